Context: an optimization exercise on an open-source flow, tuned for small area, a short achievable clock period and few clock cycles. The choices shown serve that exercise and are no tape-out recipe.
At most, simulation tests tie the RTL to the original design; equivalence was not proved.
Order is by start time. A run may have started before the one above it ended, and the first run may already hold edits.
Some runs may be left out. An edit can pass the tests and still lose a function that they never use.
Only the layout flow was run in runs 7 to 10, 12 and 14; the RTL was not checked for function there.
Power figures rest on the tool's default switching activity, not on a simulated workload.

**design/flow/design.v**
```verilog
module fetch(f_PC,imem_data,imem_error,f_icode,f_ifun,instr_valid,need_regids,need_valC,f_rA,f_rB,f_valC,f_valP,predPC,f_stat);
input [63:0]f_PC;
input [79:0]imem_data;
output reg imem_error;
output reg[3:0]f_icode,f_ifun;
output reg  instr_valid,need_regids,need_valC;
output reg [3:0]f_rA,f_rB;
output reg[63:0]f_valC;
output reg [63:0] f_valP;
reg halt;
output reg [63:0]predPC;
output reg [2:0] f_stat;
always@(*)begin
halt = 0;
imem_error = (f_PC > 64'd1023);
if(imem_error)begin
    f_icode = 4'h1;
    f_ifun = 4'h0;
end
else begin
    f_icode = imem_data[7:4];
    f_ifun = imem_data[3:0];
end
if(f_icode==4'h0 && !imem_error)
    halt = 1;
if((f_icode)==4'h3 || (f_icode)==4'h4 || (f_icode)==4'h5 || (f_icode)==4'h7 || (f_icode)==4'h8 )
     need_valC=1'b1;
else
     need_valC=1'b0;
if((f_icode==4'h2) || (f_icode==4'h3) || (f_icode==4'h4) || (f_icode==4'h5) || (f_icode==4'h6) || (f_icode==4'hA) || (f_icode==4'hB) )
     need_regids=1'b1;
else
     need_regids=1'b0;
if(f_icode <= 4'hB)
     instr_valid = 1'b1;
else
     instr_valid = 1'b0;
if(need_regids)begin
    f_rA = imem_data[15:12];
    f_rB = imem_data[11:8];
    f_valC = imem_data[79:16];
end
else begin
    f_rA = 4'hF;
    f_rB = 4'hF;
    f_valC = imem_data[71:8];
end
f_valP = f_PC + 64'd1 + {63'd0,need_regids} + {60'd0,need_valC,3'd0};
end
always@(*)begin
if(f_icode==4'h7 || f_icode==4'h8)
    predPC=f_valC;
else
    predPC=f_valP;
end
always@(*)begin
    if(imem_error==1)
        f_stat=3'h2;
    else if(instr_valid==0)
        f_stat=3'h3;
    else if(halt==1)
        f_stat=3'h4;
    else
        f_stat=3'h1;
end
endmodule
module selectPC(F_predPC,W_valM,M_valA,M_Cnd,M_icode,W_icode,updatedPC);
input [63:0]F_predPC,W_valM,M_valA;
input M_Cnd;
input [3:0]M_icode,W_icode;
output reg[63:0]updatedPC;
always@(*)begin
    if(W_icode==4'h9)
        updatedPC=W_valM; 
    else if(M_icode==4'h7 && M_Cnd==0)
        updatedPC=M_valA;
    else
        updatedPC=F_predPC;
end
endmodule
module f_reg(clk,rst,F_stall,f_PC,predPC,F_predPC);
input clk,rst;
input F_stall;
input[63:0]predPC,f_PC;
output reg [63:0]F_predPC;
always@(posedge clk)begin
  if(rst)
    F_predPC <= 64'd0;
  else if(F_stall==1)
    F_predPC <= f_PC;
  else
    F_predPC <= predPC;
end
endmodule
module D_register(clk, rst, f_stat, f_icode, f_ifun, f_rA, f_rB, f_valC, f_valP, D_stat, D_stall, D_bubble, D_icode, D_ifun,D_rA,D_rB,D_valC,D_valP);
input clk,rst, D_bubble, D_stall;
input [3:0] f_rA, f_rB, f_icode,f_ifun;
input [63:0] f_valC, f_valP;
input [2:0] f_stat;
output reg [3:0] D_rA, D_rB, D_icode, D_ifun;
output reg [63:0] D_valC, D_valP;
output reg [2:0] D_stat;
always @(posedge(clk)) begin
    if (rst || (D_stall == 1'b0 && D_bubble == 1'b1)) begin  
        D_icode <= 4'h1;
        D_ifun <= 4'h0;
        D_rA <= 4'hF;
        D_rB <= 4'hF;
        D_stat <= 3'd1;
    end
    else if (D_stall == 1'b0) begin  
        D_icode <= f_icode;
        D_ifun <= f_ifun;
        D_rA <= f_rA;
        D_rB <= f_rB;
        D_valC <= f_valC;
        D_valP <= f_valP;
        D_stat <= f_stat;
    end
end
endmodule
module decode(D_icode,D_rA,D_rB,D_valP,
e_dstE,e_valE,M_dstE,M_valE,M_dstM,m_valM,W_dstM, W_valM,W_dstE,W_valE,
d_valA,d_valB, d_dstE,d_dstM, d_srcA,d_srcB,
rax, rcx, rdx, rbx, rsp, rbp, rsi, rdi, r8, r9, r10, r11, r12, r13, r14);
input [3:0] D_icode;
input [3:0] D_rA,D_rB;
input [63:0] e_valE, M_valE, m_valM,W_valM,W_valE, D_valP;
input [3:0] e_dstE, M_dstE, M_dstM, W_dstM, W_dstE;
input [63:0] rax;
input [63:0] rcx;
input [63:0] rdx;
input [63:0] rbx;
input [63:0] rsp;
input [63:0] rbp;
input [63:0] rsi;
input [63:0] rdi;
input [63:0] r8;
input [63:0] r9;
input [63:0] r10;
input [63:0] r11;
input [63:0] r12;
input [63:0] r13;
input [63:0] r14;
output reg [63:0] d_valA,d_valB;
output reg [3:0] d_dstE, d_dstM, d_srcA, d_srcB;
reg [63:0] rfA, rfB;
wire [63:0] rf [0:15];
assign rf[0] = rax;
assign rf[1] = rcx;
assign rf[2] = rdx;
assign rf[3] = rbx;
assign rf[4] = rsp;
assign rf[5] = rbp;
assign rf[6] = rsi;
assign rf[7] = rdi;
assign rf[8] = r8;
assign rf[9] = r9;
assign rf[10] = r10;
assign rf[11] = r11;
assign rf[12] = r12;
assign rf[13] = r13;
assign rf[14] = r14;
assign rf[15] = 64'd0;
always@(*) begin
case(D_icode)
    4'h2,4'h4,4'h6,4'hA : d_srcA = D_rA;
    4'h9,4'hB : d_srcA = 4'h4;
    default : d_srcA = 4'hF;
endcase
case(D_icode)
    4'h4,4'h6,4'h5 : d_srcB = D_rB;
    4'hA,4'hB,4'h8, 4'h9 : d_srcB = 4'h4;
    default : d_srcB = 4'hF;
endcase
case(D_icode)
    4'h2,4'h3, 4'h6 : d_dstE = D_rB;
    4'hA,4'hB,4'h8,4'h9 : d_dstE = 4'h4;
    default : d_dstE = 4'hF;
endcase
case(D_icode)
    4'h5,4'hB: d_dstM = D_rA;
    default : d_dstM = 4'hF;
endcase
end
always@(*) begin
    rfA = rf[d_srcA];
    if (D_icode == 4'h8 ||D_icode == 4'h7)
    d_valA = D_valP;  
    else if (d_srcA == 4'hF)
    d_valA = 64'd0;
    else if (d_srcA == e_dstE)
    d_valA = e_valE;  
    else if(d_srcA == M_dstM)
    d_valA = m_valM;  
    else if(d_srcA == M_dstE)
    d_valA = M_valE;  
    else if(d_srcA == W_dstM)
    d_valA = W_valM;  
    else if(d_srcA == W_dstE)
    d_valA = W_valE;  
    else
    d_valA = rfA; 
end
always @(*) begin
    rfB = rf[d_srcB];
    if (d_srcB == 4'hF)
    d_valB = 64'd0;
    else if(d_srcB == e_dstE)
    d_valB = e_valE;  
    else if(d_srcB == M_dstM)
    d_valB = m_valM;  
    else if(d_srcB == M_dstE)
    d_valB = M_valE;  
    else if(d_srcB == W_dstM)
    d_valB = W_valM;  
    else if(d_srcB == W_dstE)
    d_valB = W_valE;  
    else
    d_valB = rfB;
end
endmodule
module e_reg(clk,rst,E_bubble,D_icode,D_ifun,D_valC,d_valA,d_valB,d_dstE,d_dstM,D_stat,E_stat,E_icode,E_ifun,E_valC,E_valA,E_valB,E_dstE,E_dstM);
input clk,rst,E_bubble;
input [2:0] D_stat;
input [3:0] D_icode,D_ifun,d_dstE,d_dstM;
input [63:0] D_valC,d_valA,d_valB;
output reg [2:0]E_stat;
output reg [3:0]E_icode,E_ifun;
output reg [63:0]E_valC,E_valB,E_valA;
output reg[3:0]  E_dstE ,E_dstM;
always@(posedge(clk))begin
    if(rst || E_bubble == 1)begin  
        E_icode<=4'h1;
        E_ifun<=4'h0;
        E_dstE<=4'hF;
        E_dstM<=4'hF;
        E_stat<=3'd1;
    end
    else begin  
        E_stat <= D_stat ;
        E_icode<=D_icode;
        E_ifun<=D_ifun;
        E_dstE<=d_dstE;
        E_dstM<=d_dstM;
        E_valA <= d_valA ;
        E_valB <=d_valB ;
        E_valC <= D_valC ;
    end
end
endmodule
module full_adder_1bit(A,B,Cin,Sum,Carry);
input A,B,Cin;
output Sum,Carry;
wire temp1,temp2,temp3,temp4;
xor(temp1,A,B);
xor(Sum,temp1,Cin);
and(temp2,temp1,Cin);
and(temp3,A,B);
or(Carry,temp2,temp3);
endmodule
module adder_64bit(A,B,Sum,carry_overflow);
input [63:0]A;
input [63:0]B;
output [63:0] Sum;
output carry_overflow;
wire [64:0] Cin;
assign Cin[0]=1'b0;
genvar iterator_add;
generate
    for(iterator_add=0;iterator_add<64;iterator_add=iterator_add+1)begin
      full_adder_1bit inst3(A[iterator_add],B[iterator_add],Cin[iterator_add],Sum[iterator_add],Cin[iterator_add+1]);
    end
endgenerate
assign carry_overflow=Cin[64];
endmodule
module and_1bit(A,B,Y);
input A,B;
output Y;
wire temp;
and(temp,A,B);
assign Y=temp;
endmodule
module and_64bit(A,B,Y);
input [63:0] A;
input [63:0] B;
output[63:0] Y;
genvar iterator_and;
generate
    for(iterator_and=0;iterator_and<64;iterator_and=iterator_and+1)begin
      and_1bit inst1(A[iterator_and],B[iterator_and],Y[iterator_and]);
    end
endgenerate
endmodule
module full_subtractor_1bit(A,B,Cin,M,Sum,Carry);
input A,B,Cin,M;
output Sum,Carry;
wire temp1,temp2,temp3,temp4;
wire bxorM;
xor(bxorM,B,M);
xor(temp1,A,bxorM);
xor(Sum,temp1,Cin);
and(temp2,temp1,Cin);
and(temp3,A,bxorM);
or(Carry,temp2,temp3);
endmodule
module subtractor_64bit(A,B,Sum,carry_overflow);
input [63:0]A;
input [63:0]B;
output [63:0] Sum;
output carry_overflow;
wire M;
assign M=1'b1;
wire [64:0] Cin;
assign Cin[0]=1'b1;
genvar iterator_sub;
generate
    for(iterator_sub=0;iterator_sub<64;iterator_sub=iterator_sub+1)begin
      full_subtractor_1bit inst3(A[iterator_sub],B[iterator_sub],Cin[iterator_sub],M,Sum[iterator_sub],Cin[iterator_sub+1]);
    end
endgenerate
assign carry_overflow=Cin[64];
endmodule
module xor_1bit(A,B,Y);
input A,B;
output Y;
wire temp;
xor(temp,A,B);
assign Y=temp;
endmodule
module xor_64bit(A,B,Y);
input [63:0] A;
input [63:0] B;
output[63:0] Y;
genvar iterator_xor;
generate
    for(iterator_xor=0;iterator_xor<64;iterator_xor=iterator_xor+1)begin
      xor_1bit inst2(A[iterator_xor],B[iterator_xor],Y[iterator_xor]);
    end
endgenerate
endmodule
module alu_64bit(Control,X,Y,Result,carry,Zero_flag,Sign_flag,Overflow_flag);
input [63:0]X;
input [63:0]Y;
input [1:0] Control;
output reg [63:0] Result;
output reg carry;
output reg Zero_flag,Sign_flag,Overflow_flag;
wire[63:0]adder_out;
wire adder_overflow;
wire[63:0]subtractor_out;
wire subtractor_overflow;
wire[63:0]and_out;
wire[63:0]xor_out;
adder_64bit inst10(X,Y,adder_out,adder_overflow);
subtractor_64bit inst1(X,Y,subtractor_out,subtractor_overflow);
and_64bit inst2(X,Y,and_out);
xor_64bit inst3(X,Y,xor_out);
always@(*)
begin
    case(Control)
    2'b00:begin  
        Result=adder_out;
        carry=adder_overflow;
        Overflow_flag=(X[63]==Y[63]) && (Result[63]!=X[63]);
    end
    2'b01:begin  
        Result=subtractor_out;
        carry=subtractor_overflow;
        Overflow_flag=(X[63]!=Y[63]) && (Result[63]!=X[63]);
    end
    2'b10:begin
        Result=and_out;
        carry=1'b0;
        Overflow_flag=1'b0;
    end
    default:begin
        Result=xor_out;
        carry=1'b0;
        Overflow_flag=1'b0;
    end
    endcase
    Zero_flag=(Result==64'd0);
    Sign_flag=Result[63];
end
endmodule
module ALU_A(E_icode,E_valA,E_valC,alu_A);
input [3:0]E_icode;
input [63:0]E_valA,E_valC;
output reg [63:0] alu_A;
always @(*)begin
if(E_icode==4'h2 || E_icode==4'h6)
     alu_A=E_valA;
else if(E_icode==4'h3|| E_icode==4'h4||E_icode==4'h5)
     alu_A=E_valC;
else if(E_icode==4'h8||E_icode==4'hA)
     alu_A=-64'd8;
else if(E_icode==4'h9||E_icode==4'hB)
     alu_A=64'd8;
else
     alu_A=64'd0;
end
endmodule
module ALU_B(E_icode,E_valB,alu_B);
input [3:0]E_icode;
input [63:0]E_valB;
output reg[63:0]alu_B;
always @(*)begin
if(E_icode==4'h4||E_icode==4'h5|| E_icode==4'h6|| E_icode==4'h8||E_icode==4'h9|| E_icode==4'hA||E_icode==4'hB)
     alu_B=E_valB;
else
     alu_B=64'b0;
end
endmodule
module alu_exe(clk,rst,set_cc,E_icode,E_ifun,alu_A,alu_B,e_valE,e_Cnd);
input clk,rst;
input [3:0]E_icode,E_ifun;
input[63:0]alu_A,alu_B;
output [63:0]e_valE;
output reg e_Cnd;
input set_cc;
reg ZF,SF,OF;
wire tempzf,tempsf,tempof;
reg [1:0]alu_fn;
wire carrytemp;
always @(*)begin
if(E_icode==4'h6)
     alu_fn=E_ifun[1:0];
else
     alu_fn=2'b0;
end
alu_64bit inst(alu_fn,alu_B,alu_A,e_valE,carrytemp,tempzf,tempsf,tempof);
always @(posedge clk)begin
if(rst)begin
    ZF<=1'b1;
    SF<=1'b0;
    OF<=1'b0;
end
else if(set_cc==1)begin
    ZF<=tempzf;
    SF<=tempsf;
    OF<=tempof;
end
end
always @(*)begin
if(E_icode==4'h7||E_icode==4'h2)begin
    case(E_ifun)
    4'h0: e_Cnd=1'b1;             
    4'h1: e_Cnd=(SF^OF)|ZF;       
    4'h2: e_Cnd=SF^OF;            
    4'h3: e_Cnd=ZF;               
    4'h4: e_Cnd=~ZF;              
    4'h5: e_Cnd=~(SF^OF);         
    4'h6: e_Cnd=~(SF^OF) & ~ZF;   
    default: e_Cnd=1'b0;
    endcase
end
else
    e_Cnd=1'b0;
end
endmodule
module execute(clk,rst,set_cc,E_icode,E_ifun,E_valC,E_valA,E_valB,E_dstE,e_Cnd,e_valE,e_dstE);
input clk,rst;
input [3:0]E_icode,E_ifun;
input set_cc;
input [63:0]E_valA,E_valC,E_valB;
input [3:0] E_dstE;
wire [63:0] alu_A;
wire [63:0] alu_B;
output wire[63:0] e_valE;
output reg [3:0] e_dstE;
output wire e_Cnd;
ALU_A inst1(E_icode,E_valA,E_valC,alu_A);
ALU_B inst2(E_icode,E_valB,alu_B);
alu_exe inst3(clk,rst,set_cc,E_icode,E_ifun,alu_A,alu_B,e_valE,e_Cnd);
always @(*) begin
    if(E_icode == 4'h2 && e_Cnd == 1'b0)
        e_dstE = 4'hF;
    else
        e_dstE = E_dstE;
end
endmodule
module M_register(clk, rst, E_stat, E_icode, e_dstE, E_dstM, E_valA, e_valE, e_Cnd, M_bubble, M_stat, M_icode, M_Cnd, M_valE, M_valA, M_dstE, M_dstM);
input clk, rst;
input [2:0] E_stat;
input [3:0] E_icode;
input [3:0] e_dstE, E_dstM;
input [63:0] E_valA, e_valE;
input e_Cnd, M_bubble;
output reg [2:0] M_stat;
output reg [3:0] M_icode;
output reg [3:0] M_dstE, M_dstM;
output reg [63:0] M_valA, M_valE;
output reg M_Cnd;
always@(posedge clk)
    begin
        if(rst || M_bubble == 1'b1) 
        begin
            M_icode <= 4'h1;
            M_dstE <= 4'hF;
            M_dstM <= 4'hF;
            M_stat <= 3'd1;
        end
        else begin
            M_icode <= E_icode;
            M_dstE <= e_dstE;
            M_dstM <= E_dstM;
            M_valA <= E_valA;
            M_valE <= e_valE;
            M_Cnd <= e_Cnd;
            M_stat <= E_stat;
        end
    end
endmodule
module memory(M_icode, M_stat, M_valE, M_valA, m_stat, m_valM, dmem_addr, dmem_wdata, dmem_we, dmem_rdata);
input [3:0] M_icode;
input [2:0] M_stat;
input [63:0] M_valE, M_valA;
input [63:0] dmem_rdata;
output reg[2:0] m_stat;
output reg [63:0] m_valM;
output reg [10:0] dmem_addr;
output reg [63:0] dmem_wdata;
output reg dmem_we;
reg dmem_error;
reg mem_read,mem_write;
reg [63:0] mem_addr;
always@(*) begin
    mem_read = (M_icode == 4'h5 || M_icode == 4'hB || M_icode == 4'h9);
    mem_write = (M_icode == 4'h4|| M_icode == 4'hA || M_icode == 4'h8);
    if (M_icode == 4'hB || M_icode == 4'h9)
        mem_addr = M_valA;
    else
        mem_addr = M_valE;
    dmem_error = (mem_read || mem_write) && (mem_addr > 64'd2000);
    dmem_addr = mem_addr[10:0];
    dmem_wdata = M_valA;
    dmem_we = mem_write && !dmem_error;
    m_valM = dmem_rdata;
    if(dmem_error == 1'b1)
        m_stat = 3'd2;  
    else
        m_stat = M_stat;
end
endmodule
module W_register(clk,rst,m_stat,M_icode,M_valE,m_valM, M_dstE, M_dstM,W_stall, W_stat,W_icode, W_valE, W_valM,W_dstE,W_dstM);
input clk,rst;
input [2:0] m_stat;
input [3:0] M_icode;
input [63:0] M_valE, m_valM;
input [3:0] M_dstE, M_dstM;
input W_stall;
output reg [2:0] W_stat;
output reg [3:0] W_icode;
output reg [63:0] W_valE, W_valM;
output reg [3:0] W_dstE, W_dstM;
always @(posedge clk)begin
    if(rst)begin
        W_stat <= 3'd1;
        W_icode <= 4'h1;
        W_dstE <= 4'hF;
        W_dstM <= 4'hF;
    end
    else if(W_stall == 1'b0)begin
        W_stat <= m_stat;
        W_icode <= M_icode;
        W_valE <= M_valE;
        W_valM <= m_valM;
        W_dstE <= M_dstE;
        W_dstM <= M_dstM;
    end
end
endmodule
module writeBack(clk,rst,W_stat,W_valE, W_valM, W_dstE, W_dstM, rax, rcx, rdx, rbx, rsp, rbp, rsi, rdi, r8, r9, r10, r11, r12, r13, r14);
input clk,rst;
input [2:0] W_stat;
input [63:0] W_valE,W_valM;
input [3:0] W_dstE, W_dstM;
output [63:0] rax;
output [63:0] rcx;
output [63:0] rdx;
output [63:0] rbx;
output [63:0] rsp;
output [63:0] rbp;
output [63:0] rsi;
output [63:0] rdi;
output [63:0] r8;
output [63:0] r9;
output [63:0] r10;
output [63:0] r11;
output [63:0] r12;
output [63:0] r13;
output [63:0] r14;
reg [63:0] register_file[0:14];
wire [63:0] init_val [0:14];
assign init_val[0] = 64'h1;
assign init_val[1] = 64'h8;
assign init_val[2] = 64'h6;
assign init_val[3] = 64'h5;
assign init_val[4] = 64'h100;
assign init_val[5] = 64'h6;
assign init_val[6] = 64'h7;
assign init_val[7] = 64'h5;
assign init_val[8] = 64'h9;
assign init_val[9] = 64'ha;
assign init_val[10] = 64'hb;
assign init_val[11] = 64'h1;
assign init_val[12] = 64'h2;
assign init_val[13] = 64'h3;
assign init_val[14] = 64'h4;
genvar g;
generate
for (g = 0; g < 15; g = g + 1) begin : rf
always@(posedge clk)begin
    if(rst)
        register_file[g] <= init_val[g];
    else if(W_stat == 3'd1 && W_dstM == g)
        register_file[g] <= W_valM;
    else if(W_stat == 3'd1 && W_dstE == g)
        register_file[g] <= W_valE;
end
end
endgenerate
assign rax = register_file[0];
assign rcx = register_file[1];
assign rdx = register_file[2];
assign rbx = register_file[3];
assign rsp = register_file[4];
assign rbp = register_file[5];
assign rsi = register_file[6];
assign rdi = register_file[7];
assign r8 = register_file[8];
assign r9 = register_file[9];
assign r10 = register_file[10];
assign r11 = register_file[11];
assign r12 = register_file[12];
assign r13 = register_file[13];
assign r14 = register_file[14];
endmodule
module control(W_stat,m_stat,M_icode,e_Cnd,E_dstM,E_icode,d_srcA,d_srcB,D_icode,W_stall,M_bubble,set_cc,E_bubble,D_bubble,D_stall,F_stall);
input [2:0] W_stat,m_stat;
input [3:0] M_icode,E_icode,D_icode;
input e_Cnd;
input [3:0] E_dstM,d_srcA,d_srcB;
output reg W_stall, M_bubble, set_cc, E_bubble, D_bubble, D_stall, F_stall;
always @(*)begin
    if((E_icode == 4'h5 || E_icode == 4'hB) &&(E_dstM == d_srcA || E_dstM == d_srcB) || (D_icode == 4'h9 || E_icode == 4'h9 ||M_icode == 4'h9))
    F_stall = 1'b1;
    else
    F_stall = 1'b0;
    if((E_icode == 4'h5 || E_icode == 4'hB) &&(E_dstM == d_srcA || E_dstM == d_srcB))
    D_stall= 1'b1;
    else
    D_stall = 1'b0;
    if (((E_icode == 4'h7) && !e_Cnd) || (!((E_icode == 4'h5 || E_icode == 4'hb) && (E_dstM == d_srcA || E_dstM == d_srcB)) && (D_icode == 4'h9 || E_icode == 4'h9 || M_icode == 4'h9)))
    D_bubble =1'b1;
    else
    D_bubble = 1'b0;
    if (((E_icode == 4'h7) && !e_Cnd) || ((E_icode == 4'h5 || E_icode == 4'hb) && (E_dstM == d_srcA || E_dstM == d_srcB)))
    E_bubble =1'b1;
    else
    E_bubble = 1'b0;
    if(E_icode == 4'h6 && !(m_stat==3'd2 || m_stat == 3'd3 || m_stat==3'd4) && !(W_stat==3'd2 || W_stat == 3'd3 || W_stat==3'd4))
    set_cc = 1'b1;
    else
    set_cc=1'b0;
    if(m_stat != 3'd1 || W_stat != 3'd1 )
    M_bubble = 1'b1;
    else
    M_bubble=1'b0;
    if(W_stat != 3'd1)
    W_stall = 1'b1;
    else
    W_stall=1'b0;
end
endmodule
module y86_pipe(clk, rst, imem_addr, imem_data, dmem_addr, dmem_wdata, dmem_we, dmem_rdata, stat);
input clk;
input rst;
output [9:0] imem_addr;
input [79:0] imem_data;
output [10:0] dmem_addr;
output [63:0] dmem_wdata;
output dmem_we;
input [63:0] dmem_rdata;
output [2:0] stat;
wire [63:0] f_PC;
wire imem_error;
wire[3:0]f_icode,f_ifun;
wire  instr_valid,need_regids,need_valC;
wire [3:0]f_rA,f_rB;
wire[63:0]f_valC;
wire [63:0] f_valP;
wire [63:0]predPC;
wire [2:0] f_stat;
wire F_stall;
wire [63:0]F_predPC;
wire D_bubble, D_stall;
wire [3:0] D_rA, D_rB, D_icode, D_ifun;
wire [63:0] D_valC, D_valP;
wire [2:0] D_stat;
wire [63:0] rax, rcx, rdx, rbx, rsp, rbp, rsi, rdi;
wire [63:0] r8, r9, r10, r11, r12, r13, r14;
wire [63:0] d_valA,d_valB;
wire [3:0] d_dstE, d_dstM, d_srcA, d_srcB;
wire E_bubble;
wire [2:0]E_stat;
wire [3:0]E_icode,E_ifun;
wire [63:0]E_valC,E_valB,E_valA;
wire[3:0]  E_dstE ,E_dstM;
wire set_cc;
wire[63:0] e_valE;
wire [3:0] e_dstE;
wire e_Cnd;
wire M_bubble;
wire [2:0] M_stat;
wire [3:0] M_icode;
wire [3:0] M_dstE, M_dstM;
wire [63:0] M_valA, M_valE;
wire M_Cnd;
wire[2:0] m_stat;
wire [63:0] m_valM;
wire W_stall;
wire [2:0] W_stat;
wire [3:0] W_icode;
wire [63:0] W_valE, W_valM;
wire [3:0] W_dstE, W_dstM;
selectPC inst0(F_predPC,W_valM,M_valA,M_Cnd,M_icode,W_icode,f_PC);
f_reg inst1(clk,rst,F_stall,f_PC,predPC,F_predPC);
fetch inst2(f_PC,imem_data,imem_error,f_icode,f_ifun,instr_valid,need_regids,need_valC,f_rA,f_rB,f_valC,f_valP,predPC,f_stat);
D_register inst3(clk,rst, f_stat, f_icode, f_ifun, f_rA, f_rB, f_valC, f_valP, D_stat, D_stall, D_bubble, D_icode, D_ifun,D_rA,D_rB,D_valC,D_valP);
decode inst4(D_icode,D_rA,D_rB,D_valP,
e_dstE,e_valE,M_dstE,M_valE,M_dstM,m_valM,W_dstM, W_valM,W_dstE,W_valE,
d_valA, d_valB, d_dstE,d_dstM, d_srcA,d_srcB,
rax, rcx, rdx, rbx, rsp, rbp, rsi, rdi, r8, r9, r10, r11, r12, r13, r14);
e_reg inst5(clk,rst,E_bubble,D_icode,D_ifun,D_valC,d_valA,d_valB,d_dstE,d_dstM,D_stat,E_stat,E_icode,E_ifun,E_valC,E_valA,E_valB,E_dstE,E_dstM);
execute inst6(clk,rst,set_cc,E_icode,E_ifun,E_valC,E_valA,E_valB,E_dstE,e_Cnd,e_valE,e_dstE);
M_register inst7(clk,rst, E_stat, E_icode, e_dstE, E_dstM, E_valA, e_valE, e_Cnd, M_bubble, M_stat, M_icode, M_Cnd, M_valE, M_valA, M_dstE, M_dstM);
memory inst8(M_icode, M_stat, M_valE, M_valA, m_stat, m_valM, dmem_addr, dmem_wdata, dmem_we, dmem_rdata);
W_register inst9(clk,rst,m_stat,M_icode,M_valE,m_valM, M_dstE, M_dstM,W_stall, W_stat,W_icode, W_valE, W_valM,W_dstE,W_dstM);
writeBack inst10(clk,rst,W_stat,W_valE, W_valM, W_dstE, W_dstM, rax, rcx, rdx, rbx, rsp, rbp, rsi, rdi, r8, r9, r10, r11, r12, r13, r14);
control inst11(W_stat,m_stat,M_icode,e_Cnd,E_dstM,E_icode,d_srcA,d_srcB,D_icode,W_stall,M_bubble,set_cc,E_bubble,D_bubble,D_stall,F_stall);
assign imem_addr = f_PC[9:0];
assign stat = W_stat;
endmodule
```
**design/flow/run.sh**
```bash
#!/bin/bash
# synth_recipe.tcl (not shown) runs the flow's synth.tcl, then flattens the netlist and writes it again
# the make line also repeats each setting of config.mk as NAME=value (left out here)
make -C /OpenROAD-flow-scripts/flow DESIGN_CONFIG=/design/flow/config.mk WORK_HOME=/design/flow/orfs CLKGATE_MAP_FILE= SYNTH_SCRIPT=/design/flow/synth_recipe.tcl finish
```
**design/flow/config.mk**
```make
export PLATFORM = sky130hd
export DESIGN_NAME = y86_pipe
export DESIGN_NICKNAME = y86_pipe
export VERILOG_FILES = /design/flow/design.v
export SDC_FILE = /design/flow/constraint.sdc
export NUM_CORES = 8
export LEC_CHECK = 0
export CAP_MARGIN = 20
export CORE_MARGIN = 2
export CORE_UTILIZATION = 25
export SLEW_MARGIN = 20
```
**design/flow/constraint.sdc**
```tcl
create_clock -name core_clock -period 28.0 [get_ports {clk}]
set_input_delay 5.6000 -clock core_clock [delete_from_list [all_inputs] [get_ports {clk}]]
set_output_delay 5.6000 -clock core_clock [all_outputs]
set_load 0.01 [all_outputs]
```
==> summary.md, run 1 <==
| Metric | Value |
|---|---|
| Hold Startpoint | inst3.D_valC[19]$_DFFE_PP_ |
| CTS H-Tree Depth | 4 |
| CTS Buf Count | 187 |
| Core box area | 389,000 sq um |
| Most frequent cells in the layout | nor2_1, mux2i_1, dfxtp_1 |
| Slew of the pin with the lowest slew margin | 1330 ps |
| Reg2reg start | inst5.E_icode[1]$_SDFF_PP0_ |
| Congestion Overflow GR | 0 |
| Fin crit period | 27,340 ps |
| Die height | 630 um |
| Worst R2R Setup Slack | 660 ps |
| Synth Flop Type | dfxtp_1 |
| GRT Overall Usage | 0.266 |
| Synthesized cell area | 97,900 sq um |
| Final cycle utilization of the critical path | 0.976 |
| Fraction of registers with async set or reset after synthesis | 0 |
| DIE AREA | 396,000 sq um |
| Worst reg2reg path depth | 77 |
| FILL cells | 40,700 |
| Finished Core Util | 0.289 |
| R2R Path End | inst6.inst3.ZF$_SDFFE_PP1P_ |
| Final WL | 555,000 um |
| Leak pwr | 39.8 nW |
| Proportion of layout cells with a drive suffix above 1 | 0.113 |
| Critical Path Source Type | flip-flop |
| Hold Buf Count CTS | 0 |
| Postcts setup bufs | 0 |
| Total power | 10.1 mW |
| Vias in the first global route | 91,300 |
| Port bufs | 234 |
| Critical Path Fanout Max | 5 |
| Initial antenna violation count | 80 |
| Final setup viols | 0 |
| Vias per cell | 6.43 |
| Synth warn | 17 |
| Drt drc | 0 |
| Pwr Density | 90.0 nW/um^2 |
| Max Slew Vio Count | 0 |
| IO Count | 235 |
| Worst skew pair latency | 920 ps |
| Detail Placement HPWL | 358,000 um |
| First-pass GRT wire length | 754,000 um |
| Wire per inst | 35.4 um |
| Die width | 630 um |
| Final Skew | 56.7 ps |
| CP Class | flip-flop to flip-flop |
| Yosys reg bits | 1,672 |
| Most frequent CP cell | fa_2 |
| Multi-input logic area | 54,400 sq um |
| Most common cell after layout, fill and taps aside | nor2_1 |
| Hold Crit Depth | 0 |
| Final hold vios | 0 |
| Max stage delay on crit path | 550 ps |
| Post-Syn Area per Cell | 9.15 sq um |
| Sequential cell area | 39,300 sq um |
| Clock root buffer master | clkbuf_16 |
| Largest net degree at the start of global routing | 198 |
| DR vias | 101,000 |
| Min-delay worst type | flip-flop to flip-flop |
| WP data arrival | 28,180 ps |
| Post-synth EDFFs | 577 |
| Area growth, synth to finish | 15.0% |
| Pre-antenna DRT Iters | 14 |
| # clock sinks | 1,672 |
| Nets | 10,600 |
| Fmax | 0.0366 GHz |
| Initial core utilization | 0.251 |
| Outcome | timing/DRC/antenna clean |
| Clock Path Buffers | 3 |
| Count of unique library cells instantiated by Yosys | 106 |
| Peak supply drop | 0.127 mV |
| Slew HR | 0.114 |
| Sequential area share after synthesis | 0.401 |
| CP required | 28,840 ps |
| GPL Wtd Cong | 1.01 |
| Max-cap violation count | 0 |
| CTS tree | yes |
| Reg clk slew, reported paths | 70 ps |
| Slowest CP cell | or4_4 |
| Site Rows | 229 |
| Hold WS | 406 ps |
| Crit end category | flip-flop |
| Iter 0 DRT Violations | 18,700 |
| Syn Inst Count | 10,700 |
| WHS Endpoint | inst5.E_valC[19]$_DFFE_PN_ |
| Post-route ant nets | 0 |
==> layer usage <==
layer | share of wire | wire length, um | up-vias | track usage
met1 | 0.35 | 194000 | 48700 | 0.318
met4 | 0.11 | 60000 | 48 | 0.232
met5 | 0.0011 | 615 | - | 0.00580
met3 | 0.15 | 85900 | 2878 | 0.118
met2 | 0.39 | 214000 | 9506 | 0.358
li1 | - | - | 39700 | -
==> what timing repair did <==
item                                    4_1_cts  5_1_grt
pin swaps                                    15       40
resized for setup                            26       10
hold endpoints to repair                      0        0
endpoints found under the setup margin       10        4
==> per-stage QoR <==
step	TNS (ps)	cells	cell area, sq um	setup WS, ps
floorplan	0	10700	98100	27.7
global placement	-1990	15200	106000	-938
detailed placement	-2940	15200	106000	-1020
CTS	0	15600	112000	25.4
global route	-12.1	15600	112000	-12.1
finish	0	15700	113000	658
==> critical path: cells and delay by family (launching register included) <==
kind	cells	cell delay, ps
adders and majority gates	62	24120
and+or+nand+nor	5	1460
AOI/OAI and AO/OA	4	600
buffers and inverters	5	550
DFF	1	360
xor gates and xnor gates	1	160
==> area by class of cell <==
cell class                 count  share of cell area
antenna                       73             0.00162
multi-input combinational   7611               0.483
clock inverter                78             0.00683
inverter                     145             0.00486
clock buffer                 268              0.0480
tap                         5197              0.0578
sequential                  1672               0.349
timing repair buffer         624              0.0486
==> registers in the layout, summed over array words and instances, names as in the netlist, 64 cells and up <==
signal                cells
inst9.W_valE             64
inst5.E_valC             64
inst3.D_valP             64
inst5.E_valA             64
inst9.W_valM             64
inst5.E_valB             64
inst7.M_valA             64
inst10.register_file    960
inst1.F_predPC           64
inst7.M_valE             64
inst3.D_valC             64
==> logic make-up after synthesis <==
group,count (synthesis),share of synthesized area
AO/OA/AOI/OAI,3153,0.237
XOR/XNOR,120,0.0107
adder cells (fa/ha/maj),192,0.0341
buffers and inverters,1410,0.0556
flip-flops,1672,0.401
multiplexers,1232,0.129
AND/OR/NAND/NOR,2914,0.133
==> worst max-delay path by stage <==
stage | cells past startpoint | endpoint | from | slack, ps
2_1_floorplan | 79 | inst6.inst3.ZF$_SDFFE_PP1P_ | inst5.E_icode[1]$_SDFF_PP0_ | 30
3_3_place_gp | 78 | inst6.inst3.ZF$_SDFFE_PP1P_ | inst5.E_icode[1]$_SDFF_PP0_ | -940
3_5_place_dp | 78 | inst6.inst3.ZF$_SDFFE_PP1P_ | inst5.E_icode[1]$_SDFF_PP0_ | -1020
4_1_cts | 78 | inst6.inst3.ZF$_SDFFE_PP1P_ | inst5.E_icode[1]$_SDFF_PP0_ | 30
5_1_grt | 77 | inst6.inst3.ZF$_SDFFE_PP1P_ | inst5.E_icode[1]$_SDFF_PP0_ | -10
6_report | 77 | inst6.inst3.ZF$_SDFFE_PP1P_ | inst5.E_icode[1]$_SDFF_PP0_ | 660
==> Yosys cell counts, types with 123 or more instances <==
library cell / count / share of area
fa_1: 124 / 0.025
a22oi_1: 425 / 0.033
nor3_1: 152 / 0.0078
a21oi_1: 389 / 0.020
mux2i_1: 1091 / 0.11
edfxtp_1: 577 / 0.18
buf_1: 219 / 0.0084
nor2_1: 1325 / 0.051
nand3_1: 236 / 0.012
mux2_2: 123 / 0.014
nand4_1: 157 / 0.010
nand2_1: 687 / 0.026
inv_1: 142 / 0.0054
clkbuf_1: 961 / 0.037
o21ai_0: 328 / 0.017
a211oi_1: 1020 / 0.078
dfxtp_1: 1095 / 0.22
==> report_power, final <==
group          total (mW)  switching (mW)  internal (mW)
sequential           3.70           0.658           3.04
combinational        3.84            2.66           1.18
clock                2.59            1.14           1.45
Testbench counts, summed over its fixed seeds: cycles 17,438.
==> run 2, diff against run 1 <==
==> design/flow/design.v (replaced) <==
module y86_pipe(clk, rst, imem_addr, imem_data, dmem_addr, dmem_wdata, dmem_we, dmem_rdata, stat);
input clk;
input rst;
output [9:0] imem_addr;
input [79:0] imem_data;
output [10:0] dmem_addr;
output [63:0] dmem_wdata;
output dmem_we;
input [63:0] dmem_rdata;
output [2:0] stat;
localparam [2:0] S_AOK = 3'd1, S_ADR = 3'd2, S_INS = 3'd3, S_HLT = 3'd4;
localparam [3:0] RNONE = 4'hF, RSP = 4'h4;
reg [9:0]  pc;           
reg        pc_bad;       
reg        fetch_on;     
reg        x_v;          
reg        x_ok;         
reg [2:0]  x_stat;
reg [3:0]  x_icode, x_ifun, x_rA, x_rB;
reg [63:0] x_valC;
reg [10:0] x_valP;
reg        m_we;         
reg        m_load;       
reg        m_ret;        
reg [10:0] m_addr;
reg [63:0] m_wdata;
reg [63:0] m_valE;
reg [3:0]  m_dstE, m_dstM;
reg [63:0] rf [0:14];
reg [14:0] rv;           
reg        zf, sf, of;
reg [2:0]  stat_r;
wire live = (stat_r == S_AOK);
function [63:0] init_val(input [3:0] r);
    case (r)
        4'd0: init_val = 64'h1;
        4'd1: init_val = 64'h8;
        4'd2: init_val = 64'h6;
        4'd3: init_val = 64'h5;
        4'd4: init_val = 64'h100;
        4'd5: init_val = 64'h6;
        4'd6: init_val = 64'h7;
        4'd7: init_val = 64'h5;
        4'd8: init_val = 64'h9;
        4'd9: init_val = 64'ha;
        4'd10: init_val = 64'hb;
        4'd11: init_val = 64'h1;
        4'd12: init_val = 64'h2;
        4'd13: init_val = 64'h3;
        4'd14: init_val = 64'h4;
        default: init_val = 64'h0;
    endcase
endfunction
wire [63:0] rf_rd [0:15];
genvar gi;
generate
for (gi = 0; gi < 15; gi = gi + 1) begin : rdv
    assign rf_rd[gi] = rv[gi] ? rf[gi] : init_val(gi);
end
endgenerate
assign rf_rd[15] = 64'd0;
wire xi_rr   = (x_icode == 4'h2);
wire xi_ir   = (x_icode == 4'h3);
wire xi_rm   = (x_icode == 4'h4);
wire xi_mr   = (x_icode == 4'h5);
wire xi_op   = (x_icode == 4'h6);
wire xi_call = (x_icode == 4'h8);
wire xi_ret  = (x_icode == 4'h9);
wire xi_push = (x_icode == 4'hA);
wire xi_pop  = (x_icode == 4'hB);
wire x_useA = x_ok & (xi_rr | xi_rm | xi_op | xi_push);
wire x_useB = x_ok & (xi_rm | xi_mr | xi_op);
wire x_useS = x_ok & (xi_call | xi_ret | xi_push | xi_pop);
wire [3:0] srcA = x_rA;
wire [3:0] srcB = x_useS ? RSP : x_rB;
wire ldstall = x_v & (m_dstM != RNONE) &
               ((x_useA & (srcA == m_dstM)) | ((x_useB | x_useS) & (srcB == m_dstM)));
wire x_act = x_v & live & ~ldstall;
wire [63:0] valA = (srcA != RNONE && srcA == m_dstE) ? m_valE : rf_rd[srcA];
wire [63:0] valB = (srcB != RNONE && srcB == m_dstE) ? m_valE : rf_rd[srcB];
function cond(input [3:0] fn, input z, input s, input o);
    case (fn)
        4'h0: cond = 1'b1;
        4'h1: cond = (s ^ o) | z;
        4'h2: cond = s ^ o;
        4'h3: cond = z;
        4'h4: cond = ~z;
        4'h5: cond = ~(s ^ o);
        4'h6: cond = ~(s ^ o) & ~z;
        default: cond = 1'b0;
    endcase
endfunction
reg [63:0] aluA, aluB;
always @(*) begin
    case (x_icode)
        4'h2, 4'h6:        aluA = valA;
        4'h3, 4'h4, 4'h5:  aluA = x_valC;
        4'h8, 4'hA:        aluA = -64'd8;
        4'h9, 4'hB:        aluA = 64'd8;
        default:           aluA = 64'd0;
    endcase
    case (x_icode)
        4'h4, 4'h5, 4'h6, 4'h8, 4'h9, 4'hA, 4'hB: aluB = valB;
        default:                                  aluB = 64'd0;
    endcase
end
wire [1:0] alu_fn = xi_op ? x_ifun[1:0] : 2'b00;
wire       alu_sub = (alu_fn == 2'b01);
wire [63:0] alu_sum = aluB + (alu_sub ? ~aluA : aluA) + {63'd0, alu_sub};
reg  [63:0] valE;
always @(*) begin
    case (alu_fn)
        2'b00, 2'b01: valE = alu_sum;
        2'b10:        valE = aluB & aluA;
        default:      valE = aluB ^ aluA;
    endcase
end
wire n_zf = (valE == 64'd0);
wire n_sf = valE[63];
wire n_of = (alu_fn == 2'b00) ? ((aluA[63] == aluB[63]) & (valE[63] != aluB[63])) :
            (alu_fn == 2'b01) ? ((aluA[63] != aluB[63]) & (valE[63] != aluB[63])) : 1'b0;
wire x_setcc = x_act & xi_op;
wire c_zf = x_setcc ? n_zf : zf;
wire c_sf = x_setcc ? n_sf : sf;
wire c_of = x_setcc ? n_of : of;
wire x_cnd = cond(x_ifun, zf, sf, of);
wire x_memrd = xi_mr | xi_pop | xi_ret;
wire x_memwr = xi_rm | xi_push | xi_call;
wire x_mem   = x_ok & (x_memrd | x_memwr);
wire [63:0] x_addr = (xi_pop | xi_ret) ? valB : valE;
wire x_addr_bad = (x_addr > 64'd2000);
wire x_fault = x_act & x_mem & x_addr_bad;
wire x_go = x_act & x_ok & ~x_fault;       
wire [3:0] x_dstE = (xi_op | xi_ir | (xi_rr & x_cnd)) ? x_rB :
                    (xi_call | xi_ret | xi_push | xi_pop) ? RSP : RNONE;
wire [3:0] x_dstM = (xi_mr | xi_pop) ? x_rA : RNONE;
wire [3:0] f_icode = imem_data[7:4];
wire [3:0] f_ifun  = imem_data[3:0];
wire f_regids = (f_icode == 4'h2) | (f_icode == 4'h3) | (f_icode == 4'h4) | (f_icode == 4'h5) |
                (f_icode == 4'h6) | (f_icode == 4'hA) | (f_icode == 4'hB);
wire f_hasC   = (f_icode == 4'h3) | (f_icode == 4'h4) | (f_icode == 4'h5) |
                (f_icode == 4'h7) | (f_icode == 4'h8);
wire [63:0] f_valC = f_regids ? imem_data[79:16] : imem_data[71:8];
wire [10:0] pc1  = {1'b0, pc} + 11'd1;
wire [10:0] pc2  = {1'b0, pc} + 11'd2;
wire [10:0] pc9  = {1'b0, pc} + 11'd9;
wire [10:0] pc10 = {1'b0, pc} + 11'd10;
wire [10:0] f_valP = f_hasC ? (f_regids ? pc10 : pc9) : (f_regids ? pc2 : pc1);
wire [2:0] f_stat = pc_bad ? S_ADR :
                    (f_icode > 4'hB) ? S_INS :
                    (f_icode == 4'h0) ? S_HLT : S_AOK;
wire f_ok = (f_stat == S_AOK);
wire f_jmp  = (f_icode == 4'h7);
wire f_call = (f_icode == 4'h8);
wire f_ret  = (f_icode == 4'h9);
wire f_taken = cond(f_ifun, c_zf, c_sf, c_of);
wire f_go = fetch_on & live & ~ldstall;
wire f_to_C = f_call | (f_jmp & f_taken);
wire [9:0] f_npc = f_to_C ? f_valC[9:0] : f_valP[9:0];
wire f_nbad = f_to_C ? (|f_valC[63:10]) : f_valP[10];
wire f_early = f_go & ~f_ok & ~(x_act & x_mem);
assign dmem_addr  = m_addr;
assign dmem_wdata = m_wdata;
assign dmem_we    = m_we;
assign imem_addr  = pc;
assign stat       = stat_r;
wire m_ret_go = m_ret;
wire [63:0] wbus = m_load ? dmem_rdata : m_valE;
wire [63:0] wsp  = (m_dstM == RSP) ? dmem_rdata : m_valE;
always @(posedge clk) begin
    if (rst) begin
        pc <= 10'd0;
        pc_bad <= 1'b0;
        fetch_on <= 1'b1;
    end else if (m_ret_go) begin
        pc <= dmem_rdata[9:0];
        pc_bad <= |dmem_rdata[63:10];
        fetch_on <= 1'b1;
    end else if (f_go) begin
        pc <= f_npc;
        pc_bad <= f_nbad;
        if (f_ret | ~f_ok) fetch_on <= 1'b0;
    end
end
always @(posedge clk) begin
    if (rst) x_v <= 1'b0;
    else if (~ldstall) x_v <= f_go;
    if (~ldstall) begin
        x_ok <= f_ok;
        x_stat <= f_stat;
        x_icode <= f_icode;
        x_ifun <= f_ifun;
        x_rA <= f_regids ? imem_data[15:12] : RNONE;
        x_rB <= f_regids ? imem_data[11:8] : RNONE;
        x_valC <= f_valC;
        x_valP <= f_valP;
    end
end
always @(posedge clk) begin
    if (rst) begin
        m_we <= 1'b0;
        m_load <= 1'b0;
        m_ret <= 1'b0;
        m_dstE <= RNONE;
        m_dstM <= RNONE;
    end else begin
        m_we <= x_go & x_memwr;
        m_load <= x_go & (xi_mr | xi_pop);
        m_ret <= x_go & xi_ret;
        m_dstE <= x_go ? x_dstE : RNONE;
        m_dstM <= x_go ? x_dstM : RNONE;
    end
    m_addr <= x_addr[10:0];
    m_wdata <= xi_call ? {53'd0, x_valP} : valA;
    m_valE <= valE;
end
always @(posedge clk) begin
    if (rst) begin
        zf <= 1'b1; sf <= 1'b0; of <= 1'b0;
    end else if (x_setcc) begin
        zf <= n_zf; sf <= n_sf; of <= n_of;
    end
end
always @(posedge clk) begin
    if (rst) stat_r <= S_AOK;
    else if (live) begin
        if (x_act & ~x_ok) stat_r <= x_stat;
        else if (x_fault) stat_r <= S_ADR;
        else if (f_early) stat_r <= f_stat;
    end
end
genvar gr;
generate
for (gr = 0; gr < 15; gr = gr + 1) begin : rfw
    wire wen = (m_dstE == gr) | (m_dstM == gr);
    always @(posedge clk) begin
        if (rst) rv[gr] <= 1'b0;
        else if (wen) rv[gr] <= 1'b1;
        if (wen) rf[gr] <= (gr == 4) ? wsp : wbus;
    end
end
endgenerate
endmodule
==> summary.md, run 2 <==
| Metric | Value |
|---|---|
| Critical Path Source Type | flip-flop |
| Largest reg by FF count | rf |
| WHS Endpoint | stat_r[0]$_SDFFE_PP1P_ |
| Final Skew | 66.6 ps (+9.93 ps) |
| DR vias | 68,700 (-32%) |
| Final cycle utilization of the critical path | 0.414 (-0.562) |
| Clock root buffer master | clkbuf_16 |
| CTS-repair resized insts | 0 (-100%) |
| FILL cells | 27,800 (-32%) |
| Largest net degree at the start of global routing | 95 (-52%) |
| Pwr Density | 58.6 nW/um^2 (-35%) |
| CP required | 28,690 ps (-150 ps) |
| Synth Area in Simple Gates | 0.229 (+0.0959) |
| Pre-antenna DRT Iters | 12 (-2) |
| Iter 0 DRT Violations | 15,500 (-17%) |
| Count of unique library cells instantiated by Yosys | 102 (-3.8%) |
| Top post-synthesis cells by area | edfxtp_1, nand3_1, dfxtp_1 |
| Final setup viols | 0 (unchanged) |
| Nets | 7,219 (-32%) |
| Vias in the first global route | 63,000 (-31%) |
| Reg clk slew, reported paths | 60 ps (about the same) |
| Congestion Overflow GR | 0 (unchanged) |
| Max stage delay on crit path | 700 ps (+150 ps) |
| # clock sinks | 1,239 (-26%) |
| Port bufs | 234 (unchanged) |
| Initial antenna violation count | 31 (-61%) |
| CTS tree | yes |
| Initial core utilization | 0.252 (+0.000450) |
| Int Pwr | 3.33 mW (-41%) |
| Hold WS | 470 ps (+64.0 ps) |
| Final hold vios | 0 (unchanged) |
| DIE AREA | 277,000 sq um (-30%) |
| GPL Wtd Cong | 1.02 (+0.70%) |
| GRT Overall Usage | 0.255 (-0.0115) |
| Worst skew pair latency | 860 ps (-60 ps) |
| Setup_tns | 0 ps (unchanged) |
| Synth warn | 2 (-15) |
| Adder-cell share of the synthesized area | 0.0236 (-0.0104) |
| Outcome | timing/DRC/antenna clean |
| Fin crit period | 11,600 ps (-15,740 ps) |
| Worst reg2reg path depth | 33 (-57%) |
| XOR/XNOR share of the synthesized area | 0.0154 (+0.00465) |
| Detail Placement HPWL | 240,000 um (-33%) |
| Cell taking the most area after synthesis | edfxtp_1 |
| First-pass GRT wire length | 502,000 um (-33%) |
| Net Sw Frac | 0.287 (-0.153) |
| Die width | 527 um (-16%) |
| Slew of the pin with the lowest slew margin | 1270 ps (-54.9 ps) |
| Total power | 4.67 mW (-54%) |
| Yosys reg bits | 1,239 (-26%) |
| Finished Core Util | 0.294 (+0.00468) |
| CTS Buf Count | 138 (-26%) |
| Crit end category | flip-flop |
| Clock Power Share | 0.402 (+0.146) |
| Most common cell after layout, fill and taps aside | nand3_1 |
| Core box area | 271,000 sq um (-30%) |
| Synthesized cell area | 68,300 sq um (-30%) |
| Site Rows | 191 (-17%) |
| Drt drc | 0 (unchanged) |
| CP Class | flip-flop to flip-flop |
| Peak supply drop | 0.0488 mV (-62%) |
| Largest family of logic cells by synthesized area | simple AND/OR/NAND/NOR gates |
| Final WL | 372,000 um (-33%) |
| Share of power burned in registers | 0.463 (+0.098) |
| Multiplexer share of the synthesized area | 0.0303 (-0.0983) |
| RSZ-0062 raised after global routing | no |
| Wire per inst | 34.9 um (-1.5%) |
| CTS H-Tree Depth | 4 (unchanged) |
| Vias per cell | 6.45 (+0.18%) |
| Postcts setup bufs | 0 (unchanged) |
| Yosys top cell area share | 0.464 (+0.240) |
| WP data arrival | 12,300 ps (-15,880 ps) |
| Hold Buf Count CTS | 0 (unchanged) |
| Clock Path Buffers | 3 (unchanged) |
| Worst R2R Setup Slack | 16,400 ps (+15,740 ps) |
| Post-synth EDFFs | 1,055 (+83%) |
| Hold Startpoint | x_stat[0]$_DFFE_PN_ |
| Synth Area in Compound Gates | 0.145 (-0.0920) |
| R2R Path End | pc_bad$_SDFFE_PP0P_ |
| Logic pwr share | 0.135 (-0.244) |
| Post-Syn Area per Cell | 9.77 sq um (+6.8%) |
| Syn Inst Count | 6,987 (-35%) |
| Critical Path Fanout Max | 38 (+33) |
| Fmax | 0.0862 GHz (+140%) |
| Hold Crit Depth | 2 (+2) |
| Max-cap violation count | 0 (unchanged) |
| Leak pwr | 26.9 nW (-32%) |
| Most frequent CP cell | buf_4 |
| Sequential area share after synthesis | 0.518 (+0.117) |
| Most frequent cells in the layout | nand3_1, edfxtp_1, nand2_1 |
| Synth Flop Type | edfxtp_1 |
| Cell area after layout | 79,700 sq um (-29%) |
| Die height | 527 um (-16%) |
| Most common cell in the netlist | nand3_1 |
| Slowest CP cell | a211oi_1 |
| Post-route ant nets | 0 (unchanged) |
| Area growth, synth to finish | 16.7% |
| Post-synth top cells | nand3_1, edfxtp_1, nand2_1 |
| Min-delay worst type | flip-flop to flip-flop |
| Slew HR | 0.151 (+0.0366) |
| Max FFs per register | 960 (unchanged) |
| Proportion of layout cells with a drive suffix above 1 | 0.0979 (-0.0147) |
| IO Count | 235 (unchanged) |
| Max Slew Vio Count | 0 (unchanged) |
| Sw Pwr | 1.34 mW (-70%) |
| Reg2reg start | x_rA[0]$_SDFFCE_PP1N_ |
| Fraction of registers with async set or reset after synthesis | 0 (unchanged) |
| Placed inst area | 75,000 sq um (-29%) |
run 2: changes by cell type in the layout (fill, tap and decap cells not counted), moves of 176 or more:
cell | previous run | this run
nor2_1 | 1303 | 332
a211oi_1 | 1018 | 87
edfxtp_1 | 577 | 1055
mux2i_1 | 1089 | 47
nand3_1 | 232 | 1177
a22oi_1 | 423 | 7
a31oi_1 | 38 | 214
dfxtp_1 | 1088 | 168
run 2: cell type report:
type                       instances  area [sq um]  share of cell area
timing repair buffer             443          4100              0.0514
multi-input combinational       5072         30900               0.387
clock buffer                     188          3820              0.0479
clock inverter                    63           713             0.00895
antenna                           32          80.1             0.00101
sequential                      1239         35400               0.445
tap                             3570          4470              0.0561
inverter                          53           199             0.00250
run 2: worst max path at each step:
stage	slack, ps	startpoint	endpoint
floorplan	18630	m_dstM[1]$_SDFF_PP1_	pc_bad$_SDFFE_PP0P_
global placement	17270	x_rA[0]$_SDFFCE_PP1N_	pc_bad$_SDFFE_PP0P_
detailed placement	17210	x_rA[0]$_SDFFCE_PP1N_	pc_bad$_SDFFE_PP0P_
CTS	17130	x_rA[0]$_SDFFCE_PP1N_	pc_bad$_SDFFE_PP0P_
global route	16220	x_rA[0]$_SDFFCE_PP1N_	pc_bad$_SDFFE_PP0P_
finish	16400	x_rA[0]$_SDFFCE_PP1N_	pc_bad$_SDFFE_PP0P_
run 2: per-stage QoR:
stage          cells  worst slack, ps
2_1_floorplan   6987            18630
3_3_place_gp   10400            17270
3_5_place_dp   10400            17210
4_1_cts        10600            17130
5_1_grt        10600            16220
6_report       10700            16400
run 2: metal layers:
metal / up-vias / track usage / part of all wire
met5: - / 0 / 0.00019
met4: 10 / 0.196 / 0.098
met3: 1920 / 0.101 / 0.16
met2: 7159 / 0.350 / 0.39
met1: 32800 / 0.315 / 0.35
li1: 26800 / - / -
run 2: critical path, delay by kind of cell, from the launching register on:
family	cells	cell delay, ps
AO/OA/AOI/OAI	16	4550
AND/OR/NAND/NOR	11	3910
buffers and inverters	4	1960
adder cells (fa/ha/maj)	1	450
flip-flops	1	320
XOR/XNOR	1	120
run 2: cells by family (layout without fill, tap and decap cells):
group                      Yosys count  in the layout
and+or+nand+nor                   3090           3090
AOI/OAI and AO/OA                 1547           1547
DFF                               1239           1239
buffers and inverters              676            747
muxes                              189            189
adders and majority gates          129            129
xor gates and xnor gates           117            117
other                                0             32
run 2: power groups by stage:
stage	Combinational, mW	Sequential, mW	Clock, mW
final	0.629	2.16	1.88
after global routing	0.637	2.16	1.94
after CTS	0.593	2.16	1.87
after detailed placement	0.591	2.20	0
after global placement	0.588	2.20	0
after floorplan	0.295	2.17	0
Testbench counts for the RTL of run 2, summed over its fixed seeds: cycles 15,233.
==> run 3, diff against run 2 <==
==> design/flow/design.v (replaced) <==
module y86_pipe(clk, rst, imem_addr, imem_data, dmem_addr, dmem_wdata, dmem_we, dmem_rdata, stat);
input clk;
input rst;
output [9:0] imem_addr;
input [79:0] imem_data;
output [10:0] dmem_addr;
output [63:0] dmem_wdata;
output dmem_we;
input [63:0] dmem_rdata;
output [2:0] stat;
localparam [2:0] S_AOK = 3'd1, S_ADR = 3'd2, S_INS = 3'd3, S_HLT = 3'd4;
localparam [3:0] RNONE = 4'hF, RSP = 4'h4;
reg [9:0]  pc;           
reg        pc_bad;       
reg        fetch_on;     
reg        x_v;          
reg        x_ok;         
reg [2:0]  x_stat;
reg [3:0]  x_icode, x_ifun, x_rA, x_rB;
reg [63:0] x_valC;
reg [10:0] x_valP;
reg [14:0] x_selA, x_selB;   
reg        x_fwdA, x_fwdB;   
reg        x_ldst;           
reg        m_we;         
reg        m_load;       
reg        m_ret;        
reg [10:0] m_addr;
reg [63:0] m_wdata;
reg [63:0] m_valE;
reg [3:0]  m_dstE, m_dstM;
reg [63:0] rf [0:14];
reg [14:0] rv;           
reg        zf, sf, of;
reg [2:0]  stat_r;
wire live = (stat_r == S_AOK);
function cond(input [3:0] fn, input z, input s, input o);
    case (fn)
        4'h0: cond = 1'b1;
        4'h1: cond = (s ^ o) | z;
        4'h2: cond = s ^ o;
        4'h3: cond = z;
        4'h4: cond = ~z;
        4'h5: cond = ~(s ^ o);
        4'h6: cond = ~(s ^ o) & ~z;
        default: cond = 1'b0;
    endcase
endfunction
function [14:0] onehot(input [3:0] r);
    onehot = (r == RNONE) ? 15'd0 : (15'd1 << r);
endfunction
wire xi_rr   = (x_icode == 4'h2);
wire xi_ir   = (x_icode == 4'h3);
wire xi_rm   = (x_icode == 4'h4);
wire xi_mr   = (x_icode == 4'h5);
wire xi_op   = (x_icode == 4'h6);
wire xi_call = (x_icode == 4'h8);
wire xi_ret  = (x_icode == 4'h9);
wire xi_push = (x_icode == 4'hA);
wire xi_pop  = (x_icode == 4'hB);
wire x_act = x_v & live & ~x_ldst;
wire [64*15-1:0] rf_flat;
genvar gi;
generate
for (gi = 0; gi < 15; gi = gi + 1) begin : rff
    assign rf_flat[64*gi +: 64] = rf[gi];
end
endgenerate
wire [63:0] valA, valB;
y86_rdport rpa(.sel(x_selA), .rv(rv), .rf(rf_flat), .fwd(x_fwdA), .fval(m_valE), .val(valA));
y86_rdport rpb(.sel(x_selB), .rv(rv), .rf(rf_flat), .fwd(x_fwdB), .fval(m_valE), .val(valB));
reg [63:0] aluA, aluB;
always @(*) begin
    case (x_icode)
        4'h2, 4'h6:        aluA = valA;
        4'h3, 4'h4, 4'h5:  aluA = x_valC;
        4'h8, 4'hA:        aluA = -64'd8;
        4'h9, 4'hB:        aluA = 64'd8;
        default:           aluA = 64'd0;
    endcase
    case (x_icode)
        4'h4, 4'h5, 4'h6, 4'h8, 4'h9, 4'hA, 4'hB: aluB = valB;
        default:                                  aluB = 64'd0;
    endcase
end
wire [1:0] alu_fn = xi_op ? x_ifun[1:0] : 2'b00;
wire [63:0] valE;
wire n_zf, n_sf, n_of;
y86_alu alu(.fn(alu_fn), .a(aluA), .b(aluB), .e(valE), .zf(n_zf), .sf(n_sf), .of(n_of));
wire x_setcc = x_act & xi_op;
wire x_cnd = cond(x_ifun, zf, sf, of);
wire x_memrd = xi_mr | xi_pop | xi_ret;
wire x_memwr = xi_rm | xi_push | xi_call;
wire x_mem   = x_ok & (x_memrd | x_memwr);
wire x_spaddr = xi_pop | xi_ret;
wire x_addr_bad = x_spaddr ? (valB > 64'd2000) : (valE > 64'd2000);
wire x_fault = x_act & x_mem & x_addr_bad;
wire x_go = x_act & x_ok & ~x_fault;       
wire [3:0] x_dstE = (xi_op | xi_ir | (xi_rr & x_cnd)) ? x_rB :
                    (xi_call | xi_ret | xi_push | xi_pop) ? RSP : RNONE;
wire [3:0] x_dstM = (xi_mr | xi_pop) ? x_rA : RNONE;
wire [3:0] x_fdstE = x_act ? x_dstE : RNONE;
wire [3:0] x_fdstM = x_act ? x_dstM : RNONE;
wire [3:0] f_icode = imem_data[7:4];
wire [3:0] f_ifun  = imem_data[3:0];
wire [3:0] f_rA    = imem_data[15:12];
wire [3:0] f_rB    = imem_data[11:8];
wire f_regids = (f_icode == 4'h2) | (f_icode == 4'h3) | (f_icode == 4'h4) | (f_icode == 4'h5) |
                (f_icode == 4'h6) | (f_icode == 4'hA) | (f_icode == 4'hB);
wire f_hasC   = (f_icode == 4'h3) | (f_icode == 4'h4) | (f_icode == 4'h5) |
                (f_icode == 4'h7) | (f_icode == 4'h8);
wire [10:0] pc1  = {1'b0, pc} + 11'd1;
wire [10:0] pc2  = {1'b0, pc} + 11'd2;
wire [10:0] pc9  = {1'b0, pc} + 11'd9;
wire [10:0] pc10 = {1'b0, pc} + 11'd10;
wire [10:0] f_valP = f_hasC ? (f_regids ? pc10 : pc9) : (f_regids ? pc2 : pc1);
wire [2:0] f_stat = pc_bad ? S_ADR :
                    (f_icode > 4'hB) ? S_INS :
                    (f_icode == 4'h0) ? S_HLT : S_AOK;
wire f_ok = (f_stat == S_AOK);
wire f_jmp  = (f_icode == 4'h7);
wire f_call = (f_icode == 4'h8);
wire f_ret  = (f_icode == 4'h9);
wire f_go = fetch_on & live & ~x_ldst;
wire f_useA = f_ok & ((f_icode == 4'h2) | (f_icode == 4'h4) | (f_icode == 4'h6) | (f_icode == 4'hA));
wire f_useB = f_ok & ((f_icode == 4'h4) | (f_icode == 4'h5) | (f_icode == 4'h6));
wire f_useS = f_ok & ((f_icode == 4'h8) | (f_icode == 4'h9) | (f_icode == 4'hA) | (f_icode == 4'hB));
wire [3:0] f_srcA = f_useA ? f_rA : RNONE;
wire [3:0] f_srcB = f_useS ? RSP : f_useB ? f_rB : RNONE;
wire f_fwdA = (f_srcA != RNONE) & (f_srcA == x_fdstE);
wire f_fwdB = (f_srcB != RNONE) & (f_srcB == x_fdstE);
wire f_ldst = (x_fdstM != RNONE) & ((f_srcA == x_fdstM) | (f_srcB == x_fdstM));
wire c_zf = x_setcc ? n_zf : zf;
wire c_sf = x_setcc ? n_sf : sf;
wire c_of = x_setcc ? n_of : of;
wire f_taken = cond(f_ifun, c_zf, c_sf, c_of);
wire f_toC_now = f_call | (f_jmp & (f_ifun == 4'h0));
wire f_cjmp = f_jmp & (f_ifun != 4'h0);
wire [9:0] npc_nt  = f_toC_now ? imem_data[17:8] : f_valP[9:0];
wire       nbad_nt = f_toC_now ? (|imem_data[71:18]) : f_valP[10];
wire [9:0] f_npc   = (f_cjmp & f_taken) ? imem_data[17:8] : npc_nt;
wire       f_nbad  = (f_cjmp & f_taken) ? (|imem_data[71:18]) : nbad_nt;
wire f_early = f_go & ~f_ok & ~(x_act & x_mem);
assign dmem_addr  = m_addr;
assign dmem_wdata = m_wdata;
assign dmem_we    = m_we;
assign imem_addr  = pc;
assign stat       = stat_r;
wire [63:0] wbus = m_load ? dmem_rdata : m_valE;
wire [63:0] wsp  = (m_dstM == RSP) ? dmem_rdata : m_valE;
always @(posedge clk) begin
    if (rst) begin
        pc <= 10'd0;
        pc_bad <= 1'b0;
        fetch_on <= 1'b1;
    end else if (m_ret) begin
        pc <= dmem_rdata[9:0];
        pc_bad <= |dmem_rdata[63:10];
        fetch_on <= 1'b1;
    end else if (f_go) begin
        pc <= f_npc;
        pc_bad <= f_nbad;
        if (f_ret | ~f_ok) fetch_on <= 1'b0;
    end
end
always @(posedge clk) begin
    if (rst) begin
        x_v <= 1'b0;
        x_ldst <= 1'b0;
        x_fwdA <= 1'b0;
        x_fwdB <= 1'b0;
    end else if (x_ldst) begin
        x_ldst <= 1'b0;
        x_fwdA <= 1'b0;
        x_fwdB <= 1'b0;
    end else begin
        x_v <= f_go;
        x_ldst <= f_go & f_ldst;
        x_fwdA <= f_fwdA;
        x_fwdB <= f_fwdB;
    end
    if (~x_ldst) begin
        x_ok <= f_ok;
        x_stat <= f_stat;
        x_icode <= f_icode;
        x_ifun <= f_ifun;
        x_rA <= f_regids ? f_rA : RNONE;
        x_rB <= f_regids ? f_rB : RNONE;
        x_valC <= imem_data[79:16];
        x_valP <= f_valP;
        x_selA <= onehot(f_srcA);
        x_selB <= onehot(f_srcB);
    end
end
always @(posedge clk) begin
    if (rst) begin
        m_we <= 1'b0;
        m_load <= 1'b0;
        m_ret <= 1'b0;
        m_dstE <= RNONE;
        m_dstM <= RNONE;
    end else begin
        m_we <= x_go & x_memwr;
        m_load <= x_go & (xi_mr | xi_pop);
        m_ret <= x_go & xi_ret;
        m_dstE <= x_go ? x_dstE : RNONE;
        m_dstM <= x_go ? x_dstM : RNONE;
    end
    m_addr <= x_spaddr ? valB[10:0] : valE[10:0];
    m_wdata <= xi_call ? {53'd0, x_valP} : valA;
    m_valE <= valE;
end
always @(posedge clk) begin
    if (rst) begin
        zf <= 1'b1; sf <= 1'b0; of <= 1'b0;
    end else if (x_setcc) begin
        zf <= n_zf; sf <= n_sf; of <= n_of;
    end
end
always @(posedge clk) begin
    if (rst) stat_r <= S_AOK;
    else if (live) begin
        if (x_act & ~x_ok) stat_r <= x_stat;
        else if (x_fault) stat_r <= S_ADR;
        else if (f_early) stat_r <= f_stat;
    end
end
genvar gr;
generate
for (gr = 0; gr < 15; gr = gr + 1) begin : rfw
    wire wen = (m_dstE == gr) | (m_dstM == gr);
    always @(posedge clk) begin
        if (rst) rv[gr] <= 1'b0;
        else if (wen) rv[gr] <= 1'b1;
        if (wen) rf[gr] <= (gr == 4) ? wsp : wbus;
    end
end
endgenerate
endmodule
module y86_rdport(sel, rv, rf, fwd, fval, val);
input [14:0] sel;
input [14:0] rv;
input [64*15-1:0] rf;
input fwd;
input [63:0] fval;
output reg [63:0] val;
function [8:0] init_val(input [3:0] r);
    case (r)
        4'd0: init_val = 9'h1;
        4'd1: init_val = 9'h8;
        4'd2: init_val = 9'h6;
        4'd3: init_val = 9'h5;
        4'd4: init_val = 9'h100;
        4'd5: init_val = 9'h6;
        4'd6: init_val = 9'h7;
        4'd7: init_val = 9'h5;
        4'd8: init_val = 9'h9;
        4'd9: init_val = 9'ha;
        4'd10: init_val = 9'hb;
        4'd11: init_val = 9'h1;
        4'd12: init_val = 9'h2;
        4'd13: init_val = 9'h3;
        4'd14: init_val = 9'h4;
        default: init_val = 9'h0;
    endcase
endfunction
wire [14:0] s = sel & rv & {15{~fwd}};
wire [14:0] si = sel & ~rv & {15{~fwd}};
reg [8:0] ini;
integer i;
always @(*) begin
    ini = 9'd0;
    for (i = 0; i < 15; i = i + 1)
        ini = ini | ({9{si[i]}} & init_val(i));
    val = ({64{fwd}} & fval) | {55'd0, ini};
    for (i = 0; i < 15; i = i + 1)
        val = val | ({64{s[i]}} & rf[64*i +: 64]);
end
endmodule
module y86_alu(fn, a, b, e, zf, sf, of);
input [1:0] fn;
input [63:0] a, b;
output [63:0] e;
output zf, sf, of;
wire sub = (fn == 2'b01);
wire [63:0] a2 = sub ? ~a : a;
wire [63:0] p = b ^ a2;
wire [63:0] g = b & a2;
wire [63:0] G [0:6];
wire [63:0] P [0:6];
assign G[0] = {g[63:1], g[0] | (p[0] & sub)};
assign P[0] = p;
genvar k, i;
generate
for (k = 0; k < 6; k = k + 1) begin : lvl
    for (i = 0; i < 64; i = i + 1) begin : bt
        if (i >= (1 << k)) begin : comb
            assign G[k+1][i] = G[k][i] | (P[k][i] & G[k][i - (1 << k)]);
            assign P[k+1][i] = P[k][i] & P[k][i - (1 << k)];
        end else begin : pass
            assign G[k+1][i] = G[k][i];
            assign P[k+1][i] = P[k][i];
        end
    end
end
endgenerate
wire [64:0] c = {G[6], sub};      
wire [63:0] sum = p ^ c[63:0];
assign e = (fn == 2'b10) ? g : (fn == 2'b11) ? p : sum;
assign zf = (e == 64'd0);
assign sf = e[63];
assign of = ~fn[1] & (c[64] ^ c[63]);
endmodule
==> design/flow/flow/run.sh (new file) <==
#!/bin/bash
# The standard ORFS layout (standard.sh, unchanged synthesis), with
# repair_timing asked to leave extra setup slack, so that the design is sized
# for a clock well below the design's period. The log of the ORFS run is
# kept in standard.log; ORFS's own per-step logs are under orfs/logs.
set -e
bash standard.sh SETUP_SLACK_MARGIN=20 finish > standard.log 2>&1
==> design/flow/standard.sh (new file) <==
#!/bin/bash
# synth_recipe.tcl (not shown) runs the flow's synth.tcl, then flattens the netlist and writes it again
# the make line also repeats each setting of config.mk as NAME=value (left out here)
make -C /OpenROAD-flow-scripts/flow DESIGN_CONFIG=/design/flow/config.mk WORK_HOME=/design/flow/orfs CLKGATE_MAP_FILE= SYNTH_SCRIPT=/design/flow/synth_recipe.tcl "${@:-finish}"
--- a/design/flow/config.mk
+++ b/design/flow/config.mk
@@ -7,5 +7,5 @@
 export LEC_CHECK = 0
 export CAP_MARGIN = 20
 export CORE_MARGIN = 2
-export CORE_UTILIZATION = 25
+export CORE_UTILIZATION = 40
 export SLEW_MARGIN = 20
removed: design/flow/run.sh
==> summary.md, run 3 <==
| Metric | Value |
|---|---|
| Outcome | failed layout checks |
| SO Viols | capacitance limit, slew limit |
| Wire per inst | 40.0 um (+15%) |
| Largest reg by FF count | rf |
| Largest family of logic cells by synthesized area | compound AO/OA/AOI/OAI gates |
| Yosys top cell area share | 0.532 (+0.0685) |
| Critical Path Source Type | flip-flop |
| Critical Path Fanout Max | 33 (-13%) |
| Max FFs per register | 960 (unchanged) |
| Most common cell after layout, fill and taps aside | edfxtp_1 |
| Final Skew | 42.0 ps (-24.6 ps) |
| Die height | 395 um (-25%) |
| CP Class | flip-flop to flip-flop |
| Slew of the pin with the lowest slew margin | 1730 ps (+452 ps) |
| Final hold vios | 0 (unchanged) |
| Synthesized cell area | 61,200 sq um (-10%) |
| Yosys reg bits | 1,272 (+2.7%) |
| Max-cap violation count | 1 (+1) |
| RSZ-0062 raised after global routing | no |
| Core box area | 152,000 sq um (-44%) |
| Drt drc | 0 (unchanged) |
| Max Slew Vio Count | 16 (+16) |
| Die width | 395 um (-25%) |
| Final WL | 299,000 um (-19%) |
| First-pass GRT wire length | 401,000 um (-20%) |
| Area growth, synth to finish | 16.6% (about the same) |
| Reg clk slew, reported paths | 60 ps (about the same) |
| Total power | 4.38 mW (-6.2%) |
| Fmax | 0.124 GHz (+44%) |
| Iter 0 DRT Violations | 10,700 (-31%) |
| Hold Crit Depth | 2 (unchanged) |
| Pre-antenna DRT Iters | 8 (-4) |
| Slew HR | -0.151 (-0.301) |
| Synth Area in Compound Gates | 0.211 (+0.0663) |
| Synth Flop Type | edfxtp_1 |
| GRT Overall Usage | 0.364 (+0.109) |
| Initial antenna violation count | 28 (-9.7%) |
| Post-synth top cells | edfxtp_1, a22oi_1, nor2_1 |
| Adder-cell share of the synthesized area | 0.0140 (-0.00965) |
| XOR/XNOR share of the synthesized area | 0.0152 (-0.000219) |
| FILL cells | 13,500 (-52%) |
| Pwr Density | 61.4 nW/um^2 (+4.8%) |
| Hold Buf Count CTS | 0 (unchanged) |
| Sequential area share after synthesis | 0.594 (+0.0757) |
| Vias per cell | 7.25 (+12%) |
| Post-route ant nets | 0 (unchanged) |
| Syn Inst Count | 5,186 (-26%) |
| Post-Syn Area per Cell | 11.8 sq um (+21%) |
| Max stage delay on crit path | 630 ps (-70 ps) |
| GPL Wtd Cong | 1.01 (-1.2%) |
| Count of unique library cells instantiated by Yosys | 96 (-5.9%) |
| Multiplexer share of the synthesized area | 0.0268 (-0.00352) |
| Largest net degree at the start of global routing | 77 (-19%) |
| # clock sinks | 1,272 (+2.7%) |
| Top post-synthesis cells by area | edfxtp_1, a22oi_1, dfxtp_1 |
| CTS Buf Count | 138 (unchanged) |
| Congestion Overflow GR | 0 (unchanged) |
| Vias in the first global route | 50,800 (-19%) |
| Peak supply drop | 0.0554 mV (+14%) |
| Fin crit period | 8030 ps (-3570 ps) |
| Post-synth EDFFs | 1,085 (+2.8%) |
| R2R Path End | pc_bad$_SDFFE_PP0P_ |
| Hold Startpoint | x_rB[2]$_SDFFCE_PP1N_ |
| Synth Area in Simple Gates | 0.112 (-0.117) |
| Worst skew pair latency | 820 ps (-40 ps) |
| Most frequent cells in the layout | edfxtp_1, a22oi_1, nor2_1 |
| Detail Placement HPWL | 182,000 um (-24%) |
| CTS H-Tree Depth | 4 (unchanged) |
| Final cycle utilization of the critical path | 0.287 (-0.128) |
| DR vias | 54,200 (-21%) |
| Final setup viols | 0 (unchanged) |
| Slowest CP cell | or4_1 |
| Worst R2R Setup Slack | 19,970 ps (+3570 ps) |
| Reg2reg start | x_fwdA$_SDFF_PP0_ |
| WHS Endpoint | m_dstE[2]$_SDFF_PP1_ |
| CP required | 28,730 ps (+40 ps) |
| Min-delay worst type | flip-flop to flip-flop |
| DIE AREA | 156,000 sq um (-44%) |
| Site Rows | 143 (-25%) |
| Synth warn | 4 (+2) |
| Nets | 5,540 (-23%) |
| Worst reg2reg path depth | 26 (-21%) |
| Most common cell in the netlist | edfxtp_1 |
| Fraction of registers with async set or reset after synthesis | 0 (unchanged) |
| Setup_tns | 0 ps (unchanged) |
| IO Count | 235 (unchanged) |
| Crit end category | flip-flop |
| Proportion of layout cells with a drive suffix above 1 | 0.124 (+0.0259) |
| Clock root buffer master | clkbuf_16 |
| Cell taking the most area after synthesis | edfxtp_1 |
| Initial core utilization | 0.403 (+0.151) |
| Leak pwr | 23.6 nW (-13%) |
| Clock Path Buffers | 3 (unchanged) |
| CTS tree | yes |
| Port bufs | 234 (unchanged) |
| WP data arrival | 8760 ps (-3540 ps) |
-- run 3: area by class of cell --
type,instances,area (sq um),area share
Tap cell,2030,2540,0.0356
Clock inverter,74,712,0.00998
Clock buffer,175,3710,0.0521
Timing Repair Buffer,376,3660,0.0513
Sequential cell,1272,36300,0.509
Antenna cell,18,45.0,0.000631
Multi-Input combinational cell,3486,24100,0.338
Inverter,53,204,0.00286
-- run 3: through the flow --
step,setup slack [ps],instances,hold WS [ps],util,instance area [sq um]
final,19970,7484,463,0.470,71300
after global routing,19960,7471,501,0.469,71300
after CTS,20000,7437,463,0.465,70600
after detailed placement,18460,7178,453,0.434,65900
after global placement,18410,7177,451,0.434,65900
after floorplan,20680,5186,432,-,61200
-- run 3: worst max-delay path by stage --
stage	start	to	slack, ps	cells past startpoint
final	x_fwdA$_SDFF_PP0_	pc_bad$_SDFFE_PP0P_	19970	26
after global routing	x_fwdA$_SDFF_PP0_	pc_bad$_SDFFE_PP0P_	19960	27
after CTS	x_fwdA$_SDFF_PP0_	m_dstM[0]$_SDFF_PP1_	20000	26
after detailed placement	x_fwdA$_SDFF_PP0_	pc[3]$_SDFFE_PP0P_	18460	25
after global placement	x_fwdA$_SDFF_PP0_	pc_bad$_SDFFE_PP0P_	18410	25
after floorplan	imem_data[6]	pc[8]$_SDFFE_PP0P_	20680	10
-- run 3: per-layer routing --
metal  vias to the layer above  GRT usage  part of all wire  wire length, um
met5                         -          0           0.00049              147
met4                        22      0.216             0.073            21900
met3                      1258      0.155              0.16            49100
met2                      5357      0.532              0.42           125000
met1                     26500      0.446              0.34           103000
li1                      21100          -                 -                -
-- run 3: cell families after synthesis --
family / Yosys count
simple gates: 1391
fa+ha+maj: 68
mux: 147
flops: 1272
buf+inv: 438
xor+xnor: 106
compound gates: 1764
-- run 3: report_power, final --
part | switching (mW) | internal, mW | leakage, nW
clock network | 0.810 | 1.02 | 2.15
registers | 0.0547 | 2.13 | 11.7
logic | 0.253 | 0.114 | 9.73
total | 1.12 | 3.27 | 23.6
-- run 3: repair_timing --
action | in CTS | in global routing
resized for setup | 47 | 100
pin swaps | 3 | 11
cloned | 4 | 7
setup endpoints to repair | 25 | 24
buffers inserted | 6 | 21
-- run 3: critical path: cells and delay by family (launching register included) --
kind	cells	cell delay, ps
xor gates and xnor gates	2	290
AOI/OAI and AO/OA	10	2750
adders and majority gates	1	400
buffers and inverters	3	980
and+or+nand+nor	10	2910
DFF	1	500
Testbench counts for the RTL of run 3, summed over its fixed seeds: cycles 15,233.
==> run 4, diff against run 3 <==
==> design/flow/design.v (replaced) <==
module y86_pipe(clk, rst, imem_addr, imem_data, dmem_addr, dmem_wdata, dmem_we, dmem_rdata, stat);
input clk;
input rst;
output [9:0] imem_addr;
input [79:0] imem_data;
output [10:0] dmem_addr;
output [63:0] dmem_wdata;
output dmem_we;
input [63:0] dmem_rdata;
output [2:0] stat;
localparam [2:0] S_AOK = 3'd1, S_ADR = 3'd2;
localparam [3:0] RNONE = 4'hF, RSP = 4'h4;
reg [9:0]  pc;           
reg        pc_bad;       
reg        fetch_on;     
reg        x_v;          
reg        x_ok;         
reg [2:0]  x_stat;
reg [3:0]  x_icode, x_ifun, x_rA, x_rB;
reg [63:0] x_valC;
reg [10:0] x_valP;
reg [14:0] x_selA, x_selB;   
reg        x_fwdA, x_fwdB;   
reg        x_ldst;           
reg        x_retE;           
reg        m_we;         
reg        m_load;       
reg        m_ret;        
reg [10:0] m_addr;
reg [63:0] m_wdata;
reg [63:0] m_valE;
reg [3:0]  m_dstE, m_dstM;
reg [63:0] rf [0:14];
reg [14:0] rv;           
reg        zf, lt;       
reg [2:0]  stat_r;
wire live = (stat_r == S_AOK);
wire [64*15-1:0] rf_flat;
genvar gi;
generate
for (gi = 0; gi < 15; gi = gi + 1) begin : rff
    assign rf_flat[64*gi +: 64] = rf[gi];
end
endgenerate
wire x_act = x_v & live & ~x_ldst;
wire [63:0] valA, valE;
wire [10:0] x_addr;
wire        x_addr_bad, n_zf, n_lt, x_cnd, x_setcc, x_mem, x_memwr, x_load, x_isret, x_call;
wire [3:0]  x_dstE, x_dstM;
y86_exec ex(
    .icode(x_icode), .ifun(x_ifun), .rA(x_rA), .rB(x_rB), .valC(x_valC),
    .selA(x_selA), .selB(x_selB), .fwdA(x_fwdA), .fwdB(x_fwdB),
    .rv(rv), .rf(rf_flat), .m_valE(m_valE), .zf(zf), .lt(lt), .ok(x_ok),
    .valA(valA), .valE(valE), .addr(x_addr), .addr_bad(x_addr_bad),
    .n_zf(n_zf), .n_lt(n_lt), .cnd(x_cnd), .isop(x_setcc), .mem(x_mem), .memwr(x_memwr),
    .load(x_load), .isret(x_isret), .call(x_call), .dstE(x_dstE), .dstM(x_dstM));
wire x_fault = x_act & x_mem & x_addr_bad;
wire x_go = x_act & x_ok & ~x_fault;       
wire x_cc = x_act & x_setcc;               
wire [10:0] rsp_reg = rv[4] ? rf[4][10:0] : 11'h100;
wire [10:0] rsp_m   = (m_dstM == RSP) ? dmem_rdata[10:0] : m_valE[10:0];
wire        m_wsp   = (m_dstE == RSP) | (m_dstM == RSP);
wire [10:0] rsp_now = (x_act & (x_dstE == RSP)) ? valE[10:0] : m_wsp ? rsp_m : rsp_reg;
wire        f_go, f_ok, f_early, f_stop, f_retE, f_ldst, f_fwdA, f_fwdB;
wire [2:0]  f_stat;
wire [9:0]  f_npc;
wire        f_nbad;
wire [10:0] f_valP;
wire [3:0]  f_rA, f_rB;
wire [14:0] f_selA, f_selB;
y86_fetch fe(
    .imem_data(imem_data), .pc(pc), .pc_bad(pc_bad), .fetch_on(fetch_on), .live(live),
    .x_ldst(x_ldst), .x_act(x_act), .x_mem(x_mem),
    .x_dstE(x_dstE), .x_dstM(x_dstM),
    .x_cc(x_cc), .n_zf(n_zf), .n_lt(n_lt), .zf(zf), .lt(lt),
    .go(f_go), .ok(f_ok), .stat(f_stat), .early(f_early), .stop(f_stop), .retE(f_retE),
    .npc(f_npc), .nbad(f_nbad), .valP(f_valP), .rA(f_rA), .rB(f_rB),
    .selA(f_selA), .selB(f_selB), .fwdA(f_fwdA), .fwdB(f_fwdB), .ldst(f_ldst));
assign dmem_addr  = m_addr;
assign dmem_wdata = m_wdata;
assign dmem_we    = m_we;
assign imem_addr  = pc;
assign stat       = stat_r;
wire [63:0] wbus = m_load ? dmem_rdata : m_valE;
wire [63:0] wsp  = (m_dstM == RSP) ? dmem_rdata : m_valE;
wire ret_now = m_ret | (x_v & x_retE & live);
always @(posedge clk) begin
    if (rst) begin
        pc <= 10'd0;
        pc_bad <= 1'b0;
        fetch_on <= 1'b1;
    end else if (ret_now) begin
        pc <= dmem_rdata[9:0];
        pc_bad <= |dmem_rdata[63:10];
        fetch_on <= 1'b1;
    end else if (f_go) begin
        pc <= f_npc;
        pc_bad <= f_nbad;
        if (f_stop) fetch_on <= 1'b0;
    end
end
always @(posedge clk) begin
    if (rst) begin
        x_v <= 1'b0;
        x_ldst <= 1'b0;
        x_fwdA <= 1'b0;
        x_fwdB <= 1'b0;
        x_retE <= 1'b0;
    end else if (x_ldst) begin
        x_ldst <= 1'b0;
        x_fwdA <= 1'b0;
        x_fwdB <= 1'b0;
    end else begin
        x_v <= f_go;
        x_ldst <= f_go & f_ldst;
        x_fwdA <= f_fwdA;
        x_fwdB <= f_fwdB;
        x_retE <= f_retE;
    end
    if (~x_ldst) begin
        x_ok <= f_ok;
        x_stat <= f_stat;
        x_icode <= imem_data[7:4];
        x_ifun <= imem_data[3:0];
        x_rA <= f_rA;
        x_rB <= f_rB;
        x_valC <= imem_data[79:16];
        x_valP <= f_valP;
        x_selA <= f_selA;
        x_selB <= f_selB;
    end
end
always @(posedge clk) begin
    if (rst) begin
        m_we <= 1'b0;
        m_load <= 1'b0;
        m_ret <= 1'b0;
        m_dstE <= RNONE;
        m_dstM <= RNONE;
    end else begin
        m_we <= x_go & x_memwr;
        m_load <= x_go & x_load;
        m_ret <= x_go & x_isret & ~x_retE;
        m_dstE <= x_go ? x_dstE : RNONE;
        m_dstM <= x_go ? x_dstM : RNONE;
    end
    m_addr <= f_retE ? rsp_now : x_addr;
    m_wdata <= x_call ? {53'd0, x_valP} : valA;
    m_valE <= valE;
end
always @(posedge clk) begin
    if (rst) begin
        zf <= 1'b1; lt <= 1'b0;
    end else if (x_cc) begin
        zf <= n_zf; lt <= n_lt;
    end
end
always @(posedge clk) begin
    if (rst) stat_r <= S_AOK;
    else if (live) begin
        if (x_act & ~x_ok) stat_r <= x_stat;
        else if (x_fault) stat_r <= S_ADR;
        else if (f_early) stat_r <= f_stat;
    end
end
genvar gr;
generate
for (gr = 0; gr < 15; gr = gr + 1) begin : rfw
    wire wen = (m_dstE == gr) | (m_dstM == gr);
    always @(posedge clk) begin
        if (rst) rv[gr] <= 1'b0;
        else if (wen) rv[gr] <= 1'b1;
        if (wen) rf[gr] <= (gr == 4) ? wsp : wbus;
    end
end
endgenerate
endmodule
module y86_fetch(imem_data, pc, pc_bad, fetch_on, live, x_ldst, x_act, x_mem, x_dstE, x_dstM,
                 x_cc, n_zf, n_lt, zf, lt,
                 go, ok, stat, early, stop, retE, npc, nbad, valP, rA, rB,
                 selA, selB, fwdA, fwdB, ldst);
input [79:0] imem_data;
input [9:0]  pc;
input        pc_bad, fetch_on, live, x_ldst, x_act, x_mem;
input [3:0]  x_dstE, x_dstM;
input        x_cc, n_zf, n_lt, zf, lt;
output       go, ok, early, stop, retE;
output [2:0] stat;
output [9:0] npc;
output       nbad;
output [10:0] valP;
output [3:0] rA, rB;
output [14:0] selA, selB;
output       fwdA, fwdB, ldst;
localparam [2:0] S_AOK = 3'd1, S_ADR = 3'd2, S_INS = 3'd3, S_HLT = 3'd4;
localparam [3:0] RNONE = 4'hF, RSP = 4'h4;
wire [3:0] icode = imem_data[7:4];
wire [3:0] ifun  = imem_data[3:0];
wire regids = (icode == 4'h2) | (icode == 4'h3) | (icode == 4'h4) | (icode == 4'h5) |
              (icode == 4'h6) | (icode == 4'hA) | (icode == 4'hB);
wire hasC   = (icode == 4'h3) | (icode == 4'h4) | (icode == 4'h5) |
              (icode == 4'h7) | (icode == 4'h8);
wire [10:0] pc1  = {1'b0, pc} + 11'd1;
wire [10:0] pc2  = {1'b0, pc} + 11'd2;
wire [10:0] pc9  = {1'b0, pc} + 11'd9;
wire [10:0] pc10 = {1'b0, pc} + 11'd10;
assign valP = hasC ? (regids ? pc10 : pc9) : (regids ? pc2 : pc1);
assign stat = pc_bad ? S_ADR :
              (icode > 4'hB) ? S_INS :
              (icode == 4'h0) ? S_HLT : S_AOK;
assign ok = (stat == S_AOK);
wire jmp  = (icode == 4'h7);
wire call = (icode == 4'h8);
wire ret  = (icode == 4'h9);
assign go = fetch_on & live & ~x_ldst;
assign stop = ret | ~ok;
assign retE = go & ok & ret & ~(x_act & x_mem);
assign early = go & ~ok & ~(x_act & x_mem);
assign rA = regids ? imem_data[15:12] : RNONE;
assign rB = regids ? imem_data[11:8] : RNONE;
wire useA = ok & ((icode == 4'h2) | (icode == 4'h4) | (icode == 4'h6) | (icode == 4'hA));
wire useB = ok & ((icode == 4'h4) | (icode == 4'h5) | (icode == 4'h6));
wire useS = ok & ((icode == 4'h8) | (icode == 4'h9) | (icode == 4'hA) | (icode == 4'hB));
wire [3:0] srcA = useA ? imem_data[15:12] : RNONE;
wire [3:0] srcB = useS ? RSP : useB ? imem_data[11:8] : RNONE;
assign selA = (srcA == RNONE) ? 15'd0 : (15'd1 << srcA);
assign selB = (srcB == RNONE) ? 15'd0 : (15'd1 << srcB);
wire [3:0] pdE = x_act ? x_dstE : RNONE;
wire [3:0] pdM = x_act ? x_dstM : RNONE;
assign fwdA = (srcA != RNONE) & (srcA == pdE);
assign fwdB = (srcB != RNONE) & (srcB == pdE);
assign ldst = (pdM != RNONE) & ((srcA == pdM) | (srcB == pdM));
wire c_zf = x_cc ? n_zf : zf;
wire c_lt = x_cc ? n_lt : lt;
reg taken;
always @(*) begin
    case (ifun)
        4'h0: taken = 1'b1;
        4'h1: taken = c_lt | c_zf;
        4'h2: taken = c_lt;
        4'h3: taken = c_zf;
        4'h4: taken = ~c_zf;
        4'h5: taken = ~c_lt;
        4'h6: taken = ~c_lt & ~c_zf;
        default: taken = 1'b0;
    endcase
end
wire toC = call | (jmp & taken);
assign npc  = toC ? imem_data[17:8] : valP[9:0];
assign nbad = toC ? (|imem_data[71:18]) : valP[10];
endmodule
module y86_exec(icode, ifun, rA, rB, valC, selA, selB, fwdA, fwdB, rv, rf, m_valE, zf, lt, ok,
                valA, valE, addr, addr_bad, n_zf, n_lt, cnd, isop, mem, memwr, load, isret, call,
                dstE, dstM);
input [3:0]  icode, ifun, rA, rB;
input [63:0] valC;
input [14:0] selA, selB;
input        fwdA, fwdB;
input [14:0] rv;
input [64*15-1:0] rf;
input [63:0] m_valE;
input        zf, lt, ok;
output [63:0] valA, valE;
output [10:0] addr;
output       addr_bad, n_zf, n_lt, cnd, isop, mem, memwr, load, isret, call;
output [3:0] dstE, dstM;
localparam [3:0] RNONE = 4'hF, RSP = 4'h4;
wire i_rr   = (icode == 4'h2);
wire i_ir   = (icode == 4'h3);
wire i_rm   = (icode == 4'h4);
wire i_mr   = (icode == 4'h5);
wire i_op   = (icode == 4'h6);
wire i_call = (icode == 4'h8);
wire i_ret  = (icode == 4'h9);
wire i_push = (icode == 4'hA);
wire i_pop  = (icode == 4'hB);
wire [63:0] valB;
y86_rdport rpa(.sel(selA), .rv(rv), .rf(rf), .fwd(fwdA), .fval(m_valE), .val(valA));
y86_rdport rpb(.sel(selB), .rv(rv), .rf(rf), .fwd(fwdB), .fval(m_valE), .val(valB));
reg [63:0] aluA, aluB;
always @(*) begin
    case (icode)
        4'h2, 4'h6:        aluA = valA;
        4'h3, 4'h4, 4'h5:  aluA = valC;
        4'h8, 4'hA:        aluA = -64'd8;
        4'h9, 4'hB:        aluA = 64'd8;
        default:           aluA = 64'd0;
    endcase
    case (icode)
        4'h4, 4'h5, 4'h6, 4'h8, 4'h9, 4'hA, 4'hB: aluB = valB;
        default:                                  aluB = 64'd0;
    endcase
end
wire [1:0] fn = i_op ? ifun[1:0] : 2'b00;
y86_alu alu(.fn(fn), .a(aluA), .b(aluB), .e(valE), .zf(n_zf), .lt(n_lt));
assign isop = i_op;
reg c;
always @(*) begin
    case (ifun)
        4'h0: c = 1'b1;
        4'h1: c = lt | zf;
        4'h2: c = lt;
        4'h3: c = zf;
        4'h4: c = ~zf;
        4'h5: c = ~lt;
        4'h6: c = ~lt & ~zf;
        default: c = 1'b0;
    endcase
end
assign cnd = c;
assign memwr = i_rm | i_push | i_call;
assign mem   = ok & (i_mr | i_pop | i_ret | memwr);
assign load  = i_mr | i_pop;
assign isret = i_ret;
assign call  = i_call;
wire spaddr = i_pop | i_ret;
assign addr = spaddr ? valB[10:0] : valE[10:0];
assign addr_bad = spaddr ? (valB > 64'd2000) : (valE > 64'd2000);
assign dstE = (i_op | i_ir | (i_rr & c)) ? rB :
              (i_call | i_ret | i_push | i_pop) ? RSP : RNONE;
assign dstM = (i_mr | i_pop) ? rA : RNONE;
endmodule
module y86_rdport(sel, rv, rf, fwd, fval, val);
input [14:0] sel;
input [14:0] rv;
input [64*15-1:0] rf;
input fwd;
input [63:0] fval;
output reg [63:0] val;
function [8:0] init_val(input [3:0] r);
    case (r)
        4'd0: init_val = 9'h1;
        4'd1: init_val = 9'h8;
        4'd2: init_val = 9'h6;
        4'd3: init_val = 9'h5;
        4'd4: init_val = 9'h100;
        4'd5: init_val = 9'h6;
        4'd6: init_val = 9'h7;
        4'd7: init_val = 9'h5;
        4'd8: init_val = 9'h9;
        4'd9: init_val = 9'ha;
        4'd10: init_val = 9'hb;
        4'd11: init_val = 9'h1;
        4'd12: init_val = 9'h2;
        4'd13: init_val = 9'h3;
        4'd14: init_val = 9'h4;
        default: init_val = 9'h0;
    endcase
endfunction
wire [14:0] s = sel & rv & {15{~fwd}};
wire [14:0] si = sel & ~rv & {15{~fwd}};
reg [8:0] ini;
integer i;
always @(*) begin
    ini = 9'd0;
    for (i = 0; i < 15; i = i + 1)
        ini = ini | ({9{si[i]}} & init_val(i));
    val = ({64{fwd}} & fval) | {55'd0, ini};
    for (i = 0; i < 15; i = i + 1)
        val = val | ({64{s[i]}} & rf[64*i +: 64]);
end
endmodule
module y86_alu(fn, a, b, e, zf, lt);
input [1:0] fn;
input [63:0] a, b;
output [63:0] e;
output zf, lt;
wire sub = (fn == 2'b01);
wire [63:0] a2 = sub ? ~a : a;
wire [63:0] p = b ^ a2;
wire [63:0] g = b & a2;
wire [63:0] G [0:6];
wire [63:0] P [0:6];
assign G[0] = {g[63:1], g[0] | (p[0] & sub)};
assign P[0] = p;
genvar k, i;
generate
for (k = 0; k < 6; k = k + 1) begin : lvl
    for (i = 0; i < 64; i = i + 1) begin : bt
        if (i >= (1 << k)) begin : comb
            assign G[k+1][i] = G[k][i] | (P[k][i] & G[k][i - (1 << k)]);
            assign P[k+1][i] = P[k][i] & P[k][i - (1 << k)];
        end else begin : pass
            assign G[k+1][i] = G[k][i];
            assign P[k+1][i] = P[k][i];
        end
    end
end
endgenerate
wire [64:0] c = {G[6], sub};      
wire [63:0] sum = p ^ c[63:0];
assign e = (fn == 2'b10) ? g : (fn == 2'b11) ? p : sum;
wire [63:0] zneed = {a2[62:0] | b[62:0], sub};
wire z_sum = &(p ~^ zneed);
wire z_and = ~|g;
wire z_xor = ~|p;
assign zf = (fn == 2'b10) ? z_and : (fn == 2'b11) ? z_xor : z_sum;
assign lt = (fn == 2'b10) ? g[63] : (fn == 2'b11) ? p[63] : (p[63] ^ c[64]);
endmodule
--- a/design/flow/flow/run.sh
+++ b/design/flow/flow/run.sh
@@ -4,4 +4,4 @@
 # for a clock well below the design's period. The log of the ORFS run is
 # kept in standard.log; ORFS's own per-step logs are under orfs/logs.
 set -e
-bash standard.sh SETUP_SLACK_MARGIN=20 finish > standard.log 2>&1
+bash standard.sh SETUP_SLACK_MARGIN=20.5 finish > standard.log 2>&1
--- a/design/flow/config.mk
+++ b/design/flow/config.mk
@@ -9,3 +9,4 @@
 export CORE_MARGIN = 2
 export CORE_UTILIZATION = 40
 export SLEW_MARGIN = 20
+export SYNTH_HIERARCHICAL = 1
==> summary.md, run 4 <==
| Metric | Value |
|---|---|
| Outcome | timing/DRC/antenna clean |
| FILL cells | 13,700 (+1.7%) |
| Area growth, synth to finish | 21.7% |
| Fmax | 0.130 GHz (+4.3%) |
| Post-place setup slack | 17,090 ps (-1370 ps) |
| Hold Startpoint | x_valP[1]$_DFFE_PN_ |
| Nets | 5,794 (+4.6%) |
| GRT Overall Usage | 0.372 (+0.00800) |
| CTS Buf Count | 139 (+0.72%) |
| Syn Inst Count | 5,145 (-0.79%) |
| Final cycle utilization of the critical path | 0.275 (-0.0118) |
| Fin crit period | 7700 ps (-330 ps) |
| Final setup viols | 0 (unchanged) |
| CP startpoint | x_fwdB$_SDFF_PP0_ |
| Final hold vios | 0 (unchanged) |
| Slew HR | 0.0601 (+0.211) |
| Worst skew pair latency | 840 ps (+20 ps) |
| Net Sw Frac | 0.275 (+0.0199) |
| Critical Path Fanout Max | 46 (+39%) |
| Worst reg2reg path depth | 29 (+12%) |
| Die height | 403 um (+2.0%) |
| Largest net degree at the start of global routing | 77 (unchanged) |
| Setup WS post-layout | 20,300 ps (+330 ps) |
| Reg2reg start | x_fwdB$_SDFF_PP0_ |
| Most frequent CP cell | a21oi_4 |
| GPL Wtd Cong | 1.05 (+4.1%) |
| Hold WS | 477 ps (+14.0 ps) |
| Max stage delay on crit path | 550 ps (-80 ps) |
| Min-delay worst type | flip-flop to flip-flop |
| Max FFs per register | 960 (unchanged) |
| Detail Placement HPWL | 189,000 um (+3.8%) |
| Largest reg by FF count | rf |
| Initial antenna violation count | 44 (+57%) |
| Drt drc | 0 (unchanged) |
| Final WL | 316,000 um (+5.6%) |
| CTS tree | yes |
| Most frequent cells in the layout | edfxtp_1, a22o_1, a221oi_1 |
| Slowest CP cell | dfxtp_4 |
| Site Rows | 146 (+2.1%) |
| R2R Path End | stat_r[2]$_SDFFE_PP0P_ |
| Max Slew Vio Count | 0 (-16) |
| Iter 0 DRT Violations | 10,200 (-4.5%) |
| Post-route ant nets | 0 (unchanged) |
| Slew of the pin with the lowest slew margin | 1410 ps (-316 ps) |
| Vias in the first global route | 50,000 (-1.7%) |
| Synth warn | 12 (+8) |
| IO Count | 235 (unchanged) |
| Final Skew | 57.1 ps (+15.1 ps) |
| Reg clk slew, reported paths | 60 ps (about the same) |
| Port bufs | 234 (unchanged) |
| Synthesized cell area | 63,700 sq um (+4.1%) |
| WP data arrival | 8410 ps (-350 ps) |
| CTS H-Tree Depth | 4 (unchanged) |
| Peak supply drop | 0.0540 mV (-2.5%) |
| Clock Path Buffers | 3 (unchanged) |
| Worst R2R Setup Slack | 20,300 ps (+330 ps) |
| Fin cells | 7,732 (+3.3%) |
| Leak pwr | 26.6 nW (+13%) |
| Wire per inst | 40.9 um (+2.2%) |
| Dpl cells | 7,150 (-0.39%) |
| Int Pwr | 3.43 mW (+5.0%) |
| Sw Pwr | 1.30 mW (+16%) |
| Finished Core Util | 0.490 (+0.0202) |
| Most common cell after layout, fill and taps aside | edfxtp_1 |
| RSZ-0062 raised after global routing | yes |
| Clock Power Share | 0.401 (-0.017) |
| First-pass GRT wire length | 418,000 um (+4.4%) |
| Max-cap violation count | 0 (-1) |
| Setup_tns | 0 ps (unchanged) |
| DIE AREA | 163,000 sq um (+4.1%) |
| Core box area | 158,000 sq um (+4.3%) |
| DR vias | 55,000 (+1.5%) |
| Share of power burned in registers | 0.469 (-0.029) |
| Proportion of layout cells with a drive suffix above 1 | 0.193 (+0.0689) |
| Hold Buf Count CTS | 0 (unchanged) |
| Congestion Overflow GR | 0 (unchanged) |
| Initial core utilization | 0.402 (-0.000495) |
| Pwr Density | 61.0 nW/um^2 (-0.75%) |
| Logic pwr share | 0.131 (+0.047) |
| Hold Crit Depth | 1 (-1) |
| # clock sinks | 1,272 (unchanged) |
| WHS Endpoint | m_wdata[1]$_DFF_P_ |
| Clock root buffer master | clkbuf_16 |
| Pre-antenna DRT Iters | 7 (-1) |
| Die width | 403 um (+2.0%) |
| Crit end category | flip-flop |
| CP Class | flip-flop to flip-flop |
| Vias per cell | 7.12 (-1.8%) |
| Critical Path Source Type | flip-flop |
| Post-Syn Area per Cell | 12.4 sq um (+5.0%) |
| CP required | 28,700 ps (-30 ps) |
-- run 4: cell type report --
| type | count | area [sq um] | share of cell area |
|---|---|---|---|
| antenna | 24 | 60.1 | 0.000774 |
| clock inverter | 72 | 860 | 0.0111 |
| tap | 2072 | 2590 | 0.0334 |
| inverter | 166 | 628 | 0.00810 |
| clock buffer | 187 | 3770 | 0.0486 |
| sequential | 1272 | 36400 | 0.469 |
| multi-input combinational | 3319 | 26800 | 0.345 |
| timing repair buffer | 620 | 6520 | 0.0840 |
-- run 4: worst max-delay path, delay by kind of cell, from the launching register on --
kind / cells / cell delay [ps]
adders and majority gates: 1 / 280
AOI/OAI and AO/OA: 14 / 2660
DFF: 1 / 550
and+or+nand+nor: 8 / 2920
buffers and inverters: 5 / 860
xor gates and xnor gates: 1 / 190
-- run 4: metrics by stage --
stage,power [mW],cell area [sq um]
2_1_floorplan,2.50,63700
3_3_place_gp,2.76,67600
3_5_place_dp,2.76,67600
4_1_cts,4.66,75600
5_1_grt,4.81,77500
6_report,4.73,77600
-- run 4: power by group through the flow --
stage                     logic, mW  registers (mW)  clock network (mW)
after global placement        0.514            2.25                   0
after detailed placement      0.515            2.25                   0
after global routing          0.632            2.22                1.96
after floorplan               0.281            2.22                   0
final                         0.619            2.22                1.90
after CTS                     0.558            2.21                1.89
-- run 4: worst max-delay path by stage --
stage,end
3_3_place_gp,m_dstE[1]$_SDFF_PP1_
3_5_place_dp,m_dstE[0]$_SDFF_PP1_
4_1_cts,m_dstE[0]$_SDFF_PP1_
6_report,stat_r[2]$_SDFFE_PP0P_
2_1_floorplan,pc[6]$_SDFFE_PP0P_
5_1_grt,stat_r[2]$_SDFFE_PP0P_
-- run 4: timing repair --
action / CTS / global route
resized for setup: 318 / 188
pin swaps: 105 / 109
setup buffers: 164 / 97
gates cloned: 32 / 6
setup endpoints to repair: 50 / 28
-- run 4: layer usage --
metal	global-route usage	vias up	part of all wire
li1	-	21500	-
met1	0.463	27200	0.35
met2	0.532	5014	0.41
met3	0.134	1310	0.15
met4	0.270	24	0.092
met5	0	-	0.00058
Testbench counts for the RTL of run 4, summed over its fixed seeds: cycles 14,942.
==> run 5, diff against run 4 <==
--- a/design/flow/design.v
+++ b/design/flow/design.v
@@ -18,7 +18,6 @@
 reg [2:0]  x_stat;
 reg [3:0]  x_icode, x_ifun, x_rA, x_rB;
 reg [63:0] x_valC;
-reg [10:0] x_valP;
 reg [14:0] x_selA, x_selB;   
 reg        x_fwdA, x_fwdB;   
 reg        x_ldst;           
@@ -26,6 +25,7 @@
 reg        m_we;         
 reg        m_load;       
 reg        m_ret;        
+reg        m_bad;        
 reg [10:0] m_addr;
 reg [63:0] m_wdata;
 reg [63:0] m_valE;
@@ -34,7 +34,7 @@
 reg [14:0] rv;           
 reg        zf, lt;       
 reg [2:0]  stat_r;
-wire live = (stat_r == S_AOK);
+wire live = (stat_r == S_AOK) & ~m_bad;
 wire [64*15-1:0] rf_flat;
 genvar gi;
 generate
@@ -54,14 +54,13 @@
     .valA(valA), .valE(valE), .addr(x_addr), .addr_bad(x_addr_bad),
     .n_zf(n_zf), .n_lt(n_lt), .cnd(x_cnd), .isop(x_setcc), .mem(x_mem), .memwr(x_memwr),
     .load(x_load), .isret(x_isret), .call(x_call), .dstE(x_dstE), .dstM(x_dstM));
-wire x_fault = x_act & x_mem & x_addr_bad;
-wire x_go = x_act & x_ok & ~x_fault;       
+wire x_go = x_act & x_ok;                  
 wire x_cc = x_act & x_setcc;               
 wire [10:0] rsp_reg = rv[4] ? rf[4][10:0] : 11'h100;
 wire [10:0] rsp_m   = (m_dstM == RSP) ? dmem_rdata[10:0] : m_valE[10:0];
 wire        m_wsp   = (m_dstE == RSP) | (m_dstM == RSP);
 wire [10:0] rsp_now = (x_act & (x_dstE == RSP)) ? valE[10:0] : m_wsp ? rsp_m : rsp_reg;
-wire        f_go, f_ok, f_early, f_stop, f_retE, f_ldst, f_fwdA, f_fwdB;
+wire        f_go, f_ok, f_early, f_stop, f_retE, f_ldst, f_fwdA, f_fwdB, f_call;
 wire [2:0]  f_stat;
 wire [9:0]  f_npc;
 wire        f_nbad;
@@ -73,12 +72,12 @@
     .x_ldst(x_ldst), .x_act(x_act), .x_mem(x_mem),
     .x_dstE(x_dstE), .x_dstM(x_dstM),
     .x_cc(x_cc), .n_zf(n_zf), .n_lt(n_lt), .zf(zf), .lt(lt),
-    .go(f_go), .ok(f_ok), .stat(f_stat), .early(f_early), .stop(f_stop), .retE(f_retE),
+    .go(f_go), .ok(f_ok), .call(f_call), .stat(f_stat), .early(f_early), .stop(f_stop), .retE(f_retE),
     .npc(f_npc), .nbad(f_nbad), .valP(f_valP), .rA(f_rA), .rB(f_rB),
     .selA(f_selA), .selB(f_selB), .fwdA(f_fwdA), .fwdB(f_fwdB), .ldst(f_ldst));
 assign dmem_addr  = m_addr;
 assign dmem_wdata = m_wdata;
-assign dmem_we    = m_we;
+assign dmem_we    = m_we & ~m_bad;
 assign imem_addr  = pc;
 assign stat       = stat_r;
 wire [63:0] wbus = m_load ? dmem_rdata : m_valE;
@@ -124,8 +123,7 @@
         x_ifun <= imem_data[3:0];
         x_rA <= f_rA;
         x_rB <= f_rB;
-        x_valC <= imem_data[79:16];
-        x_valP <= f_valP;
+        x_valC <= f_call ? {53'd0, f_valP} : imem_data[79:16];
         x_selA <= f_selA;
         x_selB <= f_selB;
     end
@@ -135,17 +133,19 @@
         m_we <= 1'b0;
         m_load <= 1'b0;
         m_ret <= 1'b0;
+        m_bad <= 1'b0;
         m_dstE <= RNONE;
         m_dstM <= RNONE;
     end else begin
         m_we <= x_go & x_memwr;
         m_load <= x_go & x_load;
         m_ret <= x_go & x_isret & ~x_retE;
+        m_bad <= x_go & x_mem & x_addr_bad;
         m_dstE <= x_go ? x_dstE : RNONE;
         m_dstM <= x_go ? x_dstM : RNONE;
     end
     m_addr <= f_retE ? rsp_now : x_addr;
-    m_wdata <= x_call ? {53'd0, x_valP} : valA;
+    m_wdata <= x_call ? x_valC : valA;
     m_valE <= valE;
 end
 always @(posedge clk) begin
@@ -157,16 +157,16 @@
 end
 always @(posedge clk) begin
     if (rst) stat_r <= S_AOK;
-    else if (live) begin
-        if (x_act & ~x_ok) stat_r <= x_stat;
-        else if (x_fault) stat_r <= S_ADR;
+    else if (stat_r == S_AOK) begin
+        if (m_bad) stat_r <= S_ADR;
+        else if (x_act & ~x_ok) stat_r <= x_stat;
         else if (f_early) stat_r <= f_stat;
     end
 end
 genvar gr;
 generate
 for (gr = 0; gr < 15; gr = gr + 1) begin : rfw
-    wire wen = (m_dstE == gr) | (m_dstM == gr);
+    wire wen = ((m_dstE == gr) | (m_dstM == gr)) & ~m_bad;
     always @(posedge clk) begin
         if (rst) rv[gr] <= 1'b0;
         else if (wen) rv[gr] <= 1'b1;
@@ -177,14 +177,14 @@
 endmodule
 module y86_fetch(imem_data, pc, pc_bad, fetch_on, live, x_ldst, x_act, x_mem, x_dstE, x_dstM,
                  x_cc, n_zf, n_lt, zf, lt,
-                 go, ok, stat, early, stop, retE, npc, nbad, valP, rA, rB,
+                 go, ok, call, stat, early, stop, retE, npc, nbad, valP, rA, rB,
                  selA, selB, fwdA, fwdB, ldst);
 input [79:0] imem_data;
 input [9:0]  pc;
 input        pc_bad, fetch_on, live, x_ldst, x_act, x_mem;
 input [3:0]  x_dstE, x_dstM;
 input        x_cc, n_zf, n_lt, zf, lt;
-output       go, ok, early, stop, retE;
+output       go, ok, call, early, stop, retE;
 output [2:0] stat;
 output [9:0] npc;
 output       nbad;
@@ -210,7 +210,7 @@
               (icode == 4'h0) ? S_HLT : S_AOK;
 assign ok = (stat == S_AOK);
 wire jmp  = (icode == 4'h7);
-wire call = (icode == 4'h8);
+assign call = (icode == 4'h8);
 wire ret  = (icode == 4'h9);
 assign go = fetch_on & live & ~x_ldst;
 assign stop = ret | ~ok;
==> design/flow/flow/run.sh (replaced) <==
#!/bin/bash
# The standard ORFS layout (standard.sh, unchanged synthesis) with:
#  - repair_timing asked to leave extra setup slack (sized for a faster clock),
#    without gate cloning;
#  - ports buffered with buf_2 cells;
#  - clock tree: larger sink clusters and no dummy balancing loads.
# The log of the ORFS run is kept in standard.log; ORFS's per-step logs are
# under orfs/logs.
set -e
bash standard.sh SETUP_SLACK_MARGIN=20.5 SKIP_GATE_CLONING=1 \
  "BUFFER_PORTS_ARGS=-buffer_cell sky130_fd_sc_hd__buf_2" \
  "CTS_ARGS=-sink_clustering_enable -repair_clock_nets -dont_use_dummy_load -sink_clustering_size 22 -sink_clustering_max_diameter 80" \
  finish > standard.log 2>&1
==> summary.md, run 5 <==
| Metric | Value |
|---|---|
| Synthesized cell area | 64,400 sq um (+1.0%) |
| CTS tree | yes |
| Hold Startpoint | fetch_on$_SDFFE_PP1P_ |
| Critical Path Source Type | primary input |
| CTS Buf Count | 78 (-44%) |
| Largest reg by FF count | rf |
| Crit end category | flip-flop |
| DR vias | 53,500 (-2.8%) |
| Max FFs per register | 960 (unchanged) |
| CP Class | primary input to flip-flop |
| Final cycle utilization of the critical path | 0.271 (-0.00405) |
| Clock Path Buffers | 3 (unchanged) |
| Nets | 5,620 (-3.0%) |
| Pwr Density | 55.3 nW/um^2 (-9.4%) |
| CTS H-Tree Depth | 3 (-1) |
| Slew HR | 0.113 (+0.0525) |
| Peak supply drop | 0.0542 mV (+0.40%) |
| Largest net degree at the start of global routing | 70 (-9.1%) |
| Vias per cell | 7.10 (-0.19%) |
| Setup_tns | 0 ps (unchanged) |
| Reg2reg start | x_fwdB$_SDFF_PP0_ |
| Sequential cell area | 36,000 sq um (-0.91%) |
| Hold Crit Depth | 2 (+1) |
| Congestion Overflow GR | 0 (unchanged) |
| Reg clk slew, reported paths | 80 ps (+20 ps) |
| First-pass GRT wire length | 399,000 um (-4.6%) |
| Initial antenna violation count | 39 (-11%) |
| Min-delay worst type | flip-flop to flip-flop |
| Critical Path Fanout Max | 2 (-96%) |
| Final setup viols | 0 (unchanged) |
| Fin crit period | 7590 ps (-113 ps) |
| Drt drc | 0 (unchanged) |
| DIE AREA | 164,000 sq um (+1.0%) |
| Hold WS | 490 ps (+13.2 ps) |
| Initial core utilization | 0.402 (-0.000526) |
| R2R Path End | m_bad$_SDFF_PP0_ |
| Vias in the first global route | 49,300 (-1.3%) |
| FILL cells | 14,600 (+6.5%) |
| Final Skew | 113 ps (+55.6 ps) |
| Core box area | 160,000 sq um (+1.1%) |
| Proportion of layout cells with a drive suffix above 1 | 0.169 (-0.0240) |
| WP data arrival | 8110 ps (-300 ps) |
| Syn Inst Count | 5,231 (+1.7%) |
| Worst skew pair latency | 760 ps (-80 ps) |
| Site Rows | 147 (+0.68%) |
| Final WL | 298,000 um (-5.7%) |
| Max Slew Vio Count | 0 (unchanged) |
| Fmax | 0.132 GHz (+1.5%) |
| Post-Syn Area per Cell | 12.3 sq um (-0.64%) |
| WHS Endpoint | fetch_on$_SDFFE_PP1P_ |
| Pre-antenna DRT Iters | 10 (+3) |
| Port bufs | 234 (unchanged) |
| Slew of the pin with the lowest slew margin | 1320 ps (-86.8 ps) |
| Area growth, synth to finish | 9.96% |
| Total power | 3.91 mW (-17%) |
| Leak pwr | 24.2 nW (-9.1%) |
| Post-route ant nets | 0 (unchanged) |
| Wire per inst | 39.6 um (-3.1%) |
| Die width | 405 um (+0.50%) |
| # clock sinks | 1,262 (-0.79%) |
| Worst R2R Setup Slack | 20,460 ps (+160 ps) |
| GRT Overall Usage | 0.348 (-0.0240) |
| CP required | 28,520 ps (-180 ps) |
| Outcome | timing/DRC/antenna clean |
| RSZ-0062 raised after global routing | no |
| Worst reg2reg path depth | 24 (-17%) |
| IO Count | 235 (unchanged) |
| Final hold vios | 0 (unchanged) |
| Die height | 405 um (+0.50%) |
| Max-cap violation count | 0 (unchanged) |
| GPL Wtd Cong | 1.04 (-1.2%) |
| Clock root buffer master | clkbuf_16 |
| Most common cell after layout, fill and taps aside | edfxtp_1 |
| Most frequent cells in the layout | edfxtp_1, a22o_1, a221oi_1 |
| Multi-input logic area | 26,100 sq um (-2.7%) |
| Detail Placement HPWL | 190,000 um (+0.61%) |
| Synth warn | 12 (unchanged) |
| Iter 0 DRT Violations | 10,300 (+0.89%) |
run 5: final cells by class:
| class | instances | share of cell area |
|---|---|---|
| diodes | 25 | 0.000884 |
| clock buffers | 78 | 0.0276 |
| inverters | 180 | 0.00960 |
| multi-input cells | 3365 | 0.368 |
| flip-flops and latches | 1262 | 0.509 |
| well taps | 2160 | 0.0382 |
| repair buffers | 457 | 0.0466 |
run 5: worst max-delay path, stage by stage:
cell and delay, ps:
buf_2 120, nor4_4 850, nand4_1 230, or4_4 660, mux2_2 310, mux2i_1 130, a21o_1 140, a31oi_1 50
run 5: layer usage:
layer,global-route usage,wire length [um]
met2,0.507,125000
met5,0,477
met1,0.434,106000
met3,0.135,45500
met4,0.211,21500
run 5: worst max path at each step:
stage                           start  slack, ps  cells past startpoint                   to
finish                  imem_data[24]      20410                      8  pc_bad$_SDFFE_PP0P_
floorplan                imem_data[5]      20530                      5  x_valC[3]$_DFFE_PN_
global placement    x_fwdA$_SDFF_PP0_      18910                     28  pc_bad$_SDFFE_PP0P_
global route        x_fwdB$_SDFF_PP0_      20470                     26   pc[5]$_SDFFE_PP0P_
CTS                     imem_data[21]      20390                      8  pc_bad$_SDFFE_PP0P_
detailed placement  x_fwdA$_SDFF_PP0_      18890                     28  pc_bad$_SDFFE_PP0P_
run 5: power breakdown:
part / internal (mW) / switching [mW]
clock network: 0.495 / 0.634
logic: 0.173 / 0.408
registers: 2.14 / 0.0656
run 5: repair_timing:
action | 4_1_cts | 5_1_grt
cloned | 0 | 0
pin swaps | 18 | 24
buffers inserted | 54 | 55
resized for setup | 82 | 48
endpoints found under the setup margin | 27 | 22
hold endpoints to repair | 0 | 0
hold buffers | 0 | 0
run 5: stage by stage:
stage	std cells	worst slack [ps]	instance area [sq um]	utilization
after detailed placement	7315	18890	67200	0.419
after global placement	7315	18910	67200	0.419
after global routing	7505	20470	70700	0.441
after floorplan	5231	20530	64400	-
after CTS	7447	20390	70000	0.437
final	7527	20410	70800	0.442
Testbench counts for the RTL of run 5, summed over its fixed seeds: cycles 14,942.
==> run 6, diff against run 5 <==
--- a/design/flow/design.v
+++ b/design/flow/design.v
@@ -11,8 +11,9 @@
 localparam [2:0] S_AOK = 3'd1, S_ADR = 3'd2;
 localparam [3:0] RNONE = 4'hF, RSP = 4'h4;
 reg [9:0]  pc;           
-reg        pc_bad;       
+reg [3:0]  pcb;          
 reg        fetch_on;     
+reg [10:0] ra;           
 reg        x_v;          
 reg        x_ok;         
 reg [2:0]  x_stat;
@@ -54,79 +55,68 @@
     .valA(valA), .valE(valE), .addr(x_addr), .addr_bad(x_addr_bad),
     .n_zf(n_zf), .n_lt(n_lt), .cnd(x_cnd), .isop(x_setcc), .mem(x_mem), .memwr(x_memwr),
     .load(x_load), .isret(x_isret), .call(x_call), .dstE(x_dstE), .dstM(x_dstM));
-wire x_go = x_act & x_ok;                  
-wire x_cc = x_act & x_setcc;               
+wire x_go = x_act & x_ok & ~x_kill;        
+wire x_cc = x_act & x_setcc & ~x_kill;     
 wire [10:0] rsp_reg = rv[4] ? rf[4][10:0] : 11'h100;
 wire [10:0] rsp_m   = (m_dstM == RSP) ? dmem_rdata[10:0] : m_valE[10:0];
 wire        m_wsp   = (m_dstE == RSP) | (m_dstM == RSP);
 wire [10:0] rsp_now = (x_act & (x_dstE == RSP)) ? valE[10:0] : m_wsp ? rsp_m : rsp_reg;
-wire        f_go, f_ok, f_early, f_stop, f_retE, f_ldst, f_fwdA, f_fwdB, f_call;
+wire x_retX = x_v & x_retE & live;
+wire [10:0] pred = x_retX ? x_valC[10:0] : m_wdata[10:0];
+wire mis;
+wire x_kill = m_ret & mis;
+wire        f_go, f_ok, f_early, f_retE, f_ldst, f_fwdA, f_fwdB;
 wire [2:0]  f_stat;
-wire [9:0]  f_npc;
-wire        f_nbad;
-wire [10:0] f_valP;
 wire [3:0]  f_rA, f_rB;
 wire [14:0] f_selA, f_selB;
+wire [63:0] f_valC;
+wire [9:0]  pc_d;
+wire [3:0]  pcb_d;
+wire        fetch_on_d;
+wire [10:0] ra_d;
 y86_fetch fe(
-    .imem_data(imem_data), .pc(pc), .pc_bad(pc_bad), .fetch_on(fetch_on), .live(live),
-    .x_ldst(x_ldst), .x_act(x_act), .x_mem(x_mem),
-    .x_dstE(x_dstE), .x_dstM(x_dstM),
+    .rst(rst), .imem_data(imem_data), .pc(pc), .pcb(pcb), .fetch_on(fetch_on), .ra(ra), .live(live),
+    .x_act(x_act), .x_mem(x_mem), .x_dstE(x_dstE), .x_dstM(x_dstM),
     .x_cc(x_cc), .n_zf(n_zf), .n_lt(n_lt), .zf(zf), .lt(lt),
-    .go(f_go), .ok(f_ok), .call(f_call), .stat(f_stat), .early(f_early), .stop(f_stop), .retE(f_retE),
-    .npc(f_npc), .nbad(f_nbad), .valP(f_valP), .rA(f_rA), .rB(f_rB),
+    .rdata(dmem_rdata), .rchk(x_retX | m_ret), .pred(pred), .mis(mis),
+    .pc_d(pc_d), .pcb_d(pcb_d), .fetch_on_d(fetch_on_d), .ra_d(ra_d),
+    .go(f_go), .ok(f_ok), .stat(f_stat), .early(f_early), .retE(f_retE),
+    .valC(f_valC), .rA(f_rA), .rB(f_rB),
     .selA(f_selA), .selB(f_selB), .fwdA(f_fwdA), .fwdB(f_fwdB), .ldst(f_ldst));
 assign dmem_addr  = m_addr;
 assign dmem_wdata = m_wdata;
-assign dmem_we    = m_we & ~m_bad;
+assign dmem_we    = m_we;
 assign imem_addr  = pc;
 assign stat       = stat_r;
 wire [63:0] wbus = m_load ? dmem_rdata : m_valE;
 wire [63:0] wsp  = (m_dstM == RSP) ? dmem_rdata : m_valE;
-wire ret_now = m_ret | (x_v & x_retE & live);
 always @(posedge clk) begin
-    if (rst) begin
-        pc <= 10'd0;
-        pc_bad <= 1'b0;
-        fetch_on <= 1'b1;
-    end else if (ret_now) begin
-        pc <= dmem_rdata[9:0];
-        pc_bad <= |dmem_rdata[63:10];
-        fetch_on <= 1'b1;
-    end else if (f_go) begin
-        pc <= f_npc;
-        pc_bad <= f_nbad;
-        if (f_stop) fetch_on <= 1'b0;
-    end
+    pc <= pc_d;
+    pcb <= pcb_d;
+    fetch_on <= fetch_on_d;
+    ra <= ra_d;
 end
 always @(posedge clk) begin
     if (rst) begin
         x_v <= 1'b0;
         x_ldst <= 1'b0;
-        x_fwdA <= 1'b0;
-        x_fwdB <= 1'b0;
         x_retE <= 1'b0;
-    end else if (x_ldst) begin
-        x_ldst <= 1'b0;
-        x_fwdA <= 1'b0;
-        x_fwdB <= 1'b0;
     end else begin
-        x_v <= f_go;
-        x_ldst <= f_go & f_ldst;
-        x_fwdA <= f_fwdA;
-        x_fwdB <= f_fwdB;
-        x_retE <= f_retE;
-    end
-    if (~x_ldst) begin
-        x_ok <= f_ok;
-        x_stat <= f_stat;
-        x_icode <= imem_data[7:4];
-        x_ifun <= imem_data[3:0];
-        x_rA <= f_rA;
-        x_rB <= f_rB;
-        x_valC <= f_call ? {53'd0, f_valP} : imem_data[79:16];
-        x_selA <= f_selA;
-        x_selB <= f_selB;
-    end
+        x_v <= f_go & ~mis;
+        x_ldst <= f_go & f_ldst & ~mis;
+        x_retE <= f_retE & ~mis;
+    end
+    x_fwdA <= f_fwdA;
+    x_fwdB <= f_fwdB;
+    x_ok <= f_ok;
+    x_stat <= f_stat;
+    x_icode <= imem_data[7:4];
+    x_ifun <= imem_data[3:0];
+    x_rA <= f_rA;
+    x_rB <= f_rB;
+    x_valC <= f_valC;
+    x_selA <= f_selA;
+    x_selB <= f_selB;
 end
 always @(posedge clk) begin
     if (rst) begin
@@ -137,7 +127,7 @@
         m_dstE <= RNONE;
         m_dstM <= RNONE;
     end else begin
-        m_we <= x_go & x_memwr;
+        m_we <= x_go & x_memwr & ~x_addr_bad;
         m_load <= x_go & x_load;
         m_ret <= x_go & x_isret & ~x_retE;
         m_bad <= x_go & x_mem & x_addr_bad;
@@ -145,7 +135,7 @@
         m_dstM <= x_go ? x_dstM : RNONE;
     end
     m_addr <= f_retE ? rsp_now : x_addr;
-    m_wdata <= x_call ? x_valC : valA;
+    m_wdata <= (x_call | x_isret) ? x_valC : valA;
     m_valE <= valE;
 end
 always @(posedge clk) begin
@@ -159,8 +149,8 @@
     if (rst) stat_r <= S_AOK;
     else if (stat_r == S_AOK) begin
         if (m_bad) stat_r <= S_ADR;
-        else if (x_act & ~x_ok) stat_r <= x_stat;
-        else if (f_early) stat_r <= f_stat;
+        else if (x_act & ~x_ok & ~x_kill) stat_r <= x_stat;
+        else if (f_early & ~mis) stat_r <= f_stat;
     end
 end
 genvar gr;
@@ -175,20 +165,31 @@
 end
 endgenerate
 endmodule
-module y86_fetch(imem_data, pc, pc_bad, fetch_on, live, x_ldst, x_act, x_mem, x_dstE, x_dstM,
-                 x_cc, n_zf, n_lt, zf, lt,
-                 go, ok, call, stat, early, stop, retE, npc, nbad, valP, rA, rB,
+module y86_fetch(rst, imem_data, pc, pcb, fetch_on, ra, live, x_act, x_mem, x_dstE, x_dstM,
+                 x_cc, n_zf, n_lt, zf, lt, rdata, rchk, pred, mis,
+                 pc_d, pcb_d, fetch_on_d, ra_d,
+                 go, ok, stat, early, retE, valC, rA, rB,
                  selA, selB, fwdA, fwdB, ldst);
+input        rst;
 input [79:0] imem_data;
 input [9:0]  pc;
-input        pc_bad, fetch_on, live, x_ldst, x_act, x_mem;
+input [3:0]  pcb;
+input        fetch_on;
+input [10:0] ra;
+input        live, x_act, x_mem;
 input [3:0]  x_dstE, x_dstM;
 input        x_cc, n_zf, n_lt, zf, lt;
-output       go, ok, call, early, stop, retE;
+input [63:0] rdata;
+input        rchk;
+input [10:0] pred;
+output       mis;
+output [9:0] pc_d;
+output [3:0] pcb_d;
+output       fetch_on_d;
+output [10:0] ra_d;
+output       go, ok, early, retE;
 output [2:0] stat;
-output [9:0] npc;
-output       nbad;
-output [10:0] valP;
+output [63:0] valC;
 output [3:0] rA, rB;
 output [14:0] selA, selB;
 output       fwdA, fwdB, ldst;
@@ -204,20 +205,20 @@
 wire [10:0] pc2  = {1'b0, pc} + 11'd2;
 wire [10:0] pc9  = {1'b0, pc} + 11'd9;
 wire [10:0] pc10 = {1'b0, pc} + 11'd10;
-assign valP = hasC ? (regids ? pc10 : pc9) : (regids ? pc2 : pc1);
-assign stat = pc_bad ? S_ADR :
+wire [10:0] valP = hasC ? (regids ? pc10 : pc9) : (regids ? pc2 : pc1);
+assign stat = (|pcb) ? S_ADR :
               (icode > 4'hB) ? S_INS :
               (icode == 4'h0) ? S_HLT : S_AOK;
 assign ok = (stat == S_AOK);
 wire jmp  = (icode == 4'h7);
-assign call = (icode == 4'h8);
+wire call = (icode == 4'h8);
 wire ret  = (icode == 4'h9);
-assign go = fetch_on & live & ~x_ldst;
-assign stop = ret | ~ok;
+assign go = fetch_on & live;
 assign retE = go & ok & ret & ~(x_act & x_mem);
 assign early = go & ~ok & ~(x_act & x_mem);
 assign rA = regids ? imem_data[15:12] : RNONE;
 assign rB = regids ? imem_data[11:8] : RNONE;
+assign valC = call ? {53'd0, valP} : ret ? {53'd0, ra} : imem_data[79:16];
 wire useA = ok & ((icode == 4'h2) | (icode == 4'h4) | (icode == 4'h6) | (icode == 4'hA));
 wire useB = ok & ((icode == 4'h4) | (icode == 4'h5) | (icode == 4'h6));
 wire useS = ok & ((icode == 4'h8) | (icode == 4'h9) | (icode == 4'hA) | (icode == 4'hB));
@@ -246,8 +247,17 @@
     endcase
 end
 wire toC = call | (jmp & taken);
-assign npc  = toC ? imem_data[17:8] : valP[9:0];
-assign nbad = toC ? (|imem_data[71:18]) : valP[10];
+function [3:0] hi4(input [63:0] v);
+    hi4 = {|v[63:50], |v[49:36], |v[35:22], |v[21:10]};
+endfunction
+wire [9:0] npc  = ret ? ra[9:0] : toC ? imem_data[17:8] : valP[9:0];
+wire [3:0] npcb = ret ? {3'd0, ra[10]} : toC ? hi4(imem_data[71:8]) : {3'd0, valP[10]};
+assign mis = rchk & (rdata != {53'd0, pred});
+wire adv = go & ~ldst;             
+assign pc_d       = rst ? 10'd0 : mis ? rdata[9:0] : adv ? npc : pc;
+assign pcb_d      = rst ? 4'd0 : mis ? hi4(rdata) : adv ? npcb : pcb;
+assign fetch_on_d = rst | mis | (fetch_on & ~(adv & ~ok));
+assign ra_d       = rst ? 11'd0 : (go & call & ~mis) ? valP : ra;
 endmodule
 module y86_exec(icode, ifun, rA, rB, valC, selA, selB, fwdA, fwdB, rv, rf, m_valE, zf, lt, ok,
                 valA, valE, addr, addr_bad, n_zf, n_lt, cnd, isop, mem, memwr, load, isret, call,
==> summary.md, run 6 <==
| Metric | Value |
|---|---|
| Outcome | timing/DRC/antenna clean |
| DIE AREA | 164,000 sq um (-0.13%) |
| Die width | 405 um (about the same) |
| Largest reg by FF count | rf |
| CP required | 28,550 ps (+30 ps) |
| Most frequent cells in the layout | edfxtp_1, a22o_1, a221oi_1 |
| Final WL | 300,000 um (+0.55%) |
| Fin crit period | 8560 ps (+975 ps) |
| Slowest CP cell | nor3_4 |
| GRT Overall Usage | 0.353 (+0.00480) |
| Nets | 5,770 (+2.7%) |
| Vias in the first global route | 49,200 (-0.24%) |
| Pre-antenna DRT Iters | 7 (-3) |
| Peak supply drop | 0.0442 mV (-19%) |
| Finished Core Util | 0.440 (-0.00210) |
| CTS H-Tree Depth | 3 (unchanged) |
| Setup_tns | 0 ps (unchanged) |
| Worst R2R Setup Slack | 19,590 ps (-870 ps) |
| Setup WS post-layout | 19,440 ps (-975 ps) |
| DR vias | 53,600 (+0.26%) |
| Final setup viols | 0 (unchanged) |
| Die height | 405 um (about the same) |
| Hold Crit Depth | 1 (-1) |
| Post-Syn Area per Cell | 11.9 sq um (-3.3%) |
| Max Slew Vio Count | 0 (unchanged) |
| Final hold vios | 0 (unchanged) |
| Iter 0 DRT Violations | 9,936 (-3.7%) |
| Largest net degree at the start of global routing | 54 (-23%) |
| Proportion of layout cells with a drive suffix above 1 | 0.161 (-0.00807) |
| Max FFs per register | 960 (unchanged) |
| Most common cell after layout, fill and taps aside | edfxtp_1 |
| Leak pwr | 24.1 nW (-0.53%) |
| Hold Startpoint | x_retE$_SDFF_PP0_ |
| Final Skew | 97.1 ps (-15.5 ps) |
| Reg2reg start | x_fwdA$_DFF_P_ |
| Slew of the pin with the lowest slew margin | 1300 ps (-20.8 ps) |
| Most frequent CP cell | buf_4 |
| First-pass GRT wire length | 403,000 um (+1.0%) |
| Hold Buf Count CTS | 0 (unchanged) |
| Synthesized cell area | 64,300 sq um (-0.14%) |
| WHS Endpoint | m_ret$_SDFF_PP0_ |
| Worst skew pair latency | 730 ps (-30 ps) |
| Min-delay worst type | flip-flop to flip-flop |
| Wire per inst | 39.5 um (-0.33%) |
| GPL Wtd Cong | 1.09 (+5.3%) |
| Synth warn | 12 (unchanged) |
| Reg clk slew, reported paths | 80 ps (about the same) |
| RSZ-0062 raised after global routing | yes |
| Max stage delay on crit path | 530 ps (-320 ps) |
| Drt drc | 0 (unchanged) |
| CTS Buf Count | 78 (unchanged) |
| Syn Inst Count | 5,404 (+3.3%) |
| IO Count | 235 (unchanged) |
| Slew HR | 0.124 (+0.0112) |
| Detail Placement HPWL | 200,000 um (+5.3%) |
| Pwr Density | 58.9 nW/um^2 (+6.6%) |
| Clock root buffer master | clkbuf_16 |
| Congestion Overflow GR | 0 (unchanged) |
| Final cycle utilization of the critical path | 0.306 (+0.0348) |
| Critical Path, Cell by Cell | buf_8 -> nor4_4 -> buf_4 -> nand3_4 -> nor3_4 -> a21boi_4 -> buf_12 -> nand2_4 -> nand4_1 -> inv_2 -> mux2i_2 -> a211oi_2 -> o221ai_4 -> buf_6 -> nand2_8 -> buf_4 -> a22o_1 -> o211ai_1 -> a31oi_1 |
| Post-route ant nets | 0 (unchanged) |
| Clock Path Buffers | 3 (unchanged) |
| Total power | 4.15 mW (+6.0%) |
| CP Class | primary input to flip-flop |
| Initial core utilization | 0.402 (about the same) |
| Core box area | 160,000 sq um (-0.11%) |
| Crit end category | flip-flop |
| # clock sinks | 1,276 (+1.1%) |
| WP data arrival | 9110 ps (+1000 ps) |
| Critical Path Source Type | primary input |
| Post-place setup slack | 18,080 ps (-805 ps) |
| Area growth, synth to finish | 9.46% |
| Critical Path Fanout Max | 6 (+4) |
| R2R Path End | pc[6]$_DFF_P_ |
| Max-cap violation count | 0 (unchanged) |
| Worst reg2reg path depth | 27 (+13%) |
| Initial antenna violation count | 23 (-41%) |
| Vias per cell | 7.06 (-0.61%) |
| Port bufs | 234 (unchanged) |
| Fmax | 0.117 GHz (-11%) |
| CTS tree | yes |
| Site Rows | 147 (unchanged) |
==> run 6: cell count changes in the layout (fill, tap and decap cells not counted), sizes merged, moves of 14 or more <==
cell / change
nor3: +18
and2: +17
o21ai: +56
inv: +26
edfxtp: -114
xor2: +14
buf: -15
dfxtp: +128
==> run 6: worst max-delay path by stage <==
stage	from	endpoint	cells after the start
after floorplan	dmem_rdata[44]	pc[1]$_DFF_P_	15
after global placement	dmem_rdata[13]	pc[1]$_DFF_P_	17
after detailed placement	dmem_rdata[13]	pc[5]$_DFF_P_	17
after CTS	dmem_rdata[14]	pc[1]$_DFF_P_	17
after global routing	dmem_rdata[14]	pc[1]$_DFF_P_	17
final	dmem_rdata[14]	pc[7]$_DFF_P_	19
==> run 6: where the power goes <==
part / leakage, nW / internal [mW] / switching [mW]
logic: 11.7 / 0.219 / 0.533
registers: 11.4 / 2.16 / 0.109
clock network: 0.961 / 0.495 / 0.632
==> run 6: critical path, delay by kind of cell <==
| family | cells | cell delay (ps) |
|---|---|---|
| AND/OR/NAND/NOR | 6 | 1230 |
| multiplexers | 1 | 260 |
| buffers and inverters | 6 | 980 |
| AO/OA/AOI/OAI | 6 | 1030 |
==> run 6: per-stage QoR <==
step / std cells / hold slack [ps] / instance area [sq um]
global route: 7579 / 452 / 70300
finish: 7593 / 446 / 70400
global placement: 7419 / 414 / 67100
detailed placement: 7420 / 419 / 67200
CTS: 7555 / 444 / 70000
floorplan: 5404 / 399 / 64400
==> run 6: repair_timing <==
action,CTS,global route
resized for setup,93,38
buffers inserted,57,23
pin swaps,38,32
endpoints found under the setup margin,59,56
==> run 6: layout make-up <==
class / count / area (sq um)
Fill cell: 14700 / 89700
Sequential cell: 1276 / 35200
Multi-Input combinational cell: 3493 / 26900
Timing Repair Buffer: 440 / 2930
Tap cell: 2086 / 2610
Clock buffer: 78 / 1950
Inverter: 205 / 769
Antenna cell: 15 / 37.5
==> run 6: layer usage <==
metal	global-route usage	vias to the layer above	wire length, um
met5	0	-	71
met4	0.213	10	21600
met3	0.125	907	43800
met2	0.519	4393	127000
met1	0.443	26700	107000
li1	-	21600	-
Testbench counts for the RTL of run 6, summed over its fixed seeds: cycles 14,529.
==> run 7, diff against run 6 <==
--- a/design/flow/design.v
+++ b/design/flow/design.v
@@ -226,14 +226,38 @@
 wire [3:0] srcB = useS ? RSP : useB ? imem_data[11:8] : RNONE;
 assign selA = (srcA == RNONE) ? 15'd0 : (15'd1 << srcA);
 assign selB = (srcB == RNONE) ? 15'd0 : (15'd1 << srcB);
-wire [3:0] pdE = x_act ? x_dstE : RNONE;
-wire [3:0] pdM = x_act ? x_dstM : RNONE;
-assign fwdA = (srcA != RNONE) & (srcA == pdE);
-assign fwdB = (srcB != RNONE) & (srcB == pdE);
-assign ldst = (pdM != RNONE) & ((srcA == pdM) | (srcB == pdM));
+y86_hazard hz(.srcA(srcA), .srcB(srcB), .pdE(x_act ? x_dstE : RNONE), .pdM(x_act ? x_dstM : RNONE),
+              .fwdA(fwdA), .fwdB(fwdB), .ldst(ldst));
+wire taken;
+y86_taken tk(.ifun(ifun), .x_cc(x_cc), .n_zf(n_zf), .n_lt(n_lt), .zf(zf), .lt(lt), .taken(taken));
+wire [3:0] rhi, chi;
+y86_retchk rc(.rdata(rdata), .rchk(rchk), .pred(pred), .mis(mis), .hi(rhi));
+y86_hi4 ch(.v(imem_data[71:8]), .hi(chi));
+wire adv = go & ~ldst;             
+wire uj  = call | (jmp & (ifun == 4'h0));
+wire [9:0] npc  = ret ? ra[9:0] : uj ? imem_data[17:8] : valP[9:0];
+wire [3:0] npcb = ret ? {3'd0, ra[10]} : uj ? chi : {3'd0, valP[10]};
+y86_pcnext pn(.rst(rst), .mis(mis), .rpc(rdata[9:0]), .rpcb(rhi),
+              .cj(adv & jmp & (ifun != 4'h0)), .taken(taken), .cpc(imem_data[17:8]), .cpcb(chi),
+              .adv(adv), .npc(npc), .npcb(npcb), .pc(pc), .pcb(pcb), .pc_d(pc_d), .pcb_d(pcb_d));
+assign fetch_on_d = rst | mis | (fetch_on & ~(adv & ~ok));
+assign ra_d       = rst ? 11'd0 : (go & call & ~mis) ? valP : ra;
+endmodule
+module y86_pcnext(rst, mis, rpc, rpcb, cj, taken, cpc, cpcb, adv, npc, npcb, pc, pcb, pc_d, pcb_d);
+input        rst, mis, cj, taken, adv;
+input [9:0]  rpc, cpc, npc, pc;
+input [3:0]  rpcb, cpcb, npcb, pcb;
+output [9:0] pc_d;
+output [3:0] pcb_d;
+assign pc_d  = rst ? 10'd0 : mis ? rpc : (cj & taken) ? cpc : adv ? npc : pc;
+assign pcb_d = rst ? 4'd0 : mis ? rpcb : (cj & taken) ? cpcb : adv ? npcb : pcb;
+endmodule
+module y86_taken(ifun, x_cc, n_zf, n_lt, zf, lt, taken);
+input [3:0] ifun;
+input       x_cc, n_zf, n_lt, zf, lt;
+output reg  taken;
 wire c_zf = x_cc ? n_zf : zf;
 wire c_lt = x_cc ? n_lt : lt;
-reg taken;
 always @(*) begin
     case (ifun)
         4'h0: taken = 1'b1;
@@ -246,18 +270,28 @@
         default: taken = 1'b0;
     endcase
 end
-wire toC = call | (jmp & taken);
-function [3:0] hi4(input [63:0] v);
-    hi4 = {|v[63:50], |v[49:36], |v[35:22], |v[21:10]};
-endfunction
-wire [9:0] npc  = ret ? ra[9:0] : toC ? imem_data[17:8] : valP[9:0];
-wire [3:0] npcb = ret ? {3'd0, ra[10]} : toC ? hi4(imem_data[71:8]) : {3'd0, valP[10]};
-assign mis = rchk & (rdata != {53'd0, pred});
-wire adv = go & ~ldst;             
-assign pc_d       = rst ? 10'd0 : mis ? rdata[9:0] : adv ? npc : pc;
-assign pcb_d      = rst ? 4'd0 : mis ? hi4(rdata) : adv ? npcb : pcb;
-assign fetch_on_d = rst | mis | (fetch_on & ~(adv & ~ok));
-assign ra_d       = rst ? 11'd0 : (go & call & ~mis) ? valP : ra;
+endmodule
+module y86_hi4(v, hi);
+input [63:0] v;
+output [3:0] hi;
+assign hi = {|v[63:50], |v[49:36], |v[35:22], |v[21:10]};
+endmodule
+module y86_retchk(rdata, rchk, pred, mis, hi);
+input [63:0] rdata;
+input        rchk;
+input [10:0] pred;
+output       mis;
+output [3:0] hi;
+assign hi = {|rdata[63:50], |rdata[49:36], |rdata[35:22], |rdata[21:10]};
+assign mis = rchk & ((rdata[10:0] != pred) | (|rdata[63:11]));
+endmodule
+module y86_hazard(srcA, srcB, pdE, pdM, fwdA, fwdB, ldst);
+input [3:0] srcA, srcB, pdE, pdM;
+output fwdA, fwdB, ldst;
+localparam [3:0] RNONE = 4'hF;
+assign fwdA = (srcA != RNONE) & (srcA == pdE);
+assign fwdB = (srcB != RNONE) & (srcB == pdE);
+assign ldst = (pdM != RNONE) & ((srcA == pdM) | (srcB == pdM));
 endmodule
 module y86_exec(icode, ifun, rA, rB, valC, selA, selB, fwdA, fwdB, rv, rf, m_valE, zf, lt, ok,
                 valA, valE, addr, addr_bad, n_zf, n_lt, cnd, isop, mem, memwr, load, isret, call,
==> summary.md, run 7 <==
| Metric | Value |
|---|---|
| Nets | 5,854 (+1.5%) |
| Placed inst area | 67,500 sq um (+0.43%) |
| Min-delay worst type | flip-flop to flip-flop |
| Setup WS post-layout | 19,720 ps (+286 ps) |
| Fmax | 0.121 GHz (+3.5%) |
| Cell area after layout | 71,400 sq um (+1.5%) |
| # clock sinks | 1,276 (unchanged) |
| Port bufs | 234 (unchanged) |
| Vias in the first global route | 49,900 (+1.6%) |
| Synth warn | 12 (unchanged) |
| Hold Buf Count CTS | 0 (unchanged) |
| Proportion of layout cells with a drive suffix above 1 | 0.167 (+0.00673) |
| Iter 0 DRT Violations | 9,466 (-4.7%) |
| Setup_tns | 0 ps (unchanged) |
| CP Class | primary input to flip-flop |
| Slew HR | 0.0860 (-0.0378) |
| Site Rows | 147 (unchanged) |
| Most common cell after layout, fill and taps aside | edfxtp_1 |
| Detail Placement HPWL | 193,000 um (-3.5%) |
| Max-cap violation count | 0 (unchanged) |
| Worst reg2reg path depth | 22 (-19%) |
| Clock Path Buffers | 3 (unchanged) |
| R2R Path End | m_we$_SDFF_PP0_ |
| Hold Crit Depth | 1 (unchanged) |
| Final WL | 302,000 um (+0.59%) |
| Final Skew | 91.3 ps (-5.81 ps) |
| Final setup viols | 0 (unchanged) |
| Post-route ant nets | 0 (unchanged) |
| Core box area | 161,000 sq um (+0.34%) |
| Clock root buffer master | clkbuf_16 |
| CTS tree | yes |
| First-pass GRT wire length | 405,000 um (+0.44%) |
| Pwr Density | 58.6 nW/um^2 (-0.59%) |
| Crit end category | flip-flop |
| Peak supply drop | 0.0463 mV (+4.9%) |
| Fin cells | 7,754 (+2.1%) |
| WHS Endpoint | m_ret$_SDFF_PP0_ |
| Most frequent cells in the layout | edfxtp_1, a22o_1, a221oi_1 |
| Largest reg by FF count | rf |
| Reg2reg start | x_fwdB$_DFF_P_ |
| Max stage delay on crit path | 560 ps (+30 ps) |
| GPL Wtd Cong | 1.04 (-4.3%) |
| Max FFs per register | 960 (unchanged) |
| Wire per inst | 38.9 um (-1.5%) |
| FILL cells | 14,800 (+0.33%) |
| Initial core utilization | 0.403 (+0.00135) |
| Area growth, synth to finish | 10.3% |
| Synthesized cell area | 64,700 sq um (+0.68%) |
| Post-Syn Area per Cell | 11.8 sq um (-0.50%) |
| Post-place setup slack | 17,680 ps (-405 ps) |
| Reg clk slew, reported paths | 90 ps (about the same) |
| Max Slew Vio Count | 0 (unchanged) |
| Dpl cells | 7,539 (+1.6%) |
| Most frequent CP cell | nand4_1 |
| CTS H-Tree Depth | 3 (unchanged) |
| Total power | 4.18 mW (+0.88%) |
| DIE AREA | 165,000 sq um (+0.67%) |
| Die height | 406 um (+0.34%) |
| Vias per cell | 6.98 (-1.1%) |
| Syn Inst Count | 5,468 (+1.2%) |
| WP data arrival | 8860 ps (-250 ps) |
| Slowest CP cell | nor4_4 |
| Largest net degree at the start of global routing | 69 (+28%) |
| GRT Overall Usage | 0.351 (-0.00164) |
| Critical Path Fanout Max | 7 (+1) |
| Congestion Overflow GR | 0 (unchanged) |
| Sequential cell area | 35,200 sq um (about the same) |
| Hold Startpoint | x_retE$_SDFF_PP0_ |
| IO Count | 235 (unchanged) |
| Outcome | timing/DRC/antenna clean |
| Initial antenna violation count | 40 (+74%) |
| Die width | 406 um (+0.34%) |
| Leak pwr | 24.5 nW (+1.7%) |
| DR vias | 54,200 (+1.0%) |
| CP required | 28,580 ps (+30 ps) |
| Fin crit period | 8280 ps (-286 ps) |
| Critical Path, Cell by Cell | buf_8 -> nor4_4 -> nand4_1 -> buf_4 -> nor2_4 -> a31oi_4 -> buf_12 -> nand2_4 -> nand4_1 -> inv_2 -> mux2i_4 -> mux2i_1 -> nand4_1 -> buf_4 -> nand2_4 -> buf_12 -> nor3_1 -> a2111oi_1 |
| RSZ-0062 raised after global routing | yes |
| Drt drc | 0 (unchanged) |
| Worst R2R Setup Slack | 20,380 ps (+790 ps) |
| Pre-antenna DRT Iters | 7 (unchanged) |
| CTS Buf Count | 81 (+3.8%) |
| Final hold vios | 0 (unchanged) |
| Worst skew pair latency | 730 ps (about the same) |
| Critical Path Source Type | primary input |
| CP startpoint | dmem_rdata[61] |
| Multi-input logic area | 27,300 sq um (+1.5%) |
| Final cycle utilization of the critical path | 0.296 (-0.0102) |
| Slew of the pin with the lowest slew margin | 1360 ps (+54.3 ps) |
==> run 7: per-stage QoR <==
step / utilization / hold WS, ps
after CTS: 0.440 / 423
after global routing: 0.444 / 458
after detailed placement: 0.420 / 418
after global placement: 0.420 / 415
after floorplan: - / 399
final: 0.445 / 430
==> run 7: how the worst max path moves through the flow <==
stage,end,slack [ps],depth (start not counted)
2_1_floorplan,pc[2]$_DFF_P_,19790,13
3_5_place_dp,pc[9]$_DFF_P_,17680,15
4_1_cts,pcb[2]$_DFF_P_,19930,17
5_1_grt,pc[1]$_DFF_P_,19650,17
3_3_place_gp,pc[0]$_DFF_P_,17690,15
6_report,pcb[3]$_DFF_P_,19720,18
==> run 7: final cells by class <==
cell class	instances	area share
clock buffer	81	0.0284
multi-input combinational	3551	0.382
antenna	18	0.000631
sequential	1276	0.493
timing repair buffer	461	0.0475
inverter	207	0.0109
tap	2160	0.0378
==> run 7: timing repair <==
item	in CTS	in global routing
gates resized for setup	112	69
hold endpoints to repair	0	0
buffers inserted	76	40
setup endpoints to repair	58	30
pin swaps	45	33
==> run 7: critical path, delay by kind of cell <==
family                 cells  cell delay (ps)
multiplexers               2              510
AO/OA/AOI/OAI              2              490
AND/OR/NAND/NOR            8             1360
buffers and inverters      6              890
==> run 7: power by group <==
part / internal (mW) / switching [mW] / total, mW
Clock: 0.513 / 0.638 / 1.15
Sequential: 2.15 / 0.0925 / 2.24
Combinational: 0.244 / 0.547 / 0.791
Total: 2.91 / 1.28 / 4.18
==> run 7: layer usage <==
layer | global-route usage | share of wire | vias to the layer above
met5 | 0 | 0.00082 | -
met4 | 0.189 | 0.064 | 28
met3 | 0.117 | 0.14 | 941
met2 | 0.517 | 0.43 | 4343
met1 | 0.454 | 0.37 | 27000
li1 | - | - | 21900
==> run 8, diff against run 7 <==
--- a/design/flow/design.v
+++ b/design/flow/design.v
@@ -13,7 +13,6 @@
 reg [9:0]  pc;           
 reg [3:0]  pcb;          
 reg        fetch_on;     
-reg [10:0] ra;           
 reg        x_v;          
 reg        x_ok;         
 reg [2:0]  x_stat;
@@ -55,16 +54,13 @@
     .valA(valA), .valE(valE), .addr(x_addr), .addr_bad(x_addr_bad),
     .n_zf(n_zf), .n_lt(n_lt), .cnd(x_cnd), .isop(x_setcc), .mem(x_mem), .memwr(x_memwr),
     .load(x_load), .isret(x_isret), .call(x_call), .dstE(x_dstE), .dstM(x_dstM));
-wire x_go = x_act & x_ok & ~x_kill;        
-wire x_cc = x_act & x_setcc & ~x_kill;     
+wire x_go = x_act & x_ok;                  
+wire x_cc = x_act & x_setcc;               
 wire [10:0] rsp_reg = rv[4] ? rf[4][10:0] : 11'h100;
 wire [10:0] rsp_m   = (m_dstM == RSP) ? dmem_rdata[10:0] : m_valE[10:0];
 wire        m_wsp   = (m_dstE == RSP) | (m_dstM == RSP);
 wire [10:0] rsp_now = (x_act & (x_dstE == RSP)) ? valE[10:0] : m_wsp ? rsp_m : rsp_reg;
-wire x_retX = x_v & x_retE & live;
-wire [10:0] pred = x_retX ? x_valC[10:0] : m_wdata[10:0];
-wire mis;
-wire x_kill = m_ret & mis;
+wire ret_now = m_ret | (x_v & x_retE & live);
 wire        f_go, f_ok, f_early, f_retE, f_ldst, f_fwdA, f_fwdB;
 wire [2:0]  f_stat;
 wire [3:0]  f_rA, f_rB;
@@ -73,13 +69,12 @@
 wire [9:0]  pc_d;
 wire [3:0]  pcb_d;
 wire        fetch_on_d;
-wire [10:0] ra_d;
 y86_fetch fe(
-    .rst(rst), .imem_data(imem_data), .pc(pc), .pcb(pcb), .fetch_on(fetch_on), .ra(ra), .live(live),
+    .rst(rst), .imem_data(imem_data), .pc(pc), .pcb(pcb), .fetch_on(fetch_on), .live(live),
     .x_act(x_act), .x_mem(x_mem), .x_dstE(x_dstE), .x_dstM(x_dstM),
     .x_cc(x_cc), .n_zf(n_zf), .n_lt(n_lt), .zf(zf), .lt(lt),
-    .rdata(dmem_rdata), .rchk(x_retX | m_ret), .pred(pred), .mis(mis),
-    .pc_d(pc_d), .pcb_d(pcb_d), .fetch_on_d(fetch_on_d), .ra_d(ra_d),
+    .rdata(dmem_rdata), .ret_now(ret_now),
+    .pc_d(pc_d), .pcb_d(pcb_d), .fetch_on_d(fetch_on_d),
     .go(f_go), .ok(f_ok), .stat(f_stat), .early(f_early), .retE(f_retE),
     .valC(f_valC), .rA(f_rA), .rB(f_rB),
     .selA(f_selA), .selB(f_selB), .fwdA(f_fwdA), .fwdB(f_fwdB), .ldst(f_ldst));
@@ -94,7 +89,6 @@
     pc <= pc_d;
     pcb <= pcb_d;
     fetch_on <= fetch_on_d;
-    ra <= ra_d;
 end
 always @(posedge clk) begin
     if (rst) begin
@@ -102,9 +96,9 @@
         x_ldst <= 1'b0;
         x_retE <= 1'b0;
     end else begin
-        x_v <= f_go & ~mis;
-        x_ldst <= f_go & f_ldst & ~mis;
-        x_retE <= f_retE & ~mis;
+        x_v <= f_go;
+        x_ldst <= f_go & f_ldst;
+        x_retE <= f_retE;
     end
     x_fwdA <= f_fwdA;
     x_fwdB <= f_fwdB;
@@ -135,7 +129,7 @@
         m_dstM <= x_go ? x_dstM : RNONE;
     end
     m_addr <= f_retE ? rsp_now : x_addr;
-    m_wdata <= (x_call | x_isret) ? x_valC : valA;
+    m_wdata <= x_call ? x_valC : valA;
     m_valE <= valE;
 end
 always @(posedge clk) begin
@@ -149,8 +143,8 @@
     if (rst) stat_r <= S_AOK;
     else if (stat_r == S_AOK) begin
         if (m_bad) stat_r <= S_ADR;
-        else if (x_act & ~x_ok & ~x_kill) stat_r <= x_stat;
-        else if (f_early & ~mis) stat_r <= f_stat;
+        else if (x_act & ~x_ok) stat_r <= x_stat;
+        else if (f_early) stat_r <= f_stat;
     end
 end
 genvar gr;
@@ -165,9 +159,9 @@
 end
 endgenerate
 endmodule
-module y86_fetch(rst, imem_data, pc, pcb, fetch_on, ra, live, x_act, x_mem, x_dstE, x_dstM,
-                 x_cc, n_zf, n_lt, zf, lt, rdata, rchk, pred, mis,
-                 pc_d, pcb_d, fetch_on_d, ra_d,
+module y86_fetch(rst, imem_data, pc, pcb, fetch_on, live, x_act, x_mem, x_dstE, x_dstM,
+                 x_cc, n_zf, n_lt, zf, lt, rdata, ret_now,
+                 pc_d, pcb_d, fetch_on_d,
                  go, ok, stat, early, retE, valC, rA, rB,
                  selA, selB, fwdA, fwdB, ldst);
 input        rst;
@@ -175,18 +169,14 @@
 input [9:0]  pc;
 input [3:0]  pcb;
 input        fetch_on;
-input [10:0] ra;
 input        live, x_act, x_mem;
 input [3:0]  x_dstE, x_dstM;
 input        x_cc, n_zf, n_lt, zf, lt;
 input [63:0] rdata;
-input        rchk;
-input [10:0] pred;
-output       mis;
+input        ret_now;
 output [9:0] pc_d;
 output [3:0] pcb_d;
 output       fetch_on_d;
-output [10:0] ra_d;
 output       go, ok, early, retE;
 output [2:0] stat;
 output [63:0] valC;
@@ -218,7 +208,7 @@
 assign early = go & ~ok & ~(x_act & x_mem);
 assign rA = regids ? imem_data[15:12] : RNONE;
 assign rB = regids ? imem_data[11:8] : RNONE;
-assign valC = call ? {53'd0, valP} : ret ? {53'd0, ra} : imem_data[79:16];
+assign valC = call ? {53'd0, valP} : imem_data[79:16];
 wire useA = ok & ((icode == 4'h2) | (icode == 4'h4) | (icode == 4'h6) | (icode == 4'hA));
 wire useB = ok & ((icode == 4'h4) | (icode == 4'h5) | (icode == 4'h6));
 wire useS = ok & ((icode == 4'h8) | (icode == 4'h9) | (icode == 4'hA) | (icode == 4'hB));
@@ -231,26 +221,25 @@
 wire taken;
 y86_taken tk(.ifun(ifun), .x_cc(x_cc), .n_zf(n_zf), .n_lt(n_lt), .zf(zf), .lt(lt), .taken(taken));
 wire [3:0] rhi, chi;
-y86_retchk rc(.rdata(rdata), .rchk(rchk), .pred(pred), .mis(mis), .hi(rhi));
+y86_hi4 rh(.v(rdata), .hi(rhi));
 y86_hi4 ch(.v(imem_data[71:8]), .hi(chi));
 wire adv = go & ~ldst;             
 wire uj  = call | (jmp & (ifun == 4'h0));
-wire [9:0] npc  = ret ? ra[9:0] : uj ? imem_data[17:8] : valP[9:0];
-wire [3:0] npcb = ret ? {3'd0, ra[10]} : uj ? chi : {3'd0, valP[10]};
-y86_pcnext pn(.rst(rst), .mis(mis), .rpc(rdata[9:0]), .rpcb(rhi),
+wire [9:0] npc  = uj ? imem_data[17:8] : valP[9:0];
+wire [3:0] npcb = uj ? chi : {3'd0, valP[10]};
+y86_pcnext pn(.rst(rst), .redir(ret_now), .rpc(rdata[9:0]), .rpcb(rhi),
               .cj(adv & jmp & (ifun != 4'h0)), .taken(taken), .cpc(imem_data[17:8]), .cpcb(chi),
               .adv(adv), .npc(npc), .npcb(npcb), .pc(pc), .pcb(pcb), .pc_d(pc_d), .pcb_d(pcb_d));
-assign fetch_on_d = rst | mis | (fetch_on & ~(adv & ~ok));
-assign ra_d       = rst ? 11'd0 : (go & call & ~mis) ? valP : ra;
+assign fetch_on_d = rst | ret_now | (fetch_on & ~(adv & (ret | ~ok)));
 endmodule
-module y86_pcnext(rst, mis, rpc, rpcb, cj, taken, cpc, cpcb, adv, npc, npcb, pc, pcb, pc_d, pcb_d);
-input        rst, mis, cj, taken, adv;
+module y86_pcnext(rst, redir, rpc, rpcb, cj, taken, cpc, cpcb, adv, npc, npcb, pc, pcb, pc_d, pcb_d);
+input        rst, redir, cj, taken, adv;
 input [9:0]  rpc, cpc, npc, pc;
 input [3:0]  rpcb, cpcb, npcb, pcb;
 output [9:0] pc_d;
 output [3:0] pcb_d;
-assign pc_d  = rst ? 10'd0 : mis ? rpc : (cj & taken) ? cpc : adv ? npc : pc;
-assign pcb_d = rst ? 4'd0 : mis ? rpcb : (cj & taken) ? cpcb : adv ? npcb : pcb;
+assign pc_d  = rst ? 10'd0 : redir ? rpc : (cj & taken) ? cpc : adv ? npc : pc;
+assign pcb_d = rst ? 4'd0 : redir ? rpcb : (cj & taken) ? cpcb : adv ? npcb : pcb;
 endmodule
 module y86_taken(ifun, x_cc, n_zf, n_lt, zf, lt, taken);
 input [3:0] ifun;
@@ -276,15 +265,6 @@
 output [3:0] hi;
 assign hi = {|v[63:50], |v[49:36], |v[35:22], |v[21:10]};
 endmodule
-module y86_retchk(rdata, rchk, pred, mis, hi);
-input [63:0] rdata;
-input        rchk;
-input [10:0] pred;
-output       mis;
-output [3:0] hi;
-assign hi = {|rdata[63:50], |rdata[49:36], |rdata[35:22], |rdata[21:10]};
-assign mis = rchk & ((rdata[10:0] != pred) | (|rdata[63:11]));
-endmodule
 module y86_hazard(srcA, srcB, pdE, pdM, fwdA, fwdB, ldst);
 input [3:0] srcA, srcB, pdE, pdM;
 output fwdA, fwdB, ldst;
==> summary.md, run 8 <==
| Metric | Value |
|---|---|
| Drt drc | 0 (unchanged) |
| CP startpoint | x_fwdA$_DFF_P_ |
| Congestion Overflow GR | 0 (unchanged) |
| CP Buf/Inv Count | 4 (-2) |
| Setup_tns | 0 ps (unchanged) |
| Die height | 403 um (-0.74%) |
| Largest reg by FF count | rf |
| Worst R2R Setup Slack | 20,450 ps (+70 ps) |
| Proportion of layout cells with a drive suffix above 1 | 0.161 (-0.00599) |
| Initial core utilization | 0.403 (-0.000537) |
| Worst skew pair latency | 740 ps (about the same) |
| Max stage delay on crit path | 570 ps (about the same) |
| Clock Path Buffers | 3 (unchanged) |
| Worst reg2reg path depth | 24 (+9.1%) |
| Wire per inst | 39.2 um (+0.83%) |
| Synthesized cell area | 63,800 sq um (-1.5%) |
| Max FFs per register | 960 (unchanged) |
| Vias in the first global route | 48,600 (-2.8%) |
| CP required | 28,580 ps (about the same) |
| Crit end category | flip-flop |
| R2R Path End | m_we$_SDFF_PP0_ |
| DR vias | 52,800 (-2.4%) |
| Max-cap violation count | 0 (unchanged) |
| Final WL | 293,000 um (-2.9%) |
| Min-delay worst type | flip-flop to flip-flop |
| Final hold vios | 0 (unchanged) |
| Final setup viols | 0 (unchanged) |
| Hold Buf Count CTS | 0 (unchanged) |
| Pwr Density | 59.4 nW/um^2 (+1.4%) |
| Port bufs | 234 (unchanged) |
| CP Class | flip-flop to flip-flop |
| Fmax | 0.132 GHz (+9.6%) |
| Reg clk slew, reported paths | 90 ps (about the same) |
| Post-route ant nets | 0 (unchanged) |
| Family with the most delay on the worst path | simple AND/OR/NAND/NOR gates |
| Detail Placement HPWL | 188,000 um (-2.8%) |
| Slowest CP cell | buf_4 |
| Leak pwr | 23.8 nW (-2.9%) |
| Critical Path, Cell by Cell | and3b_4 -> buf_4 -> buf_6 -> a221oi_1 -> nand4_1 -> buf_4 -> a22o_1 -> xnor2_1 -> inv_1 -> ha_1 -> a31oi_1 -> o221ai_4 -> a31oi_4 -> o21ai_1 -> or3_1 -> a31o_2 -> xor2_1 -> nor2_1 -> a21oi_1 -> nor3_1 -> nand3_1 -> nor4_4 -> a21oi_1 -> nor3b_2 |
| Max Slew Vio Count | 0 (unchanged) |
| Hold Startpoint | x_retE$_SDFF_PP0_ |
| Critical Path Source Type | flip-flop |
| Final Skew | 104 ps (+13.1 ps) |
| Final cycle utilization of the critical path | 0.270 (-0.0259) |
| Die width | 403 um (-0.74%) |
| GRT Overall Usage | 0.343 (-0.00782) |
| Synth warn | 12 (unchanged) |
| Slew of the pin with the lowest slew margin | 1220 ps (-134 ps) |
| Most common cell after layout, fill and taps aside | edfxtp_1 |
| Most frequent cells in the layout | edfxtp_1, a22o_1, a221oi_1 |
| Pre-antenna DRT Iters | 8 (+1) |
| WP data arrival | 8130 ps (-730 ps) |
| Fin crit period | 7550 ps (-726 ps) |
| Outcome | timing/DRC/antenna clean |
| Post-Syn Area per Cell | 12.0 sq um (+1.8%) |
| # clock sinks | 1,265 (-0.86%) |
| GPL Wtd Cong | 1.03 (-1.1%) |
| Site Rows | 146 (-0.68%) |
| Nets | 5,658 (-3.3%) |
| RSZ-0062 raised after global routing | yes |
| CTS H-Tree Depth | 3 (unchanged) |
| CTS Buf Count | 81 (unchanged) |
| Initial antenna violation count | 42 (+5.0%) |
| Critical Path Fanout Max | 27 (+20) |
| IO Count | 235 (unchanged) |
| Slew HR | 0.177 (+0.0913) |
| Reg2reg start | x_fwdA$_DFF_P_ |
| Core box area | 158,000 sq um (-1.4%) |
| Syn Inst Count | 5,293 (-3.2%) |
| CTS tree | yes |
| Clock root buffer master | clkbuf_16 |
| Hold Crit Depth | 1 (unchanged) |
| Peak supply drop | 0.0506 mV (+9.1%) |
| Area growth, synth to finish | 9.29% |
| Largest net degree at the start of global routing | 65 (-5.8%) |
| DIE AREA | 163,000 sq um (-1.5%) |
| WHS Endpoint | m_ret$_SDFF_PP0_ |
| Vias per cell | 7.08 (+1.3%) |
| First-pass GRT wire length | 392,000 um (-3.1%) |
| Total power | 4.14 mW (-1.0%) |
| Iter 0 DRT Violations | 9,457 (-0.095%) |
run 8: changes by cell type in the layout (fill, tap and decap cells not counted), moves of 12 or more:
cell	change
inv_1	-13
o22ai_1	-20
mux2_2	-12
nand4_1	-19
a211oi_1	+13
nor3_1	-17
o31ai_1	+13
nor2_1	-20
buf_4	-22
or3_1	-12
a21o_1	-23
run 8: timing repair:
item	in CTS	in global routing
pin swaps	26	46
setup endpoints to repair	27	19
resized for setup	66	60
setup buffers	31	52
run 8: layout make-up:
type	instances	area (sq um)
diodes	14	35.0
clock buffers	81	2030
fillers	14500	88700
well taps	2072	2590
flip-flops and latches	1265	34900
repair buffers	430	3100
inverters	193	724
multi-input cells	3411	26200
run 8: metal layers:
| metal | routed length, um | GRT usage |
|---|---|---|
| met5 | 163 | 0 |
| met2 | 127000 | 0.516 |
| met1 | 106000 | 0.437 |
| met3 | 42300 | 0.116 |
| met4 | 17600 | 0.180 |
run 8: through the flow:
step	cells	instance area (sq um)	hold slack, ps	utilization	setup WS (ps)
finish	7466	69700	436	0.440	20450
global route	7453	69600	457	0.440	20440
CTS	7400	68900	435	0.435	20490
detailed placement	7288	66300	435	0.418	19240
global placement	7285	66200	425	0.418	19290
floorplan	5293	63800	411	-	20260
run 8: worst reg2reg max path, stage by stage, from the launching register on:
cell,delay (ps)
dfxtp_4,430
and3b_4,540
buf_4,580
buf_6,450
a221oi_1,230
nand4_1,120
buf_4,170
a22o_1,150
xnor2_1,200
inv_1,80
ha_1,400
a31oi_1,330
o221ai_4,180
a31oi_4,360
o21ai_1,270
or3_1,460
a31o_2,290
xor2_1,160
nor2_1,110
a21oi_1,210
nor3_1,520
nand3_1,300
nor4_4,510
a21oi_1,180
nor3b_2,190
run 8: worst max path at each step:
stage	end	slack (ps)	cells after the start
2_1_floorplan	pc[2]$_DFF_P_	20260	13
3_3_place_gp	pc[0]$_DFF_P_	19290	13
5_1_grt	pc[4]$_DFF_P_	20440	14
3_5_place_dp	m_we$_SDFF_PP0_	19240	24
6_report	m_we$_SDFF_PP0_	20450	24
4_1_cts	m_we$_SDFF_PP0_	20490	25
run 8: where the power goes:
part	leakage [nW]	total, mW	switching, mW	internal [mW]
registers	11.3	2.21	0.0769	2.13
logic	11.5	0.780	0.542	0.237
clock network	0.998	1.15	0.635	0.513
total	23.8	4.14	1.25	2.88
==> run 9, diff against run 8 <==
--- a/design/flow/design.v
+++ b/design/flow/design.v
@@ -19,6 +19,7 @@
 reg [3:0]  x_icode, x_ifun, x_rA, x_rB;
 reg [63:0] x_valC;
 reg [14:0] x_selA, x_selB;   
+reg [8:0]  x_iniA, x_iniB;   
 reg        x_fwdA, x_fwdB;   
 reg        x_ldst;           
 reg        x_retE;           
@@ -46,11 +47,15 @@
 wire [63:0] valA, valE;
 wire [10:0] x_addr;
 wire        x_addr_bad, n_zf, n_lt, x_cnd, x_setcc, x_mem, x_memwr, x_load, x_isret, x_call;
+wire [3:0]  f_t;             
+wire        f_told;          
+wire        taken;           
 wire [3:0]  x_dstE, x_dstM;
 y86_exec ex(
     .icode(x_icode), .ifun(x_ifun), .rA(x_rA), .rB(x_rB), .valC(x_valC),
-    .selA(x_selA), .selB(x_selB), .fwdA(x_fwdA), .fwdB(x_fwdB),
-    .rv(rv), .rf(rf_flat), .m_valE(m_valE), .zf(zf), .lt(lt), .ok(x_ok),
+    .selA(x_selA), .selB(x_selB), .iniA(x_iniA), .iniB(x_iniB), .fwdA(x_fwdA), .fwdB(x_fwdB),
+    .rf(rf_flat), .m_valE(m_valE), .zf(zf), .lt(lt), .ok(x_ok),
+    .act(x_act), .ft(f_t), .ftold(f_told), .taken(taken),
     .valA(valA), .valE(valE), .addr(x_addr), .addr_bad(x_addr_bad),
     .n_zf(n_zf), .n_lt(n_lt), .cnd(x_cnd), .isop(x_setcc), .mem(x_mem), .memwr(x_memwr),
     .load(x_load), .isret(x_isret), .call(x_call), .dstE(x_dstE), .dstM(x_dstM));
@@ -65,6 +70,8 @@
 wire [2:0]  f_stat;
 wire [3:0]  f_rA, f_rB;
 wire [14:0] f_selA, f_selB;
+wire [8:0]  f_iniA, f_iniB;
+wire [14:0] rwen;            
 wire [63:0] f_valC;
 wire [9:0]  pc_d;
 wire [3:0]  pcb_d;
@@ -72,12 +79,13 @@
 y86_fetch fe(
     .rst(rst), .imem_data(imem_data), .pc(pc), .pcb(pcb), .fetch_on(fetch_on), .live(live),
     .x_act(x_act), .x_mem(x_mem), .x_dstE(x_dstE), .x_dstM(x_dstM),
-    .x_cc(x_cc), .n_zf(n_zf), .n_lt(n_lt), .zf(zf), .lt(lt),
+    .zf(zf), .lt(lt), .t(f_t), .told(f_told), .taken(taken),
+    .rv_n(rv | rwen),
     .rdata(dmem_rdata), .ret_now(ret_now),
     .pc_d(pc_d), .pcb_d(pcb_d), .fetch_on_d(fetch_on_d),
     .go(f_go), .ok(f_ok), .stat(f_stat), .early(f_early), .retE(f_retE),
     .valC(f_valC), .rA(f_rA), .rB(f_rB),
-    .selA(f_selA), .selB(f_selB), .fwdA(f_fwdA), .fwdB(f_fwdB), .ldst(f_ldst));
+    .selA(f_selA), .selB(f_selB), .iniA(f_iniA), .iniB(f_iniB), .fwdA(f_fwdA), .fwdB(f_fwdB), .ldst(f_ldst));
 assign dmem_addr  = m_addr;
 assign dmem_wdata = m_wdata;
 assign dmem_we    = m_we;
@@ -111,6 +119,8 @@
     x_valC <= f_valC;
     x_selA <= f_selA;
     x_selB <= f_selB;
+    x_iniA <= f_iniA;
+    x_iniB <= f_iniB;
 end
 always @(posedge clk) begin
     if (rst) begin
@@ -151,6 +161,7 @@
 generate
 for (gr = 0; gr < 15; gr = gr + 1) begin : rfw
     wire wen = ((m_dstE == gr) | (m_dstM == gr)) & ~m_bad;
+    assign rwen[gr] = wen;
     always @(posedge clk) begin
         if (rst) rv[gr] <= 1'b0;
         else if (wen) rv[gr] <= 1'b1;
@@ -160,10 +171,10 @@
 endgenerate
 endmodule
 module y86_fetch(rst, imem_data, pc, pcb, fetch_on, live, x_act, x_mem, x_dstE, x_dstM,
-                 x_cc, n_zf, n_lt, zf, lt, rdata, ret_now,
+                 zf, lt, t, told, taken, rv_n, rdata, ret_now,
                  pc_d, pcb_d, fetch_on_d,
                  go, ok, stat, early, retE, valC, rA, rB,
-                 selA, selB, fwdA, fwdB, ldst);
+                 selA, selB, iniA, iniB, fwdA, fwdB, ldst);
 input        rst;
 input [79:0] imem_data;
 input [9:0]  pc;
@@ -171,7 +182,11 @@
 input        fetch_on;
 input        live, x_act, x_mem;
 input [3:0]  x_dstE, x_dstM;
-input        x_cc, n_zf, n_lt, zf, lt;
+input        zf, lt;
+output [3:0] t;
+output       told;
+input        taken;
+input [14:0] rv_n;
 input [63:0] rdata;
 input        ret_now;
 output [9:0] pc_d;
@@ -182,9 +197,29 @@
 output [63:0] valC;
 output [3:0] rA, rB;
 output [14:0] selA, selB;
+output [8:0] iniA, iniB;
 output       fwdA, fwdB, ldst;
 localparam [2:0] S_AOK = 3'd1, S_ADR = 3'd2, S_INS = 3'd3, S_HLT = 3'd4;
 localparam [3:0] RNONE = 4'hF, RSP = 4'h4;
+function [8:0] init9(input [14:0] oh);
+    init9 = ({9{oh[0]}} & 9'h1) | ({9{oh[1]}} & 9'h8) | ({9{oh[2]}} & 9'h6) |
+            ({9{oh[3]}} & 9'h5) | ({9{oh[4]}} & 9'h100) | ({9{oh[5]}} & 9'h6) |
+            ({9{oh[6]}} & 9'h7) | ({9{oh[7]}} & 9'h5) | ({9{oh[8]}} & 9'h9) |
+            ({9{oh[9]}} & 9'ha) | ({9{oh[10]}} & 9'hb) | ({9{oh[11]}} & 9'h1) |
+            ({9{oh[12]}} & 9'h2) | ({9{oh[13]}} & 9'h3) | ({9{oh[14]}} & 9'h4);
+endfunction
+function cond(input [3:0] fn, input z, input l);
+    case (fn)
+        4'h0: cond = 1'b1;
+        4'h1: cond = l | z;
+        4'h2: cond = l;
+        4'h3: cond = z;
+        4'h4: cond = ~z;
+        4'h5: cond = ~l;
+        4'h6: cond = ~l & ~z;
+        default: cond = 1'b0;
+    endcase
+endfunction
 wire [3:0] icode = imem_data[7:4];
 wire [3:0] ifun  = imem_data[3:0];
 wire regids = (icode == 4'h2) | (icode == 4'h3) | (icode == 4'h4) | (icode == 4'h5) |
@@ -214,12 +249,16 @@
 wire useS = ok & ((icode == 4'h8) | (icode == 4'h9) | (icode == 4'hA) | (icode == 4'hB));
 wire [3:0] srcA = useA ? imem_data[15:12] : RNONE;
 wire [3:0] srcB = useS ? RSP : useB ? imem_data[11:8] : RNONE;
-assign selA = (srcA == RNONE) ? 15'd0 : (15'd1 << srcA);
-assign selB = (srcB == RNONE) ? 15'd0 : (15'd1 << srcB);
 y86_hazard hz(.srcA(srcA), .srcB(srcB), .pdE(x_act ? x_dstE : RNONE), .pdM(x_act ? x_dstM : RNONE),
               .fwdA(fwdA), .fwdB(fwdB), .ldst(ldst));
-wire taken;
-y86_taken tk(.ifun(ifun), .x_cc(x_cc), .n_zf(n_zf), .n_lt(n_lt), .zf(zf), .lt(lt), .taken(taken));
+wire [14:0] ohA = (srcA == RNONE) ? 15'd0 : (15'd1 << srcA);
+wire [14:0] ohB = (srcB == RNONE) ? 15'd0 : (15'd1 << srcB);
+assign selA = ohA & rv_n & {15{~fwdA}};
+assign selB = ohB & rv_n & {15{~fwdB}};
+assign iniA = fwdA ? 9'd0 : init9(ohA & ~rv_n);
+assign iniB = fwdB ? 9'd0 : init9(ohB & ~rv_n);
+assign t = {cond(ifun, 1'b1, 1'b1), cond(ifun, 1'b1, 1'b0), cond(ifun, 1'b0, 1'b1), cond(ifun, 1'b0, 1'b0)};
+assign told = cond(ifun, zf, lt);
 wire [3:0] rhi, chi;
 y86_hi4 rh(.v(rdata), .hi(rhi));
 y86_hi4 ch(.v(imem_data[71:8]), .hi(chi));
@@ -238,27 +277,11 @@
 input [3:0]  rpcb, cpcb, npcb, pcb;
 output [9:0] pc_d;
 output [3:0] pcb_d;
-assign pc_d  = rst ? 10'd0 : redir ? rpc : (cj & taken) ? cpc : adv ? npc : pc;
-assign pcb_d = rst ? 4'd0 : redir ? rpcb : (cj & taken) ? cpcb : adv ? npcb : pcb;
-endmodule
-module y86_taken(ifun, x_cc, n_zf, n_lt, zf, lt, taken);
-input [3:0] ifun;
-input       x_cc, n_zf, n_lt, zf, lt;
-output reg  taken;
-wire c_zf = x_cc ? n_zf : zf;
-wire c_lt = x_cc ? n_lt : lt;
-always @(*) begin
-    case (ifun)
-        4'h0: taken = 1'b1;
-        4'h1: taken = c_lt | c_zf;
-        4'h2: taken = c_lt;
-        4'h3: taken = c_zf;
-        4'h4: taken = ~c_zf;
-        4'h5: taken = ~c_lt;
-        4'h6: taken = ~c_lt & ~c_zf;
-        default: taken = 1'b0;
-    endcase
-end
+wire tk = cj & ~rst & ~redir;
+wire [9:0] opc  = rst ? 10'd0 : redir ? rpc : adv ? npc : pc;
+wire [3:0] opcb = rst ? 4'd0 : redir ? rpcb : adv ? npcb : pcb;
+assign pc_d  = (tk & taken) ? cpc : opc;
+assign pcb_d = (tk & taken) ? cpcb : opcb;
 endmodule
 module y86_hi4(v, hi);
 input [63:0] v;
@@ -273,17 +296,22 @@
 assign fwdB = (srcB != RNONE) & (srcB == pdE);
 assign ldst = (pdM != RNONE) & ((srcA == pdM) | (srcB == pdM));
 endmodule
-module y86_exec(icode, ifun, rA, rB, valC, selA, selB, fwdA, fwdB, rv, rf, m_valE, zf, lt, ok,
+module y86_exec(icode, ifun, rA, rB, valC, selA, selB, iniA, iniB, fwdA, fwdB, rf, m_valE, zf, lt, ok,
+                act, ft, ftold, taken,
                 valA, valE, addr, addr_bad, n_zf, n_lt, cnd, isop, mem, memwr, load, isret, call,
                 dstE, dstM);
 input [3:0]  icode, ifun, rA, rB;
 input [63:0] valC;
 input [14:0] selA, selB;
+input [8:0]  iniA, iniB;
 input        fwdA, fwdB;
-input [14:0] rv;
 input [64*15-1:0] rf;
 input [63:0] m_valE;
 input        zf, lt, ok;
+input        act;
+input [3:0]  ft;
+input        ftold;
+output       taken;
 output [63:0] valA, valE;
 output [10:0] addr;
 output       addr_bad, n_zf, n_lt, cnd, isop, mem, memwr, load, isret, call;
@@ -299,8 +327,8 @@
 wire i_push = (icode == 4'hA);
 wire i_pop  = (icode == 4'hB);
 wire [63:0] valB;
-y86_rdport rpa(.sel(selA), .rv(rv), .rf(rf), .fwd(fwdA), .fval(m_valE), .val(valA));
-y86_rdport rpb(.sel(selB), .rv(rv), .rf(rf), .fwd(fwdB), .fval(m_valE), .val(valB));
+y86_rdport rpa(.sel(selA), .ini(iniA), .rf(rf), .fwd(fwdA), .fval(m_valE), .val(valA));
+y86_rdport rpb(.sel(selB), .ini(iniB), .rf(rf), .fwd(fwdB), .fval(m_valE), .val(valB));
 reg [63:0] aluA, aluB;
 always @(*) begin
     case (icode)
@@ -318,6 +346,8 @@
 wire [1:0] fn = i_op ? ifun[1:0] : 2'b00;
 y86_alu alu(.fn(fn), .a(aluA), .b(aluB), .e(valE), .zf(n_zf), .lt(n_lt));
 assign isop = i_op;
+wire [1:0] fl = {n_zf, n_lt};
+assign taken = (act & i_op) ? ft[fl] : ftold;
 reg c;
 always @(*) begin
     case (ifun)
@@ -344,44 +374,18 @@
               (i_call | i_ret | i_push | i_pop) ? RSP : RNONE;
 assign dstM = (i_mr | i_pop) ? rA : RNONE;
 endmodule
-module y86_rdport(sel, rv, rf, fwd, fval, val);
+module y86_rdport(sel, ini, rf, fwd, fval, val);
 input [14:0] sel;
-input [14:0] rv;
+input [8:0] ini;
 input [64*15-1:0] rf;
 input fwd;
 input [63:0] fval;
 output reg [63:0] val;
-function [8:0] init_val(input [3:0] r);
-    case (r)
-        4'd0: init_val = 9'h1;
-        4'd1: init_val = 9'h8;
-        4'd2: init_val = 9'h6;
-        4'd3: init_val = 9'h5;
-        4'd4: init_val = 9'h100;
-        4'd5: init_val = 9'h6;
-        4'd6: init_val = 9'h7;
-        4'd7: init_val = 9'h5;
-        4'd8: init_val = 9'h9;
-        4'd9: init_val = 9'ha;
-        4'd10: init_val = 9'hb;
-        4'd11: init_val = 9'h1;
-        4'd12: init_val = 9'h2;
-        4'd13: init_val = 9'h3;
-        4'd14: init_val = 9'h4;
-        default: init_val = 9'h0;
-    endcase
-endfunction
-wire [14:0] s = sel & rv & {15{~fwd}};
-wire [14:0] si = sel & ~rv & {15{~fwd}};
-reg [8:0] ini;
 integer i;
 always @(*) begin
-    ini = 9'd0;
-    for (i = 0; i < 15; i = i + 1)
-        ini = ini | ({9{si[i]}} & init_val(i));
     val = ({64{fwd}} & fval) | {55'd0, ini};
     for (i = 0; i < 15; i = i + 1)
-        val = val | ({64{s[i]}} & rf[64*i +: 64]);
+        val = val | ({64{sel[i]}} & rf[64*i +: 64]);
 end
 endmodule
 module y86_alu(fn, a, b, e, zf, lt);
--- a/design/flow/flow/run.sh
+++ b/design/flow/flow/run.sh
@@ -7,7 +7,7 @@
 # The log of the ORFS run is kept in standard.log; ORFS's per-step logs are
 # under orfs/logs.
 set -e
-bash standard.sh SETUP_SLACK_MARGIN=20.5 SKIP_GATE_CLONING=1 \
+bash standard.sh SETUP_SLACK_MARGIN=21.0 SKIP_GATE_CLONING=1 \
   "BUFFER_PORTS_ARGS=-buffer_cell sky130_fd_sc_hd__buf_2" \
   "CTS_ARGS=-sink_clustering_enable -repair_clock_nets -dont_use_dummy_load -sink_clustering_size 22 -sink_clustering_max_diameter 80" \
   finish > standard.log 2>&1
==> summary.md, run 9 <==
| Metric | Value |
|---|---|
| Port bufs | 234 (unchanged) |
| # clock sinks | 1,283 (+1.4%) |
| Max-cap violation count | 0 (unchanged) |
| CP required | 28,590 ps (about the same) |
| Multi-input logic area | 26,600 sq um (+1.2%) |
| Most frequent cells in the layout | edfxtp_1, a22o_1, a221oi_1 |
| Slew HR | 0.157 (-0.0206) |
| Final Skew | 116 ps (+11.1 ps) |
| Setup_tns | 0 ps (unchanged) |
| IO Count | 235 (unchanged) |
| CP Class | primary input to flip-flop |
| Congestion Overflow GR | 0 (unchanged) |
| First-pass GRT wire length | 397,000 um (+1.2%) |
| Fmax | 0.134 GHz (+1.3%) |
| Max stage delay on crit path | 320 ps (-250 ps) |
| CTS H-Tree Depth | 3 (unchanged) |
| Post-route ant nets | 0 (unchanged) |
| Final cycle utilization of the critical path | 0.266 (-0.00344) |
| Largest reg by FF count | rf |
| DR vias | 52,800 (+0.017%) |
| Dpl cells | 7,387 (+1.4%) |
| Wire per inst | 39.1 um (-0.29%) |
| Die height | 405 um (+0.48%) |
| Area growth, synth to finish | 10.3% |
| Synthesized cell area | 64,400 sq um (+0.97%) |
| Clock Path Buffers | 3 (unchanged) |
| Site Rows | 147 (+0.68%) |
| Die width | 405 um (+0.48%) |
| Detail Placement HPWL | 188,000 um (+0.43%) |
| Max FFs per register | 960 (unchanged) |
| Crit end category | flip-flop |
| Outcome | timing/DRC/antenna clean |
| Post-Syn Area per Cell | 12.1 sq um (+0.69%) |
| Hold Buf Count CTS | 0 (unchanged) |
| Critical Path Source Type | primary input |
| WP data arrival | 8040 ps (-90 ps) |
| RSZ-0062 raised after global routing | yes |
| Leak pwr | 24.5 nW (+2.9%) |
| Proportion of layout cells with a drive suffix above 1 | 0.181 (+0.0193) |
| Vias in the first global route | 49,400 (+1.7%) |
| Final setup viols | 0 (unchanged) |
| Post-place setup slack | 19,120 ps (-126 ps) |
| Reg clk slew, reported paths | 90 ps (about the same) |
| Final WL | 298,000 um (+1.6%) |
| DIE AREA | 164,000 sq um (+0.96%) |
| GPL Wtd Cong | 1.06 (+2.1%) |
| Setup WS post-layout | 20,540 ps (+96.4 ps) |
| Vias per cell | 6.94 (-1.9%) |
| Sequential cell area | 35,400 sq um (+1.4%) |
| Largest net degree at the start of global routing | 60 (-7.7%) |
| Pre-antenna DRT Iters | 19 (+11) |
| Peak supply drop | 0.0417 mV (-17%) |
| Max Slew Vio Count | 0 (unchanged) |
| Synth warn | 12 (unchanged) |
| Min-delay worst type | flip-flop to flip-flop |
| Drt drc | 0 (unchanged) |
| Critical Path Fanout Max | 8 (-70%) |
| Finished Core Util | 0.443 (+0.00308) |
| CP Buf/Inv Count | 3 (-1) |
| Fin crit period | 7460 ps (-96.4 ps) |
| Final hold vios | 0 (unchanged) |
| Initial core utilization | 0.402 (-0.000708) |
| Core box area | 160,000 sq um (+1.1%) |
| Syn Inst Count | 5,308 (+0.28%) |
| Pwr Density | 59.2 nW/um^2 (-0.32%) |
| Family with the most delay on the worst path | simple AND/OR/NAND/NOR gates |
| Fin cells | 7,611 (+1.9%) |
| Critical Path, Cell by Cell | buf_12 -> nand2_4 -> nand2_4 -> nor3_4 -> or2b_1 -> xnor2_1 -> nand4_1 -> a21oi_2 -> nor2_4 -> buf_8 -> and3b_2 -> and4bb_4 -> buf_12 -> a32o_1 |
| CTS Buf Count | 76 (-6.2%) |
| Nets | 5,709 (+0.90%) |
| Slowest CP cell | nor3_4 |
| Slew of the pin with the lowest slew margin | 1250 ps (+28.9 ps) |
| Clock root buffer master | clkbuf_16 |
| GRT Overall Usage | 0.346 (+0.00275) |
| Initial antenna violation count | 30 (-29%) |
| Most common cell after layout, fill and taps aside | edfxtp_1 |
| Worst skew pair latency | 750 ps (about the same) |
| Iter 0 DRT Violations | 8,414 (-11%) |
| FILL cells | 14,700 (+1.9%) |
| CTS tree | yes |
[run 9: repair_timing]
| item | 4_1_cts | 5_1_grt |
|---|---|---|
| pin swaps | 50 | 37 |
| resized for setup | 131 | 107 |
| setup endpoints to repair | 83 | 63 |
| endpoints found under the hold margin | 0 | 0 |
| buffers inserted | 73 | 55 |
[run 9: final timing paths]
check,from,to,slack (ps),depth (start not counted)
worst max-delay path,imem_data[6],pc[0]$_DFF_P_,20540,14
worst min register to register,x_retE$_SDFF_PP0_,m_ret$_SDFF_PP0_,440,1
worst max register to register,x_selA[10]$_DFF_P_,pc[0]$_DFF_P_,20880,20
worst min-delay path,x_retE$_SDFF_PP0_,m_ret$_SDFF_PP0_,440,1
[run 9: per-layer routing]
metal,part of all wire,track usage
met5,0.00051,0.000595
met4,0.061,0.184
met3,0.13,0.0886
met2,0.44,0.523
met1,0.38,0.455
[run 9: cell type report]
type,instances,area share
Clock buffer,76,0.0268
Antenna cell,20,0.000705
Sequential cell,1283,0.499
Timing Repair Buffer,473,0.0516
Tap cell,2160,0.0381
Multi-Input combinational cell,3424,0.374
Inverter,175,0.00926
[run 9: power breakdown]
part / switching, mW / leakage, nW / internal (mW) / total, mW
Combinational: 0.562 / 12.1 / 0.283 / 0.844
Sequential: 0.0836 / 11.5 / 2.17 / 2.25
Clock: 0.624 / 0.937 / 0.483 / 1.11
Total: 1.27 / 24.5 / 2.93 / 4.20
[run 9: metrics by stage]
| step | power, mW | area, sq um | hold slack, ps |
|---|---|---|---|
| floorplan | 2.71 | 64500 | 411 |
| global placement | 3.03 | 66700 | 428 |
| detailed placement | 3.03 | 66700 | 428 |
| CTS | 4.14 | 69900 | 440 |
| global route | 4.30 | 70900 | 465 |
| finish | 4.20 | 71000 | 439 |
==> run 10, diff against run 9 <==
--- a/design/flow/flow/run.sh
+++ b/design/flow/flow/run.sh
@@ -7,7 +7,7 @@
 # The log of the ORFS run is kept in standard.log; ORFS's per-step logs are
 # under orfs/logs.
 set -e
-bash standard.sh SETUP_SLACK_MARGIN=21.0 SKIP_GATE_CLONING=1 \
+bash standard.sh SETUP_SLACK_MARGIN=20.5 SKIP_GATE_CLONING=1 \
   "BUFFER_PORTS_ARGS=-buffer_cell sky130_fd_sc_hd__buf_2" \
   "CTS_ARGS=-sink_clustering_enable -repair_clock_nets -dont_use_dummy_load -sink_clustering_size 22 -sink_clustering_max_diameter 80" \
   finish > standard.log 2>&1
--- a/design/flow/config.mk
+++ b/design/flow/config.mk
@@ -7,6 +7,6 @@
 export LEC_CHECK = 0
 export CAP_MARGIN = 20
 export CORE_MARGIN = 2
-export CORE_UTILIZATION = 40
+export CORE_UTILIZATION = 55
 export SLEW_MARGIN = 20
 export SYNTH_HIERARCHICAL = 1
==> summary.md, run 10 <==
| Metric | Value |
|---|---|
| Fmax | 0.132 GHz (-1.2%) |
| Slowest CP cell | nand4_1 |
| Proportion of layout cells with a drive suffix above 1 | 0.151 (-0.0292) |
| CTS H-Tree Depth | 3 (unchanged) |
| Max stage delay on crit path | 1000 ps (+680 ps) |
| Vias in the first global route | 49,800 (+0.93%) |
| Iter 0 DRT Violations | 9,499 (+13%) |
| Wire per inst | 42.3 um (+8.2%) |
| RSZ-0062 raised after global routing | no |
| CTS Buf Count | 73 (-3.9%) |
| DR vias | 53,400 (+1.0%) |
| Die width | 346 um (-15%) |
| Critical Path, Cell by Cell | buf_2 -> nor4_1 -> nand4_1 -> nand2b_1 -> a32o_1 |
| Peak supply drop | 0.0620 mV (+49%) |
| Drt drc | 0 (unchanged) |
| Worst reg2reg path depth | 26 (+30%) |
| Post-route ant nets | 0 (unchanged) |
| GPL Wtd Cong | 1.09 (+3.0%) |
| WP data arrival | 8130 ps (+90 ps) |
| Worst R2R Setup Slack | 20,590 ps (-290 ps) |
| Final cycle utilization of the critical path | 0.270 (+0.00336) |
| GRT Overall Usage | 0.471 (+0.125) |
| Critical Path Fanout Max | 3 (-5) |
| Post-Syn Area per Cell | 12.1 sq um (unchanged) |
| Detail Placement HPWL | 186,000 um (-1.1%) |
| WHS Endpoint | m_ret$_SDFF_PP0_ |
| Congestion Overflow GR | 0 (unchanged) |
| Worst skew pair latency | 720 ps (-30 ps) |
| Hold Startpoint | x_retE$_SDFF_PP0_ |
| Fin crit period | 7550 ps (+94.0 ps) |
| # clock sinks | 1,283 (unchanged) |
| Outcome | timing/DRC/antenna clean |
| Min-delay worst type | flip-flop to flip-flop |
| Hold Buf Count CTS | 0 (unchanged) |
| Synth warn | 12 (unchanged) |
| Core box area | 116,000 sq um (-27%) |
| Global Route met3 Usage | 0.131 (+0.0421) |
| Critical Path Source Type | primary input |
| Syn Inst Count | 5,308 (unchanged) |
| Clock Path Buffers | 3 (unchanged) |
| CP required | 28,580 ps (about the same) |
| GRT busiest layer | met2 |
| Pre-antenna DRT Iters | 21 (+2) |
| Hold Crit Depth | 1 (unchanged) |
| Port bufs | 234 (unchanged) |
| Pwr Density | 60.3 nW/um^2 (+1.9%) |
| Vias per cell | 7.75 (+12%) |
| Synthesized cell area | 64,400 sq um (unchanged) |
| Final Skew | 95.0 ps (-20.5 ps) |
| Final hold vios | 0 (unchanged) |
| Most frequent cells in the layout | edfxtp_1, a22o_1, a221oi_1 |
| Final WL | 291,000 um (-2.1%) |
| CTS tree | yes |
| M2 GR Usage | 0.696 (+0.173) |
| Placed inst area | 65,800 sq um (-1.3%) |
| Leak pwr | 23.8 nW (-2.6%) |
| IO Count | 235 (unchanged) |
| Crit end category | flip-flop |
| Slew of the pin with the lowest slew margin | 1430 ps (+180 ps) |
| Largest reg by FF count | rf |
| Reg clk slew, reported paths | 90 ps (about the same) |
| Largest net degree at the start of global routing | 65 (+8.3%) |
| Site Rows | 125 (-15%) |
| Slew HR | 0.0365 (-0.120) |
| Final setup viols | 0 (unchanged) |
| M1 GR Usage | 0.596 (+0.141) |
| Cell area after layout | 68,600 sq um (-3.4%) |
| Initial core utilization | 0.554 (+0.152) |
| Nets | 5,626 (-1.5%) |
| Most common cell after layout, fill and taps aside | edfxtp_1 |
| Initial antenna violation count | 26 (-13%) |
| DIE AREA | 120,000 sq um (-27%) |
| CP Class | primary input to flip-flop |
| Family with the most delay on the worst path | simple AND/OR/NAND/NOR gates |
| CP startpoint | dmem_rdata[42] |
| R2R Path End | m_we$_SDFF_PP0_ |
| Area growth, synth to finish | 6.56% |
| First-pass GRT wire length | 396,000 um (-0.24%) |
| Clock root buffer master | clkbuf_16 |
| Max FFs per register | 960 (unchanged) |
| Reg2reg start | x_selA[12]$_DFF_P_ |
| Die height | 346 um (-15%) |
| CP Buf/Inv Count | 1 (-2) |
| Max-cap violation count | 0 (unchanged) |
| Max Slew Vio Count | 0 (unchanged) |
| Setup_tns | 0 ps (unchanged) |
## run 10: cell type report
cell class	instances	area (sq um)
Sequential cell	1283	35400
Multi-Input combinational cell	3424	26100
Antenna cell	16	40.0
Timing Repair Buffer	393	2630
Inverter	175	657
Fill cell	9511	47600
Clock buffer	73	1830
Tap cell	1524	1910
## run 10: metal layers
metal / share of wire / routed length [um]
met2: 0.42 / 123000
met1: 0.35 / 101000
met3: 0.14 / 39900
met5: 0.00054 / 157
met4: 0.093 / 27100
## run 10: how the worst max path moves through the flow
stage	end	slack, ps	depth (start not counted)
after floorplan	pcb[0]$_DFF_P_	20350	13
after global placement	pcb[2]$_DFF_P_	19060	11
after detailed placement	m_we$_SDFF_PP0_	19020	22
after CTS	pc[6]$_DFF_P_	20530	10
after global routing	pcb[0]$_DFF_P_	20480	13
final	pcb[2]$_DFF_P_	20450	5
## run 10: repair_timing
item,in CTS,in global routing
gates resized for setup,20,55
setup endpoints to repair,68,29
buffers inserted,31,21
cloned,0,0
pin swaps,19,12
## run 10: worst reg2reg max path, cell delays in order, from the launching register on
cell	delay, ps
dfxtp_4	470
buf_6	340
buf_6	310
a22o_1	240
a221oi_1	220
nand4_1	120
buf_4	210
a221o_1	400
xnor2_1	510
inv_1	110
ha_2	390
inv_1	80
o21bai_1	70
a21oi_1	240
o21ai_0	240
a221oi_1	330
a21bo_2	290
a221oi_1	330
buf_4	220
o21ai_1	150
xnor2_1	240
a21oi_1	170
nor4_1	330
nand4_1	310
nor4_4	550
a21oi_1	230
nor3b_2	200
## run 10: where the power goes
group | switching, mW | internal [mW]
clock network | 0.611 | 0.465
logic | 0.561 | 0.251
registers | 0.0820 | 2.17
total | 1.25 | 2.88
## run 10: metrics by stage
stage	total power [mW]	worst slack, ps	cells	util	hold WS, ps
finish	4.14	20450	6888	0.590	444
global route	4.22	20480	6882	0.590	460
CTS	4.08	20530	6851	0.586	443
detailed placement	3.03	19020	6747	0.567	429
global placement	3.03	19060	6747	0.566	426
floorplan	2.71	20350	5315	-	411
==> run 11, diff against run 10 <==
--- a/design/flow/design.v
+++ b/design/flow/design.v
@@ -405,9 +405,9 @@
 generate
 for (k = 0; k < 6; k = k + 1) begin : lvl
     for (i = 0; i < 64; i = i + 1) begin : bt
-        if (i >= (1 << k)) begin : comb
-            assign G[k+1][i] = G[k][i] | (P[k][i] & G[k][i - (1 << k)]);
-            assign P[k+1][i] = P[k][i] & P[k][i - (1 << k)];
+        if (((i >> k) & 1) == 1) begin : comb
+            assign G[k+1][i] = G[k][i] | (P[k][i] & G[k][((i >> k) << k) - 1]);
+            assign P[k+1][i] = P[k][i] & P[k][((i >> k) << k) - 1];
         end else begin : pass
             assign G[k+1][i] = G[k][i];
             assign P[k+1][i] = P[k][i];
==> summary.md, run 11 <==
| Metric | Value |
|---|---|
| Outcome | timing/DRC/antenna clean |
| Max FFs per register | 960 (unchanged) |
| CP required | 28,610 ps (+30 ps) |
| Die height | 343 um (-0.87%) |
| Final setup viols | 0 (unchanged) |
| Syn Inst Count | 5,051 (-4.8%) |
| Clock root buffer master | clkbuf_16 |
| Share of power burned in registers | 0.554 (+0.010) |
| Pre-antenna DRT Iters | 10 (-52%) |
| Net Sw Frac | 0.295 (-0.00800) |
| Core box area | 114,000 sq um (-1.7%) |
| DR vias | 50,100 (-6.1%) |
| RSZ-0062 raised after global routing | yes |
| Synthesized cell area | 63,200 sq um (-1.8%) |
| Critical Path Fanout Max | 32 (+29) |
| Peak supply drop | 0.0778 mV (+25%) |
| Max-cap violation count | 0 (unchanged) |
| Post-route ant nets | 0 (unchanged) |
| Vias in the first global route | 46,600 (-6.6%) |
| Max stage delay on crit path | 530 ps (-470 ps) |
| CP Buf/Inv Count | 3 (+2) |
| Hold WS | 442 ps (-1.52 ps) |
| Leak pwr | 23.3 nW (-2.3%) |
| Fin crit period | 7430 ps (-121 ps) |
| Most frequent CP cell | nand4_1 |
| Port bufs | 234 (unchanged) |
| Most common cell after layout, fill and taps aside | edfxtp_1 |
| DIE AREA | 118,000 sq um (-1.7%) |
| Reg clk slew, reported paths | 90 ps (about the same) |
| Site Rows | 124 (-0.80%) |
| Sw Pwr | 1.20 mW (-4.3%) |
| Setup_tns | 0 ps (unchanged) |
| # clock sinks | 1,283 (unchanged) |
| Slew of the pin with the lowest slew margin | 1300 ps (-136 ps) |
| WP data arrival | 8040 ps (-90 ps) |
| Max Slew Vio Count | 0 (unchanged) |
| Most frequent cells in the layout | edfxtp_1, a22o_1, a221oi_1 |
| Congestion Overflow GR | 0 (unchanged) |
| Wire per inst | 40.8 um (-3.6%) |
| Drt drc | 0 (unchanged) |
| GRT Overall Usage | 0.446 (-0.0251) |
| Final WL | 270,000 um (-7.3%) |
| Iter 0 DRT Violations | 8,055 (-15%) |
| CTS tree | yes |
| Cell area after layout | 67,100 sq um (-2.1%) |
| Worst skew pair latency | 720 ps (about the same) |
| Clock Power Share | 0.261 (about the same) |
| Fmax | 0.135 GHz (+1.6%) |
| Initial antenna violation count | 16 (-38%) |
| Synth warn | 12 (unchanged) |
| CP Class | flip-flop to flip-flop |
| IO Count | 235 (unchanged) |
| Proportion of layout cells with a drive suffix above 1 | 0.157 (+0.00507) |
| Clock Path Buffers | 3 (unchanged) |
| Die width | 343 um (-0.87%) |
| Pwr Density | 60.6 nW/um^2 (+0.39%) |
| Slew HR | 0.129 (+0.0921) |
| CTS Buf Count | 71 (-2.7%) |
| Post-Syn Area per Cell | 12.5 sq um (+3.2%) |
| Area growth, synth to finish | 6.17% |
| Min-delay worst type | flip-flop to flip-flop |
| First-pass GRT wire length | 365,000 um (-7.7%) |
| Final hold vios | 0 (unchanged) |
| Vias per cell | 7.57 (-2.3%) |
| Final Skew | 102 ps (+7.18 ps) |
| Critical Path, Cell by Cell | buf_6 -> buf_6 -> a22o_1 -> a221oi_1 -> nand4_1 -> a221o_1 -> xnor2_1 -> inv_1 -> ha_1 -> nand4_1 -> or4_1 -> nor3_1 -> o21ai_2 -> a21oi_2 -> o31a_1 -> o21a_1 -> o31ai_1 -> nor4_1 -> nand4_1 -> nor4_4 -> a21oi_1 -> nor3b_2 |
| Nets | 5,381 (-4.4%) |
| Hold Buf Count CTS | 0 (unchanged) |
| Total power | 4.07 mW (-1.7%) |
| Initial core utilization | 0.554 (about the same) |
| GPL Wtd Cong | 1.08 (-1.1%) |
| Logic pwr share | 0.186 (-0.010) |
| CTS H-Tree Depth | 3 (unchanged) |
| Int Pwr | 2.87 mW (-0.60%) |
| Largest net degree at the start of global routing | 57 (-12%) |
| Crit end category | flip-flop |
| Final cycle utilization of the critical path | 0.265 (-0.00431) |
| Detail Placement HPWL | 173,000 um (-7.2%) |
| Placed inst area | 64,700 sq um (-1.7%) |
| Largest reg by FF count | rf |
| Critical Path Source Type | flip-flop |
| Slowest CP cell | ha_1 |
| Family with the most delay on the worst path | simple AND/OR/NAND/NOR gates |
-- run 11: path summary, 6_finish.rpt --
path | startpoint | end | slack (ps) | cells after the start
worst max-delay path | x_selA[13]$_DFF_P_ | m_we$_SDFF_PP0_ | 20570 | 22
worst max register to register | x_selA[13]$_DFF_P_ | m_we$_SDFF_PP0_ | 20570 | 22
worst min-delay path | x_retE$_SDFF_PP0_ | m_ret$_SDFF_PP0_ | 440 | 1
worst min register to register | x_retE$_SDFF_PP0_ | m_ret$_SDFF_PP0_ | 440 | 1
-- run 11: through the flow --
step | setup WS, ps | util | std cells
final | 20570 | 0.588 | 6621
after global routing | 20460 | 0.588 | 6615
after CTS | 20480 | 0.585 | 6586
after floorplan | 20350 | - | 5058
after global placement | 19440 | 0.567 | 6497
after detailed placement | 19440 | 0.567 | 6497
-- run 11: final cells by class --
class | instances | area [sq um]
repair buffers | 380 | 2450
diodes | 11 | 27.5
flip-flops and latches | 1283 | 35400
fillers | 9351 | 47000
inverters | 163 | 612
multi-input cells | 3201 | 25000
clock buffers | 71 | 1780
well taps | 1512 | 1890
-- run 11: timing repair --
action | CTS | global route
pin swaps | 11 | 21
endpoints found under the setup margin | 65 | 29
endpoints found under the hold margin | 0 | 0
cloned | 0 | 0
gates resized for setup | 17 | 29
buffers inserted | 18 | 24
-- run 11: power groups by stage --
stage                     sequential [mW]  clock (mW)  combinational, mW
after detailed placement             2.29           0              0.707
after CTS                            2.25        1.06              0.722
after global routing                 2.25        1.12              0.784
after global placement               2.29           0              0.704
final                                2.25        1.06              0.755
after floorplan                      2.26           0              0.440
-- run 11: per-layer routing --
layer | GRT usage | routed length (um)
met5 | 0 | 88
met1 | 0.572 | 95500
met3 | 0.119 | 35600
met2 | 0.658 | 115000
met4 | 0.313 | 23600
Testbench counts for the RTL of run 11, summed over its fixed seeds: cycles 14,933.
==> run 12, diff against run 11 <==
--- a/design/flow/design.v
+++ b/design/flow/design.v
@@ -405,9 +405,9 @@
 generate
 for (k = 0; k < 6; k = k + 1) begin : lvl
     for (i = 0; i < 64; i = i + 1) begin : bt
-        if (((i >> k) & 1) == 1) begin : comb
-            assign G[k+1][i] = G[k][i] | (P[k][i] & G[k][((i >> k) << k) - 1]);
-            assign P[k+1][i] = P[k][i] & P[k][((i >> k) << k) - 1];
+        if (i >= (1 << k)) begin : comb
+            assign G[k+1][i] = G[k][i] | (P[k][i] & G[k][i - (1 << k)]);
+            assign P[k+1][i] = P[k][i] & P[k][i - (1 << k)];
         end else begin : pass
             assign G[k+1][i] = G[k][i];
             assign P[k+1][i] = P[k][i];
--- a/design/flow/flow/run.sh
+++ b/design/flow/flow/run.sh
@@ -7,7 +7,7 @@
 # The log of the ORFS run is kept in standard.log; ORFS's per-step logs are
 # under orfs/logs.
 set -e
-bash standard.sh SETUP_SLACK_MARGIN=20.5 SKIP_GATE_CLONING=1 \
+bash standard.sh SETUP_SLACK_MARGIN=21.0 SKIP_GATE_CLONING=1 \
   "BUFFER_PORTS_ARGS=-buffer_cell sky130_fd_sc_hd__buf_2" \
   "CTS_ARGS=-sink_clustering_enable -repair_clock_nets -dont_use_dummy_load -sink_clustering_size 22 -sink_clustering_max_diameter 80" \
   finish > standard.log 2>&1
==> summary.md, run 12 <==
| Metric | Value |
|---|---|
| Outcome | timing/DRC/antenna clean |
| Nets | 5,689 (+5.7%) |
| Largest net degree at the start of global routing | 65 (+14%) |
| CP Class | primary input to flip-flop |
| Post-Syn Area per Cell | 12.1 sq um (-3.1%) |
| Net Sw Frac | 0.305 (+0.00954) |
| Critical Path Fanout Max | 6 (-81%) |
| Final hold vios | 0 (unchanged) |
| Core box area | 116,000 sq um (+1.8%) |
| Synthesized cell area | 64,400 sq um (+1.8%) |
| CTS tree | yes |
| Detail Placement HPWL | 186,000 um (+7.3%) |
| Site Rows | 125 (+0.81%) |
| CTS Buf Count | 73 (+2.8%) |
| Slowest CP cell | nand4_1 |
| FILL cells | 9,438 (+0.93%) |
| Syn Inst Count | 5,308 (+5.1%) |
| Vias in the first global route | 50,000 (+7.4%) |
| First-pass GRT wire length | 398,000 um (+8.8%) |
| Critical Path Source Type | primary input |
| CP Buf/Inv Count | 1 (-2) |
| Initial antenna violation count | 25 (+9) |
| Final WL | 294,000 um (+8.7%) |
| Hold Startpoint | x_retE$_SDFF_PP0_ |
| Max stage delay on crit path | 950 ps (+420 ps) |
| Final Skew | 90.9 ps (-11.3 ps) |
| DR vias | 54,100 (+8.0%) |
| Worst R2R Setup Slack | 20,900 ps (+330 ps) |
| Area growth, synth to finish | 8.51% |
| Logic pwr share | 0.202 (+0.016) |
| Vias per cell | 7.78 (+2.8%) |
| R2R Path End | m_bad$_SDFF_PP0_ |
| Peak supply drop | 0.0690 mV (-11%) |
| Most frequent cells in the layout | edfxtp_1, a22o_1, a221oi_1 |
| Worst skew pair latency | 710 ps (about the same) |
| GPL Wtd Cong | 1.09 (+1.4%) |
| Max Slew Vio Count | 0 (unchanged) |
| RSZ-0062 raised after global routing | yes |
| WHS Endpoint | m_ret$_SDFF_PP0_ |
| Setup_tns | 0 ps (unchanged) |
| Critical Path, Cell by Cell | buf_2 -> nor4_1 -> nand4_1 -> nand2b_1 -> a32o_1 |
| Reg clk slew, reported paths | 80 ps (about the same) |
| Proportion of layout cells with a drive suffix above 1 | 0.177 (+0.0209) |
| Synth warn | 12 (unchanged) |
| Post-route ant nets | 0 (unchanged) |
| Max FFs per register | 960 (unchanged) |
| Reg2reg start | x_selA[14]$_DFF_P_ |
| Clock root buffer master | clkbuf_16 |
| WP data arrival | 7920 ps (-120 ps) |
| Clock Power Share | 0.260 (about the same) |
| Slew HR | 0.144 (+0.0159) |
| Pwr Density | 59.8 nW/um^2 (-1.3%) |
| DIE AREA | 120,000 sq um (+1.8%) |
| Pre-antenna DRT Iters | 7 (-3) |
| CP required | 28,570 ps (-40 ps) |
| Largest reg by FF count | rf |
| Hold Crit Depth | 1 (unchanged) |
| Crit end category | flip-flop |
| Congestion Overflow GR | 0 (unchanged) |
| Leak pwr | 24.3 nW (+4.5%) |
| Iter 0 DRT Violations | 9,800 (+22%) |
| # clock sinks | 1,283 (unchanged) |
| Die height | 346 um (+0.88%) |
| Final setup viols | 0 (unchanged) |
| Fin crit period | 7350 ps (-82.4 ps) |
| Min-delay worst type | flip-flop to flip-flop |
| Hold WS | 440 ps (-2.31 ps) |
| Port bufs | 234 (unchanged) |
| IO Count | 235 (unchanged) |
| Die width | 346 um (+0.88%) |
| CTS H-Tree Depth | 3 (unchanged) |
| Initial core utilization | 0.554 (about the same) |
| Share of power burned in registers | 0.538 (-0.016) |
| Worst reg2reg path depth | 24 (+9.1%) |
| Wire per inst | 42.2 um (+3.4%) |
| Max-cap violation count | 0 (unchanged) |
| Clock Path Buffers | 3 (unchanged) |
| Most common cell after layout, fill and taps aside | edfxtp_1 |
| Final cycle utilization of the critical path | 0.262 (-0.00294) |
| Int Pwr | 2.90 mW (+1.3%) |
| Family with the most delay on the worst path | simple AND/OR/NAND/NOR gates |
| GRT Overall Usage | 0.473 (+0.0273) |
| Drt drc | 0 (unchanged) |
| Slew of the pin with the lowest slew margin | 1280 ps (-12.8 ps) |
| Sw Pwr | 1.27 mW (+6.0%) |
| Fmax | 0.136 GHz (+1.1%) |
==> run 12: cell type report <==
type / count / area, sq um / area share
diodes: 22 / 55.1 / 0.000788
clock buffers: 73 / 1830 / 0.0262
inverters: 175 / 657 / 0.00940
multi-input cells: 3424 / 26700 / 0.382
flip-flops and latches: 1283 / 35400 / 0.507
well taps: 1524 / 1910 / 0.0273
repair buffers: 456 / 3320 / 0.0475
==> run 12: timing repair <==
action	4_1_cts	5_1_grt
buffers inserted	78	30
hold buffers	0	0
resized for setup	129	110
setup endpoints to repair	81	69
pin swaps	64	32
==> run 12: power by group through the flow <==
stage | clock, mW | combinational, mW | sequential, mW
2_1_floorplan | 0 | 0.455 | 2.26
3_3_place_gp | 0 | 0.740 | 2.28
3_5_place_dp | 0 | 0.745 | 2.28
4_1_cts | 1.08 | 0.777 | 2.24
5_1_grt | 1.14 | 0.864 | 2.25
6_report | 1.08 | 0.843 | 2.25
==> run 12: stage by stage <==
stage	utilization	power (mW)	setup slack, ps	instances	cell area, sq um
after floorplan	-	2.71	20360	5315	64500
after global placement	0.567	3.02	18910	6754	65900
after detailed placement	0.568	3.03	18970	6754	65900
after CTS	0.594	4.09	20850	6905	69000
after global routing	0.601	4.26	20700	6947	69800
final	0.601	4.17	20650	6957	69900
==> run 12: worst max-delay path by stage <==
stage,start,to,slack (ps),depth (start not counted)
2_1_floorplan,imem_data[7],pcb[0]$_DFF_P_,20360,13
5_1_grt,imem_data[7],pc[2]$_DFF_P_,20700,13
3_3_place_gp,imem_data[6],x_selA[9]$_DFF_P_,18910,9
6_report,dmem_rdata[30],pcb[1]$_DFF_P_,20650,5
3_5_place_dp,imem_data[7],pcb[2]$_DFF_P_,18970,12
4_1_cts,imem_data[6],pc[2]$_DFF_P_,20850,13
==> run 12: per-layer routing <==
metal / vias up / wire [um] / GRT usage
li1: 21200 / - / -
met1: 26600 / 102000 / 0.603
met2: 5041 / 120000 / 0.669
met3: 1222 / 42200 / 0.145
met4: 20 / 29500 / 0.375
met5: - / 299 / 0.0112
==> run 13, diff against run 12 <==
--- a/design/flow/design.v
+++ b/design/flow/design.v
@@ -405,9 +405,9 @@
 generate
 for (k = 0; k < 6; k = k + 1) begin : lvl
     for (i = 0; i < 64; i = i + 1) begin : bt
-        if (i >= (1 << k)) begin : comb
-            assign G[k+1][i] = G[k][i] | (P[k][i] & G[k][i - (1 << k)]);
-            assign P[k+1][i] = P[k][i] & P[k][i - (1 << k)];
+        if (((i >> k) & 1) == 1) begin : comb
+            assign G[k+1][i] = G[k][i] | (P[k][i] & G[k][((i >> k) << k) - 1]);
+            assign P[k+1][i] = P[k][i] & P[k][((i >> k) << k) - 1];
         end else begin : pass
             assign G[k+1][i] = G[k][i];
             assign P[k+1][i] = P[k][i];
--- a/design/flow/flow/run.sh
+++ b/design/flow/flow/run.sh
@@ -7,7 +7,7 @@
 # The log of the ORFS run is kept in standard.log; ORFS's per-step logs are
 # under orfs/logs.
 set -e
-bash standard.sh SETUP_SLACK_MARGIN=21.0 SKIP_GATE_CLONING=1 \
+bash standard.sh SETUP_SLACK_MARGIN=20.5 SKIP_GATE_CLONING=1 \
   "BUFFER_PORTS_ARGS=-buffer_cell sky130_fd_sc_hd__buf_2" \
   "CTS_ARGS=-sink_clustering_enable -repair_clock_nets -dont_use_dummy_load -sink_clustering_size 22 -sink_clustering_max_diameter 80" \
   finish > standard.log 2>&1
--- a/design/flow/config.mk
+++ b/design/flow/config.mk
@@ -7,6 +7,6 @@
 export LEC_CHECK = 0
 export CAP_MARGIN = 20
 export CORE_MARGIN = 2
-export CORE_UTILIZATION = 55
+export CORE_UTILIZATION = 65
 export SLEW_MARGIN = 20
 export SYNTH_HIERARCHICAL = 1
==> summary.md, run 13 <==
| Metric | Value |
|---|---|
| Congestion Overflow GR | 0 (unchanged) |
| Final hold vios | 0 (unchanged) |
| Synth warn | 12 (unchanged) |
| Reg clk slew, reported paths | 90 ps (about the same) |
| CTS H-Tree Depth | 3 (unchanged) |
| FILL cells | 6,983 (-26%) |
| Critical Path Source Type | flip-flop |
| Max FFs per register | 960 (unchanged) |
| Final Skew | 65.0 ps (-25.9 ps) |
| Most common cell after layout, fill and taps aside | edfxtp_1 |
| DR vias | 51,500 (-4.9%) |
| Critical Path Fanout Max | 42 (+36) |
| Int Pwr | 2.86 mW (-1.5%) |
| RSZ-0062 raised after global routing | yes |
| Pre-antenna DRT Iters | 10 (+3) |
| Vias in the first global route | 48,200 (-3.7%) |
| Dpl cells | 6,248 (-7.5%) |
| CP Depth | 19 (+14) |
| Final setup viols | 0 (unchanged) |
| Fin cells | 6,375 (-8.4%) |
| Post-route ant nets | 0 (unchanged) |
| Die width | 316 um (-8.7%) |
| Port bufs | 234 (unchanged) |
| Pwr Density | 60.6 nW/um^2 (+1.4%) |
| Min-delay worst type | flip-flop to flip-flop |
| Syn Inst Count | 5,051 (-4.8%) |
| Clock Path Buffers | 3 (unchanged) |
| Share of power burned in registers | 0.558 (+0.020) |
| CP Class | flip-flop to flip-flop |
| Largest net degree at the start of global routing | 84 (+29%) |
| Sequential cell area | 35,400 sq um (about the same) |
| Initial antenna violation count | 14 (-44%) |
| Hold Startpoint | x_retE$_SDFF_PP0_ |
| Post-place setup slack | 19,090 ps (+119 ps) |
| Core box area | 96,600 sq um (-17%) |
| Iter 0 DRT Violations | 10,200 (+4.1%) |
| Vias per cell | 8.08 (+3.8%) |
| Setup_tns | 0 ps (unchanged) |
| Leak pwr | 23.2 nW (-4.7%) |
| Clock root buffer master | clkbuf_16 |
| Total power | 4.04 mW (-3.2%) |
| Slew HR | 0.213 (+0.0684) |
| CTS Buf Count | 70 (-4.1%) |
| Family with the most delay on the worst path | compound AO/OA/AOI/OAI gates |
| Placed inst area | 64,300 sq um (-2.5%) |
| Synthesized cell area | 63,200 sq um (-1.8%) |
| Setup WS post-layout | 20,380 ps (-270 ps) |
| Site Rows | 114 (-8.8%) |
| CP Buf/Inv Count | 3 (+2) |
| DIE AREA | 99,800 sq um (-17%) |
| WP data arrival | 8220 ps (+300 ps) |
| Max-cap violation count | 0 (unchanged) |
| Post-Syn Area per Cell | 12.5 sq um (+3.2%) |
| Clock Power Share | 0.259 (about the same) |
| Final cycle utilization of the critical path | 0.272 (+0.00964) |
| # clock sinks | 1,283 (unchanged) |
| Nets | 5,367 (-5.7%) |
| Fin crit period | 7620 ps (+270 ps) |
| Area growth, synth to finish | 5.36% |
| Final WL | 257,000 um (-13%) |
| CP required | 28,600 ps (+30 ps) |
| First-pass GRT wire length | 353,000 um (-11%) |
| Multi-input logic area | 24,900 sq um (-6.5%) |
| Proportion of layout cells with a drive suffix above 1 | 0.152 (-0.0252) |
| GRT Overall Usage | 0.504 (+0.0305) |
| IO Count | 235 (unchanged) |
| Critical Path, Cell by Cell | buf_4 -> a22o_1 -> a221oi_1 -> nand4_1 -> a221o_1 -> xnor2_1 -> inv_1 -> ha_1 -> xnor2_1 -> nor4_1 -> nand4_1 -> nor4_1 -> a41oi_1 -> o21ai_0 -> mux4_2 -> mux2_2 -> a31oi_4 -> buf_4 -> a32o_1 |
| Peak supply drop | 0.0833 mV (+21%) |
| Sw Pwr | 1.18 mW (-7.3%) |
| Die height | 316 um (-8.7%) |
| Drt drc | 0 (unchanged) |
| Initial core utilization | 0.655 (+0.101) |
| Reg2reg start | x_selA[6]$_DFF_P_ |
| Max stage delay on crit path | 910 ps (-40 ps) |
| Net Sw Frac | 0.292 (-0.0129) |
| Cell area after layout | 66,600 sq um (-4.6%) |
| Crit end category | flip-flop |
| Detail Placement HPWL | 159,000 um (-14%) |
| Hold Crit Depth | 1 (unchanged) |
| Largest reg by FF count | rf |
| Max Slew Vio Count | 0 (unchanged) |
| Slew of the pin with the lowest slew margin | 1180 ps (-103 ps) |
| Most frequent cells in the layout | edfxtp_1, a22o_1, a221oi_1 |
| CP startpoint | x_selA[6]$_DFF_P_ |
| Worst reg2reg path depth | 19 (-21%) |
| Worst skew pair latency | 710 ps (about the same) |
| Fmax | 0.131 GHz (-3.5%) |
| Logic pwr share | 0.183 (-0.019) |
| Wire per inst | 40.3 um (-4.5%) |
| CTS tree | yes |
| Worst R2R Setup Slack | 20,380 ps (-520 ps) |
| Slowest CP cell | o21ai_0 |
| Outcome | timing/DRC/antenna clean |
| GPL Wtd Cong | 1.09 (about the same) |
[run 13: layout make-up]
cell class              instances  area share
flip-flops and latches       1283       0.532
multi-input cells            3201       0.374
clock buffers                  70      0.0263
inverters                     163     0.00918
repair buffers                367      0.0344
diodes                         15    0.000563
well taps                    1276      0.0240
[run 13: final timing paths]
path                                         end
worst min-delay path            m_ret$_SDFF_PP0_
worst max register to register    pcb[3]$_DFF_P_
worst max-delay path              pcb[3]$_DFF_P_
worst min register to register  m_ret$_SDFF_PP0_
[run 13: power groups by stage]
stage	clock [mW]	combinational (mW)	sequential (mW)
after detailed placement	0	0.680	2.29
after global placement	0	0.673	2.29
after CTS	1.03	0.694	2.25
final	1.05	0.738	2.25
after floorplan	0	0.440	2.26
after global routing	1.09	0.763	2.26
[run 13: worst reg2reg max path: cells and delay by family (launching register included)]
kind / cells / cell delay, ps
flip-flops: 1 / 530
XOR/XNOR: 2 / 600
AND/OR/NAND/NOR: 4 / 1570
AO/OA/AOI/OAI: 7 / 2670
adder cells (fa/ha/maj): 1 / 620
multiplexers: 2 / 770
buffers and inverters: 3 / 790
[run 13: layer usage]
metal,wire (um),GRT usage,part of all wire
met3,40600,0.173,0.16
met1,85000,0.633,0.33
met2,106000,0.718,0.41
met4,24800,0.387,0.096
met5,107,0,0.00042
[run 13: repair_timing]
action                     4_1_cts  5_1_grt
buffers inserted                11       31
resized for setup                7       24
hold endpoints to repair         0        0
pin swaps                        7       25
setup endpoints to repair       43       48
hold buffers                     0        0
[run 13: per-stage QoR]
| step | hold WS, ps | utilization |
|---|---|---|
| floorplan | 411 | - |
| global placement | 436 | 0.666 |
| detailed placement | 423 | 0.666 |
| CTS | 421 | 0.686 |
| global route | 451 | 0.690 |
| finish | 422 | 0.690 |
Testbench counts for the RTL of run 13, summed over its fixed seeds: cycles 14,933.
==> run 14, diff against run 13 <==
--- a/design/flow/design.v
+++ b/design/flow/design.v
@@ -344,7 +344,8 @@
     endcase
 end
 wire [1:0] fn = i_op ? ifun[1:0] : 2'b00;
-y86_alu alu(.fn(fn), .a(aluA), .b(aluB), .e(valE), .zf(n_zf), .lt(n_lt));
+wire big;
+y86_alu alu(.fn(fn), .a(aluA), .b(aluB), .e(valE), .zf(n_zf), .lt(n_lt), .big(big));
 assign isop = i_op;
 wire [1:0] fl = {n_zf, n_lt};
 assign taken = (act & i_op) ? ft[fl] : ftold;
@@ -369,7 +370,7 @@
 assign call  = i_call;
 wire spaddr = i_pop | i_ret;
 assign addr = spaddr ? valB[10:0] : valE[10:0];
-assign addr_bad = spaddr ? (valB > 64'd2000) : (valE > 64'd2000);
+assign addr_bad = spaddr ? (valB > 64'd2000) : big;
 assign dstE = (i_op | i_ir | (i_rr & c)) ? rB :
               (i_call | i_ret | i_push | i_pop) ? RSP : RNONE;
 assign dstM = (i_mr | i_pop) ? rA : RNONE;
@@ -388,11 +389,12 @@
         val = val | ({64{sel[i]}} & rf[64*i +: 64]);
 end
 endmodule
-module y86_alu(fn, a, b, e, zf, lt);
+module y86_alu(fn, a, b, e, zf, lt, big);
 input [1:0] fn;
 input [63:0] a, b;
 output [63:0] e;
 output zf, lt;
+output big;      
 wire sub = (fn == 2'b01);
 wire [63:0] a2 = sub ? ~a : a;
 wire [63:0] p = b ^ a2;
@@ -419,7 +421,11 @@
 wire [63:0] sum = p ^ c[63:0];
 assign e = (fn == 2'b10) ? g : (fn == 2'b11) ? p : sum;
 wire [63:0] zneed = {a2[62:0] | b[62:0], sub};
-wire z_sum = &(p ~^ zneed);
+wire zhi = &(p[63:12] ~^ zneed[63:12]);
+wire z_sum = zhi & (&(p[11:0] ~^ zneed[11:0]));
+wire [10:0] sl = sum[10:0];
+assign big = ~(zhi & (p[11] ~^ c[11])) |
+             (&sl[10:6] & (sl[5] | (sl[4] & (|sl[3:0]))));
 wire z_and = ~|g;
 wire z_xor = ~|p;
 assign zf = (fn == 2'b10) ? z_and : (fn == 2'b11) ? z_xor : z_sum;
--- a/design/flow/flow/run.sh
+++ b/design/flow/flow/run.sh
@@ -7,7 +7,7 @@
 # The log of the ORFS run is kept in standard.log; ORFS's per-step logs are
 # under orfs/logs.
 set -e
-bash standard.sh SETUP_SLACK_MARGIN=20.5 SKIP_GATE_CLONING=1 \
+bash standard.sh SETUP_SLACK_MARGIN=21.0 SKIP_GATE_CLONING=1 \
   "BUFFER_PORTS_ARGS=-buffer_cell sky130_fd_sc_hd__buf_2" \
   "CTS_ARGS=-sink_clustering_enable -repair_clock_nets -dont_use_dummy_load -sink_clustering_size 22 -sink_clustering_max_diameter 80" \
   finish > standard.log 2>&1
--- a/design/flow/config.mk
+++ b/design/flow/config.mk
@@ -7,6 +7,6 @@
 export LEC_CHECK = 0
 export CAP_MARGIN = 20
 export CORE_MARGIN = 2
-export CORE_UTILIZATION = 65
+export CORE_UTILIZATION = 55
 export SLEW_MARGIN = 20
 export SYNTH_HIERARCHICAL = 1
==> summary.md, run 14 <==
| Metric | Value |
|---|---|
| Outcome | timing/DRC/antenna clean |
| FILL cells | 9,324 (+34%) |
| Worst skew pair latency | 690 ps (-20 ps) |
| Largest reg by FF count | rf |
| WL met3 | 37,600 um (-7.2%) |
| DR vias | 50,800 (-1.3%) |
| Most common cell in the netlist | edfxtp_1 |
| Vias per cell | 7.64 (-5.4%) |
| Final WL | 274,000 um (+6.9%) |
| Max layer used | met5 |
| Top post-synthesis cells by area | edfxtp_1, dfxtp_1, a22o_1 |
| # clock sinks | 1,283 (unchanged) |
| Final Skew | 70.8 ps (+5.79 ps) |
| Most common cell after layout, fill and taps aside | edfxtp_1 |
| Hold Buf Count CTS | 0 (unchanged) |
| Worst R2R Setup Slack | 20,450 ps (+60 ps) |
| Area growth, synth to finish | 6.44% |
| Most frequent CP cell | nand4_1 |
| R2R Path End | pc[5]$_DFF_P_ |
| CTS Buf Count | 71 (+1.4%) |
| WL met2 | 117,000 um (+9.9%) |
| Worst reg2reg path depth | 20 (+1) |
| Leak pwr | 23.7 nW (+2.4%) |
| Count of unique library cells instantiated by Yosys | 120 |
| Slew of the pin with the lowest slew margin | 1180 ps (-1.36 ps) |
| Post-place setup slack | 19,300 ps (+210 ps) |
| Synthesized cell area | 63,500 sq um (+0.34%) |
| Min-delay worst type | flip-flop to flip-flop |
| Drt drc | 0 (unchanged) |
| Congestion Overflow GR | 0 (unchanged) |
| Final setup viols | 0 (unchanged) |
| Max Slew Vio Count | 0 (unchanged) |
| RSZ-0062 raised after global routing | yes |
| DIE AREA | 118,000 sq um (+18%) |
| Setup WS post-layout | 20,450 ps (+64.3 ps) |
| Setup_tns | 0 ps (unchanged) |
| Core box area | 114,000 sq um (+18%) |
| Clock Path Buffers | 3 (unchanged) |
| CP Class | flip-flop to flip-flop |
| Critical Path Source Type | flip-flop |
| Wire per inst | 41.3 um (+2.5%) |
| Most frequent cells in the layout | edfxtp_1, a22o_1, a221oi_1 |
| Pwr Density | 60.7 nW/um^2 (+0.20%) |
| Proportion of layout cells with a drive suffix above 1 | 0.165 (+0.0125) |
| First-pass GRT wire length | 373,000 um (+5.8%) |
| Port bufs | 234 (unchanged) |
| Yosys top cell area share | 0.454 |
| CP required | 28,540 ps (-60 ps) |
| Die width | 344 um (+8.8%) |
| Family with the most delay on the worst path | simple AND/OR/NAND/NOR gates |
| Max-cap violation count | 0 (unchanged) |
| Fmax | 0.132 GHz (+0.85%) |
| Met1 Wirelength | 98,100 um (+15%) |
| Slew HR | 0.214 (+0.000904) |
| WP data arrival | 8100 ps (-120 ps) |
| Sequential area share after synthesis | 0.556 |
| CTS H-Tree Depth | 3 (unchanged) |
| Nets | 5,406 (+0.73%) |
| Critical Path Fanout Max | 29 (-31%) |
| Yosys reg bits | 1,283 |
| Crit end category | flip-flop |
| Max stage delay on crit path | 600 ps (-310 ps) |
| Synth warn | 12 (unchanged) |
| Post-synth EDFFs | 960 |
| Hold Startpoint | x_retE$_SDFF_PP0_ |
| GRT Overall Usage | 0.453 (-0.0507) |
| IO Count | 235 (unchanged) |
| Detail Placement HPWL | 171,000 um (+7.1%) |
| Pre-antenna DRT Iters | 8 (-2) |
| Final hold vios | 0 (unchanged) |
| Post-Syn Area per Cell | 12.5 sq um (about the same) |
| CTS tree | yes |
| Site Rows | 124 (+8.8%) |
| Total power | 4.10 mW (+1.6%) |
| Cell area after layout | 67,500 sq um (+1.4%) |
| Reg clk slew, reported paths | 90 ps (about the same) |
| CP Buf/Inv Count | 3 (unchanged) |
| Peak supply drop | 0.0677 mV (-19%) |
| Largest net degree at the start of global routing | 78 (-7.1%) |
| Hold Crit Depth | 1 (unchanged) |
| Synth Flop Type | edfxtp_1 |
| Fraction of registers with async set or reset after synthesis | 0 |
| Post-synth top cells | edfxtp_1, a22o_1, a221oi_1 |
| Post-route ant nets | 0 (unchanged) |
| Initial core utilization | 0.555 (-0.100) |
| Slowest CP cell | a221o_1 |
| GPL Wtd Cong | 1.04 (-4.1%) |
| Cell taking the most area after synthesis | edfxtp_1 |
| Final cycle utilization of the critical path | 0.270 (-0.00230) |
| Clock root buffer master | clkbuf_16 |
| Placed inst area | 65,000 sq um (+0.99%) |
| Fin crit period | 7550 ps (-64.3 ps) |
| Iter 0 DRT Violations | 8,357 (-18%) |
| Reg2reg start | x_selA[9]$_DFF_P_ |
| Syn Inst Count | 5,068 (+0.34%) |
| Die height | 344 um (+8.8%) |
| Vias in the first global route | 47,600 (-1.2%) |
| WHS Endpoint | m_ret$_SDFF_PP0_ |
| Critical Path, Cell by Cell | buf_4 -> a22o_1 -> a221oi_1 -> nand4_1 -> a221o_1 -> xnor2_1 -> inv_1 -> ha_1 -> xor2_1 -> nand4_1 -> nor4_1 -> nand4_1 -> nor4_1 -> a41oi_1 -> o21ai_2 -> mux4_2 -> mux2_2 -> and4bb_4 -> buf_12 -> a32o_1 |
| Max FFs per register | 960 (unchanged) |
| Initial antenna violation count | 20 (+6) |
run 14: changes by cell type in the layout (fill, tap and decap cells not counted), sizes merged, moves of 5 or more:
cell,previous run,this run
buf,365,395
and2b,3,23
a21o,10,26
nor2,129,113
nor2b,105,90
xnor2,111,123
nor4,95,84
a31oi,8,15
a211oi,19,25
a21oi,140,134
a22oi,80,75
nand2b,37,32
run 14: worst register-to-register path, cell delays in order, from the launching register on:
cell      delay (ps)
dfxtp_4          550
buf_4            470
a22o_1           340
a221oi_1         290
nand4_1          590
a221o_1          600
xnor2_1          540
inv_1            100
ha_1             450
xor2_1           170
nand4_1          110
nor4_1           500
nand4_1          320
nor4_1           580
a41oi_1          110
o21ai_2          390
mux4_2           380
mux2_2           330
and4bb_4         250
buf_12           140
a32o_1           210
run 14: cells by family (layout without fill, tap and decap cells):
kind of cell,count (synthesis),after routing,synth area share
fa+ha+maj,136,136,0.0275
flops,1283,1283,0.556
xor+xnor,183,183,0.0253
other cells,1,23,0.0000591
compound gates,1493,1493,0.195
mux,219,219,0.0382
simple gates,1169,1169,0.104
buf+inv,584,632,0.0544
run 14: worst max path at each step:
stage / to / cells past startpoint / slack (ps) / from
detailed placement: m_addr[8]$_DFF_P_ / 8 / 19300 / imem_data[7]
CTS: pc[5]$_DFF_P_ / 14 / 20750 / imem_data[6]
global placement: m_addr[8]$_DFF_P_ / 8 / 19360 / imem_data[7]
global route: pc[7]$_DFF_P_ / 16 / 20580 / imem_data[6]
finish: pc[5]$_DFF_P_ / 20 / 20450 / x_selA[9]$_DFF_P_
floorplan: pcb[0]$_DFF_P_ / 13 / 20360 / imem_data[7]
run 14: power breakdown:
group | switching (mW) | internal (mW)
clock | 0.609 | 0.453
sequential | 0.0881 | 2.17
combinational | 0.520 | 0.258
total | 1.22 | 2.88
run 14: final cells by class:
| type | instances | area [sq um] | area share |
|---|---|---|---|
| antenna | 15 | 37.5 | 0.000556 |
| clock buffer | 71 | 1780 | 0.0263 |
| inverter | 165 | 619 | 0.00917 |
| multi-input combinational | 3208 | 25200 | 0.373 |
| sequential | 1283 | 35400 | 0.525 |
| tap | 1512 | 1890 | 0.0280 |
| timing repair buffer | 396 | 2590 | 0.0383 |
run 14: layer usage:
metal,up-vias,global-route usage
li1,20200,-
met2,4302,0.665
met4,14,0.292
met1,25300,0.590
met3,970,0.128
met5,-,0
run 14: repair_timing:
item,CTS,global route
setup buffers,40,16
setup endpoints to repair,77,56
gates resized for setup,41,23
pin swaps,27,15
run 14: modules after synthesis, one instance, submodules excluded:
module / flops+latches / cell area (sq um)
y86_alu: 0 / 7320
y86_exec: 0 / 2010
y86_fetch: 0 / 2440
y86_hazard: 0 / 211
y86_hi4: 0 / 110
y86_pcnext: 0 / 534
y86_pipe: 1283 / 39100
y86_rdport: 0 / 5830
run 14: stage by stage:
step	std cells	hold WS, ps	util
after floorplan	5075	411	-
after global routing	6637	496	0.590
after CTS	6619	469	0.588
final	6650	482	0.591
after global placement	6508	450	0.568
after detailed placement	6508	446	0.568
==> run 15, diff against run 14 <==
--- a/design/flow/design.v
+++ b/design/flow/design.v
@@ -344,8 +344,7 @@
     endcase
 end
 wire [1:0] fn = i_op ? ifun[1:0] : 2'b00;
-wire big;
-y86_alu alu(.fn(fn), .a(aluA), .b(aluB), .e(valE), .zf(n_zf), .lt(n_lt), .big(big));
+y86_alu alu(.fn(fn), .a(aluA), .b(aluB), .e(valE), .zf(n_zf), .lt(n_lt));
 assign isop = i_op;
 wire [1:0] fl = {n_zf, n_lt};
 assign taken = (act & i_op) ? ft[fl] : ftold;
@@ -370,7 +369,7 @@
 assign call  = i_call;
 wire spaddr = i_pop | i_ret;
 assign addr = spaddr ? valB[10:0] : valE[10:0];
-assign addr_bad = spaddr ? (valB > 64'd2000) : big;
+assign addr_bad = spaddr ? (valB > 64'd2000) : (valE > 64'd2000);
 assign dstE = (i_op | i_ir | (i_rr & c)) ? rB :
               (i_call | i_ret | i_push | i_pop) ? RSP : RNONE;
 assign dstM = (i_mr | i_pop) ? rA : RNONE;
@@ -389,12 +388,11 @@
         val = val | ({64{sel[i]}} & rf[64*i +: 64]);
 end
 endmodule
-module y86_alu(fn, a, b, e, zf, lt, big);
+module y86_alu(fn, a, b, e, zf, lt);
 input [1:0] fn;
 input [63:0] a, b;
 output [63:0] e;
 output zf, lt;
-output big;      
 wire sub = (fn == 2'b01);
 wire [63:0] a2 = sub ? ~a : a;
 wire [63:0] p = b ^ a2;
@@ -421,11 +419,7 @@
 wire [63:0] sum = p ^ c[63:0];
 assign e = (fn == 2'b10) ? g : (fn == 2'b11) ? p : sum;
 wire [63:0] zneed = {a2[62:0] | b[62:0], sub};
-wire zhi = &(p[63:12] ~^ zneed[63:12]);
-wire z_sum = zhi & (&(p[11:0] ~^ zneed[11:0]));
-wire [10:0] sl = sum[10:0];
-assign big = ~(zhi & (p[11] ~^ c[11])) |
-             (&sl[10:6] & (sl[5] | (sl[4] & (|sl[3:0]))));
+wire z_sum = &(p ~^ zneed);
 wire z_and = ~|g;
 wire z_xor = ~|p;
 assign zf = (fn == 2'b10) ? z_and : (fn == 2'b11) ? z_xor : z_sum;
==> summary.md, run 15 <==
| Metric | Value |
|---|---|
| Outcome | timing/DRC/antenna clean |
| Max Slew Vio Count | 0 (unchanged) |
| Most frequent CP cell | nand2_4 |
| Largest net degree at the start of global routing | 75 (-3.8%) |
| Slew HR | 0.140 (-0.0739) |
| Slew of the pin with the lowest slew margin | 1280 ps (+97.3 ps) |
| First-pass GRT wire length | 368,000 um (-1.3%) |
| Finished Core Util | 0.594 (+0.00285) |
| Pwr Density | 60.3 nW/um^2 (-0.69%) |
| Die width | 343 um (-0.17%) |
| Critical Path Fanout Max | 8 (-72%) |
| Final hold vios | 0 (unchanged) |
| CP required | 28,550 ps (about the same) |
| Clock root buffer master | clkbuf_16 |
| Core box area | 114,000 sq um (-0.14%) |
| Fmax | 0.136 GHz (+2.9%) |
| Slowest CP cell | or2b_1 |
| Iter 0 DRT Violations | 8,363 (+0.072%) |
| Port bufs | 234 (unchanged) |
| Congestion Overflow GR | 0 (unchanged) |
| Peak supply drop | 0.0474 mV (-30%) |
| GRT Overall Usage | 0.447 (-0.00600) |
| Critical Path Source Type | primary input |
| Vias per cell | 7.59 (-0.64%) |
| # clock sinks | 1,283 (unchanged) |
| Min-delay worst type | flip-flop to flip-flop |
| Worst skew pair latency | 710 ps (+20 ps) |
| Initial antenna violation count | 12 (-40%) |
| Final cycle utilization of the critical path | 0.262 (-0.00770) |
| FILL cells | 9,396 (+0.77%) |
| Most common cell after layout, fill and taps aside | edfxtp_1 |
| Post-Syn Area per Cell | 12.5 sq um (about the same) |
| Total power | 4.09 mW (-0.34%) |
| GPL Wtd Cong | 1.08 (+3.3%) |
| Synthesized cell area | 63,200 sq um (-0.34%) |
| Max stage delay on crit path | 310 ps (-290 ps) |
| Site Rows | 124 (unchanged) |
| Critical Path, Cell by Cell | buf_12 -> nand2_4 -> nand2_4 -> nor3_4 -> or2b_1 -> xnor2_1 -> nand4_1 -> a21oi_2 -> nor2_4 -> and3b_2 -> and4bb_4 -> buf_6 -> a32o_1 |
| Crit end category | flip-flop |
| Max-cap violation count | 0 (unchanged) |
| WP data arrival | 7890 ps (-210 ps) |
| CP Class | primary input to flip-flop |
| Nets | 5,418 (+0.22%) |
| Largest reg by FF count | rf |
| Clock Path Buffers | 3 (unchanged) |
| Detail Placement HPWL | 169,000 um (-0.89%) |
| CTS tree | yes |
| Post-route ant nets | 0 (unchanged) |
| CTS Buf Count | 71 (unchanged) |
| Die height | 343 um (-0.17%) |
| Fin crit period | 7340 ps (-215 ps) |
| Final setup viols | 0 (unchanged) |
| Synth warn | 12 (unchanged) |
| Proportion of layout cells with a drive suffix above 1 | 0.170 (+0.00526) |
| Most frequent cells in the layout | edfxtp_1, a22o_1, a221oi_1 |
| Final WL | 270,000 um (-1.5%) |
| Syn Inst Count | 5,051 (-0.34%) |
| Leak pwr | 23.5 nW (-0.79%) |
| Post-place setup slack | 19,110 ps (-193 ps) |
| DR vias | 50,500 (-0.53%) |
| RSZ-0062 raised after global routing | yes |
| Max FFs per register | 960 (unchanged) |
| Wire per inst | 40.6 um (-1.6%) |
| Vias in the first global route | 47,600 (-0.090%) |
| Area growth, synth to finish | 7.16% |
| Pre-antenna DRT Iters | 7 (-1) |
| IO Count | 235 (unchanged) |
| Reg clk slew, reported paths | 90 ps (about the same) |
| Drt drc | 0 (unchanged) |
| Setup_tns | 0 ps (unchanged) |
| Setup WS post-layout | 20,660 ps (+215 ps) |
| Initial core utilization | 0.554 (-0.00111) |
| DIE AREA | 118,000 sq um (-0.33%) |
| Final Skew | 79.3 ps (+8.59 ps) |
| CTS H-Tree Depth | 3 (unchanged) |
[run 15: changes by cell type in the layout (fill, tap and decap cells not counted), sizes merged, moves of 6 or more]
cell,change
a21o,-16
and2b,-20
buf,+21
nor4,+11
nor2b,+15
a211oi,-6
xnor2,-12
a31oi,-7
a21oi,+6
nor2,+16
[run 15: power breakdown]
group	switching [mW]	internal (mW)	leakage, nW
clock	0.612	0.453	0.875
combinational	0.508	0.258	11.2
sequential	0.0874	2.17	11.5
total	1.21	2.88	23.5
[run 15: layout make-up]
| type | instances | area [sq um] | share of cell area |
|---|---|---|---|
| multi-input combinational | 3201 | 25200 | 0.371 |
| clock buffer | 71 | 1780 | 0.0262 |
| tap | 1512 | 1890 | 0.0279 |
| timing repair buffer | 417 | 2870 | 0.0424 |
| antenna | 10 | 25.0 | 0.000369 |
| sequential | 1283 | 35400 | 0.523 |
| inverter | 163 | 612 | 0.00903 |
[run 15: what timing repair did]
item | in CTS | in global routing
setup buffers | 55 | 28
hold buffers | 0 | 0
resized for setup | 52 | 64
endpoints found under the setup margin | 73 | 66
pin swaps | 38 | 46
[run 15: path summary, 6_finish.rpt]
kind	from	end	slack (ps)	cells after the start
setup / recovery	imem_data[7]	pc[5]$_DFF_P_	20660	13
setup reg to reg	x_selA[13]$_DFF_P_	pc[5]$_DFF_P_	20800	19
hold reg to reg	x_retE$_SDFF_PP0_	m_ret$_SDFF_PP0_	460	1
hold / removal	x_retE$_SDFF_PP0_	m_ret$_SDFF_PP0_	460	1
[run 15: worst max-delay path, delay by kind of cell]
family | cells | cell delay [ps]
simple gates | 8 | 1390
compound gates | 2 | 470
buf+inv | 2 | 250
xor+xnor | 1 | 170
[run 15: routing by layer]
layer / wire length [um] / GRT usage
met2: 116000 / 0.667
met5: 35 / 0
met4: 23500 / 0.309
met3: 35400 / 0.113
met1: 95500 / 0.574
[run 15: metrics by stage]
stage,hold WS (ps),instance area (sq um),cells
floorplan,411,63400,5058
global placement,432,64700,6493
detailed placement,440,64700,6493
CTS,452,67200,6619
global route,474,67800,6649
finish,456,67800,6657
Testbench counts for the RTL of run 15, summed over its fixed seeds: cycles 14,933.
==> run 16, diff against run 15 <==
--- a/design/flow/design.v
+++ b/design/flow/design.v
@@ -47,15 +47,11 @@
 wire [63:0] valA, valE;
 wire [10:0] x_addr;
 wire        x_addr_bad, n_zf, n_lt, x_cnd, x_setcc, x_mem, x_memwr, x_load, x_isret, x_call;
-wire [3:0]  f_t;             
-wire        f_told;          
-wire        taken;           
 wire [3:0]  x_dstE, x_dstM;
 y86_exec ex(
     .icode(x_icode), .ifun(x_ifun), .rA(x_rA), .rB(x_rB), .valC(x_valC),
     .selA(x_selA), .selB(x_selB), .iniA(x_iniA), .iniB(x_iniB), .fwdA(x_fwdA), .fwdB(x_fwdB),
     .rf(rf_flat), .m_valE(m_valE), .zf(zf), .lt(lt), .ok(x_ok),
-    .act(x_act), .ft(f_t), .ftold(f_told), .taken(taken),
     .valA(valA), .valE(valE), .addr(x_addr), .addr_bad(x_addr_bad),
     .n_zf(n_zf), .n_lt(n_lt), .cnd(x_cnd), .isop(x_setcc), .mem(x_mem), .memwr(x_memwr),
     .load(x_load), .isret(x_isret), .call(x_call), .dstE(x_dstE), .dstM(x_dstM));
@@ -79,7 +75,7 @@
 y86_fetch fe(
     .rst(rst), .imem_data(imem_data), .pc(pc), .pcb(pcb), .fetch_on(fetch_on), .live(live),
     .x_act(x_act), .x_mem(x_mem), .x_dstE(x_dstE), .x_dstM(x_dstM),
-    .zf(zf), .lt(lt), .t(f_t), .told(f_told), .taken(taken),
+    .zf(zf), .lt(lt), .x_cc(x_cc), .n_zf(n_zf), .n_lt(n_lt),
     .rv_n(rv | rwen),
     .rdata(dmem_rdata), .ret_now(ret_now),
     .pc_d(pc_d), .pcb_d(pcb_d), .fetch_on_d(fetch_on_d),
@@ -171,7 +167,7 @@
 endgenerate
 endmodule
 module y86_fetch(rst, imem_data, pc, pcb, fetch_on, live, x_act, x_mem, x_dstE, x_dstM,
-                 zf, lt, t, told, taken, rv_n, rdata, ret_now,
+                 zf, lt, x_cc, n_zf, n_lt, rv_n, rdata, ret_now,
                  pc_d, pcb_d, fetch_on_d,
                  go, ok, stat, early, retE, valC, rA, rB,
                  selA, selB, iniA, iniB, fwdA, fwdB, ldst);
@@ -183,9 +179,7 @@
 input        live, x_act, x_mem;
 input [3:0]  x_dstE, x_dstM;
 input        zf, lt;
-output [3:0] t;
-output       told;
-input        taken;
+input        x_cc, n_zf, n_lt;
 input [14:0] rv_n;
 input [63:0] rdata;
 input        ret_now;
@@ -249,7 +243,8 @@
 wire useS = ok & ((icode == 4'h8) | (icode == 4'h9) | (icode == 4'hA) | (icode == 4'hB));
 wire [3:0] srcA = useA ? imem_data[15:12] : RNONE;
 wire [3:0] srcB = useS ? RSP : useB ? imem_data[11:8] : RNONE;
-y86_hazard hz(.srcA(srcA), .srcB(srcB), .pdE(x_act ? x_dstE : RNONE), .pdM(x_act ? x_dstM : RNONE),
+y86_hazard hz(.rA(imem_data[15:12]), .rB(imem_data[11:8]), .useA(useA), .useB(useB), .useS(useS),
+              .pdE(x_act ? x_dstE : RNONE), .pdM(x_act ? x_dstM : RNONE),
               .fwdA(fwdA), .fwdB(fwdB), .ldst(ldst));
 wire [14:0] ohA = (srcA == RNONE) ? 15'd0 : (15'd1 << srcA);
 wire [14:0] ohB = (srcB == RNONE) ? 15'd0 : (15'd1 << srcB);
@@ -257,8 +252,9 @@
 assign selB = ohB & rv_n & {15{~fwdB}};
 assign iniA = fwdA ? 9'd0 : init9(ohA & ~rv_n);
 assign iniB = fwdB ? 9'd0 : init9(ohB & ~rv_n);
-assign t = {cond(ifun, 1'b1, 1'b1), cond(ifun, 1'b1, 1'b0), cond(ifun, 1'b0, 1'b1), cond(ifun, 1'b0, 1'b0)};
-assign told = cond(ifun, zf, lt);
+wire told = cond(ifun, zf, lt);
+wire tl1 = x_cc ? cond(ifun, n_zf, 1'b1) : told;     
+wire tl0 = x_cc ? cond(ifun, n_zf, 1'b0) : told;     
 wire [3:0] rhi, chi;
 y86_hi4 rh(.v(rdata), .hi(rhi));
 y86_hi4 ch(.v(imem_data[71:8]), .hi(chi));
@@ -266,38 +262,53 @@
 wire uj  = call | (jmp & (ifun == 4'h0));
 wire [9:0] npc  = uj ? imem_data[17:8] : valP[9:0];
 wire [3:0] npcb = uj ? chi : {3'd0, valP[10]};
+wire [13:0] pn1, pn0;
 y86_pcnext pn(.rst(rst), .redir(ret_now), .rpc(rdata[9:0]), .rpcb(rhi),
-              .cj(adv & jmp & (ifun != 4'h0)), .taken(taken), .cpc(imem_data[17:8]), .cpcb(chi),
-              .adv(adv), .npc(npc), .npcb(npcb), .pc(pc), .pcb(pcb), .pc_d(pc_d), .pcb_d(pcb_d));
+              .cj(adv & jmp & (ifun != 4'h0)), .tl1(tl1), .tl0(tl0), .cpc(imem_data[17:8]), .cpcb(chi),
+              .adv(adv), .npc(npc), .npcb(npcb), .pc(pc), .pcb(pcb), .pn1(pn1), .pn0(pn0));
+wire [13:0] pnx;
+y86_lsel ls(.lt(n_lt), .a(pn1), .b(pn0), .y(pnx));
+assign pc_d  = pnx[9:0];
+assign pcb_d = pnx[13:10];
 assign fetch_on_d = rst | ret_now | (fetch_on & ~(adv & (ret | ~ok)));
 endmodule
-module y86_pcnext(rst, redir, rpc, rpcb, cj, taken, cpc, cpcb, adv, npc, npcb, pc, pcb, pc_d, pcb_d);
-input        rst, redir, cj, taken, adv;
+module y86_pcnext(rst, redir, rpc, rpcb, cj, tl1, tl0, cpc, cpcb, adv, npc, npcb, pc, pcb, pn1, pn0);
+input        rst, redir, cj, tl1, tl0, adv;
 input [9:0]  rpc, cpc, npc, pc;
 input [3:0]  rpcb, cpcb, npcb, pcb;
-output [9:0] pc_d;
-output [3:0] pcb_d;
+output [13:0] pn1, pn0;
 wire tk = cj & ~rst & ~redir;
-wire [9:0] opc  = rst ? 10'd0 : redir ? rpc : adv ? npc : pc;
-wire [3:0] opcb = rst ? 4'd0 : redir ? rpcb : adv ? npcb : pcb;
-assign pc_d  = (tk & taken) ? cpc : opc;
-assign pcb_d = (tk & taken) ? cpcb : opcb;
+wire [13:0] o = rst ? 14'd0 : redir ? {rpcb, rpc} : adv ? {npcb, npc} : {pcb, pc};
+assign pn1 = (tk & tl1) ? {cpcb, cpc} : o;
+assign pn0 = (tk & tl0) ? {cpcb, cpc} : o;
+endmodule
+module y86_lsel(lt, a, b, y);
+input lt;
+input [13:0] a, b;
+output [13:0] y;
+assign y = lt ? a : b;
 endmodule
 module y86_hi4(v, hi);
 input [63:0] v;
 output [3:0] hi;
 assign hi = {|v[63:50], |v[49:36], |v[35:22], |v[21:10]};
 endmodule
-module y86_hazard(srcA, srcB, pdE, pdM, fwdA, fwdB, ldst);
-input [3:0] srcA, srcB, pdE, pdM;
+module y86_hazard(rA, rB, useA, useB, useS, pdE, pdM, fwdA, fwdB, ldst);
+input [3:0] rA, rB, pdE, pdM;
+input useA, useB, useS;
 output fwdA, fwdB, ldst;
-localparam [3:0] RNONE = 4'hF;
-assign fwdA = (srcA != RNONE) & (srcA == pdE);
-assign fwdB = (srcB != RNONE) & (srcB == pdE);
-assign ldst = (pdM != RNONE) & ((srcA == pdM) | (srcB == pdM));
+localparam [3:0] RNONE = 4'hF, RSP = 4'h4;
+wire aE = (rA == pdE) & (rA != RNONE);
+wire bE = (rB == pdE) & (rB != RNONE);
+wire sE = (pdE == RSP);
+wire aM = (rA == pdM) & (rA != RNONE);
+wire bM = (rB == pdM) & (rB != RNONE);
+wire sM = (pdM == RSP);
+assign fwdA = useA & aE;
+assign fwdB = (useS & sE) | (useB & bE);
+assign ldst = (useA & aM) | (useS & sM) | (useB & bM);
 endmodule
 module y86_exec(icode, ifun, rA, rB, valC, selA, selB, iniA, iniB, fwdA, fwdB, rf, m_valE, zf, lt, ok,
-                act, ft, ftold, taken,
                 valA, valE, addr, addr_bad, n_zf, n_lt, cnd, isop, mem, memwr, load, isret, call,
                 dstE, dstM);
 input [3:0]  icode, ifun, rA, rB;
@@ -308,10 +319,6 @@
 input [64*15-1:0] rf;
 input [63:0] m_valE;
 input        zf, lt, ok;
-input        act;
-input [3:0]  ft;
-input        ftold;
-output       taken;
 output [63:0] valA, valE;
 output [10:0] addr;
 output       addr_bad, n_zf, n_lt, cnd, isop, mem, memwr, load, isret, call;
@@ -344,10 +351,9 @@
     endcase
 end
 wire [1:0] fn = i_op ? ifun[1:0] : 2'b00;
-y86_alu alu(.fn(fn), .a(aluA), .b(aluB), .e(valE), .zf(n_zf), .lt(n_lt));
+wire big;
+y86_alu alu(.fn(fn), .a(aluA), .b(aluB), .e(valE), .zf(n_zf), .lt(n_lt), .big(big));
 assign isop = i_op;
-wire [1:0] fl = {n_zf, n_lt};
-assign taken = (act & i_op) ? ft[fl] : ftold;
 reg c;
 always @(*) begin
     case (ifun)
@@ -369,7 +375,7 @@
 assign call  = i_call;
 wire spaddr = i_pop | i_ret;
 assign addr = spaddr ? valB[10:0] : valE[10:0];
-assign addr_bad = spaddr ? (valB > 64'd2000) : (valE > 64'd2000);
+assign addr_bad = spaddr ? (valB > 64'd2000) : big;
 assign dstE = (i_op | i_ir | (i_rr & c)) ? rB :
               (i_call | i_ret | i_push | i_pop) ? RSP : RNONE;
 assign dstM = (i_mr | i_pop) ? rA : RNONE;
@@ -388,11 +394,12 @@
         val = val | ({64{sel[i]}} & rf[64*i +: 64]);
 end
 endmodule
-module y86_alu(fn, a, b, e, zf, lt);
+module y86_alu(fn, a, b, e, zf, lt, big);
 input [1:0] fn;
 input [63:0] a, b;
 output [63:0] e;
 output zf, lt;
+output big;      
 wire sub = (fn == 2'b01);
 wire [63:0] a2 = sub ? ~a : a;
 wire [63:0] p = b ^ a2;
@@ -419,7 +426,11 @@
 wire [63:0] sum = p ^ c[63:0];
 assign e = (fn == 2'b10) ? g : (fn == 2'b11) ? p : sum;
 wire [63:0] zneed = {a2[62:0] | b[62:0], sub};
-wire z_sum = &(p ~^ zneed);
+wire zhi = &(p[63:12] ~^ zneed[63:12]);
+wire z_sum = zhi & (&(p[11:0] ~^ zneed[11:0]));
+wire [10:0] sl = sum[10:0];
+assign big = ~(zhi & (p[11] ~^ c[11])) |
+             (&sl[10:6] & (sl[5] | (sl[4] & (|sl[3:0]))));
 wire z_and = ~|g;
 wire z_xor = ~|p;
 assign zf = (fn == 2'b10) ? z_and : (fn == 2'b11) ? z_xor : z_sum;
==> summary.md, run 16 <==
| Metric | Value |
|---|---|
| Clock root buffer master | clkbuf_16 |
| Fmax | 0.136 GHz (-0.13%) |
| Slew of the pin with the lowest slew margin | 1210 ps (-64.1 ps) |
| Top post-synthesis cells by area | edfxtp_1, dfxtp_1, a22o_1 |
| Largest reg by FF count | rf |
| Yosys top cell area share | 0.452 |
| Slew HR | 0.185 (+0.0448) |
| Final Skew | 76.0 ps (-3.39 ps) |
| Setup_tns | 0 ps (unchanged) |
| WP data arrival | 7900 ps (about the same) |
| Largest family of logic cells by synthesized area | compound AO/OA/AOI/OAI gates |
| Most common cell after layout, fill and taps aside | edfxtp_1 |
| CP Class | primary input to flip-flop |
| Site Rows | 124 (unchanged) |
| Count of unique library cells instantiated by Yosys | 109 |
| Sequential area share after synthesis | 0.553 |
| Synthesized cell area | 63,800 sq um (+0.95%) |
| First-pass GRT wire length | 371,000 um (+0.71%) |
| Post-synth top cells | edfxtp_1, a22o_1, a221oi_1 |
| Die width | 345 um (+0.47%) |
| GRT Overall Usage | 0.445 (-0.00169) |
| Wire per inst | 40.6 um (-0.13%) |
| Crit end category | flip-flop |
| Post-synth EDFFs | 960 |
| Logic pwr share | 0.145 (-0.042) |
| Worst skew pair latency | 710 ps (about the same) |
| CP startpoint | dmem_rdata[50] |
| Family with the most delay on the worst path | simple AND/OR/NAND/NOR gates |
| Reg clk slew, reported paths | 70 ps (-20 ps) |
| CP Depth | 6 (-7) |
| DR vias | 50,500 (+0.018%) |
| Nets | 5,462 (+0.81%) |
| # clock sinks | 1,283 (unchanged) |
| CP required | 28,560 ps (about the same) |
| Max-cap violation count | 0 (unchanged) |
| Net Sw Frac | 0.271 (-0.0243) |
| Finished Core Util | 0.597 (+0.00381) |
| Vias per cell | 7.55 (-0.55%) |
| Worst R2R Setup Slack | 20,920 ps (+120 ps) |
| Clock Power Share | 0.281 (+0.020) |
| Detail Placement HPWL | 167,000 um (-1.1%) |
| M1 GR Usage | 0.563 (-0.0109) |
| CP endpoint | pcb[3]$_DFF_P_ |
| Clock Path Buffers | 3 (unchanged) |
| Max Slew Vio Count | 0 (unchanged) |
| RSZ-0062 raised after global routing | yes |
| Iter 0 DRT Violations | 8,238 (-1.5%) |
| Most frequent cells in the layout | edfxtp_1, a22o_1, a221oi_1 |
| Synth warn | 12 (unchanged) |
| Outcome | timing/DRC/antenna clean |
| Final setup viols | 0 (unchanged) |
| Peak supply drop | 0.0493 mV (+4.1%) |
| XOR/XNOR share of the synthesized area | 0.0255 |
| Reg2reg start | x_selA[0]$_DFF_P_ |
| IO Count | 235 (unchanged) |
| Initial antenna violation count | 7 (-5) |
| Fin crit period | 7350 ps (+9.50 ps) |
| Int Pwr | 2.77 mW (-3.8%) |
| Final hold vios | 0 (unchanged) |
| Fin cells | 6,695 (+0.57%) |
| Area growth, synth to finish | 7.42% |
| CTS H-Tree Depth | 3 (unchanged) |
| GRT busiest layer | met2 |
| Synth Area in Compound Gates | 0.198 |
| Congestion Overflow GR | 0 (unchanged) |
| Min-delay worst type | flip-flop to flip-flop |
| Initial core utilization | 0.556 (+0.00224) |
| Share of power burned in registers | 0.575 (+0.023) |
| Worst reg2reg path depth | 25 (+6) |
| Synth Flop Type | edfxtp_1 |
| DIE AREA | 119,000 sq um (+0.94%) |
| Critical Path Fanout Max | 3 (-5) |
| Max FFs per register | 960 (unchanged) |
| R2R Path End | pc[4]$_DFF_P_ |
| Final WL | 272,000 um (+0.44%) |
| Most common cell in the netlist | edfxtp_1 |
| Final cycle utilization of the critical path | 0.262 (+0.000339) |
| Post-route ant nets | 0 (unchanged) |
| Hold WS | 482 ps (+25.9 ps) |
| Syn Inst Count | 5,120 (+1.4%) |
| Hold Buf Count CTS | 0 (unchanged) |
| Drt drc | 0 (unchanged) |
| Die height | 345 um (+0.47%) |
| Leak pwr | 24.0 nW (+2.1%) |
| Pre-antenna DRT Iters | 6 (-1) |
| Multiplexer share of the synthesized area | 0.0377 |
| Synth Area in Simple Gates | 0.104 |
| Critical Path Source Type | primary input |
| Critical Path, Cell by Cell | buf_2 -> nor4_1 -> nand4_1 -> nor2b_1 -> o41ai_1 -> mux2_4 |
| CTS tree | yes |
| Dpl cells | 6,542 (+0.75%) |
| M2 GR Usage | 0.663 (-0.00384) |
| Max stage delay on crit path | 780 ps (+470 ps) |
| Pwr Density | 55.4 nW/um^2 (-8.1%) |
| Largest net degree at the start of global routing | 72 (-4.0%) |
| Sw Pwr | 1.03 mW (-15%) |
| Fraction of registers with async set or reset after synthesis | 0 |
| Total power | 3.80 mW (-7.0%) |
| Cell taking the most area after synthesis | edfxtp_1 |
| Global Route met3 Usage | 0.110 (-0.00332) |
| Port bufs | 234 (unchanged) |
| Core box area | 115,000 sq um (+0.54%) |
| Slowest CP cell | nand4_1 |
| Vias in the first global route | 48,400 (+1.9%) |
| GPL Wtd Cong | 0.991 (-8.1%) |
| Proportion of layout cells with a drive suffix above 1 | 0.178 (+0.00840) |
| Post-Syn Area per Cell | 12.5 sq um (-0.41%) |
| CTS Buf Count | 71 (unchanged) |
| Adder-cell share of the synthesized area | 0.0272 |
| FILL cells | 9,412 (+0.17%) |
| Yosys reg bits | 1,283 |
| CP Buf/Inv Count | 1 (-1) |
run 16: worst min path at each step:
stage                     slack [ps]              start  depth (start not counted)               end
after floorplan                  410  x_retE$_SDFF_PP0_                          1  m_ret$_SDFF_PP0_
final                            480   fetch_on$_DFF_P_                          1  fetch_on$_DFF_P_
after CTS                        490   fetch_on$_DFF_P_                          1  fetch_on$_DFF_P_
after global placement           460   fetch_on$_DFF_P_                          1  fetch_on$_DFF_P_
after global routing             510   fetch_on$_DFF_P_                          1  fetch_on$_DFF_P_
after detailed placement         470   fetch_on$_DFF_P_                          1  fetch_on$_DFF_P_
run 16: modules after synthesis, one instance, submodules excluded:
module | cells inside | cell area, sq um | flip-flops and latches
y86_rdport | 697 | 5830 | 0
y86_exec | 250 | 1870 | 0
y86_pcnext | 115 | 1010 | 0
y86_alu | 1036 | 7320 | 0
y86_fetch | 391 | 2290 | 0
y86_hi4 | 19 | 110 | 0
y86_pipe | 1849 | 39100 | 1283
y86_hazard | 32 | 238 | 0
y86_lsel | 15 | 169 | 0
run 16: timing repair:
| item | CTS | global route |
|---|---|---|
| endpoints found under the setup margin | 39 | 43 |
| gates resized for setup | 98 | 46 |
| pin swaps | 44 | 15 |
| setup buffers | 66 | 11 |
run 16: per-stage QoR:
stage	setup slack, ps	cell area [sq um]
final	20650	68600
after global routing	20760	68600
after CTS	20910	68200
after detailed placement	19120	65400
after global placement	19200	65400
after floorplan	20430	64100
run 16: area by class of cell:
cell class,instances,area [sq um],area share
sequential,1283,35400,0.517
tap,1512,1890,0.0276
antenna,4,10.0,0.000146
timing repair buffer,409,2890,0.0421
multi-input combinational,3253,26000,0.379
inverter,163,617,0.00899
clock buffer,71,1780,0.0259
run 16: logic make-up (layout without fill, tap and decap cells):
| logic type | count (synthesis) | in the layout |
|---|---|---|
| mux | 217 | 217 |
| xor+xnor | 186 | 186 |
| buf+inv | 591 | 643 |
| simple gates | 1188 | 1188 |
| flops | 1283 | 1283 |
| fa+ha+maj | 135 | 135 |
| compound gates | 1519 | 1519 |
| other cells | 1 | 12 |
run 16: power groups by stage:
stage,Clock (mW),Combinational (mW),Sequential (mW)
after detailed placement,0,0.488,2.22
final,1.07,0.551,2.18
after CTS,1.06,0.527,2.18
after floorplan,0,0.330,2.21
after global placement,0,0.485,2.22
after global routing,1.12,0.576,2.19
run 16: worst reg2reg max path, delay by kind of cell (launching register included):
family	cells	cell delay (ps)
flops	1	570
fa+ha+maj	1	390
buf+inv	5	1050
simple gates	8	2270
mux	1	300
compound gates	8	1810
xor+xnor	2	560
run 16: layer usage:
| layer | wire length (um) | part of all wire |
|---|---|---|
| met3 | 34000 | 0.13 |
| met5 | 39 | 0.00014 |
| met4 | 25000 | 0.092 |
| met1 | 96000 | 0.35 |
| met2 | 117000 | 0.43 |
Testbench counts for the RTL of run 16, summed over its fixed seeds: cycles 14,933.
==> run 17, diff against run 16 <==
--- a/design/flow/flow/run.sh
+++ b/design/flow/flow/run.sh
@@ -7,7 +7,7 @@
 # The log of the ORFS run is kept in standard.log; ORFS's per-step logs are
 # under orfs/logs.
 set -e
-bash standard.sh SETUP_SLACK_MARGIN=21.0 SKIP_GATE_CLONING=1 \
+bash standard.sh SETUP_SLACK_MARGIN=21.5 SKIP_GATE_CLONING=1 \
   "BUFFER_PORTS_ARGS=-buffer_cell sky130_fd_sc_hd__buf_2" \
   "CTS_ARGS=-sink_clustering_enable -repair_clock_nets -dont_use_dummy_load -sink_clustering_size 22 -sink_clustering_max_diameter 80" \
   finish > standard.log 2>&1
==> summary.md, run 17 <==
| Metric | Value |
|---|---|
| Min-delay worst type | flip-flop to flip-flop |
| CTS tree | yes |
| Initial antenna violation count | 11 (+4) |
| Most common cell in the netlist | edfxtp_1 |
| Sequential cell area | 35,500 sq um (+0.33%) |
| Critical Path Fanout Max | 4 (+1) |
| Vias in the first global route | 48,100 (-0.66%) |
| Final WL | 273,000 um (+0.35%) |
| Largest reg by FF count | rf |
| Multi-input logic area | 26,300 sq um (+1.4%) |
| Slew of the pin with the lowest slew margin | 1160 ps (-54.3 ps) |
| RSZ-0062 raised after global routing | yes |
| Reg clk slew, reported paths | 90 ps (+20 ps) |
| Sequential area share after synthesis | 0.553 (unchanged) |
| Post-synth EDFFs | 960 (unchanged) |
| Peak supply drop | 0.0665 mV (+35%) |
| R2R Path End | pc[3]$_DFF_P_ |
| Max Slew Vio Count | 0 (unchanged) |
| Die width | 345 um (unchanged) |
| Post-route ant nets | 0 (unchanged) |
| Core box area | 115,000 sq um (unchanged) |
| WHS Endpoint | m_ret$_SDFF_PP0_ |
| Worst skew pair latency | 710 ps (about the same) |
| Cell area after layout | 69,900 sq um (+1.9%) |
| Largest net degree at the start of global routing | 88 (+22%) |
| Proportion of layout cells with a drive suffix above 1 | 0.206 (+0.0281) |
| Nets | 5,504 (+0.77%) |
| Yosys reg bits | 1,283 (unchanged) |
| Worst reg2reg path depth | 24 (-4.0%) |
| Final cycle utilization of the critical path | 0.258 (-0.00446) |
| Vias per cell | 7.57 (+0.33%) |
| Setup_tns | 0 ps (unchanged) |
| Worst R2R Setup Slack | 20,800 ps (-120 ps) |
| Final hold vios | 0 (unchanged) |
| Slowest CP cell | o41ai_1 |
| CP required | 28,610 ps (+50 ps) |
| Slew HR | 0.221 (+0.0367) |
| Crit end category | flip-flop |
| Max FFs per register | 960 (unchanged) |
| Pwr Density | 55.4 nW/um^2 (about the same) |
| Placed inst area | 65,400 sq um (about the same) |
| Drt drc | 0 (unchanged) |
| Synth warn | 12 (unchanged) |
| CP Class | primary input to flip-flop |
| First-pass GRT wire length | 370,000 um (-0.26%) |
| Setup WS post-layout | 20,780 ps (+125 ps) |
| Site Rows | 124 (unchanged) |
| Finished Core Util | 0.609 (+0.0116) |
| Top post-synthesis cells by area | edfxtp_1, dfxtp_1, a22o_1 |
| Critical Path Source Type | primary input |
| Wire per inst | 40.4 um (-0.34%) |
| GPL Wtd Cong | 1.03 (+3.9%) |
| Final Skew | 80.6 ps (+4.64 ps) |
| DIE AREA | 119,000 sq um (unchanged) |
| WP data arrival | 7830 ps (-70 ps) |
| Hold Buf Count CTS | 0 (unchanged) |
| Post-Syn Area per Cell | 12.5 sq um (unchanged) |
| Post-place setup slack | 19,090 ps (-34.9 ps) |
| Max-cap violation count | 0 (unchanged) |
| Max stage delay on crit path | 420 ps (-360 ps) |
| Outcome | timing/DRC/antenna clean |
| Fin crit period | 7220 ps (-125 ps) |
| DR vias | 51,100 (+1.0%) |
| Iter 0 DRT Violations | 8,159 (-0.96%) |
| Post-synth top cells | edfxtp_1, a22o_1, a221oi_1 |
| Most frequent cells in the layout | edfxtp_1, a22o_1, a221oi_1 |
| Fraction of registers with async set or reset after synthesis | 0 (unchanged) |
| GRT Overall Usage | 0.444 (-0.00123) |
| Most common cell after layout, fill and taps aside | edfxtp_1 |
| Syn Inst Count | 5,120 (unchanged) |
| Detail Placement HPWL | 165,000 um (-1.1%) |
| Pre-antenna DRT Iters | 10 (+4) |
| Initial core utilization | 0.556 (unchanged) |
| FILL cells | 9,162 (-2.7%) |
| Total power | 3.87 mW (+1.8%) |
| Final setup viols | 0 (unchanged) |
| Count of unique library cells instantiated by Yosys | 109 (unchanged) |
| CTS H-Tree Depth | 3 (unchanged) |
| Fmax | 0.138 GHz (+1.7%) |
| Congestion Overflow GR | 0 (unchanged) |
| Reg2reg start | x_selB[9]$_DFF_P_ |
| Critical Path, Cell by Cell | buf_12 -> buf_4 -> nor3b_4 -> or3_4 -> xor2_1 -> xnor2_1 -> o21ai_0 -> a211oi_4 -> o41ai_1 -> mux2_2 |
| Hold Crit Depth | 1 (unchanged) |
| Port bufs | 234 (unchanged) |
| Clock root buffer master | clkbuf_16 |
| Synthesized cell area | 63,800 sq um (unchanged) |
| Yosys top cell area share | 0.452 (unchanged) |
| # clock sinks | 1,283 (unchanged) |
| CTS Buf Count | 73 (+2.8%) |
| IO Count | 235 (unchanged) |
| Die height | 345 um (unchanged) |
| Clock Path Buffers | 3 (unchanged) |
| Synth Flop Type | edfxtp_1 |
| Leak pwr | 24.5 nW (+1.7%) |
| Area growth, synth to finish | 9.50% |
| Cell taking the most area after synthesis | edfxtp_1 |
| Hold Startpoint | x_retE$_SDFF_PP0_ |
-- run 17: cell counts after synthesis --
No cell type changed its count.
-- run 17: layer usage --
metal | global-route usage | vias to the layer above | part of all wire
li1 | - | 20500 | -
met1 | 0.567 | 25700 | 0.35
met2 | 0.665 | 3854 | 0.43
met3 | 0.102 | 945 | 0.12
met4 | 0.323 | 8 | 0.092
met5 | 0 | - | 0.00024
-- run 17: worst max path at each step --
stage                       startpoint             end  slack, ps  cells after the start
after floorplan           imem_data[6]   pc[8]$_DFF_P_      20430                     14
after global placement    imem_data[5]  pcb[3]$_DFF_P_      19190                     13
after detailed placement  imem_data[5]  pcb[3]$_DFF_P_      19090                     13
after CTS                 imem_data[5]   pc[6]$_DFF_P_      20840                     10
after global routing      imem_data[5]   pc[3]$_DFF_P_      20690                     10
final                     imem_data[5]   pc[3]$_DFF_P_      20780                     10
-- run 17: kinds of logic (layout without fill, tap and decap cells) --
family / after synthesis / count (layout) / share of synthesized area
buf+inv: 591 / 685 / 0.0537
other cells: 1 / 16 / 0.0000587
flops: 1283 / 1283 / 0.553
simple gates: 1188 / 1188 / 0.104
compound gates: 1519 / 1519 / 0.198
xor+xnor: 186 / 186 / 0.0255
fa+ha+maj: 135 / 135 / 0.0272
mux: 217 / 217 / 0.0377
-- run 17: Yosys stat by module (local to each module, per instance), a selection --
module / area (sq um) / flip-flops and latches / cells inside / times used
y86_hazard: 238 / 0 / 32 / 1
y86_lsel: 169 / 0 / 15 / 1
y86_pipe: 39100 / 1283 / 1849 / 1
y86_rdport: 5830 / 0 / 697 / 2
y86_fetch: 2290 / 0 / 391 / 1
y86_alu: 7320 / 0 / 1036 / 1
y86_exec: 1870 / 0 / 250 / 1
y86_pcnext: 1010 / 0 / 115 / 1
-- run 17: area by class of cell --
type                            instances  area share
Sequential cell                      1283       0.508
Tap cell                             1512      0.0271
Antenna cell                            8    0.000286
Multi-Input combinational cell       3253       0.377
Inverter                              163     0.00882
Timing Repair Buffer                  449      0.0526
Clock buffer                           73      0.0261
-- run 17: worst max-delay path, delay by kind of cell --
kind | cells | cell delay [ps]
AOI/OAI and AO/OA | 3 | 830
and+or+nand+nor | 2 | 530
xor gates and xnor gates | 2 | 360
buffers and inverters | 2 | 260
muxes | 1 | 240
-- run 17: report_power, final --
part	internal (mW)	switching [mW]
combinational	0.221	0.375
sequential	2.13	0.0573
clock	0.465	0.621
-- run 17: repair_timing --
action	in CTS	in global routing
setup endpoints to repair	178	178
pin swaps	60	39
setup buffers	91	37
resized for setup	209	157
gates cloned	0	0
-- run 17: per-stage QoR --
stage	std cells	hold WS, ps
after floorplan	5127	411
after global placement	6532	452
after detailed placement	6532	439
after CTS	6696	462
after global routing	6735	497
final	6741	488
==> run 18, diff against run 17 <==
--- a/design/flow/flow/run.sh
+++ b/design/flow/flow/run.sh
@@ -7,7 +7,7 @@
 # The log of the ORFS run is kept in standard.log; ORFS's per-step logs are
 # under orfs/logs.
 set -e
-bash standard.sh SETUP_SLACK_MARGIN=21.5 SKIP_GATE_CLONING=1 \
+bash standard.sh SETUP_SLACK_MARGIN=21.0 SKIP_GATE_CLONING=1 \
   "BUFFER_PORTS_ARGS=-buffer_cell sky130_fd_sc_hd__buf_2" \
   "CTS_ARGS=-sink_clustering_enable -repair_clock_nets -dont_use_dummy_load -sink_clustering_size 22 -sink_clustering_max_diameter 80" \
   finish > standard.log 2>&1
--- a/design/flow/config.mk
+++ b/design/flow/config.mk
@@ -7,6 +7,6 @@
 export LEC_CHECK = 0
 export CAP_MARGIN = 20
 export CORE_MARGIN = 2
-export CORE_UTILIZATION = 55
+export CORE_UTILIZATION = 48
 export SLEW_MARGIN = 20
 export SYNTH_HIERARCHICAL = 1
==> summary.md, run 18 <==
| Metric | Value |
|---|---|
| Synthesized cell area | 63,800 sq um (unchanged) |
| Final setup viols | 0 (unchanged) |
| Nets | 5,480 (-0.44%) |
| Die width | 369 um (+7.0%) |
| Synth warn | 12 (unchanged) |
| Leak pwr | 24.2 nW (-1.1%) |
| First-pass GRT wire length | 373,000 um (+0.87%) |
| Max Slew Vio Count | 0 (unchanged) |
| Logic pwr share | 0.144 (-0.010) |
| CTS H-Tree Depth | 3 (unchanged) |
| Most frequent cells in the layout | edfxtp_1, a22o_1, a221oi_1 |
| Top post-synthesis cells by area | edfxtp_1, dfxtp_1, a22o_1 |
| IO Count | 235 (unchanged) |
| Critical Path Source Type | primary input |
| Cell taking the most area after synthesis | edfxtp_1 |
| Finished Core Util | 0.524 (-0.0846) |
| Int Pwr | 2.81 mW (-0.19%) |
| Multi-input logic area | 26,000 sq um (-1.4%) |
| Hold Buf Count CTS | 0 (unchanged) |
| Max-cap violation count | 0 (unchanged) |
| Final Skew | 77.6 ps (-3.01 ps) |
| Clock root buffer master | clkbuf_16 |
| Count of unique library cells instantiated by Yosys | 109 (unchanged) |
| Sw Pwr | 1.04 mW (-1.7%) |
| Congestion Overflow GR | 0 (unchanged) |
| CTS tree | yes |
| FILL cells | 11,400 (+24%) |
| Iter 0 DRT Violations | 7,954 (-2.5%) |
| Post-route ant nets | 0 (unchanged) |
| CTS Buf Count | 77 (+5.5%) |
| RSZ-0062 raised after global routing | yes |
| Setup WS post-layout | 20,810 ps (+34.2 ps) |
| Crit end category | flip-flop |
| Worst skew pair latency | 740 ps (+30 ps) |
| Pre-antenna DRT Iters | 8 (-2) |
| Clock Path Buffers | 3 (unchanged) |
| Core box area | 132,000 sq um (+15%) |
| Vias in the first global route | 48,100 (+0.033%) |
| Largest reg by FF count | rf |
| Clock Power Share | 0.289 (+0.008) |
| Pwr Density | 55.7 nW/um^2 (+0.56%) |
| Most common cell in the netlist | edfxtp_1 |
| Syn Inst Count | 5,120 (unchanged) |
| Post-synth top cells | edfxtp_1, a22o_1, a221oi_1 |
| DR vias | 50,700 (-0.70%) |
| Net Sw Frac | 0.269 (-0.00297) |
| Slew HR | 0.218 (-0.00325) |
| Fmax | 0.139 GHz (+0.48%) |
| Max stage delay on crit path | 330 ps (-90 ps) |
| Slowest CP cell | nor4b_4 |
| Critical Path Fanout Max | 14 (+10) |
| Setup_tns | 0 ps (unchanged) |
| # clock sinks | 1,283 (unchanged) |
| Vias per cell | 7.29 (-3.8%) |
| Sequential cell area | 35,400 sq um (-0.33%) |
| CP Class | primary input to flip-flop |
| Initial core utilization | 0.484 (-0.0717) |
| Slew of the pin with the lowest slew margin | 1170 ps (+14.5 ps) |
| Fraction of registers with async set or reset after synthesis | 0 (unchanged) |
| Post-synth EDFFs | 960 (unchanged) |
| GRT Overall Usage | 0.389 (-0.0547) |
| Final hold vios | 0 (unchanged) |
| Sequential area share after synthesis | 0.553 (unchanged) |
| Post-place setup slack | 19,150 ps (+64.0 ps) |
| Max FFs per register | 960 (unchanged) |
| Fin crit period | 7190 ps (-34.2 ps) |
| Most frequent CP cell | buf_12 |
| CP required | 28,580 ps (-30 ps) |
| Yosys reg bits | 1,283 (unchanged) |
| Initial antenna violation count | 5 (-6) |
| GPL Wtd Cong | 1.01 (-1.6%) |
| Final WL | 273,000 um (+0.16%) |
| WP data arrival | 7770 ps (-60 ps) |
| Wire per inst | 39.2 um (-2.9%) |
| Yosys top cell area share | 0.452 (unchanged) |
| Synth Flop Type | edfxtp_1 |
| Site Rows | 133 (+7.3%) |
| Die height | 369 um (+7.0%) |
| Critical Path, Cell by Cell | buf_12 -> buf_12 -> nor4b_4 -> nand2_1 -> o21bai_2 -> nor2_4 -> and3b_2 -> nor4bb_4 -> buf_12 -> buf_12 -> nand2_2 -> o41ai_4 -> mux2_4 |
| Most common cell after layout, fill and taps aside | edfxtp_1 |
| Final cycle utilization of the critical path | 0.257 (-0.00122) |
| Largest net degree at the start of global routing | 66 (-25%) |
| Min-delay worst type | flip-flop to flip-flop |
| Area growth, synth to finish | 8.25% |
| Reg clk slew, reported paths | 90 ps (about the same) |
| Drt drc | 0 (unchanged) |
| DIE AREA | 136,000 sq um (+14%) |
| Share of power burned in registers | 0.567 (+0.002) |
| Port bufs | 234 (unchanged) |
| Detail Placement HPWL | 168,000 um (+1.6%) |
| Post-Syn Area per Cell | 12.5 sq um (unchanged) |
| Hold WS | 475 ps (-12.7 ps) |
| Proportion of layout cells with a drive suffix above 1 | 0.182 (-0.0244) |
| Outcome | timing/DRC/antenna clean |
| Peak supply drop | 0.0548 mV (-18%) |
-- run 18: cell counts after synthesis --
No cell type changed its count.
-- run 18: stage by stage --
step | instances | power [mW] | instance area (sq um)
global placement | 6795 | 2.71 | 65800
global route | 6952 | 3.94 | 69100
finish | 6955 | 3.85 | 69100
floorplan | 5127 | 2.54 | 64100
detailed placement | 6795 | 2.71 | 65800
CTS | 6933 | 3.82 | 68700
-- run 18: layer usage --
metal	GRT usage	routed length, um	vias to the layer above
met5	0.00178	0	-
met4	0.255	21600	0
met3	0.0813	30900	828
met2	0.599	121000	3747
met1	0.498	99700	25600
li1	-	-	20500
-- run 18: critical path, delay by kind of cell --
family	cells	cell delay, ps
buffers and inverters	4	570
AND/OR/NAND/NOR	6	1010
multiplexers	1	290
AO/OA/AOI/OAI	2	280
-- run 18: what timing repair did --
action                                  4_1_cts  5_1_grt
setup buffers                                61       19
cloned                                        0        0
pin swaps                                    42       20
endpoints found under the setup margin       50       20
gates resized for setup                      76       60
-- run 18: layout make-up --
type | count | share of cell area
clock buffer | 77 | 0.0279
multi-input combinational | 3253 | 0.376
antenna | 3 | 0.000109
sequential | 1283 | 0.513
inverter | 163 | 0.00896
tap | 1755 | 0.0318
timing repair buffer | 421 | 0.0430
-- run 18: final timing paths --
path              slack, ps  cells after the start               from          endpoint
setup / recovery      20810                     13       imem_data[4]     pc[2]$_DFF_P_
hold / removal          480                      1  x_retE$_SDFF_PP0_  m_ret$_SDFF_PP0_
setup reg to reg      20940                     20  x_selA[7]$_DFF_P_     pc[3]$_DFF_P_
hold reg to reg         480                      1  x_retE$_SDFF_PP0_  m_ret$_SDFF_PP0_
-- run 18: per-module statistics from Yosys, one instance, submodules excluded --
module / flops+latches / cell area, sq um / cells / times used
y86_rdport: 0 / 5830 / 697 / 2
y86_alu: 0 / 7320 / 1036 / 1
y86_pcnext: 0 / 1010 / 115 / 1
y86_fetch: 0 / 2290 / 391 / 1
y86_pipe: 1283 / 39100 / 1849 / 1
y86_hi4: 0 / 110 / 19 / 2
y86_lsel: 0 / 169 / 15 / 1
y86_hazard: 0 / 238 / 32 / 1
y86_exec: 0 / 1870 / 250 / 1
-- run 18: kinds of logic after synthesis --
family,count (synthesis),synth area share
xor+xnor,186,0.0255
flops,1283,0.553
compound gates,1519,0.198
fa+ha+maj,135,0.0272
mux,217,0.0377
other cells,1,0.0000587
simple gates,1188,0.104
buf+inv,591,0.0537
-- run 18: power groups by stage --
stage | registers, mW | logic [mW] | clock network [mW]
3_5_place_dp | 2.22 | 0.488 | 0
3_3_place_gp | 2.22 | 0.485 | 0
2_1_floorplan | 2.21 | 0.330 | 0
5_1_grt | 2.19 | 0.578 | 1.17
6_report | 2.18 | 0.554 | 1.11
4_1_cts | 2.18 | 0.528 | 1.11
==> run 19, diff against run 18 <==
--- a/design/flow/config.mk
+++ b/design/flow/config.mk
@@ -8,5 +8,6 @@
 export CAP_MARGIN = 20
 export CORE_MARGIN = 2
 export CORE_UTILIZATION = 48
+export PLACE_DENSITY = 0.75
 export SLEW_MARGIN = 20
 export SYNTH_HIERARCHICAL = 1
==> summary.md, run 19 <==
| Metric | Value |
|---|---|
| Outcome | timing/DRC/antenna clean |
| Fin crit period | 7170 ps (-21.2 ps) |
| Post-Syn Area per Cell | 12.5 sq um (unchanged) |
| Cell taking the most area after synthesis | edfxtp_1 |
| Min-delay worst type | flip-flop to flip-flop |
| DR vias | 51,800 (+2.1%) |
| Finished Core Util | 0.525 (+0.000788) |
| Slew of the pin with the lowest slew margin | 1190 ps (+20.1 ps) |
| Final setup viols | 0 (unchanged) |
| Hold Buf Count CTS | 0 (unchanged) |
| Clock root buffer master | clkbuf_16 |
| Total power | 3.85 mW (+0.12%) |
| Final Skew | 78.3 ps (+0.736 ps) |
| Pwr Density | 55.7 nW/um^2 (about the same) |
| Peak supply drop | 0.0565 mV (+3.0%) |
| Initial core utilization | 0.484 (unchanged) |
| Final hold vios | 0 (unchanged) |
| Critical Path Fanout Max | 9 (-5) |
| Setup WS post-layout | 20,830 ps (+21.2 ps) |
| Hold Crit Depth | 1 (unchanged) |
| Top post-synthesis cells by area | edfxtp_1, dfxtp_1, a22o_1 |
| Slew HR | 0.205 (-0.0134) |
| CP required | 28,610 ps (+30 ps) |
| CTS Buf Count | 73 (-5.2%) |
| Die width | 369 um (unchanged) |
| Nets | 5,482 (+0.036%) |
| Sequential area share after synthesis | 0.553 (unchanged) |
| CTS tree | yes |
| Setup_tns | 0 ps (unchanged) |
| Synth Flop Type | edfxtp_1 |
| Vias in the first global route | 49,700 (+3.2%) |
| # clock sinks | 1,283 (unchanged) |
| Yosys top cell area share | 0.452 (unchanged) |
| Worst skew pair latency | 740 ps (about the same) |
| Congestion Overflow GR | 0 (unchanged) |
| GRT Overall Usage | 0.371 (-0.0185) |
| Post-route ant nets | 0 (unchanged) |
| Site Rows | 133 (unchanged) |
| Reg clk slew, reported paths | 90 ps (about the same) |
| Post-place setup slack | 19,160 ps (+9.80 ps) |
| Iter 0 DRT Violations | 9,368 (+18%) |
| Wire per inst | 37.7 um (-4.0%) |
| Max Slew Vio Count | 0 (unchanged) |
| Pre-antenna DRT Iters | 9 (+1) |
| Sequential cell area | 35,400 sq um (about the same) |
| Port bufs | 234 (unchanged) |
| Multi-input logic area | 26,100 sq um (+0.46%) |
| WP data arrival | 7770 ps (about the same) |
| Detail Placement HPWL | 161,000 um (-4.3%) |
| Largest net degree at the start of global routing | 66 (unchanged) |
| Synth warn | 12 (unchanged) |
| Count of unique library cells instantiated by Yosys | 109 (unchanged) |
| IO Count | 235 (unchanged) |
| Die height | 369 um (unchanged) |
| Fraction of registers with async set or reset after synthesis | 0 (unchanged) |
| Proportion of layout cells with a drive suffix above 1 | 0.184 (+0.00243) |
| Largest reg by FF count | rf |
| Syn Inst Count | 5,120 (unchanged) |
| Core box area | 132,000 sq um (unchanged) |
| RSZ-0062 raised after global routing | yes |
| Clock Path Buffers | 3 (unchanged) |
| Max-cap violation count | 0 (unchanged) |
| Post-synth top cells | edfxtp_1, a22o_1, a221oi_1 |
| Worst reg2reg path depth | 24 (+20%) |
| Area growth, synth to finish | 8.41% |
| CP Class | primary input to flip-flop |
| Crit end category | flip-flop |
| DIE AREA | 136,000 sq um (unchanged) |
| Leak pwr | 24.2 nW (about the same) |
| Hold WS | 465 ps (-9.59 ps) |
| Drt drc | 0 (unchanged) |
| Max FFs per register | 960 (unchanged) |
| Post-synth EDFFs | 960 (unchanged) |
| Fmax | 0.140 GHz (+0.30%) |
| Synthesized cell area | 63,800 sq um (unchanged) |
| FILL cells | 11,100 (-2.5%) |
| Most frequent cells in the layout | edfxtp_1, a22o_1, a221oi_1 |
| Most common cell in the netlist | edfxtp_1 |
| GPL Wtd Cong | 1.03 (+1.6%) |
| Yosys reg bits | 1,283 (unchanged) |
| Vias per cell | 7.44 (+2.0%) |
| Most common cell after layout, fill and taps aside | edfxtp_1 |
| Final cycle utilization of the critical path | 0.256 (-0.000757) |
| CTS H-Tree Depth | 3 (unchanged) |
| Critical Path Source Type | primary input |
| First-pass GRT wire length | 362,000 um (-3.1%) |
| Final WL | 262,000 um (-4.0%) |
| Initial antenna violation count | 7 (+2) |
==> run 19: cell counts after synthesis <==
Identical to the previous run, type by type.
==> run 19: kinds of logic (layout without fill, tap and decap cells) <==
family / count (synthesis) / after routing / share of synthesized area
DFF: 1283 / 1283 / 0.553
and+or+nand+nor: 1188 / 1188 / 0.104
buffers and inverters: 591 / 663 / 0.0537
other: 1 / 15 / 0.0000587
adders and majority gates: 135 / 135 / 0.0272
AOI/OAI and AO/OA: 1519 / 1519 / 0.198
xor gates and xnor gates: 186 / 186 / 0.0255
muxes: 217 / 217 / 0.0377
==> run 19: layer usage <==
layer | vias up | global-route usage | share of wire
met2 | 4874 | 0.534 | 0.41
met5 | - | 0.00249 | 0.00027
met4 | 8 | 0.275 | 0.099
met3 | 1297 | 0.115 | 0.16
li1 | 20500 | - | -
met1 | 25100 | 0.469 | 0.34
==> run 19: final timing paths <==
path,endpoint,startpoint,slack [ps]
setup / recovery,pc[6]$_DFF_P_,imem_data[5],20830
hold / removal,m_ret$_SDFF_PP0_,x_retE$_SDFF_PP0_,470
setup reg to reg,pcb[0]$_DFF_P_,x_selA[1]$_DFF_P_,20950
hold reg to reg,m_ret$_SDFF_PP0_,x_retE$_SDFF_PP0_,470
==> run 19: modules after synthesis, one instance, submodules excluded, excerpt <==
module | times used | cells | area [sq um]
y86_hi4 | 2 | 19 | 110
y86_hazard | 1 | 32 | 238
y86_rdport | 2 | 697 | 5830
y86_fetch | 1 | 391 | 2290
y86_pipe | 1 | 1849 | 39100
y86_exec | 1 | 250 | 1870
y86_pcnext | 1 | 115 | 1010
==> run 19: cell type report <==
cell class                 count  area share
antenna                        7    0.000253
clock buffer                  73      0.0264
inverter                     163     0.00895
sequential                  1283       0.512
tap                         1755      0.0317
multi-input combinational   3253       0.377
timing repair buffer         427      0.0441
==> run 19: through the flow <==
step,instance area [sq um],std cells
finish,69200,6961
global route,69200,6954
CTS,68500,6919
detailed placement,65800,6786
global placement,65800,6786
floorplan,64100,5127
==> run 19: repair_timing <==
item / in CTS / in global routing
endpoints found under the setup margin: 54 / 37
pin swaps: 40 / 39
setup buffers: 60 / 35
gates resized for setup: 87 / 82
==> run 19: report_power, final <==
| part | internal [mW] | total (mW) | switching (mW) | leakage, nW |
|---|---|---|---|---|
| logic | 0.220 | 0.596 | 0.376 | 11.8 |
| clock network | 0.465 | 1.07 | 0.610 | 0.900 |
| registers | 2.13 | 2.18 | 0.0551 | 11.5 |
| total | 2.81 | 3.85 | 1.04 | 24.2 |
==> run 19: critical path, cell delays in order <==
cell	delay [ps]
buf_12	110
buf_6	120
a21oi_2	70
or3_4	430
a41oi_4	330
nor3_2	100
xnor2_1	260
o21ai_2	120
a211oi_4	260
o41ai_2	100
mux2_4	290
==> run 20, diff against run 19 <==
--- a/design/flow/flow/run.sh
+++ b/design/flow/flow/run.sh
@@ -8,6 +8,6 @@
 # under orfs/logs.
 set -e
 bash standard.sh SETUP_SLACK_MARGIN=21.0 SKIP_GATE_CLONING=1 \
-  "BUFFER_PORTS_ARGS=-buffer_cell sky130_fd_sc_hd__buf_2" \
+  "BUFFER_PORTS_ARGS=-buffer_cell sky130_fd_sc_hd__buf_1" \
   "CTS_ARGS=-sink_clustering_enable -repair_clock_nets -dont_use_dummy_load -sink_clustering_size 22 -sink_clustering_max_diameter 80" \
   finish > standard.log 2>&1
--- a/design/flow/config.mk
+++ b/design/flow/config.mk
@@ -8,6 +8,5 @@
 export CAP_MARGIN = 20
 export CORE_MARGIN = 2
 export CORE_UTILIZATION = 48
-export PLACE_DENSITY = 0.75
 export SLEW_MARGIN = 20
 export SYNTH_HIERARCHICAL = 1
==> summary.md, run 20 <==
| Metric | Value |
|---|---|
| Largest family of logic cells by synthesized area | compound AO/OA/AOI/OAI gates |
| Initial core utilization | 0.484 (unchanged) |
| Largest reg by FF count | rf |
| Port bufs | 234 (unchanged) |
| Most common cell in the netlist | edfxtp_1 |
| Synth Area in Compound Gates | 0.198 (unchanged) |
| Synthesized cell area | 63,800 sq um (unchanged) |
| Worst skew pair latency | 760 ps (+20 ps) |
| Yosys reg bits | 1,283 (unchanged) |
| CTS H-Tree Depth | 3 (unchanged) |
| Final setup viols | 0 (unchanged) |
| Synth Area in Simple Gates | 0.104 (unchanged) |
| Detail Placement HPWL | 169,000 um (+4.7%) |
| Met1 Wirelength | 98,800 um (+12%) |
| First-pass GRT wire length | 371,000 um (+2.5%) |
| Final WL | 271,000 um (+3.4%) |
| Setup WS post-layout | 20,820 ps (-9.80 ps) |
| Dpl cells | 6,802 (+0.24%) |
| Max layer used | met5 |
| Vias in the first global route | 48,200 (-3.0%) |
| Net Sw Frac | 0.271 (+0.000931) |
| GPL Wtd Cong | 1.02 (-0.68%) |
| Slew of the pin with the lowest slew margin | 1200 ps (+5.26 ps) |
| WL met3 | 31,100 um (-24%) |
| Wire per inst | 38.9 um (+3.3%) |
| Hold WS | 463 ps (-2.95 ps) |
| Sequential area share after synthesis | 0.553 (unchanged) |
| Iter 0 DRT Violations | 7,239 (-23%) |
| Clock root buffer master | clkbuf_16 |
| Post-Syn Area per Cell | 12.5 sq um (unchanged) |
| Fmax | 0.139 GHz (-0.14%) |
| Reg clk slew, reported paths | 90 ps (about the same) |
| Pwr Density | 56.1 nW/um^2 (+0.71%) |
| Core box area | 132,000 sq um (unchanged) |
| Congestion Overflow GR | 0 (unchanged) |
| CTS tree | yes |
| Final Skew | 99.8 ps (+21.5 ps) |
| Fraction of registers with async set or reset after synthesis | 0 (unchanged) |
| Cell taking the most area after synthesis | edfxtp_1 |
| Multiplexer share of the synthesized area | 0.0377 (unchanged) |
| Synth Flop Type | edfxtp_1 |
| Adder-cell share of the synthesized area | 0.0272 (unchanged) |
| WL met2 | 118,000 um (+9.9%) |
| Setup_tns | 0 ps (unchanged) |
| Share of power burned in registers | 0.565 (-0.002) |
| Pre-antenna DRT Iters | 8 (-1) |
| Proportion of layout cells with a drive suffix above 1 | 0.142 (-0.0425) |
| Sw Pwr | 1.05 mW (+0.63%) |
| Post-synth EDFFs | 960 (unchanged) |
| Max Slew Vio Count | 0 (unchanged) |
| WHS Endpoint | m_ret$_SDFF_PP0_ |
| Hold Crit Depth | 1 (unchanged) |
| Vias per cell | 7.26 (-2.4%) |
| FILL cells | 11,500 (+3.4%) |
| Initial antenna violation count | 6 (-1) |
| Slowest CP cell | nand4_1 |
| Clock Path Buffers | 3 (unchanged) |
| WP data arrival | 7780 ps (about the same) |
| Logic pwr share | 0.141 (-0.014) |
| Post-route ant nets | 0 (unchanged) |
| Leak pwr | 23.5 nW (-3.0%) |
| Finished Core Util | 0.523 (-0.00224) |
| Crit end category | flip-flop |
| Drt drc | 0 (unchanged) |
| Critical Path Fanout Max | 3 (-6) |
| RSZ-0062 raised after global routing | yes |
| DIE AREA | 136,000 sq um (unchanged) |
| Die height | 369 um (unchanged) |
| Total power | 3.86 mW (+0.28%) |
| IO Count | 235 (unchanged) |
| Critical Path Source Type | primary input |
| Top post-synthesis cells by area | edfxtp_1, dfxtp_1, a22o_1 |
| Largest net degree at the start of global routing | 68 (+3.0%) |
| Final hold vios | 0 (unchanged) |
| Final cycle utilization of the critical path | 0.256 (+0.000350) |
| Int Pwr | 2.82 mW (+0.15%) |
| Fin cells | 6,964 (+0.043%) |
| Count of unique library cells instantiated by Yosys | 109 (unchanged) |
| Cell area after layout | 68,900 sq um (-0.43%) |
| Post-place setup slack | 18,840 ps (-323 ps) |
| Hold Startpoint | x_retE$_SDFF_PP0_ |
| R2R Path End | pc[7]$_DFF_P_ |
| Syn Inst Count | 5,120 (unchanged) |
| CP required | 28,610 ps (about the same) |
| Yosys top cell area share | 0.452 (unchanged) |
| Max FFs per register | 960 (unchanged) |
| Most frequent cells in the layout | edfxtp_1, a22o_1, a221oi_1 |
| Post-synth top cells | edfxtp_1, a22o_1, a221oi_1 |
| Family with the most delay on the worst path | simple AND/OR/NAND/NOR gates |
| Worst R2R Setup Slack | 20,880 ps (-70 ps) |
| Min-delay worst type | flip-flop to flip-flop |
| Die width | 369 um (unchanged) |
| Peak supply drop | 0.0546 mV (-3.4%) |
| Area growth, synth to finish | 7.95% |
| DR vias | 50,500 (-2.4%) |
| CP Buf/Inv Count | 1 (-1) |
| Nets | 5,487 (+0.091%) |
| # clock sinks | 1,283 (unchanged) |
| Placed inst area | 65,600 sq um (-0.29%) |
| CP Class | primary input to flip-flop |
| GRT Overall Usage | 0.386 (+0.0152) |
| Synth warn | 12 (unchanged) |
| XOR/XNOR share of the synthesized area | 0.0255 (unchanged) |
| Site Rows | 133 (unchanged) |
| Most common cell after layout, fill and taps aside | edfxtp_1 |
| Worst reg2reg path depth | 26 (+8.3%) |
| Slew HR | 0.201 (-0.00351) |
| Fin crit period | 7180 ps (+9.80 ps) |
| CTS Buf Count | 79 (+8.2%) |
| Clock Power Share | 0.294 (+0.015) |
| Max-cap violation count | 0 (unchanged) |
| Critical Path, Cell by Cell | buf_1 -> nor4_4 -> nand4_1 -> nor2b_2 -> o41ai_2 -> mux2_4 |
| Reg2reg start | x_selA[4]$_DFF_P_ |
| Max stage delay on crit path | 850 ps (+420 ps) |
| Outcome | timing/DRC/antenna clean |
run 20: cell counts after synthesis:
Identical to the previous run, type by type.
run 20: kinds of logic (layout without fill, tap and decap cells):
logic type / Yosys count / count (layout)
other cells: 1 / 13
xor+xnor: 186 / 186
buf+inv: 591 / 668
flops: 1283 / 1283
simple gates: 1188 / 1188
mux: 217 / 217
compound gates: 1519 / 1519
fa+ha+maj: 135 / 135
run 20: metal layers:
metal	up-vias	global-route usage
li1	20500	-
met1	25500	0.492
met2	3697	0.586
met3	873	0.0857
met4	10	0.269
met5	-	0
run 20: what timing repair did:
action	CTS	global route
resized for setup	105	44
pin swaps	39	31
hold buffers	0	0
buffers inserted	60	18
setup endpoints to repair	69	26
run 20: final cells by class:
type                            instances  area [sq um]  area share
Inverter                              163           619     0.00899
Clock buffer                           79          1980      0.0287
Tap cell                             1755          2200      0.0319
Sequential cell                      1283         35400       0.514
Multi-Input combinational cell       3253         26000       0.378
Timing Repair Buffer                  426          2650      0.0385
Antenna cell                            5          12.5    0.000182
run 20: worst max path at each step:
| stage | to | from | cells after the start | slack, ps |
|---|---|---|---|---|
| global placement | pcb[3]$_DFF_P_ | imem_data[5] | 13 | 18920 |
| finish | pcb[2]$_DFF_P_ | dmem_rdata[37] | 6 | 20820 |
| CTS | pc[6]$_DFF_P_ | imem_data[4] | 10 | 20860 |
| floorplan | pc[9]$_DFF_P_ | imem_data[6] | 11 | 20430 |
| detailed placement | pcb[3]$_DFF_P_ | imem_data[5] | 13 | 18840 |
| global route | pc[5]$_DFF_P_ | imem_data[7] | 12 | 20800 |
run 20: power by group through the flow:
stage | Sequential [mW] | Clock [mW] | Combinational [mW]
2_1_floorplan | 2.21 | 0 | 0.330
3_3_place_gp | 2.22 | 0 | 0.479
3_5_place_dp | 2.22 | 0 | 0.481
4_1_cts | 2.18 | 1.14 | 0.522
5_1_grt | 2.19 | 1.20 | 0.573
6_report | 2.18 | 1.13 | 0.545
run 20: Yosys stat by module (local to each module, per instance):
module	times used	area (sq um)
y86_hi4	2	110
y86_hazard	1	238
y86_exec	1	1870
y86_lsel	1	169
y86_pipe	1	39100
y86_rdport	2	5830
y86_alu	1	7320
y86_pcnext	1	1010
y86_fetch	1	2290
==> run 21, diff against run 20 <==
--- a/design/flow/flow/run.sh
+++ b/design/flow/flow/run.sh
@@ -9,5 +9,5 @@
 set -e
 bash standard.sh SETUP_SLACK_MARGIN=21.0 SKIP_GATE_CLONING=1 \
   "BUFFER_PORTS_ARGS=-buffer_cell sky130_fd_sc_hd__buf_1" \
-  "CTS_ARGS=-sink_clustering_enable -repair_clock_nets -dont_use_dummy_load -sink_clustering_size 22 -sink_clustering_max_diameter 80" \
+  "CTS_ARGS=-sink_clustering_enable -repair_clock_nets -dont_use_dummy_load -sink_clustering_size 12 -sink_clustering_max_diameter 50 -buf_list sky130_fd_sc_hd__clkbuf_8" \
   finish > standard.log 2>&1
==> summary.md, run 21 <==
| Metric | Value |
|---|---|
| Outcome | timing/DRC/antenna clean |
| Top post-synthesis cells by area | edfxtp_1, dfxtp_1, a22o_1 |
| Detail Placement HPWL | 169,000 um (unchanged) |
| Core box area | 132,000 sq um (unchanged) |
| Setup_tns | 0 ps (unchanged) |
| First-pass GRT wire length | 372,000 um (+0.41%) |
| Most frequent cells in the layout | edfxtp_1, a22o_1, a221oi_1 |
| Critical Path Fanout Max | 28 (+25) |
| R2R Path End | m_valE[58]$_DFF_P_ |
| Setup WS post-layout | 20,890 ps (+66.4 ps) |
| FILL cells | 11,500 (+0.17%) |
| Worst reg2reg path depth | 17 (-35%) |
| CTS Buf Count | 150 (+90%) |
| GPL Wtd Cong | 1.02 (unchanged) |
| Most common cell after layout, fill and taps aside | edfxtp_1 |
| Final cycle utilization of the critical path | 0.254 (-0.00237) |
| Sequential area share after synthesis | 0.553 (unchanged) |
| Worst skew pair latency | 950 ps (+190 ps) |
| Synth Flop Type | edfxtp_1 |
| Total power | 3.87 mW (+0.21%) |
| Slew of the pin with the lowest slew margin | 1200 ps (+4.31 ps) |
| Post-synth EDFFs | 960 (unchanged) |
| Sw Pwr | 1.07 mW (+2.0%) |
| Nets | 5,564 (+1.4%) |
| Peak supply drop | 0.0557 mV (+2.1%) |
| CTS tree | yes |
| Final setup viols | 0 (unchanged) |
| Synth warn | 12 (unchanged) |
| Max Slew Vio Count | 0 (unchanged) |
| Fmax | 0.141 GHz (+0.93%) |
| Pre-antenna DRT Iters | 8 (unchanged) |
| Slew HR | 0.198 (-0.00287) |
| GRT Overall Usage | 0.388 (+0.00234) |
| Vias in the first global route | 48,600 (+0.90%) |
| Die height | 369 um (unchanged) |
| Leak pwr | 23.9 nW (+2.0%) |
| Reg clk slew, reported paths | 80 ps (about the same) |
| Reg2reg start | x_selA[11]$_DFF_P_ |
| Pwr Density | 55.9 nW/um^2 (-0.30%) |
| Fin cells | 7,043 (+1.1%) |
| Post-route ant nets | 0 (unchanged) |
| Int Pwr | 2.80 mW (-0.47%) |
| Fin crit period | 7110 ps (-66.4 ps) |
| Net Sw Frac | 0.276 (+0.00490) |
| Dpl cells | 6,802 (unchanged) |
| Final Skew | 113 ps (+12.8 ps) |
| Wire per inst | 38.7 um (-0.56%) |
| Logic pwr share | 0.144 (+0.003) |
| Initial antenna violation count | 9 (+3) |
| Fraction of registers with async set or reset after synthesis | 0 (unchanged) |
| WP data arrival | 7860 ps (+80 ps) |
| Clock Path Buffers | 3 (unchanged) |
| Max FFs per register | 960 (unchanged) |
| Drt drc | 0 (unchanged) |
| Clock Power Share | 0.292 (-0.002) |
| Yosys reg bits | 1,283 (unchanged) |
| DR vias | 50,900 (+0.79%) |
| WHS Endpoint | m_ret$_SDFF_PP0_ |
| Synthesized cell area | 63,800 sq um (unchanged) |
| Most common cell in the netlist | edfxtp_1 |
| CP Class | flip-flop to flip-flop |
| Cell taking the most area after synthesis | edfxtp_1 |
| Largest net degree at the start of global routing | 68 (unchanged) |
| Worst R2R Setup Slack | 20,890 ps (about the same) |
| Post-synth top cells | edfxtp_1, a22o_1, a221oi_1 |
| CTS H-Tree Depth | 4 (+1) |
| # clock sinks | 1,283 (unchanged) |
| Vias per cell | 7.23 (-0.34%) |
| Die width | 369 um (unchanged) |
| Critical Path Source Type | flip-flop |
| Count of unique library cells instantiated by Yosys | 109 (unchanged) |
| Area growth, synth to finish | 8.50% |
| Site Rows | 133 (unchanged) |
| Post-place setup slack | 18,840 ps (unchanged) |
| Congestion Overflow GR | 0 (unchanged) |
| Post-Syn Area per Cell | 12.5 sq um (unchanged) |
| Proportion of layout cells with a drive suffix above 1 | 0.174 (+0.0316) |
| Clock root buffer master | clkbuf_8 |
| Hold Crit Depth | 1 (unchanged) |
| Port bufs | 234 (unchanged) |
| Final WL | 272,000 um (+0.57%) |
| Crit end category | flip-flop |
| DIE AREA | 136,000 sq um (unchanged) |
| IO Count | 235 (unchanged) |
| RSZ-0062 raised after global routing | yes |
| Hold Startpoint | x_retE$_SDFF_PP0_ |
| CP required | 28,750 ps (+140 ps) |
| Share of power burned in registers | 0.564 (about the same) |
| Max-cap violation count | 0 (unchanged) |
| Initial core utilization | 0.484 (unchanged) |
| Largest reg by FF count | rf |
| Final hold vios | 0 (unchanged) |
| Min-delay worst type | flip-flop to flip-flop |
| Syn Inst Count | 5,120 (unchanged) |
| Iter 0 DRT Violations | 7,923 (+9.4%) |
| Yosys top cell area share | 0.452 (unchanged) |
| Hold Buf Count CTS | 0 (unchanged) |
-- run 21: cell types whose count changed in the layout (fill, tap and decap cells not counted), sizes merged --
cell	previous run	this run
diode	5	7
clkbuf	81	156
clkinv	2	1
inv	161	162
buf	424	426
-- run 21: area by class of cell --
| cell class | instances | area, sq um | share of cell area |
|---|---|---|---|
| antenna | 7 | 17.5 | 0.000253 |
| tap | 1755 | 2200 | 0.0317 |
| clock buffer | 150 | 2060 | 0.0298 |
| multi-input combinational | 3253 | 25800 | 0.373 |
| inverter | 163 | 617 | 0.00891 |
| timing repair buffer | 432 | 3030 | 0.0438 |
| sequential | 1283 | 35500 | 0.513 |
-- run 21: timing repair --
action,in CTS,in global routing
buffers inserted,41,43
pin swaps,16,39
hold endpoints to repair,0,0
endpoints found under the setup margin,127,70
resized for setup,214,83
-- run 21: critical path, cell delays in order, from the launching register on --
cell and delay (ps):
dfxtp_4 530, buf_4 420, a22oi_1 250, and4_1 230, nand4_1 540, a221o_1 620
xnor2_1 360, inv_1 90, ha_1 450, o211ai_1 180, o211ai_2 260, nand4b_1 400
a211oi_2 510, o211ai_2 220, a211oi_4 630, o311a_1 300, nor3_1 60, o31ai_1 880
-- run 21: power groups by stage --
stage	registers, mW	logic (mW)	clock network, mW
floorplan	2.21	0.330	0
global placement	2.22	0.479	0
detailed placement	2.22	0.481	0
CTS	2.18	0.525	1.14
global route	2.19	0.584	1.21
finish	2.18	0.557	1.13
-- run 21: per-layer routing --
metal / part of all wire / GRT usage / vias to the layer above
li1: - / - / 20600
met1: 0.36 / 0.497 / 25600
met4: 0.085 / 0.273 / 2
met5: 0.000048 / 0 / -
met3: 0.12 / 0.0868 / 883
met2: 0.43 / 0.585 / 3844
-- run 21: worst max path at each step --
stage,startpoint,to,slack [ps]
after floorplan,imem_data[6],pc[9]$_DFF_P_,20430
after detailed placement,imem_data[5],pcb[3]$_DFF_P_,18840
after global placement,imem_data[5],pcb[3]$_DFF_P_,18920
after CTS,pc[7]$_DFF_P_,imem_addr[7],20920
after global routing,imem_data[4],pc[8]$_DFF_P_,20880
final,x_selA[11]$_DFF_P_,m_valE[58]$_DFF_P_,20890
-- run 21: per-module statistics from Yosys, one instance, submodules excluded, a selection --
| module | flops+latches | cells inside |
|---|---|---|
| y86_rdport | 0 | 697 |
| y86_hazard | 0 | 32 |
| y86_pipe | 1283 | 1849 |
| y86_hi4 | 0 | 19 |
| y86_exec | 0 | 250 |
| y86_fetch | 0 | 391 |
| y86_pcnext | 0 | 115 |
| y86_alu | 0 | 1036 |
-- run 21: through the flow --
stage	hold slack (ps)	util	instance area [sq um]
floorplan	411	-	64100
global placement	448	0.497	65600
detailed placement	445	0.497	65600
CTS	469	0.520	68600
global route	495	0.525	69300
finish	472	0.526	69300
-- run 21: logic make-up after synthesis --
logic type                 count (synthesis)  synth area share
AOI/OAI and AO/OA                       1519             0.198
adders and majority gates                135            0.0272
DFF                                     1283             0.553
other                                      1         0.0000587
and+or+nand+nor                         1188             0.104
muxes                                    217            0.0377
buffers and inverters                    591            0.0537
xor gates and xnor gates                 186            0.0255

==> separate check: timing with driven ports <==
In the flow no input, the clock included, has a driving cell. The finished layouts below were timed again as built, in two steps.
Step 1, drivers: a clkbuf_16 drives clk and a buf_2 each remaining input, both assumed.
Step 2 also shifts input and output timing later by t, the mid clock arrival at the registers, as if the neighbouring blocks saw the same clock.
Three values: ideal, step 1, step 2; two values: the first two.
| run | shift t [ns] | setup slack, ns | clock arrival spread, ns | pins driven straight from the clock port |
|---|---|---|---|---|
| run 1 | 1.006 | 0.658 / 0.658 / 0.658 | 0.060 / 0.060 | 1 |
| run 2 | 0.921 | 16.396 / 16.396 / 16.396 | 0.067 / 0.066 | 1 |
| run 3 | 0.879 | 19.966 / 19.966 / 19.159 | 0.044 / 0.044 | 1 |
| run 4 | 0.893 | 20.297 / 20.297 / 19.582 | 0.057 / 0.058 | 1 |
| run 5 | 0.788 | 20.410 / 20.463 / 19.684 | 0.114 / 0.114 | 1 |
| run 6 | 0.756 | 19.435 / 19.469 / 18.712 | 0.121 / 0.121 | 1 |
| run 7 | 0.778 | 19.721 / 19.772 / 18.993 | 0.092 / 0.091 | 1 |
| run 8 | 0.787 | 20.448 / 20.448 / 19.771 | 0.105 / 0.104 | 1 |
| run 9 | 0.782 | 20.544 / 20.581 / 19.799 | 0.116 / 0.116 | 1 |
| run 10 | 0.746 | 20.450 / 20.489 / 19.743 | 0.095 / 0.095 | 1 |
| run 11 | 0.750 | 20.571 / 20.571 / 19.894 | 0.102 / 0.102 | 1 |
| run 12 | 0.744 | 20.653 / 20.708 / 19.964 | 0.091 / 0.091 | 1 |
| run 13 | 0.747 | 20.383 / 20.383 / 19.888 | 0.066 / 0.066 | 1 |
| run 14 | 0.730 | 20.448 / 20.448 / 19.941 | 0.071 / 0.071 | 1 |
| run 15 | 0.754 | 20.663 / 20.692 / 19.938 | 0.080 / 0.079 | 1 |
| run 16 | 0.750 | 20.653 / 20.710 / 19.960 | 0.078 / 0.077 | 1 |
| run 17 | 0.752 | 20.778 / 20.796 / 20.054 | 0.081 / 0.081 | 1 |
| run 18 | 0.785 | 20.813 / 20.840 / 20.055 | 0.078 / 0.078 | 1 |
| run 19 | 0.785 | 20.834 / 20.848 / 20.063 | 0.079 / 0.078 | 1 |
| run 20 | 0.793 | 20.824 / 20.853 / 20.060 | 0.101 / 0.101 | 1 |
| run 21 | 0.977 | 20.890 / 20.887 / 19.933 | 0.113 / 0.112 | 1 |
The setup slack of run 21, which loses most, moves by -0.003 ns with the drivers and by -0.957 ns with both steps.
